Context: an optimization exercise on an open-source flow, tuned for small area and a short achievable clock period. The choices shown serve that exercise and are no tape-out recipe.
Only simulation tests tie the RTL to the original design; equivalence was not proved.
The runs stand in the order in which they began. Some may have run side by side, so a run need not build on the results above it, and the first need not be the original design.
Some runs may be left out. An edit can pass the tests and still lose a function that they never use.

==> flow/design.v <==
module Q8_8_Mapper (
    input       wire        signed      [7 : 0]         i_binVal,
    output      wire        signed      [15 : 0]        o_qVal
);
    assign o_qVal = i_binVal << 8;
endmodule
module BIN_Mapper #(
    parameter                           INTEGER_WIDTH   =   16
)(
    input       wire        signed      [2*INTEGER_WIDTH - 1 : 0]        i_qVal,
    output      wire        signed      [INTEGER_WIDTH - 1   : 0]        o_binVal
);
    assign o_binVal = i_qVal[2*INTEGER_WIDTH - 1 -: INTEGER_WIDTH];
endmodule
module sin_LUT (
    input       wire                                    i_reset,
    input       wire        signed      [15 : 0]        i_radVal_q8_8,
    output      wire        signed      [15 : 0]        o_sinVal_q8_8
);
                reg         signed      [15 : 0]        r_sinVal;
    always @(*) begin
        if (i_reset) begin
            r_sinVal = 0;
        end
        else begin
            case (i_radVal_q8_8)
                0   :   r_sinVal = 0;
                1   :   r_sinVal = 1;
                2   :   r_sinVal = 2;
                3   :   r_sinVal = 3;
                4   :   r_sinVal = 4;
                5   :   r_sinVal = 5;
                6   :   r_sinVal = 6;
                7   :   r_sinVal = 7;
                8   :   r_sinVal = 8;
                9   :   r_sinVal = 9;
                10  :   r_sinVal = 10;
                11  :   r_sinVal = 11;
                12  :   r_sinVal = 12;
                13  :   r_sinVal = 13;
                14  :   r_sinVal = 14;
                15  :   r_sinVal = 15;
                16  :   r_sinVal = 16;
                17  :   r_sinVal = 17;
                18  :   r_sinVal = 18;
                19  :   r_sinVal = 19;
                20  :   r_sinVal = 20;
                21  :   r_sinVal = 21;
                22  :   r_sinVal = 22;
                23  :   r_sinVal = 23;
                24  :   r_sinVal = 24;
                25  :   r_sinVal = 25;
                26  :   r_sinVal = 26;
                27  :   r_sinVal = 27;
                28  :   r_sinVal = 28;
                29  :   r_sinVal = 29;
                30  :   r_sinVal = 30;
                31  :   r_sinVal = 31;
                32  :   r_sinVal = 32;
                33  :   r_sinVal = 33;
                34  :   r_sinVal = 34;
                35  :   r_sinVal = 35;
                36  :   r_sinVal = 36;
                37  :   r_sinVal = 37;
                38  :   r_sinVal = 38;
                39  :   r_sinVal = 39;
                40  :   r_sinVal = 40;
                41  :   r_sinVal = 41;
                42  :   r_sinVal = 42;
                43  :   r_sinVal = 43;
                44  :   r_sinVal = 44;
                45  :   r_sinVal = 44;
                46  :   r_sinVal = 46;
                47  :   r_sinVal = 47;
                48  :   r_sinVal = 48;
                49  :   r_sinVal = 49;
                50  :   r_sinVal = 50;
                51  :   r_sinVal = 51;
                52  :   r_sinVal = 52;
                53  :   r_sinVal = 53;
                54  :   r_sinVal = 53;
                55  :   r_sinVal = 55;
                56  :   r_sinVal = 56;
                57  :   r_sinVal = 57;
                58  :   r_sinVal = 58;
                59  :   r_sinVal = 59;
                60  :   r_sinVal = 60;
                61  :   r_sinVal = 61;
                62  :   r_sinVal = 62;
                63  :   r_sinVal = 62;
                63  :   r_sinVal = 62;
                64  :   r_sinVal = 64;
                65  :   r_sinVal = 65;
                66  :   r_sinVal = 66;
                67  :   r_sinVal = 66;
                68  :   r_sinVal = 68;
                69  :   r_sinVal = 69;
                70  :   r_sinVal = 70;
                71  :   r_sinVal = 71;
                72  :   r_sinVal = 72;
                73  :   r_sinVal = 73;
                74  :   r_sinVal = 74;
                75  :   r_sinVal = 75;
                76  :   r_sinVal = 75;
                77  :   r_sinVal = 77;
                78  :   r_sinVal = 78;
                79  :   r_sinVal = 79;
                80  :   r_sinVal = 79;
                81  :   r_sinVal = 80;
                82  :   r_sinVal = 81;
                83  :   r_sinVal = 82;
                84  :   r_sinVal = 83;
                85  :   r_sinVal = 83;
                86  :   r_sinVal = 86;
                87  :   r_sinVal = 87;
                88  :   r_sinVal = 88;
                89  :   r_sinVal = 88;
                90  :   r_sinVal = 90;
                91  :   r_sinVal = 90;
                92  :   r_sinVal = 91;
                93  :   r_sinVal = 91;
                94  :   r_sinVal = 92;
                95  :   r_sinVal = 93;
                96  :   r_sinVal = 94;
                97  :   r_sinVal = 95;
                98  :   r_sinVal = 96;
                99  :   r_sinVal = 97;
                100 :   r_sinVal = 98;
                101 :   r_sinVal = 99;
                102 :   r_sinVal = 100;
                103 :   r_sinVal = 100;
                104 :   r_sinVal = 101;
                105 :   r_sinVal = 102;
                106 :   r_sinVal = 103;
                107 :   r_sinVal = 104;
                108 :   r_sinVal = 104;
                109 :   r_sinVal = 105;
                110 :   r_sinVal = 106;
                111 :   r_sinVal = 107;
                112 :   r_sinVal = 108;
                113 :   r_sinVal = 109;
                114 :   r_sinVal = 110;
                115 :   r_sinVal = 111;
                116 :   r_sinVal = 111;
                117 :   r_sinVal = 112;
                118 :   r_sinVal = 113;
                119 :   r_sinVal = 114;
                120 :   r_sinVal = 115;
                121 :   r_sinVal = 116;
                125 :   r_sinVal = 120;
                126 :   r_sinVal = 120;
                127 :   r_sinVal = 121;
                128 :   r_sinVal = 122;
                129 :   r_sinVal = 123;
                130 :   r_sinVal = 124;
                131 :   r_sinVal = 125;
                132 :   r_sinVal = 126;
                133 :   r_sinVal = 127;
                134 :   r_sinVal = 128;
                135 :   r_sinVal = 128;
                136 :   r_sinVal = 129;
                137 :   r_sinVal = 130;
                138 :   r_sinVal = 131;
                139 :   r_sinVal = 132;
                140 :   r_sinVal = 133;
                141 :   r_sinVal = 134;
                142 :   r_sinVal = 135;
                143 :   r_sinVal = 136;
                144 :   r_sinVal = 136;
                145 :   r_sinVal = 137;
                146 :   r_sinVal = 138;
                147 :   r_sinVal = 139;
                148 :   r_sinVal = 139;
                149 :   r_sinVal = 140;
                150 :   r_sinVal = 141;
                151 :   r_sinVal = 142;
                152 :   r_sinVal = 143;
                153 :   r_sinVal = 144;
                154 :   r_sinVal = 145;
                155 :   r_sinVal = 146;
                156 :   r_sinVal = 147;
                157 :   r_sinVal = 147;
                158 :   r_sinVal = 147;
                159 :   r_sinVal = 148;
                160 :   r_sinVal = 149;
                161 :   r_sinVal = 150;
                162 :   r_sinVal = 151;
                163 :   r_sinVal = 152;
                164 :   r_sinVal = 153;
                165 :   r_sinVal = 154;
                166 :   r_sinVal = 154;
                167 :   r_sinVal = 155;
                168 :   r_sinVal = 156;
                169 :   r_sinVal = 157;
                170 :   r_sinVal = 158;
                171 :   r_sinVal = 158;
                172 :   r_sinVal = 159;
                173 :   r_sinVal = 160;
                174 :   r_sinVal = 161;
                175 :   r_sinVal = 161;
                176 :   r_sinVal = 162;
                177 :   r_sinVal = 163;
                178 :   r_sinVal = 164;
                179 :   r_sinVal = 164;
                180 :   r_sinVal = 165;
                181 :   r_sinVal = 166;
                182 :   r_sinVal = 167;
                183 :   r_sinVal = 167;
                184 :   r_sinVal = 168;
                185 :   r_sinVal = 168;
                186 :   r_sinVal = 169;
                187 :   r_sinVal = 170;
                188 :   r_sinVal = 171;
                189 :   r_sinVal = 172;
                190 :   r_sinVal = 173;
                191 :   r_sinVal = 174;
                192 :   r_sinVal = 174;
                193 :   r_sinVal = 175;
                194 :   r_sinVal = 175;
                195 :   r_sinVal = 176;
                196 :   r_sinVal = 177;
                197 :   r_sinVal = 178;
                198 :   r_sinVal = 179;
                199 :   r_sinVal = 180;
                200 :   r_sinVal = 180;
                201 :   r_sinVal = 181;
                202 :   r_sinVal = 181;
                203 :   r_sinVal = 182;
                204 :   r_sinVal = 182;
                205 :   r_sinVal = 183;
                206 :   r_sinVal = 184;
                207 :   r_sinVal = 184;
                208 :   r_sinVal = 185;
                209 :   r_sinVal = 186;
                210 :   r_sinVal = 187;
                211 :   r_sinVal = 187;
                212 :   r_sinVal = 188;
                213 :   r_sinVal = 189;
                214 :   r_sinVal = 190;
                215 :   r_sinVal = 191;
                216 :   r_sinVal = 191;
                217 :   r_sinVal = 192;
                218 :   r_sinVal = 192;
                219 :   r_sinVal = 193;
                220 :   r_sinVal = 193;
                221 :   r_sinVal = 194;
                222 :   r_sinVal = 195;
                223 :   r_sinVal = 195;
                224 :   r_sinVal = 196;
                225 :   r_sinVal = 197;
                226 :   r_sinVal = 197;
                227 :   r_sinVal = 198;
                228 :   r_sinVal = 199;
                229 :   r_sinVal = 200;
                230 :   r_sinVal = 201;
                231 :   r_sinVal = 202;
                232 :   r_sinVal = 202;
                233 :   r_sinVal = 203;
                234 :   r_sinVal = 203;
                235 :   r_sinVal = 204;
                236 :   r_sinVal = 204;
                237 :   r_sinVal = 205;
                238 :   r_sinVal = 205;
                239 :   r_sinVal = 206;
                240 :   r_sinVal = 207;
                241 :   r_sinVal = 207;
                242 :   r_sinVal = 208;
                243 :   r_sinVal = 208;
                244 :   r_sinVal = 209;
                245 :   r_sinVal = 210;
                246 :   r_sinVal = 210;
                247 :   r_sinVal = 211;
                248 :   r_sinVal = 211;
                249 :   r_sinVal = 212;
                250 :   r_sinVal = 212;
                251 :   r_sinVal = 213;
                252 :   r_sinVal = 213;
                253 :   r_sinVal = 214;
                254 :   r_sinVal = 215;
                255 :   r_sinVal = 215;
                256 :   r_sinVal = 216;
                257 :   r_sinVal = 216;
                258 :   r_sinVal = 217;
                259 :   r_sinVal = 217;
                260 :   r_sinVal = 217;
                261 :   r_sinVal = 218;
                262 :   r_sinVal = 218;
                263 :   r_sinVal = 219;
                264 :   r_sinVal = 219;
                265 :   r_sinVal = 220;
                266 :   r_sinVal = 220;
                267 :   r_sinVal = 221;
                268 :   r_sinVal = 222;
                269 :   r_sinVal = 222;
                270 :   r_sinVal = 223;
                271 :   r_sinVal = 223;
                272 :   r_sinVal = 224;
                273 :   r_sinVal = 224;
                274 :   r_sinVal = 225;
                275 :   r_sinVal = 225;
                276 :   r_sinVal = 226;
                277 :   r_sinVal = 226;
                278 :   r_sinVal = 227;
                279 :   r_sinVal = 227;
                280 :   r_sinVal = 228;
                281 :   r_sinVal = 228;
                282 :   r_sinVal = 228;
                283 :   r_sinVal = 229;
                284 :   r_sinVal = 229;
                285 :   r_sinVal = 230;
                286 :   r_sinVal = 230;
                287 :   r_sinVal = 231;
                288 :   r_sinVal = 231;
                289 :   r_sinVal = 232;
                290 :   r_sinVal = 232;
                291 :   r_sinVal = 232;
                292 :   r_sinVal = 233;
                293 :   r_sinVal = 233;
                294 :   r_sinVal = 234;
                295 :   r_sinVal = 234;
                296 :   r_sinVal = 235;
                297 :   r_sinVal = 235;
                298 :   r_sinVal = 236;
                299 :   r_sinVal = 236;
                300 :   r_sinVal = 236;
                301 :   r_sinVal = 236;
                302 :   r_sinVal = 236;
                303 :   r_sinVal = 237;
                304 :   r_sinVal = 237;
                305 :   r_sinVal = 238;
                306 :   r_sinVal = 238;
                307 :   r_sinVal = 239;
                308 :   r_sinVal = 239;
                309 :   r_sinVal = 239;
                310 :   r_sinVal = 240;
                311 :   r_sinVal = 240;
                312 :   r_sinVal = 241;
                313 :   r_sinVal = 241;
                314 :   r_sinVal = 241;
                315 :   r_sinVal = 242;
                316 :   r_sinVal = 242;
                317 :   r_sinVal = 242;
                318 :   r_sinVal = 242;
                319 :   r_sinVal = 242;
                320 :   r_sinVal = 242;
                321 :   r_sinVal = 243;
                322 :   r_sinVal = 243;
                323 :   r_sinVal = 244;
                324 :   r_sinVal = 244;
                325 :   r_sinVal = 245;
                326 :   r_sinVal = 245;
                327 :   r_sinVal = 245;
                328 :   r_sinVal = 245;
                329 :   r_sinVal = 246;
                330 :   r_sinVal = 246;
                331 :   r_sinVal = 246;
                332 :   r_sinVal = 246;
                333 :   r_sinVal = 247;
                334 :   r_sinVal = 247;
                335 :   r_sinVal = 247;
                336 :   r_sinVal = 247;
                337 :   r_sinVal = 248;
                338 :   r_sinVal = 248;
                339 :   r_sinVal = 248;
                340 :   r_sinVal = 248;
                341 :   r_sinVal = 248;
                342 :   r_sinVal = 249;
                343 :   r_sinVal = 249;
                344 :   r_sinVal = 249;
                345 :   r_sinVal = 249;
                346 :   r_sinVal = 250;
                347 :   r_sinVal = 250;
                348 :   r_sinVal = 250;
                349 :   r_sinVal = 250;
                350 :   r_sinVal = 251;
                351 :   r_sinVal = 251;
                352 :   r_sinVal = 251;
                353 :   r_sinVal = 251;
                354 :   r_sinVal = 252;
                355 :   r_sinVal = 252;
                356 :   r_sinVal = 252;
                357 :   r_sinVal = 252;
                358 :   r_sinVal = 253;
                359 :   r_sinVal = 253;
                360 :   r_sinVal = 253;
                361 :   r_sinVal = 253;
                362 :   r_sinVal = 253;
                363 :   r_sinVal = 254;
                364 :   r_sinVal = 254;
                365 :   r_sinVal = 254;
                366 :   r_sinVal = 254;
                367 :   r_sinVal = 254;
                368 :   r_sinVal = 254;
                369 :   r_sinVal = 254;
                370 :   r_sinVal = 254;
                371 :   r_sinVal = 255;
                372 :   r_sinVal = 255;
                373 :   r_sinVal = 255;
                374 :   r_sinVal = 255;
                375 :   r_sinVal = 255;
                376 :   r_sinVal = 255;
                377 :   r_sinVal = 255;
                378 :   r_sinVal = 255;
                379 :   r_sinVal = 255;
                380 :   r_sinVal = 255;
                384 :   r_sinVal = 255;
                385 :   r_sinVal = 255;
                386 :   r_sinVal = 256;
                387 :   r_sinVal = 256;
                388 :   r_sinVal = 256;
                389 :   r_sinVal = 256;
                390 :   r_sinVal = 256;
                391 :   r_sinVal = 256;
                392 :   r_sinVal = 256;
                393 :   r_sinVal = 256;
                394 :   r_sinVal = 256;
                395 :   r_sinVal = 256;
                396 :   r_sinVal = 256;
                397 :   r_sinVal = 256;
                398 :   r_sinVal = 256;
                399 :   r_sinVal = 256;
                400 :   r_sinVal = 256;
                401 :   r_sinVal = 256;
                402 :   r_sinVal = 256;
                403 :   r_sinVal = 256;
                404 :   r_sinVal = 256;
                405 :   r_sinVal = 256;
                406 :   r_sinVal = 256;
                407 :   r_sinVal = 256;
                408 :   r_sinVal = 256;
                409 :   r_sinVal = 256;
                410 :   r_sinVal = 256;
                411 :   r_sinVal = 256;
                412 :   r_sinVal = 256;
                413 :   r_sinVal = 256;
                414 :   r_sinVal = 256;
                415 :   r_sinVal = 256;
                416 :   r_sinVal = 256;
                420 :   r_sinVal = 255;
                421 :   r_sinVal = 255;
                422 :   r_sinVal = 255;
                423 :   r_sinVal = 255;
                424 :   r_sinVal = 255;
                425 :   r_sinVal = 255;
                426 :   r_sinVal = 255;
                427 :   r_sinVal = 255;
                428 :   r_sinVal = 255;
                429 :   r_sinVal = 255;
                430 :   r_sinVal = 254;
                431 :   r_sinVal = 254;
                432 :   r_sinVal = 254;
                433 :   r_sinVal = 254;
                434 :   r_sinVal = 254;
                435 :   r_sinVal = 254;
                436 :   r_sinVal = 254;
                437 :   r_sinVal = 254;
                438 :   r_sinVal = 253;
                439 :   r_sinVal = 253;
                440 :   r_sinVal = 253;
                441 :   r_sinVal = 253;
                442 :   r_sinVal = 253;
                443 :   r_sinVal = 252;
                444 :   r_sinVal = 252;
                445 :   r_sinVal = 252;
                446 :   r_sinVal = 252;
                447 :   r_sinVal = 251;
                448 :   r_sinVal = 251;
                449 :   r_sinVal = 251;
                450 :   r_sinVal = 251;
                451 :   r_sinVal = 251;
                452 :   r_sinVal = 251;
                453 :   r_sinVal = 250;
                454 :   r_sinVal = 250;
                455 :   r_sinVal = 250;
                456 :   r_sinVal = 250;
                457 :   r_sinVal = 249;
                458 :   r_sinVal = 249;
                459 :   r_sinVal = 249;
                460 :   r_sinVal = 249;
                461 :   r_sinVal = 249;
                462 :   r_sinVal = 248;
                463 :   r_sinVal = 248;
                464 :   r_sinVal = 248;
                465 :   r_sinVal = 248;
                466 :   r_sinVal = 247;
                467 :   r_sinVal = 247;
                468 :   r_sinVal = 247;
                469 :   r_sinVal = 247;
                470 :   r_sinVal = 247;
                471 :   r_sinVal = 246;
                472 :   r_sinVal = 246;
                473 :   r_sinVal = 246;
                474 :   r_sinVal = 246;
                475 :   r_sinVal = 245;
                476 :   r_sinVal = 245;
                477 :   r_sinVal = 245;
                478 :   r_sinVal = 245;
                479 :   r_sinVal = 244;
                480 :   r_sinVal = 244;
                481 :   r_sinVal = 244;
                482 :   r_sinVal = 244;
                483 :   r_sinVal = 243;
                484 :   r_sinVal = 243;
                485 :   r_sinVal = 243;
                486 :   r_sinVal = 242;
                487 :   r_sinVal = 242;
                488 :   r_sinVal = 242;
                489 :   r_sinVal = 241;
                490 :   r_sinVal = 241;
                491 :   r_sinVal = 241;
                492 :   r_sinVal = 241;
                493 :   r_sinVal = 240;
                494 :   r_sinVal = 240;
                495 :   r_sinVal = 240;
                496 :   r_sinVal = 239;
                497 :   r_sinVal = 239;
                498 :   r_sinVal = 239;
                499 :   r_sinVal = 239;
                500 :   r_sinVal = 238;
                501 :   r_sinVal = 238;
                502 :   r_sinVal = 238;
                503 :   r_sinVal = 237;
                504 :   r_sinVal = 237;
                505 :   r_sinVal = 236;
                506 :   r_sinVal = 236;
                507 :   r_sinVal = 235;
                508 :   r_sinVal = 235;
                509 :   r_sinVal = 234;
                510 :   r_sinVal = 234;
                511 :   r_sinVal = 234;
                512 :   r_sinVal = 233;
                513 :   r_sinVal = 233;
                514 :   r_sinVal = 232;
                515 :   r_sinVal = 232;
                516 :   r_sinVal = 231;
                517 :   r_sinVal = 231;
                518 :   r_sinVal = 230;
                519 :   r_sinVal = 230;
                520 :   r_sinVal = 229;
                521 :   r_sinVal = 229;
                522 :   r_sinVal = 229;
                523 :   r_sinVal = 228;
                524 :   r_sinVal = 228;
                525 :   r_sinVal = 227;
                526 :   r_sinVal = 227;
                527 :   r_sinVal = 226;
                528 :   r_sinVal = 226;
                529 :   r_sinVal = 226;
                530 :   r_sinVal = 225;
                531 :   r_sinVal = 225;
                532 :   r_sinVal = 224;
                533 :   r_sinVal = 224;
                534 :   r_sinVal = 223;
                535 :   r_sinVal = 223;
                536 :   r_sinVal = 222;
                537 :   r_sinVal = 222;
                538 :   r_sinVal = 221;
                539 :   r_sinVal = 221;
                540 :   r_sinVal = 220;
                541 :   r_sinVal = 220;
                542 :   r_sinVal = 219;
                543 :   r_sinVal = 219;
                544 :   r_sinVal = 218;
                545 :   r_sinVal = 217;
                546 :   r_sinVal = 217;
                547 :   r_sinVal = 217;
                548 :   r_sinVal = 216;
                549 :   r_sinVal = 216;
                550 :   r_sinVal = 215;
                551 :   r_sinVal = 215;
                552 :   r_sinVal = 214;
                553 :   r_sinVal = 213;
                554 :   r_sinVal = 212;
                555 :   r_sinVal = 212;
                556 :   r_sinVal = 212;
                557 :   r_sinVal = 211;
                558 :   r_sinVal = 211;
                559 :   r_sinVal = 210;
                560 :   r_sinVal = 209;
                561 :   r_sinVal = 208;
                562 :   r_sinVal = 207;
                563 :   r_sinVal = 207;
                564 :   r_sinVal = 206;
                565 :   r_sinVal = 205;
                566 :   r_sinVal = 205;
                567 :   r_sinVal = 204;
                568 :   r_sinVal = 204;
                569 :   r_sinVal = 203;
                570 :   r_sinVal = 203;
                571 :   r_sinVal = 202;
                572 :   r_sinVal = 202;
                573 :   r_sinVal = 201;
                574 :   r_sinVal = 201;
                575 :   r_sinVal = 200;
                576 :   r_sinVal = 199;
                577 :   r_sinVal = 199;
                578 :   r_sinVal = 198;
                579 :   r_sinVal = 198;
                580 :   r_sinVal = 197;
                581 :   r_sinVal = 196;
                582 :   r_sinVal = 195;
                583 :   r_sinVal = 194;
                584 :   r_sinVal = 193;
                585 :   r_sinVal = 193;
                586 :   r_sinVal = 192;
                587 :   r_sinVal = 192;
                588 :   r_sinVal = 191;
                589 :   r_sinVal = 191;
                590 :   r_sinVal = 190;
                591 :   r_sinVal = 190;
                592 :   r_sinVal = 189;
                593 :   r_sinVal = 188;
                594 :   r_sinVal = 187;
                595 :   r_sinVal = 187;
                596 :   r_sinVal = 186;
                597 :   r_sinVal = 185;
                598 :   r_sinVal = 185;
                599 :   r_sinVal = 184;
                600 :   r_sinVal = 184;
                601 :   r_sinVal = 183;
                602 :   r_sinVal = 182;
                603 :   r_sinVal = 181;
                604 :   r_sinVal = 181;
                605 :   r_sinVal = 180;
                606 :   r_sinVal = 179;
                607 :   r_sinVal = 178;
                608 :   r_sinVal = 178;
                609 :   r_sinVal = 177;
                610 :   r_sinVal = 176;
                611 :   r_sinVal = 175;
                612 :   r_sinVal = 175;
                613 :   r_sinVal = 174;
                614 :   r_sinVal = 174;
                615 :   r_sinVal = 173;
                616 :   r_sinVal = 172;
                617 :   r_sinVal = 171;
                618 :   r_sinVal = 170;
                619 :   r_sinVal = 169;
                620 :   r_sinVal = 168;
                621 :   r_sinVal = 168;
                622 :   r_sinVal = 167;
                623 :   r_sinVal = 166;
                624 :   r_sinVal = 166;
                625 :   r_sinVal = 165;
                626 :   r_sinVal = 165;
                627 :   r_sinVal = 164;
                628 :   r_sinVal = 163;
                629 :   r_sinVal = 162;
                630 :   r_sinVal = 161;
                631 :   r_sinVal = 161;
                632 :   r_sinVal = 160;
                633 :   r_sinVal = 159;
                634 :   r_sinVal = 158;
                635 :   r_sinVal = 158;
                636 :   r_sinVal = 157;
                637 :   r_sinVal = 156;
                638 :   r_sinVal = 155;
                639 :   r_sinVal = 154;
                640 :   r_sinVal = 153;
                641 :   r_sinVal = 152;
                642 :   r_sinVal = 151;
                643 :   r_sinVal = 150;
                644 :   r_sinVal = 150;
                645 :   r_sinVal = 150;
                646 :   r_sinVal = 149;
                647 :   r_sinVal = 148;
                648 :   r_sinVal = 147;
                649 :   r_sinVal = 146;
                650 :   r_sinVal = 145;
                651 :   r_sinVal = 144;
                652 :   r_sinVal = 143;
                653 :   r_sinVal = 142;
                654 :   r_sinVal = 141;
                655 :   r_sinVal = 140;
                656 :   r_sinVal = 139;
                657 :   r_sinVal = 139;
                658 :   r_sinVal = 138;
                659 :   r_sinVal = 138;
                660 :   r_sinVal = 137;
                661 :   r_sinVal = 136;
                662 :   r_sinVal = 135;
                663 :   r_sinVal = 134;
                664 :   r_sinVal = 133;
                665 :   r_sinVal = 133;
                666 :   r_sinVal = 132;
                667 :   r_sinVal = 131;
                668 :   r_sinVal = 130;
                669 :   r_sinVal = 129;
                670 :   r_sinVal = 128;
                671 :   r_sinVal = 127;
                672 :   r_sinVal = 126;
                673 :   r_sinVal = 125;
                674 :   r_sinVal = 125;
                675 :   r_sinVal = 124;
                676 :   r_sinVal = 123;
                677 :   r_sinVal = 122;
                678 :   r_sinVal = 121;
                679 :   r_sinVal = 120;
                680 :   r_sinVal = 120;
                681 :   r_sinVal = 119;
                682 :   r_sinVal = 118;
                683 :   r_sinVal = 117;
                684 :   r_sinVal = 116;
                685 :   r_sinVal = 115;
                686 :   r_sinVal = 114;
                687 :   r_sinVal = 113;
                688 :   r_sinVal = 112;
                689 :   r_sinVal = 112;
                690 :   r_sinVal = 111;
                691 :   r_sinVal = 110;
                692 :   r_sinVal = 109;
                693 :   r_sinVal = 108;
                694 :   r_sinVal = 107;
                695 :   r_sinVal = 106;
                696 :   r_sinVal = 105;
                697 :   r_sinVal = 104;
                698 :   r_sinVal = 103;
                699 :   r_sinVal = 102;
                700 :   r_sinVal = 101;
                701 :   r_sinVal = 100;
                702 :   r_sinVal = 100;
                703 :   r_sinVal = 99;
                704 :   r_sinVal = 98;
                705 :   r_sinVal = 97;
                706 :   r_sinVal = 96;
                707 :   r_sinVal = 96;
                708 :   r_sinVal = 95;
                709 :   r_sinVal = 94;
                710 :   r_sinVal = 93;
                711 :   r_sinVal = 92;
                712 :   r_sinVal = 91;
                713 :   r_sinVal = 90;
                714 :   r_sinVal = 89;
                715 :   r_sinVal = 88;
                716 :   r_sinVal = 87;
                717 :   r_sinVal = 86;
                718 :   r_sinVal = 85;
                719 :   r_sinVal = 84;
                720 :   r_sinVal = 83;
                721 :   r_sinVal = 82;
                722 :   r_sinVal = 81;
                723 :   r_sinVal = 80;
                724 :   r_sinVal = 79;
                725 :   r_sinVal = 78;
                726 :   r_sinVal = 77;
                727 :   r_sinVal = 76;
                728 :   r_sinVal = 75;
                729 :   r_sinVal = 74;
                730 :   r_sinVal = 73;
                731 :   r_sinVal = 72;
                732 :   r_sinVal = 71;
                733 :   r_sinVal = 70;
                734 :   r_sinVal = 69;
                735 :   r_sinVal = 68;
                736 :   r_sinVal = 67;
                737 :   r_sinVal = 66;
                738 :   r_sinVal = 65;
                739 :   r_sinVal = 64;
                740 :   r_sinVal = 63;
                741 :   r_sinVal = 62;
                742 :   r_sinVal = 61;
                743 :   r_sinVal = 60;
                744 :   r_sinVal = 59;
                745 :   r_sinVal = 59;
                746 :   r_sinVal = 58;
                747 :   r_sinVal = 57;
                748 :   r_sinVal = 56;
                749 :   r_sinVal = 55;
                750 :   r_sinVal = 54;
                751 :   r_sinVal = 53;
                752 :   r_sinVal = 52;
                753 :   r_sinVal = 51;
                754 :   r_sinVal = 50;
                755 :   r_sinVal = 49;
                756 :   r_sinVal = 48;
                757 :   r_sinVal = 47;
                758 :   r_sinVal = 46;
                759 :   r_sinVal = 45;
                760 :   r_sinVal = 44;
                761 :   r_sinVal = 43;
                762 :   r_sinVal = 42;
                763 :   r_sinVal = 41;
                764 :   r_sinVal = 40;
                765 :   r_sinVal = 39;
                766 :   r_sinVal = 38;
                767 :   r_sinVal = 37;
                768 :   r_sinVal = 36;
                769 :   r_sinVal = 35;
                770 :   r_sinVal = 34;
                771 :   r_sinVal = 33;
                772 :   r_sinVal = 32;
                773 :   r_sinVal = 31;
                774 :   r_sinVal = 30;
                775 :   r_sinVal = 29;
                776 :   r_sinVal = 28;
                777 :   r_sinVal = 27;
                778 :   r_sinVal = 26;
                779 :   r_sinVal = 25;
                780 :   r_sinVal = 24;
                781 :   r_sinVal = 23;
                782 :   r_sinVal = 22;
                783 :   r_sinVal = 21;
                784 :   r_sinVal = 20;
                785 :   r_sinVal = 19;
                786 :   r_sinVal = 18;
                787 :   r_sinVal = 17;
                788 :   r_sinVal = 16;
                789 :   r_sinVal = 15;
                790 :   r_sinVal = 14;
                791 :   r_sinVal = 13;
                792 :   r_sinVal = 12;
                793 :   r_sinVal = 11;
                794 :   r_sinVal = 10;
                795 :   r_sinVal = 9;
                796 :   r_sinVal = 8;
                797 :   r_sinVal = 7;
                798 :   r_sinVal = 6;
                799 :   r_sinVal = 5;
                800 :   r_sinVal = 4;
                800 :   r_sinVal = 3;
                800 :   r_sinVal = 2;
                800 :   r_sinVal = 1;
                804 :   r_sinVal = 0;
                default : r_sinVal = 0;
            endcase
        end
    end
    assign o_sinVal_q8_8 = r_sinVal;
endmodule
module arccos_LUT (
    input       wire                                    i_reset,
    input       wire        signed      [15 : 0]        i_cosVal_q8_8,
    output      wire        signed      [15 : 0]        o_radVal_q8_8
);
                reg         signed      [15 : 0]        r_radVal;
    always @(*) begin
        if (i_reset) begin
            r_radVal = 0;
        end
        else begin
            case (i_cosVal_q8_8)
                256  : r_radVal = 0;
                256  : r_radVal = 4;
                256  : r_radVal = 9;
                256  : r_radVal = 13;
                255  : r_radVal = 18;
                255  : r_radVal = 22;
                255  : r_radVal = 27;
                254  : r_radVal = 31;
                254  : r_radVal = 36;
                253  : r_radVal = 40;
                252  : r_radVal = 45;
                251  : r_radVal = 49;
                250  : r_radVal = 54;
                249  : r_radVal = 58;
                248  : r_radVal = 63;
                247  : r_radVal = 67;
                246  : r_radVal = 71;
                245  : r_radVal = 76;
                244  : r_radVal = 78;
                243  : r_radVal = 80;
                242  : r_radVal = 85;
                241  : r_radVal = 89;
                240  : r_radVal = 92;
                239  : r_radVal = 94;
                238  : r_radVal = 96;
                237  : r_radVal = 98;
                236  : r_radVal = 103;
                235  : r_radVal = 105;
                234  : r_radVal = 107;
                233  : r_radVal = 109;
                232  : r_radVal = 112;
                231  : r_radVal = 114;
                230  : r_radVal = 116;
                229  : r_radVal = 118;
                228  : r_radVal = 121;
                227  : r_radVal = 123;
                226  : r_radVal = 125;
                225  : r_radVal = 128;
                224  : r_radVal = 130;
                223  : r_radVal = 132;
                222  : r_radVal = 134;
                221  : r_radVal = 136;
                220  : r_radVal = 137;
                219  : r_radVal = 139;
                218  : r_radVal = 140;
                217  : r_radVal = 143;
                216  : r_radVal = 145;
                215  : r_radVal = 147;
                214  : r_radVal = 149;  
                213  : r_radVal = 150;  
                212  : r_radVal = 152;
                211  : r_radVal = 154;
                210  : r_radVal = 156;
                209  : r_radVal = 158;  
                208  : r_radVal = 160;  
                207  : r_radVal = 161;
                206  : r_radVal = 163;
                205  : r_radVal = 164;  
                204  : r_radVal = 165;
                203  : r_radVal = 167;  
                202  : r_radVal = 170;
                201  : r_radVal = 172;  
                200  : r_radVal = 173;  
                199  : r_radVal = 174;
                198  : r_radVal = 176;  
                197  : r_radVal = 177;  
                196  : r_radVal = 179;
                195  : r_radVal = 181;  
                194  : r_radVal = 182;  
                193  : r_radVal = 183;
                192  : r_radVal = 185;  
                191  : r_radVal = 187;  
                190  : r_radVal = 188;
                189  : r_radVal = 190;  
                188  : r_radVal = 191;  
                187  : r_radVal = 192;
                186  : r_radVal = 194;  
                185  : r_radVal = 195;  
                184  : r_radVal = 197;
                183  : r_radVal = 199;  
                182  : r_radVal = 200;  
                181  : r_radVal = 201;
                180  : r_radVal = 203;  
                179  : r_radVal = 204;  
                178  : r_radVal = 206;
                177  : r_radVal = 208;  
                176  : r_radVal = 209;  
                175  : r_radVal = 210;
                174  : r_radVal = 212;  
                173  : r_radVal = 213;  
                172  : r_radVal = 215;  
                171  : r_radVal = 214;
                170  : r_radVal = 217;  
                169  : r_radVal = 218;  
                168  : r_radVal = 219;
                167  : r_radVal = 220;  
                166  : r_radVal = 221;  
                165  : r_radVal = 223;
                164  : r_radVal = 224;  
                163  : r_radVal = 225;
                162  : r_radVal = 227;  
                161  : r_radVal = 228;
                160  : r_radVal = 230;
                159  : r_radVal = 231;
                158  : r_radVal = 232;
                157  : r_radVal = 233;  
                156  : r_radVal = 234;  
                155  : r_radVal = 236;  
                154  : r_radVal = 237;
                153  : r_radVal = 239;  
                152  : r_radVal = 240;  
                150  : r_radVal = 241;
                149  : r_radVal = 243;  
                148  : r_radVal = 244;  
                147  : r_radVal = 246;
                146  : r_radVal = 247;  
                145  : r_radVal = 248;  
                144  : r_radVal = 249;  
                143  : r_radVal = 250;
                142  : r_radVal = 252;  
                141  : r_radVal = 253;  
                140  : r_radVal = 254;  
                139  : r_radVal = 255;
                138  : r_radVal = 257;  
                137  : r_radVal = 258;  
                136  : r_radVal = 259;
                135  : r_radVal = 261;  
                134  : r_radVal = 262;  
                133  : r_radVal = 263;  
                132  : r_radVal = 264;
                131  : r_radVal = 266;  
                130  : r_radVal = 267;  
                129  : r_radVal = 268;  
                128  : r_radVal = 268;
                127  : r_radVal = 269;  
                126  : r_radVal = 270;  
                125  : r_radVal = 270;
                124  : r_radVal = 273;
                123  : r_radVal = 274;  
                122  : r_radVal = 275;  
                121  : r_radVal = 276;  
                120  : r_radVal = 277;
                119  : r_radVal = 279;
                118  : r_radVal = 280;  
                117  : r_radVal = 281;  
                116  : r_radVal = 281;
                115  : r_radVal = 282;
                114  : r_radVal = 283;  
                113  : r_radVal = 284;
                112  : r_radVal = 286;
                111  : r_radVal = 287;  
                110  : r_radVal = 288;  
                109  : r_radVal = 289;  
                108  : r_radVal = 290;
                107  : r_radVal = 292;  
                106  : r_radVal = 293;  
                105  : r_radVal = 294;  
                104  : r_radVal = 295;
                103  : r_radVal = 297;  
                102  : r_radVal = 298;  
                101  : r_radVal = 299;  
                100  : r_radVal = 299;
                99   : r_radVal = 301;  
                98   : r_radVal = 302;  
                97   : r_radVal = 303;  
                96   : r_radVal = 304;
                95   : r_radVal = 306;  
                94   : r_radVal = 307;  
                93   : r_radVal = 308;
                92   : r_radVal = 308;
                91   : r_radVal = 310;  
                90   : r_radVal = 311;  
                89   : r_radVal = 312;  
                88   : r_radVal = 313;
                87   : r_radVal = 315;  
                86   : r_radVal = 316;  
                85   : r_radVal = 317;  
                84   : r_radVal = 318;  
                83   : r_radVal = 317;
                82   : r_radVal = 319;  
                81   : r_radVal = 320;  
                80   : r_radVal = 321;  
                79   : r_radVal = 322;
                78   : r_radVal = 323;  
                77   : r_radVal = 324;  
                76   : r_radVal = 324;
                75   : r_radVal = 326;
                74   : r_radVal = 327;  
                73   : r_radVal = 328;  
                72   : r_radVal = 329;
                71   : r_radVal = 331;
                70   : r_radVal = 332;  
                69   : r_radVal = 333;  
                68   : r_radVal = 334;  
                67   : r_radVal = 335;
                66   : r_radVal = 335;
                65   : r_radVal = 337;  
                64   : r_radVal = 338;  
                63   : r_radVal = 339;  
                62   : r_radVal = 340;
                61   : r_radVal = 341;  
                60   : r_radVal = 342;  
                59   : r_radVal = 343;  
                58   : r_radVal = 344;
                57   : r_radVal = 345;  
                56   : r_radVal = 346;  
                55   : r_radVal = 347;  
                54   : r_radVal = 348;  
                53   : r_radVal = 349;
                52   : r_radVal = 350;  
                51   : r_radVal = 351;  
                50   : r_radVal = 352;  
                49   : r_radVal = 353;
                48   : r_radVal = 354;  
                47   : r_radVal = 355;  
                46   : r_radVal = 356;  
                45   : r_radVal = 357;
                44   : r_radVal = 357;
                43   : r_radVal = 360;
                42   : r_radVal = 361;  
                41   : r_radVal = 362;  
                40   : r_radVal = 362;
                39   : r_radVal = 363;  
                38   : r_radVal = 364;  
                37   : r_radVal = 364;
                36   : r_radVal = 366;
                35   : r_radVal = 366;  
                34   : r_radVal = 367;  
                33   : r_radVal = 368;
                32   : r_radVal = 369;
                31   : r_radVal = 371;
                30   : r_radVal = 372;  
                29   : r_radVal = 373;  
                28   : r_radVal = 374;  
                27   : r_radVal = 375;
                26   : r_radVal = 376;  
                25   : r_radVal = 377;  
                24   : r_radVal = 378;  
                23   : r_radVal = 379;  
                22   : r_radVal = 380;
                21   : r_radVal = 381;  
                20   : r_radVal = 382;  
                19   : r_radVal = 383;  
                18   : r_radVal = 384;
                17   : r_radVal = 385;  
                16   : r_radVal = 386;  
                15   : r_radVal = 387;  
                14   : r_radVal = 388;  
                13   : r_radVal = 389;
                12   : r_radVal = 390;  
                11   : r_radVal = 391;  
                10   : r_radVal = 392;  
                9    : r_radVal = 393;
                8    : r_radVal = 394;  
                7    : r_radVal = 395;  
                6    : r_radVal = 395;
                5    : r_radVal = 397;  
                4    : r_radVal = 398;
                3    : r_radVal = 399;  
                2    : r_radVal = 400;  
                1    : r_radVal = 401;  
                0    : r_radVal = 402;
                -1   : r_radVal = 403;  
                -2   : r_radVal = 404;  
                -3   : r_radVal = 405;  
                -4   : r_radVal = 407;
                -5   : r_radVal = 408;  
                -6   : r_radVal = 409;
                -7   : r_radVal = 410;  
                -8   : r_radVal = 411;  
                -9   : r_radVal = 411;
                -10  : r_radVal = 412;  
                -11  : r_radVal = 413;  
                -12  : r_radVal = 414;  
                -13  : r_radVal = 416;
                -14  : r_radVal = 417;  
                -15  : r_radVal = 418;  
                -16  : r_radVal = 419;  
                -17  : r_radVal = 420;  
                -18  : r_radVal = 420;
                -19  : r_radVal = 422;  
                -20  : r_radVal = 423;  
                -21  : r_radVal = 424;
                -22  : r_radVal = 424;
                -23  : r_radVal = 426;  
                -24  : r_radVal = 427;  
                -25  : r_radVal = 428;  
                -26  : r_radVal = 429;  
                -27  : r_radVal = 429;
                -28  : r_radVal = 430;  
                -29  : r_radVal = 431;
                -30  : r_radVal = 432;  
                -31  : r_radVal = 433;
                -32  : r_radVal = 434;  
                -33  : r_radVal = 435;  
                -34  : r_radVal = 436;  
                -35  : r_radVal = 436;
                -36  : r_radVal = 438;
                -37  : r_radVal = 439;  
                -38  : r_radVal = 440;  
                -39  : r_radVal = 440;
                -40  : r_radVal = 442;
                -41  : r_radVal = 443;  
                -42  : r_radVal = 444;  
                -43  : r_radVal = 445;  
                -44  : r_radVal = 447;
                -45  : r_radVal = 448;  
                -46  : r_radVal = 449;  
                -47  : r_radVal = 450;  
                -48  : r_radVal = 451;  
                -49  : r_radVal = 451;
                -50  : r_radVal = 453;  
                -51  : r_radVal = 454;  
                -52  : r_radVal = 455;  
                -53  : r_radVal = 456;
                -54  : r_radVal = 457;  
                -55  : r_radVal = 458;  
                -56  : r_radVal = 459;  
                -57  : r_radVal = 460;  
                -58  : r_radVal = 460;
                -59  : r_radVal = 462;  
                -60  : r_radVal = 463;  
                -61  : r_radVal = 463;
                -62  : r_radVal = 465;
                -63  : r_radVal = 466;  
                -64  : r_radVal = 467;  
                -65  : r_radVal = 468;  
                -66  : r_radVal = 469;
                -67  : r_radVal = 470;
                -68  : r_radVal = 471;  
                -69  : r_radVal = 472;  
                -70  : r_radVal = 473;  
                -71  : r_radVal = 474;
                -72  : r_radVal = 476;
                -73  : r_radVal = 477;  
                -74  : r_radVal = 478;  
                -75  : r_radVal = 478;
                -76  : r_radVal = 480;  
                -77  : r_radVal = 481;  
                -78  : r_radVal = 482;  
                -79  : r_radVal = 483;
                -80  : r_radVal = 484;  
                -81  : r_radVal = 485;  
                -82  : r_radVal = 486;  
                -83  : r_radVal = 487;
                -84  : r_radVal = 488;  
                -85  : r_radVal = 489;  
                -86  : r_radVal = 490;  
                -87  : r_radVal = 491;  
                -88  : r_radVal = 491;
                -89  : r_radVal = 493;  
                -90  : r_radVal = 494;
                -91  : r_radVal = 495;  
                -92  : r_radVal = 496;
                -93  : r_radVal = 497;  
                -94  : r_radVal = 498;  
                -95  : r_radVal = 499;  
                -96  : r_radVal = 500;
                -97  : r_radVal = 501;  
                -98  : r_radVal = 502;  
                -99  : r_radVal = 503;  
                -100 : r_radVal = 505;
                -101 : r_radVal = 506;  
                -102 : r_radVal = 507;
                -103 : r_radVal = 508;  
                -104 : r_radVal = 509;
                -105 : r_radVal = 510;  
                -106 : r_radVal = 511;  
                -107 : r_radVal = 512;  
                -108 : r_radVal = 514;
                -109 : r_radVal = 515;  
                -110 : r_radVal = 516;  
                -111 : r_radVal = 517;  
                -112 : r_radVal = 518;
                -113 : r_radVal = 519;  
                -114 : r_radVal = 520;  
                -115 : r_radVal = 521;  
                -116 : r_radVal = 523;
                -117 : r_radVal = 525;
                -118 : r_radVal = 526;  
                -119 : r_radVal = 527;  
                -120 : r_radVal = 527;
                -121 : r_radVal = 528;  
                -122 : r_radVal = 529;  
                -123 : r_radVal = 531;
                -124 : r_radVal = 532;
                -125 : r_radVal = 533;  
                -126 : r_radVal = 534;  
                -127 : r_radVal = 534;
                -128 : r_radVal = 536;
                -129 : r_radVal = 537;  
                -130 : r_radVal = 538;  
                -131 : r_radVal = 539;  
                -132 : r_radVal = 541;
                -133 : r_radVal = 542;  
                -134 : r_radVal = 543;  
                -135 : r_radVal = 544;  
                -136 : r_radVal = 545;
                -137 : r_radVal = 546;  
                -138 : r_radVal = 547;  
                -139 : r_radVal = 550;
                -140 : r_radVal = 551;
                -141 : r_radVal = 552;
                -142 : r_radVal = 553;  
                -143 : r_radVal = 554;
                -144 : r_radVal = 555;  
                -145 : r_radVal = 556;  
                -146 : r_radVal = 557;  
                -147 : r_radVal = 559;
                -148 : r_radVal = 561;
                -149 : r_radVal = 562;  
                -150 : r_radVal = 563;
                -151 : r_radVal = 564;  
                -152 : r_radVal = 564;
                -153 : r_radVal = 565;
                -154 : r_radVal = 567;
                -155 : r_radVal = 568;  
                -156 : r_radVal = 569;  
                -157 : r_radVal = 570;  
                -158 : r_radVal = 572;
                -159 : r_radVal = 573;  
                -160 : r_radVal = 574;  
                -161 : r_radVal = 576;
                -162 : r_radVal = 577;  
                -163 : r_radVal = 579;
                -164 : r_radVal = 580;  
                -165 : r_radVal = 581;
                -166 : r_radVal = 582;  
                -167 : r_radVal = 583;  
                -168 : r_radVal = 585;
                -169 : r_radVal = 587;
                -170 : r_radVal = 588;  
                -171 : r_radVal = 590;
                -172 : r_radVal = 591;  
                -173 : r_radVal = 592;
                -174 : r_radVal = 593;  
                -175 : r_radVal = 594;
                -176 : r_radVal = 595;  
                -177 : r_radVal = 596;  
                -178 : r_radVal = 599;
                -179 : r_radVal = 600;  
                -180 : r_radVal = 601;  
                -181 : r_radVal = 603;
                -182 : r_radVal = 605;
                -183 : r_radVal = 606;  
                -184 : r_radVal = 608;
                -185 : r_radVal = 609;  
                -186 : r_radVal = 610;  
                -187 : r_radVal = 612;
                -188 : r_radVal = 613;  
                -189 : r_radVal = 615;
                -190 : r_radVal = 617;
                -191 : r_radVal = 618;  
                -192 : r_radVal = 619;
                -193 : r_radVal = 621;
                -194 : r_radVal = 624;
                -195 : r_radVal = 625;  
                -196 : r_radVal = 626;
                -197 : r_radVal = 628;  
                -198 : r_radVal = 629;  
                -199 : r_radVal = 630;
                -200 : r_radVal = 631;  
                -201 : r_radVal = 632;  
                -202 : r_radVal = 634;
                -203 : r_radVal = 635;  
                -204 : r_radVal = 639;
                -205 : r_radVal = 641;
                -206 : r_radVal = 642;  
                -207 : r_radVal = 643;
                -208 : r_radVal = 644;  
                -209 : r_radVal = 646;
                -210 : r_radVal = 648;
                -211 : r_radVal = 650;
                -212 : r_radVal = 652;
                -213 : r_radVal = 654;
                -214 : r_radVal = 656;
                -215 : r_radVal = 658;
                -216 : r_radVal = 660;
                -217 : r_radVal = 662;
                -218 : r_radVal = 664;
                -219 : r_radVal = 666;
                -220 : r_radVal = 668;  
                -221 : r_radVal = 669;  
                -222 : r_radVal = 670;
                -223 : r_radVal = 673;
                -224 : r_radVal = 675;
                -225 : r_radVal = 677;  
                -226 : r_radVal = 679;
                -227 : r_radVal = 681;  
                -228 : r_radVal = 684;
                -229 : r_radVal = 686;  
                -230 : r_radVal = 688;
                -231 : r_radVal = 690;
                -232 : r_radVal = 693;
                -233 : r_radVal = 695;  
                -234 : r_radVal = 697;
                -235 : r_radVal = 699;
                -236 : r_radVal = 701;
                -237 : r_radVal = 706;
                -238 : r_radVal = 708;  
                -239 : r_radVal = 710;
                -240 : r_radVal = 712;
                -241 : r_radVal = 715;
                -242 : r_radVal = 719;
                -243 : r_radVal = 724;
                -244 : r_radVal = 726;
                -245 : r_radVal = 728;
                -246 : r_radVal = 733;
                -247 : r_radVal = 737;
                -248 : r_radVal = 742;
                -249 : r_radVal = 746;
                -250 : r_radVal = 751;
                -251 : r_radVal = 755;
                -252 : r_radVal = 760;
                -253 : r_radVal = 764;
                -254 : r_radVal = 769;
                -255 : r_radVal = 777;
                -256 : r_radVal = 791;
                default : r_radVal = 0;
            endcase
        end
    end
    assign o_radVal_q8_8 = r_radVal;
endmodule
module arctan_LUT (
    input       wire                                    i_reset,
    input       wire        signed      [15 : 0]        i_tanVal_q8_8,
    output      wire        signed      [15 : 0]        o_radVal_q8_8
);
                reg         signed      [15 : 0]        r_radVal;
    always @(*) begin
        if (i_reset) begin
            r_radVal = 0;
        end
        else begin
            case (i_tanVal_q8_8)
                0       :   r_radVal = 0;
                256     :   r_radVal = 201;
                128     :   r_radVal = 119;
                85      :   r_radVal = 82;
                64      :   r_radVal = 63;
                51      :   r_radVal = 51;
                43      :   r_radVal = 42;
                37      :   r_radVal = 36;
                32      :   r_radVal = 32;
                28      :   r_radVal = 28;
                26      :   r_radVal = 26;
                23      :   r_radVal = 23;
                21      :   r_radVal = 21;
                20      :   r_radVal = 20;
                18      :   r_radVal = 18;
                17      :   r_radVal = 17;
                16      :   r_radVal = 16;
                15      :   r_radVal = 15;
                14      :   r_radVal = 14;
                13      :   r_radVal = 13;
                13      :   r_radVal = 13;
                512     :   r_radVal = 283;
                256     :   r_radVal = 201;
                171     :   r_radVal = 151;
                128     :   r_radVal = 119;
                102     :   r_radVal = 97;
                85      :   r_radVal = 82;
                73      :   r_radVal = 71;
                64      :   r_radVal = 63;
                57      :   r_radVal = 56;
                51      :   r_radVal = 51;
                47      :   r_radVal = 46;
                43      :   r_radVal = 42;
                39      :   r_radVal = 39;
                37      :   r_radVal = 36;
                34      :   r_radVal = 34;
                32      :   r_radVal = 32;
                30      :   r_radVal = 30;
                28      :   r_radVal = 28;
                27      :   r_radVal = 27;
                26      :   r_radVal = 26;
                768     :   r_radVal = 320;
                384     :   r_radVal = 252;
                256     :   r_radVal = 201;
                192     :   r_radVal = 165;
                154     :   r_radVal = 138;
                128     :   r_radVal = 119;
                110     :   r_radVal = 104;
                96      :   r_radVal = 92;
                85      :   r_radVal = 82;
                77      :   r_radVal = 75;
                70      :   r_radVal = 68;
                64      :   r_radVal = 63;
                59      :   r_radVal = 58;
                55      :   r_radVal = 54;
                51      :   r_radVal = 51;
                48      :   r_radVal = 47;
                45      :   r_radVal = 45;
                43      :   r_radVal = 42;
                40      :   r_radVal = 40;
                38      :   r_radVal = 38;
                1024    :   r_radVal = 339;
                512     :   r_radVal = 283;
                341     :   r_radVal = 237;
                256     :   r_radVal = 201;
                205     :   r_radVal = 173;
                171     :   r_radVal = 151;
                146     :   r_radVal = 133;
                128     :   r_radVal = 119;
                114     :   r_radVal = 107;
                102     :   r_radVal = 97;
                93      :   r_radVal = 89;
                85      :   r_radVal = 82;
                79      :   r_radVal = 76;
                73      :   r_radVal = 71;
                68      :   r_radVal = 67;
                64      :   r_radVal = 63;
                60      :   r_radVal = 59;
                57      :   r_radVal = 56;
                54      :   r_radVal = 53;
                51      :   r_radVal = 51;
                1280    :   r_radVal = 352;
                640     :   r_radVal = 305;
                427     :   r_radVal = 264;
                320     :   r_radVal = 229;
                256     :   r_radVal = 201;
                213     :   r_radVal = 178;
                183     :   r_radVal = 159;
                160     :   r_radVal = 143;
                142     :   r_radVal = 130;
                128     :   r_radVal = 119;
                116     :   r_radVal = 109;
                107     :   r_radVal = 101;
                98      :   r_radVal = 94;
                91      :   r_radVal = 88;
                85      :   r_radVal = 82;
                80      :   r_radVal = 78;
                75      :   r_radVal = 73;
                71      :   r_radVal = 69;
                67      :   r_radVal = 66;
                64      :   r_radVal = 63;
                1536    :   r_radVal = 360;
                768     :   r_radVal = 320;
                512     :   r_radVal = 283;
                384     :   r_radVal = 252;
                307     :   r_radVal = 224;
                256     :   r_radVal = 201;
                219     :   r_radVal = 181;
                192     :   r_radVal = 165;
                171     :   r_radVal = 151;
                154     :   r_radVal = 138;
                140     :   r_radVal = 128;
                128     :   r_radVal = 119;
                118     :   r_radVal = 111;
                110     :   r_radVal = 104;
                102     :   r_radVal = 97;
                96      :   r_radVal = 92;
                90      :   r_radVal = 87;
                85      :   r_radVal = 82;
                81      :   r_radVal = 78;
                77      :   r_radVal = 75;
                1792    :   r_radVal = 366;
                896     :   r_radVal = 331;
                597     :   r_radVal = 298;
                448     :   r_radVal = 269;
                358     :   r_radVal = 243;
                299     :   r_radVal = 221;
                256     :   r_radVal = 201;
                224     :   r_radVal = 184;
                199     :   r_radVal = 169;
                179     :   r_radVal = 156;
                163     :   r_radVal = 145;
                149     :   r_radVal = 135;
                138     :   r_radVal = 126;
                128     :   r_radVal = 119;
                119     :   r_radVal = 112;
                112     :   r_radVal = 106;
                105     :   r_radVal = 100;
                100     :   r_radVal = 95;
                94      :   r_radVal = 90;
                90      :   r_radVal = 86;
                2048    :   r_radVal = 370;
                1024    :   r_radVal = 339;
                683     :   r_radVal = 310;
                512     :   r_radVal = 283;
                410     :   r_radVal = 259;
                341     :   r_radVal = 237;
                293     :   r_radVal = 218;
                256     :   r_radVal = 201;
                228     :   r_radVal = 186;
                205     :   r_radVal = 173;
                186     :   r_radVal = 161;
                171     :   r_radVal = 151;
                158     :   r_radVal = 141;
                146     :   r_radVal = 133;
                137     :   r_radVal = 125;
                128     :   r_radVal = 119;
                120     :   r_radVal = 113;
                114     :   r_radVal = 107;
                108     :   r_radVal = 102;
                102     :   r_radVal = 97;
                2304    :   r_radVal = 374;
                1152    :   r_radVal = 346;
                768     :   r_radVal = 320;
                576     :   r_radVal = 295;
                461     :   r_radVal = 272;
                384     :   r_radVal = 252;
                329     :   r_radVal = 233;
                288     :   r_radVal = 216;
                256     :   r_radVal = 201;
                230     :   r_radVal = 188;
                209     :   r_radVal = 176;
                192     :   r_radVal = 165;
                177     :   r_radVal = 155;
                165     :   r_radVal = 146;
                154     :   r_radVal = 138;
                144     :   r_radVal = 131;
                136     :   r_radVal = 125;
                128     :   r_radVal = 119;
                121     :   r_radVal = 113;
                115     :   r_radVal = 108;
                2560    :   r_radVal = 377;
                1280    :   r_radVal = 352;
                853     :   r_radVal = 328;
                640     :   r_radVal = 305;
                512     :   r_radVal = 283;
                427     :   r_radVal = 264;
                366     :   r_radVal = 246;
                320     :   r_radVal = 229;
                284     :   r_radVal = 215;
                256     :   r_radVal = 201;
                233     :   r_radVal = 189;
                213     :   r_radVal = 178;
                197     :   r_radVal = 168;
                183     :   r_radVal = 159;
                171     :   r_radVal = 151;
                160     :   r_radVal = 143;
                151     :   r_radVal = 136;
                142     :   r_radVal = 130;
                135     :   r_radVal = 124;
                128     :   r_radVal = 119;
                2816    :   r_radVal = 379;
                1408    :   r_radVal = 356;
                939     :   r_radVal = 334;
                704     :   r_radVal = 313;
                563     :   r_radVal = 293;
                469     :   r_radVal = 274;
                402     :   r_radVal = 257;
                352     :   r_radVal = 241;
                313     :   r_radVal = 227;
                282     :   r_radVal = 213;
                256     :   r_radVal = 201;
                235     :   r_radVal = 190;
                217     :   r_radVal = 180;
                201     :   r_radVal = 170;
                188     :   r_radVal = 162;
                176     :   r_radVal = 154;
                166     :   r_radVal = 147;
                156     :   r_radVal = 140;
                148     :   r_radVal = 134;
                141     :   r_radVal = 129;
                3072    :   r_radVal = 381;
                1536    :   r_radVal = 360;
                1024    :   r_radVal = 339;
                768     :   r_radVal = 320;
                614     :   r_radVal = 301;
                512     :   r_radVal = 283;
                439     :   r_radVal = 267;
                384     :   r_radVal = 252;
                341     :   r_radVal = 237;
                307     :   r_radVal = 224;
                279     :   r_radVal = 212;
                256     :   r_radVal = 201;
                236     :   r_radVal = 191;
                219     :   r_radVal = 181;
                205     :   r_radVal = 173;
                192     :   r_radVal = 165;
                181     :   r_radVal = 157;
                171     :   r_radVal = 151;
                162     :   r_radVal = 144;
                154     :   r_radVal = 138;
                3328    :   r_radVal = 382;
                1664    :   r_radVal = 363;
                1109    :   r_radVal = 344;
                832     :   r_radVal = 326;
                666     :   r_radVal = 308;
                555     :   r_radVal = 291;
                475     :   r_radVal = 276;
                416     :   r_radVal = 261;
                370     :   r_radVal = 247;
                333     :   r_radVal = 234;
                303     :   r_radVal = 222;
                277     :   r_radVal = 211;
                256     :   r_radVal = 201;
                238     :   r_radVal = 192;
                222     :   r_radVal = 183;
                208     :   r_radVal = 175;
                196     :   r_radVal = 167;
                185     :   r_radVal = 160;
                175     :   r_radVal = 154;
                166     :   r_radVal = 148;
                3584    :   r_radVal = 384;
                1792    :   r_radVal = 366;
                1195    :   r_radVal = 348;
                896     :   r_radVal = 331;
                717     :   r_radVal = 314;
                597     :   r_radVal = 298;
                512     :   r_radVal = 283;
                448     :   r_radVal = 269;
                398     :   r_radVal = 256;
                358     :   r_radVal = 243;
                326     :   r_radVal = 232;
                299     :   r_radVal = 221;
                276     :   r_radVal = 211;
                256     :   r_radVal = 201;
                239     :   r_radVal = 192;
                224     :   r_radVal = 184;
                211     :   r_radVal = 176;
                199     :   r_radVal = 169;
                189     :   r_radVal = 163;
                179     :   r_radVal = 156;
                3840    :   r_radVal = 385;
                1920    :   r_radVal = 368;
                1280    :   r_radVal = 352;
                960     :   r_radVal = 335;
                768     :   r_radVal = 320;
                640     :   r_radVal = 305;
                549     :   r_radVal = 290;
                480     :   r_radVal = 277;
                427     :   r_radVal = 264;
                384     :   r_radVal = 252;
                349     :   r_radVal = 240;
                320     :   r_radVal = 229;
                295     :   r_radVal = 219;
                274     :   r_radVal = 210;
                256     :   r_radVal = 201;
                240     :   r_radVal = 193;
                226     :   r_radVal = 185;
                213     :   r_radVal = 178;
                202     :   r_radVal = 171;
                192     :   r_radVal = 165;
                4096    :   r_radVal = 386;
                2048    :   r_radVal = 370;
                1365    :   r_radVal = 355;
                1024    :   r_radVal = 339;
                819     :   r_radVal = 325;
                683     :   r_radVal = 310;
                585     :   r_radVal = 297;
                512     :   r_radVal = 283;
                455     :   r_radVal = 271;
                410     :   r_radVal = 259;
                372     :   r_radVal = 248;
                341     :   r_radVal = 237;
                315     :   r_radVal = 227;
                293     :   r_radVal = 218;
                273     :   r_radVal = 209;
                256     :   r_radVal = 201;
                241     :   r_radVal = 193;
                228     :   r_radVal = 186;
                216     :   r_radVal = 179;
                205     :   r_radVal = 173;
                4352    :   r_radVal = 387;
                2176    :   r_radVal = 372;
                1451    :   r_radVal = 357;
                1088    :   r_radVal = 343;
                870     :   r_radVal = 329;
                725     :   r_radVal = 315;
                622     :   r_radVal = 302;
                544     :   r_radVal = 290;
                484     :   r_radVal = 277;
                435     :   r_radVal = 266;
                396     :   r_radVal = 255;
                363     :   r_radVal = 245;
                335     :   r_radVal = 235;
                311     :   r_radVal = 226;
                290     :   r_radVal = 217;
                272     :   r_radVal = 209;
                256     :   r_radVal = 201;
                242     :   r_radVal = 194;
                229     :   r_radVal = 187;
                218     :   r_radVal = 180;
                4608    :   r_radVal = 388;
                2304    :   r_radVal = 374;
                1536    :   r_radVal = 360;
                1152    :   r_radVal = 346;
                922     :   r_radVal = 333;
                768     :   r_radVal = 320;
                658     :   r_radVal = 307;
                576     :   r_radVal = 295;
                512     :   r_radVal = 283;
                461     :   r_radVal = 272;
                419     :   r_radVal = 262;
                384     :   r_radVal = 252;
                354     :   r_radVal = 242;
                329     :   r_radVal = 233;
                307     :   r_radVal = 224;
                288     :   r_radVal = 216;
                271     :   r_radVal = 208;
                256     :   r_radVal = 201;
                243     :   r_radVal = 194;
                230     :   r_radVal = 188;
                4864    :   r_radVal = 389;
                2432    :   r_radVal = 375;
                1621    :   r_radVal = 362;
                1216    :   r_radVal = 349;
                973     :   r_radVal = 336;
                811     :   r_radVal = 324;
                695     :   r_radVal = 312;
                608     :   r_radVal = 300;
                540     :   r_radVal = 289;
                486     :   r_radVal = 278;
                442     :   r_radVal = 268;
                405     :   r_radVal = 258;
                374     :   r_radVal = 249;
                347     :   r_radVal = 240;
                324     :   r_radVal = 231;
                304     :   r_radVal = 223;
                286     :   r_radVal = 215;
                270     :   r_radVal = 208;
                256     :   r_radVal = 201;
                243     :   r_radVal = 194;
                6912    :   r_radVal = 393;
                2508    :   r_radVal = 376;
                1745    :   r_radVal = 365;
                1280    :   r_radVal = 352;
                992     :   r_radVal = 337;
                818     :   r_radVal = 324;
                685     :   r_radVal = 311;
                591     :   r_radVal = 297;
                509     :   r_radVal = 283;
                444     :   r_radVal = 268;
                390     :   r_radVal = 253;
                340     :   r_radVal = 237;
                299     :   r_radVal = 221;
                262     :   r_radVal = 204;
                225     :   r_radVal = 185;
                192     :   r_radVal = 165;
                158     :   r_radVal = 142;
                124     :   r_radVal = 115;
                84      :   r_radVal = 81;
                6912    :   r_radVal = 393;
                4480    :   r_radVal = 388;
                2261    :   r_radVal = 373;
                1642    :   r_radVal = 363;
                1243    :   r_radVal = 350;
                969     :   r_radVal = 336;
                811     :   r_radVal = 324;
                676     :   r_radVal = 309;
                582     :   r_radVal = 296;
                507     :   r_radVal = 282;
                442     :   r_radVal = 268;
                387     :   r_radVal = 253;
                340     :   r_radVal = 237;
                298     :   r_radVal = 220;
                260     :   r_radVal = 203;
                224     :   r_radVal = 184;
                192     :   r_radVal = 165;
                157     :   r_radVal = 141;
                123     :   r_radVal = 115;
                82      :   r_radVal = 79;
                2508    :   r_radVal = 376;
                2261    :   r_radVal = 373;
                1792    :   r_radVal = 366;
                1456    :   r_radVal = 358;
                1136    :   r_radVal = 345;
                913     :   r_radVal = 332;
                762     :   r_radVal = 319;
                661     :   r_radVal = 308;
                564     :   r_radVal = 293;
                493     :   r_radVal = 280;
                433     :   r_radVal = 265;
                380     :   r_radVal = 250;
                334     :   r_radVal = 235;
                294     :   r_radVal = 219;
                256     :   r_radVal = 201;
                221     :   r_radVal = 182;
                188     :   r_radVal = 162;
                154     :   r_radVal = 139;
                120     :   r_radVal = 112;
                79      :   r_radVal = 77;
                1745    :   r_radVal = 365;
                1642    :   r_radVal = 363;
                1456    :   r_radVal = 358;
                1179    :   r_radVal = 347;
                992     :   r_radVal = 337;
                839     :   r_radVal = 326;
                723     :   r_radVal = 315;
                622     :   r_radVal = 302;
                545     :   r_radVal = 290;
                476     :   r_radVal = 276;
                418     :   r_radVal = 261;
                370     :   r_radVal = 247;
                325     :   r_radVal = 231;
                286     :   r_radVal = 215;
                250     :   r_radVal = 198;
                216     :   r_radVal = 179;
                182     :   r_radVal = 158;
                149     :   r_radVal = 135;
                115     :   r_radVal = 108;
                73      :   r_radVal = 71;
                1280    :   r_radVal = 352;
                1243    :   r_radVal = 350;
                1136    :   r_radVal = 345;
                992     :   r_radVal = 337;
                876     :   r_radVal = 329;
                758     :   r_radVal = 319;
                663     :   r_radVal = 308;
                582     :   r_radVal = 296;
                512     :   r_radVal = 283;
                454     :   r_radVal = 271;
                401     :   r_radVal = 257;
                355     :   r_radVal = 242;
                313     :   r_radVal = 227;
                276     :   r_radVal = 211;
                241     :   r_radVal = 193;
                208     :   r_radVal = 175;
                175     :   r_radVal = 154;
                143     :   r_radVal = 130;
                107     :   r_radVal = 101;
                63      :   r_radVal = 62;
                992     :   r_radVal = 337;
                969     :   r_radVal = 336;
                913     :   r_radVal = 332;
                839     :   r_radVal = 326;
                758     :   r_radVal = 319;
                676     :   r_radVal = 309;
                603     :   r_radVal = 299;
                541     :   r_radVal = 289;
                480     :   r_radVal = 277;
                428     :   r_radVal = 264;
                380     :   r_radVal = 250;
                338     :   r_radVal = 236;
                299     :   r_radVal = 221;
                264     :   r_radVal = 205;
                231     :   r_radVal = 188;
                198     :   r_radVal = 169;
                167     :   r_radVal = 148;
                134     :   r_radVal = 123;
                98      :   r_radVal = 94;
                48      :   r_radVal = 47;
                818     :   r_radVal = 324;
                811     :   r_radVal = 324;
                762     :   r_radVal = 319;
                723     :   r_radVal = 315;
                663     :   r_radVal = 308;
                603     :   r_radVal = 299;
                548     :   r_radVal = 290;
                493     :   r_radVal = 280;
                444     :   r_radVal = 268;
                400     :   r_radVal = 256;
                356     :   r_radVal = 243;
                318     :   r_radVal = 229;
                283     :   r_radVal = 214;
                250     :   r_radVal = 198;
                218     :   r_radVal = 181;
                187     :   r_radVal = 162;
                156     :   r_radVal = 140;
                123     :   r_radVal = 115;
                85      :   r_radVal = 82;
                22      :   r_radVal = 22;
                685     :   r_radVal = 311;
                676     :   r_radVal = 309;
                661     :   r_radVal = 308;
                622     :   r_radVal = 302;
                582     :   r_radVal = 296;
                541     :   r_radVal = 289;
                493     :   r_radVal = 280;
                452     :   r_radVal = 270;
                408     :   r_radVal = 259;
                370     :   r_radVal = 247;
                332     :   r_radVal = 234;
                298     :   r_radVal = 220;
                265     :   r_radVal = 205;
                233     :   r_radVal = 189;
                203     :   r_radVal = 172;
                174     :   r_radVal = 153;
                143     :   r_radVal = 130;
                110     :   r_radVal = 104;
                69      :   r_radVal = 67;
                591     :   r_radVal = 297;
                582     :   r_radVal = 296;
                564     :   r_radVal = 293;
                545     :   r_radVal = 290;
                512     :   r_radVal = 283;
                480     :   r_radVal = 277;
                444     :   r_radVal = 268;
                408     :   r_radVal = 259;
                375     :   r_radVal = 249;
                340     :   r_radVal = 237;
                307     :   r_radVal = 224;
                276     :   r_radVal = 211;
                246     :   r_radVal = 196;
                217     :   r_radVal = 180;
                188     :   r_radVal = 162;
                158     :   r_radVal = 142;
                128     :   r_radVal = 119;
                94      :   r_radVal = 90;
                46      :   r_radVal = 46;
                509     :   r_radVal = 283;
                507     :   r_radVal = 282;
                493     :   r_radVal = 280;
                476     :   r_radVal = 276;
                454     :   r_radVal = 271;
                428     :   r_radVal = 264;
                400     :   r_radVal = 256;
                370     :   r_radVal = 247;
                340     :   r_radVal = 237;
                310     :   r_radVal = 225;
                282     :   r_radVal = 213;
                254     :   r_radVal = 200;
                225     :   r_radVal = 185;
                198     :   r_radVal = 169;
                170     :   r_radVal = 150;
                142     :   r_radVal = 130;
                111     :   r_radVal = 105;
                73      :   r_radVal = 71;
                444     :   r_radVal = 268;
                442     :   r_radVal = 268;
                433     :   r_radVal = 265;
                418     :   r_radVal = 261;
                401     :   r_radVal = 257;
                380     :   r_radVal = 250;
                356     :   r_radVal = 243;
                332     :   r_radVal = 234;
                307     :   r_radVal = 224;
                282     :   r_radVal = 213;
                256     :   r_radVal = 201;
                231     :   r_radVal = 188;
                205     :   r_radVal = 173;
                179     :   r_radVal = 156;
                152     :   r_radVal = 137;
                123     :   r_radVal = 115;
                90      :   r_radVal = 87;
                45      :   r_radVal = 45;
                390     :   r_radVal = 253;
                387     :   r_radVal = 253;
                380     :   r_radVal = 250;
                370     :   r_radVal = 247;
                355     :   r_radVal = 242;
                338     :   r_radVal = 236;
                318     :   r_radVal = 229;
                298     :   r_radVal = 220;
                276     :   r_radVal = 211;
                254     :   r_radVal = 200;
                231     :   r_radVal = 188;
                207     :   r_radVal = 174;
                182     :   r_radVal = 158;
                157     :   r_radVal = 141;
                131     :   r_radVal = 121;
                101     :   r_radVal = 96;
                63      :   r_radVal = 62;
                340     :   r_radVal = 237;
                340     :   r_radVal = 237;
                334     :   r_radVal = 235;
                325     :   r_radVal = 231;
                313     :   r_radVal = 227;
                299     :   r_radVal = 221;
                283     :   r_radVal = 214;
                265     :   r_radVal = 205;
                246     :   r_radVal = 196;
                225     :   r_radVal = 185;
                205     :   r_radVal = 173;
                182     :   r_radVal = 158;
                160     :   r_radVal = 143;
                135     :   r_radVal = 124;
                107     :   r_radVal = 101;
                74      :   r_radVal = 72;
                299     :   r_radVal = 221;
                298     :   r_radVal = 220;
                294     :   r_radVal = 219;
                286     :   r_radVal = 215;
                276     :   r_radVal = 211;
                264     :   r_radVal = 205;
                250     :   r_radVal = 198;
                233     :   r_radVal = 189;
                217     :   r_radVal = 180;
                198     :   r_radVal = 169;
                179     :   r_radVal = 156;
                157     :   r_radVal = 141;
                135     :   r_radVal = 124;
                110     :   r_radVal = 104;
                79      :   r_radVal = 77;
                31      :   r_radVal = 31;
                262     :   r_radVal = 204;
                260     :   r_radVal = 203;
                256     :   r_radVal = 201;
                250     :   r_radVal = 198;
                241     :   r_radVal = 193;
                231     :   r_radVal = 188;
                218     :   r_radVal = 181;
                203     :   r_radVal = 172;
                188     :   r_radVal = 162;
                170     :   r_radVal = 150;
                152     :   r_radVal = 137;
                131     :   r_radVal = 121;
                107     :   r_radVal = 101;
                79      :   r_radVal = 77;
                38      :   r_radVal = 38;
                225     :   r_radVal = 185;
                224     :   r_radVal = 184;
                221     :   r_radVal = 182;
                216     :   r_radVal = 179;
                208     :   r_radVal = 175;
                198     :   r_radVal = 169;
                187     :   r_radVal = 162;
                174     :   r_radVal = 153;
                158     :   r_radVal = 142;
                142     :   r_radVal = 130;
                123     :   r_radVal = 115;
                101     :   r_radVal = 96;
                74      :   r_radVal = 72;
                31      :   r_radVal = 31;
                192     :   r_radVal = 165;
                192     :   r_radVal = 165;
                188     :   r_radVal = 162;
                182     :   r_radVal = 158;
                175     :   r_radVal = 154;
                167     :   r_radVal = 148;
                156     :   r_radVal = 140;
                143     :   r_radVal = 130;
                128     :   r_radVal = 119;
                111     :   r_radVal = 105;
                90      :   r_radVal = 87;
                63      :   r_radVal = 62;
                158     :   r_radVal = 142;
                157     :   r_radVal = 141;
                154     :   r_radVal = 139;
                149     :   r_radVal = 135;
                143     :   r_radVal = 130;
                134     :   r_radVal = 123;
                123     :   r_radVal = 115;
                110     :   r_radVal = 104;
                94      :   r_radVal = 90;
                73      :   r_radVal = 71;
                45      :   r_radVal = 45;
                124     :   r_radVal = 115;
                123     :   r_radVal = 115;
                120     :   r_radVal = 112;
                115     :   r_radVal = 108;
                107     :   r_radVal = 101;
                98      :   r_radVal = 94;
                85      :   r_radVal = 82;
                69      :   r_radVal = 67;
                46      :   r_radVal = 46;
                84      :   r_radVal = 81;
                82      :   r_radVal = 79;
                79      :   r_radVal = 77;
                73      :   r_radVal = 71;
                63      :   r_radVal = 62;
                48      :   r_radVal = 47;
                22      :   r_radVal = 22;
                256     :   r_radVal = 201;
                128     :   r_radVal = 119;
                85      :   r_radVal = 82;
                64      :   r_radVal = 63;
                51      :   r_radVal = 50;
                42      :   r_radVal = 42;
                36      :   r_radVal = 36;
                32      :   r_radVal = 32;
                28      :   r_radVal = 28;
                25      :   r_radVal = 25;
                23      :   r_radVal = 23;
                21      :   r_radVal = 21;
                19      :   r_radVal = 19;
                18      :   r_radVal = 18;
                17      :   r_radVal = 17;
                16      :   r_radVal = 16;
                15      :   r_radVal = 15;
                14      :   r_radVal = 14;
                13      :   r_radVal = 13;
                0       :   r_radVal = 0;
                512     :   r_radVal = 283;
                256     :   r_radVal = 201;
                170     :   r_radVal = 150;
                128     :   r_radVal = 119;
                102     :   r_radVal = 97;
                85      :   r_radVal = 82;
                73      :   r_radVal = 71;
                64      :   r_radVal = 63;
                56      :   r_radVal = 55;
                51      :   r_radVal = 50;
                46      :   r_radVal = 46;
                42      :   r_radVal = 42;
                39      :   r_radVal = 39;
                36      :   r_radVal = 36;
                34      :   r_radVal = 34;
                32      :   r_radVal = 32;
                30      :   r_radVal = 30;
                28      :   r_radVal = 28;
                26      :   r_radVal = 26;
                0       :   r_radVal = 0;
                768     :   r_radVal = 320;
                384     :   r_radVal = 252;
                256     :   r_radVal = 201;
                192     :   r_radVal = 165;
                153     :   r_radVal = 138;
                128     :   r_radVal = 119;
                109     :   r_radVal = 103;
                96      :   r_radVal = 92;
                85      :   r_radVal = 82;
                76      :   r_radVal = 74;
                69      :   r_radVal = 67;
                64      :   r_radVal = 63;
                59      :   r_radVal = 58;
                54      :   r_radVal = 53;
                51      :   r_radVal = 50;
                48      :   r_radVal = 47;
                45      :   r_radVal = 45;
                42      :   r_radVal = 42;
                40      :   r_radVal = 40;
                0       :   r_radVal = 0;
                1024    :   r_radVal = 339;
                512     :   r_radVal = 283;
                341     :   r_radVal = 237;
                256     :   r_radVal = 201;
                204     :   r_radVal = 172;
                170     :   r_radVal = 150;
                146     :   r_radVal = 133;
                128     :   r_radVal = 119;
                113     :   r_radVal = 106;
                102     :   r_radVal = 97;
                93      :   r_radVal = 89;
                85      :   r_radVal = 82;
                78      :   r_radVal = 76;
                73      :   r_radVal = 71;
                68      :   r_radVal = 66;
                64      :   r_radVal = 63;
                60      :   r_radVal = 59;
                56      :   r_radVal = 55;
                53      :   r_radVal = 52;
                0       :   r_radVal = 0;
                1280    :   r_radVal = 352;
                640     :   r_radVal = 305;
                426     :   r_radVal = 264;
                320     :   r_radVal = 229;
                256     :   r_radVal = 201;
                213     :   r_radVal = 178;
                182     :   r_radVal = 158;
                160     :   r_radVal = 143;
                142     :   r_radVal = 130;
                128     :   r_radVal = 119;
                116     :   r_radVal = 109;
                106     :   r_radVal = 100;
                98      :   r_radVal = 94;
                91      :   r_radVal = 87;
                85      :   r_radVal = 82;
                80      :   r_radVal = 78;
                75      :   r_radVal = 73;
                71      :   r_radVal = 69;
                67      :   r_radVal = 66;
                0       :   r_radVal = 0;
                1536    :   r_radVal = 360;
                768     :   r_radVal = 320;
                512     :   r_radVal = 283;
                384     :   r_radVal = 252;
                307     :   r_radVal = 224;
                256     :   r_radVal = 201;
                219     :   r_radVal = 181;
                192     :   r_radVal = 165;
                170     :   r_radVal = 150;
                153     :   r_radVal = 138;
                139     :   r_radVal = 127;
                128     :   r_radVal = 119;
                118     :   r_radVal = 111;
                109     :   r_radVal = 103;
                102     :   r_radVal = 97;
                96      :   r_radVal = 92;
                90      :   r_radVal = 87;
                85      :   r_radVal = 82;
                80      :   r_radVal = 78;
                0       :   r_radVal = 0;
                1792    :   r_radVal = 366;
                896     :   r_radVal = 331;
                597     :   r_radVal = 298;
                448     :   r_radVal = 269;
                358     :   r_radVal = 243;
                298     :   r_radVal = 220;
                256     :   r_radVal = 201;
                224     :   r_radVal = 184;
                199     :   r_radVal = 169;
                179     :   r_radVal = 156;
                162     :   r_radVal = 144;
                149     :   r_radVal = 135;
                137     :   r_radVal = 126;
                128     :   r_radVal = 119;
                119     :   r_radVal = 111;
                112     :   r_radVal = 106;
                105     :   r_radVal = 100;
                99      :   r_radVal = 94;
                0       :   r_radVal = 0;
                2048    :   r_radVal = 370;
                1024    :   r_radVal = 339;
                682     :   r_radVal = 310;
                512     :   r_radVal = 283;
                409     :   r_radVal = 259;
                341     :   r_radVal = 237;
                292     :   r_radVal = 218;
                256     :   r_radVal = 201;
                227     :   r_radVal = 186;
                204     :   r_radVal = 172;
                186     :   r_radVal = 161;
                170     :   r_radVal = 150;
                157     :   r_radVal = 141;
                146     :   r_radVal = 133;
                136     :   r_radVal = 125;
                128     :   r_radVal = 119;
                120     :   r_radVal = 112;
                113     :   r_radVal = 106;
                0       :   r_radVal = 0;
                2304    :   r_radVal = 374;
                1152    :   r_radVal = 346;
                768     :   r_radVal = 320;
                576     :   r_radVal = 295;
                460     :   r_radVal = 272;
                384     :   r_radVal = 252;
                329     :   r_radVal = 233;
                288     :   r_radVal = 216;
                256     :   r_radVal = 201;
                230     :   r_radVal = 187;
                209     :   r_radVal = 175;
                192     :   r_radVal = 165;
                177     :   r_radVal = 155;
                164     :   r_radVal = 146;
                153     :   r_radVal = 138;
                144     :   r_radVal = 131;
                135     :   r_radVal = 124;
                0       :   r_radVal = 0;
                2560    :   r_radVal = 377;
                1280    :   r_radVal = 352;
                853     :   r_radVal = 327;
                640     :   r_radVal = 305;
                512     :   r_radVal = 283;
                426     :   r_radVal = 264;
                365     :   r_radVal = 246;
                320     :   r_radVal = 229;
                284     :   r_radVal = 214;
                256     :   r_radVal = 201;
                232     :   r_radVal = 188;
                213     :   r_radVal = 178;
                196     :   r_radVal = 167;
                182     :   r_radVal = 158;
                170     :   r_radVal = 150;
                160     :   r_radVal = 143;
                150     :   r_radVal = 136;
                0       :   r_radVal = 0;
                2816    :   r_radVal = 379;
                1408    :   r_radVal = 356;
                938     :   r_radVal = 334;
                704     :   r_radVal = 313;
                563     :   r_radVal = 293;
                469     :   r_radVal = 274;
                402     :   r_radVal = 257;
                352     :   r_radVal = 241;
                312     :   r_radVal = 226;
                281     :   r_radVal = 213;
                256     :   r_radVal = 201;
                234     :   r_radVal = 190;
                216     :   r_radVal = 179;
                201     :   r_radVal = 170;
                187     :   r_radVal = 162;
                176     :   r_radVal = 154;
                0       :   r_radVal = 0;
                3072    :   r_radVal = 381;
                1536    :   r_radVal = 360;
                1024    :   r_radVal = 339;
                768     :   r_radVal = 320;
                614     :   r_radVal = 301;
                512     :   r_radVal = 283;
                438     :   r_radVal = 267;
                384     :   r_radVal = 252;
                341     :   r_radVal = 237;
                307     :   r_radVal = 224;
                279     :   r_radVal = 212;
                256     :   r_radVal = 201;
                236     :   r_radVal = 191;
                219     :   r_radVal = 181;
                204     :   r_radVal = 172;
                0       :   r_radVal = 0;
                3328    :   r_radVal = 382;
                1664    :   r_radVal = 363;
                1109    :   r_radVal = 344;
                832     :   r_radVal = 326;
                665     :   r_radVal = 308;
                554     :   r_radVal = 291;
                475     :   r_radVal = 276;
                416     :   r_radVal = 261;
                369     :   r_radVal = 247;
                332     :   r_radVal = 234;
                302     :   r_radVal = 222;
                277     :   r_radVal = 211;
                256     :   r_radVal = 201;
                237     :   r_radVal = 191;
                221     :   r_radVal = 182;
                0       :   r_radVal = 0;
                3584    :   r_radVal = 384;
                1792    :   r_radVal = 366;
                1194    :   r_radVal = 348;
                896     :   r_radVal = 331;
                716     :   r_radVal = 314;
                597     :   r_radVal = 298;
                512     :   r_radVal = 283;
                448     :   r_radVal = 269;
                398     :   r_radVal = 256;
                358     :   r_radVal = 243;
                325     :   r_radVal = 231;
                298     :   r_radVal = 220;
                275     :   r_radVal = 210;
                256     :   r_radVal = 201;
                0       :   r_radVal = 0;
                3840    :   r_radVal = 385;
                1920    :   r_radVal = 368;
                1280    :   r_radVal = 352;
                960     :   r_radVal = 335;
                768     :   r_radVal = 320;
                640     :   r_radVal = 305;
                548     :   r_radVal = 290;
                480     :   r_radVal = 277;
                426     :   r_radVal = 264;
                384     :   r_radVal = 252;
                349     :   r_radVal = 240;
                320     :   r_radVal = 229;
                295     :   r_radVal = 219;
                0       :   r_radVal = 0;
                4096    :   r_radVal = 386;
                2048    :   r_radVal = 370;
                1365    :   r_radVal = 355;
                1024    :   r_radVal = 339;
                819     :   r_radVal = 325;
                682     :   r_radVal = 310;
                585     :   r_radVal = 297;
                512     :   r_radVal = 283;
                455     :   r_radVal = 271;
                409     :   r_radVal = 259;
                372     :   r_radVal = 248;
                0       :   r_radVal = 0;
                4352    :   r_radVal = 387;
                2176    :   r_radVal = 372;
                1450    :   r_radVal = 357;
                1088    :   r_radVal = 343;
                870     :   r_radVal = 329;
                725     :   r_radVal = 315;
                621     :   r_radVal = 302;
                544     :   r_radVal = 290;
                483     :   r_radVal = 277;
                435     :   r_radVal = 266;
                0       :   r_radVal = 0;
                4608    :   r_radVal = 388;
                2304    :   r_radVal = 374;
                1536    :   r_radVal = 360;
                1152    :   r_radVal = 346;
                921     :   r_radVal = 333;
                768     :   r_radVal = 320;
                658     :   r_radVal = 307;
                576     :   r_radVal = 295;
                0       :   r_radVal = 0;
                4864    :   r_radVal = 389;
                2432    :   r_radVal = 375;
                1621    :   r_radVal = 362;
                1216    :   r_radVal = 349;
                972     :   r_radVal = 336;
                810     :   r_radVal = 324;
                default :   r_radVal = 0;
            endcase
        end
    end
    assign o_radVal_q8_8 = r_radVal;
endmodule
module manipulatorSolver #(
    parameter                           [7 : 0]         L1  =   10,
    parameter                           [7 : 0]         L2  =   10
)(
    input       wire                                    i_clk,
    input       wire                                    i_reset,
    input       wire                    [7  : 0]        i_coord_x,
    input       wire                    [7  : 0]        i_coord_y,
    output      wire        signed      [31 : 0]        o_q_theta_1,
    output      wire        signed      [31 : 0]        o_q_theta_2
);
        localparam  signed      [15 : 0]    Q_RAD_2_DEG = 16'd14667;
        localparam  signed      [15 : 0]    Q_2PI       = 16'd1608;
            wire    signed  [15 : 0]    w_q_coord_x;
            wire    signed  [15 : 0]    w_q_coord_y;
            wire    signed  [15 : 0]    w_q_L1;
            wire    signed  [15 : 0]    w_q_L2;
            wire    signed  [31 : 0]    w_q_coord_x_sq;
            wire    signed  [31 : 0]    w_q_coord_y_sq;
            wire    signed  [31 : 0]    w_q_L1_sq;
            wire    signed  [31 : 0]    w_q_L2_sq;
            wire    signed  [31 : 0]    w_sq_numerator;
            wire    signed  [63 : 0]    w_sq_numerator_extended;
            wire    signed  [31 : 0]    w_sq_denominator;
            wire    signed  [63 : 0]    w_cos_theta_2_temp;
            wire    signed  [15 : 0]    w_cos_theta_2;
        Q8_8_Mapper                         Q_COORD_X(
            .i_binVal                       (i_coord_x),
            .o_qVal                         (w_q_coord_x)
        );
        Q8_8_Mapper                         Q_COORD_Y(
            .i_binVal                       (i_coord_y),
            .o_qVal                         (w_q_coord_y)
        );
        Q8_8_Mapper                         Q_L1(
            .i_binVal                       (L1),
            .o_qVal                         (w_q_L1)
        );
        Q8_8_Mapper                         Q_L2(
            .i_binVal                       (L2),
            .o_qVal                         (w_q_L2)
        );
        assign w_q_coord_x_sq           = w_q_coord_x*w_q_coord_x;
        assign w_q_coord_y_sq           = w_q_coord_y*w_q_coord_y;
        assign w_q_L1_sq                = w_q_L1*w_q_L1;
        assign w_q_L2_sq                = w_q_L2*w_q_L2;
        assign w_sq_numerator           = w_q_coord_x_sq + w_q_coord_y_sq - w_q_L1_sq - w_q_L2_sq;
        assign w_sq_denominator         = (w_q_L1 * w_q_L2) << 1;    
        assign w_sq_numerator_extended  = w_sq_numerator << 16;      
        assign w_cos_theta_2_temp       = (w_sq_denominator != 0) ? (w_sq_numerator_extended / w_sq_denominator) : (0);
        assign w_cos_theta_2            = w_cos_theta_2_temp[23 : 8];   
                wire    signed  [15 : 0]    w_q_theta_2_rad;
        arccos_LUT                          ARCCOS(
            .i_reset                        (i_reset),
            .i_cosVal_q8_8                  (w_cos_theta_2),
            .o_radVal_q8_8                  (w_q_theta_2_rad)
        );
                wire    signed  [15 : 0]    w_q_sin_theta_2;
        sin_LUT                             SIN(
            .i_reset                        (i_reset),
            .i_radVal_q8_8                  (w_q_theta_2_rad),
            .o_sinVal_q8_8                  (w_q_sin_theta_2)
        );
                wire    signed  [31 : 0]    w_q_coord_y_extended;
                wire    signed  [31 : 0]    w_q_y_over_x_temp;
                wire    signed  [15 : 0]    w_q_y_over_x;
        assign w_q_coord_y_extended = (w_q_coord_y << 16);
        assign w_q_y_over_x_temp = (w_q_coord_x != 0) ? (w_q_coord_y_extended / w_q_coord_x) : (0);
        assign w_q_y_over_x = w_q_y_over_x_temp[23 : 8];
                wire    signed  [31 : 0]    w_sin_theta_2_numerator;
        assign w_sin_theta_2_numerator = w_q_sin_theta_2 * w_q_L2;
                wire    signed  [31 : 0]    w_cos_theta_2_denominator;
                wire    signed  [31 : 0]    w_q_L1_extended;
        assign w_q_L1_extended = w_q_L1 << 8;
        assign w_cos_theta_2_denominator = w_cos_theta_2 * w_q_L2 + w_q_L1_extended;
                wire    signed  [31 : 0]    w_T2_temp;
                wire    signed  [63 : 0]    w_sin_theta_2_numerator_extended;
                wire    signed  [15 : 0]    w_T2;
        assign w_sin_theta_2_numerator_extended = w_sin_theta_2_numerator << 16;
        assign w_T2_temp = (w_cos_theta_2_denominator != 0) ? (w_sin_theta_2_numerator_extended / w_cos_theta_2_denominator) : (0);
        assign w_T2 = w_T2_temp[23 : 8];
                wire    signed  [15 : 0]    w_arctan_y_over_x;
        arctan_LUT                          ARCTAN_Y_OVER_X(
            .i_reset                        (i_reset),
            .i_tanVal_q8_8                  (w_q_y_over_x),
            .o_radVal_q8_8                  (w_arctan_y_over_x)
        );
                wire    signed  [15 : 0]    w_arctan_T2;
        arctan_LUT                          ARCTAN_T2(
            .i_reset                        (i_reset),
            .i_tanVal_q8_8                  (w_T2),
            .o_radVal_q8_8                  (w_arctan_T2)
        );
                wire    signed  [15 : 0]    w_q_theta_1_rad;
        assign w_q_theta_1_rad = w_arctan_y_over_x - w_arctan_T2;
                wire    signed  [63 : 0]    w_q_theta_1_deg_temp;
                wire    signed  [63 : 0]    w_q_theta_2_deg_temp;
                wire    signed  [31 : 0]    w_q_theta_1_deg;
                wire    signed  [31 : 0]    w_q_theta_2_deg;
        assign w_q_theta_1_deg_temp = w_q_theta_1_rad * Q_RAD_2_DEG << 16;
        assign w_q_theta_2_deg_temp = w_q_theta_2_rad * Q_RAD_2_DEG << 16;
        assign w_q_theta_1_deg = {w_q_theta_1_deg_temp[63 - 16 -: 16], w_q_theta_1_deg_temp[31 -: 16]}; 
        assign w_q_theta_2_deg = {w_q_theta_2_deg_temp[63 - 16 -: 16], w_q_theta_2_deg_temp[31 -: 16]}; 
                wire    signed  [15 : 0]    w_theta_1_deg;
                wire    signed  [15 : 0]    w_theta_2_deg;
        BIN_Mapper                              #(
            .INTEGER_WIDTH                      (16)
        )                                       THETA_1_Q_TO_BIN(
            .i_qVal                             (w_q_theta_1_deg),
            .o_binVal                           (w_theta_1_deg)
        );
        BIN_Mapper                              #(
            .INTEGER_WIDTH                      (16)
        )                                       THETA_2_Q_TO_BIN(
            .i_qVal                             (w_q_theta_2_deg),
            .o_binVal                           (w_theta_2_deg)
        );
    assign o_q_theta_1 = w_q_theta_1_deg;
    assign o_q_theta_2 = w_q_theta_2_deg;
endmodule
module mrra_ik_solver (
    input       wire                        i_clk,
    input       wire                        i_reset,
    input       wire        [7  : 0]        i_coord_x,
    input       wire        [7  : 0]        i_coord_y,
    output      reg         [31 : 0]        o_q_theta_1,
    output      reg         [31 : 0]        o_q_theta_2
);
    reg         [7  : 0]        r_coord_x;
    reg         [7  : 0]        r_coord_y;
    wire signed [31 : 0]        w_q_theta_1;
    wire signed [31 : 0]        w_q_theta_2;
    manipulatorSolver                       #(
        .L1                                 (8),
        .L2                                 (8)
    )                                       SOLVER(
        .i_clk                              (i_clk),
        .i_reset                            (1'b0),
        .i_coord_x                          (r_coord_x),
        .i_coord_y                          (r_coord_y),
        .o_q_theta_1                        (w_q_theta_1),
        .o_q_theta_2                        (w_q_theta_2)
    );
    always @(posedge i_clk) begin
        if (i_reset) begin
            r_coord_x   <= 8'd0;
            r_coord_y   <= 8'd0;
            o_q_theta_1 <= 32'd0;
            o_q_theta_2 <= 32'd0;
        end
        else begin
            r_coord_x   <= i_coord_x;
            r_coord_y   <= i_coord_y;
            o_q_theta_1 <= w_q_theta_1;
            o_q_theta_2 <= w_q_theta_2;
        end
    end
endmodule
==> flow/run.sh <==
#!/bin/bash
# synth_recipe.tcl (not shown) runs the flow's synth.tcl, then flattens the netlist and writes it again
# the make line also repeats each setting of config.mk as NAME=value (left out here)
make -C /OpenROAD-flow-scripts/flow DESIGN_CONFIG=/design/flow/config.mk WORK_HOME=/design/flow/orfs CLKGATE_MAP_FILE= SYNTH_SCRIPT=/design/flow/synth_recipe.tcl finish
==> flow/config.mk <==
export PLATFORM = sky130hd
export DESIGN_NAME = mrra_ik_solver
export DESIGN_NICKNAME = mrra_ik_solver
export VERILOG_FILES = /design/flow/design.v
export SDC_FILE = /design/flow/constraint.sdc
export NUM_CORES = 4
export LEC_CHECK = 0
export CAP_MARGIN = 20
export CORE_MARGIN = 2
export CORE_UTILIZATION = 40
export SLEW_MARGIN = 20
export SYNTH_MEMORY_MAX_BITS = 65536
==> flow/constraint.sdc <==
create_clock -name core_clock -period 180.0 [get_ports {i_clk}]
set_input_delay 36.0000 -clock core_clock [delete_from_list [all_inputs] [get_ports {i_clk}]]
set_output_delay 36.0000 -clock core_clock [all_outputs]
set_load 0.01 [all_outputs]
==> summary.md, run 1 <==
- final setup violation count: 0
- antenna violation net count after detailed routing: 0
- number of hold buffers added after cts: 0
- via/cell ratio: 6.23
- count of buffer and inverter cells on the critical path: 39
- worst clock skew: 0.00920 ns
- iteration count of the initial detailed-routing pass: 9
- sum of negative setup slack: 0 ns
- Layout area overhead: 9.84%
- clock tree from TritonCTS: yes
- Critical Path Fanout Max: 63
- Global Route met1 Usage: 46.9%
- clock latency on the worst-skew pair: 0.36 ns
- path type of the worst setup path: reg2reg
- number of cells on the worst reg-to-reg path: 714
- number of nets in the layout: 20700
- Crit path required time: 180.22 ns
- met3 Track Usage GR: 5.24%
- outcome: finished clean
- Setup WS post-layout: 10.79 ns
- placed cell areas: 0.130 mm²
- total global routing track utilization: 35.6%
- Final Hold Fails: 0
- post-synthesis average cell area: 6.70 µm²
- Horiz. Die Dim: 551 µm
- Max Root-Sink Buffers: 2
- grt ovf: 0
- nature of the critical path startpoint: register
- Worst path slowest cell: sky130_fd_sc_hd__o21ai_0
- count of pins over their slew limit: 0
- detailed router's first-iteration violation count: 14600
- count of state elements after synthesis: 65
- core area: 0.298 mm²
- clock input transition at the sequential cells of the worst setup and hold paths: 0.07 ns
- largest stage delay on the critical path: 0.79 ns
- most frequent cell on the critical path: sky130_fd_sc_hd__o21a_1
- routed wire length: 568000 µm
- capturing element type of the critical path: register
- DP Wirelength: 457000 µm
- worst flop-to-flop path endpoint: o_q_theta_1[23]$_SDFF_PP0_
- WHS Endpoint: o_q_theta_1[30]$_SDFF_PP0_
- clk sink count: 65
- # Max-Cap Violations: 0
- Hold Crit Class: reg2reg
- end point of the critical path: o_q_theta_1[23]$_SDFF_PP0_
- CTS H-tree depth: 3
- start point of the worst hold path: r_coord_x[6]$_SDFF_PP0_
- gr busiest metal: met2
- kind of cell adding the most delay to the critical path: compound AO/OA/AOI/OAI gates
- total stage count of the critical path: 714
- pre-CTS WS: -1.95 ns
- CTS root buffer: sky130_fd_sc_hd__clkbuf_16
- row cnt: 200
- worst r2r src: r_coord_y[0]$_SDFF_PP0_
- Gate Count Post-Synth: 17900
- DRC: 0
- GR met2 Demand/Resource: 56.7%
- Port Buffer Count: 73
- remaining max-slew budget at the tightest pin: 13.4%
- vertical extent of the die: 551 µm
- count of flip-flops with a built-in enable after synthesis: 0
- timing-limited maximum frequency: 5.91 MHz
- maximum number of pins on one net before global-route repair: 81
- minimum period implied by the final worst setup slack: 169.21 ns
- main flop type after synthesis: sky130_fd_sc_hd__dfxtp_1
- worst setup path start: r_coord_y[0]$_SDFF_PP0_
- total CTS buffers: 9
- global-route wire length before repair: 839000 µm
- full die area: 0.304 mm²
- count of different cell masters after synthesis: 116
- signal arrival time at the worst endpoint: 169.43 ns
- commonest non-fill, non-tap cell in the layout: sky130_fd_sc_hd__ha_1
- weighted congestion reported at the end of routability-driven placement: 1.09
- total standard cell area after synthesis: 0.120 mm²
- antenna violations before repair: 16
- share of flip-flops with an asynchronous set or reset after synthesis: 0%
- commonest cells after routing, fill and taps aside: 1918 x sky130_fd_sc_hd__ha_1, 1850 x sky130_fd_sc_hd__nand2_1, 1800 x sky130_fd_sc_hd__nor2_1
- Synthesis Warnings: 4
- sequential element share of the synthesized area: 1.09%
- worst setup slack for register-to-register paths: 10.79 ns
- via count: 141000
- WL/cell: 25.2 µm
- via count of the first global-routing pass: 131000
- Min-Delay Path Depth: 8
- fin crit share: 94.0%
- Layout Cell Area excl Fill: 0.132 mm²
- I/O pin total: 82
- effective utilization at floorplan: 40.3%
- fraction of layout cells with a size suffix above 1: 7.12%
- slew of the pin with the lowest slew margin: 1.29 ns
## stage by stage
step / std cells / util (%) / hold slack [ns]
floorplan: 18800 / - / 1.84
global placement: 22500 / 43.7 / 2.24
detailed placement: 22500 / 43.7 / 2.24
CTS: 22500 / 43.8 / 2.27
global route: 22600 / 44.2 / 2.32
finish: 22600 / 44.2 / 2.20
## final cells by class
type,instances,area [µm²]
sequential,65,1310
inverter,928,3490
multi-input combinational,17100,117000
clock buffer,9,225
fill,31600,166000
tap,3939,4930
timing repair buffer,558,4470
clock inverter,7,46.3
antenna,5,12.5
## logic make-up (layout without fill, tap and decap cells)
kind of cell	Yosys count	after routing	synth area share [%]
other cells	2	880	0.00627
simple gates	6396	6396	25.0
buf+inv	1642	1502	5.39
flops	65	65	1.09
compound gates	6129	6132	33.5
xor+xnor	1210	1210	8.87
mux	363	363	3.37
fa+ha+maj	2086	2086	22.8
## metal layers
metal  up-vias  wire length (µm)
met5         -               127
met4        20             32800
met1     66000            241000
met2      6471            246000
li1      66700                 -
met3      1474             48300
## sequential cells by signal (all words and copies together), names as in the netlist
register,count
r_coord_y,8
o_q_theta_2,24
o_q_theta_1,25
r_coord_x,8
## Yosys cell counts, types with 68 or more instances
library cell	instances	area share [%]
sky130_fd_sc_hd__o21a_1	457	2.9
sky130_fd_sc_hd__inv_1	917	2.9
sky130_fd_sc_hd__ha_1	1923	20
sky130_fd_sc_hd__and2_1	119	0.62
sky130_fd_sc_hd__o2111ai_1	75	0.55
sky130_fd_sc_hd__a211o_1	68	0.50
sky130_fd_sc_hd__fa_1	162	2.7
sky130_fd_sc_hd__xnor2_1	798	5.8
sky130_fd_sc_hd__buf_1	99	0.31
sky130_fd_sc_hd__nor3_1	594	2.5
sky130_fd_sc_hd__nor2_1	1837	5.8
sky130_fd_sc_hd__o22ai_1	124	0.65
sky130_fd_sc_hd__o211ai_1	181	1.1
sky130_fd_sc_hd__buf_2	83	0.35
sky130_fd_sc_hd__mux2i_1	91	0.76
sky130_fd_sc_hd__o21bai_1	240	1.5
sky130_fd_sc_hd__nor4_1	131	0.68
sky130_fd_sc_hd__a31oi_1	234	1.2
sky130_fd_sc_hd__a211oi_1	172	1.1
sky130_fd_sc_hd__a21boi_0	114	0.71
sky130_fd_sc_hd__nand3_1	455	1.9
sky130_fd_sc_hd__or2_2	102	0.53
sky130_fd_sc_hd__a21oi_1	1550	6.5
sky130_fd_sc_hd__xor2_1	410	3.0
sky130_fd_sc_hd__o31ai_1	174	1.1
sky130_fd_sc_hd__and3_1	145	0.76
sky130_fd_sc_hd__nor2b_1	255	1.3
sky130_fd_sc_hd__mux2_2	255	2.4
sky130_fd_sc_hd__nand2_1	1863	5.8
sky130_fd_sc_hd__o21ai_0	1163	4.9
sky130_fd_sc_hd__nand4_1	214	1.1
sky130_fd_sc_hd__nand2b_1	267	1.4
sky130_fd_sc_hd__clkbuf_1	485	1.5
sky130_fd_sc_hd__or3_1	179	0.93
sky130_fd_sc_hd__a21o_1	706	4.4
## repair_timing
item | CTS | global route
pin swaps | 2 | 22
gates cloned | 1 | 2
setup endpoints to repair | 17 | 25
setup buffers | 1 | 35
resized for setup | 19 | 227
Power of run 1 is not shown: the default activity estimate is doubtful for this run.
## Run 2: large edit since run 1, in outline
flow/design.v: 2562 -> 1764 lines; modules unchanged: 0
  near_s: new, 268 lines
  atan_q: new, 420 lines, not shown
  ik_core: new, 1054 lines, shown in part
  mrra_ik_solver: edited, 38 -> 22 lines
  removed: Q8_8_Mapper, BIN_Mapper, sin_LUT, arccos_LUT, arctan_LUT, manipulatorSolver
==> module near_s as of run 2 <==
module near_s (
    input  wire [8:0] s,
    output wire [9:0] r2,
    output wire [8:0] bt
);
    assign r2[0] = (~s[8] & ~s[7] & s[5] & ~s[4] & ~s[2]) |
        (s[7] & s[4] & ~s[3] & s[0]) |
        (s[7] & s[6] & ~s[5] & ~s[4] & ~s[1]) |
        (~s[8] & s[5] & s[4] & s[3] & s[0]) |
        (~s[7] & ~s[6] & s[3] & s[1]) |
        (~s[8] & s[7] & ~s[6] & s[5] & s[2]) |
        (~s[8] & ~s[7] & s[6] & s[2] & ~s[0]) |
        (~s[8] & ~s[6] & ~s[3] & s[2] & s[0]) |
        (~s[8] & s[5] & s[4] & ~s[3] & s[1]) |
        (~s[6] & s[4] & ~s[2] & ~s[1] & ~s[0]) |
        (~s[7] & ~s[6] & ~s[5] & ~s[4] & ~s[3] & ~s[2] & ~s[1]) |
        (s[6] & s[5] & ~s[3] & s[1]) |
        (~s[8] & s[6] & ~s[5] & s[2] & ~s[0]) |
        (s[7] & ~s[6] & s[5] & ~s[2] & s[0]) |
        (s[7] & s[6] & ~s[5] & s[4] & s[1]) |
        (~s[7] & ~s[5] & s[4] & s[3] & s[2]) |
        (~s[7] & s[6] & s[5] & ~s[4] & ~s[3]);
    assign r2[1] = (~s[7] & s[6] & s[5] & ~s[0]) |
        (s[7] & ~s[6] & s[5] & ~s[2]) |
        (s[7] & s[6] & ~s[5] & s[4]) |
        (~s[7] & ~s[5] & s[4] & ~s[2] & s[0]) |
        (s[7] & ~s[4] & ~s[3] & ~s[2] & ~s[1]) |
        (~s[8] & ~s[6] & s[5] & s[3] & s[2]) |
        (~s[8] & ~s[5] & ~s[4] & s[2] & ~s[0]) |
        (s[7] & ~s[6] & ~s[3] & s[1]) |
        (~s[6] & s[4] & s[3] & s[1]) |
        (~s[8] & ~s[7] & ~s[6] & ~s[3] & ~s[2] & ~s[1] & ~s[0]) |
        (s[7] & ~s[6] & s[4] & s[2] & ~s[0]) |
        (~s[7] & s[6] & ~s[4] & s[3] & ~s[0]) |
        (s[7] & s[6] & s[5] & ~s[4] & ~s[3]) |
        (~s[8] & ~s[7] & s[6] & ~s[5] & ~s[3] & s[0]) |
        (s[7] & s[6] & s[4] & s[3]) |
        (s[7] & ~s[6] & ~s[3] & ~s[2] & s[0]) |
        (s[7] & s[6] & s[4] & s[2] & s[0]) |
        (~s[8] & s[7] & ~s[6] & s[3] & ~s[0]) |
        (~s[8] & ~s[6] & s[5] & s[3] & ~s[0]) |
        (~s[8] & ~s[7] & ~s[6] & s[4] & ~s[3] & s[2] & s[0]);
    assign r2[2] = (~s[8] & ~s[6] & s[3] & s[1]) |
        (s[7] & s[6] & s[5] & ~s[2] & s[0]) |
        (~s[8] & ~s[7] & ~s[5] & s[2] & ~s[0]) |
        (~s[6] & s[4] & ~s[3] & ~s[2] & s[0]) |
        (~s[8] & ~s[6] & s[5] & s[3] & s[2]) |
        (s[7] & ~s[6] & ~s[4] & ~s[3] & s[1]) |
        (s[6] & s[4] & ~s[2] & ~s[1] & ~s[0]) |
        (~s[6] & s[5] & s[4] & s[2] & ~s[0]) |
        (~s[8] & ~s[6] & ~s[5] & s[4] & s[1]) |
        (s[6] & ~s[5] & ~s[4] & s[3] & s[0]) |
        (~s[8] & ~s[6] & ~s[4] & ~s[3] & s[2] & s[0]) |
        (s[5] & s[4] & s[3] & s[1]) |
        (s[7] & ~s[6] & s[5] & ~s[4] & s[3]) |
        (~s[7] & ~s[5] & s[4] & s[3] & s[2]) |
        (~s[8] & ~s[7] & s[5] & ~s[4] & s[1]) |
        (s[7] & ~s[6] & s[5] & s[4] & s[2]) |
        (s[7] & s[6] & ~s[5] & ~s[4] & s[3] & s[1]) |
        (~s[7] & s[6] & ~s[5] & ~s[4] & ~s[2] & s[0]) |
        (~s[7] & s[6] & ~s[5] & s[3] & ~s[1] & ~s[0]) |
        (~s[8] & ~s[7] & ~s[5] & ~s[4] & s[3] & ~s[2] & s[0]) |
        (~s[8] & ~s[7] & ~s[6] & ~s[5] & ~s[4] & ~s[3] & ~s[1] & ~s[0]);
    assign r2[3] = (~s[8] & ~s[7] & s[6] & s[2]) |
        (s[7] & s[4] & s[1]) |
        (~s[8] & ~s[6] & ~s[5] & s[1]) |
        (s[5] & ~s[4] & s[3] & s[1]) |
        (s[7] & ~s[6] & ~s[5] & s[2]) |
        (~s[6] & s[4] & ~s[3] & ~s[2] & s[0]) |
        (s[7] & s[5] & s[3] & ~s[2] & s[0]) |
        (~s[7] & s[6] & s[5] & s[1]) |
        (s[7] & s[6] & s[5] & s[4] & s[0]) |
        (~s[8] & s[7] & s[5] & ~s[4] & ~s[3] & s[2]) |
        (~s[8] & ~s[6] & ~s[4] & ~s[3] & s[2] & s[0]) |
        (s[7] & s[6] & ~s[5] & ~s[4] & s[3] & ~s[1]) |
        (~s[8] & s[7] & s[6] & ~s[5] & ~s[4] & ~s[3] & ~s[2]) |
        (s[7] & ~s[6] & ~s[3] & s[1]) |
        (~s[7] & s[6] & ~s[4] & ~s[3] & ~s[0]) |
        (~s[7] & ~s[6] & ~s[5] & s[3] & ~s[0]) |
        (s[7] & ~s[5] & s[4] & s[2] & ~s[0]) |
        (~s[8] & s[5] & s[4] & s[3] & s[2]) |
        (~s[8] & s[5] & s[4] & ~s[3] & s[1]) |
        (~s[8] & ~s[7] & ~s[6] & s[5] & ~s[3] & ~s[2] & ~s[1]);
    assign r2[4] = (s[7] & s[5] & ~s[2] & s[0]) |
        (~s[8] & ~s[7] & s[6] & ~s[3] & ~s[2] & ~s[1]) |
        (~s[8] & ~s[7] & ~s[6] & s[4] & s[2]) |
        (~s[8] & ~s[7] & ~s[6] & ~s[5] & s[1]) |
        (s[5] & ~s[4] & s[3] & s[1]) |
        (s[7] & s[6] & s[5] & ~s[3] & ~s[0]) |
        (s[7] & ~s[6] & ~s[3] & ~s[2] & ~s[1] & ~s[0]) |
        (s[7] & ~s[6] & s[3] & s[2]) |
        (~s[8] & ~s[7] & s[6] & s[3] & s[2]) |
        (~s[8] & ~s[6] & s[5] & ~s[2] & s[0]) |
        (~s[8] & ~s[7] & s[4] & ~s[3] & s[1]) |
        (~s[8] & ~s[6] & ~s[5] & ~s[4] & s[2] & s[0]) |
        (s[7] & s[6] & ~s[5] & ~s[4] & s[3] & ~s[2]) |
        (~s[7] & s[6] & s[5] & s[4] & s[1]) |
        (s[7] & s[6] & s[4] & s[2] & ~s[0]) |
        (~s[8] & ~s[6] & ~s[4] & ~s[3] & s[2] & s[0]) |
        (~s[7] & ~s[5] & s[4] & ~s[3] & ~s[2] & s[0]) |
        (~s[8] & ~s[6] & s[5] & s[3] & ~s[1] & ~s[0]) |
        (~s[7] & ~s[5] & ~s[4] & ~s[3] & ~s[2] & ~s[0]);
    assign r2[5] = (~s[8] & s[5] & s[4] & ~s[3]) |
        (~s[8] & ~s[7] & s[6] & ~s[5] & s[4]) |
        (s[7] & ~s[6] & s[4] & ~s[3]) |
        (~s[8] & ~s[6] & s[3] & s[1]) |
        (s[7] & s[6] & s[5] & ~s[3]) |
        (s[7] & s[6] & ~s[5] & ~s[4] & s[3]) |
        (~s[8] & ~s[7] & ~s[6] & s[5] & ~s[3] & ~s[0]) |
        (s[4] & ~s[2] & ~s[1] & ~s[0]) |
        (s[7] & ~s[6] & s[5] & ~s[4] & s[3]) |
        (~s[8] & ~s[7] & ~s[5] & s[3] & s[2]) |
        (~s[8] & s[6] & s[4] & ~s[2] & ~s[1]) |
        (~s[7] & ~s[6] & ~s[5] & ~s[4] & s[1]) |
        (s[7] & s[5] & s[3] & ~s[1] & ~s[0]) |
        (~s[7] & s[5] & ~s[4] & s[3] & s[1]) |
        (~s[8] & s[6] & ~s[4] & s[3] & s[2]) |
        (s[7] & ~s[6] & ~s[5] & s[4] & ~s[2]) |
        (~s[8] & ~s[6] & ~s[5] & ~s[4] & s[2] & ~s[0]);
    assign r2[6] = (s[7] & ~s[5] & s[4]) |
        (~s[8] & ~s[7] & s[5] & ~s[4] & ~s[3]) |
        (s[7] & s[6] & s[4]) |
        (~s[8] & s[6] & ~s[5] & s[4]) |
        (s[7] & s[6] & ~s[5] & s[3]) |
        (~s[8] & ~s[6] & ~s[4] & ~s[3] & s[2]) |
        (~s[8] & ~s[7] & ~s[6] & s[5] & ~s[4]) |
        (~s[8] & ~s[6] & s[5] & ~s[4] & ~s[3]) |
        (~s[8] & ~s[7] & ~s[6] & ~s[4] & s[3] & ~s[2] & ~s[1]) |
        (~s[5] & s[4] & s[3] & s[2]) |
        (~s[7] & ~s[5] & ~s[4] & ~s[3] & s[1]) |
        (~s[8] & ~s[5] & s[4] & s[3] & s[1]) |
        (~s[8] & ~s[7] & s[5] & ~s[2] & ~s[1] & ~s[0]);
    assign r2[7] = (~s[8] & s[6] & s[5] & ~s[4]) |
        (~s[8] & ~s[7] & s[6] & s[4]) |
        (~s[8] & ~s[6] & ~s[5] & ~s[4] & s[3]) |
        (s[7] & s[6] & ~s[5] & s[3]) |
        (~s[8] & ~s[7] & ~s[5] & s[4] & ~s[3]) |
        (~s[8] & s[6] & ~s[5] & s[4]) |
        (s[7] & ~s[6] & ~s[5] & ~s[4] & ~s[3]) |
        (~s[8] & ~s[6] & ~s[5] & ~s[4] & s[2]) |
        (~s[7] & ~s[6] & ~s[5] & ~s[4] & s[1]) |
        (~s[7] & ~s[5] & s[4] & ~s[2] & s[0]);
    assign r2[8] = (~s[8] & s[7] & ~s[6]) |
        (~s[8] & ~s[7] & s[6] & s[5]) |
        (~s[8] & ~s[7] & s[6] & s[4]) |
        (~s[8] & s[7] & ~s[5] & ~s[4] & ~s[3]) |
        (~s[6] & ~s[5] & ~s[4] & ~s[3] & ~s[2] & ~s[1]);
    assign r2[9] = (~s[8] & ~s[7] & ~s[6]) |
        (~s[8] & ~s[7] & ~s[5] & ~s[4]);
    assign bt[0] = (s[7] & s[5] & ~s[1] & ~s[0]) |
        (~s[8] & s[7] & s[6] & ~s[5] & ~s[3] & ~s[0]) |
        (s[7] & ~s[6] & s[5] & s[3] & s[0]) |
        (~s[8] & s[7] & ~s[6] & ~s[2] & ~s[1] & ~s[0]) |
        (s[6] & s[5] & s[2] & ~s[0]) |
        (~s[7] & s[6] & ~s[5] & ~s[4] & s[3] & ~s[0]) |
        (~s[7] & ~s[6] & ~s[5] & s[4] & ~s[1] & ~s[0]) |
        (s[6] & ~s[5] & ~s[4] & ~s[3] & ~s[2] & s[0]) |
        (s[7] & ~s[4] & s[3] & s[2]) |
        (s[7] & s[5] & s[4] & s[3]) |
        (s[7] & ~s[5] & s[4] & ~s[3] & s[1]) |
        (s[7] & s[6] & s[4] & ~s[3] & s[2]) |
        (~s[7] & ~s[5] & ~s[4] & ~s[3] & s[1]) |
        (~s[6] & ~s[5] & s[4] & s[3] & s[1]) |
        (~s[6] & s[5] & ~s[4] & s[3] & s[2]) |
        (~s[7] & s[6] & s[5] & ~s[4] & ~s[3] & s[2]) |
        (~s[8] & s[5] & ~s[3] & ~s[2] & ~s[1] & ~s[0]);
    assign bt[1] = (s[7] & s[5] & ~s[4] & s[3] & ~s[1]) |
        (~s[8] & ~s[7] & ~s[4] & ~s[3] & s[2] & s[0]) |
        (s[6] & s[4] & ~s[2] & ~s[1] & ~s[0]) |
        (s[7] & s[5] & s[4] & s[2] & ~s[0]) |
        (~s[7] & ~s[5] & s[3] & ~s[1] & ~s[0]) |
        (s[6] & ~s[5] & ~s[4] & s[3] & s[0]) |
        (s[7] & ~s[6] & s[5] & ~s[4] & s[3]) |
        (s[7] & s[5] & s[4] & s[3] & s[1]) |
        (s[7] & s[6] & s[4] & ~s[2] & ~s[1]) |
        (s[7] & ~s[5] & s[4] & ~s[3] & s[1]) |
        (~s[7] & s[5] & ~s[4] & s[3] & s[1]) |
        (~s[7] & ~s[5] & ~s[4] & ~s[3] & s[1]) |
        (~s[6] & s[5] & s[4] & s[2] & ~s[0]) |
        (~s[6] & ~s[5] & s[4] & s[3] & s[1]) |
        (s[7] & ~s[6] & s[5] & s[4] & s[2]) |
        (~s[6] & s[5] & ~s[4] & s[3] & s[2]) |
        (~s[7] & s[6] & ~s[5] & ~s[4] & ~s[2] & s[0]) |
        (~s[8] & s[6] & ~s[5] & ~s[4] & ~s[3] & s[1]);
    assign bt[2] = (s[7] & s[5] & s[3] & ~s[2]) |
        (s[6] & s[5] & s[2] & ~s[0]) |
        (s[7] & ~s[6] & ~s[5] & s[2]) |
        (~s[8] & ~s[6] & ~s[4] & ~s[3] & s[0]) |
        (s[7] & ~s[5] & s[4] & s[1]) |
        (s[7] & s[6] & ~s[4] & s[3] & ~s[1]) |
        (s[7] & s[6] & s[5] & s[4] & ~s[1]) |
        (s[5] & ~s[4] & s[3] & s[1]) |
        (~s[8] & s[6] & s[4] & s[2] & ~s[0]) |
        (s[7] & s[6] & ~s[5] & ~s[2] & s[0]) |
        (~s[6] & ~s[5] & s[4] & s[3] & s[1]) |
        (s[7] & s[5] & ~s[4] & s[2] & ~s[0]) |
        (~s[7] & s[6] & s[4] & s[3] & s[2]) |
        (~s[7] & ~s[6] & ~s[5] & s[3] & ~s[1] & ~s[0]) |
        (s[6] & ~s[4] & ~s[3] & ~s[2] & ~s[1] & ~s[0]) |
        (~s[8] & ~s[7] & s[5] & ~s[3] & ~s[2] & ~s[1] & ~s[0]);
    assign bt[3] = (s[7] & s[5] & ~s[4] & s[3]) |
        (s[7] & ~s[6] & ~s[3] & ~s[2] & ~s[1]) |
        (s[7] & s[5] & s[4] & ~s[2] & ~s[1]) |
        (~s[7] & ~s[6] & s[4] & s[2] & ~s[0]) |
        (~s[7] & s[6] & ~s[5] & ~s[4] & ~s[3] & ~s[2]) |
        (~s[8] & ~s[6] & ~s[4] & ~s[3] & s[2] & s[0]) |
        (s[7] & ~s[6] & s[3] & s[2]) |
        (s[5] & ~s[4] & s[3] & s[1]) |
        (s[7] & s[6] & s[3] & ~s[1] & ~s[0]) |
        (~s[7] & ~s[5] & ~s[4] & ~s[3] & s[1]) |
        (~s[6] & ~s[5] & s[4] & s[3] & s[1]) |
        (~s[7] & s[6] & s[4] & s[3] & s[2]) |
        (~s[8] & s[6] & ~s[5] & s[4] & s[2] & ~s[0]) |
        (~s[7] & s[6] & ~s[3] & ~s[2] & ~s[1] & ~s[0]);
    assign bt[4] = (s[7] & ~s[6] & s[4] & ~s[3] & ~s[1]) |
        (s[4] & ~s[2] & ~s[1] & ~s[0]) |
        (s[5] & s[4] & s[2] & ~s[0]) |
        (s[7] & ~s[6] & s[5] & ~s[4] & s[3]) |
        (s[7] & s[4] & ~s[3] & s[0]) |
        (s[7] & ~s[6] & ~s[5] & s[4] & ~s[2]) |
        (~s[8] & ~s[7] & ~s[5] & s[4] & s[3] & ~s[0]) |
        (s[7] & s[6] & ~s[5] & ~s[4] & s[3] & ~s[1]) |
        (~s[7] & s[5] & ~s[4] & s[3] & s[1]) |
        (~s[7] & ~s[5] & ~s[4] & ~s[3] & s[1]) |
        (~s[8] & ~s[7] & s[5] & ~s[3] & ~s[2] & ~s[1] & ~s[0]);
    assign bt[5] = (s[7] & ~s[5] & s[4]) |
        (s[7] & s[6] & s[4] & ~s[1]) |
        (~s[7] & ~s[6] & ~s[5] & s[3] & ~s[0]) |
        (~s[8] & ~s[7] & ~s[4] & ~s[3] & s[2] & s[0]) |
        (s[7] & s[6] & ~s[5] & s[3] & ~s[1]) |
        (~s[8] & s[5] & ~s[3] & ~s[2] & ~s[1] & ~s[0]) |
        (s[7] & s[4] & s[3] & s[1]) |
        (s[6] & s[4] & ~s[2] & ~s[1] & ~s[0]) |
        (~s[7] & ~s[6] & ~s[5] & ~s[4] & s[1]) |
        (~s[8] & ~s[5] & s[4] & s[3] & s[1]) |
        (s[7] & s[5] & ~s[4] & s[2] & ~s[0]) |
        (s[6] & s[5] & ~s[4] & s[2] & ~s[0]) |
        (~s[7] & ~s[6] & s[5] & ~s[4] & s[2] & s[0]);
    assign bt[6] = (s[7] & s[6] & s[3] & ~s[1]) |
        (s[7] & s[6] & ~s[5] & s[4]) |
        (~s[8] & s[7] & ~s[6] & ~s[5] & ~s[4] & ~s[1]) |
        (~s[8] & ~s[7] & ~s[5] & s[4] & ~s[1] & ~s[0]) |
        (~s[7] & s[6] & s[5] & s[2] & ~s[0]) |
        (~s[7] & ~s[6] & ~s[5] & ~s[4] & s[1]) |
        (s[6] & s[5] & ~s[4] & s[3] & s[1]) |
        (s[6] & s[4] & s[3] & s[2]) |
        (~s[8] & ~s[6] & ~s[5] & s[3] & ~s[1] & ~s[0]) |
        (~s[7] & s[6] & s[5] & ~s[4] & ~s[3] & s[2]) |
        (~s[8] & s[6] & ~s[5] & s[4] & s[3] & s[1]) |
        (~s[8] & ~s[7] & ~s[6] & ~s[5] & ~s[3] & s[2] & s[0]);
    assign bt[7] = (~s[8] & s[7] & ~s[6] & ~s[1]) |
        (~s[8] & s[7] & s[6] & ~s[5] & ~s[4] & ~s[3]) |
        (s[7] & ~s[6] & s[5] & s[3]) |
        (s[7] & ~s[6] & ~s[5] & s[4]) |
        (~s[7] & s[5] & ~s[4] & s[3] & s[1]) |
        (~s[7] & s[6] & s[4] & s[3] & s[2]) |
        (~s[8] & ~s[7] & s[6] & s[4] & ~s[1] & ~s[0]) |
        (~s[7] & s[6] & s[5] & ~s[4] & ~s[3] & s[2]) |
        (~s[6] & ~s[5] & ~s[4] & ~s[3] & ~s[2] & s[0]) |
        (~s[8] & ~s[7] & s[6] & ~s[5] & s[4] & s[3] & s[1]);
    assign bt[8] = (~s[7] & s[6] & ~s[5] & ~s[4] & ~s[2]) |
        (~s[7] & ~s[6] & ~s[5] & s[3] & ~s[0]) |
        (~s[7] & ~s[6] & s[4] & ~s[1] & ~s[0]) |
        (~s[8] & ~s[6] & ~s[4] & ~s[3] & s[0]) |
        (~s[7] & ~s[5] & ~s[4] & s[1]) |
        (~s[7] & ~s[6] & s[5] & ~s[4] & s[2] & s[0]) |
        (~s[8] & ~s[7] & s[5] & ~s[3] & ~s[2] & ~s[1] & ~s[0]);
endmodule
==> module ik_core as of run 2, first 52 of 1054 lines <==
module ik_core (
    input  wire [7:0]  x,
    input  wire [7:0]  y,
    output wire [23:0] t1,
    output wire [23:0] t2
);
    wire n0 = x[1] ^ (x[7] & x[0]);
    wire n1 = x[0] | x[1];
    wire n2 = x[2] ^ (x[7] & n1);
    wire n3 = n1 | x[2];
    wire n4 = x[3] ^ (x[7] & n3);
    wire n5 = n3 | x[3];
    wire n6 = x[4] ^ (x[7] & n5);
    wire n7 = n5 | x[4];
    wire n8 = x[5] ^ (x[7] & n7);
    wire n9 = n7 | x[5];
    wire n10 = x[6] ^ (x[7] & n9);
    wire n11 = n9 | x[6];
    wire n12 = x[7] ^ (x[7] & n11);
    wire n13 = y[1] ^ (y[7] & y[0]);
    wire n14 = y[0] | y[1];
    wire n15 = y[2] ^ (y[7] & n14);
    wire n16 = n14 | y[2];
    wire n17 = y[3] ^ (y[7] & n16);
    wire n18 = n16 | y[3];
    wire n19 = y[4] ^ (y[7] & n18);
    wire n20 = n18 | y[4];
    wire n21 = y[5] ^ (y[7] & n20);
    wire n22 = n20 | y[5];
    wire n23 = y[6] ^ (y[7] & n22);
    wire n24 = n22 | y[6];
    wire n25 = y[7] ^ (y[7] & n24);
    wire n26 = (x[0]);
    wire n27 = (n0 & ~x[0]);
    wire n28 = (n2 & ~n0 & x[0]) | (~n2 & n0 & x[0]);
    wire n29 = (n2 & ~n0 & ~x[0]) | (n4 & ~n2 & x[0]) | (~n4 & n2 & x[0]);
    wire n30 = (n4 & ~n2 & n0) | (n4 & n2 & x[0]) | (~n4 & n2 & n0);
    wire n31 = (n4 & n0) | (n4 & ~n2);
    wire n32 = (n4 & n2);
    wire n33 = (y[0]);
    wire n34 = (n13 & ~y[0]);
    wire n35 = (n15 & ~n13 & y[0]) | (~n15 & n13 & y[0]);
    wire n36 = (n15 & ~n13 & ~y[0]) | (n17 & ~n15 & y[0]) | (~n17 & n15 & y[0]);
    wire n37 = (n17 & ~n15 & n13) | (n17 & n15 & y[0]) | (~n17 & n15 & n13);
    wire n38 = (n17 & n13) | (n17 & ~n15);
    wire n39 = (n17 & n15);
    wire n40 = n26 ^ n33;
    wire n41 = n26 & n33;
    wire n42 = n41;
    wire n43 = n27 ^ n34;
    wire n44 = n27 & n34;
    wire n45 = n28 ^ n35 ^ n44;
==> module mrra_ik_solver as of run 2 <==
module mrra_ik_solver (
    input       wire                        i_clk,
    input       wire                        i_reset,
    input       wire        [7  : 0]        i_coord_x,
    input       wire        [7  : 0]        i_coord_y,
    output      reg         [31 : 0]        o_q_theta_1,
    output      reg         [31 : 0]        o_q_theta_2
);
    reg  [7:0]  r_coord_x, r_coord_y;
    wire [23:0] w_t1, w_t2;
    ik_core CORE(.x(r_coord_x), .y(r_coord_y), .t1(w_t1), .t2(w_t2));
    always @(posedge i_clk) begin
        if (i_reset) begin
            r_coord_x <= 8'd0; r_coord_y <= 8'd0;
            o_q_theta_1 <= 32'd0; o_q_theta_2 <= 32'd0;
        end else begin
            r_coord_x <= i_coord_x; r_coord_y <= i_coord_y;
            o_q_theta_1 <= {{8{w_t1[23]}}, w_t1};
            o_q_theta_2 <= {8'd0, w_t2};
        end
    end
endmodule
==> run 2 against run 1 <==
  * Synthesized cell count is 88% lower
  * Clock skew fell by 0.0014 ns
  * Setup slack improved by 110 ns
  * Routed wire length down 87%
  * Global-route usage rose by 1.9 points
  * Fmax grew to 3.0 times the previous value
  * Area after synthesis shrank 87%
  * Count of clock-buffer cells in the layout unchanged
==> summary.md, run 2 <==
- outcome: finished clean
- signal arrival time at the worst endpoint: 57.43 ns, -112.00 ns
- via count: 17900, -87%
- met3 Track Usage GR: 10.6%, +5.4 points
- path type of the worst setup path: reg2reg
- full die area: 0.0401 mm², -87%
- gr busiest metal: met2
- Gate Count Post-Synth: 2080, -88%
- cell types with the largest area share after synthesis: sky130_fd_sc_hd__fa_1 22%, sky130_fd_sc_hd__dfxtp_1 8.3%, sky130_fd_sc_hd__nand2_1 5.4%
- weighted congestion reported at the end of routability-driven placement: 1.11, +2.3%
- detailed router's first-iteration violation count: 2559, -82%
- sequential element share of the synthesized area: 8.32%, +7.2 points
- clock tree from TritonCTS: yes
- clk sink count: 64, -1.5%
- top cell type by total area after synthesis: sky130_fd_sc_hd__fa_1
- Hold Crit Class: reg2reg
- maximum number of pins on one net before global-route repair: 65, -20%
- fin crit share: 31.8%, -62 points
- clock latency on the worst-skew pair: 0.35 ns, about the same
- capturing element type of the critical path: register
- I/O pin total: 82, unchanged
- commonest cells after routing, fill and taps aside: 222 x sky130_fd_sc_hd__nand2_1, 213 x sky130_fd_sc_hd__nor2_1, 166 x sky130_fd_sc_hd__fa_1
- fraction of layout cells with a size suffix above 1: 7.71%, +0.60 points
- Port Buffer Count: 73, unchanged
- top-count cell post-synth: sky130_fd_sc_hd__nand2_1
- number of nets in the layout: 2305, -89%
- Worst path slowest cell: sky130_fd_sc_hd__dfxtp_1
- number of hold buffers added after cts: 0, unchanged
- GR met2 Demand/Resource: 57.1%, +0.31 points
- Largest regs: o_q_theta_1 x24, o_q_theta_2 x24
- Commonest cells post-synth: 222 x sky130_fd_sc_hd__nand2_1, 216 x sky130_fd_sc_hd__nor2_1, 168 x sky130_fd_sc_hd__fa_1, 140 x sky130_fd_sc_hd__inv_1, 127 x sky130_fd_sc_hd__a21oi_1
- main flop type after synthesis: sky130_fd_sc_hd__dfxtp_1
- post-synthesis average cell area: 7.40 µm², +11%
- number of resized instances in the post-cts repair step: 0, -19
- Synthesis Warnings: 1, -3
- row cnt: 71, -65%
- Horiz. Die Dim: 200 µm, -64%
- slew of the pin with the lowest slew margin: 1.18 ns, -0.105 ns
- routed wire length: 76700 µm, -87%
- WL/cell: 29.6 µm, +18%
- core area: 0.0378 mm², -87%
- Max Root-Sink Buffers: 2, unchanged
- final setup violation count: 0, unchanged
- total standard cell area after synthesis: 0.0154 mm², -87%
- count of different cell masters after synthesis: 96, -17%
- setup repair after global routing missed its margin: no
- antenna violations before repair: 3, -13
- DP Wirelength: 55300 µm, -88%
- count of pins over their slew limit: 0, unchanged
- # Max-Cap Violations: 0, unchanged
- via/cell ratio: 6.90, +11%
- DRC: 0, unchanged
- vertical extent of the die: 200 µm, -64%
- nature of the critical path startpoint: register
- Crit path required time: 180.22 ns, about the same
- CTS H-tree depth: 3, unchanged
- largest stage delay on the critical path: 0.89 ns, +0.10 ns
- minimum period implied by the final worst setup slack: 57.20 ns, -112.01 ns
- worst clock skew: 0.00781 ns, -0.00139 ns
- grt ovf: 0, unchanged
- commonest non-fill, non-tap cell in the layout: sky130_fd_sc_hd__nand2_1
- most frequent cell on the critical path: sky130_fd_sc_hd__fa_1
- number of setup buffers added after CTS: 0, -1
- total global routing track utilization: 37.6%, +1.9 points
- via count of the first global-routing pass: 17400, -87%
- count of flip-flops with a built-in enable after synthesis: 0, unchanged
- iteration count of the initial detailed-routing pass: 10, +1
- remaining max-slew budget at the tightest pin: 20.0%, +6.6 points
- post-synth top area share: 21.8%, +1.8 points
- Final Hold Fails: 0, unchanged
- antenna violation net count after detailed routing: 0, unchanged
- Global Route met1 Usage: 45.9%, -1.1 points
- global-route wire length before repair: 114000 µm, -86%
- Critical Path Fanout Max: 43, -32%
- worst setup slack for register-to-register paths: 122.80 ns, +112.01 ns
- CTS root buffer: sky130_fd_sc_hd__clkbuf_16
- total CTS buffers: 9, unchanged
- count of state elements after synthesis: 64, -1.5%
- clock input transition at the sequential cells of the worst setup and hold paths: 0.06 ns, about the same
- timing-limited maximum frequency: 17.5 MHz, +200%
- effective utilization at floorplan: 40.8%, +0.50 points
- share of flip-flops with an asynchronous set or reset after synthesis: 0%, unchanged
- Layout area overhead: 10.2%
- sum of negative setup slack: 0 ns, unchanged
-- run 2: kinds of logic after synthesis --
kind of cell | after synthesis | synth area share (%)
AND/OR/NAND/NOR | 746 | 22.7
AO/OA/AOI/OAI | 632 | 27.9
buffers and inverters | 309 | 8.08
adder cells (fa/ha/maj) | 225 | 26.4
flip-flops | 64 | 8.32
XOR/XNOR | 63 | 3.76
multiplexers | 40 | 2.90
other | 1 | 0.0244
-- run 2: worst max-delay path: cells and delay by family, from the launching register on --
family                   cells  cell delay, ns
adder cells (fa/ha/maj)    100           34.78
AO/OA/AOI/OAI               27            8.58
buffers and inverters       35            6.38
AND/OR/NAND/NOR             20            4.57
multiplexers                 4            1.09
flip-flops                   1            0.89
XOR/XNOR                     4            0.67
-- run 2: cell type report --
cell class | instances | area, µm²
well taps | 511 | 639
inverters | 141 | 529
diodes | 3 | 7.51
multi-input cells | 1714 | 13000
clock buffers | 9 | 225
fillers | 3843 | 20800
clock inverters | 7 | 72.6
flip-flops and latches | 64 | 1280
repair buffers | 139 | 1220
-- run 2: through the flow --
step	worst slack, ns	std cells	hold slack, ns	utilization (%)	cell area [µm²]
after global routing	120.27	2586	1.35	44.9	17000
after floorplan	122.81	2087	0.846	-	15400
after global placement	124.88	2569	1.28	44.1	16700
after detailed placement	123.50	2569	1.31	44.1	16700
after CTS	123.54	2585	1.32	44.9	17000
final	122.80	2588	1.33	45.0	17000
-- run 2: per-layer routing --
layer,routed length [µm],part of all wire (%)
met3,9070,12
met5,28,0.037
met2,32600,43
met4,6490,8.5
met1,28500,37
-- run 2: path summary, 6_finish.rpt --
| check | start | to | depth (start not counted) |
|---|---|---|---|
| worst max-delay path | r_coord_x[0]$_SDFF_PP0_ | o_q_theta_1[23]$_SDFF_PP0_ | 190 |
| worst min register to register | r_coord_y[6]$_SDFF_PP0_ | o_q_theta_2[0]$_SDFF_PP0_ | 5 |
| worst max register to register | r_coord_x[0]$_SDFF_PP0_ | o_q_theta_1[23]$_SDFF_PP0_ | 190 |
| worst min-delay path | r_coord_y[6]$_SDFF_PP0_ | o_q_theta_2[0]$_SDFF_PP0_ | 5 |
Power of run 2 is not shown: default switching activity piles up to over one toggle a cycle in this logic, so the estimate is an artifact.
--- run 3: outline of the changes from run 2 ---
flow/design.v: 1764 -> 2031 lines; modules unchanged: 3
  ik_core: edited, 1054 -> 1321 lines, shown in part
==> module ik_core as of run 3, first 52 of 1321 lines <==
module ik_core (
    input  wire [7:0]  x,
    input  wire [7:0]  y,
    output wire [23:0] t1,
    output wire [23:0] t2
);
    wire n0 = x[1] ^ (x[7] & x[0]);
    wire n1 = x[0] | x[1];
    wire n2 = x[2] ^ (x[7] & n1);
    wire n3 = n1 | x[2];
    wire n4 = x[3] ^ (x[7] & n3);
    wire n5 = n3 | x[3];
    wire n6 = x[4] ^ (x[7] & n5);
    wire n7 = n5 | x[4];
    wire n8 = x[5] ^ (x[7] & n7);
    wire n9 = n7 | x[5];
    wire n10 = x[6] ^ (x[7] & n9);
    wire n11 = n9 | x[6];
    wire n12 = x[7] ^ (x[7] & n11);
    wire n13 = y[1] ^ (y[7] & y[0]);
    wire n14 = y[0] | y[1];
    wire n15 = y[2] ^ (y[7] & n14);
    wire n16 = n14 | y[2];
    wire n17 = y[3] ^ (y[7] & n16);
    wire n18 = n16 | y[3];
    wire n19 = y[4] ^ (y[7] & n18);
    wire n20 = n18 | y[4];
    wire n21 = y[5] ^ (y[7] & n20);
    wire n22 = n20 | y[5];
    wire n23 = y[6] ^ (y[7] & n22);
    wire n24 = n22 | y[6];
    wire n25 = y[7] ^ (y[7] & n24);
    wire n26 = (x[0]);
    wire n27 = (n0 & ~x[0]);
    wire n28 = (n2 & ~n0 & x[0]) | (~n2 & n0 & x[0]);
    wire n29 = (n2 & ~n0 & ~x[0]) | (n4 & ~n2 & x[0]) | (~n4 & n2 & x[0]);
    wire n30 = (n4 & ~n2 & n0) | (n4 & n2 & x[0]) | (~n4 & n2 & n0);
    wire n31 = (n4 & n0) | (n4 & ~n2);
    wire n32 = (n4 & n2);
    wire n33 = (y[0]);
    wire n34 = (n13 & ~y[0]);
    wire n35 = (n15 & ~n13 & y[0]) | (~n15 & n13 & y[0]);
    wire n36 = (n15 & ~n13 & ~y[0]) | (n17 & ~n15 & y[0]) | (~n17 & n15 & y[0]);
    wire n37 = (n17 & ~n15 & n13) | (n17 & n15 & y[0]) | (~n17 & n15 & n13);
    wire n38 = (n17 & n13) | (n17 & ~n15);
    wire n39 = (n17 & n15);
    wire n40 = n26 ^ n33;
    wire n41 = n26 & n33;
    wire n42 = n41;
    wire n43 = n27 ^ n34;
    wire n44 = n27 & n34;
    wire n45 = n28 ^ n35 ^ n44;
==> run 3 against run 2 <==
  * Still clean on timing, DRC and antenna
  * Critical path depth down 62
  * Core utilization down 0.90 points
  * First-iteration DRC count up 4.3%
  * Worst hold slack better by 0.14 ns
  * Largest cell class unchanged
==> summary.md, run 3 <==
- number of resized instances in the post-cts repair step: 0, unchanged
- CTS root buffer: sky130_fd_sc_hd__clkbuf_16
- Commonest cells post-synth: 220 x sky130_fd_sc_hd__nand2_1, 212 x sky130_fd_sc_hd__nor2_1, 190 x sky130_fd_sc_hd__fa_1, 152 x sky130_fd_sc_hd__inv_1
- effective utilization at floorplan: 40.3%, -0.44 points
- clock tree from TritonCTS: yes
- remaining max-slew budget at the tightest pin: 21.8%, +1.9 points
- total of fill cells in the finished design: 4329, +13%
- count of state elements after synthesis: 64, unchanged
- number of placed cells counting well taps: 2747, +6.9%
- Synthesis Warnings: 1, unchanged
- via count of the first global-routing pass: 18600, +6.6%
- timing-limited maximum frequency: 25.6 MHz, +47%
- minimum period implied by the final worst setup slack: 39.01 ns, -18.19 ns
- top-count cell post-synth: sky130_fd_sc_hd__nand2_1
- post-synthesis average cell area: 7.52 µm², +1.6%
- antenna violations before repair: 2, -1
- grt ovf: 0, unchanged
- clock input transition at the sequential cells of the worst setup and hold paths: 0.05 ns, about the same
- commonest non-fill, non-tap cell in the layout: sky130_fd_sc_hd__nand2_1
- number of setup buffers added after CTS: 0, unchanged
- share of flip-flops with an asynchronous set or reset after synthesis: 0%, unchanged
- number of hold buffers added after cts: 0, unchanged
- # Max-Cap Violations: 0, unchanged
- Post-Route Utilization: 44.1%, -0.90 points
- clock latency on the worst-skew pair: 0.35 ns, about the same
- clk sink count: 64, unchanged
- multi-input combinational cell area: 0.0143 mm², +9.8%
- FF+latch area: 0.00128 mm², unchanged
- core area: 0.0417 mm², +10%
- maximum number of pins on one net before global-route repair: 67, +3.1%
- Layout area overhead: 9.21%
- top cell type by total area after synthesis: sky130_fd_sc_hd__fa_1
- number of nets in the layout: 2488, +7.9%
- Port Buffer Count: 73, unchanged
- total global routing track utilization: 34.5%, -3.0 points
- commonest cells after routing, fill and taps aside: 220 x sky130_fd_sc_hd__nand2_1, 209 x sky130_fd_sc_hd__nor2_1, 189 x sky130_fd_sc_hd__fa_1
- slew of the pin with the lowest slew margin: 1.16 ns, -0.0219 ns
- sequential element share of the synthesized area: 7.62%, -0.70 points
- Worst path slowest cell: sky130_fd_sc_hd__a21oi_1
- Max Root-Sink Buffers: 2, unchanged
- fraction of layout cells with a size suffix above 1: 7.33%, -0.39 points
- worst clock skew: 0.0113 ns, +0.00348 ns
- path type of the worst setup path: reg2reg
- full die area: 0.0437 mm², +9.0%
- row cnt: 75, +5.6%
- via/cell ratio: 6.72, -2.7%
- final setup violation count: 0, unchanged
- Hold Crit Class: reg2reg
- Crit path required time: 180.27 ns, +0.05 ns
- WL/cell: 27.4 µm, -7.4%
- count of pins over their slew limit: 0, unchanged
- Gate Count Post-Synth: 2235, +7.5%
- setup repair after global routing missed its margin: no
- count of flip-flops with a built-in enable after synthesis: 0, unchanged
- Final Hold Fails: 0, unchanged
- post-synth top area share: 22.6%, +0.79 points
- I/O pin total: 82, unchanged
- most frequent cell on the critical path: sky130_fd_sc_hd__fa_1
- vertical extent of the die: 209 µm, +4.4%
- nature of the critical path startpoint: register
- global-route wire length before repair: 115000 µm, +1.2%
- Min Hold Slack: 1.47 ns, +0.141 ns
- via count: 18600, +3.9%
- weighted congestion reported at the end of routability-driven placement: 1.06, -4.7%
- fin crit share: 21.7%, -10 points
- count of different cell masters after synthesis: 106, +10%
- antenna violation net count after detailed routing: 0, unchanged
- Horiz. Die Dim: 209 µm, +4.4%
- DP Wirelength: 55200 µm, -0.11%
- capturing element type of the critical path: register
- DRC: 0, unchanged
- Largest regs: o_q_theta_1 x24, o_q_theta_2 x24
- outcome: finished clean
- detailed router's first-iteration violation count: 2668, +4.3%
- Critical Path Fanout Max: 37, -14%
- final standard cell count with taps included and fillers excluded: 2764, +6.8%
- sum of negative setup slack: 0 ns, unchanged
- signal arrival time at the worst endpoint: 39.28 ns, -18.15 ns
- total CTS buffers: 9, unchanged
- routed wire length: 75800 µm, -1.1%
- iteration count of the initial detailed-routing pass: 6, -4
- total standard cell area after synthesis: 0.0168 mm², +9.2%
- CTS H-tree depth: 3, unchanged
- largest stage delay on the critical path: 0.97 ns, +0.08 ns
- main flop type after synthesis: sky130_fd_sc_hd__dfxtp_1
- cell types with the largest area share after synthesis: sky130_fd_sc_hd__fa_1 23%, sky130_fd_sc_hd__dfxtp_1 7.6%, sky130_fd_sc_hd__nand2_1 4.9%
==> run 3: path summary, 6_finish.rpt <==
| path | startpoint | end | slack, ns | cells after the start |
|---|---|---|---|---|
| setup reg to reg | r_coord_y[0]$_SDFF_PP0_ | o_q_theta_1[23]$_SDFF_PP0_ | 140.99 | 128 |
| hold reg to reg | r_coord_y[7]$_SDFF_PP0_ | o_q_theta_1[0]$_SDFF_PP0_ | 1.47 | 5 |
| hold / removal | r_coord_y[7]$_SDFF_PP0_ | o_q_theta_1[0]$_SDFF_PP0_ | 1.47 | 5 |
| setup / recovery | r_coord_y[0]$_SDFF_PP0_ | o_q_theta_1[23]$_SDFF_PP0_ | 140.99 | 128 |
==> run 3: layout make-up <==
type / count / share of cell area [%]
multi-input combinational: 1846 / 77.7
clock inverter: 6 / 0.457
timing repair buffer: 140 / 6.71
inverter: 158 / 3.23
clock buffer: 10 / 1.25
tap: 539 / 3.67
sequential: 64 / 6.98
antenna: 1 / 0.0136
==> run 3: stage by stage <==
| step | setup WS [ns] | area (µm²) |
|---|---|---|
| after floorplan | 143.27 | 16800 |
| after global placement | 141.72 | 18000 |
| after detailed placement | 141.46 | 18000 |
| after CTS | 141.41 | 18300 |
| after global routing | 139.36 | 18400 |
| final | 140.99 | 18400 |
==> run 3: cell families (layout without fill, tap and decap cells) <==
kind of cell | after synthesis | count (layout) | share of synthesized area, %
flip-flops | 64 | 64 | 7.62
AO/OA/AOI/OAI | 713 | 713 | 29.0
adder cells (fa/ha/maj) | 273 | 273 | 28.5
XOR/XNOR | 73 | 73 | 3.80
other | 1 | 9 | 0.0223
buffers and inverters | 332 | 314 | 8.27
AND/OR/NAND/NOR | 745 | 745 | 20.6
multiplexers | 34 | 34 | 2.20
==> run 3: per-layer routing <==
layer | part of all wire (%) | vias up | track usage (%) | wire, µm
met5 | 0 | - | 0 | 0
met4 | 6.2 | 0 | 17.9 | 4720
met3 | 11 | 340 | 10.2 | 8260
met2 | 44 | 1236 | 53.7 | 33400
met1 | 39 | 8947 | 43.5 | 29400
li1 | - | 8050 | - | -
==> run 3: worst max-delay path, delay by kind of cell (launching register included) <==
kind	cells	cell delay, ns
xor gates and xnor gates	3	0.51
buffers and inverters	22	3.98
DFF	1	0.48
muxes	1	0.27
adders and majority gates	61	21.65
and+or+nand+nor	14	3.62
AOI/OAI and AO/OA	27	8.29
Power of run 3 is left out for the same reason.
==> run 4: changes to the inputs <==
--- a/flow/design.v
+++ b/flow/design.v
@@ -1535,477 +1535,346 @@
     wire n835 = n809 ^ n818 ^ n834;
     wire n836 = (n809 & n818) | (n809 & n834) | (n818 & n834);
     wire n837 = ~(n836);
-    wire n838 = ~(n836);
-    wire n839 = ~n819;
-    wire n840 = ~n821;
-    wire n841 = ~n823;
-    wire n842 = ~n825;
-    wire n843 = ~n827;
-    wire n844 = ~n829;
-    wire n845 = ~n831;
-    wire n846 = ~n833;
-    wire n847 = ~n835;
+    wire n838 = ~n819;
+    wire n839 = ~n821;
+    wire n840 = ~n823;
+    wire n841 = ~n825;
+    wire n842 = ~n827;
+    wire n843 = ~n829;
+    wire n844 = ~n831;
+    wire n845 = ~n833;
+    wire n846 = ~n835;
+    wire n847 = ~n837;
     wire n848 = ~n837;
-    wire n849 = ~n838;
-    wire n850 = ~n838;
-    wire n851 = ~n838;
-    wire n852 = ~n838;
-    wire n853 = ~n838;
-    wire n854 = ~n838;
-    wire n855 = ~n838;
-    wire n856 = ~n838;
-    wire n857 = ~n838;
-    wire n858 = ~n838;
-    wire n859 = ~n838;
-    wire n860 = ~n838;
-    wire n861 = ~n838;
-    wire n862 = ~n838;
-    wire n863 = ~(n839);
-    wire n864 = n840 ^ n839;
-    wire n865 = n840 & n839;
-    wire n866 = n841 ^ n865;
-    wire n867 = n841 & n865;
-    wire n868 = n842 ^ n867;
-    wire n869 = n842 & n867;
-    wire n870 = n819 ^ n843 ^ n869;
-    wire n871 = (n819 & n843) | (n819 & n869) | (n843 & n869);
-    wire n872 = n821 ^ n844 ^ n871;
-    wire n873 = (n821 & n844) | (n821 & n871) | (n844 & n871);
-    wire n874 = n823 ^ n845 ^ n873;
-    wire n875 = (n823 & n845) | (n823 & n873) | (n845 & n873);
-    wire n876 = n825 ^ n846 ^ n875;
-    wire n877 = (n825 & n846) | (n825 & n875) | (n846 & n875);
-    wire n878 = n827 ^ n847 ^ n877;
-    wire n879 = (n827 & n847) | (n827 & n877) | (n847 & n877);
-    wire n880 = n829 ^ n848 ^ n879;
-    wire n881 = (n829 & n848) | (n829 & n879) | (n848 & n879);
-    wire n882 = n831 ^ n849 ^ n881;
-    wire n883 = (n831 & n849) | (n831 & n881) | (n849 & n881);
-    wire n884 = n833 ^ n850 ^ n883;
-    wire n885 = (n833 & n850) | (n833 & n883) | (n850 & n883);
-    wire n886 = n835 ^ n851 ^ n885;
-    wire n887 = (n835 & n851) | (n835 & n885) | (n851 & n885);
-    wire n888 = n837 ^ n852 ^ n887;
-    wire n889 = (n837 & n852) | (n837 & n887) | (n852 & n887);
-    wire n890 = n838 ^ n853 ^ n889;
-    wire n891 = (n838 & n853) | (n838 & n889) | (n853 & n889);
-    wire n892 = n838 ^ n854 ^ n891;
-    wire n893 = (n838 & n854) | (n838 & n891) | (n854 & n891);
-    wire n894 = n838 ^ n855 ^ n893;
-    wire n895 = (n838 & n855) | (n838 & n893) | (n855 & n893);
-    wire n896 = n838 ^ n856 ^ n895;
-    wire n897 = (n838 & n856) | (n838 & n895) | (n856 & n895);
-    wire n898 = n838 ^ n857 ^ n897;
-    wire n899 = (n838 & n857) | (n838 & n897) | (n857 & n897);
-    wire n900 = n838 ^ n858 ^ n899;
-    wire n901 = (n838 & n858) | (n838 & n899) | (n858 & n899);
-    wire n902 = n838 ^ n859 ^ n901;
-    wire n903 = (n838 & n859) | (n838 & n901) | (n859 & n901);
-    wire n904 = n838 ^ n860 ^ n903;
-    wire n905 = (n838 & n860) | (n838 & n903) | (n860 & n903);
-    wire n906 = n838 ^ n861 ^ n905;
-    wire n907 = (n838 & n861) | (n838 & n905) | (n861 & n905);
-    wire n908 = n838 ^ n862 ^ n907;
-    wire n909 = (n838 & n862) | (n838 & n907) | (n862 & n907);
-    wire n910 = ~n819;
-    wire n911 = ~n821;
-    wire n912 = ~n823;
-    wire n913 = ~n825;
-    wire n914 = ~n827;
-    wire n915 = ~n829;
-    wire n916 = ~n831;
-    wire n917 = ~n833;
-    wire n918 = ~n835;
-    wire n919 = ~n837;
-    wire n920 = ~n838;
-    wire n921 = ~n838;
-    wire n922 = ~n838;
-    wire n923 = ~n838;
-    wire n924 = ~n838;
-    wire n925 = ~n838;
-    wire n926 = ~n838;
-    wire n927 = ~n838;
-    wire n928 = ~n838;
-    wire n929 = ~n838;
-    wire n930 = ~n838;
-    wire n931 = ~n838;
-    wire n932 = n863;
-    wire n933 = n864;
-    wire n934 = ~(n866 ^ n910);
-    wire n935 = n866 | n910;
-    wire n936 = n868 ^ n911 ^ n935;
-    wire n937 = (n868 & n911) | (n868 & n935) | (n911 & n935);
-    wire n938 = n870 ^ n912 ^ n937;
-    wire n939 = (n870 & n912) | (n870 & n937) | (n912 & n937);
-    wire n940 = n872 ^ n913 ^ n939;
-    wire n941 = (n872 & n913) | (n872 & n939) | (n913 & n939);
-    wire n942 = n874 ^ n914 ^ n941;
-    wire n943 = (n874 & n914) | (n874 & n941) | (n914 & n941);
-    wire n944 = n876 ^ n915 ^ n943;
-    wire n945 = (n876 & n915) | (n876 & n943) | (n915 & n943);
-    wire n946 = n878 ^ n916 ^ n945;
-    wire n947 = (n878 & n916) | (n878 & n945) | (n916 & n945);
-    wire n948 = n880 ^ n917 ^ n947;
-    wire n949 = (n880 & n917) | (n880 & n947) | (n917 & n947);
-    wire n950 = n882 ^ n918 ^ n949;
-    wire n951 = (n882 & n918) | (n882 & n949) | (n918 & n949);
-    wire n952 = n884 ^ n919 ^ n951;
-    wire n953 = (n884 & n919) | (n884 & n951) | (n919 & n951);
-    wire n954 = n886 ^ n920 ^ n953;
-    wire n955 = (n886 & n920) | (n886 & n953) | (n920 & n953);
-    wire n956 = n888 ^ n921 ^ n955;
-    wire n957 = (n888 & n921) | (n888 & n955) | (n921 & n955);
-    wire n958 = n890 ^ n922 ^ n957;
-    wire n959 = (n890 & n922) | (n890 & n957) | (n922 & n957);
-    wire n960 = n892 ^ n923 ^ n959;
-    wire n961 = (n892 & n923) | (n892 & n959) | (n923 & n959);
-    wire n962 = n894 ^ n924 ^ n961;
-    wire n963 = (n894 & n924) | (n894 & n961) | (n924 & n961);
-    wire n964 = n896 ^ n925 ^ n963;
-    wire n965 = (n896 & n925) | (n896 & n963) | (n925 & n963);
-    wire n966 = n898 ^ n926 ^ n965;
-    wire n967 = (n898 & n926) | (n898 & n965) | (n926 & n965);
-    wire n968 = n900 ^ n927 ^ n967;
-    wire n969 = (n900 & n927) | (n900 & n967) | (n927 & n967);
-    wire n970 = n902 ^ n928 ^ n969;
-    wire n971 = (n902 & n928) | (n902 & n969) | (n928 & n969);
-    wire n972 = n904 ^ n929 ^ n971;
-    wire n973 = (n904 & n929) | (n904 & n971) | (n929 & n971);
-    wire n974 = n906 ^ n930 ^ n973;
-    wire n975 = (n906 & n930) | (n906 & n973) | (n930 & n973);
-    wire n976 = n908 ^ n931 ^ n975;
-    wire n977 = (n908 & n931) | (n908 & n975) | (n931 & n975);
-    wire n978 = ~n932;
-    wire n979 = ~n933;
-    wire n980 = ~n934;
-    wire n981 = ~n936;
-    wire n982 = ~n938;
-    wire n983 = ~n940;
-    wire n984 = ~n942;
-    wire n985 = ~n944;
-    wire n986 = ~n946;
-    wire n987 = ~n948;
-    wire n988 = ~n950;
-    wire n989 = ~n952;
-    wire n990 = ~n954;
-    wire n991 = ~n956;
-    wire n992 = ~n958;
-    wire n993 = ~n960;
-    wire n994 = ~n962;
-    wire n995 = ~n964;
-    wire n996 = ~n966;
-    wire n997 = ~n968;
-    wire n998 = ~n970;
-    wire n999 = ~n972;
-    wire n1000 = ~n974;
-    wire n1001 = ~n976;
-    wire n1002 = ~(n978);
-    wire n1003 = n979 ^ n978;
-    wire n1004 = n979 & n978;
-    wire n1005 = n980 ^ n1004;
-    wire n1006 = n980 & n1004;
-    wire n1007 = n981 ^ n1006;
-    wire n1008 = n981 & n1006;
-    wire n1009 = n863 ^ n982 ^ n1008;
-    wire n1010 = (n863 & n982) | (n863 & n1008) | (n982 & n1008);
-    wire n1011 = n864 ^ n983 ^ n1010;
-    wire n1012 = (n864 & n983) | (n864 & n1010) | (n983 & n1010);
-    wire n1013 = n866 ^ n984 ^ n1012;
-    wire n1014 = (n866 & n984) | (n866 & n1012) | (n984 & n1012);
-    wire n1015 = n868 ^ n985 ^ n1014;
-    wire n1016 = (n868 & n985) | (n868 & n1014) | (n985 & n1014);
-    wire n1017 = n870 ^ n986 ^ n1016;
-    wire n1018 = (n870 & n986) | (n870 & n1016) | (n986 & n1016);
-    wire n1019 = n872 ^ n987 ^ n1018;
-    wire n1020 = (n872 & n987) | (n872 & n1018) | (n987 & n1018);
-    wire n1021 = n874 ^ n988 ^ n1020;
-    wire n1022 = (n874 & n988) | (n874 & n1020) | (n988 & n1020);
-    wire n1023 = n876 ^ n989 ^ n1022;
-    wire n1024 = (n876 & n989) | (n876 & n1022) | (n989 & n1022);
-    wire n1025 = n878 ^ n990 ^ n1024;
-    wire n1026 = (n878 & n990) | (n878 & n1024) | (n990 & n1024);
-    wire n1027 = n880 ^ n991 ^ n1026;
-    wire n1028 = (n880 & n991) | (n880 & n1026) | (n991 & n1026);
-    wire n1029 = n882 ^ n992 ^ n1028;
-    wire n1030 = (n882 & n992) | (n882 & n1028) | (n992 & n1028);
-    wire n1031 = n884 ^ n993 ^ n1030;
-    wire n1032 = (n884 & n993) | (n884 & n1030) | (n993 & n1030);
-    wire n1033 = n886 ^ n994 ^ n1032;
-    wire n1034 = (n886 & n994) | (n886 & n1032) | (n994 & n1032);
-    wire n1035 = n888 ^ n995 ^ n1034;
-    wire n1036 = (n888 & n995) | (n888 & n1034) | (n995 & n1034);
-    wire n1037 = n890 ^ n996 ^ n1036;
-    wire n1038 = (n890 & n996) | (n890 & n1036) | (n996 & n1036);
-    wire n1039 = n892 ^ n997 ^ n1038;
-    wire n1040 = (n892 & n997) | (n892 & n1038) | (n997 & n1038);
-    wire n1041 = n894 ^ n998 ^ n1040;
-    wire n1042 = (n894 & n998) | (n894 & n1040) | (n998 & n1040);
-    wire n1043 = n896 ^ n999 ^ n1042;
-    wire n1044 = (n896 & n999) | (n896 & n1042) | (n999 & n1042);
-    wire n1045 = n898 ^ n1000 ^ n1044;
-    wire n1046 = (n898 & n1000) | (n898 & n1044) | (n1000 & n1044);
-    wire n1047 = n900 ^ n1001 ^ n1046;
-    wire n1048 = (n900 & n1001) | (n900 & n1046) | (n1001 & n1046);
-    wire n1049 = n932;
-    wire n1050 = n933;
-    wire n1051 = n934;
-    wire n1052 = n936;
-    wire n1053 = n938;
-    wire n1054 = n940;
-    wire n1055 = n1002 ^ n942;
-    wire n1056 = n1002 & n942;
-    wire n1057 = n1003 ^ n944 ^ n1056;
-    wire n1058 = (n1003 & n944) | (n1003 & n1056) | (n944 & n1056);
-    wire n1059 = n1005 ^ n946 ^ n1058;
-    wire n1060 = (n1005 & n946) | (n1005 & n1058) | (n946 & n1058);
-    wire n1061 = n1007 ^ n948 ^ n1060;
-    wire n1062 = (n1007 & n948) | (n1007 & n1060) | (n948 & n1060);
-    wire n1063 = n1009 ^ n950 ^ n1062;
-    wire n1064 = (n1009 & n950) | (n1009 & n1062) | (n950 & n1062);
-    wire n1065 = n1011 ^ n952 ^ n1064;
-    wire n1066 = (n1011 & n952) | (n1011 & n1064) | (n952 & n1064);
-    wire n1067 = n1013 ^ n954 ^ n1066;
-    wire n1068 = (n1013 & n954) | (n1013 & n1066) | (n954 & n1066);
-    wire n1069 = n1015 ^ n956 ^ n1068;
-    wire n1070 = (n1015 & n956) | (n1015 & n1068) | (n956 & n1068);
-    wire n1071 = n1017 ^ n958 ^ n1070;
-    wire n1072 = (n1017 & n958) | (n1017 & n1070) | (n958 & n1070);
-    wire n1073 = n1019 ^ n960 ^ n1072;
-    wire n1074 = (n1019 & n960) | (n1019 & n1072) | (n960 & n1072);
-    wire n1075 = n1021 ^ n962 ^ n1074;
-    wire n1076 = (n1021 & n962) | (n1021 & n1074) | (n962 & n1074);
-    wire n1077 = n1023 ^ n964 ^ n1076;
-    wire n1078 = (n1023 & n964) | (n1023 & n1076) | (n964 & n1076);
-    wire n1079 = n1025 ^ n966 ^ n1078;
-    wire n1080 = (n1025 & n966) | (n1025 & n1078) | (n966 & n1078);
-    wire n1081 = n1027 ^ n968 ^ n1080;
-    wire n1082 = (n1027 & n968) | (n1027 & n1080) | (n968 & n1080);
-    wire n1083 = n1029 ^ n970 ^ n1082;
-    wire n1084 = (n1029 & n970) | (n1029 & n1082) | (n970 & n1082);
-    wire n1085 = n1031 ^ n972 ^ n1084;
-    wire n1086 = (n1031 & n972) | (n1031 & n1084) | (n972 & n1084);
-    wire n1087 = n1033 ^ n974 ^ n1086;
-    wire n1088 = (n1033 & n974) | (n1033 & n1086) | (n974 & n1086);
-    wire n1089 = n1035 ^ n976 ^ n1088;
-    wire n1090 = (n1035 & n976) | (n1035 & n1088) | (n976 & n1088);
-    wire n1091 = ~n781;
-    wire n1092 = ~n782;
-    wire n1093 = ~n783;
-    wire n1094 = ~n784;
-    wire n1095 = ~n785;
-    wire n1096 = ~n786;
-    wire n1097 = ~n787;
-    wire n1098 = ~n788;
-    wire n1099 = ~n789;
-    wire n1100 = ~n790;
-    wire n1101 = ~(n1091);
-    wire n1102 = n1092 ^ n1091;
-    wire n1103 = n1092 & n1091;
-    wire n1104 = n1093 ^ n1103;
-    wire n1105 = n1093 & n1103;
-    wire n1106 = n1094 ^ n1105;
-    wire n1107 = n1094 & n1105;
-    wire n1108 = n781 ^ n1095 ^ n1107;
-    wire n1109 = (n781 & n1095) | (n781 & n1107) | (n1095 & n1107);
-    wire n1110 = n782 ^ n1096 ^ n1109;
-    wire n1111 = (n782 & n1096) | (n782 & n1109) | (n1096 & n1109);
-    wire n1112 = n783 ^ n1097 ^ n1111;
-    wire n1113 = (n783 & n1097) | (n783 & n1111) | (n1097 & n1111);
-    wire n1114 = n784 ^ n1098 ^ n1113;
-    wire n1115 = (n784 & n1098) | (n784 & n1113) | (n1098 & n1113);
-    wire n1116 = n785 ^ n1099 ^ n1115;
-    wire n1117 = (n785 & n1099) | (n785 & n1115) | (n1099 & n1115);
-    wire n1118 = n786 ^ n1100 ^ n1117;
-    wire n1119 = (n786 & n1100) | (n786 & n1117) | (n1100 & n1117);
-    wire n1120 = ~(n787 ^ n1119);
-    wire n1121 = n787 | n1119;
-    wire n1122 = ~(n788 ^ n1121);
-    wire n1123 = n788 | n1121;
-    wire n1124 = ~(n789 ^ n1123);
-    wire n1125 = n789 | n1123;
-    wire n1126 = ~(n790 ^ n1125);
-    wire n1127 = n790 | n1125;
-    wire n1128 = ~(n1127);
-    wire n1129 = ~(n1127);
-    wire n1130 = ~(n1127);
-    wire n1131 = ~(n1127);
-    wire n1132 = ~(n1127);
-    wire n1133 = ~(n1127);
-    wire n1134 = ~(n1127);
-    wire n1135 = ~(n1127);
-    wire n1136 = ~(n1127);
-    wire n1137 = ~(n1127);
-    wire n1138 = ~n781;
-    wire n1139 = ~n782;
-    wire n1140 = ~n783;
-    wire n1141 = ~n784;
-    wire n1142 = ~n785;
-    wire n1143 = ~n786;
-    wire n1144 = ~n787;
-    wire n1145 = ~n788;
-    wire n1146 = ~n789;
-    wire n1147 = ~n790;
-    wire n1148 = n1101;
-    wire n1149 = n1102;
-    wire n1150 = ~(n1104 ^ n1138);
-    wire n1151 = n1104 | n1138;
-    wire n1152 = n1106 ^ n1139 ^ n1151;
-    wire n1153 = (n1106 & n1139) | (n1106 & n1151) | (n1139 & n1151);
-    wire n1154 = n1108 ^ n1140 ^ n1153;
-    wire n1155 = (n1108 & n1140) | (n1108 & n1153) | (n1140 & n1153);
-    wire n1156 = n1110 ^ n1141 ^ n1155;
-    wire n1157 = (n1110 & n1141) | (n1110 & n1155) | (n1141 & n1155);
-    wire n1158 = n1112 ^ n1142 ^ n1157;
-    wire n1159 = (n1112 & n1142) | (n1112 & n1157) | (n1142 & n1157);
-    wire n1160 = n1114 ^ n1143 ^ n1159;
-    wire n1161 = (n1114 & n1143) | (n1114 & n1159) | (n1143 & n1159);
-    wire n1162 = n1116 ^ n1144 ^ n1161;
-    wire n1163 = (n1116 & n1144) | (n1116 & n1161) | (n1144 & n1161);
-    wire n1164 = n1118 ^ n1145 ^ n1163;
-    wire n1165 = (n1118 & n1145) | (n1118 & n1163) | (n1145 & n1163);
-    wire n1166 = n1120 ^ n1146 ^ n1165;
-    wire n1167 = (n1120 & n1146) | (n1120 & n1165) | (n1146 & n1165);
-    wire n1168 = n1122 ^ n1147 ^ n1167;
-    wire n1169 = (n1122 & n1147) | (n1122 & n1167) | (n1147 & n1167);
-    wire n1170 = ~(n1124 ^ n1169);
-    wire n1171 = n1124 | n1169;
-    wire n1172 = ~(n1126 ^ n1171);
-    wire n1173 = n1126 | n1171;
-    wire n1174 = ~(n1128 ^ n1173);
-    wire n1175 = n1128 | n1173;
-    wire n1176 = ~(n1129 ^ n1175);
-    wire n1177 = n1129 | n1175;
-    wire n1178 = ~(n1130 ^ n1177);
-    wire n1179 = n1130 | n1177;
-    wire n1180 = ~(n1131 ^ n1179);
-    wire n1181 = n1131 | n1179;
-    wire n1182 = ~(n1132 ^ n1181);
-    wire n1183 = n1132 | n1181;
-    wire n1184 = ~(n1133 ^ n1183);
-    wire n1185 = n1133 | n1183;
-    wire n1186 = ~(n1134 ^ n1185);
-    wire n1187 = n1134 | n1185;
-    wire n1188 = ~(n1135 ^ n1187);
-    wire n1189 = n1135 | n1187;
-    wire n1190 = ~(n1136 ^ n1189);
-    wire n1191 = n1136 | n1189;
-    wire n1192 = ~(n1137 ^ n1191);
-    wire n1193 = n1137 | n1191;
-    wire n1194 = ~n1148;
-    wire n1195 = ~n1149;
-    wire n1196 = ~n1150;
-    wire n1197 = ~n1152;
-    wire n1198 = ~n1154;
-    wire n1199 = ~n1156;
-    wire n1200 = ~n1158;
-    wire n1201 = ~n1160;
-    wire n1202 = ~n1162;
-    wire n1203 = ~n1164;
-    wire n1204 = ~n1166;
-    wire n1205 = ~n1168;
-    wire n1206 = ~n1170;
-    wire n1207 = ~n1172;
-    wire n1208 = ~n1174;
-    wire n1209 = ~n1176;
-    wire n1210 = ~n1178;
-    wire n1211 = ~n1180;
-    wire n1212 = ~n1182;
-    wire n1213 = ~n1184;
-    wire n1214 = ~n1186;
-    wire n1215 = ~n1188;
-    wire n1216 = ~n1190;
-    wire n1217 = ~n1192;
-    wire n1218 = ~(n1194);
-    wire n1219 = n1195 ^ n1194;
-    wire n1220 = n1195 & n1194;
-    wire n1221 = n1196 ^ n1220;
-    wire n1222 = n1196 & n1220;
-    wire n1223 = n1197 ^ n1222;
-    wire n1224 = n1197 & n1222;
-    wire n1225 = n1101 ^ n1198 ^ n1224;
-    wire n1226 = (n1101 & n1198) | (n1101 & n1224) | (n1198 & n1224);
-    wire n1227 = n1102 ^ n1199 ^ n1226;
-    wire n1228 = (n1102 & n1199) | (n1102 & n1226) | (n1199 & n1226);
-    wire n1229 = n1104 ^ n1200 ^ n1228;
-    wire n1230 = (n1104 & n1200) | (n1104 & n1228) | (n1200 & n1228);
-    wire n1231 = n1106 ^ n1201 ^ n1230;
-    wire n1232 = (n1106 & n1201) | (n1106 & n1230) | (n1201 & n1230);
-    wire n1233 = n1108 ^ n1202 ^ n1232;
-    wire n1234 = (n1108 & n1202) | (n1108 & n1232) | (n1202 & n1232);
-    wire n1235 = n1110 ^ n1203 ^ n1234;
-    wire n1236 = (n1110 & n1203) | (n1110 & n1234) | (n1203 & n1234);
-    wire n1237 = n1112 ^ n1204 ^ n1236;
-    wire n1238 = (n1112 & n1204) | (n1112 & n1236) | (n1204 & n1236);
-    wire n1239 = n1114 ^ n1205 ^ n1238;
-    wire n1240 = (n1114 & n1205) | (n1114 & n1238) | (n1205 & n1238);
-    wire n1241 = n1116 ^ n1206 ^ n1240;
-    wire n1242 = (n1116 & n1206) | (n1116 & n1240) | (n1206 & n1240);
-    wire n1243 = n1118 ^ n1207 ^ n1242;
-    wire n1244 = (n1118 & n1207) | (n1118 & n1242) | (n1207 & n1242);
-    wire n1245 = n1120 ^ n1208 ^ n1244;
-    wire n1246 = (n1120 & n1208) | (n1120 & n1244) | (n1208 & n1244);
-    wire n1247 = n1122 ^ n1209 ^ n1246;
-    wire n1248 = (n1122 & n1209) | (n1122 & n1246) | (n1209 & n1246);
-    wire n1249 = n1124 ^ n1210 ^ n1248;
-    wire n1250 = (n1124 & n1210) | (n1124 & n1248) | (n1210 & n1248);
-    wire n1251 = n1126 ^ n1211 ^ n1250;
-    wire n1252 = (n1126 & n1211) | (n1126 & n1250) | (n1211 & n1250);
-    wire n1253 = n1128 ^ n1212 ^ n1252;
-    wire n1254 = (n1128 & n1212) | (n1128 & n1252) | (n1212 & n1252);
-    wire n1255 = n1129 ^ n1213 ^ n1254;
-    wire n1256 = (n1129 & n1213) | (n1129 & n1254) | (n1213 & n1254);
-    wire n1257 = n1130 ^ n1214 ^ n1256;
-    wire n1258 = (n1130 & n1214) | (n1130 & n1256) | (n1214 & n1256);
-    wire n1259 = n1131 ^ n1215 ^ n1258;
-    wire n1260 = (n1131 & n1215) | (n1131 & n1258) | (n1215 & n1258);
-    wire n1261 = n1132 ^ n1216 ^ n1260;
-    wire n1262 = (n1132 & n1216) | (n1132 & n1260) | (n1216 & n1260);
-    wire n1263 = n1133 ^ n1217 ^ n1262;
-    wire n1264 = (n1133 & n1217) | (n1133 & n1262) | (n1217 & n1262);
-    wire n1265 = n1148;
-    wire n1266 = n1149;
-    wire n1267 = n1150;
-    wire n1268 = n1152;
-    wire n1269 = n1154;
-    wire n1270 = n1156;
-    wire n1271 = n1218 ^ n1158;
-    wire n1272 = n1218 & n1158;
-    wire n1273 = n1219 ^ n1160 ^ n1272;
-    wire n1274 = (n1219 & n1160) | (n1219 & n1272) | (n1160 & n1272);
-    wire n1275 = n1221 ^ n1162 ^ n1274;
-    wire n1276 = (n1221 & n1162) | (n1221 & n1274) | (n1162 & n1274);
-    wire n1277 = n1223 ^ n1164 ^ n1276;
-    wire n1278 = (n1223 & n1164) | (n1223 & n1276) | (n1164 & n1276);
-    wire n1279 = n1225 ^ n1166 ^ n1278;
-    wire n1280 = (n1225 & n1166) | (n1225 & n1278) | (n1166 & n1278);
-    wire n1281 = n1227 ^ n1168 ^ n1280;
-    wire n1282 = (n1227 & n1168) | (n1227 & n1280) | (n1168 & n1280);
-    wire n1283 = n1229 ^ n1170 ^ n1282;
-    wire n1284 = (n1229 & n1170) | (n1229 & n1282) | (n1170 & n1282);
-    wire n1285 = n1231 ^ n1172 ^ n1284;
-    wire n1286 = (n1231 & n1172) | (n1231 & n1284) | (n1172 & n1284);
-    wire n1287 = n1233 ^ n1174 ^ n1286;
-    wire n1288 = (n1233 & n1174) | (n1233 & n1286) | (n1174 & n1286);
-    wire n1289 = n1235 ^ n1176 ^ n1288;
-    wire n1290 = (n1235 & n1176) | (n1235 & n1288) | (n1176 & n1288);
-    wire n1291 = n1237 ^ n1178 ^ n1290;
-    wire n1292 = (n1237 & n1178) | (n1237 & n1290) | (n1178 & n1290);
-    wire n1293 = n1239 ^ n1180 ^ n1292;
-    wire n1294 = (n1239 & n1180) | (n1239 & n1292) | (n1180 & n1292);
-    wire n1295 = n1241 ^ n1182 ^ n1294;
-    wire n1296 = (n1241 & n1182) | (n1241 & n1294) | (n1182 & n1294);
-    wire n1297 = n1243 ^ n1184 ^ n1296;
-    wire n1298 = (n1243 & n1184) | (n1243 & n1296) | (n1184 & n1296);
-    wire n1299 = n1245 ^ n1186 ^ n1298;
-    wire n1300 = (n1245 & n1186) | (n1245 & n1298) | (n1186 & n1298);
-    wire n1301 = n1247 ^ n1188 ^ n1300;
-    wire n1302 = (n1247 & n1188) | (n1247 & n1300) | (n1188 & n1300);
-    wire n1303 = n1249 ^ n1190 ^ n1302;
-    wire n1304 = (n1249 & n1190) | (n1249 & n1302) | (n1190 & n1302);
-    wire n1305 = n1251 ^ n1192 ^ n1304;
-    wire n1306 = (n1251 & n1192) | (n1251 & n1304) | (n1192 & n1304);
-    assign t1 = {n1089,n1087,n1085,n1083,n1081,n1079,n1077,n1075,n1073,n1071,n1069,n1067,n1065,n1063,n1061,n1059,n1057,n1055,n1054,n1053,n1052,n1051,n1050,n1049};
-    assign t2 = {n1305,n1303,n1301,n1299,n1297,n1295,n1293,n1291,n1289,n1287,n1285,n1283,n1281,n1279,n1277,n1275,n1273,n1271,n1270,n1269,n1268,n1267,n1266,n1265};
+    wire n849 = ~n837;
+    wire n850 = ~n837;
+    wire n851 = ~n837;
+    wire n852 = ~(n838);
+    wire n853 = n839 ^ n838;
+    wire n854 = n839 & n838;
+    wire n855 = n840 ^ n854;
+    wire n856 = n840 & n854;
+    wire n857 = n841 ^ n856;
+    wire n858 = n841 & n856;
+    wire n859 = n819 ^ n842 ^ n858;
+    wire n860 = (n819 & n842) | (n819 & n858) | (n842 & n858);
+    wire n861 = n821 ^ n843 ^ n860;
+    wire n862 = (n821 & n843) | (n821 & n860) | (n843 & n860);
+    wire n863 = n823 ^ n844 ^ n862;
+    wire n864 = (n823 & n844) | (n823 & n862) | (n844 & n862);
+    wire n865 = n825 ^ n845 ^ n864;
+    wire n866 = (n825 & n845) | (n825 & n864) | (n845 & n864);
+    wire n867 = n827 ^ n846 ^ n866;
+    wire n868 = (n827 & n846) | (n827 & n866) | (n846 & n866);
+    wire n869 = n829 ^ n847 ^ n868;
+    wire n870 = (n829 & n847) | (n829 & n868) | (n847 & n868);
+    wire n871 = n831 ^ n848 ^ n870;
+    wire n872 = (n831 & n848) | (n831 & n870) | (n848 & n870);
+    wire n873 = n833 ^ n849 ^ n872;
+    wire n874 = (n833 & n849) | (n833 & n872) | (n849 & n872);
+    wire n875 = n835 ^ n850 ^ n874;
+    wire n876 = (n835 & n850) | (n835 & n874) | (n850 & n874);
+    wire n877 = n837 ^ n851 ^ n876;
+    wire n878 = (n837 & n851) | (n837 & n876) | (n851 & n876);
+    wire n879 = ~n819;
+    wire n880 = ~n821;
+    wire n881 = ~n823;
+    wire n882 = ~n825;
+    wire n883 = ~n827;
+    wire n884 = ~n829;
+    wire n885 = ~n831;
+    wire n886 = ~n833;
+    wire n887 = ~n835;
+    wire n888 = ~n837;
+    wire n889 = ~n837;
+    wire n890 = ~n837;
+    wire n891 = n852;
+    wire n892 = n853;
+    wire n893 = ~(n855 ^ n879);
+    wire n894 = n855 | n879;
+    wire n895 = n857 ^ n880 ^ n894;
+    wire n896 = (n857 & n880) | (n857 & n894) | (n880 & n894);
+    wire n897 = n859 ^ n881 ^ n896;
+    wire n898 = (n859 & n881) | (n859 & n896) | (n881 & n896);
+    wire n899 = n861 ^ n882 ^ n898;
+    wire n900 = (n861 & n882) | (n861 & n898) | (n882 & n898);
+    wire n901 = n863 ^ n883 ^ n900;
+    wire n902 = (n863 & n883) | (n863 & n900) | (n883 & n900);
+    wire n903 = n865 ^ n884 ^ n902;
+    wire n904 = (n865 & n884) | (n865 & n902) | (n884 & n902);
+    wire n905 = n867 ^ n885 ^ n904;
+    wire n906 = (n867 & n885) | (n867 & n904) | (n885 & n904);
+    wire n907 = n869 ^ n886 ^ n906;
+    wire n908 = (n869 & n886) | (n869 & n906) | (n886 & n906);
+    wire n909 = n871 ^ n887 ^ n908;
+    wire n910 = (n871 & n887) | (n871 & n908) | (n887 & n908);
+    wire n911 = n873 ^ n888 ^ n910;
+    wire n912 = (n873 & n888) | (n873 & n910) | (n888 & n910);
+    wire n913 = n875 ^ n889 ^ n912;
+    wire n914 = (n875 & n889) | (n875 & n912) | (n889 & n912);
+    wire n915 = n877 ^ n890 ^ n914;
+    wire n916 = (n877 & n890) | (n877 & n914) | (n890 & n914);
+    wire n917 = ~n891;
+    wire n918 = ~n892;
+    wire n919 = ~n893;
+    wire n920 = ~n895;
+    wire n921 = ~n897;
+    wire n922 = ~n899;
+    wire n923 = ~n901;
+    wire n924 = ~n903;
+    wire n925 = ~n905;
+    wire n926 = ~n907;
+    wire n927 = ~n909;
+    wire n928 = ~n911;
+    wire n929 = ~n913;
+    wire n930 = ~n915;
+    wire n931 = ~n915;
+    wire n932 = ~n915;
+    wire n933 = ~n915;
+    wire n934 = ~n915;
+    wire n935 = ~(n917);
+    wire n936 = n918 ^ n917;
+    wire n937 = n918 & n917;
+    wire n938 = n919 ^ n937;
+    wire n939 = n919 & n937;
+    wire n940 = n920 ^ n939;
+    wire n941 = n920 & n939;
+    wire n942 = n852 ^ n921 ^ n941;
+    wire n943 = (n852 & n921) | (n852 & n941) | (n921 & n941);
+    wire n944 = n853 ^ n922 ^ n943;
+    wire n945 = (n853 & n922) | (n853 & n943) | (n922 & n943);
+    wire n946 = n855 ^ n923 ^ n945;
+    wire n947 = (n855 & n923) | (n855 & n945) | (n923 & n945);
+    wire n948 = n857 ^ n924 ^ n947;
+    wire n949 = (n857 & n924) | (n857 & n947) | (n924 & n947);
+    wire n950 = n859 ^ n925 ^ n949;
+    wire n951 = (n859 & n925) | (n859 & n949) | (n925 & n949);
+    wire n952 = n861 ^ n926 ^ n951;
+    wire n953 = (n861 & n926) | (n861 & n951) | (n926 & n951);
+    wire n954 = n863 ^ n927 ^ n953;
+    wire n955 = (n863 & n927) | (n863 & n953) | (n927 & n953);
+    wire n956 = n865 ^ n928 ^ n955;
+    wire n957 = (n865 & n928) | (n865 & n955) | (n928 & n955);
+    wire n958 = n867 ^ n929 ^ n957;
+    wire n959 = (n867 & n929) | (n867 & n957) | (n929 & n957);
+    wire n960 = n869 ^ n930 ^ n959;
+    wire n961 = (n869 & n930) | (n869 & n959) | (n930 & n959);
+    wire n962 = n871 ^ n931 ^ n961;
+    wire n963 = (n871 & n931) | (n871 & n961) | (n931 & n961);
+    wire n964 = n873 ^ n932 ^ n963;
+    wire n965 = (n873 & n932) | (n873 & n963) | (n932 & n963);
+    wire n966 = n875 ^ n933 ^ n965;
+    wire n967 = (n875 & n933) | (n875 & n965) | (n933 & n965);
+    wire n968 = n877 ^ n934 ^ n967;
+    wire n969 = (n877 & n934) | (n877 & n967) | (n934 & n967);
+    wire n970 = n891;
+    wire n971 = n892;
+    wire n972 = n893;
+    wire n973 = n895;
+    wire n974 = n897;
+    wire n975 = n899;
+    wire n976 = n935 ^ n901;
+    wire n977 = n935 & n901;
+    wire n978 = n936 ^ n903 ^ n977;
+    wire n979 = (n936 & n903) | (n936 & n977) | (n903 & n977);
+    wire n980 = n938 ^ n905 ^ n979;
+    wire n981 = (n938 & n905) | (n938 & n979) | (n905 & n979);
+    wire n982 = n940 ^ n907 ^ n981;
+    wire n983 = (n940 & n907) | (n940 & n981) | (n907 & n981);
+    wire n984 = n942 ^ n909 ^ n983;
+    wire n985 = (n942 & n909) | (n942 & n983) | (n909 & n983);
+    wire n986 = n944 ^ n911 ^ n985;
+    wire n987 = (n944 & n911) | (n944 & n985) | (n911 & n985);
+    wire n988 = n946 ^ n913 ^ n987;
+    wire n989 = (n946 & n913) | (n946 & n987) | (n913 & n987);
+    wire n990 = n948 ^ n915 ^ n989;
+    wire n991 = (n948 & n915) | (n948 & n989) | (n915 & n989);
+    wire n992 = n950 ^ n915 ^ n991;
+    wire n993 = (n950 & n915) | (n950 & n991) | (n915 & n991);
+    wire n994 = n952 ^ n915 ^ n993;
+    wire n995 = (n952 & n915) | (n952 & n993) | (n915 & n993);
+    wire n996 = n954 ^ n915 ^ n995;
+    wire n997 = (n954 & n915) | (n954 & n995) | (n915 & n995);
+    wire n998 = n956 ^ n915 ^ n997;
+    wire n999 = (n956 & n915) | (n956 & n997) | (n915 & n997);
+    wire n1000 = n958 ^ n915 ^ n999;
+    wire n1001 = (n958 & n915) | (n958 & n999) | (n915 & n999);
+    wire n1002 = n960 ^ n915 ^ n1001;
+    wire n1003 = (n960 & n915) | (n960 & n1001) | (n915 & n1001);
+    wire n1004 = n962 ^ n915 ^ n1003;
+    wire n1005 = (n962 & n915) | (n962 & n1003) | (n915 & n1003);
+    wire n1006 = n964 ^ n915 ^ n1005;
+    wire n1007 = (n964 & n915) | (n964 & n1005) | (n915 & n1005);
+    wire n1008 = n966 ^ n915 ^ n1007;
+    wire n1009 = (n966 & n915) | (n966 & n1007) | (n915 & n1007);
+    wire n1010 = n968 ^ n915 ^ n1009;
+    wire n1011 = (n968 & n915) | (n968 & n1009) | (n915 & n1009);
+    wire n1012 = ~n781;
+    wire n1013 = ~n782;
+    wire n1014 = ~n783;
+    wire n1015 = ~n784;
+    wire n1016 = ~n785;
+    wire n1017 = ~n786;
+    wire n1018 = ~n787;
+    wire n1019 = ~n788;
+    wire n1020 = ~n789;
+    wire n1021 = ~n790;
+    wire n1022 = ~(n1012);
+    wire n1023 = n1013 ^ n1012;
+    wire n1024 = n1013 & n1012;
+    wire n1025 = n1014 ^ n1024;
+    wire n1026 = n1014 & n1024;
+    wire n1027 = n1015 ^ n1026;
+    wire n1028 = n1015 & n1026;
+    wire n1029 = n781 ^ n1016 ^ n1028;
+    wire n1030 = (n781 & n1016) | (n781 & n1028) | (n1016 & n1028);
+    wire n1031 = n782 ^ n1017 ^ n1030;
+    wire n1032 = (n782 & n1017) | (n782 & n1030) | (n1017 & n1030);
+    wire n1033 = n783 ^ n1018 ^ n1032;
+    wire n1034 = (n783 & n1018) | (n783 & n1032) | (n1018 & n1032);
+    wire n1035 = n784 ^ n1019 ^ n1034;
+    wire n1036 = (n784 & n1019) | (n784 & n1034) | (n1019 & n1034);
+    wire n1037 = n785 ^ n1020 ^ n1036;
+    wire n1038 = (n785 & n1020) | (n785 & n1036) | (n1020 & n1036);
+    wire n1039 = n786 ^ n1021 ^ n1038;
+    wire n1040 = (n786 & n1021) | (n786 & n1038) | (n1021 & n1038);
+    wire n1041 = ~(n787 ^ n1040);
+    wire n1042 = n787 | n1040;
+    wire n1043 = ~(n788 ^ n1042);
+    wire n1044 = n788 | n1042;
+    wire n1045 = ~(n789 ^ n1044);
+    wire n1046 = n789 | n1044;
+    wire n1047 = ~(n790 ^ n1046);
+    wire n1048 = n790 | n1046;
+    wire n1049 = ~n781;
+    wire n1050 = ~n782;
+    wire n1051 = ~n783;
+    wire n1052 = ~n784;
+    wire n1053 = ~n785;
+    wire n1054 = ~n786;
+    wire n1055 = ~n787;
+    wire n1056 = ~n788;
+    wire n1057 = ~n789;
+    wire n1058 = ~n790;
+    wire n1059 = n1022;
+    wire n1060 = n1023;
+    wire n1061 = ~(n1025 ^ n1049);
+    wire n1062 = n1025 | n1049;
+    wire n1063 = n1027 ^ n1050 ^ n1062;
+    wire n1064 = (n1027 & n1050) | (n1027 & n1062) | (n1050 & n1062);
+    wire n1065 = n1029 ^ n1051 ^ n1064;
+    wire n1066 = (n1029 & n1051) | (n1029 & n1064) | (n1051 & n1064);
+    wire n1067 = n1031 ^ n1052 ^ n1066;
+    wire n1068 = (n1031 & n1052) | (n1031 & n1066) | (n1052 & n1066);
+    wire n1069 = n1033 ^ n1053 ^ n1068;
+    wire n1070 = (n1033 & n1053) | (n1033 & n1068) | (n1053 & n1068);
+    wire n1071 = n1035 ^ n1054 ^ n1070;
+    wire n1072 = (n1035 & n1054) | (n1035 & n1070) | (n1054 & n1070);
+    wire n1073 = n1037 ^ n1055 ^ n1072;
+    wire n1074 = (n1037 & n1055) | (n1037 & n1072) | (n1055 & n1072);
+    wire n1075 = n1039 ^ n1056 ^ n1074;
+    wire n1076 = (n1039 & n1056) | (n1039 & n1074) | (n1056 & n1074);
+    wire n1077 = n1041 ^ n1057 ^ n1076;
+    wire n1078 = (n1041 & n1057) | (n1041 & n1076) | (n1057 & n1076);
+    wire n1079 = n1043 ^ n1058 ^ n1078;
+    wire n1080 = (n1043 & n1058) | (n1043 & n1078) | (n1058 & n1078);
+    wire n1081 = ~(n1045 ^ n1080);
+    wire n1082 = n1045 | n1080;
+    wire n1083 = ~(n1047 ^ n1082);
+    wire n1084 = n1047 | n1082;
+    wire n1085 = ~n1059;
+    wire n1086 = ~n1060;
+    wire n1087 = ~n1061;
+    wire n1088 = ~n1063;
+    wire n1089 = ~n1065;
+    wire n1090 = ~n1067;
+    wire n1091 = ~n1069;
+    wire n1092 = ~n1071;
+    wire n1093 = ~n1073;
+    wire n1094 = ~n1075;
+    wire n1095 = ~n1077;
+    wire n1096 = ~n1079;
+    wire n1097 = ~n1081;
+    wire n1098 = ~n1083;
+    wire n1099 = ~(n1085);
+    wire n1100 = n1086 ^ n1085;
+    wire n1101 = n1086 & n1085;
+    wire n1102 = n1087 ^ n1101;
+    wire n1103 = n1087 & n1101;
+    wire n1104 = n1088 ^ n1103;
+    wire n1105 = n1088 & n1103;
+    wire n1106 = n1022 ^ n1089 ^ n1105;
+    wire n1107 = (n1022 & n1089) | (n1022 & n1105) | (n1089 & n1105);
+    wire n1108 = n1023 ^ n1090 ^ n1107;
+    wire n1109 = (n1023 & n1090) | (n1023 & n1107) | (n1090 & n1107);
+    wire n1110 = n1025 ^ n1091 ^ n1109;
+    wire n1111 = (n1025 & n1091) | (n1025 & n1109) | (n1091 & n1109);
+    wire n1112 = n1027 ^ n1092 ^ n1111;
+    wire n1113 = (n1027 & n1092) | (n1027 & n1111) | (n1092 & n1111);
+    wire n1114 = n1029 ^ n1093 ^ n1113;
+    wire n1115 = (n1029 & n1093) | (n1029 & n1113) | (n1093 & n1113);
+    wire n1116 = n1031 ^ n1094 ^ n1115;
+    wire n1117 = (n1031 & n1094) | (n1031 & n1115) | (n1094 & n1115);
+    wire n1118 = n1033 ^ n1095 ^ n1117;
+    wire n1119 = (n1033 & n1095) | (n1033 & n1117) | (n1095 & n1117);
+    wire n1120 = n1035 ^ n1096 ^ n1119;
+    wire n1121 = (n1035 & n1096) | (n1035 & n1119) | (n1096 & n1119);
+    wire n1122 = n1037 ^ n1097 ^ n1121;
+    wire n1123 = (n1037 & n1097) | (n1037 & n1121) | (n1097 & n1121);
+    wire n1124 = n1039 ^ n1098 ^ n1123;
+    wire n1125 = (n1039 & n1098) | (n1039 & n1123) | (n1098 & n1123);
+    wire n1126 = ~(n1041 ^ n1125);
+    wire n1127 = n1041 | n1125;
+    wire n1128 = ~(n1043 ^ n1127);
+    wire n1129 = n1043 | n1127;
+    wire n1130 = ~(n1045 ^ n1129);
+    wire n1131 = n1045 | n1129;
+    wire n1132 = ~(n1047 ^ n1131);
+    wire n1133 = n1047 | n1131;
+    wire n1134 = n1059;
+    wire n1135 = n1060;
+    wire n1136 = n1061;
+    wire n1137 = n1063;
+    wire n1138 = n1065;
+    wire n1139 = n1067;
+    wire n1140 = n1099 ^ n1069;
+    wire n1141 = n1099 & n1069;
+    wire n1142 = n1100 ^ n1071 ^ n1141;
+    wire n1143 = (n1100 & n1071) | (n1100 & n1141) | (n1071 & n1141);
+    wire n1144 = n1102 ^ n1073 ^ n1143;
+    wire n1145 = (n1102 & n1073) | (n1102 & n1143) | (n1073 & n1143);
+    wire n1146 = n1104 ^ n1075 ^ n1145;
+    wire n1147 = (n1104 & n1075) | (n1104 & n1145) | (n1075 & n1145);
+    wire n1148 = n1106 ^ n1077 ^ n1147;
+    wire n1149 = (n1106 & n1077) | (n1106 & n1147) | (n1077 & n1147);
+    wire n1150 = n1108 ^ n1079 ^ n1149;
+    wire n1151 = (n1108 & n1079) | (n1108 & n1149) | (n1079 & n1149);
+    wire n1152 = n1110 ^ n1081 ^ n1151;
+    wire n1153 = (n1110 & n1081) | (n1110 & n1151) | (n1081 & n1151);
+    wire n1154 = n1112 ^ n1083 ^ n1153;
+    wire n1155 = (n1112 & n1083) | (n1112 & n1153) | (n1083 & n1153);
+    wire n1156 = n1114 ^ n1155;
+    wire n1157 = n1114 & n1155;
+    wire n1158 = n1116 ^ n1157;
+    wire n1159 = n1116 & n1157;
+    wire n1160 = n1118 ^ n1159;
+    wire n1161 = n1118 & n1159;
+    wire n1162 = n1120 ^ n1161;
+    wire n1163 = n1120 & n1161;
+    wire n1164 = n1122 ^ n1163;
+    wire n1165 = n1122 & n1163;
+    wire n1166 = n1124 ^ n1165;
+    wire n1167 = n1124 & n1165;
+    wire n1168 = n1126 ^ n1167;
+    wire n1169 = n1126 & n1167;
+    wire n1170 = n1128 ^ n1169;
+    wire n1171 = n1128 & n1169;
+    wire n1172 = n1130 ^ n1171;
+    wire n1173 = n1130 & n1171;
+    wire n1174 = n1132 ^ n1173;
+    wire n1175 = n1132 & n1173;
+    assign t1 = {n1010,n1008,n1006,n1004,n1002,n1000,n998,n996,n994,n992,n990,n988,n986,n984,n982,n980,n978,n976,n975,n974,n973,n972,n971,n970};
+    assign t2 = {n1174,n1172,n1170,n1168,n1166,n1164,n1162,n1160,n1158,n1156,n1154,n1152,n1150,n1148,n1146,n1144,n1142,n1140,n1139,n1138,n1137,n1136,n1135,n1134};
 endmodule
 module mrra_ik_solver (
     input       wire                        i_clk,
==> run 4 against run 3 <==
  * Largest cell class unchanged
  * Register-to-register slack better by 1.4 ns
  * Core utilization is 0.34 points higher
  * Synthesized cell count is 2.3% lower
  * Critical endpoint unchanged
  * Global-route usage is 0.91 points lower
  * Routed wire length is 5.8% lower
  * Cell count is 2.7% lower
  * Setup slack better by 1.4 ns
  * Sequential share of layout area is 0.27 points higher
  * Still clean
==> summary.md, run 4 <==
- outcome: finished clean
- start point of the worst hold path: r_coord_y[6]$_SDFF_PP0_
- WL/cell: 26.5 µm, -3.2%
- commonest non-fill, non-tap cell in the layout: sky130_fd_sc_hd__nor2_1
- clock input transition at the sequential cells of the worst setup and hold paths: 0.06 ns, about the same
- number of cells on the worst reg-to-reg path: 117, -8.6%
- antenna violations before repair: 1, -1
- number of hold buffers added after cts: 0, unchanged
- Largest regs: o_q_theta_1 x24, o_q_theta_2 x24
- number of resized instances in the post-cts repair step: 0, unchanged
- count of pins over their slew limit: 0, unchanged
- remaining max-slew budget at the tightest pin: 26.4%, +4.6 points
- worst r2r src: r_coord_y[0]$_SDFF_PP0_
- clock tree from TritonCTS: yes
- sum of negative setup slack: 0 ns, unchanged
- count of buffer and inverter cells on the critical path: 15, -32%
- DP Wirelength: 51200 µm, -7.2%
- worst flop-to-flop path endpoint: o_q_theta_1[23]$_SDFF_PP0_
- effective utilization at floorplan: 40.6%, +0.22 points
- grt ovf: 0, unchanged
- global-route wire length before repair: 108000 µm, -6.1%
- slew of the pin with the lowest slew margin: 1.10 ns, -0.0664 ns
- Gate Count Post-Synth: 2183, -2.3%
- Crit path required time: 180.19 ns, -0.08 ns
- setup repair after global routing missed its margin: no
- count of different cell masters after synthesis: 98, -7.5%
- number of setup buffers added after CTS: 0, unchanged
- Critical Path Fanout Max: 35, -5.4%
- worst setup slack for register-to-register paths: 142.40 ns, +1.41 ns
- worst clock skew: 0.0106 ns, -0.000731 ns
- Min-Delay Path Depth: 4, -1
- post-synthesis average cell area: 7.40 µm², -1.6%
- weighted congestion reported at the end of routability-driven placement: 1.06, +0.18%
- row cnt: 73, -2.7%
- detailed router's first-iteration violation count: 3083, +16%
- main flop type after synthesis: sky130_fd_sc_hd__dfxtp_1
- minimum period implied by the final worst setup slack: 37.60 ns, -1.41 ns
- Horiz. Die Dim: 205 µm, -1.9%
- clock latency on the worst-skew pair: 0.34 ns, about the same
- # Max-Cap Violations: 0, unchanged
- antenna violation net count after detailed routing: 0, unchanged
- number of placed cells counting well taps: 2674, -2.7%
- capturing element type of the critical path: register
- via/cell ratio: 6.85, +2.0%
- most frequent cell on the critical path: sky130_fd_sc_hd__fa_1
- via count: 18400, -0.75%
- top cell type by total area after synthesis: sky130_fd_sc_hd__fa_1
- via count of the first global-routing pass: 17600, -5.6%
- Synthesis Warnings: 1, unchanged
- Commonest cells post-synth: 218 x sky130_fd_sc_hd__nor2_1, 197 x sky130_fd_sc_hd__nand2_1, 170 x sky130_fd_sc_hd__fa_1, 152 x sky130_fd_sc_hd__a21oi_1, 141 x sky130_fd_sc_hd__o21ai_0
- iteration count of the initial detailed-routing pass: 7, +1
- WHS Endpoint: o_q_theta_2[0]$_SDFF_PP0_
- nature of the critical path startpoint: register
- post-synth top area share: 21.1%, -1.6 points
- total CTS buffers: 9, unchanged
- final standard cell count with taps included and fillers excluded: 2690, -2.7%
- maximum number of pins on one net before global-route repair: 67, unchanged
- fraction of layout cells with a size suffix above 1: 6.05%, -1.3 points
- Hold Crit Class: reg2reg
- largest stage delay on the critical path: 0.97 ns, about the same
- Max Root-Sink Buffers: 2, unchanged
- I/O pin total: 82, unchanged
- Layout area overhead: 9.46%
- routed wire length: 71400 µm, -5.8%
- total standard cell area after synthesis: 0.0162 mm², -3.9%
- Final Hold Fails: 0, unchanged
- share of flip-flops with an asynchronous set or reset after synthesis: 0%, unchanged
- kind of cell adding the most delay to the critical path: adder cells
- sequential element share of the synthesized area: 7.93%, +0.31 points
- count of flip-flops with a built-in enable after synthesis: 0, unchanged
- top-count cell post-synth: sky130_fd_sc_hd__nor2_1
- fin crit share: 20.9%, -0.78 points
- final setup violation count: 0, unchanged
- Worst path slowest cell: sky130_fd_sc_hd__a2111oi_2
- DRC: 0, unchanged
- clk sink count: 64, unchanged
- total global routing track utilization: 33.6%, -0.91 points
- vertical extent of the die: 205 µm, -1.9%
- signal arrival time at the worst endpoint: 37.79 ns, -1.49 ns
- Antenna Cells: 0, -1
- path type of the worst setup path: reg2reg
- number of nets in the layout: 2416, -2.9%
- count of state elements after synthesis: 64, unchanged
- CTS H-tree depth: 3, unchanged
- full die area: 0.0420 mm², -3.8%
- core area: 0.0398 mm², -4.4%
- CTS root buffer: sky130_fd_sc_hd__clkbuf_16
- cell types with the largest area share after synthesis: sky130_fd_sc_hd__fa_1 21%, sky130_fd_sc_hd__dfxtp_1 7.9%, sky130_fd_sc_hd__ha_1 5.3%
- commonest cells after routing, fill and taps aside: 217 x sky130_fd_sc_hd__nor2_1, 197 x sky130_fd_sc_hd__nand2_1, 168 x sky130_fd_sc_hd__fa_1
- total of fill cells in the finished design: 4128, -4.6%
- timing-limited maximum frequency: 26.6 MHz, +3.8%
- Port Buffer Count: 73, unchanged
run 4: cell count changes in the layout (fill, tap and decap cells not counted), sizes merged, moves of 10 or more:
cell,before,now
a211o,4,14
a21oi,141,154
a311oi,14,3
fa,190,170
inv,153,138
maj3,22,11
mux2,14,4
nand2,221,197
nor2b,44,54
run 4: how the worst max path moves through the flow:
stage | startpoint | end | slack (ns) | cells past startpoint
after detailed placement | i_reset | o_q_theta_2[21]$_SDFF_PP0_ | 142.91 | 2
after global routing | r_coord_y[0]$_SDFF_PP0_ | o_q_theta_1[23]$_SDFF_PP0_ | 140.83 | 115
after floorplan | i_reset | o_q_theta_1[23]$_SDFF_PP0_ | 143.27 | 3
final | r_coord_y[0]$_SDFF_PP0_ | o_q_theta_1[23]$_SDFF_PP0_ | 142.40 | 117
after global placement | i_reset | o_q_theta_1[5]$_SDFF_PP0_ | 142.97 | 2
after CTS | o_q_theta_1[23]$_SDFF_PP0_ | o_q_theta_1[23] | 142.62 | 1
run 4: cell type report:
class / count / area, µm² / area share (%)
clock buffers: 9 / 225 / 1.27
clock inverters: 7 / 77.6 / 0.439
inverters: 137 / 514 / 2.91
multi-input cells: 1813 / 13700 / 77.7
flip-flops and latches: 64 / 1280 / 7.25
well taps: 525 / 657 / 3.71
repair buffers: 135 / 1190 / 6.75
run 4: worst reg2reg max path, delay by kind of cell (launching register included):
family | cells | cell delay (ns)
XOR/XNOR | 4 | 1.14
buffers and inverters | 15 | 2.79
multiplexers | 1 | 0.22
AO/OA/AOI/OAI | 26 | 8.60
adder cells (fa/ha/maj) | 58 | 20.74
flip-flops | 1 | 0.44
AND/OR/NAND/NOR | 13 | 3.48
run 4: logic make-up (layout without fill, tap and decap cells):
| kind of cell | after synthesis | count (layout) | share of synthesized area [%] |
|---|---|---|---|
| other | 1 | 8 | 0.0232 |
| adders and majority gates | 249 | 249 | 27.0 |
| buffers and inverters | 313 | 288 | 7.72 |
| and+or+nand+nor | 758 | 758 | 22.2 |
| xor gates and xnor gates | 62 | 62 | 3.36 |
| muxes | 29 | 29 | 1.83 |
| DFF | 64 | 64 | 7.93 |
| AOI/OAI and AO/OA | 707 | 707 | 29.9 |
run 4: through the flow:
| step | area (µm²) | setup slack [ns] | utilization, % | hold WS [ns] |
|---|---|---|---|---|
| CTS | 17700 | 142.62 | 44.4 | 1.15 |
| detailed placement | 17400 | 142.91 | 43.6 | 1.14 |
| finish | 17700 | 142.40 | 44.4 | 1.15 |
| floorplan | 16200 | 143.27 | - | 0.887 |
| global route | 17700 | 140.83 | 44.4 | 1.23 |
| global placement | 17400 | 142.97 | 43.6 | 1.14 |
run 4: layer usage:
metal  global-route usage, %  wire, µm  share of wire (%)  vias up
li1                        -         -                  -     7917
met1                    44.0     27500                 39     8758
met2                    51.0     30600                 43     1404
met3                    8.83      8700                 12      355
met4                    16.8      4540                6.4        0
met5                       0         0                  0        -
Power of run 4 is left out for the same reason.
==> run 5: changes to the inputs <==
==> flow/flow/run.sh (new file) <==
#!/bin/bash
# Layout flow: the standard flow (standard.sh) unchanged, except that synthesis maps the
# combinational logic with an area-oriented ABC script (flow/abc_map.script) instead of ORFS's
# delay-oriented one. Registers are mapped by the same dfflibmap step as in the standard flow.
set -euo pipefail
W=$(pwd)
rm -rf "$W/scripts_area"
mkdir -p "$W/scripts_area"
cp -r "$FLOW_HOME/scripts/." "$W/scripts_area/"
cp "$W/flow/abc_map.script" "$W/scripts_area/abc_speed.script"
cp "$W/flow/abc_map.script" "$W/scripts_area/abc_area.script"
SCRIPTS_DIR="$W/scripts_area" bash standard.sh synth > "$W/synth.log" 2>&1
bash standard.sh > "$W/layout.log" 2>&1
==> flow/flow/abc_map.script (new file) <==
&get -n
&st
&deepsyn -T 120
&dch -f
&nf -R 1000
&put
buffer -c
topo
stime -c
upsize -c
dnsize -c
==> flow/standard.sh (new file) <==
#!/bin/bash
# synth_recipe.tcl (not shown) runs the flow's synth.tcl, then flattens the netlist and writes it again
# the make line also repeats each setting of config.mk as NAME=value (left out here)
make -C /OpenROAD-flow-scripts/flow DESIGN_CONFIG=/design/flow/config.mk WORK_HOME=/design/flow/orfs CLKGATE_MAP_FILE= SYNTH_SCRIPT=/design/flow/synth_recipe.tcl "${@:-finish}"
removed: flow/run.sh
==> run 5 against run 4 <==
  * Still clean
  * Core utilization is 0.38 points higher
  * Critical path depth is 14 higher
  * Area after synthesis is 14% lower
  * Via count is 15% lower
  * Clock skew hardly changed
  * Highest routed layer is now met5
==> summary.md, run 5 <==
- setup repair after global routing missed its margin: no
- worst clock skew: 0.0101 ns, -0.000411 ns
- number of hold buffers added after cts: 0, unchanged
- final setup violation count: 0, unchanged
- CTS H-tree depth: 3, unchanged
- clk sink count: 64, unchanged
- most frequent cell on the critical path: sky130_fd_sc_hd__fa_1
- Crit path required time: 180.24 ns, +0.05 ns
- top-count cell post-synth: sky130_fd_sc_hd__nor2_1
- row cnt: 68, -6.8%
- fraction of layout cells with a size suffix above 1: 7.02%, +0.96 points
- remaining max-slew budget at the tightest pin: 28.1%, +1.7 points
- vertical extent of the die: 190 µm, -7.2%
- Min-Delay Path Depth: 5, +1
- Gate Count Post-Synth: 1824, -16%
- Commonest cells post-synth: 203 x sky130_fd_sc_hd__nor2_1, 202 x sky130_fd_sc_hd__nand2_1, 170 x sky130_fd_sc_hd__fa_1, 129 x sky130_fd_sc_hd__a21oi_1, 122 x sky130_fd_sc_hd__inv_1
- Largest regs: o_q_theta_1 x24, o_q_theta_2 x24
- via count of the first global-routing pass: 15300, -13%
- post-synthesis average cell area: 7.61 µm², +2.8%
- DP Wirelength: 51600 µm, +0.75%
- routed wire length: 68600 µm, -3.9%
- Worst path slowest cell: sky130_fd_sc_hd__or4_1
- post-synth top area share: 24.5%, +3.5 points
- WHS Endpoint: o_q_theta_2[0]$_SDFF_PP0_
- capturing element type of the critical path: register
- DRC: 0, unchanged
- cell types with the largest area share after synthesis: sky130_fd_sc_hd__fa_1 25%, sky130_fd_sc_hd__dfxtp_1 9.2%, sky130_fd_sc_hd__ha_1 6.1%
- count of flip-flops with a built-in enable after synthesis: 0, unchanged
- outcome: finished clean
- number of cells on the worst reg-to-reg path: 131, +12%
- number of setup buffers added after CTS: 0, unchanged
- number of resized instances in the post-cts repair step: 0, unchanged
- clock tree from TritonCTS: yes
- signal arrival time at the worst endpoint: 38.37 ns, +0.58 ns
- clock latency on the worst-skew pair: 0.35 ns, about the same
- path type of the worst setup path: reg2reg
- multi-input combinational cell area: 0.0116 mm², -16%
- top cell type by total area after synthesis: sky130_fd_sc_hd__fa_1
- count of different cell masters after synthesis: 86, -12%
- effective utilization at floorplan: 40.4%, -0.18 points
- total of fill cells in the finished design: 3567, -14%
- antenna violation net count after detailed routing: 0, unchanged
- Port Buffer Count: 73, unchanged
- global-route wire length before repair: 101000 µm, -6.8%
- total global routing track utilization: 37.8%, +4.2 points
- worst r2r src: r_coord_y[0]$_SDFF_PP0_
- Final Hold Fails: 0, unchanged
- fin crit share: 21.2%, +0.30 points
- timing-limited maximum frequency: 26.2 MHz, -1.4%
- antenna violations before repair: 0, -1
- core area: 0.0344 mm², -14%
- sum of negative setup slack: 0 ns, unchanged
- sequential element share of the synthesized area: 9.23%, +1.3 points
- total standard cell area after synthesis: 0.0139 mm², -14%
- via count: 15700, -15%
- # Max-Cap Violations: 0, unchanged
- slew of the pin with the lowest slew margin: 1.07 ns, -0.0216 ns
- largest stage delay on the critical path: 0.64 ns, -0.33 ns
- pre-CTS WS: 142.57 ns, -0.346 ns
- Setup WS post-layout: 141.87 ns, -0.535 ns
- Horiz. Die Dim: 190 µm, -7.2%
- worst setup slack for register-to-register paths: 141.87 ns, -0.53 ns
- main flop type after synthesis: sky130_fd_sc_hd__dfxtp_1
- share of flip-flops with an asynchronous set or reset after synthesis: 0%, unchanged
- number of nets in the layout: 2104, -13%
- maximum number of pins on one net before global-route repair: 65, -3.0%
- I/O pin total: 82, unchanged
- total CTS buffers: 9, unchanged
- CTS root buffer: sky130_fd_sc_hd__clkbuf_16
- Synthesis Warnings: 1, unchanged
- iteration count of the initial detailed-routing pass: 9, +2
- WL/cell: 29.7 µm, +12%
- Hold Crit Class: reg2reg
- Layout area overhead: 10.9%
- worst flop-to-flop path endpoint: o_q_theta_1[23]$_SDFF_PP0_
- count of pins over their slew limit: 0, unchanged
- FF+latch area: 0.00128 mm², unchanged
- clock input transition at the sequential cells of the worst setup and hold paths: 0.07 ns, about the same
- commonest cells after routing, fill and taps aside: 202 x sky130_fd_sc_hd__nand2_1, 202 x sky130_fd_sc_hd__nor2_1, 170 x sky130_fd_sc_hd__fa_1
- via/cell ratio: 6.79, -0.94%
- Max Root-Sink Buffers: 2, unchanged
- minimum period implied by the final worst setup slack: 38.13 ns, +0.535 ns
- start point of the worst hold path: r_coord_y[7]$_SDFF_PP0_
- Critical Path Fanout Max: 28, -20%
- nature of the critical path startpoint: register
- full die area: 0.0362 mm², -14%
- detailed router's first-iteration violation count: 2559, -17%
- weighted congestion reported at the end of routability-driven placement: 1.11, +5.1%
- count of state elements after synthesis: 64, unchanged
- grt ovf: 0, unchanged
run 5: cell types whose count changed in the layout (fill, tap and decap cells not counted), moves of 14 or more:
cell,previous run,this run
sky130_fd_sc_hd__o21ai_0,140,110
sky130_fd_sc_hd__mux2i_1,25,2
sky130_fd_sc_hd__nand3_1,72,58
sky130_fd_sc_hd__a21oi_1,150,129
sky130_fd_sc_hd__a211oi_1,26,8
sky130_fd_sc_hd__nor2_1,217,202
sky130_fd_sc_hd__a31oi_1,52,30
sky130_fd_sc_hd__nor3_1,69,49
run 5: worst max-delay path by stage:
stage,from,endpoint,depth (start not counted)
after floorplan,i_reset,o_q_theta_1[4]$_SDFF_PP0_,3
after global placement,i_reset,r_coord_y[0]$_SDFF_PP0_,3
after detailed placement,r_coord_y[0]$_SDFF_PP0_,o_q_theta_1[23]$_SDFF_PP0_,132
after CTS,r_coord_y[0]$_SDFF_PP0_,o_q_theta_1[23]$_SDFF_PP0_,132
after global routing,r_coord_y[0]$_SDFF_PP0_,o_q_theta_1[23]$_SDFF_PP0_,137
final,r_coord_y[0]$_SDFF_PP0_,o_q_theta_1[23]$_SDFF_PP0_,131
run 5: per-layer routing:
layer / global-route usage [%] / vias to the layer above / part of all wire [%] / wire length, µm
met3: 12.3 / 303 / 13 / 8840
met1: 49.7 / 7542 / 39 / 26700
li1: - / 6485 / - / -
met5: 0.962 / - / 0.060 / 41
met4: 16.9 / 2 / 5.4 / 3720
met2: 56.3 / 1342 / 43 / 29300
run 5: final cells by class:
type / instances / area share (%)
antenna: 1 / 0.0163
sequential: 64 / 8.32
tap: 455 / 3.70
clock buffer: 9 / 1.46
multi-input combinational: 1520 / 75.4
clock inverter: 7 / 0.667
inverter: 124 / 3.02
timing repair buffer: 129 / 7.45
run 5: cell families after synthesis:
family	count (synthesis)	synth area share [%]
adder cells (fa/ha/maj)	252	31.7
AND/OR/NAND/NOR	697	23.9
AO/OA/AOI/OAI	503	23.8
multiplexers	2	0.144
flip-flops	64	9.23
other	1	0.0270
XOR/XNOR	58	3.66
buffers and inverters	247	7.58
run 5: metrics by stage:
| stage | util, % | cells | hold slack, ns | instance area [µm²] |
|---|---|---|---|---|
| final | 44.8 | 2309 | 1.24 | 15400 |
| after global routing | 44.8 | 2308 | 1.34 | 15400 |
| after CTS | 44.8 | 2308 | 1.26 | 15400 |
| after detailed placement | 43.8 | 2292 | 1.26 | 15100 |
| after global placement | 43.8 | 2292 | 1.26 | 15100 |
| after floorplan | - | 1831 | 0.784 | 13900 |
run 5: worst max-delay path: cells and delay by family, from the launching register on:
| kind | cells | cell delay, ns |
|---|---|---|
| and+or+nand+nor | 26 | 6.56 |
| xor gates and xnor gates | 4 | 0.97 |
| muxes | 1 | 0.59 |
| DFF | 1 | 0.44 |
| adders and majority gates | 60 | 21.40 |
| AOI/OAI and AO/OA | 24 | 5.38 |
| buffers and inverters | 16 | 2.62 |
Power of run 5 is left out for the same reason.
==> run 6: too many edits to list; what changed since run 5 <==
flow/design.v: 1900 -> 1761 lines; modules unchanged: 3
  ik_core: edited, 1190 -> 1051 lines, shown in part
==> module ik_core as of run 6, first 52 of 1051 lines <==
module ik_core (
    input  wire [7:0]  x,
    input  wire [7:0]  y,
    output wire [23:0] t1,
    output wire [23:0] t2
);
    wire n0 = x[1] ^ (x[7] & x[0]);
    wire n1 = x[0] | x[1];
    wire n2 = x[2] ^ (x[7] & n1);
    wire n3 = n1 | x[2];
    wire n4 = x[3] ^ (x[7] & n3);
    wire n5 = n3 | x[3];
    wire n6 = x[4] ^ (x[7] & n5);
    wire n7 = n5 | x[4];
    wire n8 = x[5] ^ (x[7] & n7);
    wire n9 = n7 | x[5];
    wire n10 = x[6] ^ (x[7] & n9);
    wire n11 = n9 | x[6];
    wire n12 = x[7] ^ (x[7] & n11);
    wire n13 = y[1] ^ (y[7] & y[0]);
    wire n14 = y[0] | y[1];
    wire n15 = y[2] ^ (y[7] & n14);
    wire n16 = n14 | y[2];
    wire n17 = y[3] ^ (y[7] & n16);
    wire n18 = n16 | y[3];
    wire n19 = y[4] ^ (y[7] & n18);
    wire n20 = n18 | y[4];
    wire n21 = y[5] ^ (y[7] & n20);
    wire n22 = n20 | y[5];
    wire n23 = y[6] ^ (y[7] & n22);
    wire n24 = n22 | y[6];
    wire n25 = y[7] ^ (y[7] & n24);
    wire n26 = (x[0]);
    wire n27 = (n0 & ~x[0]);
    wire n28 = (n2 & ~n0 & x[0]) | (~n2 & n0 & x[0]);
    wire n29 = (n2 & ~n0 & ~x[0]) | (n4 & ~n2 & x[0]) | (~n4 & n2 & x[0]);
    wire n30 = (n4 & ~n2 & n0) | (n4 & n2 & x[0]) | (~n4 & n2 & n0);
    wire n31 = (n4 & n0) | (n4 & ~n2);
    wire n32 = (n4 & n2);
    wire n33 = (y[0]);
    wire n34 = (n13 & ~y[0]);
    wire n35 = (n15 & ~n13 & y[0]) | (~n15 & n13 & y[0]);
    wire n36 = (n15 & ~n13 & ~y[0]) | (n17 & ~n15 & y[0]) | (~n17 & n15 & y[0]);
    wire n37 = (n17 & ~n15 & n13) | (n17 & n15 & y[0]) | (~n17 & n15 & n13);
    wire n38 = (n17 & n13) | (n17 & ~n15);
    wire n39 = (n17 & n15);
    wire n40 = n26 ^ n33;
    wire n41 = n26 & n33;
    wire n42 = n41;
    wire n43 = n27 ^ n34;
    wire n44 = n27 & n34;
    wire n45 = n28 ^ n35 ^ n44;
==> run 6 against run 5 <==
  * Still clean
  * Non-clock buffer count rose by 6
  * Core utilization increased by 0.61 points
  * Sequential cell count is the same
  * Synthesized cell count fell by 4.2%
  * Clock skew fell by 0.0029 ns
  * Routed wire length is 4.6% lower
  * Area after synthesis down 4.5%
  * Highest routed layer is now met4
==> summary.md, run 6 <==
- met3 routed wirelength: 8500 µm, -3.8%
- Horiz. Die Dim: 186 µm, -2.2%
- number of setup buffers added after CTS: 0, unchanged
- path type of the worst setup path: reg2reg
- Commonest cells post-synth: 196 x sky130_fd_sc_hd__nor2_1, 178 x sky130_fd_sc_hd__fa_1, 177 x sky130_fd_sc_hd__nand2_1, 131 x sky130_fd_sc_hd__inv_1, 119 x sky130_fd_sc_hd__a21oi_1
- row cnt: 66, -2.9%
- clock tree from TritonCTS: yes
- Post-Route Utilization: 45.4%, +0.61 points
- met2 layer wire length in the routed design: 27200 µm, -7.1%
- Critical Path Fanout Max: 30, +7.1%
- antenna violation net count after detailed routing: 0, unchanged
- post-route met1 wirelength: 25900 µm, -3.0%
- worst clock skew: 0.00729 ns, -0.00285 ns
- maximum number of pins on one net before global-route repair: 65, unchanged
- weighted congestion reported at the end of routability-driven placement: 1.13, +1.2%
- Worst path slowest cell: sky130_fd_sc_hd__nor2_1
- start point of the worst hold path: r_coord_y[7]$_SDFF_PP0_
- commonest cells after routing, fill and taps aside: 194 x sky130_fd_sc_hd__nor2_1, 178 x sky130_fd_sc_hd__fa_1, 177 x sky130_fd_sc_hd__nand2_1
- largest stage delay on the critical path: 0.83 ns, +0.19 ns
- WL/cell: 29.5 µm, -0.78%
- post-synthesis average cell area: 7.59 µm², -0.31%
- effective utilization at floorplan: 40.6%, +0.25 points
- count of flip-flops with a built-in enable after synthesis: 0, unchanged
- signal arrival time at the worst endpoint: 38.93 ns, +0.56 ns
- placed cell areas: 0.0145 mm², -3.7%
- core area: 0.0326 mm², -5.1%
- DRC: 0, unchanged
- number of resized instances in the post-cts repair step: 0, unchanged
- slew of the pin with the lowest slew margin: 1.20 ns, +0.131 ns
- Synthesis Warnings: 1, unchanged
- total global routing track utilization: 38.3%, +0.50 points
- grt ovf: 0, unchanged
- Hold Crit Class: reg2reg
- final setup violation count: 0, unchanged
- remaining max-slew budget at the tightest pin: 18.6%, -9.5 points
- total CTS buffers: 9, unchanged
- worst r2r src: r_coord_x[0]$_SDFF_PP0_
- global-route wire length before repair: 96300 µm, -4.6%
- main flop type after synthesis: sky130_fd_sc_hd__dfxtp_1
- share of flip-flops with an asynchronous set or reset after synthesis: 0%, unchanged
- CTS root buffer: sky130_fd_sc_hd__clkbuf_16
- Gate Count Post-Synth: 1747, -4.2%
- clock input transition at the sequential cells of the worst setup and hold paths: 0.06 ns, about the same
- worst setup path start: r_coord_x[0]$_SDFF_PP0_
- Final Hold Fails: 0, unchanged
- count of pins over their slew limit: 0, unchanged
- top-count cell post-synth: sky130_fd_sc_hd__nor2_1
- cell types with the largest area share after synthesis: sky130_fd_sc_hd__fa_1 27%, sky130_fd_sc_hd__dfxtp_1 9.7%, sky130_fd_sc_hd__nor2_1 5.6%
- post-synth top area share: 26.9%, +2.4 points
- fin crit share: 21.5%, +0.29 points
- count of buffer and inverter cells on the critical path: 15, -1
- commonest non-fill, non-tap cell in the layout: sky130_fd_sc_hd__nor2_1
- top cell type by total area after synthesis: sky130_fd_sc_hd__fa_1
- count of different cell masters after synthesis: 94, +9.3%
- most frequent cell on the critical path: sky130_fd_sc_hd__fa_1
- worst setup slack for register-to-register paths: 141.34 ns, -0.52 ns
- count of state elements after synthesis: 64, unchanged
- sum of negative setup slack: 0 ns, unchanged
- full die area: 0.0346 mm², -4.4%
- minimum period implied by the final worst setup slack: 38.66 ns, +0.523 ns
- top routing layer in use: met4
- via/cell ratio: 6.69, -1.4%
- DP Wirelength: 48900 µm, -5.3%
- clk sink count: 64, unchanged
- sequential element share of the synthesized area: 9.67%, +0.44 points
- fraction of layout cells with a size suffix above 1: 7.43%, +0.42 points
- capturing element type of the critical path: register
- number of hold buffers added after cts: 0, unchanged
- Port Buffer Count: 73, unchanged
- kind of cell adding the most delay to the critical path: adder cells
- via count: 14800, -5.3%
- CTS H-tree depth: 3, unchanged
- # Max-Cap Violations: 0, unchanged
- setup repair after global routing missed its margin: no
- timing-limited maximum frequency: 25.9 MHz, -1.4%
- iteration count of the initial detailed-routing pass: 6, -3
- Layout Cell Area excl Fill: 0.0148 mm², -3.8%
- Layout area overhead: 11.7%
- total standard cell area after synthesis: 0.0133 mm², -4.5%
- Largest regs: o_q_theta_1 x24, o_q_theta_2 x24
- Crit path required time: 180.27 ns, +0.03 ns
- nature of the critical path startpoint: register
- number of nets in the layout: 2021, -3.9%
- clock latency on the worst-skew pair: 0.34 ns, about the same
- I/O pin total: 82, unchanged
- routed wire length: 65400 µm, -4.6%
- Min Hold Slack: 1.18 ns, -0.0662 ns
- outcome: finished clean
- vertical extent of the die: 186 µm, -2.2%
- via count of the first global-routing pass: 14400, -5.7%
- antenna violations before repair: 2, +2
- Max Root-Sink Buffers: 2, unchanged
- detailed router's first-iteration violation count: 2589, +1.2%
==> run 6: cell types whose count changed after synthesis, moves of 9 or more <==
cell / previous run / this run
sky130_fd_sc_hd__nand2_1: 202 / 177
sky130_fd_sc_hd__clkbuf_1: 66 / 85
sky130_fd_sc_hd__xor2_1: 22 / 9
sky130_fd_sc_hd__o22ai_1: 30 / 51
sky130_fd_sc_hd__ha_1: 68 / 54
sky130_fd_sc_hd__xnor2_1: 36 / 17
sky130_fd_sc_hd__maj3_1: 11 / 1
sky130_fd_sc_hd__buf_2: 25 / 16
sky130_fd_sc_hd__inv_1: 122 / 131
sky130_fd_sc_hd__a21oi_1: 129 / 119
==> run 6: routing by layer <==
layer | global-route usage [%] | up-vias
met2 | 55.1 | 1196
met1 | 52.4 | 7134
li1 | - | 6216
met3 | 11.3 | 300
met5 | 0 | -
met4 | 18.2 | 0
==> run 6: path summary, 6_finish.rpt <==
kind,endpoint,cells after the start
setup / recovery,o_q_theta_1[23]$_SDFF_PP0_,128
hold / removal,o_q_theta_2[0]$_SDFF_PP0_,5
setup reg to reg,o_q_theta_1[23]$_SDFF_PP0_,128
hold reg to reg,o_q_theta_2[0]$_SDFF_PP0_,5
==> run 6: cell families after synthesis <==
group           Yosys count  share of synthesized area [%]
flops                    64                           9.67
other cells               1                         0.0283
fa+ha+maj               238                           32.5
compound gates          504                           24.7
mux                       2                          0.160
xor+xnor                 26                           1.72
simple gates            649                           23.2
buf+inv                 263                           8.07
==> run 6: per-stage QoR <==
step | setup slack [ns] | cells
6_report | 141.34 | 2219
5_1_grt | 139.86 | 2218
4_1_cts | 142.05 | 2218
3_5_place_dp | 142.13 | 2202
3_3_place_gp | 142.59 | 2202
2_1_floorplan | 143.28 | 1754
==> run 6: tightest hold or removal path: cells and delay by family, from the launching register on <==
| kind | cells | cell delay (ns) |
|---|---|---|
| AOI/OAI and AO/OA | 1 | 0.23 |
| and+or+nand+nor | 4 | 0.48 |
| DFF | 1 | 0.41 |
==> run 6: layout make-up <==
| type | count | area (µm²) |
|---|---|---|
| antenna | 1 | 2.50 |
| clock buffer | 10 | 239 |
| clock inverter | 6 | 66.3 |
| fill | 3393 | 17800 |
| inverter | 134 | 505 |
| multi-input combinational | 1427 | 11000 |
| sequential | 64 | 1280 |
| tap | 442 | 553 |
| timing repair buffer | 135 | 1190 |
Power of run 6 is left out for the same reason.
==> run 7: changes to the inputs <==
==> flow/flow/abc_map.script (replaced) <==
&get -n
&st
&deepsyn -T 300
&dch -f
&nf -R 1000
&put
buffer -c
topo
stime -c
upsize -c
dnsize -c
==> run 7 against run 6 <==
  * Global-route usage shrank 2.3 points
  * Sequential cell count unchanged
  * Worst hold slack better by 0.037 ns
  * Fmax down 0.59%
  * Clock skew shrank 0.0022 ns
==> summary.md, run 7 <==
- top-count cell post-synth: sky130_fd_sc_hd__nor2_1
- via/cell ratio: 6.57, -1.8%
- commonest non-fill, non-tap cell in the layout: sky130_fd_sc_hd__nor2_1
- DP Wirelength: 46000 µm, -5.9%
- clock input transition at the sequential cells of the worst setup and hold paths: 0.05 ns, about the same
- CTS H-tree depth: 3, unchanged
- Synthesis Warnings: 1, unchanged
- top cell type by total area after synthesis: sky130_fd_sc_hd__fa_1
- I/O pin total: 82, unchanged
- Hold Crit Class: reg2reg
- slew of the pin with the lowest slew margin: 1.21 ns, +0.00410 ns
- Commonest cells post-synth: 183 x sky130_fd_sc_hd__nor2_1, 178 x sky130_fd_sc_hd__fa_1, 177 x sky130_fd_sc_hd__nand2_1, 124 x sky130_fd_sc_hd__a21oi_1, 122 x sky130_fd_sc_hd__inv_1
- maximum number of pins on one net before global-route repair: 65, unchanged
- total standard cell area after synthesis: 0.0131 mm², -0.85%
- Final Hold Fails: 0, unchanged
- number of resized instances in the post-cts repair step: 0, unchanged
- nature of the critical path startpoint: register
- fin crit share: 21.6%, +0.13 points
- detailed router's first-iteration violation count: 2471, -4.6%
- number of nets in the layout: 1993, -1.4%
- sum of negative setup slack: 0 ns, unchanged
- commonest cells after routing, fill and taps aside: 183 x sky130_fd_sc_hd__nor2_1, 178 x sky130_fd_sc_hd__fa_1, 177 x sky130_fd_sc_hd__nand2_1
- via count of the first global-routing pass: 14100, -2.4%
- count of state elements after synthesis: 64, unchanged
- WL/cell: 27.8 µm, -5.8%
- weighted congestion reported at the end of routability-driven placement: 1.04, -7.7%
- path type of the worst setup path: reg2reg
- antenna violations before repair: 2, unchanged
- # Max-Cap Violations: 0, unchanged
- Critical Path Fanout Max: 26, -13%
- sequential element share of the synthesized area: 9.75%, +0.083 points
- Worst path slowest cell: sky130_fd_sc_hd__o21ai_2
- vertical extent of the die: 185 µm, -0.42%
- routed wire length: 60800 µm, -7.0%
- cell types with the largest area share after synthesis: sky130_fd_sc_hd__fa_1 27%, sky130_fd_sc_hd__dfxtp_1 9.7%, sky130_fd_sc_hd__nor2_1 5.2%
- DRC: 0, unchanged
- Port Buffer Count: 73, unchanged
- post-synth top area share: 27.1%, +0.23 points
- total global routing track utilization: 35.9%, -2.3 points
- grt ovf: 0, unchanged
- outcome: finished clean
- number of hold buffers added after cts: 0, unchanged
- clock latency on the worst-skew pair: 0.35 ns, about the same
- via count: 14400, -3.2%
- core area: 0.0325 mm², -0.51%
- global-route wire length before repair: 90800 µm, -5.7%
- Layout area overhead: 11.4%
- setup repair after global routing missed its margin: no
- count of flip-flops with a built-in enable after synthesis: 0, unchanged
- worst clock skew: 0.00507 ns, -0.00223 ns
- main flop type after synthesis: sky130_fd_sc_hd__dfxtp_1
- total of fill cells in the finished design: 3413, +0.59%
- Largest regs: o_q_theta_1 x24, o_q_theta_2 x24
- antenna violation net count after detailed routing: 0, unchanged
- Antenna Cells: 0, -1
- clock tree from TritonCTS: yes
- post-synthesis average cell area: 7.63 µm², +0.59%
- Crit path required time: 180.24 ns, -0.03 ns
- capturing element type of the critical path: register
- CTS root buffer: sky130_fd_sc_hd__clkbuf_16
- final setup violation count: 0, unchanged
- iteration count of the initial detailed-routing pass: 8, +2
- Max Root-Sink Buffers: 2, unchanged
- signal arrival time at the worst endpoint: 39.13 ns, +0.20 ns
- full die area: 0.0343 mm², -0.83%
- clk sink count: 64, unchanged
- most frequent cell on the critical path: sky130_fd_sc_hd__fa_1
- Horiz. Die Dim: 185 µm, -0.42%
- share of flip-flops with an asynchronous set or reset after synthesis: 0%, unchanged
- Gate Count Post-Synth: 1722, -1.4%
- count of different cell masters after synthesis: 89, -5.3%
- row cnt: 66, unchanged
- total CTS buffers: 9, unchanged
- effective utilization at floorplan: 40.5%, -0.14 points
- largest stage delay on the critical path: 0.77 ns, -0.06 ns
- fraction of layout cells with a size suffix above 1: 7.27%, -0.16 points
- minimum period implied by the final worst setup slack: 38.89 ns, +0.228 ns
- count of pins over their slew limit: 0, unchanged
- remaining max-slew budget at the tightest pin: 18.4%, -0.25 points
- number of setup buffers added after CTS: 0, unchanged
- timing-limited maximum frequency: 25.7 MHz, -0.59%
run 7: cell count changes after synthesis, moves of 6 or more:
cell,before,now
sky130_fd_sc_hd__nor2_1,196,183
sky130_fd_sc_hd__a31oi_1,38,27
sky130_fd_sc_hd__inv_1,131,122
sky130_fd_sc_hd__nor2b_1,54,67
sky130_fd_sc_hd__xnor2_1,17,10
sky130_fd_sc_hd__buf_2,16,6
sky130_fd_sc_hd__o211ai_1,5,11
sky130_fd_sc_hd__o22ai_1,51,44
sky130_fd_sc_hd__o2111ai_1,3,10
sky130_fd_sc_hd__o21ai_0,116,108
run 7: kinds of logic (layout without fill, tap and decap cells):
logic type,count (synthesis),after routing,share of synthesized area [%]
AO/OA/AOI/OAI,477,477,23.5
XOR/XNOR,25,25,1.81
adder cells (fa/ha/maj),239,239,32.8
buffers and inverters,251,269,7.88
flip-flops,64,64,9.75
multiplexers,1,1,0.0762
other,1,8,0.0285
AND/OR/NAND/NOR,664,664,24.1
run 7: per-stage QoR:
stage	area [µm²]	hold slack [ns]	util (%)	worst slack, ns	std cells
floorplan	13200	0.961	-	143.19	1729
global placement	14300	1.24	44.2	141.89	2174
detailed placement	14300	1.25	44.2	141.81	2174
CTS	14600	1.26	45.1	141.72	2189
global route	14600	1.38	45.1	139.55	2189
finish	14600	1.21	45.1	141.11	2189
run 7: layout make-up:
type	count	area [µm²]	area share, %
clock inverters	5	56.3	0.385
well taps	442	553	3.78
repair buffers	129	1150	7.85
multi-input cells	1414	10900	74.4
inverters	125	469	3.20
flip-flops and latches	64	1280	8.75
clock buffers	10	239	1.63
run 7: per-layer routing:
| layer | vias up | GRT usage (%) | wire length [µm] | part of all wire, % |
|---|---|---|---|---|
| met3 | 249 | 11.4 | 7930 | 13 |
| met4 | 4 | 14.5 | 2870 | 4.7 |
| met1 | 6910 | 48.8 | 24400 | 40 |
| met5 | - | 0 | 21 | 0.035 |
| li1 | 6094 | - | - | - |
| met2 | 1118 | 52.8 | 25600 | 42 |
run 7: path summary, 6_finish.rpt:
kind,from,to,slack [ns],cells past startpoint
min,r_coord_y[7]$_SDFF_PP0_,o_q_theta_2[0]$_SDFF_PP0_,1.21,4
min reg2reg,r_coord_y[7]$_SDFF_PP0_,o_q_theta_2[0]$_SDFF_PP0_,1.21,4
max,r_coord_y[0]$_SDFF_PP0_,o_q_theta_1[23]$_SDFF_PP0_,141.11,128
max reg2reg,r_coord_y[0]$_SDFF_PP0_,o_q_theta_1[23]$_SDFF_PP0_,141.11,128
run 7: critical path: cells and delay by family, from the launching register on:
family | cells | cell delay (ns)
simple gates | 33 | 8.88
xor+xnor | 2 | 0.62
flops | 1 | 0.43
buf+inv | 14 | 2.27
compound gates | 18 | 4.73
fa+ha+maj | 61 | 21.76
Power of run 7 is left out for the same reason.
==> run 8: changes to the inputs <==
==> flow/flow/run.sh (replaced) <==
#!/bin/bash
# Layout flow: the standard flow (standard.sh) unchanged, except that synthesis maps the
# combinational logic with an area-oriented ABC script (flow/abc_map.script) instead of ORFS's
# delay-oriented one. Registers are mapped by the same dfflibmap step as in the standard flow.
# Every input and output port is still buffered (buffer_ports), with the small buf_1 cell
# instead of the delay cell the resizer picks by default. Timing repair is asked for 142.5 ns of
# setup slack (the constraints are unchanged), so that it works on the paths that set the period.
set -euo pipefail
W=$(pwd)
rm -rf "$W/scripts_area"
mkdir -p "$W/scripts_area"
cp -r "$FLOW_HOME/scripts/." "$W/scripts_area/"
cp "$W/flow/abc_map.script" "$W/scripts_area/abc_speed.script"
cp "$W/flow/abc_map.script" "$W/scripts_area/abc_area.script"
SCRIPTS_DIR="$W/scripts_area" bash standard.sh synth > "$W/synth.log" 2>&1
SETUP_SLACK_MARGIN=142.5 BUFFER_PORTS_ARGS="-inputs -outputs -buffer_cell sky130_fd_sc_hd__buf_1" bash standard.sh > "$W/layout.log" 2>&1
==> flow/flow/abc_map.script (replaced) <==
&get -n
&st
&deepsyn -T 120
&dch -f
&nf -R 1000
&put
buffer -c
topo
stime -c
upsize -c
dnsize -c
==> run 8 against run 7 <==
  * Still clean
  * Sequential share of layout area increased by 0.13 points
  * Global-route usage up 0.56 points
  * Cell count increased by 0.18%
  * Worst hold slack got worse by 0.024 ns
  * Routed wire length increased by 1.6%
  * Core utilization is 0.83 points lower
  * Cell area decreased by 1.4%
  * Via count is 2.4% higher
  * Area after synthesis is 0.83% higher
  * Critical path type is now reg2out
  * Highest routed layer is now met4
==> summary.md, run 8 <==
- path type of the worst setup path: reg2out
- clock tree from TritonCTS: yes
- CTS root buffer: sky130_fd_sc_hd__clkbuf_16
- via count: 14700, +2.4%
- Gate Count Post-Synth: 1714, -0.46%
- signal arrival time at the worst endpoint: 0.94 ns, -38.19 ns
- CTS H-tree depth: 3, unchanged
- Antenna Cells: 0, unchanged
- Commonest cells post-synth: 186 x sky130_fd_sc_hd__nor2_1, 178 x sky130_fd_sc_hd__fa_1, 168 x sky130_fd_sc_hd__nand2_1, 120 x sky130_fd_sc_hd__inv_1, 109 x sky130_fd_sc_hd__a21oi_1
- routed wire length: 61800 µm, +1.6%
- capturing element type of the critical path: output port
- number of nets in the layout: 1996, +0.15%
- DP Wirelength: 46100 µm, +0.15%
- setup repair after global routing missed its margin: no
- Synthesis Warnings: 1, unchanged
- count of different cell masters after synthesis: 88, -1.1%
- clk sink count: 64, unchanged
- core area: 0.0326 mm², +0.51%
- post-synthesis average cell area: 7.73 µm², +1.3%
- Worst path slowest cell: sky130_fd_sc_hd__dfxtp_1
- DRC: 0, unchanged
- Horiz. Die Dim: 186 µm, +0.40%
- kind of cell adding the most delay to the critical path: flip-flops
- full die area: 0.0346 mm², +0.81%
- total stage count of the critical path: 1, -99%
- antenna violation net count after detailed routing: 0, unchanged
- antenna violations before repair: 0, -2
- commonest non-fill, non-tap cell in the layout: sky130_fd_sc_hd__nor2_1
- Min-Delay Path Depth: 4, unchanged
- nature of the critical path startpoint: register
- top cell type by total area after synthesis: sky130_fd_sc_hd__fa_1
- detailed router's first-iteration violation count: 1795, -27%
- remaining max-slew budget at the tightest pin: 24.2%, +5.8 points
- I/O pin total: 82, unchanged
- row cnt: 66, unchanged
- effective utilization at floorplan: 40.6%, +0.13 points
- post-synth top area share: 26.9%, -0.22 points
- outcome: finished clean
- CP cell instances: buf_1
- Max Root-Sink Buffers: 2, unchanged
- total CTS buffers: 9, unchanged
- share of flip-flops with an asynchronous set or reset after synthesis: 0%, unchanged
- count of state elements after synthesis: 64, unchanged
- vertical extent of the die: 186 µm, +0.40%
- Hold Crit Class: reg2reg
- sum of negative setup slack: 0 ns, unchanged
- clock latency on the worst-skew pair: 0.33 ns, -0.02 ns
- Largest regs: o_q_theta_1 x24, o_q_theta_2 x24
- count of flip-flops with a built-in enable after synthesis: 0, unchanged
- worst clock skew: 0.00960 ns, +0.00454 ns
- main flop type after synthesis: sky130_fd_sc_hd__dfxtp_1
- cell types with the largest area share after synthesis: sky130_fd_sc_hd__fa_1 27%, sky130_fd_sc_hd__dfxtp_1 9.7%, sky130_fd_sc_hd__nor2_1 5.3%
- number of cells on the worst reg-to-reg path: 123, -3.9%
- via/cell ratio: 6.71, +2.2%
- via count of the first global-routing pass: 14600, +4.0%
- Final Hold Fails: 0, unchanged
- slew of the pin with the lowest slew margin: 1.13 ns, -0.0805 ns
- # Max-Cap Violations: 0, unchanged
- fin crit share: 20.5%, -1.1 points
- minimum period implied by the final worst setup slack: 36.94 ns, -1.94 ns
- total standard cell area after synthesis: 0.0133 mm², +0.83%
- timing-limited maximum frequency: 27.1 MHz, +5.3%
- WL/cell: 28.2 µm, +1.4%
- fraction of layout cells with a size suffix above 1: 8.22%, +0.95 points
- maximum number of pins on one net before global-route repair: 65, unchanged
- sequential element share of the synthesized area: 9.67%, -0.080 points
- grt ovf: 0, unchanged
- global-route wire length before repair: 93200 µm, +2.6%
- Layout area overhead: 9.00%
- clock input transition at the sequential cells of the worst setup and hold paths: 0.05 ns, about the same
- Critical Path Fanout Max: 9, -65%
- final setup violation count: 0, unchanged
- count of pins over their slew limit: 0, unchanged
- largest stage delay on the critical path: 0.44 ns, -0.33 ns
- iteration count of the initial detailed-routing pass: 9, +1
- top-count cell post-synth: sky130_fd_sc_hd__nor2_1
- weighted congestion reported at the end of routability-driven placement: 1.05, +0.37%
- Port Buffer Count: 73, unchanged
- count of buffer and inverter cells on the critical path: 1, -13
- Crit path required time: 144.00 ns, -36.24 ns
- total global routing track utilization: 36.5%, +0.56 points
- commonest cells after routing, fill and taps aside: 182 x sky130_fd_sc_hd__nor2_1, 178 x sky130_fd_sc_hd__fa_1, 164 x sky130_fd_sc_hd__nand2_1
==> run 8: changes by cell type after synthesis, sizes merged, moves of 7 or more <==
cell    before  now
o41ai        5   13
nor4        26   15
nand2      181  173
a21oi      124  113
nand3       53   71
clkbuf      87   80
o21ai      119  101
nor3        61   52
==> run 8: cell families (layout without fill, tap and decap cells) <==
logic type,count (synthesis),count (layout),synth area share [%]
simple gates,654,654,23.7
xor+xnor,27,27,1.78
compound gates,484,484,24.6
flops,64,64,9.67
fa+ha+maj,235,235,32.2
buf+inv,245,275,7.69
mux,4,4,0.321
other cells,1,8,0.0283
==> run 8: path summary, 6_finish.rpt <==
path / slack, ns / from / end
setup reg to reg: 144.01 / r_coord_y[0]$_SDFF_PP0_ / o_q_theta_1[23]$_SDFF_PP0_
hold reg to reg: 1.19 / r_coord_y[7]$_SDFF_PP0_ / o_q_theta_2[0]$_SDFF_PP0_
hold / removal: 1.19 / r_coord_y[7]$_SDFF_PP0_ / o_q_theta_2[0]$_SDFF_PP0_
setup / recovery: 143.06 / o_q_theta_1[23]$_SDFF_PP0_ / o_q_theta_1[28]
==> run 8: metal layers <==
| metal | vias up | global-route usage [%] | share of wire (%) | routed length, µm |
|---|---|---|---|---|
| met3 | 335 | 6.34 | 11 | 6840 |
| li1 | 6159 | - | - | - |
| met5 | - | 0 | 0 | 0 |
| met1 | 7057 | 45.7 | 37 | 22800 |
| met4 | 0 | 23.9 | 7.8 | 4840 |
| met2 | 1173 | 57.9 | 44 | 27300 |
==> run 8: per-stage QoR <==
step / cells / cell area [µm²] / hold WS (ns) / setup slack (ns) / utilization (%)
after floorplan: 1721 / 13300 / 0.943 / 143.28 / -
after global placement: 2175 / 14100 / 1.18 / 142.19 / 43.1
after detailed placement: 2175 / 14100 / 1.18 / 142.32 / 43.1
after CTS: 2191 / 14400 / 1.20 / 142.53 / 44.1
after global routing: 2193 / 14400 / 1.33 / 142.44 / 44.3
final: 2193 / 14400 / 1.19 / 143.06 / 44.3
==> run 8: area by class of cell <==
class	count	area, µm²
multi-input combinational	1412	11100
timing repair buffer	136	752
clock inverter	3	40.0
sequential	64	1280
fill	3346	18200
inverter	123	462
clock buffer	13	260
tap	442	553
==> run 8: timing repair <==
| item | 4_1_cts | 5_1_grt |
|---|---|---|
| setup buffers | 0 | 2 |
| gates resized for setup | 1 | 13 |
| pin swaps | 0 | 2 |
| endpoints found under the setup margin | 2 | 7 |
| hold buffers | 0 | 0 |
Power of run 8 is left out for the same reason.
==> run 9: changes to the inputs <==
--- a/flow/design.v
+++ b/flow/design.v
@@ -1,7 +1,8 @@
 module near_s (
     input  wire [8:0] s,
     output wire [9:0] r2,
-    output wire [8:0] bt
+    output wire       bz,
+    output wire [3:0] be
 );
     assign r2[0] = (~s[8] & ~s[7] & s[5] & ~s[4] & ~s[2]) |
         (s[7] & s[4] & ~s[3] & s[0]) |
@@ -147,124 +148,56 @@
         (~s[6] & ~s[5] & ~s[4] & ~s[3] & ~s[2] & ~s[1]);
     assign r2[9] = (~s[8] & ~s[7] & ~s[6]) |
         (~s[8] & ~s[7] & ~s[5] & ~s[4]);
-    assign bt[0] = (s[7] & s[5] & ~s[1] & ~s[0]) |
-        (~s[8] & s[7] & s[6] & ~s[5] & ~s[3] & ~s[0]) |
-        (s[7] & ~s[6] & s[5] & s[3] & s[0]) |
-        (~s[8] & s[7] & ~s[6] & ~s[2] & ~s[1] & ~s[0]) |
-        (s[6] & s[5] & s[2] & ~s[0]) |
-        (~s[7] & s[6] & ~s[5] & ~s[4] & s[3] & ~s[0]) |
-        (~s[7] & ~s[6] & ~s[5] & s[4] & ~s[1] & ~s[0]) |
-        (s[6] & ~s[5] & ~s[4] & ~s[3] & ~s[2] & s[0]) |
-        (s[7] & ~s[4] & s[3] & s[2]) |
-        (s[7] & s[5] & s[4] & s[3]) |
-        (s[7] & ~s[5] & s[4] & ~s[3] & s[1]) |
-        (s[7] & s[6] & s[4] & ~s[3] & s[2]) |
-        (~s[7] & ~s[5] & ~s[4] & ~s[3] & s[1]) |
-        (~s[6] & ~s[5] & s[4] & s[3] & s[1]) |
-        (~s[6] & s[5] & ~s[4] & s[3] & s[2]) |
-        (~s[7] & s[6] & s[5] & ~s[4] & ~s[3] & s[2]) |
-        (~s[8] & s[5] & ~s[3] & ~s[2] & ~s[1] & ~s[0]);
-    assign bt[1] = (s[7] & s[5] & ~s[4] & s[3] & ~s[1]) |
-        (~s[8] & ~s[7] & ~s[4] & ~s[3] & s[2] & s[0]) |
-        (s[6] & s[4] & ~s[2] & ~s[1] & ~s[0]) |
-        (s[7] & s[5] & s[4] & s[2] & ~s[0]) |
-        (~s[7] & ~s[5] & s[3] & ~s[1] & ~s[0]) |
-        (s[6] & ~s[5] & ~s[4] & s[3] & s[0]) |
-        (s[7] & ~s[6] & s[5] & ~s[4] & s[3]) |
-        (s[7] & s[5] & s[4] & s[3] & s[1]) |
-        (s[7] & s[6] & s[4] & ~s[2] & ~s[1]) |
-        (s[7] & ~s[5] & s[4] & ~s[3] & s[1]) |
-        (~s[7] & s[5] & ~s[4] & s[3] & s[1]) |
-        (~s[7] & ~s[5] & ~s[4] & ~s[3] & s[1]) |
-        (~s[6] & s[5] & s[4] & s[2] & ~s[0]) |
-        (~s[6] & ~s[5] & s[4] & s[3] & s[1]) |
-        (s[7] & ~s[6] & s[5] & s[4] & s[2]) |
-        (~s[6] & s[5] & ~s[4] & s[3] & s[2]) |
-        (~s[7] & s[6] & ~s[5] & ~s[4] & ~s[2] & s[0]) |
-        (~s[8] & s[6] & ~s[5] & ~s[4] & ~s[3] & s[1]);
-    assign bt[2] = (s[7] & s[5] & s[3] & ~s[2]) |
-        (s[6] & s[5] & s[2] & ~s[0]) |
-        (s[7] & ~s[6] & ~s[5] & s[2]) |
-        (~s[8] & ~s[6] & ~s[4] & ~s[3] & s[0]) |
-        (s[7] & ~s[5] & s[4] & s[1]) |
-        (s[7] & s[6] & ~s[4] & s[3] & ~s[1]) |
-        (s[7] & s[6] & s[5] & s[4] & ~s[1]) |
-        (s[5] & ~s[4] & s[3] & s[1]) |
-        (~s[8] & s[6] & s[4] & s[2] & ~s[0]) |
-        (s[7] & s[6] & ~s[5] & ~s[2] & s[0]) |
-        (~s[6] & ~s[5] & s[4] & s[3] & s[1]) |
-        (s[7] & s[5] & ~s[4] & s[2] & ~s[0]) |
-        (~s[7] & s[6] & s[4] & s[3] & s[2]) |
-        (~s[7] & ~s[6] & ~s[5] & s[3] & ~s[1] & ~s[0]) |
-        (s[6] & ~s[4] & ~s[3] & ~s[2] & ~s[1] & ~s[0]) |
-        (~s[8] & ~s[7] & s[5] & ~s[3] & ~s[2] & ~s[1] & ~s[0]);
-    assign bt[3] = (s[7] & s[5] & ~s[4] & s[3]) |
-        (s[7] & ~s[6] & ~s[3] & ~s[2] & ~s[1]) |
-        (s[7] & s[5] & s[4] & ~s[2] & ~s[1]) |
-        (~s[7] & ~s[6] & s[4] & s[2] & ~s[0]) |
-        (~s[7] & s[6] & ~s[5] & ~s[4] & ~s[3] & ~s[2]) |
-        (~s[8] & ~s[6] & ~s[4] & ~s[3] & s[2] & s[0]) |
-        (s[7] & ~s[6] & s[3] & s[2]) |
-        (s[5] & ~s[4] & s[3] & s[1]) |
-        (s[7] & s[6] & s[3] & ~s[1] & ~s[0]) |
-        (~s[7] & ~s[5] & ~s[4] & ~s[3] & s[1]) |
-        (~s[6] & ~s[5] & s[4] & s[3] & s[1]) |
-        (~s[7] & s[6] & s[4] & s[3] & s[2]) |
-        (~s[8] & s[6] & ~s[5] & s[4] & s[2] & ~s[0]) |
-        (~s[7] & s[6] & ~s[3] & ~s[2] & ~s[1] & ~s[0]);
-    assign bt[4] = (s[7] & ~s[6] & s[4] & ~s[3] & ~s[1]) |
-        (s[4] & ~s[2] & ~s[1] & ~s[0]) |
-        (s[5] & s[4] & s[2] & ~s[0]) |
-        (s[7] & ~s[6] & s[5] & ~s[4] & s[3]) |
-        (s[7] & s[4] & ~s[3] & s[0]) |
-        (s[7] & ~s[6] & ~s[5] & s[4] & ~s[2]) |
-        (~s[8] & ~s[7] & ~s[5] & s[4] & s[3] & ~s[0]) |
-        (s[7] & s[6] & ~s[5] & ~s[4] & s[3] & ~s[1]) |
-        (~s[7] & s[5] & ~s[4] & s[3] & s[1]) |
-        (~s[7] & ~s[5] & ~s[4] & ~s[3] & s[1]) |
-        (~s[8] & ~s[7] & s[5] & ~s[3] & ~s[2] & ~s[1] & ~s[0]);
-    assign bt[5] = (s[7] & ~s[5] & s[4]) |
-        (s[7] & s[6] & s[4] & ~s[1]) |
-        (~s[7] & ~s[6] & ~s[5] & s[3] & ~s[0]) |
-        (~s[8] & ~s[7] & ~s[4] & ~s[3] & s[2] & s[0]) |
-        (s[7] & s[6] & ~s[5] & s[3] & ~s[1]) |
-        (~s[8] & s[5] & ~s[3] & ~s[2] & ~s[1] & ~s[0]) |
-        (s[7] & s[4] & s[3] & s[1]) |
-        (s[6] & s[4] & ~s[2] & ~s[1] & ~s[0]) |
-        (~s[7] & ~s[6] & ~s[5] & ~s[4] & s[1]) |
-        (~s[8] & ~s[5] & s[4] & s[3] & s[1]) |
-        (s[7] & s[5] & ~s[4] & s[2] & ~s[0]) |
-        (s[6] & s[5] & ~s[4] & s[2] & ~s[0]) |
-        (~s[7] & ~s[6] & s[5] & ~s[4] & s[2] & s[0]);
-    assign bt[6] = (s[7] & s[6] & s[3] & ~s[1]) |
-        (s[7] & s[6] & ~s[5] & s[4]) |
-        (~s[8] & s[7] & ~s[6] & ~s[5] & ~s[4] & ~s[1]) |
-        (~s[8] & ~s[7] & ~s[5] & s[4] & ~s[1] & ~s[0]) |
-        (~s[7] & s[6] & s[5] & s[2] & ~s[0]) |
-        (~s[7] & ~s[6] & ~s[5] & ~s[4] & s[1]) |
-        (s[6] & s[5] & ~s[4] & s[3] & s[1]) |
-        (s[6] & s[4] & s[3] & s[2]) |
-        (~s[8] & ~s[6] & ~s[5] & s[3] & ~s[1] & ~s[0]) |
-        (~s[7] & s[6] & s[5] & ~s[4] & ~s[3] & s[2]) |
-        (~s[8] & s[6] & ~s[5] & s[4] & s[3] & s[1]) |
-        (~s[8] & ~s[7] & ~s[6] & ~s[5] & ~s[3] & s[2] & s[0]);
-    assign bt[7] = (~s[8] & s[7] & ~s[6] & ~s[1]) |
-        (~s[8] & s[7] & s[6] & ~s[5] & ~s[4] & ~s[3]) |
-        (s[7] & ~s[6] & s[5] & s[3]) |
-        (s[7] & ~s[6] & ~s[5] & s[4]) |
-        (~s[7] & s[5] & ~s[4] & s[3] & s[1]) |
-        (~s[7] & s[6] & s[4] & s[3] & s[2]) |
-        (~s[8] & ~s[7] & s[6] & s[4] & ~s[1] & ~s[0]) |
-        (~s[7] & s[6] & s[5] & ~s[4] & ~s[3] & s[2]) |
-        (~s[6] & ~s[5] & ~s[4] & ~s[3] & ~s[2] & s[0]) |
-        (~s[8] & ~s[7] & s[6] & ~s[5] & s[4] & s[3] & s[1]);
-    assign bt[8] = (~s[7] & s[6] & ~s[5] & ~s[4] & ~s[2]) |
-        (~s[7] & ~s[6] & ~s[5] & s[3] & ~s[0]) |
-        (~s[7] & ~s[6] & s[4] & ~s[1] & ~s[0]) |
-        (~s[8] & ~s[6] & ~s[4] & ~s[3] & s[0]) |
-        (~s[7] & ~s[5] & ~s[4] & s[1]) |
-        (~s[7] & ~s[6] & s[5] & ~s[4] & s[2] & s[0]) |
-        (~s[8] & ~s[7] & s[5] & ~s[3] & ~s[2] & ~s[1] & ~s[0]);
+    assign bz = (s[8]) |
+        (s[5] & ~s[3] & s[1]) |
+        (~s[7] & s[4] & ~s[2] & s[0]) |
+        (~s[7] & ~s[6] & s[4] & s[0]) |
+        (~s[7] & ~s[6] & s[5] & s[3] & ~s[2]) |
+        (~s[7] & s[4] & ~s[3] & s[0]) |
+        (~s[7] & s[4] & ~s[3] & s[1]) |
+        (~s[7] & ~s[5] & ~s[4] & s[2] & ~s[0]) |
+        (s[5] & ~s[4] & ~s[3] & ~s[2] & s[0]) |
+        (~s[7] & ~s[6] & ~s[5] & s[3] & s[0]) |
+        (~s[7] & s[6] & s[5] & ~s[4] & s[3] & ~s[1]) |
+        (~s[7] & s[5] & s[4] & ~s[2]) |
+        (s[7] & ~s[6] & ~s[4] & ~s[3] & s[1]) |
+        (s[7] & s[6] & s[5] & ~s[4] & s[2]) |
+        (~s[7] & ~s[6] & ~s[4] & s[2] & ~s[0]) |
+        (s[7] & ~s[5] & ~s[4] & s[3] & s[1]) |
+        (~s[7] & ~s[6] & ~s[5] & ~s[4] & ~s[3] & ~s[1] & ~s[0]);
+    assign be[0] = (~s[4] & ~s[3] & s[1]) |
+        (s[7] & s[6] & s[3] & s[2]) |
+        (~s[6] & ~s[5] & s[2] & ~s[0]) |
+        (s[7] & s[6] & s[5] & ~s[1] & ~s[0]) |
+        (s[7] & ~s[6] & s[4] & ~s[3] & ~s[2] & ~s[1]) |
+        (~s[7] & s[5] & s[1]) |
+        (~s[6] & s[5] & s[1]) |
+        (s[7] & ~s[5] & s[3] & s[1]) |
+        (~s[6] & ~s[4] & s[2] & ~s[0]) |
+        (~s[7] & s[6] & ~s[4] & s[2] & s[0]);
+    assign be[1] = (~s[6] & ~s[4] & s[1]) |
+        (s[7] & s[6] & ~s[5] & s[1]) |
+        (~s[6] & ~s[5] & s[2] & ~s[0]) |
+        (s[7] & s[6] & s[5] & ~s[1] & ~s[0]) |
+        (~s[7] & s[5] & s[1]) |
+        (s[6] & ~s[5] & s[4] & s[0]) |
+        (s[6] & s[5] & ~s[4] & ~s[3] & s[0]) |
+        (~s[7] & ~s[6] & ~s[5] & ~s[4] & ~s[0]);
+    assign be[2] = (~s[4] & ~s[3] & s[1]) |
+        (~s[6] & ~s[5] & s[2] & ~s[0]) |
+        (s[7] & s[6] & s[5] & ~s[1] & ~s[0]) |
+        (s[7] & s[6] & ~s[5] & s[4] & s[3]) |
+        (~s[7] & s[5] & s[1]) |
+        (~s[6] & s[5] & s[1]) |
+        (~s[7] & ~s[6] & ~s[2] & s[0]) |
+        (s[6] & s[5] & ~s[4] & ~s[3] & s[0]);
+    assign be[3] = (~s[4] & ~s[3] & s[1]) |
+        (~s[6] & ~s[5] & s[2] & ~s[0]) |
+        (s[7] & s[6] & s[5] & ~s[1] & ~s[0]) |
+        (s[7] & s[6] & ~s[5] & s[4] & s[3]) |
+        (~s[7] & s[5] & s[1]) |
+        (~s[6] & s[5] & s[1]) |
+        (~s[7] & s[6] & ~s[4] & s[2] & s[0]);
 endmodule
 module atan_q (
     input  wire [12:0] q,
@@ -1336,8 +1269,8 @@
     wire n641 = n633 ? (n634 ? n627 : n600) : (n634 ? n577 : n555);
     wire [12:0] q = {n105,n209,n210,n297,n298,n381,n382,n465,n466,n549,n550,n633,n634};
     wire [8:0] s = {n54,n53,n51,n49,n47,n45,n43,n42,n40};
-    wire [9:0] r2_n; wire [8:0] bt_n; wire [8:0] at_q;
-    near_s NEAR(.s(s), .r2(r2_n), .bt(bt_n));
+    wire [9:0] r2_n;  wire [3:0] be_n; wire [8:0] at_q;
+    near_s NEAR(.s(s), .r2(r2_n), .bz(bz), .be(be_n));
     atan_q ATAN(.q(q), .at(at_q));
     wire n642 = (n55 & r2_n[0]) | n56;
     wire n643 = (n55 & r2_n[1]) | n56;
@@ -1349,393 +1282,412 @@
     wire n649 = n55 & r2_n[7];
     wire n650 = (n55 & r2_n[8]) | n56;
     wire n651 = (n55 & r2_n[9]) | n56;
-    wire n652 = n55 & bt_n[0];
-    wire n653 = n55 & bt_n[1];
-    wire n654 = n55 & bt_n[2];
-    wire n655 = n55 & bt_n[3];
-    wire n656 = n55 & bt_n[4];
-    wire n657 = n55 & bt_n[5];
-    wire n658 = n55 & bt_n[6];
-    wire n659 = n55 & bt_n[7];
-    wire n660 = n55 & bt_n[8];
-    wire n661 = n57 & ~n81;
-    wire n662 = n661 & at_q[0];
-    wire n663 = n661 & at_q[1];
-    wire n664 = n661 & at_q[2];
-    wire n665 = n661 & at_q[3];
-    wire n666 = n661 & at_q[4];
-    wire n667 = n661 & at_q[5];
-    wire n668 = n661 & at_q[6];
-    wire n669 = n661 & at_q[7];
-    wire n670 = n661 & at_q[8];
-    wire n671 = ~n652;
-    wire n672 = ~n653;
-    wire n673 = ~n654;
-    wire n674 = ~n655;
-    wire n675 = ~n656;
-    wire n676 = ~n657;
-    wire n677 = ~n658;
-    wire n678 = ~n659;
-    wire n679 = ~n660;
-    wire n680 = ~(n662 ^ n671);
-    wire n681 = n662 | n671;
-    wire n682 = n663 ^ n672 ^ n681;
-    wire n683 = (n663 & n672) | (n663 & n681) | (n672 & n681);
-    wire n684 = n664 ^ n673 ^ n683;
-    wire n685 = (n664 & n673) | (n664 & n683) | (n673 & n683);
-    wire n686 = n665 ^ n674 ^ n685;
-    wire n687 = (n665 & n674) | (n665 & n685) | (n674 & n685);
-    wire n688 = n666 ^ n675 ^ n687;
-    wire n689 = (n666 & n675) | (n666 & n687) | (n675 & n687);
-    wire n690 = n667 ^ n676 ^ n689;
-    wire n691 = (n667 & n676) | (n667 & n689) | (n676 & n689);
-    wire n692 = n668 ^ n677 ^ n691;
-    wire n693 = (n668 & n677) | (n668 & n691) | (n677 & n691);
-    wire n694 = n669 ^ n678 ^ n693;
-    wire n695 = (n669 & n678) | (n669 & n693) | (n678 & n693);
-    wire n696 = n670 ^ n679 ^ n695;
-    wire n697 = (n670 & n679) | (n670 & n695) | (n679 & n695);
-    wire n698 = ~(n697);
-    wire n699 = ~n680;
-    wire n700 = ~n682;
-    wire n701 = ~n684;
-    wire n702 = ~n686;
-    wire n703 = ~n688;
-    wire n704 = ~n690;
-    wire n705 = ~n692;
-    wire n706 = ~n694;
-    wire n707 = ~n696;
-    wire n708 = ~n698;
-    wire n709 = ~n698;
-    wire n710 = ~n698;
-    wire n711 = ~n698;
-    wire n712 = ~n698;
-    wire n713 = ~(n699);
-    wire n714 = n700 ^ n699;
-    wire n715 = n700 & n699;
-    wire n716 = n701 ^ n715;
-    wire n717 = n701 & n715;
-    wire n718 = n702 ^ n717;
-    wire n719 = n702 & n717;
-    wire n720 = n680 ^ n703 ^ n719;
-    wire n721 = (n680 & n703) | (n680 & n719) | (n703 & n719);
-    wire n722 = n682 ^ n704 ^ n721;
-    wire n723 = (n682 & n704) | (n682 & n721) | (n704 & n721);
-    wire n724 = n684 ^ n705 ^ n723;
-    wire n725 = (n684 & n705) | (n684 & n723) | (n705 & n723);
-    wire n726 = n686 ^ n706 ^ n725;
-    wire n727 = (n686 & n706) | (n686 & n725) | (n706 & n725);
-    wire n728 = n688 ^ n707 ^ n727;
-    wire n729 = (n688 & n707) | (n688 & n727) | (n707 & n727);
-    wire n730 = n690 ^ n708 ^ n729;
-    wire n731 = (n690 & n708) | (n690 & n729) | (n708 & n729);
-    wire n732 = n692 ^ n709 ^ n731;
-    wire n733 = (n692 & n709) | (n692 & n731) | (n709 & n731);
-    wire n734 = n694 ^ n710 ^ n733;
-    wire n735 = (n694 & n710) | (n694 & n733) | (n710 & n733);
-    wire n736 = n696 ^ n711 ^ n735;
-    wire n737 = (n696 & n711) | (n696 & n735) | (n711 & n735);
-    wire n738 = n698 ^ n712 ^ n737;
-    wire n739 = (n698 & n712) | (n698 & n737) | (n712 & n737);
-    wire n740 = ~n680;
-    wire n741 = ~n682;
-    wire n742 = ~n684;
-    wire n743 = ~n686;
-    wire n744 = ~n688;
-    wire n745 = ~n690;
-    wire n746 = ~n692;
-    wire n747 = ~n694;
-    wire n748 = ~n696;
-    wire n749 = ~n698;
-    wire n750 = ~n698;
-    wire n751 = ~n698;
-    wire n752 = n713;
-    wire n753 = n714;
-    wire n754 = ~(n716 ^ n740);
-    wire n755 = n716 | n740;
-    wire n756 = n718 ^ n741 ^ n755;
-    wire n757 = (n718 & n741) | (n718 & n755) | (n741 & n755);
-    wire n758 = n720 ^ n742 ^ n757;
-    wire n759 = (n720 & n742) | (n720 & n757) | (n742 & n757);
-    wire n760 = n722 ^ n743 ^ n759;
-    wire n761 = (n722 & n743) | (n722 & n759) | (n743 & n759);
-    wire n762 = n724 ^ n744 ^ n761;
-    wire n763 = (n724 & n744) | (n724 & n761) | (n744 & n761);
-    wire n764 = n726 ^ n745 ^ n763;
-    wire n765 = (n726 & n745) | (n726 & n763) | (n745 & n763);
-    wire n766 = n728 ^ n746 ^ n765;
-    wire n767 = (n728 & n746) | (n728 & n765) | (n746 & n765);
-    wire n768 = n730 ^ n747 ^ n767;
-    wire n769 = (n730 & n747) | (n730 & n767) | (n747 & n767);
-    wire n770 = n732 ^ n748 ^ n769;
-    wire n771 = (n732 & n748) | (n732 & n769) | (n748 & n769);
-    wire n772 = n734 ^ n749 ^ n771;
-    wire n773 = (n734 & n749) | (n734 & n771) | (n749 & n771);
-    wire n774 = n736 ^ n750 ^ n773;
-    wire n775 = (n736 & n750) | (n736 & n773) | (n750 & n773);
-    wire n776 = n738 ^ n751 ^ n775;
-    wire n777 = (n738 & n751) | (n738 & n775) | (n751 & n775);
-    wire n778 = ~n752;
-    wire n779 = ~n753;
-    wire n780 = ~n754;
-    wire n781 = ~n756;
-    wire n782 = ~n758;
-    wire n783 = ~n760;
-    wire n784 = ~n762;
-    wire n785 = ~n764;
-    wire n786 = ~n766;
-    wire n787 = ~n768;
-    wire n788 = ~n770;
-    wire n789 = ~n772;
-    wire n790 = ~n774;
-    wire n791 = ~n776;
-    wire n792 = ~n776;
-    wire n793 = ~n776;
-    wire n794 = ~n776;
-    wire n795 = ~n776;
-    wire n796 = ~(n778);
-    wire n797 = n779 ^ n778;
-    wire n798 = n779 & n778;
-    wire n799 = n780 ^ n798;
-    wire n800 = n780 & n798;
-    wire n801 = n781 ^ n800;
-    wire n802 = n781 & n800;
-    wire n803 = n713 ^ n782 ^ n802;
-    wire n804 = (n713 & n782) | (n713 & n802) | (n782 & n802);
-    wire n805 = n714 ^ n783 ^ n804;
-    wire n806 = (n714 & n783) | (n714 & n804) | (n783 & n804);
-    wire n807 = n716 ^ n784 ^ n806;
-    wire n808 = (n716 & n784) | (n716 & n806) | (n784 & n806);
-    wire n809 = n718 ^ n785 ^ n808;
-    wire n810 = (n718 & n785) | (n718 & n808) | (n785 & n808);
-    wire n811 = n720 ^ n786 ^ n810;
-    wire n812 = (n720 & n786) | (n720 & n810) | (n786 & n810);
-    wire n813 = n722 ^ n787 ^ n812;
-    wire n814 = (n722 & n787) | (n722 & n812) | (n787 & n812);
-    wire n815 = n724 ^ n788 ^ n814;
-    wire n816 = (n724 & n788) | (n724 & n814) | (n788 & n814);
-    wire n817 = n726 ^ n789 ^ n816;
-    wire n818 = (n726 & n789) | (n726 & n816) | (n789 & n816);
-    wire n819 = n728 ^ n790 ^ n818;
-    wire n820 = (n728 & n790) | (n728 & n818) | (n790 & n818);
-    wire n821 = n730 ^ n791 ^ n820;
-    wire n822 = (n730 & n791) | (n730 & n820) | (n791 & n820);
-    wire n823 = n732 ^ n792 ^ n822;
-    wire n824 = (n732 & n792) | (n732 & n822) | (n792 & n822);
-    wire n825 = n734 ^ n793 ^ n824;
-    wire n826 = (n734 & n793) | (n734 & n824) | (n793 & n824);
-    wire n827 = n736 ^ n794 ^ n826;
-    wire n828 = (n736 & n794) | (n736 & n826) | (n794 & n826);
-    wire n829 = n738 ^ n795 ^ n828;
-    wire n830 = (n738 & n795) | (n738 & n828) | (n795 & n828);
-    wire n831 = n752;
-    wire n832 = n753;
-    wire n833 = n754;
-    wire n834 = n756;
-    wire n835 = n758;
-    wire n836 = n760;
-    wire n837 = n796 ^ n762;
-    wire n838 = n796 & n762;
-    wire n839 = n797 ^ n764 ^ n838;
-    wire n840 = (n797 & n764) | (n797 & n838) | (n764 & n838);
-    wire n841 = n799 ^ n766 ^ n840;
-    wire n842 = (n799 & n766) | (n799 & n840) | (n766 & n840);
-    wire n843 = n801 ^ n768 ^ n842;
-    wire n844 = (n801 & n768) | (n801 & n842) | (n768 & n842);
-    wire n845 = n803 ^ n770 ^ n844;
-    wire n846 = (n803 & n770) | (n803 & n844) | (n770 & n844);
-    wire n847 = n805 ^ n772 ^ n846;
-    wire n848 = (n805 & n772) | (n805 & n846) | (n772 & n846);
-    wire n849 = n807 ^ n774 ^ n848;
-    wire n850 = (n807 & n774) | (n807 & n848) | (n774 & n848);
-    wire n851 = n809 ^ n776 ^ n850;
-    wire n852 = (n809 & n776) | (n809 & n850) | (n776 & n850);
-    wire n853 = n811 ^ n776 ^ n852;
-    wire n854 = (n811 & n776) | (n811 & n852) | (n776 & n852);
-    wire n855 = n813 ^ n776 ^ n854;
-    wire n856 = (n813 & n776) | (n813 & n854) | (n776 & n854);
-    wire n857 = n815 ^ n776 ^ n856;
-    wire n858 = (n815 & n776) | (n815 & n856) | (n776 & n856);
-    wire n859 = n817 ^ n776 ^ n858;
-    wire n860 = (n817 & n776) | (n817 & n858) | (n776 & n858);
-    wire n861 = n819 ^ n776 ^ n860;
-    wire n862 = (n819 & n776) | (n819 & n860) | (n776 & n860);
-    wire n863 = n821 ^ n776 ^ n862;
-    wire n864 = (n821 & n776) | (n821 & n862) | (n776 & n862);
-    wire n865 = n823 ^ n776 ^ n864;
-    wire n866 = (n823 & n776) | (n823 & n864) | (n776 & n864);
-    wire n867 = n825 ^ n776 ^ n866;
-    wire n868 = (n825 & n776) | (n825 & n866) | (n776 & n866);
-    wire n869 = n827 ^ n776 ^ n868;
-    wire n870 = (n827 & n776) | (n827 & n868) | (n776 & n868);
-    wire n871 = n829 ^ n776 ^ n870;
-    wire n872 = (n829 & n776) | (n829 & n870) | (n776 & n870);
-    wire n873 = ~n642;
-    wire n874 = ~n643;
-    wire n875 = ~n644;
-    wire n876 = ~n645;
-    wire n877 = ~n646;
-    wire n878 = ~n647;
-    wire n879 = ~n648;
-    wire n880 = ~n649;
-    wire n881 = ~n650;
-    wire n882 = ~n651;
-    wire n883 = ~(n873);
-    wire n884 = n874 ^ n873;
-    wire n885 = n874 & n873;
-    wire n886 = n875 ^ n885;
-    wire n887 = n875 & n885;
-    wire n888 = n876 ^ n887;
-    wire n889 = n876 & n887;
-    wire n890 = n642 ^ n877 ^ n889;
-    wire n891 = (n642 & n877) | (n642 & n889) | (n877 & n889);
-    wire n892 = n643 ^ n878 ^ n891;
-    wire n893 = (n643 & n878) | (n643 & n891) | (n878 & n891);
-    wire n894 = n644 ^ n879 ^ n893;
-    wire n895 = (n644 & n879) | (n644 & n893) | (n879 & n893);
-    wire n896 = n645 ^ n880 ^ n895;
-    wire n897 = (n645 & n880) | (n645 & n895) | (n880 & n895);
-    wire n898 = n646 ^ n881 ^ n897;
-    wire n899 = (n646 & n881) | (n646 & n897) | (n881 & n897);
-    wire n900 = n647 ^ n882 ^ n899;
-    wire n901 = (n647 & n882) | (n647 & n899) | (n882 & n899);
-    wire n902 = ~(n648 ^ n901);
-    wire n903 = n648 | n901;
-    wire n904 = ~(n649 ^ n903);
-    wire n905 = n649 | n903;
-    wire n906 = ~(n650 ^ n905);
-    wire n907 = n650 | n905;
-    wire n908 = ~(n651 ^ n907);
-    wire n909 = n651 | n907;
-    wire n910 = ~n642;
-    wire n911 = ~n643;
-    wire n912 = ~n644;
-    wire n913 = ~n645;
-    wire n914 = ~n646;
-    wire n915 = ~n647;
-    wire n916 = ~n648;
-    wire n917 = ~n649;
-    wire n918 = ~n650;
-    wire n919 = ~n651;
-    wire n920 = n883;
-    wire n921 = n884;
-    wire n922 = ~(n886 ^ n910);
-    wire n923 = n886 | n910;
-    wire n924 = n888 ^ n911 ^ n923;
-    wire n925 = (n888 & n911) | (n888 & n923) | (n911 & n923);
-    wire n926 = n890 ^ n912 ^ n925;
-    wire n927 = (n890 & n912) | (n890 & n925) | (n912 & n925);
-    wire n928 = n892 ^ n913 ^ n927;
-    wire n929 = (n892 & n913) | (n892 & n927) | (n913 & n927);
-    wire n930 = n894 ^ n914 ^ n929;
-    wire n931 = (n894 & n914) | (n894 & n929) | (n914 & n929);
-    wire n932 = n896 ^ n915 ^ n931;
-    wire n933 = (n896 & n915) | (n896 & n931) | (n915 & n931);
-    wire n934 = n898 ^ n916 ^ n933;
-    wire n935 = (n898 & n916) | (n898 & n933) | (n916 & n933);
-    wire n936 = n900 ^ n917 ^ n935;
-    wire n937 = (n900 & n917) | (n900 & n935) | (n917 & n935);
-    wire n938 = n902 ^ n918 ^ n937;
-    wire n939 = (n902 & n918) | (n902 & n937) | (n918 & n937);
-    wire n940 = n904 ^ n919 ^ n939;
-    wire n941 = (n904 & n919) | (n904 & n939) | (n919 & n939);
-    wire n942 = ~(n906 ^ n941);
-    wire n943 = n906 | n941;
-    wire n944 = ~(n908 ^ n943);
-    wire n945 = n908 | n943;
-    wire n946 = ~n920;
-    wire n947 = ~n921;
-    wire n948 = ~n922;
-    wire n949 = ~n924;
-    wire n950 = ~n926;
-    wire n951 = ~n928;
-    wire n952 = ~n930;
-    wire n953 = ~n932;
-    wire n954 = ~n934;
-    wire n955 = ~n936;
-    wire n956 = ~n938;
-    wire n957 = ~n940;
-    wire n958 = ~n942;
-    wire n959 = ~n944;
-    wire n960 = ~(n946);
-    wire n961 = n947 ^ n946;
-    wire n962 = n947 & n946;
-    wire n963 = n948 ^ n962;
-    wire n964 = n948 & n962;
-    wire n965 = n949 ^ n964;
-    wire n966 = n949 & n964;
-    wire n967 = n883 ^ n950 ^ n966;
-    wire n968 = (n883 & n950) | (n883 & n966) | (n950 & n966);
-    wire n969 = n884 ^ n951 ^ n968;
-    wire n970 = (n884 & n951) | (n884 & n968) | (n951 & n968);
-    wire n971 = n886 ^ n952 ^ n970;
-    wire n972 = (n886 & n952) | (n886 & n970) | (n952 & n970);
-    wire n973 = n888 ^ n953 ^ n972;
-    wire n974 = (n888 & n953) | (n888 & n972) | (n953 & n972);
-    wire n975 = n890 ^ n954 ^ n974;
-    wire n976 = (n890 & n954) | (n890 & n974) | (n954 & n974);
-    wire n977 = n892 ^ n955 ^ n976;
-    wire n978 = (n892 & n955) | (n892 & n976) | (n955 & n976);
-    wire n979 = n894 ^ n956 ^ n978;
-    wire n980 = (n894 & n956) | (n894 & n978) | (n956 & n978);
-    wire n981 = n896 ^ n957 ^ n980;
-    wire n982 = (n896 & n957) | (n896 & n980) | (n957 & n980);
-    wire n983 = n898 ^ n958 ^ n982;
-    wire n984 = (n898 & n958) | (n898 & n982) | (n958 & n982);
-    wire n985 = n900 ^ n959 ^ n984;
-    wire n986 = (n900 & n959) | (n900 & n984) | (n959 & n984);
-    wire n987 = ~(n902 ^ n986);
-    wire n988 = n902 | n986;
-    wire n989 = ~(n904 ^ n988);
-    wire n990 = n904 | n988;
-    wire n991 = ~(n906 ^ n990);
-    wire n992 = n906 | n990;
-    wire n993 = ~(n908 ^ n992);
-    wire n994 = n908 | n992;
-    wire n995 = n920;
-    wire n996 = n921;
-    wire n997 = n922;
-    wire n998 = n924;
-    wire n999 = n926;
-    wire n1000 = n928;
-    wire n1001 = n960 ^ n930;
-    wire n1002 = n960 & n930;
-    wire n1003 = n961 ^ n932 ^ n1002;
-    wire n1004 = (n961 & n932) | (n961 & n1002) | (n932 & n1002);
-    wire n1005 = n963 ^ n934 ^ n1004;
-    wire n1006 = (n963 & n934) | (n963 & n1004) | (n934 & n1004);
-    wire n1007 = n965 ^ n936 ^ n1006;
-    wire n1008 = (n965 & n936) | (n965 & n1006) | (n936 & n1006);
-    wire n1009 = n967 ^ n938 ^ n1008;
-    wire n1010 = (n967 & n938) | (n967 & n1008) | (n938 & n1008);
-    wire n1011 = n969 ^ n940 ^ n1010;
-    wire n1012 = (n969 & n940) | (n969 & n1010) | (n940 & n1010);
-    wire n1013 = n971 ^ n942 ^ n1012;
-    wire n1014 = (n971 & n942) | (n971 & n1012) | (n942 & n1012);
-    wire n1015 = n973 ^ n944 ^ n1014;
-    wire n1016 = (n973 & n944) | (n973 & n1014) | (n944 & n1014);
-    wire n1017 = n975 ^ n1016;
-    wire n1018 = n975 & n1016;
-    wire n1019 = n977 ^ n1018;
-    wire n1020 = n977 & n1018;
-    wire n1021 = n979 ^ n1020;
-    wire n1022 = n979 & n1020;
-    wire n1023 = n981 ^ n1022;
-    wire n1024 = n981 & n1022;
-    wire n1025 = n983 ^ n1024;
-    wire n1026 = n983 & n1024;
-    wire n1027 = n985 ^ n1026;
-    wire n1028 = n985 & n1026;
-    wire n1029 = n987 ^ n1028;
-    wire n1030 = n987 & n1028;
-    wire n1031 = n989 ^ n1030;
-    wire n1032 = n989 & n1030;
-    wire n1033 = n991 ^ n1032;
-    wire n1034 = n991 & n1032;
-    wire n1035 = n993 ^ n1034;
-    wire n1036 = n993 & n1034;
-    assign t1 = {n871,n869,n867,n865,n863,n861,n859,n857,n855,n853,n851,n849,n847,n845,n843,n841,n839,n837,n836,n835,n834,n833,n832,n831};
-    assign t2 = {n1035,n1033,n1031,n1029,n1027,n1025,n1023,n1021,n1019,n1017,n1015,n1013,n1011,n1009,n1007,n1005,n1003,n1001,n1000,n999,n998,n997,n996,n995};
+    wire n652 = r2_n[1] ^ be_n[0];
+    wire n653 = r2_n[1] & be_n[0];
+    wire n654 = r2_n[2] ^ be_n[1] ^ n653;
+    wire n655 = (r2_n[2] & be_n[1]) | (r2_n[2] & n653) | (be_n[1] & n653);
+    wire n656 = r2_n[3] ^ be_n[2] ^ n655;
+    wire n657 = (r2_n[3] & be_n[2]) | (r2_n[3] & n655) | (be_n[2] & n655);
+    wire n658 = r2_n[4] ^ be_n[3] ^ n657;
+    wire n659 = (r2_n[4] & be_n[3]) | (r2_n[4] & n657) | (be_n[3] & n657);
+    wire n660 = r2_n[5] ^ be_n[3] ^ n659;
+    wire n661 = (r2_n[5] & be_n[3]) | (r2_n[5] & n659) | (be_n[3] & n659);
+    wire n662 = r2_n[6] ^ be_n[3] ^ n661;
+    wire n663 = (r2_n[6] & be_n[3]) | (r2_n[6] & n661) | (be_n[3] & n661);
+    wire n664 = r2_n[7] ^ be_n[3] ^ n663;
+    wire n665 = (r2_n[7] & be_n[3]) | (r2_n[7] & n663) | (be_n[3] & n663);
+    wire n666 = r2_n[8] ^ be_n[3] ^ n665;
+    wire n667 = (r2_n[8] & be_n[3]) | (r2_n[8] & n665) | (be_n[3] & n665);
+    wire n668 = r2_n[9] ^ be_n[3] ^ n667;
+    wire n669 = (r2_n[9] & be_n[3]) | (r2_n[9] & n667) | (be_n[3] & n667);
+    wire n670 = n55 & ~bz;
+    wire n671 = n670 & n652;
+    wire n672 = n670 & n654;
+    wire n673 = n670 & n656;
+    wire n674 = n670 & n658;
+    wire n675 = n670 & n660;
+    wire n676 = n670 & n662;
+    wire n677 = n670 & n664;
+    wire n678 = n670 & n666;
+    wire n679 = n670 & n668;
+    wire n680 = n57 & ~n81;
+    wire n681 = n680 & at_q[0];
+    wire n682 = n680 & at_q[1];
+    wire n683 = n680 & at_q[2];
+    wire n684 = n680 & at_q[3];
+    wire n685 = n680 & at_q[4];
+    wire n686 = n680 & at_q[5];
+    wire n687 = n680 & at_q[6];
+    wire n688 = n680 & at_q[7];
+    wire n689 = n680 & at_q[8];
+    wire n690 = ~n671;
+    wire n691 = ~n672;
+    wire n692 = ~n673;
+    wire n693 = ~n674;
+    wire n694 = ~n675;
+    wire n695 = ~n676;
+    wire n696 = ~n677;
+    wire n697 = ~n678;
+    wire n698 = ~n679;
+    wire n699 = ~(n681 ^ n690);
+    wire n700 = n681 | n690;
+    wire n701 = n682 ^ n691 ^ n700;
+    wire n702 = (n682 & n691) | (n682 & n700) | (n691 & n700);
+    wire n703 = n683 ^ n692 ^ n702;
+    wire n704 = (n683 & n692) | (n683 & n702) | (n692 & n702);
+    wire n705 = n684 ^ n693 ^ n704;
+    wire n706 = (n684 & n693) | (n684 & n704) | (n693 & n704);
+    wire n707 = n685 ^ n694 ^ n706;
+    wire n708 = (n685 & n694) | (n685 & n706) | (n694 & n706);
+    wire n709 = n686 ^ n695 ^ n708;
+    wire n710 = (n686 & n695) | (n686 & n708) | (n695 & n708);
+    wire n711 = n687 ^ n696 ^ n710;
+    wire n712 = (n687 & n696) | (n687 & n710) | (n696 & n710);
+    wire n713 = n688 ^ n697 ^ n712;
+    wire n714 = (n688 & n697) | (n688 & n712) | (n697 & n712);
+    wire n715 = n689 ^ n698 ^ n714;
+    wire n716 = (n689 & n698) | (n689 & n714) | (n698 & n714);
+    wire n717 = ~(n716);
+    wire n718 = ~n699;
+    wire n719 = ~n701;
+    wire n720 = ~n703;
+    wire n721 = ~n705;
+    wire n722 = ~n707;
+    wire n723 = ~n709;
+    wire n724 = ~n711;
+    wire n725 = ~n713;
+    wire n726 = ~n715;
+    wire n727 = ~n717;
+    wire n728 = ~n717;
+    wire n729 = ~n717;
+    wire n730 = ~n717;
+    wire n731 = ~n717;
+    wire n732 = ~(n718);
+    wire n733 = n719 ^ n718;
+    wire n734 = n719 & n718;
+    wire n735 = n720 ^ n734;
+    wire n736 = n720 & n734;
+    wire n737 = n721 ^ n736;
+    wire n738 = n721 & n736;
+    wire n739 = n699 ^ n722 ^ n738;
+    wire n740 = (n699 & n722) | (n699 & n738) | (n722 & n738);
+    wire n741 = n701 ^ n723 ^ n740;
+    wire n742 = (n701 & n723) | (n701 & n740) | (n723 & n740);
+    wire n743 = n703 ^ n724 ^ n742;
+    wire n744 = (n703 & n724) | (n703 & n742) | (n724 & n742);
+    wire n745 = n705 ^ n725 ^ n744;
+    wire n746 = (n705 & n725) | (n705 & n744) | (n725 & n744);
+    wire n747 = n707 ^ n726 ^ n746;
+    wire n748 = (n707 & n726) | (n707 & n746) | (n726 & n746);
+    wire n749 = n709 ^ n727 ^ n748;
+    wire n750 = (n709 & n727) | (n709 & n748) | (n727 & n748);
+    wire n751 = n711 ^ n728 ^ n750;
+    wire n752 = (n711 & n728) | (n711 & n750) | (n728 & n750);
+    wire n753 = n713 ^ n729 ^ n752;
+    wire n754 = (n713 & n729) | (n713 & n752) | (n729 & n752);
+    wire n755 = n715 ^ n730 ^ n754;
+    wire n756 = (n715 & n730) | (n715 & n754) | (n730 & n754);
+    wire n757 = n717 ^ n731 ^ n756;
+    wire n758 = (n717 & n731) | (n717 & n756) | (n731 & n756);
+    wire n759 = ~n699;
+    wire n760 = ~n701;
+    wire n761 = ~n703;
+    wire n762 = ~n705;
+    wire n763 = ~n707;
+    wire n764 = ~n709;
+    wire n765 = ~n711;
+    wire n766 = ~n713;
+    wire n767 = ~n715;
+    wire n768 = ~n717;
+    wire n769 = ~n717;
+    wire n770 = ~n717;
+    wire n771 = n732;
+    wire n772 = n733;
+    wire n773 = ~(n735 ^ n759);
+    wire n774 = n735 | n759;
+    wire n775 = n737 ^ n760 ^ n774;
+    wire n776 = (n737 & n760) | (n737 & n774) | (n760 & n774);
+    wire n777 = n739 ^ n761 ^ n776;
+    wire n778 = (n739 & n761) | (n739 & n776) | (n761 & n776);
+    wire n779 = n741 ^ n762 ^ n778;
+    wire n780 = (n741 & n762) | (n741 & n778) | (n762 & n778);
+    wire n781 = n743 ^ n763 ^ n780;
+    wire n782 = (n743 & n763) | (n743 & n780) | (n763 & n780);
+    wire n783 = n745 ^ n764 ^ n782;
+    wire n784 = (n745 & n764) | (n745 & n782) | (n764 & n782);
+    wire n785 = n747 ^ n765 ^ n784;
+    wire n786 = (n747 & n765) | (n747 & n784) | (n765 & n784);
+    wire n787 = n749 ^ n766 ^ n786;
+    wire n788 = (n749 & n766) | (n749 & n786) | (n766 & n786);
+    wire n789 = n751 ^ n767 ^ n788;
+    wire n790 = (n751 & n767) | (n751 & n788) | (n767 & n788);
+    wire n791 = n753 ^ n768 ^ n790;
+    wire n792 = (n753 & n768) | (n753 & n790) | (n768 & n790);
+    wire n793 = n755 ^ n769 ^ n792;
+    wire n794 = (n755 & n769) | (n755 & n792) | (n769 & n792);
+    wire n795 = n757 ^ n770 ^ n794;
+    wire n796 = (n757 & n770) | (n757 & n794) | (n770 & n794);
+    wire n797 = ~n771;
+    wire n798 = ~n772;
+    wire n799 = ~n773;
+    wire n800 = ~n775;
+    wire n801 = ~n777;
+    wire n802 = ~n779;
+    wire n803 = ~n781;
+    wire n804 = ~n783;
+    wire n805 = ~n785;
+    wire n806 = ~n787;
+    wire n807 = ~n789;
+    wire n808 = ~n791;
+    wire n809 = ~n793;
+    wire n810 = ~n795;
+    wire n811 = ~n795;
+    wire n812 = ~n795;
+    wire n813 = ~n795;
+    wire n814 = ~n795;
+    wire n815 = ~(n797);
+    wire n816 = n798 ^ n797;
+    wire n817 = n798 & n797;
+    wire n818 = n799 ^ n817;
+    wire n819 = n799 & n817;
+    wire n820 = n800 ^ n819;
+    wire n821 = n800 & n819;
+    wire n822 = n732 ^ n801 ^ n821;
+    wire n823 = (n732 & n801) | (n732 & n821) | (n801 & n821);
+    wire n824 = n733 ^ n802 ^ n823;
+    wire n825 = (n733 & n802) | (n733 & n823) | (n802 & n823);
+    wire n826 = n735 ^ n803 ^ n825;
+    wire n827 = (n735 & n803) | (n735 & n825) | (n803 & n825);
+    wire n828 = n737 ^ n804 ^ n827;
+    wire n829 = (n737 & n804) | (n737 & n827) | (n804 & n827);
+    wire n830 = n739 ^ n805 ^ n829;
+    wire n831 = (n739 & n805) | (n739 & n829) | (n805 & n829);
+    wire n832 = n741 ^ n806 ^ n831;
+    wire n833 = (n741 & n806) | (n741 & n831) | (n806 & n831);
+    wire n834 = n743 ^ n807 ^ n833;
+    wire n835 = (n743 & n807) | (n743 & n833) | (n807 & n833);
+    wire n836 = n745 ^ n808 ^ n835;
+    wire n837 = (n745 & n808) | (n745 & n835) | (n808 & n835);
+    wire n838 = n747 ^ n809 ^ n837;
+    wire n839 = (n747 & n809) | (n747 & n837) | (n809 & n837);
+    wire n840 = n749 ^ n810 ^ n839;
+    wire n841 = (n749 & n810) | (n749 & n839) | (n810 & n839);
+    wire n842 = n751 ^ n811 ^ n841;
+    wire n843 = (n751 & n811) | (n751 & n841) | (n811 & n841);
+    wire n844 = n753 ^ n812 ^ n843;
+    wire n845 = (n753 & n812) | (n753 & n843) | (n812 & n843);
+    wire n846 = n755 ^ n813 ^ n845;
+    wire n847 = (n755 & n813) | (n755 & n845) | (n813 & n845);
+    wire n848 = n757 ^ n814 ^ n847;
+    wire n849 = (n757 & n814) | (n757 & n847) | (n814 & n847);
+    wire n850 = n771;
+    wire n851 = n772;
+    wire n852 = n773;
+    wire n853 = n775;
+    wire n854 = n777;
+    wire n855 = n779;
+    wire n856 = n815 ^ n781;
+    wire n857 = n815 & n781;
+    wire n858 = n816 ^ n783 ^ n857;
+    wire n859 = (n816 & n783) | (n816 & n857) | (n783 & n857);
+    wire n860 = n818 ^ n785 ^ n859;
+    wire n861 = (n818 & n785) | (n818 & n859) | (n785 & n859);
+    wire n862 = n820 ^ n787 ^ n861;
+    wire n863 = (n820 & n787) | (n820 & n861) | (n787 & n861);
+    wire n864 = n822 ^ n789 ^ n863;
+    wire n865 = (n822 & n789) | (n822 & n863) | (n789 & n863);
+    wire n866 = n824 ^ n791 ^ n865;
+    wire n867 = (n824 & n791) | (n824 & n865) | (n791 & n865);
+    wire n868 = n826 ^ n793 ^ n867;
+    wire n869 = (n826 & n793) | (n826 & n867) | (n793 & n867);
+    wire n870 = n828 ^ n795 ^ n869;
+    wire n871 = (n828 & n795) | (n828 & n869) | (n795 & n869);
+    wire n872 = n830 ^ n795 ^ n871;
+    wire n873 = (n830 & n795) | (n830 & n871) | (n795 & n871);
+    wire n874 = n832 ^ n795 ^ n873;
+    wire n875 = (n832 & n795) | (n832 & n873) | (n795 & n873);
+    wire n876 = n834 ^ n795 ^ n875;
+    wire n877 = (n834 & n795) | (n834 & n875) | (n795 & n875);
+    wire n878 = n836 ^ n795 ^ n877;
+    wire n879 = (n836 & n795) | (n836 & n877) | (n795 & n877);
+    wire n880 = n838 ^ n795 ^ n879;
+    wire n881 = (n838 & n795) | (n838 & n879) | (n795 & n879);
+    wire n882 = n840 ^ n795 ^ n881;
+    wire n883 = (n840 & n795) | (n840 & n881) | (n795 & n881);
+    wire n884 = n842 ^ n795 ^ n883;
+    wire n885 = (n842 & n795) | (n842 & n883) | (n795 & n883);
+    wire n886 = n844 ^ n795 ^ n885;
+    wire n887 = (n844 & n795) | (n844 & n885) | (n795 & n885);
+    wire n888 = n846 ^ n795 ^ n887;
+    wire n889 = (n846 & n795) | (n846 & n887) | (n795 & n887);
+    wire n890 = n848 ^ n795 ^ n889;
+    wire n891 = (n848 & n795) | (n848 & n889) | (n795 & n889);
+    wire n892 = ~n642;
+    wire n893 = ~n643;
+    wire n894 = ~n644;
+    wire n895 = ~n645;
+    wire n896 = ~n646;
+    wire n897 = ~n647;
+    wire n898 = ~n648;
+    wire n899 = ~n649;
+    wire n900 = ~n650;
+    wire n901 = ~n651;
+    wire n902 = ~(n892);
+    wire n903 = n893 ^ n892;
+    wire n904 = n893 & n892;
+    wire n905 = n894 ^ n904;
+    wire n906 = n894 & n904;
+    wire n907 = n895 ^ n906;
+    wire n908 = n895 & n906;
+    wire n909 = n642 ^ n896 ^ n908;
+    wire n910 = (n642 & n896) | (n642 & n908) | (n896 & n908);
+    wire n911 = n643 ^ n897 ^ n910;
+    wire n912 = (n643 & n897) | (n643 & n910) | (n897 & n910);
+    wire n913 = n644 ^ n898 ^ n912;
+    wire n914 = (n644 & n898) | (n644 & n912) | (n898 & n912);
+    wire n915 = n645 ^ n899 ^ n914;
+    wire n916 = (n645 & n899) | (n645 & n914) | (n899 & n914);
+    wire n917 = n646 ^ n900 ^ n916;
+    wire n918 = (n646 & n900) | (n646 & n916) | (n900 & n916);
+    wire n919 = n647 ^ n901 ^ n918;
+    wire n920 = (n647 & n901) | (n647 & n918) | (n901 & n918);
+    wire n921 = ~(n648 ^ n920);
+    wire n922 = n648 | n920;
+    wire n923 = ~(n649 ^ n922);
+    wire n924 = n649 | n922;
+    wire n925 = ~(n650 ^ n924);
+    wire n926 = n650 | n924;
+    wire n927 = ~(n651 ^ n926);
+    wire n928 = n651 | n926;
+    wire n929 = ~n642;
+    wire n930 = ~n643;
+    wire n931 = ~n644;
+    wire n932 = ~n645;
+    wire n933 = ~n646;
+    wire n934 = ~n647;
+    wire n935 = ~n648;
+    wire n936 = ~n649;
+    wire n937 = ~n650;
+    wire n938 = ~n651;
+    wire n939 = n902;
+    wire n940 = n903;
+    wire n941 = ~(n905 ^ n929);
+    wire n942 = n905 | n929;
+    wire n943 = n907 ^ n930 ^ n942;
+    wire n944 = (n907 & n930) | (n907 & n942) | (n930 & n942);
+    wire n945 = n909 ^ n931 ^ n944;
+    wire n946 = (n909 & n931) | (n909 & n944) | (n931 & n944);
+    wire n947 = n911 ^ n932 ^ n946;
+    wire n948 = (n911 & n932) | (n911 & n946) | (n932 & n946);
+    wire n949 = n913 ^ n933 ^ n948;
+    wire n950 = (n913 & n933) | (n913 & n948) | (n933 & n948);
+    wire n951 = n915 ^ n934 ^ n950;
+    wire n952 = (n915 & n934) | (n915 & n950) | (n934 & n950);
+    wire n953 = n917 ^ n935 ^ n952;
+    wire n954 = (n917 & n935) | (n917 & n952) | (n935 & n952);
+    wire n955 = n919 ^ n936 ^ n954;
+    wire n956 = (n919 & n936) | (n919 & n954) | (n936 & n954);
+    wire n957 = n921 ^ n937 ^ n956;
+    wire n958 = (n921 & n937) | (n921 & n956) | (n937 & n956);
+    wire n959 = n923 ^ n938 ^ n958;
+    wire n960 = (n923 & n938) | (n923 & n958) | (n938 & n958);
+    wire n961 = ~(n925 ^ n960);
+    wire n962 = n925 | n960;
+    wire n963 = ~(n927 ^ n962);
+    wire n964 = n927 | n962;
+    wire n965 = ~n939;
+    wire n966 = ~n940;
+    wire n967 = ~n941;
+    wire n968 = ~n943;
+    wire n969 = ~n945;
+    wire n970 = ~n947;
+    wire n971 = ~n949;
+    wire n972 = ~n951;
+    wire n973 = ~n953;
+    wire n974 = ~n955;
+    wire n975 = ~n957;
+    wire n976 = ~n959;
+    wire n977 = ~n961;
+    wire n978 = ~n963;
+    wire n979 = ~(n965);
+    wire n980 = n966 ^ n965;
+    wire n981 = n966 & n965;
+    wire n982 = n967 ^ n981;
+    wire n983 = n967 & n981;
+    wire n984 = n968 ^ n983;
+    wire n985 = n968 & n983;
+    wire n986 = n902 ^ n969 ^ n985;
+    wire n987 = (n902 & n969) | (n902 & n985) | (n969 & n985);
+    wire n988 = n903 ^ n970 ^ n987;
+    wire n989 = (n903 & n970) | (n903 & n987) | (n970 & n987);
+    wire n990 = n905 ^ n971 ^ n989;
+    wire n991 = (n905 & n971) | (n905 & n989) | (n971 & n989);
+    wire n992 = n907 ^ n972 ^ n991;
+    wire n993 = (n907 & n972) | (n907 & n991) | (n972 & n991);
+    wire n994 = n909 ^ n973 ^ n993;
+    wire n995 = (n909 & n973) | (n909 & n993) | (n973 & n993);
+    wire n996 = n911 ^ n974 ^ n995;
+    wire n997 = (n911 & n974) | (n911 & n995) | (n974 & n995);
+    wire n998 = n913 ^ n975 ^ n997;
+    wire n999 = (n913 & n975) | (n913 & n997) | (n975 & n997);
+    wire n1000 = n915 ^ n976 ^ n999;
+    wire n1001 = (n915 & n976) | (n915 & n999) | (n976 & n999);
+    wire n1002 = n917 ^ n977 ^ n1001;
+    wire n1003 = (n917 & n977) | (n917 & n1001) | (n977 & n1001);
+    wire n1004 = n919 ^ n978 ^ n1003;
+    wire n1005 = (n919 & n978) | (n919 & n1003) | (n978 & n1003);
+    wire n1006 = ~(n921 ^ n1005);
+    wire n1007 = n921 | n1005;
+    wire n1008 = ~(n923 ^ n1007);
+    wire n1009 = n923 | n1007;
+    wire n1010 = ~(n925 ^ n1009);
+    wire n1011 = n925 | n1009;
+    wire n1012 = ~(n927 ^ n1011);
+    wire n1013 = n927 | n1011;
+    wire n1014 = n939;
+    wire n1015 = n940;
+    wire n1016 = n941;
+    wire n1017 = n943;
+    wire n1018 = n945;
+    wire n1019 = n947;
+    wire n1020 = n979 ^ n949;
+    wire n1021 = n979 & n949;
+    wire n1022 = n980 ^ n951 ^ n1021;
+    wire n1023 = (n980 & n951) | (n980 & n1021) | (n951 & n1021);
+    wire n1024 = n982 ^ n953 ^ n1023;
+    wire n1025 = (n982 & n953) | (n982 & n1023) | (n953 & n1023);
+    wire n1026 = n984 ^ n955 ^ n1025;
+    wire n1027 = (n984 & n955) | (n984 & n1025) | (n955 & n1025);
+    wire n1028 = n986 ^ n957 ^ n1027;
+    wire n1029 = (n986 & n957) | (n986 & n1027) | (n957 & n1027);
+    wire n1030 = n988 ^ n959 ^ n1029;
+    wire n1031 = (n988 & n959) | (n988 & n1029) | (n959 & n1029);
+    wire n1032 = n990 ^ n961 ^ n1031;
+    wire n1033 = (n990 & n961) | (n990 & n1031) | (n961 & n1031);
+    wire n1034 = n992 ^ n963 ^ n1033;
+    wire n1035 = (n992 & n963) | (n992 & n1033) | (n963 & n1033);
+    wire n1036 = n994 ^ n1035;
+    wire n1037 = n994 & n1035;
+    wire n1038 = n996 ^ n1037;
+    wire n1039 = n996 & n1037;
+    wire n1040 = n998 ^ n1039;
+    wire n1041 = n998 & n1039;
+    wire n1042 = n1000 ^ n1041;
+    wire n1043 = n1000 & n1041;
+    wire n1044 = n1002 ^ n1043;
+    wire n1045 = n1002 & n1043;
+    wire n1046 = n1004 ^ n1045;
+    wire n1047 = n1004 & n1045;
+    wire n1048 = n1006 ^ n1047;
+    wire n1049 = n1006 & n1047;
+    wire n1050 = n1008 ^ n1049;
+    wire n1051 = n1008 & n1049;
+    wire n1052 = n1010 ^ n1051;
+    wire n1053 = n1010 & n1051;
+    wire n1054 = n1012 ^ n1053;
+    wire n1055 = n1012 & n1053;
+    assign t1 = {n890,n888,n886,n884,n882,n880,n878,n876,n874,n872,n870,n868,n866,n864,n862,n860,n858,n856,n855,n854,n853,n852,n851,n850};
+    assign t2 = {n1054,n1052,n1050,n1048,n1046,n1044,n1042,n1040,n1038,n1036,n1034,n1032,n1030,n1028,n1026,n1024,n1022,n1020,n1019,n1018,n1017,n1016,n1015,n1014};
 endmodule
 module mrra_ik_solver (
     input       wire                        i_clk,
==> run 9 against run 8 <==
  * Die area hardly changed
  * Cell count decreased by 2.0%
  * Count of clock-buffer cells in the layout fell by 3
  * Critical path depth is the same
  * Largest cell class unchanged
==> summary.md, run 9 <==
- largest stage delay on the critical path: 0.50 ns, +0.06 ns
- count of flip-flops with a built-in enable after synthesis: 0, unchanged
- total global routing track utilization: 34.8%, -1.7 points
- Synthesis Warnings: 2, +1
- worst clock skew: 0.00871 ns, -0.000890 ns
- via count of the first global-routing pass: 14100, -3.4%
- number of hold buffers added after cts: 0, unchanged
- Largest regs: o_q_theta_1 x24, o_q_theta_2 x24
- sequential element share of the synthesized area: 9.66%, about the same
- number of nets in the layout: 1957, -2.0%
- via/cell ratio: 6.62, -1.4%
- antenna violation net count after detailed routing: 0, unchanged
- top-count cell post-synth: sky130_fd_sc_hd__fa_1
- top cell type by total area after synthesis: sky130_fd_sc_hd__fa_1
- commonest cells after routing, fill and taps aside: 185 x sky130_fd_sc_hd__fa_1, 172 x sky130_fd_sc_hd__nor2_1, 152 x sky130_fd_sc_hd__nand2_1
- signal arrival time at the worst endpoint: 1.04 ns, +0.10 ns
- Worst path slowest cell: sky130_fd_sc_hd__dfxtp_1
- Max Root-Sink Buffers: 2, unchanged
- routed wire length: 59700 µm, -3.4%
- clock tree from TritonCTS: yes
- Commonest cells post-synth: 185 x sky130_fd_sc_hd__fa_1, 173 x sky130_fd_sc_hd__nor2_1, 157 x sky130_fd_sc_hd__nand2_1, 127 x sky130_fd_sc_hd__inv_1, 114 x sky130_fd_sc_hd__a21oi_1
- global-route wire length before repair: 88500 µm, -5.0%
- nature of the critical path startpoint: register
- clock input transition at the sequential cells of the worst setup and hold paths: 0.06 ns, about the same
- full die area: 0.0346 mm², about the same
- fraction of layout cells with a size suffix above 1: 8.74%, +0.52 points
- CP cell instances: buf_1
- cell types with the largest area share after synthesis: sky130_fd_sc_hd__fa_1 28%, sky130_fd_sc_hd__dfxtp_1 9.7%, sky130_fd_sc_hd__ha_1 5.2%
- commonest non-fill, non-tap cell in the layout: sky130_fd_sc_hd__fa_1
- Critical Path Fanout Max: 9, unchanged
- clk sink count: 64, unchanged
- count of pins over their slew limit: 0, unchanged
- DRC: 0, unchanged
- remaining max-slew budget at the tightest pin: 32.8%, +8.6 points
- kind of cell adding the most delay to the critical path: flip-flops
- Crit path required time: 144.00 ns, about the same
- CTS root buffer: sky130_fd_sc_hd__clkbuf_16
- vertical extent of the die: 186 µm, about the same
- main flop type after synthesis: sky130_fd_sc_hd__dfxtp_1
- setup repair after global routing missed its margin: no
- sum of negative setup slack: 0 ns, unchanged
- total CTS buffers: 9, unchanged
- WL/cell: 27.8 µm, -1.5%
- post-synthesis average cell area: 7.89 µm², +2.0%
- timing-limited maximum frequency: 27.0 MHz, -0.28%
- grt ovf: 0, unchanged
- outcome: finished clean
- core area: 0.0326 mm², unchanged
- effective utilization at floorplan: 40.6%, about the same
- Post-Route Utilization: 44.0%, -0.29 points
- Port Buffer Count: 73, unchanged
- capturing element type of the critical path: output port
- DP Wirelength: 44500 µm, -3.4%
- clock latency on the worst-skew pair: 0.35 ns, +0.02 ns
- CTS H-tree depth: 3, unchanged
- fin crit share: 20.6%, +0.057 points
- antenna violations before repair: 5, +5
- Final Hold Fails: 0, unchanged
- share of flip-flops with an asynchronous set or reset after synthesis: 0%, unchanged
- slew of the pin with the lowest slew margin: 1.01 ns, -0.120 ns
- iteration count of the initial detailed-routing pass: 8, -1
- maximum number of pins on one net before global-route repair: 65, unchanged
- count of buffer and inverter cells on the critical path: 1, unchanged
- row cnt: 66, unchanged
- path type of the worst setup path: reg2out
- Horiz. Die Dim: 186 µm, about the same
- final setup violation count: 0, unchanged
- Hold Crit Class: reg2reg
- minimum period implied by the final worst setup slack: 37.04 ns, +0.102 ns
- detailed router's first-iteration violation count: 1792, -0.17%
- weighted congestion reported at the end of routability-driven placement: 1.07, +2.7%
- post-synth top area share: 27.9%, +1.0 points
- I/O pin total: 82, unchanged
- # Max-Cap Violations: 0, unchanged
- count of different cell masters after synthesis: 89, +1.1%
- via count: 14200, -3.4%
- Layout area overhead: 8.21%
- count of state elements after synthesis: 64, unchanged
- Gate Count Post-Synth: 1681, -1.9%
- total standard cell area after synthesis: 0.0133 mm², about the same
## run 9: cell count changes after synthesis, sizes merged, moves of 11 or more
cell | previous run | this run
nand3 | 71 | 43
nor2 | 198 | 183
clkbuf | 80 | 69
buf | 42 | 57
nand2 | 173 | 161
## run 9: stage by stage
step / instance area (µm²) / worst slack (ns) / hold slack [ns] / cells
finish: 14300 / 142.96 / 1.30 / 2150
global route: 14300 / 142.49 / 1.38 / 2146
global placement: 13900 / 142.05 / 1.23 / 2124
detailed placement: 13900 / 141.55 / 1.24 / 2124
CTS: 14200 / 142.50 / 1.25 / 2140
floorplan: 13300 / 143.28 / 0.901 / 1688
## run 9: worst paths after layout
kind,endpoint,slack (ns),depth (start not counted),start
worst max-delay path,o_q_theta_1[24],142.96,1,o_q_theta_1[23]$_SDFF_PP0_
worst min-delay path,o_q_theta_2[0]$_SDFF_PP0_,1.30,5,r_coord_y[6]$_SDFF_PP0_
worst max register to register,o_q_theta_1[23]$_SDFF_PP0_,143.92,129,r_coord_y[0]$_SDFF_PP0_
worst min register to register,o_q_theta_2[0]$_SDFF_PP0_,1.30,5,r_coord_y[6]$_SDFF_PP0_
## run 9: cell type report
class                           instances  area [µm²]
Timing Repair Buffer                  125         681
Sequential cell                        64        1280
Tap cell                              442         553
Fill cell                            3372       18300
Clock buffer                           10         239
Clock inverter                          6        43.8
Inverter                              129         484
Antenna cell                            4        10.0
Multi-Input combinational cell       1370       11100
## run 9: what timing repair did
action | CTS | global route
endpoints found under the setup margin | 4 | 7
buffers inserted | 0 | 5
gates cloned | 0 | 1
pin swaps | 0 | 4
resized for setup | 7 | 23
## run 9: cells by family (layout without fill, tap and decap cells)
logic type	Yosys count	in the layout	synth area share (%)
other cells	1	12	0.0283
mux	4	4	0.321
fa+ha+maj	250	250	33.9
simple gates	588	588	21.2
compound gates	488	489	24.5
buf+inv	255	270	8.28
xor+xnor	31	31	2.10
flops	64	64	9.66
## run 9: layer usage
layer  routed length, µm  track usage, %
met4                3890            18.8
met5                  27               0
met1               22800            44.8
met3                7730            10.3
met2               25300            52.4
## run 9: worst min-delay path, delay by kind of cell (launching register included)
kind | cells | cell delay [ns]
flip-flops | 1 | 0.35
AND/OR/NAND/NOR | 4 | 0.63
AO/OA/AOI/OAI | 1 | 0.27
Power of run 9 is left out for the same reason.
==> run 10: changes to the inputs <==
==> flow/flow/run.sh (replaced) <==
#!/bin/bash
# Layout flow: the standard flow (standard.sh) unchanged, except that synthesis maps the
# combinational logic with an area-oriented ABC script (flow/abc_map.script) instead of ORFS's
# delay-oriented one. Registers are mapped by the same dfflibmap step as in the standard flow.
# Every input and output port is still buffered (buffer_ports), with the small buf_1 cell
# instead of the delay cell the resizer picks by default. Timing repair is asked for 143 ns of
# setup slack (the constraints are unchanged), so that it works on the paths that set the period.
set -euo pipefail
W=$(pwd)
rm -rf "$W/scripts_area"
mkdir -p "$W/scripts_area"
cp -r "$FLOW_HOME/scripts/." "$W/scripts_area/"
cp "$W/flow/abc_map.script" "$W/scripts_area/abc_speed.script"
cp "$W/flow/abc_map.script" "$W/scripts_area/abc_area.script"
SCRIPTS_DIR="$W/scripts_area" bash standard.sh synth > "$W/synth.log" 2>&1
SETUP_SLACK_MARGIN=143 BUFFER_PORTS_ARGS="-inputs -outputs -buffer_cell sky130_fd_sc_hd__buf_1" bash standard.sh > "$W/layout.log" 2>&1
==> flow/flow/abc_map.script (replaced) <==
&get -n
&st
&deepsyn -T 120
&dch -f
&nf -R 1000
&put
topo
==> run 10 against run 9 <==
  * Critical path type unchanged
  * Area after synthesis down 5.1%
  * First-iteration DRC count grew 22%
  * Still clean
  * Non-clock buffer count grew 23
==> summary.md, run 10 <==
- outcome: finished clean
- signal arrival time at the worst endpoint: 0.90 ns, -0.14 ns
- commonest non-fill, non-tap cell in the layout: sky130_fd_sc_hd__fa_1
- count of buffer and inverter cells on the critical path: 1, unchanged
- vertical extent of the die: 181 µm, -2.5%
- Final Hold Fails: 0, unchanged
- kind of cell adding the most delay to the critical path: flip-flops
- CTS H-tree depth: 3, unchanged
- Worst path slowest cell: sky130_fd_sc_hd__dfxtp_2
- grt ovf: 0, unchanged
- top-count cell post-synth: sky130_fd_sc_hd__fa_1
- Commonest cells post-synth: 185 x sky130_fd_sc_hd__fa_1, 183 x sky130_fd_sc_hd__nor2_1, 161 x sky130_fd_sc_hd__nand2_1, 129 x sky130_fd_sc_hd__clkinv_1, 115 x sky130_fd_sc_hd__a21oi_1
- I/O pin total: 82, unchanged
- total standard cell area after synthesis: 0.0126 mm², -5.1%
- fin crit share: 20.5%, -0.082 points
- via count of the first global-routing pass: 14100, -0.35%
- fraction of layout cells with a size suffix above 1: 7.07%, -1.7 points
- count of different cell masters after synthesis: 61, -31%
- row cnt: 64, -3.0%
- Layout area overhead: 13.6%
- total CTS buffers: 9, unchanged
- maximum number of pins on one net before global-route repair: 65, unchanged
- post-synthesis average cell area: 8.01 µm², +1.6%
- count of pins over their slew limit: 0, unchanged
- clock input transition at the sequential cells of the worst setup and hold paths: 0.06 ns, about the same
- capturing element type of the critical path: output port
- final setup violation count: 0, unchanged
- Synthesis Warnings: 2, unchanged
- iteration count of the initial detailed-routing pass: 6, -2
- global-route wire length before repair: 92000 µm, +4.0%
- DRC: 0, unchanged
- Port Buffer Count: 73, unchanged
- worst setup slack for register-to-register paths: 144.21 ns, +0.29 ns
- count of flip-flops with a built-in enable after synthesis: 0, unchanged
- routed wire length: 61800 µm, +3.6%
- timing-limited maximum frequency: 27.1 MHz, +0.40%
- path type of the worst setup path: reg2out
- clock tree from TritonCTS: yes
- Hold Crit Class: reg2reg
- main flop type after synthesis: sky130_fd_sc_hd__dfxtp_1
- top cell type by total area after synthesis: sky130_fd_sc_hd__fa_1
- worst clock skew: 0.00796 ns, -0.000752 ns
- CTS root buffer: sky130_fd_sc_hd__clkbuf_16
- count of state elements after synthesis: 64, unchanged
- DP Wirelength: 46100 µm, +3.6%
- cell types with the largest area share after synthesis: sky130_fd_sc_hd__fa_1 29%, sky130_fd_sc_hd__dfxtp_1 10%, sky130_fd_sc_hd__ha_1 5.5%
- Largest regs: o_q_theta_1 x24, o_q_theta_2 x24
- sequential element share of the synthesized area: 10.2%, +0.52 points
- effective utilization at floorplan: 40.9%, +0.29 points
- Horiz. Die Dim: 181 µm, -2.5%
- number of hold buffers added after cts: 0, unchanged
- Gate Count Post-Synth: 1571, -6.5%
- antenna violations before repair: 1, -4
- sum of negative setup slack: 0 ns, unchanged
- nature of the critical path startpoint: register
- # Max-Cap Violations: 0, unchanged
- post-synth top area share: 29.4%, +1.5 points
- slew of the pin with the lowest slew margin: 1.28 ns, +0.267 ns
- remaining max-slew budget at the tightest pin: 13.9%, -19 points
- weighted congestion reported at the end of routability-driven placement: 1.05, -2.5%
- via/cell ratio: 6.75, +2.0%
- clk sink count: 64, unchanged
- setup repair after global routing missed its margin: yes
- Max Root-Sink Buffers: 2, unchanged
- Critical Path Fanout Max: 9, unchanged
- WL/cell: 29.1 µm, +4.8%
- share of flip-flops with an asynchronous set or reset after synthesis: 0%, unchanged
- Crit path required time: 144.00 ns, about the same
- commonest cells after routing, fill and taps aside: 185 x sky130_fd_sc_hd__fa_1, 177 x sky130_fd_sc_hd__nor2_1, 159 x sky130_fd_sc_hd__nand2_1
- minimum period implied by the final worst setup slack: 36.90 ns, -0.148 ns
- number of nets in the layout: 1979, +1.1%
- core area: 0.0307 mm², -5.7%
- via count: 14300, +0.81%
- clock latency on the worst-skew pair: 0.35 ns, about the same
- CP cell instances: buf_1
- antenna violation net count after detailed routing: 0, unchanged
- detailed router's first-iteration violation count: 2179, +22%
- full die area: 0.0329 mm², -5.0%
- largest stage delay on the critical path: 0.38 ns, -0.12 ns
- total global routing track utilization: 37.5%, +2.7 points
-- run 10: path summary, 6_finish.rpt --
| kind | start | end | depth (start not counted) |
|---|---|---|---|
| worst min-delay path | r_coord_x[6]$_SDFF_PP0_ | o_q_theta_2[0]$_SDFF_PP0_ | 5 |
| worst min register to register | r_coord_x[6]$_SDFF_PP0_ | o_q_theta_2[0]$_SDFF_PP0_ | 5 |
| worst max-delay path | o_q_theta_1[23]$_SDFF_PP0_ | o_q_theta_1[30] | 1 |
| worst max register to register | r_coord_y[0]$_SDFF_PP0_ | o_q_theta_1[23]$_SDFF_PP0_ | 125 |
-- run 10: final cells by class --
class / instances / area, µm²
clock inverter: 6 / 43.8
fill: 3134 / 16400
multi-input combinational: 1369 / 10900
sequential: 64 / 1280
inverter: 129 / 493
timing repair buffer: 148 / 848
clock buffer: 10 / 239
tap: 396 / 495
antenna: 2 / 5.00
-- run 10: stage by stage --
step	cells	util, %	hold WS, ns	setup WS, ns	area (µm²)
finish	2124	46.5	1.36	143.10	14300
global route	2122	46.5	1.41	142.83	14300
CTS	2110	45.9	1.32	143.02	14100
detailed placement	2093	44.9	1.29	142.39	13800
global placement	2093	44.9	1.30	142.99	13800
floorplan	1578	-	0.932	143.01	12700
-- run 10: tightest hold or removal path: cells and delay by family, from the launching register on --
family / cells / cell delay, ns
AND/OR/NAND/NOR: 3 / 0.38
AO/OA/AOI/OAI: 1 / 0.29
buffers and inverters: 1 / 0.20
flip-flops: 1 / 0.44
-- run 10: cell families (layout without fill, tap and decap cells) --
family,after synthesis,in the layout,share of synthesized area (%)
multiplexers,4,4,0.338
AND/OR/NAND/NOR,588,588,21.6
adder cells (fa/ha/maj),250,250,35.7
AO/OA/AOI/OAI,488,488,25.2
XOR/XNOR,31,31,2.16
other,1,10,0.0298
buffers and inverters,145,293,4.80
flip-flops,64,64,10.2
-- run 10: timing repair --
item                       in CTS  in global routing
resized for setup               4                 27
buffers inserted                1                 12
pin swaps                       1                  9
setup endpoints to repair       3                 15
-- run 10: per-layer routing --
layer / vias up / GRT usage (%) / share of wire [%]
li1: 6028 / - / -
met1: 6976 / 48.9 / 39
met2: 1081 / 55.8 / 43
met3: 259 / 13.6 / 13
met4: 0 / 16.7 / 5.3
met5: - / 0.296 / 0
Power of run 10 is left out for the same reason.
==> run 11: changes to the inputs <==
==> flow/flow/abc_map.script (replaced) <==
&get -n
&st
&deepsyn -T 300
&dch -f
&nf -R 1000
&put
topo
==> run 11 against run 10 <==
  * Critical path type unchanged
  * Cell count shrank 0.42%
  * Via count decreased by 3.1%
  * Still clean
  * Largest cell class unchanged
  * Sequential share of layout area grew 0.092 points
  * Highest routed layer unchanged
  * First-iteration DRC count down 0.46%
  * Fmax is essentially flat
  * Setup slack better by 0.021 ns
==> summary.md, run 11 <==
- path type of the worst setup path: reg2out
- fraction of layout cells with a size suffix above 1: 7.21%, +0.15 points
- Setup WS post-layout: 143.13 ns, +0.0210 ns
- DP Wirelength: 42900 µm, -6.9%
- top-count cell post-synth: sky130_fd_sc_hd__fa_1
- Commonest cells post-synth: 185 x sky130_fd_sc_hd__fa_1, 176 x sky130_fd_sc_hd__nor2_1, 165 x sky130_fd_sc_hd__nand2_1, 130 x sky130_fd_sc_hd__o21ai_0, 126 x sky130_fd_sc_hd__clkinv_1
- sum of negative setup slack: 0 ns, unchanged
- worst clock skew: 0.0101 ns, +0.00217 ns
- number of placed cells counting well taps: 2093, unchanged
- count of flip-flops with a built-in enable after synthesis: 0, unchanged
- Gate Count Post-Synth: 1564, -0.45%
- slew of the pin with the lowest slew margin: 1.17 ns, -0.106 ns
- post-synthesis average cell area: 7.97 µm², -0.58%
- Min Hold Slack: 1.33 ns, -0.0283 ns
- vertical extent of the die: 180 µm, -0.50%
- commonest cells after routing, fill and taps aside: 183 x sky130_fd_sc_hd__fa_1, 172 x sky130_fd_sc_hd__nor2_1, 162 x sky130_fd_sc_hd__nand2_1
- top cell type by total area after synthesis: sky130_fd_sc_hd__fa_1
- total of fill cells in the finished design: 3138, +0.13%
- WL/cell: 27.7 µm, -4.9%
- CTS root buffer: sky130_fd_sc_hd__clkbuf_16
- Crit path required time: 144.00 ns, about the same
- Final Hold Fails: 0, unchanged
- full die area: 0.0326 mm², -1.0%
- count of different cell masters after synthesis: 58, -4.9%
- timing-limited maximum frequency: 27.1 MHz, about the same
- worst r2r src: r_coord_y[0]$_SDFF_PP0_
- Port Buffer Count: 73, unchanged
- final standard cell count with taps included and fillers excluded: 2115, -0.42%
- multi-input combinational cell area: 0.0108 mm², -1.3%
- Min-Delay Path Depth: 5, unchanged
- Synthesis Warnings: 2, unchanged
- antenna violation net count after detailed routing: 0, unchanged
- largest stage delay on the critical path: 0.38 ns, about the same
- row cnt: 64, unchanged
- CTS H-tree depth: 3, unchanged
- core area: 0.0307 mm², -0.26%
- count of buffer and inverter cells on the critical path: 1, unchanged
- nature of the critical path startpoint: register
- via count of the first global-routing pass: 13800, -2.1%
- count of state elements after synthesis: 64, unchanged
- start point of the worst hold path: r_coord_y[7]$_SDFF_PP0_
- detailed router's first-iteration violation count: 2169, -0.46%
- Worst path slowest cell: sky130_fd_sc_hd__dfxtp_2
- Critical Path Fanout Max: 9, unchanged
- gr busiest metal: met2
- Antenna Cells: 0, -2
- clk sink count: 64, unchanged
- outcome: finished clean
- global-route wire length before repair: 89000 µm, -3.3%
- via/cell ratio: 6.57, -2.7%
- total stage count of the critical path: 1, unchanged
- signal arrival time at the worst endpoint: 0.88 ns, -0.02 ns
- capturing element type of the critical path: output port
- iteration count of the initial detailed-routing pass: 9, +3
- Layout area overhead: 14.0%
- final setup violation count: 0, unchanged
- total CTS buffers: 9, unchanged
- weighted congestion reported at the end of routability-driven placement: 1.02, -3.0%
- Largest regs: o_q_theta_1 x24, o_q_theta_2 x24
- Max Root-Sink Buffers: 2, unchanged
- Horiz. Die Dim: 180 µm, -0.50%
- number of hold buffers added after cts: 0, unchanged
- routed wire length: 58600 µm, -5.3%
- kind of cell adding the most delay to the critical path: flip-flops
- setup repair after global routing missed its margin: no
- count of pins over their slew limit: 0, unchanged
- GR met2 Demand/Resource: 53.1%, -2.7 points
- met3 Track Usage GR: 9.16%, -4.4 points
- total standard cell area after synthesis: 0.0125 mm², -1.0%
- antenna violations before repair: 0, -1
- post-synth top area share: 29.7%, +0.30 points
- number of cells on the worst reg-to-reg path: 135, +8.0%
- clock tree from TritonCTS: yes
- remaining max-slew budget at the tightest pin: 21.1%, +7.2 points
- Global Route met1 Usage: 49.9%, +1.0 points
- I/O pin total: 82, unchanged
- worst setup path start: o_q_theta_1[23]$_SDFF_PP0_
- share of flip-flops with an asynchronous set or reset after synthesis: 0%, unchanged
- minimum period implied by the final worst setup slack: 36.88 ns, -0.0210 ns
- grt ovf: 0, unchanged
- effective utilization at floorplan: 40.6%, -0.31 points
- total global routing track utilization: 36.0%, -1.5 points
- main flop type after synthesis: sky130_fd_sc_hd__dfxtp_1
- DRC: 0, unchanged
- FF+latch area: 0.00129 mm², +0.29%
- maximum number of pins on one net before global-route repair: 65, unchanged
- Hold Crit Class: reg2reg
- CP cell instances: buf_1
- clock latency on the worst-skew pair: 0.33 ns, -0.02 ns
- # Max-Cap Violations: 0, unchanged
- via count: 13900, -3.1%
- cell types with the largest area share after synthesis: sky130_fd_sc_hd__fa_1 30%, sky130_fd_sc_hd__dfxtp_1 10%, sky130_fd_sc_hd__ha_1 5.5%
- pre-CTS WS: 141.05 ns, -1.34 ns
- commonest non-fill, non-tap cell in the layout: sky130_fd_sc_hd__fa_1
- number of nets in the layout: 1972, -0.35%
- sequential element share of the synthesized area: 10.3%, +0.11 points
- clock input transition at the sequential cells of the worst setup and hold paths: 0.07 ns, about the same
- fin crit share: 20.5%, about the same
run 11: cell count changes in the layout (fill, tap and decap cells not counted), moves of 5 or more:
cell	delta
sky130_fd_sc_hd__a2111oi_0	-7
sky130_fd_sc_hd__a21oi_1	+8
sky130_fd_sc_hd__a221oi_1	-6
sky130_fd_sc_hd__nand2b_1	+11
sky130_fd_sc_hd__nand3_1	-6
sky130_fd_sc_hd__nor2_1	-5
sky130_fd_sc_hd__nor2b_1	-6
sky130_fd_sc_hd__o21ai_0	+25
sky130_fd_sc_hd__o21ai_1	-6
sky130_fd_sc_hd__o22ai_1	+8
sky130_fd_sc_hd__or2_0	-11
run 11: what timing repair did:
item | in CTS | in global routing
gates cloned | 0 | 0
gates resized for setup | 8 | 31
pin swaps | 1 | 5
endpoints found under the setup margin | 6 | 16
setup buffers | 2 | 4
run 11: path summary, 6_finish.rpt:
check	slack, ns	to
worst max register to register	144.64	o_q_theta_1[23]$_SDFF_PP0_
worst max-delay path	143.13	o_q_theta_1[26]
worst min register to register	1.33	o_q_theta_1[0]$_SDFF_PP0_
worst min-delay path	1.33	o_q_theta_1[0]$_SDFF_PP0_
run 11: through the flow:
stage | instance area (µm²) | utilization, %
2_1_floorplan | 12500 | -
3_3_place_gp | 13700 | 44.7
3_5_place_dp | 13700 | 44.7
4_1_cts | 14100 | 45.8
5_1_grt | 14200 | 46.3
6_report | 14200 | 46.3
run 11: final cells by class:
| cell class | count | share of cell area, % |
|---|---|---|
| multi-input cells | 1365 | 75.7 |
| flip-flops and latches | 64 | 9.06 |
| repair buffers | 148 | 6.06 |
| well taps | 396 | 3.49 |
| inverters | 126 | 3.35 |
| clock buffers | 9 | 1.59 |
| clock inverters | 7 | 0.705 |
run 11: cells by family after synthesis:
kind of cell	Yosys count	synth area share [%]
buf+inv	142	4.76
mux	5	0.412
fa+ha+maj	246	35.7
compound gates	500	25.4
flops	64	10.3
other cells	1	0.0301
simple gates	577	21.4
xor+xnor	29	2.04
run 11: per-layer routing:
layer | wire length [µm] | share of wire [%]
met1 | 23800 | 41
met2 | 24900 | 42
met3 | 6870 | 12
met4 | 2970 | 5.1
met5 | 0 | 0
Power of run 11 is left out for the same reason.
==> run 12: changes to the inputs <==
==> flow/flow/abc_map.script (replaced) <==
&get -n
&st
&deepsyn -T 300
&dch -f
&nf -R 1000
&put
buffer -c
topo
stime -c
upsize -c
dnsize -c
==> run 12 against run 11 <==
  * Still clean
  * Sequential share of layout area barely moved
  * Setup slack got worse by 0.010 ns
  * Via count rose by 0.45%
  * First-iteration DRC count rose by 1.9%
  * Cell count rose by 1.5%
  * Worst hold slack improved by 0.015 ns
==> summary.md, run 12 <==
- FF+latch area: 0.00129 mm², unchanged
- iteration count of the initial detailed-routing pass: 7, -2
- row cnt: 66, +3.1%
- number of nets in the layout: 1958, -0.71%
- count of flip-flops with a built-in enable after synthesis: 0, unchanged
- commonest cells after routing, fill and taps aside: 185 x sky130_fd_sc_hd__fa_1, 170 x sky130_fd_sc_hd__nor2_1, 156 x sky130_fd_sc_hd__nand2_1
- core area: 0.0325 mm², +5.8%
- antenna violations before repair: 1, +1
- maximum number of pins on one net before global-route repair: 65, unchanged
- sum of negative setup slack: 0 ns, unchanged
- minimum period implied by the final worst setup slack: 36.88 ns, +0.0100 ns
- CTS root buffer: sky130_fd_sc_hd__clkbuf_16
- share of flip-flops with an asynchronous set or reset after synthesis: 0%, unchanged
- via count: 14000, +0.45%
- Final Hold Fails: 0, unchanged
- multi-input combinational cell area: 0.0109 mm², +1.0%
- routed wire length: 56100 µm, -4.2%
- clock latency on the worst-skew pair: 0.34 ns, about the same
- simple-gate share of the synthesized area: 20.8%, -0.59 points
- Horiz. Die Dim: 185 µm, +2.6%
- I/O pin total: 82, unchanged
- CP cell instances: buf_1
- main flop type after synthesis: sky130_fd_sc_hd__dfxtp_1
- Setup WS post-layout: 143.12 ns, -0.0100 ns
- outcome: finished clean
- total of fill cells in the finished design: 3340, +6.4%
- Max Root-Sink Buffers: 2, unchanged
- path type of the worst setup path: reg2out
- number of hold buffers added after cts: 0, unchanged
- Critical Path Fanout Max: 9, unchanged
- capturing element type of the critical path: output port
- largest stage delay on the critical path: 0.38 ns, about the same
- via count of the first global-routing pass: 13900, +1.2%
- top cell type by total area after synthesis: sky130_fd_sc_hd__fa_1
- WL/cell: 26.1 µm, -5.7%
- fraction of layout cells with a size suffix above 1: 7.74%, +0.53 points
- remaining max-slew budget at the tightest pin: 27.6%, +6.5 points
- timing-limited maximum frequency: 27.1 MHz, about the same
- DRC: 0, unchanged
- post-synth top area share: 28.2%, -1.5 points
- final setup violation count: 0, unchanged
- total global routing track utilization: 33.2%, -2.8 points
- Port Buffer Count: 73, unchanged
- Min Hold Slack: 1.35 ns, +0.0148 ns
- count of state elements after synthesis: 64, unchanged
- worst clock skew: 0.00582 ns, -0.00431 ns
- kind of cell adding the most delay to the critical path: flip-flops
- vertical extent of the die: 185 µm, +2.6%
- Worst path slowest cell: sky130_fd_sc_hd__dfxtp_2
- weighted congestion reported at the end of routability-driven placement: 1.02, +0.77%
- count of buffer and inverter cells on the critical path: 1, unchanged
- Hold Crit Class: reg2reg
- cell types with the largest area share after synthesis: sky130_fd_sc_hd__fa_1 28%, sky130_fd_sc_hd__dfxtp_1 9.8%, sky130_fd_sc_hd__ha_1 5.2%
- placed cell areas: 0.0138 mm², +0.83%
- slew of the pin with the lowest slew margin: 1.08 ns, -0.0871 ns
- fraction of synthesized cell area in xor and xnor cells: 1.93%, -0.10 points
- Layout area overhead: 8.40%
- signal arrival time at the worst endpoint: 0.88 ns, about the same
- setup repair after global routing missed its margin: no
- sequential element share of the synthesized area: 9.76%, -0.53 points
- fin crit share: 20.5%, about the same
- proportion of synthesized area in mux cells: 0.391%, -0.021 points
- pre-CTS WS: 143.02 ns, +1.97 ns
- global-route wire length before repair: 85100 µm, -4.4%
- nature of the critical path startpoint: register
- post-synthesis average cell area: 7.85 µm², -1.4%
- Crit path required time: 144.00 ns, about the same
- total standard cell area after synthesis: 0.0131 mm², +5.4%
- DP Wirelength: 41000 µm, -4.4%
- fraction of the mapped netlist area in compound gates: 24.7%, -0.61 points
- commonest non-fill, non-tap cell in the layout: sky130_fd_sc_hd__fa_1
- antenna violation net count after detailed routing: 0, unchanged
- # Max-Cap Violations: 0, unchanged
- clk sink count: 64, unchanged
- count of pins over their slew limit: 0, unchanged
- largest family of logic cells by synthesized area: adder cells
- Antenna Cells: 0, unchanged
- grt ovf: 0, unchanged
- total CTS buffers: 9, unchanged
- count of different cell masters after synthesis: 89, +53%
- via/cell ratio: 6.50, -1.0%
- adder and majority cell fraction of the synthesized area: 33.9%, -1.8 points
- detailed router's first-iteration violation count: 2211, +1.9%
- Largest regs: o_q_theta_1 x24, o_q_theta_2 x24
- Commonest cells post-synth: 185 x sky130_fd_sc_hd__fa_1, 172 x sky130_fd_sc_hd__nor2_1, 159 x sky130_fd_sc_hd__nand2_1, 124 x sky130_fd_sc_hd__inv_1, 122 x sky130_fd_sc_hd__a21oi_1
- full die area: 0.0343 mm², +5.3%
- effective utilization at floorplan: 40.5%, -0.16 points
- top-count cell post-synth: sky130_fd_sc_hd__fa_1
- Synthesis Warnings: 2, unchanged
- clock tree from TritonCTS: yes
- clock input transition at the sequential cells of the worst setup and hold paths: 0.06 ns, about the same
- Layout Cell Area excl Fill: 0.0142 mm², +0.26%
- CTS H-tree depth: 3, unchanged
- Gate Count Post-Synth: 1672, +6.9%
-- run 12: cell types whose count changed in the layout (fill, tap and decap cells not counted), moves of 4 or more --
cell	delta
sky130_fd_sc_hd__clkinv_1	-122
sky130_fd_sc_hd__and2_1	+5
sky130_fd_sc_hd__nand2_2	+5
sky130_fd_sc_hd__or2_0	-4
sky130_fd_sc_hd__nand2_1	-6
sky130_fd_sc_hd__buf_4	-9
sky130_fd_sc_hd__o21ai_1	+6
sky130_fd_sc_hd__o21ai_0	-7
sky130_fd_sc_hd__buf_6	-4
sky130_fd_sc_hd__and2_0	-5
sky130_fd_sc_hd__inv_1	+124
-- run 12: path summary, 6_finish.rpt --
kind	slack (ns)	startpoint	to	cells past startpoint
max	143.12	o_q_theta_1[23]$_SDFF_PP0_	o_q_theta_1[24]	1
min	1.35	r_coord_y[7]$_SDFF_PP0_	o_q_theta_1[0]$_SDFF_PP0_	5
max reg2reg	144.46	r_coord_y[0]$_SDFF_PP0_	o_q_theta_1[23]$_SDFF_PP0_	129
min reg2reg	1.35	r_coord_y[7]$_SDFF_PP0_	o_q_theta_1[0]$_SDFF_PP0_	5
-- run 12: what timing repair did --
action	4_1_cts	5_1_grt
endpoints found under the setup margin	0	16
gates resized for setup	0	17
setup buffers	0	3
-- run 12: cell type report --
type | count | area share, %
Timing Repair Buffer | 134 | 5.15
Clock buffer | 9 | 1.58
Tap cell | 442 | 3.89
Inverter | 126 | 3.32
Clock inverter | 7 | 0.703
Sequential cell | 64 | 9.04
Multi-Input combinational cell | 1365 | 76.3
-- run 12: stage by stage --
| step | std cells | utilization (%) |
|---|---|---|
| 2_1_floorplan | 1679 | - |
| 5_1_grt | 2147 | 43.9 |
| 6_report | 2147 | 43.9 |
| 4_1_cts | 2144 | 43.6 |
| 3_5_place_dp | 2128 | 42.6 |
| 3_3_place_gp | 2128 | 42.6 |
-- run 12: layer usage --
layer | GRT usage [%] | vias up | wire length [µm]
met5 | 0 | - | 0
met4 | 14.7 | 0 | 2960
met3 | 9.95 | 277 | 6560
met2 | 50.4 | 1038 | 24400
met1 | 43.5 | 6688 | 22200
li1 | - | 5953 | -
-- run 12: logic make-up after synthesis --
kind of cell,after synthesis
buffers and inverters,250
xor gates and xnor gates,29
DFF,64
adders and majority gates,246
and+or+nand+nor,577
muxes,5
AOI/OAI and AO/OA,500
other,1
-- run 12: tightest hold or removal path, stage by stage (launching register included) --
cell                       delay, ns
sky130_fd_sc_hd__dfxtp_1        0.42
sky130_fd_sc_hd__xnor2_1        0.23
sky130_fd_sc_hd__o211ai_4       0.11
sky130_fd_sc_hd__o21bai_1       0.12
sky130_fd_sc_hd__ha_1           0.31
sky130_fd_sc_hd__nor2_1         0.08
Power of run 12 is left out for the same reason.
==> run 13: changes to the inputs <==
==> flow/flow/run.sh (replaced) <==
#!/bin/bash
# Layout flow: the standard flow (standard.sh) unchanged, except that synthesis maps the
# combinational logic with an area-oriented ABC script (flow/abc_map.script) instead of ORFS's
# delay-oriented one. Registers are mapped by the same dfflibmap step as in the standard flow.
# Every input and output port is still buffered (buffer_ports), with the small buf_1 cell
# instead of the delay cell the resizer picks by default. Timing repair is asked for 143.3 ns of
# setup slack (the constraints are unchanged), so that it works on the paths that set the period.
set -euo pipefail
W=$(pwd)
rm -rf "$W/scripts_area"
mkdir -p "$W/scripts_area"
cp -r "$FLOW_HOME/scripts/." "$W/scripts_area/"
cp "$W/flow/abc_map.script" "$W/scripts_area/abc_speed.script"
cp "$W/flow/abc_map.script" "$W/scripts_area/abc_area.script"
SCRIPTS_DIR="$W/scripts_area" bash standard.sh synth > "$W/synth.log" 2>&1
SETUP_SLACK_MARGIN=143.3 BUFFER_PORTS_ARGS="-inputs -outputs -buffer_cell sky130_fd_sc_hd__buf_1" bash standard.sh > "$W/layout.log" 2>&1
==> flow/flow/abc_map.script (replaced) <==
&get -n
&st
&deepsyn -T 300
&dch -f
&nf -R 1000
&put
topo
==> run 13 against run 12 <==
  * First-iteration DRC count rose by 1.5%
  * Global-route usage is 5.2 points higher
  * Highest routed layer unchanged
  * Fmax is essentially flat
  * Critical endpoint is now o_q_theta_1[29]
==> summary.md, run 13 <==
- Final Hold Fails: 0, unchanged
- detailed router's first-iteration violation count: 2244, +1.5%
- remaining max-slew budget at the tightest pin: 28.4%, +0.77 points
- share of flip-flops with an asynchronous set or reset after synthesis: 0%, unchanged
- post-synthesis average cell area: 7.96 µm², +1.4%
- final setup violation count: 0, unchanged
- clk sink count: 64, unchanged
- nature of the critical path startpoint: register
- signal arrival time at the worst endpoint: 0.85 ns, -0.03 ns
- count of buffer and inverter cells on the critical path: 1, unchanged
- worst r2r src: r_coord_y[0]$_SDFF_PP0_
- outcome: finished clean
- global-route wire length before repair: 93300 µm, +9.6%
- DP Wirelength: 46400 µm, +13%
- effective utilization at floorplan: 40.8%, +0.33 points
- sum of negative setup slack: 0 ns, unchanged
- Largest regs: o_q_theta_1 x24, o_q_theta_2 x24
- Worst path slowest cell: sky130_fd_sc_hd__dfxtp_4
- maximum number of pins on one net before global-route repair: 65, unchanged
- count of pins over their slew limit: 0, unchanged
- Critical Path Fanout Max: 9, unchanged
- worst setup slack for register-to-register paths: 144.40 ns, -0.06 ns
- path type of the worst setup path: reg2out
- vertical extent of the die: 181 µm, -2.2%
- worst setup path start: o_q_theta_1[23]$_SDFF_PP0_
- number of cells on the worst reg-to-reg path: 117, -9.3%
- commonest cells after routing, fill and taps aside: 183 x sky130_fd_sc_hd__fa_1, 180 x sky130_fd_sc_hd__nor2_1, 172 x sky130_fd_sc_hd__nand2_1
- I/O pin total: 82, unchanged
- count of state elements after synthesis: 64, unchanged
- start point of the worst hold path: r_coord_y[7]$_SDFF_PP0_
- Hold Crit Class: reg2reg
- antenna violation net count after detailed routing: 0, unchanged
- total global routing track utilization: 38.4%, +5.2 points
- top-count cell post-synth: sky130_fd_sc_hd__nor2_1
- antenna violations before repair: 0, -1
- WHS Endpoint: o_q_theta_2[0]$_SDFF_PP0_
- via/cell ratio: 6.79, +4.5%
- routed wire length: 63000 µm, +12%
- kind of cell adding the most delay to the critical path: flip-flops
- commonest non-fill, non-tap cell in the layout: sky130_fd_sc_hd__fa_1
- capturing element type of the critical path: output port
- Max Root-Sink Buffers: 2, unchanged
- CTS root buffer: sky130_fd_sc_hd__clkbuf_16
- WL/cell: 29.5 µm, +13%
- total CTS buffers: 9, unchanged
- Crit path required time: 144.00 ns, about the same
- timing-limited maximum frequency: 27.1 MHz, about the same
- DRC: 0, unchanged
- via count: 14500, +4.2%
- top cell type by total area after synthesis: sky130_fd_sc_hd__fa_1
- minimum period implied by the final worst setup slack: 36.85 ns, -0.0330 ns
- row cnt: 64, -3.0%
- Synthesis Warnings: 2, unchanged
- main flop type after synthesis: sky130_fd_sc_hd__dfxtp_1
- Gate Count Post-Synth: 1575, -5.8%
- count of flip-flops with a built-in enable after synthesis: 0, unchanged
- core area: 0.0307 mm², -5.3%
- Commonest cells post-synth: 186 x sky130_fd_sc_hd__nor2_1, 185 x sky130_fd_sc_hd__fa_1, 179 x sky130_fd_sc_hd__nand2_1, 135 x sky130_fd_sc_hd__clkinv_1, 109 x sky130_fd_sc_hd__a21oi_1
- fraction of layout cells with a size suffix above 1: 12.8%, +5.0 points
- clock latency on the worst-skew pair: 0.35 ns, about the same
- weighted congestion reported at the end of routability-driven placement: 1.09, +6.3%
- Min-Delay Path Depth: 5, unchanged
- largest stage delay on the critical path: 0.37 ns, about the same
- CTS H-tree depth: 3, unchanged
- slew of the pin with the lowest slew margin: 1.06 ns, -0.0215 ns
- CP cell instances: buf_2
- Horiz. Die Dim: 181 µm, -2.2%
- sequential element share of the synthesized area: 10.2%, +0.46 points
- via count of the first global-routing pass: 14300, +2.2%
- Antenna Cells: 0, unchanged
- worst clock skew: 0.00643 ns, +0.000608 ns
- number of nets in the layout: 1997, +2.0%
- worst flop-to-flop path endpoint: o_q_theta_1[23]$_SDFF_PP0_
- Port Buffer Count: 73, unchanged
- iteration count of the initial detailed-routing pass: 6, -1
- setup repair after global routing missed its margin: yes
- total of fill cells in the finished design: 3106, -7.0%
- post-synth top area share: 29.5%, +1.3 points
- clock input transition at the sequential cells of the worst setup and hold paths: 0.06 ns, about the same
- fin crit share: 20.5%, about the same
- Layout area overhead: 17.7%
- count of different cell masters after synthesis: 62, -30%
- cell types with the largest area share after synthesis: sky130_fd_sc_hd__fa_1 30%, sky130_fd_sc_hd__dfxtp_1 10%, sky130_fd_sc_hd__nor2_1 5.6%
- # Max-Cap Violations: 0, unchanged
- clock tree from TritonCTS: yes
- grt ovf: 0, unchanged
- full die area: 0.0328 mm², -4.4%
- total standard cell area after synthesis: 0.0125 mm², -4.5%
run 13: cell count changes after synthesis, moves of 9 or more:
cell	change
sky130_fd_sc_hd__nor3_1	-10
sky130_fd_sc_hd__clkinv_1	+134
sky130_fd_sc_hd__buf_2	-15
sky130_fd_sc_hd__nand2_1	+20
sky130_fd_sc_hd__clkbuf_1	-68
sky130_fd_sc_hd__inv_1	-124
sky130_fd_sc_hd__nor2_1	+14
sky130_fd_sc_hd__o31ai_1	+10
sky130_fd_sc_hd__a21oi_1	-13
sky130_fd_sc_hd__o21ai_0	-15
sky130_fd_sc_hd__buf_1	-9
sky130_fd_sc_hd__or2_0	+12
sky130_fd_sc_hd__a31oi_1	+13
sky130_fd_sc_hd__o22ai_1	-11
run 13: per-stage QoR:
stage	instances	utilization, %	cell area, µm²	setup slack [ns]	hold slack, ns
2_1_floorplan	1582	-	12700	143.33	0.912
3_3_place_gp	2101	45.1	13900	141.51	1.29
3_5_place_dp	2101	45.1	13900	140.98	1.29
4_1_cts	2125	47.1	14500	143.15	1.31
5_1_grt	2140	48.0	14800	143.07	1.40
6_report	2140	48.0	14800	143.15	1.31
run 13: repair_timing:
item | 4_1_cts | 5_1_grt
setup endpoints to repair | 63 | 64
pin swaps | 3 | 7
setup buffers | 7 | 14
hold buffers | 0 | 0
gates resized for setup | 89 | 47
cloned | 1 | 0
run 13: layout make-up:
| class | instances | area [µm²] | area share (%) |
|---|---|---|---|
| tap | 396 | 495 | 3.36 |
| timing repair buffer | 161 | 1140 | 7.73 |
| inverter | 135 | 514 | 3.48 |
| sequential | 64 | 1310 | 8.85 |
| clock buffer | 9 | 225 | 1.53 |
| multi-input combinational | 1368 | 11000 | 74.2 |
| clock inverter | 7 | 125 | 0.847 |
run 13: worst max path at each step:
stage | endpoint | cells past startpoint
after floorplan | o_q_theta_1[23]$_SDFF_PP0_ | 122
after global placement | o_q_theta_1[23]$_SDFF_PP0_ | 127
after detailed placement | o_q_theta_1[23]$_SDFF_PP0_ | 126
after CTS | o_q_theta_1[26] | 1
after global routing | o_q_theta_1[23]$_SDFF_PP0_ | 117
final | o_q_theta_1[29] | 1
run 13: logic make-up (layout without fill, tap and decap cells):
kind of cell,after synthesis,in the layout,share of synthesized area (%)
flops,64,64,10.2
compound gates,484,484,25.2
fa+ha+maj,244,244,35.3
simple gates,597,598,21.8
other cells,1,8,0.0299
xor+xnor,31,31,2.16
buf+inv,151,312,5.00
mux,3,3,0.249
run 13: layer usage:
layer | GRT usage, % | up-vias | routed length, µm
li1 | - | 6061 | -
met1 | 50.2 | 7035 | 24000
met2 | 58.9 | 1156 | 27400
met3 | 11.1 | 287 | 7900
met4 | 17.3 | 0 | 3760
met5 | 0 | - | 0
Power of run 13 is left out for the same reason.

static timing again, ports no longer ideal:
In the flow no input, the clock included, has a driving cell. The finished layouts below were timed again as built, in two steps. Step 1, drivers: a clkbuf_16 drives i_clk and a buf_2 each remaining input, both assumed. Step 2 times the ports against the registers' clock, not the clock port: input delays grow and output delays shrink by t, the midpoint of the rising clock arrivals with the driver on. Slacks: no drivers / after step 1 / after step 2; pairs: no drivers / after step 1.
| run | shift t [ns] | setup slack, ns | worst setup path after step 2 | cell pins on the clock port's net |
|---|---|---|---|---|
| run 1 | 0.404 | 10.789 / 10.789 / 10.789 | register to register | 1 |
| run 2 | 0.396 | 122.797 / 122.797 / 122.797 | register to register | 1 |
| run 3 | 0.396 | 140.989 / 140.989 / 140.989 | register to register | 1 |
| run 4 | 0.368 | 142.400 / 142.400 / 142.400 | register to register | 1 |
| run 5 | 0.395 | 141.865 / 141.865 / 141.865 | register to register | 1 |
| run 6 | 0.384 | 141.342 / 141.342 / 141.342 | register to register | 1 |
| run 7 | 0.392 | 141.114 / 141.114 / 141.114 | register to register | 1 |
| run 8 | 0.367 | 143.058 / 143.014 / 143.019 | input to register | 1 |
| run 9 | 0.395 | 142.956 / 142.908 / 143.026 | input to register | 1 |
| run 10 | 0.388 | 143.104 / 143.061 / 142.997 | input to register | 1 |
| run 11 | 0.372 | 143.125 / 143.082 / 143.007 | input to register | 1 |
| run 12 | 0.384 | 143.115 / 143.071 / 143.027 | input to register | 1 |
| run 13 | 0.387 | 143.148 / 143.104 / 143.169 | input to register | 1 |
After both steps setup and hold are still met in every run listed. For run 11, which loses most, drivers alone change the setup slack by -0.043 ns; drivers and shift together by -0.118 ns.
